Source: an optimization exercise on an open RTL-to-GDS flow (aim: small area). Production flows keep margins and buffers that such runs may drop. RTL that was checked went through simulation tests only; none was proved equivalent to the original. Order is by start time. A run may have started before the one above it ended, and the first run may already hold edits. Not every run is shown, and edits may drop behaviour that the tests do not exercise. Only the layout flow was run in runs 4 to 10, 12, 13, 16, 21, 22, 26 to 29 and 32; the RTL was not checked for function there.

[design.v]
module cordic_iter_16bit(
    input clk,
    input rst_n,
    input mode,           
    input signed [15:0] rot_z,
    input [3:0] rot_num,
    input signed [15:0] xi,
    input signed [15:0] yi,
    input signed [15:0] zi,
    output reg signed [15:0] xo,
    output reg signed [15:0] yo,
    output reg signed [15:0] zo
);
wire signed [15:0] xs,ys;
assign xs = xi >>> rot_num;
assign ys = yi >>> rot_num;
always @ (posedge clk or negedge rst_n)
begin
    if(!rst_n)
    begin
        xo <= 16'b0;                         
        yo <= 16'b0;
        zo <= 16'b0;
    end
    else if(mode == 1'b0) begin
        if(zi >= 0)   begin       
            xo <= xi - ys;
            yo <= yi + xs;
            zo <= zi - rot_z;
        end
        else   begin                   
            xo <= xi + ys;
            yo <= yi - xs;
            zo <= zi + rot_z;
        end
    end
    else begin
        if(yi >= 0)   begin       
            xo <= xi + ys;
            yo <= yi - xs;
            zo <= zi + rot_z;
        end
        else   begin                   
            xo <= xi - ys;
            yo <= yi + xs;
            zo <= zi - rot_z;
        end
    end
end
endmodule  
module cordic_pipeline_top(
    input clk,
    input rst_n,
    input en,
    input mode,
    input [15:0] xi,
    input [15:0] yi,
    input [15:0] zi,
    output [15:0] xo,
    output [15:0] yo,
    output [15:0] zo,
    output valid
);
wire [15:0] x[15:0],y[15:0],z[15:0];
reg [15:0] valid_r;
assign x[0] = xi;
assign y[0] = yi;
assign z[0] = zi;
assign valid = valid_r[14];
always @(posedge clk or negedge rst_n) begin
    if(!rst_n)
        valid_r <= 16'b0;
    else
        valid_r <= {valid_r,en};
end
reg [14:0] mode_r;
always @(posedge clk or negedge rst_n) begin
    if(!rst_n)
        mode_r <= 15'b0;
    else
        mode_r <= {mode_r[13:0],mode};
end
cordic_iter_16bit cordic_rotator_16bit_00(
    .clk(clk),
    .rst_n(rst_n),
    .mode(mode),
    .rot_z(16'h3244),
    .rot_num(4'd0),
    .xi(x[0]),
    .yi(y[0]),
    .zi(z[0]),
    .xo(x[1]),
    .yo(y[1]),
    .zo(z[1])
);
cordic_iter_16bit cordic_rotator_16bit_01(
    .clk(clk),
    .rst_n(rst_n),
    .mode(mode_r[0]),
    .rot_z(16'h1DAC),
    .rot_num(4'd1),
    .xi(x[1]),
    .yi(y[1]),
    .zi(z[1]),
    .xo(x[2]),
    .yo(y[2]),
    .zo(z[2])
);
cordic_iter_16bit cordic_rotator_16bit_02(
    .clk(clk),
    .rst_n(rst_n),
    .mode(mode_r[1]),
    .rot_z(16'h0FAE),
    .rot_num(4'd2),
    .xi(x[2]),
    .yi(y[2]),
    .zi(z[2]),
    .xo(x[3]),
    .yo(y[3]),
    .zo(z[3])
);
cordic_iter_16bit cordic_rotator_16bit_03(
    .clk(clk),
    .rst_n(rst_n),
    .mode(mode_r[2]),
    .rot_z(16'h07F5),
    .rot_num(4'd3),
    .xi(x[3]),
    .yi(y[3]),
    .zi(z[3]),
    .xo(x[4]),
    .yo(y[4]),
    .zo(z[4])
);
cordic_iter_16bit cordic_rotator_16bit_04(
    .clk(clk),
    .rst_n(rst_n),
    .mode(mode_r[3]),
    .rot_z(16'h03FF),
    .rot_num(4'd4),
    .xi(x[4]),
    .yi(y[4]),
    .zi(z[4]),
    .xo(x[5]),
    .yo(y[5]),
    .zo(z[5])
);
cordic_iter_16bit cordic_rotator_16bit_05(
    .clk(clk),
    .rst_n(rst_n),
    .mode(mode_r[4]),
    .rot_z(16'h0200),
    .rot_num(4'd5),
    .xi(x[5]),
    .yi(y[5]),
    .zi(z[5]),
    .xo(x[6]),
    .yo(y[6]),
    .zo(z[6])
);
cordic_iter_16bit cordic_rotator_16bit_06(
    .clk(clk),
    .rst_n(rst_n),
    .mode(mode_r[5]),
    .rot_z(16'h0100),
    .rot_num(4'd6),
    .xi(x[6]),
    .yi(y[6]),
    .zi(z[6]),
    .xo(x[7]),
    .yo(y[7]),
    .zo(z[7])
);
cordic_iter_16bit cordic_rotator_16bit_07(
    .clk(clk),
    .rst_n(rst_n),
    .mode(mode_r[6]),
    .rot_z(16'h0080),
    .rot_num(4'd7),
    .xi(x[7]),
    .yi(y[7]),
    .zi(z[7]),
    .xo(x[8]),
    .yo(y[8]),
    .zo(z[8])
);
cordic_iter_16bit cordic_rotator_16bit_08(
    .clk(clk),
    .rst_n(rst_n),
    .mode(mode_r[7]),
    .rot_z(16'h0040),
    .rot_num(4'd8),
    .xi(x[8]),
    .yi(y[8]),
    .zi(z[8]),
    .xo(x[9]),
    .yo(y[9]),
    .zo(z[9])
);
cordic_iter_16bit cordic_rotator_16bit_09(
    .clk(clk),
    .rst_n(rst_n),
    .mode(mode_r[8]),
    .rot_z(16'h0020),
    .rot_num(4'd9),
    .xi(x[9]),
    .yi(y[9]),
    .zi(z[9]),
    .xo(x[10]),
    .yo(y[10]),
    .zo(z[10])
);
cordic_iter_16bit cordic_rotator_16bit_10(
    .clk(clk),
    .rst_n(rst_n),
    .mode(mode_r[9]),
    .rot_z(16'h0010),
    .rot_num(4'd10),
    .xi(x[10]),
    .yi(y[10]),
    .zi(z[10]),
    .xo(x[11]),
    .yo(y[11]),
    .zo(z[11])
);
cordic_iter_16bit cordic_rotator_16bit_11(
    .clk(clk),
    .rst_n(rst_n),
    .mode(mode_r[10]),
    .rot_z(16'h0008),
    .rot_num(4'd11),
    .xi(x[11]),
    .yi(y[11]),
    .zi(z[11]),
    .xo(x[12]),
    .yo(y[12]),
    .zo(z[12])
);
cordic_iter_16bit cordic_rotator_16bit_12(
    .clk(clk),
    .rst_n(rst_n),
    .mode(mode_r[11]),
    .rot_z(16'h0004),
    .rot_num(4'd12),
    .xi(x[12]),
    .yi(y[12]),
    .zi(z[12]),
    .xo(x[13]),
    .yo(y[13]),
    .zo(z[13])
);
cordic_iter_16bit cordic_rotator_16bit_13(
    .clk(clk),
    .rst_n(rst_n),
    .mode(mode_r[12]),
    .rot_z(16'h0002),
    .rot_num(4'd13),
    .xi(x[13]),
    .yi(y[13]),
    .zi(z[13]),
    .xo(x[14]),
    .yo(y[14]),
    .zo(z[14])
);
cordic_iter_16bit cordic_rotator_16bit_14(
    .clk(clk),
    .rst_n(rst_n),
    .mode(mode_r[13]),
    .rot_z(16'h0001),
    .rot_num(4'd14),
    .xi(x[14]),
    .yi(y[14]),
    .zi(z[14]),
    .xo(x[15]),
    .yo(y[15]),
    .zo(z[15])
);
assign xo = x[15];
assign yo = y[15];
assign zo = z[15];
endmodule  
[run.sh]
#!/bin/bash
# synth_recipe.tcl (not shown) runs the flow's synth.tcl, then flattens the netlist and writes it again
# the make line also repeats each setting of config.mk as NAME=value (left out here)
make -C /OpenROAD-flow-scripts/flow DESIGN_CONFIG=/design/flow/config.mk WORK_HOME=/design/flow/orfs CLKGATE_MAP_FILE= SYNTH_SCRIPT=/design/flow/synth_recipe.tcl finish
[config.mk]
export PLATFORM = sky130hd
export DESIGN_NAME = cordic_pipeline_top
export DESIGN_NICKNAME = cordic_pipeline_top
export VERILOG_FILES = /design/flow/design.v
export SDC_FILE = /design/flow/constraint.sdc
export NUM_CORES = 4
export LEC_CHECK = 0
export CAP_MARGIN = 20
export CORE_MARGIN = 2
export CORE_UTILIZATION = 40
export SLEW_MARGIN = 20
[constraint.sdc]
create_clock -name core_clock -period 8.0 [get_ports {clk}]
set_input_delay 1.6000 -clock core_clock [delete_from_list [all_inputs] [get_ports {clk}]]
set_output_delay 1.6000 -clock core_clock [all_outputs]
set_load 0.01 [all_outputs]
==> flow_metrics.env, run 1 <==
export IMPL_setup_violations=0
export IMPL_crit_chain="clkdlybuf4s50_1, inv_1, ha_1, nand2b_1, a221oi_1, nor3b_1, o21ai_1, o22ai_1, o41ai_1, a32oi_1, xnor2_1"
export IMPL_dp_cells=9343
export IMPL_area_delta_synth_final_pct=9.737
export IMPL_cts_resized=0
export IMPL_hp_start="cordic_rotator_16bit_04.zo[1]"
export IMPL_avgRoutedWirePerCell_um=17.20
export IMPL_synth_fp_nets=8431
export IMPL_die_w_um=404.5
export IMPL_clock_latency_ns=0.72
export IMPL_cts_buffers_inserted=93
export IMPL_slowest_stage="clkdlybuf4s50_1"
export IMPL_synthFlopType="dfrtp_1"
export IMPL_synth_seq_cells=748
export IMPL_fp_row_count=146
export IMPL_layout_nets=8401
export IMPL_grt_pass1_wl_um=270000
export IMPL_rr_worst_depth=10
export IMPL_grt_pass1_vias=51750
export IMPL_synth_avg_cell_area_um2=8.675
export IMPL_hold_viol=0
export IMPL_io_buffers=100
export IMPL_drt_pass1_iterations=8
export IMPL_worstReg2RegStart="cordic_rotator_16bit_13.xo[15]"
export IMPL_grt_overflow=0
export IMPL_gp_congestion=0.8940
export IMPL_cts_root_buffer="clkbuf_16"
export IMPL_crit_path_end_kind="register"
export IMPL_async_reset_ff_share_pct=100.0
export IMPL_cp_num_buf_inv=2
export IMPL_worst_clock_skew_ns=0.03878
export IMPL_slowest_delay_ns=0.65
export IMPL_ant_nets=0
export IMPL_initialDrtViolationCount=3552
export IMPL_drv_cap=0
export IMPL_cts_sinks=748
export IMPL_hold_depth=0
export IMPL_fmax_mhz=235.8
export IMPL_die_h_um=404.5
export IMPL_setup_tns_ns=0
export IMPL_track_usage_pct=19.73
export IMPL_initial_core_util_pct=40.37
export IMPL_yosysWarnings=2
export IMPL_antenna_found_initial=0
export IMPL_worst_r2r_setup_slack_ns=4.22
export IMPL_fillers=15430
export IMPL_min_period_ns=4.241
export IMPL_crit_type="in2reg"
export IMPL_drc=0
export IMPL_synthDistinctLibCells=94
export IMPL_cts_setup_buffers=0
export IMPL_clk_path_buf_depth=3
export IMPL_final_area_um2=70410
export IMPL_fin_cells=9513
export IMPL_postCtsHoldBufs=0
export IMPL_routed_via_density=5.540
export IMPL_n_antenna_cell=0
export IMPL_path_max_fanout=5
export IMPL_run_status="no timing/DRC/antenna violations"
export IMPL_post_dp_cell_area_um2=67200
export IMPL_grt_max_degree=148
export IMPL_period_share_pct=53.01
export IMPL_synth_cell_area_um2=64160
export IMPL_finalWirelength_um=163600
export IMPL_cts_tree="done"
export IMPL_rsz0062_at_grt="no"
export IMPL_drv_slew=0
export IMPL_fp_dieArea_um2=163600
export IMPL_core_area_um2=158900
export IMPL_relSlewSlack_pct=35.57
export IMPL_startpoint_type="input port"
export IMPL_htreeDepth=3
export IMPL_syn_inst=7396
export IMPL_tightest_slew_ns=0.9664
export IMPL_dp_final_hpwl_um=124400
export IMPL_vias=52700
export IMPL_r2r_end="cordic_rotator_16bit_14.yo[13]"
export IMPL_crit_family="compound AO/OA/AOI/OAI gates"
export IMPL_synth_edf_count=0
export IMPL_hold_end="cordic_rotator_16bit_05.zo[1]"
export IMPL_drive_gt1_share_pct=3.924
export IMPL_hold_class="reg2reg"
export IMPL_ios=101
export IMPL_synth_seq_area_share_pct=29.17
export IMPL_worstPathRequired_ns=8.57
export IMPL_cp_arrival_ns=4.82
export IMPL_clk_pin_slew_ns=0.06
cells in the mapped netlist, types with 78 or more instances:
| master | instances | area (µm²) |
|---|---|---|
| nand2_1 | 373 | 1400 |
| mux2i_1 | 90 | 900.9 |
| inv_1 | 698 | 2620 |
| nor3_1 | 220 | 1101 |
| nor2b_1 | 130 | 813.3 |
| a21o_1 | 125 | 938.4 |
| a211oi_1 | 83 | 623.1 |
| dfrtp_1 | 748 | 18720 |
| xnor2_1 | 422 | 3696 |
| clkbuf_1 | 200 | 750.7 |
| a31oi_1 | 99 | 619.3 |
| o21ai_0 | 520 | 2603 |
| xor2_1 | 168 | 1471 |
| ha_1 | 924 | 11560 |
| o21bai_1 | 78 | 585.6 |
| nor2_1 | 527 | 1978 |
| nand3_1 | 128 | 640.6 |
| o31ai_1 | 99 | 743.2 |
| a21oi_1 | 606 | 3033 |
| nand2b_1 | 107 | 669.4 |
| o21a_1 | 78 | 585.6 |
cells in the final DEF, fill, tap and decap left out, types with 83 or more instances in the layout:
cell,netlist,routed
a211oi_1,83,83
a21o_1,125,125
a21oi_1,606,599
a31oi_1,99,99
clkbuf_16,0,93
clkdlybuf4s50_1,0,99
dfrtp_1,748,748
ha_1,924,924
inv_1,698,698
mux2i_1,90,85
nand2_1,373,373
nand2b_1,107,107
nand3_1,128,128
nor2_1,527,527
nor2b_1,130,130
nor3_1,220,220
o21ai_0,520,517
o31ai_1,99,99
xnor2_1,422,422
xor2_1,168,168
layer usage:
layer	wire (µm)	track usage [%]	up-vias
li1	-	-	26120
met1	76260	26.86	25350
met2	77680	33.40	1031
met3	6335	2.274	207
met4	3347	4.550	0
met5	0	0	-
layout make-up:
| cell class | count | area, µm² | share of cell area (%) |
|---|---|---|---|
| Clock buffer | 124 | 2654 | 3.769 |
| Clock inverter | 46 | 556.8 | 0.7908 |
| Inverter | 700 | 2628 | 3.732 |
| Multi-Input combinational cell | 5690 | 41950 | 59.57 |
| Sequential cell | 748 | 18720 | 26.58 |
| Tap cell | 2072 | 2592 | 3.682 |
| Timing Repair Buffer | 133 | 1316 | 1.869 |
how the worst max path moves through the flow:
stage | startpoint | end | cells past startpoint
after floorplan | xi[1] | cordic_rotator_16bit_00.xo[15] | 10
after global placement | xi[1] | cordic_rotator_16bit_00.yo[15] | 11
after detailed placement | xi[1] | cordic_rotator_16bit_00.xo[15] | 11
after CTS | xi[1] | cordic_rotator_16bit_00.xo[15] | 11
after global routing | xi[1] | cordic_rotator_16bit_00.xo[15] | 11
final | xi[1] | cordic_rotator_16bit_00.xo[15] | 11
kinds of logic (layout without fill, tap and decap cells):
logic type	Yosys count	in the layout	share of synthesized area, %
and+or+nand+nor	1844	1844	14.19
adders and majority gates	983	983	19.86
DFF	748	748	29.17
buffers and inverters	958	1003	5.667
AOI/OAI and AO/OA	2174	2174	21.50
muxes	99	99	1.562
xor gates and xnor gates	590	590	8.054
metrics by stage:
step | setup WS, ns | hold slack [ns] | utilization (%)
final | 3.759 | 0.3400 | 44.30
after global routing | 3.692 | 0.3334 | 44.30
after CTS | 3.889 | 0.3347 | 44.30
after detailed placement | 3.114 | 0.3347 | 42.28
after global placement | 3.157 | 0.3346 | 42.28
after floorplan | 4.444 | 0.3312 | -
Power of run 1 is left out: the tool's default activity adds up to more than one toggle a clock period on the data nets, which glitch-free logic cannot reach.
==> run 2: changes to the inputs <==
==> design.v (replaced) <==
module rca16(
    input [15:0] a,
    input [15:0] b,
    input ci,
    output [15:0] s
);
wire [16:0] c;
assign c[0] = ci;
genvar k;
generate for (k = 0; k < 16; k = k + 1) begin : g
    assign s[k] = a[k] ^ b[k] ^ c[k];
    assign c[k+1] = (a[k] & b[k]) | (a[k] & c[k]) | (b[k] & c[k]);
end endgenerate
endmodule
module cordic_pipeline_top(
    input clk,
    input rst_n,
    input en,
    input mode,
    input [15:0] xi,
    input [15:0] yi,
    input [15:0] zi,
    output [15:0] xo,
    output [15:0] yo,
    output [15:0] zo,
    output valid
);
reg [6:0] valid_r;
always @(posedge clk or negedge rst_n)
    if (!rst_n) valid_r <= 7'b0;
    else valid_r <= {valid_r, en};
assign valid = valid_r[6];
wire [15:0] x0 = xi, y0 = yi, z0 = zi;
wire m0 = mode;
wire d0 = m0 ? y0[15] : ~z0[15];
wire [15:0] xs0 = x0;
wire [15:0] ys0 = y0;
wire [15:0] xn0 = d0 ? x0 - ys0 : x0 + ys0;
wire [15:0] yn0 = d0 ? y0 + xs0 : y0 - xs0;
wire [15:0] zn0 = d0 ? z0 - 16'h3244 : z0 + 16'h3244;
wire d1 = m0 ? yn0[15] : ~zn0[15];
wire [15:0] xs1 = {{1{xn0[15]}}, xn0[15:1]};
wire [15:0] ys1 = {{1{yn0[15]}}, yn0[15:1]};
wire [15:0] xn1 = d1 ? xn0 - ys1 : xn0 + ys1;
wire [15:0] yn1 = d1 ? yn0 + xs1 : yn0 - xs1;
wire [15:0] zn1 = d1 ? zn0 - 16'h1DAC : zn0 + 16'h1DAC;
reg [15:0] xr0, yr0, zr0;
reg mr0;
always @(posedge clk) begin
    xr0 <= xn1; yr0 <= yn1; zr0 <= zn1; mr0 <= m0;
end
wire d2 = mr0 ? yr0[15] : ~zr0[15];
wire [15:0] xs2 = {{2{xr0[15]}}, xr0[15:2]};
wire [15:0] ys2 = {{2{yr0[15]}}, yr0[15:2]};
wire [15:0] xn2 = d2 ? xr0 - ys2 : xr0 + ys2;
wire [15:0] yn2 = d2 ? yr0 + xs2 : yr0 - xs2;
wire [15:0] zn2 = d2 ? zr0 - 16'h0FAE : zr0 + 16'h0FAE;
wire d3 = mr0 ? yn2[15] : ~zn2[15];
wire [15:0] xs3 = {{3{xn2[15]}}, xn2[15:3]};
wire [15:0] ys3 = {{3{yn2[15]}}, yn2[15:3]};
wire [15:0] xn3 = d3 ? xn2 - ys3 : xn2 + ys3;
wire [15:0] yn3 = d3 ? yn2 + xs3 : yn2 - xs3;
wire [15:0] zn3 = d3 ? zn2 - 16'h07F5 : zn2 + 16'h07F5;
reg [15:0] xr1, yr1, zr1;
reg mr1;
always @(posedge clk) begin
    xr1 <= xn3; yr1 <= yn3; zr1 <= zn3; mr1 <= mr0;
end
wire d4 = mr1 ? yr1[15] : ~zr1[15];
wire [15:0] xs4 = {{4{xr1[15]}}, xr1[15:4]};
wire [15:0] ys4 = {{4{yr1[15]}}, yr1[15:4]};
wire [15:0] xn4 = d4 ? xr1 - ys4 : xr1 + ys4;
wire [15:0] yn4 = d4 ? yr1 + xs4 : yr1 - xs4;
wire [15:0] zn4 = d4 ? zr1 - 16'h03FF : zr1 + 16'h03FF;
wire d5 = mr1 ? yn4[15] : ~zn4[15];
wire [15:0] xs5 = {{5{xn4[15]}}, xn4[15:5]};
wire [15:0] ys5 = {{5{yn4[15]}}, yn4[15:5]};
wire [15:0] xn5 = d5 ? xn4 - ys5 : xn4 + ys5;
wire [15:0] yn5 = d5 ? yn4 + xs5 : yn4 - xs5;
wire [15:0] zn5 = d5 ? zn4 - 16'h0200 : zn4 + 16'h0200;
reg [15:0] xr2, yr2, zr2;
reg mr2;
always @(posedge clk) begin
    xr2 <= xn5; yr2 <= yn5; zr2 <= zn5; mr2 <= mr1;
end
wire d6 = mr2 ? yr2[15] : ~zr2[15];
wire [15:0] xs6 = {{6{xr2[15]}}, xr2[15:6]};
wire [15:0] ys6 = {{6{yr2[15]}}, yr2[15:6]};
wire [15:0] xn6 = d6 ? xr2 - ys6 : xr2 + ys6;
wire [15:0] yn6 = d6 ? yr2 + xs6 : yr2 - xs6;
wire [15:0] zn6 = d6 ? zr2 - 16'h0100 : zr2 + 16'h0100;
wire d7 = mr2 ? yn6[15] : ~zn6[15];
wire [15:0] xs7 = {{7{xn6[15]}}, xn6[15:7]};
wire [15:0] ys7 = {{7{yn6[15]}}, yn6[15:7]};
wire [15:0] xn7 = d7 ? xn6 - ys7 : xn6 + ys7;
wire [15:0] yn7 = d7 ? yn6 + xs7 : yn6 - xs7;
wire [15:0] zn7 = d7 ? zn6 - 16'h0080 : zn6 + 16'h0080;
reg [15:0] xr3, yr3, zr3;
reg mr3;
always @(posedge clk) begin
    xr3 <= xn7; yr3 <= yn7; zr3 <= zn7; mr3 <= mr2;
end
wire d8 = mr3 ? yr3[15] : ~zr3[15];
wire [15:0] xs8 = {{8{xr3[15]}}, xr3[15:8]};
wire [15:0] ys8 = {{8{yr3[15]}}, yr3[15:8]};
wire [15:0] xn8 = d8 ? xr3 - ys8 : xr3 + ys8;
wire [15:0] yn8 = d8 ? yr3 + xs8 : yr3 - xs8;
wire [15:0] zn8 = d8 ? zr3 - 16'h0040 : zr3 + 16'h0040;
wire d9 = mr3 ? yn8[15] : ~zn8[15];
wire [15:0] xs9 = {{9{xn8[15]}}, xn8[15:9]};
wire [15:0] ys9 = {{9{yn8[15]}}, yn8[15:9]};
wire [15:0] xn9 = d9 ? xn8 - ys9 : xn8 + ys9;
wire [15:0] yn9 = d9 ? yn8 + xs9 : yn8 - xs9;
wire [15:0] zn9 = d9 ? zn8 - 16'h0020 : zn8 + 16'h0020;
reg [15:0] xr4, yr4, zr4;
reg mr4;
always @(posedge clk) begin
    xr4 <= xn9; yr4 <= yn9; zr4 <= zn9; mr4 <= mr3;
end
wire d10 = mr4 ? yr4[15] : ~zr4[15];
wire [15:0] xs10 = {{10{xr4[15]}}, xr4[15:10]};
wire [15:0] ys10 = {{10{yr4[15]}}, yr4[15:10]};
wire [15:0] xn10 = d10 ? xr4 - ys10 : xr4 + ys10;
wire [15:0] yn10 = d10 ? yr4 + xs10 : yr4 - xs10;
wire [15:0] zn10 = d10 ? zr4 - 16'h0010 : zr4 + 16'h0010;
wire d11 = mr4 ? yn10[15] : ~zn10[15];
wire [15:0] xs11 = {{11{xn10[15]}}, xn10[15:11]};
wire [15:0] ys11 = {{11{yn10[15]}}, yn10[15:11]};
wire [15:0] xn11 = d11 ? xn10 - ys11 : xn10 + ys11;
wire [15:0] yn11 = d11 ? yn10 + xs11 : yn10 - xs11;
wire [15:0] zn11 = d11 ? zn10 - 16'h0008 : zn10 + 16'h0008;
reg [15:0] xr5, yr5, zr5;
reg mr5;
always @(posedge clk) begin
    xr5 <= xn11; yr5 <= yn11; zr5 <= zn11; mr5 <= mr4;
end
wire d12 = mr5 ? yr5[15] : ~zr5[15];
wire [15:0] xs12 = {{12{xr5[15]}}, xr5[15:12]};
wire [15:0] ys12 = {{12{yr5[15]}}, yr5[15:12]};
wire [15:0] xn12 = d12 ? xr5 - ys12 : xr5 + ys12;
wire [15:0] yn12 = d12 ? yr5 + xs12 : yr5 - xs12;
wire [15:0] zn12 = d12 ? zr5 - 16'h0004 : zr5 + 16'h0004;
wire d13 = mr5 ? yn12[15] : ~zn12[15];
wire [15:0] xs13 = {{13{xn12[15]}}, xn12[15:13]};
wire [15:0] ys13 = {{13{yn12[15]}}, yn12[15:13]};
wire [15:0] xn13 = d13 ? xn12 - ys13 : xn12 + ys13;
wire [15:0] yn13 = d13 ? yn12 + xs13 : yn12 - xs13;
wire [15:0] zn13 = d13 ? zn12 - 16'h0002 : zn12 + 16'h0002;
reg [15:0] xr6, yr6, zr6;
reg mr6;
always @(posedge clk) begin
    xr6 <= xn13; yr6 <= yn13; zr6 <= zn13; mr6 <= mr5;
end
wire d14 = mr6 ? yr6[15] : ~zr6[15];
wire [15:0] xs14 = {{14{xr6[15]}}, xr6[15:14]};
wire [15:0] ys14 = {{14{yr6[15]}}, yr6[15:14]};
wire [15:0] xn14 = d14 ? xr6 - ys14 : xr6 + ys14;
wire [15:0] yn14 = d14 ? yr6 + xs14 : yr6 - xs14;
wire [15:0] zn14 = d14 ? zr6 - 16'h0001 : zr6 + 16'h0001;
assign xo = xn14;
assign yo = yn14;
assign zo = zn14;
endmodule
==> run 2 against run 1 <==
  * Still clean
  * Global-route usage decreased by 0.98 points
  * Synthesized area decreased by 34%
  * Synthesized cell count decreased by 27%
  * Via count decreased by 30%
  * Fmax decreased by 41%
  * Critical path depth increased by 15
  * Die area decreased by 34%
  * Largest cell class unchanged
==> flow_metrics.env, run 2 <==
export IMPL_run_status="no timing/DRC/antenna violations"
export IMPL_cts_root_buffer="clkbuf_16"
export IMPL_clk_path_buf_depth=3
export IMPL_final_cell_mix="ha_1 (709), nor2_1 (523), xnor2_1 (477)"
export IMPL_die_h_um=329.4
export IMPL_path_max_fanout=16
export IMPL_synth_seq_cells=350
export IMPL_crit_path_end_kind="register"
export IMPL_antenna_found_initial=2
export IMPL_drv_cap=0
export IMPL_tightest_slew_ns=1.037
export IMPL_slowest_delay_ns=0.70
export IMPL_cts_buffers_inserted=44
export IMPL_period_share_pct=90.60
export IMPL_worst_clock_skew_ns=0.04579
export IMPL_yosysWarnings=1
export IMPL_drt_pass1_iterations=5
export IMPL_hold_viol=0
export IMPL_clock_latency_ns=0.63
export IMPL_io_buffers=100
export IMPL_syn_inst=5373
export IMPL_synthFlopType="dfxtp_1"
export IMPL_cts_tree="done"
export IMPL_synth_edf_count=0
export IMPL_cts_sinks=350
export IMPL_async_reset_ff_share_pct=2.000
export IMPL_setup_tns_ns=0
export IMPL_grt_max_degree=37
export IMPL_avgRoutedWirePerCell_um=14.91
export IMPL_ios=101
export IMPL_n_antenna_cell=0
export IMPL_fmax_mhz=138.0
export IMPL_vias=37000
export IMPL_synthDistinctLibCells=103
export IMPL_postCtsHoldBufs=0
export IMPL_grt_pass1_vias=35340
export IMPL_clk_pin_slew_ns=0.06
export IMPL_fp_dieArea_um2=108500
export IMPL_initial_core_util_pct=40.28
export IMPL_worstPathRequired_ns=8.50
export IMPL_synth_avg_cell_area_um2=7.880
export IMPL_dp_final_hpwl_um=85500
export IMPL_synth_cell_area_um2=42340
export IMPL_min_period_ns=7.248
export IMPL_area_sequential_um2=7042
export IMPL_multi_input_area_um2=33250
export IMPL_cp_common_cell="ha_1"
export IMPL_fillers=10610
export IMPL_relSlewSlack_pct=29.11
export IMPL_drc=0
export IMPL_synth_seq_area_share_pct=16.63
export IMPL_finalWirelength_um=102900
export IMPL_track_usage_pct=18.75
export IMPL_cp_arrival_ns=7.74
export IMPL_layout_nets=6281
export IMPL_drive_gt1_share_pct=3.612
export IMPL_slowest_stage="dfxtp_1"
export IMPL_final_area_um2=46540
export IMPL_synth_fp_nets=6179
export IMPL_initialDrtViolationCount=1879
export IMPL_grt_overflow=0
export IMPL_core_area_um2=105100
export IMPL_synth_most_common_cell="ha_1"
export IMPL_synth_area_leaders="ha_1 (21%), dfxtp_1 (16%), xnor2_1 (9.9%)"
export IMPL_die_w_um=329.4
export IMPL_routed_via_density=5.362
export IMPL_post_dp_cell_area_um2=44980
export IMPL_startpoint_type="register"
export IMPL_setup_violations=0
export IMPL_rsz0062_at_grt="no"
export IMPL_area_delta_synth_final_pct=9.905
export IMPL_hold_class="reg2reg"
export IMPL_synth_top_cells_by_count="ha_1 (709), nor2_1 (523), xnor2_1 (477)"
export IMPL_drv_slew=0
export IMPL_crit_type="reg2reg"
export IMPL_layout_commonest_cell="ha_1"
export IMPL_ant_nets=0
export IMPL_yosysTopAreaCellShare_pct=20.95
export IMPL_synth_top_area_cell="ha_1"
export IMPL_fp_row_count=119
export IMPL_gp_congestion=0.8699
export IMPL_grt_pass1_wl_um=170700
export IMPL_htreeDepth=2
==> run 2: cell types whose count changed in the layout (fill, tap and decap cells not counted), moves of 92 or more <==
| cell | delta |
|---|---|
| inv_1 | -248 |
| ha_1 | -215 |
| o21ai_0 | -196 |
| dfxtp_1 | +343 |
| dfrtp_1 | -741 |
| a21oi_1 | -222 |
| nor3_1 | -92 |
==> run 2: area by class of cell <==
class	instances	area share, %
repair buffers	129	2.619
flip-flops and latches	350	15.13
multi-input cells	4488	71.45
well taps	1391	3.740
inverters	462	3.726
clock buffers	61	2.675
clock inverters	19	0.6587
==> run 2: kinds of logic after synthesis <==
group | after synthesis | synth area share, %
buffers and inverters | 535 | 4.870
AND/OR/NAND/NOR | 1531 | 17.31
AO/OA/AOI/OAI | 1493 | 23.11
multiplexers | 41 | 1.028
XOR/XNOR | 669 | 13.98
flip-flops | 350 | 16.63
adder cells (fa/ha/maj) | 754 | 23.08
==> run 2: metal layers <==
layer	share of wire, %	wire length (µm)	up-vias	track usage, %
met4	2.3	2380	2	4.753
met1	47	47950	16980	23.95
met2	47	48810	577	33.36
met3	3.6	3740	126	2.162
li1	-	-	19320	-
met5	0.0097	10	-	0
==> run 2: path summary, 6_finish.rpt <==
| check | startpoint | end | slack (ns) | cells past startpoint |
|---|---|---|---|---|
| min in group asynchronous | rst_n | valid_r[1] | 1.24 | 1 |
| setup / recovery | mr3 | yr4[15] | 0.75 | 26 |
| setup reg to reg | mr3 | yr4[15] | 0.75 | 26 |
| hold reg to reg | zr2[4] | zr3[4] | 0.29 | 0 |
| max in group asynchronous | rst_n | valid_r[6] | 6.51 | 1 |
| hold / removal | zr2[4] | zr3[4] | 0.29 | 0 |
==> run 2: critical path: cells and delay by family (launching register included) <==
kind / cells / cell delay (ns)
and+or+nand+nor: 8 / 2.06
xor gates and xnor gates: 3 / 0.79
DFF: 1 / 0.70
AOI/OAI and AO/OA: 9 / 2.10
buffers and inverters: 2 / 0.40
adders and majority gates: 4 / 1.10
==> run 2: per-stage QoR <==
step | hold slack [ns] | utilization [%] | cells | setup WS, ns
2_1_floorplan | 0.3096 | - | 5373 | 0.9906
3_3_place_gp | 0.3106 | 42.79 | 6820 | 0.6074
3_5_place_dp | 0.3121 | 42.79 | 6820 | 0.5650
4_1_cts | 0.2851 | 44.27 | 6900 | 0.6145
5_1_grt | 0.3119 | 44.27 | 6900 | 0.07656
6_report | 0.2930 | 44.27 | 6900 | 0.7517
==> run 2: timing repair <==
| action | 4_1_cts | 5_1_grt |
|---|---|---|
| endpoints found under the setup margin | 0 | 2 |
| gates resized for setup | 0 | 1 |
| buffers inserted | 0 | 0 |
Power of run 2 is left out for the same reason.
==> run 3: changes to the inputs <==
==> design.v (replaced) <==
module add16_sk(
    input [15:0] a,
    input [15:0] b,
    input ci,
    output [15:0] s
);
wire [15:0] p = a ^ b;
wire [15:0] g = a & b;
wire G0_0 = g[0] | (p[0] & ci);
wire Gn1 = g[1] | (p[1] & G0_0);
wire Gn2 = g[3] | (p[3] & g[2]);
wire Pn2 = p[3] & p[2];
wire Gn3 = g[5] | (p[5] & g[4]);
wire Pn3 = p[5] & p[4];
wire Gn4 = g[7] | (p[7] & g[6]);
wire Pn4 = p[7] & p[6];
wire Gn5 = g[9] | (p[9] & g[8]);
wire Pn5 = p[9] & p[8];
wire Gn6 = g[11] | (p[11] & g[10]);
wire Pn6 = p[11] & p[10];
wire Gn7 = g[13] | (p[13] & g[12]);
wire Pn7 = p[13] & p[12];
wire Gn8 = g[15] | (p[15] & g[14]);
wire Pn8 = p[15] & p[14];
wire Gn9 = g[2] | (p[2] & Gn1);
wire Gn10 = Gn2 | (Pn2 & Gn1);
wire Gn11 = g[6] | (p[6] & Gn3);
wire Pn11 = p[6] & Pn3;
wire Gn12 = Gn4 | (Pn4 & Gn3);
wire Pn12 = Pn4 & Pn3;
wire Gn13 = g[10] | (p[10] & Gn5);
wire Pn13 = p[10] & Pn5;
wire Gn14 = Gn6 | (Pn6 & Gn5);
wire Pn14 = Pn6 & Pn5;
wire Gn15 = g[14] | (p[14] & Gn7);
wire Pn15 = p[14] & Pn7;
wire Gn16 = Gn8 | (Pn8 & Gn7);
wire Pn16 = Pn8 & Pn7;
wire Gn17 = g[4] | (p[4] & Gn10);
wire Gn18 = Gn3 | (Pn3 & Gn10);
wire Gn19 = Gn11 | (Pn11 & Gn10);
wire Gn20 = Gn12 | (Pn12 & Gn10);
wire Gn21 = g[12] | (p[12] & Gn14);
wire Pn21 = p[12] & Pn14;
wire Gn22 = Gn7 | (Pn7 & Gn14);
wire Pn22 = Pn7 & Pn14;
wire Gn23 = Gn15 | (Pn15 & Gn14);
wire Pn23 = Pn15 & Pn14;
wire Gn24 = Gn16 | (Pn16 & Gn14);
wire Pn24 = Pn16 & Pn14;
wire Gn25 = g[8] | (p[8] & Gn20);
wire Gn26 = Gn5 | (Pn5 & Gn20);
wire Gn27 = Gn13 | (Pn13 & Gn20);
wire Gn28 = Gn14 | (Pn14 & Gn20);
wire Gn29 = Gn21 | (Pn21 & Gn20);
wire Gn30 = Gn22 | (Pn22 & Gn20);
wire Gn31 = Gn23 | (Pn23 & Gn20);
wire Gn32 = Gn24 | (Pn24 & Gn20);
wire [15:0] c;
assign c[0] = ci;
assign c[1] = G0_0;
assign c[2] = Gn1;
assign c[3] = Gn9;
assign c[4] = Gn10;
assign c[5] = Gn17;
assign c[6] = Gn18;
assign c[7] = Gn19;
assign c[8] = Gn20;
assign c[9] = Gn25;
assign c[10] = Gn26;
assign c[11] = Gn27;
assign c[12] = Gn28;
assign c[13] = Gn29;
assign c[14] = Gn30;
assign c[15] = Gn31;
assign s = p ^ c;
endmodule
module cordic_pipeline_top(
    input clk,
    input rst_n,
    input en,
    input mode,
    input [15:0] xi,
    input [15:0] yi,
    input [15:0] zi,
    output [15:0] xo,
    output [15:0] yo,
    output [15:0] zo,
    output valid
);
reg [6:0] valid_r;
always @(posedge clk or negedge rst_n)
    if (!rst_n) valid_r <= 7'b0;
    else valid_r <= {valid_r[5:0], en};
assign valid = valid_r[6];
wire d0 = mode ? yi[15] : ~zi[15];
wire [15:0] x1, y1;
add16_sk ux0(.a(xi), .b(yi ^ {16{d0}}), .ci(d0), .s(x1));
add16_sk uy0(.a(yi), .b(xi ^ {16{~d0}}), .ci(~d0), .s(y1));
wire [15:0] z1;
add16_sk uz0(.a(zi), .b(16'h3244 ^ {16{d0}}), .ci(d0), .s(z1));
reg [15:0] xr0, yr0, zr0;
reg mr0;
always @(posedge clk) begin
    xr0 <= x1;
    yr0 <= y1;
    zr0 <= z1;
    mr0 <= mode;
end
wire d1 = mr0 ? yr0[15] : ~zr0[15];
wire [15:0] x2, y2;
add16_sk ux1(.a(xr0), .b({{1{yr0[15]}}, yr0[15:1]} ^ {16{d1}}), .ci(d1), .s(x2));
add16_sk uy1(.a(yr0), .b({{1{xr0[15]}}, xr0[15:1]} ^ {16{~d1}}), .ci(~d1), .s(y2));
wire [15:0] z2;
add16_sk uz1(.a(zr0), .b(16'h1DAC ^ {16{d1}}), .ci(d1), .s(z2));
wire d2 = mr0 ? y2[15] : ~z2[15];
wire [15:0] x3, y3;
add16_sk ux2(.a(x2), .b({{2{y2[15]}}, y2[15:2]} ^ {16{d2}}), .ci(d2), .s(x3));
add16_sk uy2(.a(y2), .b({{2{x2[15]}}, x2[15:2]} ^ {16{~d2}}), .ci(~d2), .s(y3));
wire [15:0] z3;
add16_sk uz2(.a(z2), .b(16'h0FAE ^ {16{d2}}), .ci(d2), .s(z3));
reg [15:0] xr1, yr1, zr1;
reg mr1;
always @(posedge clk) begin
    xr1 <= x3;
    yr1 <= y3;
    zr1 <= z3;
    mr1 <= mr0;
end
wire d3 = mr1 ? yr1[15] : ~zr1[15];
wire [15:0] x4, y4;
add16_sk ux3(.a(xr1), .b({{3{yr1[15]}}, yr1[15:3]} ^ {16{d3}}), .ci(d3), .s(x4));
add16_sk uy3(.a(yr1), .b({{3{xr1[15]}}, xr1[15:3]} ^ {16{~d3}}), .ci(~d3), .s(y4));
wire [15:0] z4;
add16_sk uz3(.a(zr1), .b(16'h07F5 ^ {16{d3}}), .ci(d3), .s(z4));
wire d4 = mr1 ? y4[15] : ~z4[15];
wire [15:0] x5, y5;
add16_sk ux4(.a(x4), .b({{4{y4[15]}}, y4[15:4]} ^ {16{d4}}), .ci(d4), .s(x5));
add16_sk uy4(.a(y4), .b({{4{x4[15]}}, x4[15:4]} ^ {16{~d4}}), .ci(~d4), .s(y5));
wire [15:0] z5;
add16_sk uz4(.a(z4), .b(16'h03FF ^ {16{d4}}), .ci(d4), .s(z5));
reg [15:0] xr2, yr2, zr2;
reg mr2;
always @(posedge clk) begin
    xr2 <= x5;
    yr2 <= y5;
    zr2 <= z5;
    mr2 <= mr1;
end
wire zin5 = (zr2[15:9] == {7{1'b0}}) | (zr2[15:9] == {7{1'b1}});   
wire d5 = mr2 ? yr2[15] : ~zr2[15];
wire [15:0] x6, y6;
add16_sk ux5(.a(xr2), .b({{5{yr2[15]}}, yr2[15:5]} ^ {16{d5}}), .ci(d5), .s(x6));
add16_sk uy5(.a(yr2), .b({{5{xr2[15]}}, xr2[15:5]} ^ {16{~d5}}), .ci(~d5), .s(y6));
wire d6 = mr2 ? y6[15] : (zin5 ? zr2[9] : ~zr2[15]);
wire [15:0] x7, y7;
add16_sk ux6(.a(x6), .b({{6{y6[15]}}, y6[15:6]} ^ {16{d6}}), .ci(d6), .s(x7));
add16_sk uy6(.a(y6), .b({{6{x6[15]}}, x6[15:6]} ^ {16{~d6}}), .ci(~d6), .s(y7));
wire [15:0] zk3 = 16'd768 - ({14'b0, {d5, d6}} << 9);
wire [15:0] zs3;
add16_sk uzs3(.a(zr2), .b(zk3), .ci(1'b0), .s(zs3));
reg [15:0] xr3, yr3, zr3;
reg mr3;
always @(posedge clk) begin
    xr3 <= x7;
    yr3 <= y7;
    zr3 <= zs3;
    mr3 <= mr2;
end
wire zin7 = (zr3[15:7] == {9{1'b0}}) | (zr3[15:7] == {9{1'b1}});   
wire d7 = mr3 ? yr3[15] : ~zr3[15];
wire [15:0] x8, y8;
add16_sk ux7(.a(xr3), .b({{7{yr3[15]}}, yr3[15:7]} ^ {16{d7}}), .ci(d7), .s(x8));
add16_sk uy7(.a(yr3), .b({{7{xr3[15]}}, xr3[15:7]} ^ {16{~d7}}), .ci(~d7), .s(y8));
wire d8 = mr3 ? y8[15] : (zin7 ? zr3[7] : ~zr3[15]);
wire [15:0] x9, y9;
add16_sk ux8(.a(x8), .b({{8{y8[15]}}, y8[15:8]} ^ {16{d8}}), .ci(d8), .s(x9));
add16_sk uy8(.a(y8), .b({{8{x8[15]}}, x8[15:8]} ^ {16{~d8}}), .ci(~d8), .s(y9));
wire [15:0] zk4 = 16'd192 - ({14'b0, {d7, d8}} << 7);
wire [15:0] zs4;
add16_sk uzs4(.a(zr3), .b(zk4), .ci(1'b0), .s(zs4));
reg [15:0] xr4, yr4, zr4;
reg mr4;
always @(posedge clk) begin
    xr4 <= x9;
    yr4 <= y9;
    zr4 <= zs4;
    mr4 <= mr3;
end
wire zin9 = (zr4[15:5] == {11{1'b0}}) | (zr4[15:5] == {11{1'b1}});   
wire d9 = mr4 ? yr4[15] : ~zr4[15];
wire [15:0] x10, y10;
add16_sk ux9(.a(xr4), .b({{9{yr4[15]}}, yr4[15:9]} ^ {16{d9}}), .ci(d9), .s(x10));
add16_sk uy9(.a(yr4), .b({{9{xr4[15]}}, xr4[15:9]} ^ {16{~d9}}), .ci(~d9), .s(y10));
wire d10 = mr4 ? y10[15] : (zin9 ? zr4[5] : ~zr4[15]);
wire [15:0] x11, y11;
add16_sk ux10(.a(x10), .b({{10{y10[15]}}, y10[15:10]} ^ {16{d10}}), .ci(d10), .s(x11));
add16_sk uy10(.a(y10), .b({{10{x10[15]}}, x10[15:10]} ^ {16{~d10}}), .ci(~d10), .s(y11));
wire [15:0] zk5 = 16'd48 - ({14'b0, {d9, d10}} << 5);
wire [15:0] zs5;
add16_sk uzs5(.a(zr4), .b(zk5), .ci(1'b0), .s(zs5));
reg [15:0] xr5, yr5, zr5;
reg mr5;
always @(posedge clk) begin
    xr5 <= x11;
    yr5 <= y11;
    zr5 <= zs5;
    mr5 <= mr4;
end
wire zin11 = (zr5[15:3] == {13{1'b0}}) | (zr5[15:3] == {13{1'b1}});   
wire d11 = mr5 ? yr5[15] : ~zr5[15];
wire [15:0] x12, y12;
add16_sk ux11(.a(xr5), .b({{11{yr5[15]}}, yr5[15:11]} ^ {16{d11}}), .ci(d11), .s(x12));
add16_sk uy11(.a(yr5), .b({{11{xr5[15]}}, xr5[15:11]} ^ {16{~d11}}), .ci(~d11), .s(y12));
wire d12 = mr5 ? y12[15] : (zin11 ? zr5[3] : ~zr5[15]);
wire [15:0] x13, y13;
add16_sk ux12(.a(x12), .b({{12{y12[15]}}, y12[15:12]} ^ {16{d12}}), .ci(d12), .s(x13));
add16_sk uy12(.a(y12), .b({{12{x12[15]}}, x12[15:12]} ^ {16{~d12}}), .ci(~d12), .s(y13));
wire [15:0] zk6 = 16'd12 - ({14'b0, {d11, d12}} << 3);
wire [15:0] zs6;
add16_sk uzs6(.a(zr5), .b(zk6), .ci(1'b0), .s(zs6));
reg [15:0] xr6, yr6, zr6;
reg mr6;
always @(posedge clk) begin
    xr6 <= x13;
    yr6 <= y13;
    zr6 <= zs6;
    mr6 <= mr5;
end
wire zin13 = (zr6[15:1] == {15{1'b0}}) | (zr6[15:1] == {15{1'b1}});   
wire d13 = mr6 ? yr6[15] : ~zr6[15];
wire [15:0] x14, y14;
add16_sk ux13(.a(xr6), .b({{13{yr6[15]}}, yr6[15:13]} ^ {16{d13}}), .ci(d13), .s(x14));
add16_sk uy13(.a(yr6), .b({{13{xr6[15]}}, xr6[15:13]} ^ {16{~d13}}), .ci(~d13), .s(y14));
wire d14 = mr6 ? y14[15] : (zin13 ? zr6[1] : ~zr6[15]);
wire [15:0] x15, y15;
add16_sk ux14(.a(x14), .b({{14{y14[15]}}, y14[15:14]} ^ {16{d14}}), .ci(d14), .s(x15));
add16_sk uy14(.a(y14), .b({{14{x14[15]}}, x14[15:14]} ^ {16{~d14}}), .ci(~d14), .s(y15));
wire [15:0] zk7 = 16'd3 - ({14'b0, {d13, d14}} << 1);
wire [15:0] zs7;
add16_sk uzs7(.a(zr6), .b(zk7), .ci(1'b0), .s(zs7));
assign xo = x15;
assign yo = y15;
assign zo = zs7;
endmodule
==> run 3 against run 2 <==
  * Still clean on timing, DRC and antenna
  * Routed wire length decreased by 38%
  * Synthesized area decreased by 27%
  * Final cell count decreased by 34%
  * Via count decreased by 38%
  * Global-route usage decreased by 2.6 points
  * Clock-buffer cell count decreased by 8
  * Synthesized cell count decreased by 37%
  * Setup slack got worse by 0.41 ns
  * Non-clock buffer count increased by 24
  * Largest cell class unchanged
==> flow_metrics.env, run 3 <==
export IMPL_run_status="no timing/DRC/antenna violations"
export IMPL_vias=22890
export IMPL_grt_overflow=0
export IMPL_drive_gt1_share_pct=6.086
export IMPL_fp_row_count=102
export IMPL_area_sequential_um2=7028
export IMPL_yosysWarnings=1
export IMPL_grt_max_degree=41
export IMPL_grt_pass1_wl_um=108000
export IMPL_die_h_um=282.4
export IMPL_track_usage_pct=16.17
export IMPL_clock_latency_ns=0.57
export IMPL_met1_usage_pct=19.64
export IMPL_tightest_slew_ns=1.089
export IMPL_drv_slew=0
export IMPL_cts_tree="done"
export IMPL_avgRoutedWirePerCell_um=13.91
export IMPL_period_share_pct=95.72
export IMPL_setup_tns_ns=0
export IMPL_synth_area_leaders="dfxtp_1 (22%), ha_1 (17%), xnor2_1 (14%)"
export IMPL_synth_avg_cell_area_um2=9.191
export IMPL_n_antenna_cell=0
export IMPL_htreeDepth=2
export IMPL_cts_root_buffer="clkbuf_16"
export IMPL_cp_arrival_ns=6.06
export IMPL_setup_violations=0
export IMPL_hold_class="reg2reg"
export IMPL_multi_input_area_um2=23160
export IMPL_synth_fp_nets=3967
export IMPL_globalRoute_busiestLayer="met2"
export IMPL_hold_viol=0
export IMPL_layout_commonest_cell="xnor2_1"
export IMPL_drc=0
export IMPL_crit_path_end_kind="primary output"
export IMPL_clk_pin_slew_ns=0.06
export IMPL_layout_nets=4080
export IMPL_synth_seq_area_share_pct=22.65
export IMPL_syn_inst=3373
export IMPL_grt_pass1_vias=22750
export IMPL_worstPathRequired_ns=6.40
export IMPL_gp_congestion=0.8547
export IMPL_core_area_um2=77080
export IMPL_worst_clock_skew_ns=0.01747
export IMPL_synth_seq_cells=349
export IMPL_min_period_ns=7.658
export IMPL_area_delta_synth_final_pct=12.90
export IMPL_routed_via_density=5.023
export IMPL_fillers=7528
export IMPL_final_cell_mix="xnor2_1 (484), ha_1 (426), dfxtp_1 (339)"
export IMPL_cts_buffers_inserted=43
export IMPL_die_w_um=282.4
export IMPL_synth_edf_count=0
export IMPL_fp_dieArea_um2=79740
export IMPL_drt_pass1_iterations=5
export IMPL_antenna_found_initial=0
export IMPL_io_buffers=100
export IMPL_dp_final_hpwl_um=52560
export IMPL_async_reset_ff_share_pct=2.006
export IMPL_cts_sinks=349
export IMPL_fmax_mhz=130.6
export IMPL_startpoint_type="register"
export IMPL_initial_core_util_pct=40.22
export IMPL_synthDistinctLibCells=102
export IMPL_crit_type="reg2out"
export IMPL_initialDrtViolationCount=679
export IMPL_ant_nets=0
export IMPL_synth_top_area_cell="dfxtp_1"
export IMPL_ios=101
export IMPL_clk_path_buf_depth=3
export IMPL_synth_cell_area_um2=31000
export IMPL_grtUsageMet2_pct=29.61
export IMPL_drv_cap=0
export IMPL_yosysTopAreaCellShare_pct=22.08
export IMPL_path_max_fanout=17
export IMPL_synth_most_common_cell="xnor2_1"
export IMPL_finalWirelength_um=63390
export IMPL_synthFlopType="dfxtp_1"
export IMPL_use_met3_pct=1.809
export IMPL_relSlewSlack_pct=26.48
export IMPL_synth_top_cells_by_count="xnor2_1 (485), ha_1 (426), dfxtp_1 (342)"
-- run 3: cell types whose count changed after synthesis, moves of 51 or more --
cell / change
inv_1: -289
fa_1: +71
nor2_1: -316
ha_1: -283
nand2_1: -233
a21boi_0: -52
nor2b_1: -66
a21oi_1: -186
o211ai_1: -51
o21ai_0: -199
-- run 3: worst max-delay path, stage by stage (launching register included) --
cell	delay, ns
dfxtp_4	0.37
nand2_1	0.11
o21ai_4	0.11
xnor2_1	0.14
buf_4	0.21
ha_1	0.26
or4_1	0.58
o21ai_4	0.18
o21ai_1	0.15
and2_2	0.25
xnor2_1	0.15
a21oi_2	0.16
mux2i_1	0.12
fa_2	0.45
o21a_1	0.24
o211ai_1	0.27
o2111ai_4	0.17
o41ai_2	0.24
nand2_1	0.16
a21oi_4	0.24
mux2i_1	0.24
xnor2_1	0.14
clkdlybuf4s50_1	0.55
-- run 3: path summary, 6_finish.rpt --
path	start	endpoint	slack, ns	cells past startpoint
max in group asynchronous	rst_n	valid_r[4]	6.47	1
worst min-delay path	zr2[3]	zr3[3]	0.32	0
worst max-delay path	yr6[15]	xo[15]	0.34	22
min in group asynchronous	rst_n	valid_r[6]	1.29	1
worst min register to register	zr2[3]	zr3[3]	0.32	0
worst max register to register	mr0	xr1[15]	0.69	31
-- run 3: stage by stage --
| stage | cell area, µm² | util (%) | hold WS (ns) | cells | worst slack, ns |
|---|---|---|---|---|---|
| 3_5_place_dp | 33330 | 43.24 | 0.3121 | 4473 | 0.2866 |
| 2_1_floorplan | 31000 | - | 0.3096 | 3373 | 0.1495 |
| 6_report | 35000 | 45.41 | 0.3209 | 4556 | 0.3421 |
| 4_1_cts | 34850 | 45.21 | 0.3222 | 4550 | 0.01271 |
| 3_3_place_gp | 33330 | 43.24 | 0.3108 | 4473 | 0.4452 |
| 5_1_grt | 35000 | 45.41 | 0.3212 | 4556 | -0.02173 |
-- run 3: layout make-up --
class,instances,area share (%)
multi-input combinational,2768,66.17
tap,1040,3.718
timing repair buffer,153,4.018
clock inverter,22,0.7864
inverter,171,1.848
sequential,349,20.08
clock buffer,53,3.385
-- run 3: routing by layer --
| layer | share of wire [%] | wire, µm | up-vias |
|---|---|---|---|
| li1 | - | - | 12080 |
| met2 | 49 | 31020 | 226 |
| met5 | 0 | 0 | - |
| met4 | 2.9 | 1844 | 0 |
| met1 | 46 | 28970 | 10490 |
| met3 | 2.5 | 1558 | 93 |
-- run 3: logic make-up (layout without fill, tap and decap cells) --
logic type,count (synthesis),count (layout),synth area share [%]
DFF,349,349,22.65
and+or+nand+nor,708,708,11.34
muxes,37,37,1.247
AOI/OAI and AO/OA,761,761,16.43
adders and majority gates,555,555,25.10
buffers and inverters,256,399,3.180
xor gates and xnor gates,707,707,20.05
-- run 3: timing repair --
item,CTS,global route
cloned,0,0
setup buffers,2,6
gates resized for setup,9,24
hold buffers,0,0
setup endpoints to repair,10,23
pin swaps,3,12
Power of run 3 is left out for the same reason.
==> run 4: changes to the inputs <==
--- a/design.v
+++ b/design.v
@@ -90,7 +90,7 @@
 );
-reg [6:0] valid_r;
+reg [5:0] valid_r;
 always @(posedge clk or negedge rst_n)
-    if (!rst_n) valid_r <= 7'b0;
-    else valid_r <= {valid_r[5:0], en};
-assign valid = valid_r[6];
+    if (!rst_n) valid_r <= 6'b0;
+    else valid_r <= {valid_r[4:0], en};
+assign valid = valid_r[5];
 wire d0 = mode ? yi[15] : ~zi[15];
@@ -158,3 +158,7 @@
 add16_sk uy6(.a(y6), .b({{6{x6[15]}}, x6[15:6]} ^ {16{~d6}}), .ci(~d6), .s(y7));
-wire [15:0] zk3 = 16'd768 - ({14'b0, {d5, d6}} << 9);
+wire d7 = mr2 ? y7[15] : (zin5 ? zr2[8] : ~zr2[15]);
+wire [15:0] x8, y8;
+add16_sk ux7(.a(x7), .b({{7{y7[15]}}, y7[15:7]} ^ {16{d7}}), .ci(d7), .s(x8));
+add16_sk uy7(.a(y7), .b({{7{x7[15]}}, x7[15:7]} ^ {16{~d7}}), .ci(~d7), .s(y8));
+wire [15:0] zk3 = 16'd896 - ({13'b0, {d5, d6, d7}} << 8);
 wire [15:0] zs3;
@@ -164,4 +168,4 @@
 always @(posedge clk) begin
-    xr3 <= x7;
-    yr3 <= y7;
+    xr3 <= x8;
+    yr3 <= y8;
     zr3 <= zs3;
@@ -169,12 +173,16 @@
 end
-wire zin7 = (zr3[15:7] == {9{1'b0}}) | (zr3[15:7] == {9{1'b1}});   
-wire d7 = mr3 ? yr3[15] : ~zr3[15];
-wire [15:0] x8, y8;
-add16_sk ux7(.a(xr3), .b({{7{yr3[15]}}, yr3[15:7]} ^ {16{d7}}), .ci(d7), .s(x8));
-add16_sk uy7(.a(yr3), .b({{7{xr3[15]}}, xr3[15:7]} ^ {16{~d7}}), .ci(~d7), .s(y8));
-wire d8 = mr3 ? y8[15] : (zin7 ? zr3[7] : ~zr3[15]);
+wire zin8 = (zr3[15:6] == {10{1'b0}}) | (zr3[15:6] == {10{1'b1}});   
+wire d8 = mr3 ? yr3[15] : ~zr3[15];
 wire [15:0] x9, y9;
-add16_sk ux8(.a(x8), .b({{8{y8[15]}}, y8[15:8]} ^ {16{d8}}), .ci(d8), .s(x9));
-add16_sk uy8(.a(y8), .b({{8{x8[15]}}, x8[15:8]} ^ {16{~d8}}), .ci(~d8), .s(y9));
-wire [15:0] zk4 = 16'd192 - ({14'b0, {d7, d8}} << 7);
+add16_sk ux8(.a(xr3), .b({{8{yr3[15]}}, yr3[15:8]} ^ {16{d8}}), .ci(d8), .s(x9));
+add16_sk uy8(.a(yr3), .b({{8{xr3[15]}}, xr3[15:8]} ^ {16{~d8}}), .ci(~d8), .s(y9));
+wire d9 = mr3 ? y9[15] : (zin8 ? zr3[6] : ~zr3[15]);
+wire [15:0] x10, y10;
+add16_sk ux9(.a(x9), .b({{9{y9[15]}}, y9[15:9]} ^ {16{d9}}), .ci(d9), .s(x10));
+add16_sk uy9(.a(y9), .b({{9{x9[15]}}, x9[15:9]} ^ {16{~d9}}), .ci(~d9), .s(y10));
+wire d10 = mr3 ? y10[15] : (zin8 ? zr3[5] : ~zr3[15]);
+wire [15:0] x11, y11;
+add16_sk ux10(.a(x10), .b({{10{y10[15]}}, y10[15:10]} ^ {16{d10}}), .ci(d10), .s(x11));
+add16_sk uy10(.a(y10), .b({{10{x10[15]}}, x10[15:10]} ^ {16{~d10}}), .ci(~d10), .s(y11));
+wire [15:0] zk4 = 16'd112 - ({13'b0, {d8, d9, d10}} << 5);
 wire [15:0] zs4;
@@ -184,4 +192,4 @@
 always @(posedge clk) begin
-    xr4 <= x9;
-    yr4 <= y9;
+    xr4 <= x11;
+    yr4 <= y11;
     zr4 <= zs4;
@@ -189,12 +197,16 @@
 end
-wire zin9 = (zr4[15:5] == {11{1'b0}}) | (zr4[15:5] == {11{1'b1}});   
-wire d9 = mr4 ? yr4[15] : ~zr4[15];
-wire [15:0] x10, y10;
-add16_sk ux9(.a(xr4), .b({{9{yr4[15]}}, yr4[15:9]} ^ {16{d9}}), .ci(d9), .s(x10));
-add16_sk uy9(.a(yr4), .b({{9{xr4[15]}}, xr4[15:9]} ^ {16{~d9}}), .ci(~d9), .s(y10));
-wire d10 = mr4 ? y10[15] : (zin9 ? zr4[5] : ~zr4[15]);
-wire [15:0] x11, y11;
-add16_sk ux10(.a(x10), .b({{10{y10[15]}}, y10[15:10]} ^ {16{d10}}), .ci(d10), .s(x11));
-add16_sk uy10(.a(y10), .b({{10{x10[15]}}, x10[15:10]} ^ {16{~d10}}), .ci(~d10), .s(y11));
-wire [15:0] zk5 = 16'd48 - ({14'b0, {d9, d10}} << 5);
+wire zin11 = (zr4[15:3] == {13{1'b0}}) | (zr4[15:3] == {13{1'b1}});   
+wire d11 = mr4 ? yr4[15] : ~zr4[15];
+wire [15:0] x12, y12;
+add16_sk ux11(.a(xr4), .b({{11{yr4[15]}}, yr4[15:11]} ^ {16{d11}}), .ci(d11), .s(x12));
+add16_sk uy11(.a(yr4), .b({{11{xr4[15]}}, xr4[15:11]} ^ {16{~d11}}), .ci(~d11), .s(y12));
+wire d12 = mr4 ? y12[15] : (zin11 ? zr4[3] : ~zr4[15]);
+wire [15:0] x13, y13;
+add16_sk ux12(.a(x12), .b({{12{y12[15]}}, y12[15:12]} ^ {16{d12}}), .ci(d12), .s(x13));
+add16_sk uy12(.a(y12), .b({{12{x12[15]}}, x12[15:12]} ^ {16{~d12}}), .ci(~d12), .s(y13));
+wire d13 = mr4 ? y13[15] : (zin11 ? zr4[2] : ~zr4[15]);
+wire [15:0] x14, y14;
+add16_sk ux13(.a(x13), .b({{13{y13[15]}}, y13[15:13]} ^ {16{d13}}), .ci(d13), .s(x14));
+add16_sk uy13(.a(y13), .b({{13{x13[15]}}, x13[15:13]} ^ {16{~d13}}), .ci(~d13), .s(y14));
+wire [15:0] zk5 = 16'd14 - ({13'b0, {d11, d12, d13}} << 2);
 wire [15:0] zs5;
@@ -204,4 +216,4 @@
 always @(posedge clk) begin
-    xr5 <= x11;
-    yr5 <= y11;
+    xr5 <= x14;
+    yr5 <= y14;
     zr5 <= zs5;
@@ -209,37 +221,13 @@
 end
-wire zin11 = (zr5[15:3] == {13{1'b0}}) | (zr5[15:3] == {13{1'b1}});   
-wire d11 = mr5 ? yr5[15] : ~zr5[15];
-wire [15:0] x12, y12;
-add16_sk ux11(.a(xr5), .b({{11{yr5[15]}}, yr5[15:11]} ^ {16{d11}}), .ci(d11), .s(x12));
-add16_sk uy11(.a(yr5), .b({{11{xr5[15]}}, xr5[15:11]} ^ {16{~d11}}), .ci(~d11), .s(y12));
-wire d12 = mr5 ? y12[15] : (zin11 ? zr5[3] : ~zr5[15]);
-wire [15:0] x13, y13;
-add16_sk ux12(.a(x12), .b({{12{y12[15]}}, y12[15:12]} ^ {16{d12}}), .ci(d12), .s(x13));
-add16_sk uy12(.a(y12), .b({{12{x12[15]}}, x12[15:12]} ^ {16{~d12}}), .ci(~d12), .s(y13));
-wire [15:0] zk6 = 16'd12 - ({14'b0, {d11, d12}} << 3);
+wire zin14 = (zr5[15:0] == {16{1'b0}}) | (zr5[15:0] == {16{1'b1}});   
+wire d14 = mr5 ? yr5[15] : ~zr5[15];
+wire [15:0] x15, y15;
+add16_sk ux14(.a(xr5), .b({{14{yr5[15]}}, yr5[15:14]} ^ {16{d14}}), .ci(d14), .s(x15));
+add16_sk uy14(.a(yr5), .b({{14{xr5[15]}}, xr5[15:14]} ^ {16{~d14}}), .ci(~d14), .s(y15));
+wire [15:0] zk6 = 16'd1 - ({15'b0, d14} << 1);
 wire [15:0] zs6;
 add16_sk uzs6(.a(zr5), .b(zk6), .ci(1'b0), .s(zs6));
-reg [15:0] xr6, yr6, zr6;
-reg mr6;
-always @(posedge clk) begin
-    xr6 <= x13;
-    yr6 <= y13;
-    zr6 <= zs6;
-    mr6 <= mr5;
-end
-wire zin13 = (zr6[15:1] == {15{1'b0}}) | (zr6[15:1] == {15{1'b1}});   
-wire d13 = mr6 ? yr6[15] : ~zr6[15];
-wire [15:0] x14, y14;
-add16_sk ux13(.a(xr6), .b({{13{yr6[15]}}, yr6[15:13]} ^ {16{d13}}), .ci(d13), .s(x14));
-add16_sk uy13(.a(yr6), .b({{13{xr6[15]}}, xr6[15:13]} ^ {16{~d13}}), .ci(~d13), .s(y14));
-wire d14 = mr6 ? y14[15] : (zin13 ? zr6[1] : ~zr6[15]);
-wire [15:0] x15, y15;
-add16_sk ux14(.a(x14), .b({{14{y14[15]}}, y14[15:14]} ^ {16{d14}}), .ci(d14), .s(x15));
-add16_sk uy14(.a(y14), .b({{14{x14[15]}}, x14[15:14]} ^ {16{~d14}}), .ci(~d14), .s(y15));
-wire [15:0] zk7 = 16'd3 - ({14'b0, {d13, d14}} << 1);
-wire [15:0] zs7;
-add16_sk uzs7(.a(zr6), .b(zk7), .ci(1'b0), .s(zs7));
 assign xo = x15;
 assign yo = y15;
-assign zo = zs7;
+assign zo = zs6;
 endmodule
--- a/config.mk
+++ b/config.mk
@@ -7,2 +7,3 @@
 export LEC_CHECK = 0
+export ABC_AREA = 1
 export CAP_MARGIN = 20
==> run 4 against run 3 <==
  * Still clean
  * Via count is 5.5% higher
  * Routed wire length is 4.2% higher
  * Clock skew up 0.012 ns
  * Critical path depth grew 26
  * Fmax rose by 6.3%
==> flow_metrics.env, run 4 <==
export IMPL_cp_arrival_ns=7.69
export IMPL_core_area_um2=76200
export IMPL_hold_viol=0
export IMPL_fp_dieArea_um2=79560
export IMPL_dpl_worst_slack_ns=0.4378
export IMPL_startpoint_type="register"
export IMPL_final_setup_worst_slack_ns=0.7939
export IMPL_synth_area_leaders="dfxtp_1 (19%), ha_1 (19%), xor2_1 (11%)"
export IMPL_cts_root_buffer="clkbuf_16"
export IMPL_period_share_pct=90.08
export IMPL_synth_cell_area_um2=30930
export IMPL_postCtsHoldBufs=0
export IMPL_clk_pin_slew_ns=0.06
export IMPL_run_status="no timing/DRC/antenna violations"
export IMPL_synth_avg_cell_area_um2=7.764
export IMPL_final_util_pct=45.51
export IMPL_dp_cells=5114
export IMPL_n_antenna_cell=0
export IMPL_die_h_um=282.1
export IMPL_async_reset_ff_share_pct=2.007
export IMPL_synth_edf_count=0
export IMPL_synth_top_area_cell="dfxtp_1"
export IMPL_initialDrtViolationCount=913
export IMPL_drt_pass1_iterations=5
export IMPL_setup_violations=0
export IMPL_htreeDepth=2
export IMPL_crit_type="reg2reg"
export IMPL_cts_buffers_inserted=38
export IMPL_dp_final_hpwl_um=56830
export IMPL_yosysWarnings=1
export IMPL_gp_congestion=0.8841
export IMPL_layout_nets=4769
export IMPL_ios=101
export IMPL_grt_pass1_vias=23480
export IMPL_grt_overflow=0
export IMPL_grt_pass1_wl_um=111000
export IMPL_synthDistinctLibCells=54
export IMPL_worst_clock_skew_ns=0.02973
export IMPL_relSlewSlack_pct=26.47
export IMPL_vias=24140
export IMPL_drv_cap=0
export IMPL_final_cell_mix="nand2_1 (765), inv_1 (672), ha_1 (459)"
export IMPL_fmax_mhz=138.8
export IMPL_antenna_found_initial=0
export IMPL_drc=0
export IMPL_tightest_slew_ns=1.091
export IMPL_avgRoutedWirePerCell_um=12.75
export IMPL_grt_max_degree=33
export IMPL_finalWirelength_um=66040
export IMPL_cts_setup_buffers=0
export IMPL_syn_inst=3983
export IMPL_slowest_delay_ns=0.46
export IMPL_initial_core_util_pct=40.58
export IMPL_fin_cells=5181
export IMPL_synth_fp_nets=4628
export IMPL_fp_row_count=101
export IMPL_drv_slew=0
export IMPL_area_delta_synth_final_pct=12.13
export IMPL_rsz0062_at_grt="no"
export IMPL_synth_top_cells_by_count="nand2_1 (766), inv_1 (673), ha_1 (459)"
export IMPL_cts_tree="done"
export IMPL_track_usage_pct=16.96
export IMPL_cts_resized=0
export IMPL_routed_via_density=4.659
export IMPL_cts_sinks=299
export IMPL_path_max_fanout=27
export IMPL_worstPathRequired_ns=8.48
export IMPL_yosysTopAreaCellShare_pct=18.97
export IMPL_drive_gt1_share_pct=5.228
export IMPL_cp_common_cell="nand2_1"
export IMPL_setup_tns_ns=0
export IMPL_synth_seq_cells=299
export IMPL_synthFlopType="dfxtp_1"
export IMPL_hold_class="reg2reg"
export IMPL_layout_commonest_cell="nand2_1"
export IMPL_min_period_ns=7.206
export IMPL_crit_path_end_kind="register"
export IMPL_synth_most_common_cell="nand2_1"
export IMPL_clk_path_buf_depth=3
export IMPL_synth_seq_area_share_pct=19.45
export IMPL_die_w_um=282.1
export IMPL_io_buffers=100
export IMPL_ant_nets=0
export IMPL_slowest_stage="fa_1"
export IMPL_clock_latency_ns=0.57
[run 4: cell types whose count changed after synthesis, sizes merged, moves of 88 or more]
cell   change
nand2    +685
xnor2    -272
xor2     +184
inv      +515
nor3      -88
nand3    +171
[run 4: per-layer routing]
layer | track usage [%] | up-vias | share of wire, %
met1 | 20.57 | 10850 | 45
li1 | - | 12940 | -
met2 | 31.19 | 260 | 49
met5 | 0 | - | 0
met3 | 1.999 | 93 | 2.7
met4 | 5.074 | 0 | 2.9
[run 4: final timing paths]
| path | startpoint | end | slack (ns) | depth (start not counted) |
|---|---|---|---|---|
| min reg2reg | zr2[6] | zr3[6] | 0.32 | 0 |
| max in group asynchronous | rst_n | valid_r[2] | 6.52 | 1 |
| min in group asynchronous | rst_n | valid_r[4] | 1.27 | 1 |
| max | yr2[15] | xr3[15] | 0.79 | 48 |
| max reg2reg | yr2[15] | xr3[15] | 0.79 | 48 |
| min | zr2[6] | zr3[6] | 0.32 | 0 |
[run 4: cell families (layout without fill, tap and decap cells)]
| group | count (synthesis) | after routing | share of synthesized area [%] |
|---|---|---|---|
| and+or+nand+nor | 1264 | 1264 | 17.55 |
| buffers and inverters | 715 | 883 | 8.840 |
| xor gates and xnor gates | 618 | 618 | 17.50 |
| adders and majority gates | 593 | 593 | 27.24 |
| AOI/OAI and AO/OA | 488 | 488 | 9.212 |
| DFF | 299 | 299 | 19.45 |
| muxes | 6 | 6 | 0.2023 |
[run 4: cell type report]
cell class,count,area [µm²]
inverters,688,2586
clock inverters,18,254.0
multi-input cells,2969,22230
flip-flops and latches,299,6017
well taps,1030,1289
clock buffers,49,1094
repair buffers,128,1211
fillers,7685,41530
[run 4: worst max-delay path: cells and delay by family, from the launching register on]
family / cells / cell delay [ns]
DFF: 1 / 0.39
adders and majority gates: 4 / 1.61
AOI/OAI and AO/OA: 9 / 1.34
and+or+nand+nor: 25 / 2.26
buffers and inverters: 6 / 0.66
xor gates and xnor gates: 4 / 0.87
[run 4: per-stage QoR]
step	hold WS [ns]	cell area, µm²
2_1_floorplan	0.3096	30930
3_5_place_dp	0.3128	33300
5_1_grt	0.3284	34680
6_report	0.3245	34680
4_1_cts	0.3258	34640
3_3_place_gp	0.3106	33300
Power of run 4 is left out for the same reason.
==> run 5: changes to the inputs <==
--- a/config.mk
+++ b/config.mk
@@ -11,2 +11,3 @@
 export CORE_UTILIZATION = 40
+export CTS_BUF_LIST = sky130_fd_sc_hd__clkbuf_2 sky130_fd_sc_hd__clkbuf_4
 export SLEW_MARGIN = 20
==> run 5 against run 4 <==
  * Global-route usage rose by 0.17 points
  * Setup slack improved by 0.011 ns
  * Worst hold slack got worse by 0.011 ns
  * Final cell count rose by 1.7%
  * First-iteration DRC count rose by 0.33%
  * Largest cell class unchanged
  * Core utilization fell by 0.39 points
  * Critical endpoint unchanged
  * Register-to-register slack barely moved
==> flow_metrics.env, run 5 <==
export IMPL_run_status="no timing/DRC/antenna violations"
export IMPL_synthAdderAreaFrac_pct=27.24
export IMPL_setup_tns_ns=0
export IMPL_post_dp_cell_area_um2=33300
export IMPL_relSlewSlack_pct=26.61
export IMPL_cts_tree="done"
export IMPL_syn_inst=3983
export IMPL_slowest_delay_ns=0.46
export IMPL_path_max_fanout=27
export IMPL_clock_latency_ns=0.85
export IMPL_synth_cell_area_um2=30930
export IMPL_htreeDepth=3
export IMPL_cts_sinks=299
export IMPL_postCtsHoldBufs=0
export IMPL_area_delta_synth_final_pct=11.16
export IMPL_synthDistinctLibCells=54
export IMPL_synth_top_family_by_area="adder cells"
export IMPL_synth_fp_nets=4628
export IMPL_synth_top_cells_by_count="nand2_1 (766), inv_1 (673), ha_1 (459)"
export IMPL_cp_common_cell="nand2_1"
export IMPL_synth_edf_count=0
export IMPL_die_w_um=282.1
export IMPL_core_area_um2=76200
export IMPL_drc=0
export IMPL_worstPathRequired_ns=8.71
export IMPL_finalWirelength_um=66420
export IMPL_drt_pass1_iterations=6
export IMPL_clk_path_buf_depth=3
export IMPL_async_reset_ff_share_pct=2.007
export IMPL_startpoint_type="register"
export IMPL_cts_root_buffer="clkbuf_4"
export IMPL_cp_num_buf_inv=6
export IMPL_dp_final_hpwl_um=56830
export IMPL_setup_violations=0
export IMPL_dp_cells=5114
export IMPL_vias=24430
export IMPL_layout_nets=4813
export IMPL_ant_nets=0
export IMPL_cp_arrival_ns=7.90
export IMPL_synth_most_common_cell="nand2_1"
export IMPL_drv_slew=0
export IMPL_fmax_mhz=139.0
export IMPL_gp_congestion=0.8841
export IMPL_rsz0062_at_grt="no"
export IMPL_period_share_pct=89.94
export IMPL_layout_commonest_cell="nand2_1"
export IMPL_ios=101
export IMPL_routed_via_density=4.634
export IMPL_synth_simple_area_share_pct=17.55
export IMPL_synthXorXnorAreaFrac_pct=17.50
export IMPL_hold_viol=0
export IMPL_crit_type="reg2reg"
export IMPL_hold_class="reg2reg"
export IMPL_fin_cells=5271
export IMPL_synth_avg_cell_area_um2=7.764
export IMPL_die_h_um=282.1
export IMPL_clk_pin_slew_ns=0.07
export IMPL_drv_cap=0
export IMPL_cts_buffers_inserted=82
export IMPL_initial_core_util_pct=40.58
export IMPL_yosysWarnings=1
export IMPL_grt_overflow=0
export IMPL_crit_family="simple AND/OR/NAND/NOR gates"
export IMPL_min_period_ns=7.196
export IMPL_grt_max_degree=33
export IMPL_fp_row_count=101
export IMPL_synth_compound_area_share_pct=9.212
export IMPL_final_cell_mix="nand2_1 (765), inv_1 (672), ha_1 (459)"
export IMPL_tightest_slew_ns=1.089
export IMPL_final_util_pct=45.11
export IMPL_final_area_um2=34380
export IMPL_synth_seq_cells=299
export IMPL_track_usage_pct=17.13
export IMPL_synthMuxAreaShare_pct=0.2023
export IMPL_fp_dieArea_um2=79560
export IMPL_yosysTopAreaCellShare_pct=18.97
export IMPL_initialDrtViolationCount=916
export IMPL_crit_path_end_kind="register"
export IMPL_drive_gt1_share_pct=6.659
export IMPL_synth_seq_area_share_pct=19.45
export IMPL_avgRoutedWirePerCell_um=12.60
export IMPL_io_buffers=100
export IMPL_synthFlopType="dfxtp_1"
export IMPL_grt_pass1_wl_um=111500
export IMPL_slowest_stage="fa_1"
export IMPL_synth_top_area_cell="dfxtp_1"
export IMPL_grt_pass1_vias=23870
export IMPL_synth_area_leaders="dfxtp_1 (19%), ha_1 (19%), xor2_1 (11%)"
export IMPL_worst_clock_skew_ns=0.08973
export IMPL_antenna_found_initial=2
[run 5: final timing paths]
check                             start          to  slack [ns]  cells past startpoint
worst max-delay path            yr2[15]     xr3[15]        0.80                     48
worst min-delay path             zr2[0]      zr3[0]        0.31                      0
worst max register to register  yr2[15]     xr3[15]        0.80                     48
worst min register to register   zr2[0]      zr3[0]        0.31                      0
max in group asynchronous         rst_n  valid_r[3]        6.78                      1
min in group asynchronous         rst_n  valid_r[0]        1.01                      1
[run 5: final cells by class]
| type | count | area (µm²) |
|---|---|---|
| multi-input combinational | 2969 | 22230 |
| tap | 1030 | 1289 |
| antenna | 6 | 15.01 |
| sequential | 299 | 6017 |
| fill | 7784 | 41830 |
| clock buffer | 109 | 818.3 |
| inverter | 688 | 2586 |
| timing repair buffer | 128 | 1211 |
| clock inverter | 42 | 215.2 |
[run 5: per-stage QoR]
stage / setup slack, ns / hold WS, ns
2_1_floorplan: 0.3787 / 0.3096
3_5_place_dp: 0.4378 / 0.3128
5_1_grt: 0.001911 / 0.3236
3_3_place_gp: 0.6060 / 0.3106
6_report: 0.8044 / 0.3130
4_1_cts: 0.4183 / 0.3148
[run 5: per-layer routing]
metal  global-route usage, %  vias up  wire length [µm]
li1                        -    13070                 -
met1                   20.48    10960             29840
met2                   31.09      282             32750
met3                   2.577      112              1866
met4                   5.851        0              1969
met5                       0        -                 0
[run 5: kinds of logic after synthesis]
logic type      after synthesis
fa+ha+maj                   593
compound gates              488
mux                           6
xor+xnor                    618
buf+inv                     715
simple gates               1264
flops                       299
[run 5: timing repair]
| action | 4_1_cts | 5_1_grt |
|---|---|---|
| endpoints found under the setup margin | 0 | 3 |
| buffers inserted | 0 | 0 |
| resized for setup | 0 | 9 |
[run 5: worst reg2reg max path, delay by kind of cell, from the launching register on]
family                   cells  cell delay, ns
XOR/XNOR                     4            0.87
AO/OA/AOI/OAI                9            1.33
AND/OR/NAND/NOR             25            2.27
adder cells (fa/ha/maj)      4            1.61
flip-flops                   1            0.39
buffers and inverters        6            0.67
Power of run 5 is left out for the same reason.
==> run 6: changes to the inputs <==
--- a/config.mk
+++ b/config.mk
@@ -11,3 +11,3 @@
 export CORE_UTILIZATION = 40
-export CTS_BUF_LIST = sky130_fd_sc_hd__clkbuf_2 sky130_fd_sc_hd__clkbuf_4
+export CTS_BUF_LIST = sky130_fd_sc_hd__clkbuf_4 sky130_fd_sc_hd__clkbuf_8
 export SLEW_MARGIN = 20
==> run 6 against run 5 <==
  * Global-route usage decreased by 0.15 points
  * Sequential cell count unchanged
  * Die area unchanged
  * Core utilization increased by 0.30 points
  * Fmax decreased by 0.17%
  * Synthesized area unchanged
  * Clock skew decreased by 0.042 ns
  * Clock-buffer cell count decreased by 32
  * Cell area increased by 0.67%
  * Setup slack got worse by 0.012 ns
  * Non-clock buffer count unchanged
==> flow_metrics.env, run 6 <==
export IMPL_synth_top_cells_by_count="nand2_1 (766), inv_1 (673), ha_1 (459)"
export IMPL_syn_inst=3983
export IMPL_ios=101
export IMPL_synth_edf_count=0
export IMPL_cts_root_buffer="clkbuf_8"
export IMPL_area_delta_synth_final_pct=11.91
export IMPL_avgRoutedWirePerCell_um=12.72
export IMPL_yosysTopAreaCellShare_pct=18.97
export IMPL_initial_core_util_pct=40.58
export IMPL_synth_avg_cell_area_um2=7.764
export IMPL_path_max_fanout=27
export IMPL_period_share_pct=90.09
export IMPL_drv_cap=0
export IMPL_die_w_um=282.1
export IMPL_synth_most_common_cell="nand2_1"
export IMPL_track_usage_pct=16.98
export IMPL_htreeDepth=2
export IMPL_dp_final_hpwl_um=56830
export IMPL_relSlewSlack_pct=26.81
export IMPL_synthDistinctLibCells=54
export IMPL_synth_top_area_cell="dfxtp_1"
export IMPL_antenna_found_initial=0
export IMPL_setup_violations=0
export IMPL_synth_seq_area_share_pct=19.45
export IMPL_routed_via_density=4.641
export IMPL_synth_area_leaders="dfxtp_1 (19%), ha_1 (19%), xor2_1 (11%)"
export IMPL_grt_max_degree=33
export IMPL_fp_dieArea_um2=79560
export IMPL_worst_clock_skew_ns=0.04769
export IMPL_n_antenna_cell=0
export IMPL_cp_arrival_ns=7.78
export IMPL_synth_fp_nets=4628
export IMPL_io_buffers=100
export IMPL_layout_commonest_cell="nand2_1"
export IMPL_drt_pass1_iterations=5
export IMPL_cp_common_cell="nand2_1"
export IMPL_hold_viol=0
export IMPL_clock_latency_ns=0.67
export IMPL_rsz0062_at_grt="no"
export IMPL_synth_cell_area_um2=30930
export IMPL_fp_row_count=101
export IMPL_cts_tree="done"
export IMPL_yosysWarnings=1
export IMPL_tightest_slew_ns=1.086
export IMPL_slowest_delay_ns=0.46
export IMPL_drc=0
export IMPL_grt_pass1_wl_um=110800
export IMPL_final_area_um2=34610
export IMPL_ant_nets=0
export IMPL_grt_overflow=0
export IMPL_die_h_um=282.1
export IMPL_run_status="no timing/DRC/antenna violations"
export IMPL_slowest_stage="fa_1"
export IMPL_crit_path_end_kind="register"
export IMPL_finalWirelength_um=66290
export IMPL_worstPathRequired_ns=8.57
export IMPL_drv_slew=0
export IMPL_post_dp_cell_area_um2=33300
export IMPL_gp_congestion=0.8841
export IMPL_worst_r2r_setup_slack_ns=0.79
export IMPL_final_cell_mix="nand2_1 (765), inv_1 (672), ha_1 (459)"
export IMPL_drive_gt1_share_pct=5.978
export IMPL_hold_class="reg2reg"
export IMPL_synthFlopType="dfxtp_1"
export IMPL_clk_pin_slew_ns=0.06
export IMPL_initialDrtViolationCount=905
export IMPL_layout_nets=4784
export IMPL_fmax_mhz=138.7
export IMPL_crit_type="reg2reg"
export IMPL_cts_buffers_inserted=53
export IMPL_cts_sinks=299
export IMPL_synth_seq_cells=299
export IMPL_setup_tns_ns=0
export IMPL_core_area_um2=76200
export IMPL_grt_pass1_vias=23510
export IMPL_async_reset_ff_share_pct=2.007
export IMPL_min_period_ns=7.208
export IMPL_startpoint_type="register"
export IMPL_vias=24190
export IMPL_clk_path_buf_depth=3
## run 6: cell counts after synthesis
No cell type changed its count.
## run 6: cell type report
class	instances	area (µm²)
clock buffer	77	1016
clock inverter	21	264.0
fill	7703	41590
inverter	688	2586
multi-input combinational	2969	22230
sequential	299	6017
tap	1030	1289
timing repair buffer	128	1211
## run 6: cells by family after synthesis
kind of cell | share of synthesized area (%)
simple gates | 17.55
buf+inv | 8.840
xor+xnor | 17.50
fa+ha+maj | 27.24
compound gates | 9.212
flops | 19.45
mux | 0.2023
## run 6: critical path: cells and delay by family, from the launching register on
| kind | cells | cell delay, ns |
|---|---|---|
| DFF | 1 | 0.39 |
| AOI/OAI and AO/OA | 9 | 1.34 |
| adders and majority gates | 4 | 1.61 |
| buffers and inverters | 6 | 0.67 |
| xor gates and xnor gates | 4 | 0.87 |
| and+or+nand+nor | 25 | 2.27 |
## run 6: metrics by stage
step | utilization [%] | hold slack [ns] | setup WS (ns) | cells
finish | 45.42 | 0.3248 | 0.7924 | 5212
global route | 45.42 | 0.3306 | 0.008813 | 5212
CTS | 45.37 | 0.3261 | 0.3989 | 5212
detailed placement | 43.69 | 0.3128 | 0.4378 | 5114
global placement | 43.69 | 0.3106 | 0.6060 | 5114
floorplan | - | 0.3096 | 0.3787 | 3983
## run 6: final timing paths
check                      depth (start not counted)  startpoint         end
max                                               48     yr2[15]     xr3[15]
min                                                0      zr2[1]      zr3[1]
max reg2reg                                       48     yr2[15]     xr3[15]
min reg2reg                                        0      zr2[1]      zr3[1]
max in group asynchronous                          1       rst_n  valid_r[2]
min in group asynchronous                          1       rst_n  valid_r[5]
## run 6: what timing repair did
item,4_1_cts,5_1_grt
hold buffers,0,0
endpoints found under the hold margin,0,0
setup endpoints to repair,0,3
setup buffers,0,0
gates resized for setup,0,9
## run 6: per-layer routing
metal	GRT usage [%]	share of wire, %
met4	5.551	3.0
met3	2.114	2.8
met5	0	0
met2	30.98	49
met1	20.54	45
Power of run 6 is left out for the same reason.
==> run 7: changes to the inputs <==
--- a/config.mk
+++ b/config.mk
@@ -11,3 +11,5 @@
 export CORE_UTILIZATION = 40
-export CTS_BUF_LIST = sky130_fd_sc_hd__clkbuf_4 sky130_fd_sc_hd__clkbuf_8
+export CTS_BUF_LIST = sky130_fd_sc_hd__clkbuf_8 sky130_fd_sc_hd__clkbuf_16
+export CTS_CLUSTER_DIAMETER = 100
+export CTS_CLUSTER_SIZE = 30
 export SLEW_MARGIN = 20
==> run 7 against run 6 <==
  * First-iteration DRC count fell by 2.3%
  * Still clean
  * Synthesized cell count did not move
  * Highest routed layer unchanged
  * Synthesized area did not move
  * Die area did not move
==> flow_metrics.env, run 7 <==
export IMPL_run_status="no timing/DRC/antenna violations"
export IMPL_synth_fp_nets=4628
export IMPL_crit_path_end_kind="register"
export IMPL_min_period_ns=7.217
export IMPL_setup_tns_ns=0
export IMPL_cts_root_buffer="clkbuf_16"
export IMPL_period_share_pct=90.21
export IMPL_synth_cell_area_um2=30930
export IMPL_cts_sinks=299
export IMPL_hold_class="reg2reg"
export IMPL_crit_type="reg2reg"
export IMPL_async_reset_ff_share_pct=2.007
export IMPL_dpl_worst_slack_ns=0.4378
export IMPL_cts_buffers_inserted=17
export IMPL_fp_row_count=101
export IMPL_core_area_um2=76200
export IMPL_synth_seq_cells=299
export IMPL_drc=0
export IMPL_synth_avg_cell_area_um2=7.764
export IMPL_cp_arrival_ns=7.70
export IMPL_hp_start="zr3[1]"
export IMPL_synth_area_leaders="dfxtp_1 (19%), ha_1 (19%), xor2_1 (11%)"
export IMPL_ant_nets=0
export IMPL_track_usage_pct=16.67
export IMPL_hold_viol=0
export IMPL_area_delta_synth_final_pct=9.855
export IMPL_grt_pass1_wl_um=109600
export IMPL_synth_most_common_cell="nand2_1"
export IMPL_startpoint_type="register"
export IMPL_finalWirelength_um=65490
export IMPL_initialDrtViolationCount=884
export IMPL_postCtsHoldBufs=0
export IMPL_drt_pass1_iterations=5
export IMPL_hold_end="zr4[1]"
export IMPL_drv_cap=0
export IMPL_synthDistinctLibCells=54
export IMPL_fin_cells=5144
export IMPL_path_max_fanout=14
export IMPL_drv_slew=0
export IMPL_worst_clock_skew_ns=0.04657
export IMPL_routed_via_density=4.663
export IMPL_fillers=7751
export IMPL_final_cell_mix="nand2_1 (763), inv_1 (672), ha_1 (459)"
export IMPL_die_h_um=282.1
export IMPL_cp_common_cell="nand2_1"
export IMPL_final_setup_worst_slack_ns=0.7832
export IMPL_multi_input_area_um2=22270
export IMPL_io_buffers=100
export IMPL_synth_seq_area_share_pct=19.45
export IMPL_synth_top_area_cell="dfxtp_1"
export IMPL_layout_nets=4750
export IMPL_tightest_slew_ns=1.103
export IMPL_fp_dieArea_um2=79560
export IMPL_hold_depth=0
export IMPL_gp_congestion=0.8841
export IMPL_worst_r2r_setup_slack_ns=0.78
export IMPL_grt_pass1_vias=23140
export IMPL_die_w_um=282.1
export IMPL_clk_path_buf_depth=3
export IMPL_globalRoute_busiestLayer="met2"
export IMPL_antenna_found_initial=0
export IMPL_met1_usage_pct=20.62
export IMPL_initial_core_util_pct=40.58
export IMPL_setup_violations=0
export IMPL_synthFlopType="dfxtp_1"
export IMPL_slowest_delay_ns=0.53
export IMPL_vias=23980
export IMPL_drive_gt1_share_pct=4.570
export IMPL_clk_pin_slew_ns=0.11
export IMPL_cts_tree="done"
export IMPL_syn_inst=3983
export IMPL_relSlewSlack_pct=25.70
export IMPL_grtUsageMet2_pct=30.96
export IMPL_use_met3_pct=1.412
export IMPL_slowest_stage="fa_1"
export IMPL_area_sequential_um2=6017
export IMPL_synth_top_cells_by_count="nand2_1 (766), inv_1 (673), ha_1 (459)"
export IMPL_worstPathRequired_ns=8.48
export IMPL_grt_overflow=0
export IMPL_worstReg2RegStart="mr2"
export IMPL_grt_max_degree=33
export IMPL_avgRoutedWirePerCell_um=12.73
export IMPL_r2r_end="xr3[15]"
export IMPL_htreeDepth=1
export IMPL_dp_final_hpwl_um=56830
export IMPL_layout_commonest_cell="nand2_1"
export IMPL_ios=101
export IMPL_synth_edf_count=0
export IMPL_fmax_mhz=138.6
export IMPL_clock_latency_ns=0.56
export IMPL_dp_cells=5114
export IMPL_rsz0062_at_grt="no"
export IMPL_yosysWarnings=1
export IMPL_n_antenna_cell=0
export IMPL_rr_worst_depth=47
export IMPL_yosysTopAreaCellShare_pct=18.97
-- run 7: cell counts after synthesis --
Identical to the previous run, type by type.
-- run 7: worst max-delay path by stage --
| stage | endpoint | depth (start not counted) | startpoint | slack, ns |
|---|---|---|---|---|
| floorplan | xr3[15] | 45 | mr2 | 0.38 |
| global placement | xr3[15] | 46 | mr2 | 0.61 |
| detailed placement | xr3[15] | 46 | mr2 | 0.44 |
| CTS | xr3[15] | 46 | mr2 | 0.37 |
| global route | xr3[15] | 51 | mr2 | 0.03 |
| finish | xr3[15] | 47 | mr2 | 0.78 |
-- run 7: what timing repair did --
item / CTS / global route
setup buffers: 0 / 1
resized for setup: 0 / 16
setup endpoints to repair: 0 / 6
-- run 7: stage by stage --
step / area, µm² / hold WS [ns] / utilization [%]
floorplan: 30930 / 0.3096 / -
global placement: 33300 / 0.3106 / 43.69
detailed placement: 33300 / 0.3128 / 43.69
CTS: 33890 / 0.3401 / 44.47
global route: 33970 / 0.3432 / 44.58
finish: 33970 / 0.3378 / 44.58
-- run 7: routing by layer --
metal | share of wire (%) | vias up
met5 | 0 | -
met4 | 2.7 | 0
li1 | - | 12870
met1 | 46 | 10800
met3 | 2.0 | 73
met2 | 50 | 246
-- run 7: cells by family (layout without fill, tap and decap cells) --
group,Yosys count,in the layout,synth area share (%)
flip-flops,299,299,19.45
AND/OR/NAND/NOR,1264,1265,17.55
buffers and inverters,715,845,8.840
adder cells (fa/ha/maj),593,593,27.24
multiplexers,6,6,0.2023
AO/OA/AOI/OAI,488,488,9.212
XOR/XNOR,618,618,17.50
-- run 7: worst max-delay path, delay by kind of cell, from the launching register on --
kind	cells	cell delay, ns
AND/OR/NAND/NOR	25	2.24
adder cells (fa/ha/maj)	4	1.87
AO/OA/AOI/OAI	9	1.35
buffers and inverters	6	0.70
XOR/XNOR	3	0.54
flip-flops	1	0.43
-- run 7: cell type report --
cell class	instances	share of cell area [%]
flip-flops and latches	299	17.71
clock inverters	10	0.4493
multi-input cells	2970	65.54
well taps	1030	3.793
clock buffers	18	1.293
inverters	688	7.623
repair buffers	129	3.587
Power of run 7 is left out for the same reason.
==> run 8: changes to the inputs <==
--- a/config.mk
+++ b/config.mk
@@ -10,3 +10,3 @@
 export CORE_MARGIN = 2
-export CORE_UTILIZATION = 40
+export CORE_UTILIZATION = 55
 export CTS_BUF_LIST = sky130_fd_sc_hd__clkbuf_8 sky130_fd_sc_hd__clkbuf_16
==> run 8 against run 7 <==
  * Sequential cell count unchanged
  * Clock skew about the same
  * Critical path depth up 1
==> flow_metrics.env, run 8 <==
export IMPL_final_cell_mix="nand2_1 (765), inv_1 (672), ha_1 (459)"
export IMPL_tightest_slew_ns=0.7581
export IMPL_grt_max_degree=33
export IMPL_ant_nets=0
export IMPL_fin_cells=4862
export IMPL_io_buffers=100
export IMPL_hold_end="zr3[2]"
export IMPL_async_reset_ff_share_pct=2.007
export IMPL_run_status="no timing/DRC/antenna violations"
export IMPL_htreeDepth=1
export IMPL_synth_seq_cells=299
export IMPL_drc=0
export IMPL_yosysWarnings=1
export IMPL_vias=23950
export IMPL_cp_common_cell="nand2_1"
export IMPL_synthFlopType="dfxtp_1"
export IMPL_finalWirelength_um=66250
export IMPL_grt_pass1_vias=22730
export IMPL_worst_r2r_setup_slack_ns=0.72
export IMPL_cts_tree="done"
export IMPL_synthDistinctLibCells=54
export IMPL_post_dp_cell_area_um2=32970
export IMPL_die_h_um=241.1
export IMPL_hold_depth=0
export IMPL_core_area_um2=55310
export IMPL_path_max_fanout=18
export IMPL_crit_path_end_kind="register"
export IMPL_rsz0062_at_grt="no"
export IMPL_drv_cap=0
export IMPL_avgRoutedWirePerCell_um=13.63
export IMPL_clock_latency_ns=0.56
export IMPL_initialDrtViolationCount=908
export IMPL_slowest_stage="fa_1"
export IMPL_clk_pin_slew_ns=0.11
export IMPL_crit_type="reg2reg"
export IMPL_synth_avg_cell_area_um2=7.764
export IMPL_synth_simple_area_share_pct=17.55
export IMPL_ios=101
export IMPL_fp_row_count=86
export IMPL_drt_pass1_iterations=5
export IMPL_grt_pass1_wl_um=110000
export IMPL_drv_slew=0
export IMPL_setup_tns_ns=0
export IMPL_r2r_end="xr3[15]"
export IMPL_hp_start="zr2[2]"
export IMPL_synth_top_area_cell="dfxtp_1"
export IMPL_worstPathRequired_ns=8.47
export IMPL_startpoint_type="register"
export IMPL_synth_edf_count=0
export IMPL_n_antenna_cell=0
export IMPL_grt_overflow=0
export IMPL_hold_class="reg2reg"
export IMPL_synth_compound_area_share_pct=9.212
export IMPL_die_w_um=241.1
export IMPL_hold_slack_ns=0.3354
export IMPL_initial_core_util_pct=55.92
export IMPL_area_delta_synth_final_pct=8.496
export IMPL_yosysTopAreaCellShare_pct=18.97
export IMPL_cp_num_buf_inv=6
export IMPL_rr_worst_depth=48
export IMPL_antenna_found_initial=0
export IMPL_postCtsHoldBufs=0
export IMPL_period_share_pct=91.02
export IMPL_dp_cells=4835
export IMPL_synth_top_cells_by_count="nand2_1 (766), inv_1 (673), ha_1 (459)"
export IMPL_synth_most_common_cell="nand2_1"
export IMPL_drive_gt1_share_pct=4.400
export IMPL_cts_setup_buffers=0
export IMPL_syn_inst=3983
export IMPL_routed_via_density=4.927
export IMPL_crit_family="simple AND/OR/NAND/NOR gates"
export IMPL_synth_fp_nets=4628
export IMPL_clk_path_buf_depth=3
export IMPL_synth_cell_area_um2=30930
export IMPL_cp_arrival_ns=7.75
export IMPL_cts_buffers_inserted=16
export IMPL_final_area_um2=33550
export IMPL_synthMuxAreaShare_pct=0.2023
export IMPL_worstReg2RegStart="mr2"
export IMPL_slowest_delay_ns=0.47
export IMPL_fmax_mhz=137.3
export IMPL_synth_seq_area_share_pct=19.45
export IMPL_cts_root_buffer="clkbuf_16"
export IMPL_worst_clock_skew_ns=0.04644
export IMPL_synthXorXnorAreaFrac_pct=17.50
export IMPL_relSlewSlack_pct=49.12
export IMPL_fp_dieArea_um2=58140
export IMPL_synth_top_family_by_area="adder cells"
export IMPL_min_period_ns=7.281
export IMPL_layout_commonest_cell="nand2_1"
export IMPL_cts_sinks=299
export IMPL_synth_area_leaders="dfxtp_1 (19%), ha_1 (19%), xor2_1 (11%)"
export IMPL_dp_final_hpwl_um=57440
export IMPL_layout_nets=4750
export IMPL_synthAdderAreaFrac_pct=27.24
export IMPL_hold_viol=0
export IMPL_gp_congestion=0.8864
export IMPL_track_usage_pct=23.33
export IMPL_setup_violations=0
-- run 8: worst max path at each step --
stage / start / end / slack, ns / cells past startpoint
global placement: mr2 / xr3[15] / 0.52 / 46
CTS: mr2 / xr3[15] / 0.27 / 46
detailed placement: mr2 / xr3[15] / 0.31 / 46
global route: mr2 / xr3[15] / 0.02 / 48
floorplan: mr2 / xr3[15] / 0.38 / 45
finish: mr2 / xr3[15] / 0.72 / 48
-- run 8: layout make-up --
| cell class | count | area (µm²) |
|---|---|---|
| repair buffers | 131 | 1237 |
| clock inverters | 8 | 97.59 |
| fillers | 5306 | 21750 |
| well taps | 748 | 935.9 |
| multi-input cells | 2969 | 22230 |
| flip-flops and latches | 299 | 6017 |
| inverters | 688 | 2586 |
| clock buffers | 19 | 452.9 |
-- run 8: cells by family after synthesis --
group | count (synthesis)
AOI/OAI and AO/OA | 488
xor gates and xnor gates | 618
DFF | 299
muxes | 6
and+or+nand+nor | 1264
adders and majority gates | 593
buffers and inverters | 715
-- run 8: timing repair --
| item | CTS | global route |
|---|---|---|
| endpoints found under the hold margin | 0 | 0 |
| setup endpoints to repair | 0 | 6 |
| gates resized for setup | 0 | 11 |
-- run 8: layer usage --
metal  track usage [%]  wire, µm  vias up
met5                 0         0        -
met4             4.733      1399        0
met3             2.116      1650       61
met2             42.56     32460      223
met1             29.91     30730    10790
li1                  -         -    12880
-- run 8: metrics by stage --
step / worst slack, ns / util [%]
2_1_floorplan: 0.3787 / -
3_5_place_dp: 0.3126 / 59.60
3_3_place_gp: 0.5196 / 59.60
6_report: 0.7186 / 60.67
4_1_cts: 0.2703 / 60.60
5_1_grt: 0.01670 / 60.67
-- run 8: worst register-to-register path, delay by kind of cell (launching register included) --
kind / cells / cell delay [ns]
simple gates: 25 / 2.23
fa+ha+maj: 4 / 1.61
compound gates: 10 / 1.59
buf+inv: 6 / 0.64
xor+xnor: 3 / 0.63
flops: 1 / 0.46
Power of run 8 is left out for the same reason.
==> run 9: changes to the inputs <==
==> flow/run.sh (new file) <==
#!/bin/bash
# The standard layout, except that the port buffers use the smallest buffer cell.
set -euo pipefail
export BUFFER_PORTS_ARGS="-buffer_cell sky130_fd_sc_hd__buf_1"
bash standard.sh > standard_flow.log 2>&1
==> standard.sh (new file) <==
#!/bin/bash
# synth_recipe.tcl (not shown) runs the flow's synth.tcl, then flattens the netlist and writes it again
# the make line also repeats each setting of config.mk as NAME=value (left out here)
make -C /OpenROAD-flow-scripts/flow DESIGN_CONFIG=/design/flow/config.mk WORK_HOME=/design/flow/orfs CLKGATE_MAP_FILE= SYNTH_SCRIPT=/design/flow/synth_recipe.tcl "${@:-finish}"
--- a/config.mk
+++ b/config.mk
@@ -10,3 +10,3 @@
 export CORE_MARGIN = 2
-export CORE_UTILIZATION = 55
+export CORE_UTILIZATION = 40
 export CTS_BUF_LIST = sky130_fd_sc_hd__clkbuf_8 sky130_fd_sc_hd__clkbuf_16
removed: run.sh
==> run 9 against run 8 <==
  * Cell area shrank 0.62%
  * Sequential share of layout area grew 0.11 points
  * Global-route usage shrank 6.7 points
  * Largest cell class unchanged
  * Critical endpoint unchanged
==> flow_metrics.env, run 9 <==
export IMPL_run_status="no timing/DRC/antenna violations"
export IMPL_synth_edf_count=0
export IMPL_critPathCapture="xr3[15]"
export IMPL_die_h_um=282.1
export IMPL_grt_overflow=0
export IMPL_syn_inst=3983
export IMPL_clock_latency_ns=0.54
export IMPL_async_reset_ff_share_pct=2.007
export IMPL_cts_tree="done"
export IMPL_setup_violations=0
export IMPL_fillers=7782
export IMPL_drive_gt1_share_pct=4.448
export IMPL_antenna_found_initial=0
export IMPL_synth_seq_area_share_pct=19.45
export IMPL_n_antenna_cell=0
export IMPL_final_util_pct=43.76
export IMPL_layout_nets=4749
export IMPL_setup_worst_path_start="mr2"
export IMPL_cts_sinks=299
export IMPL_relSlewSlack_pct=51.06
export IMPL_layout_commonest_cell="nand2_1"
export IMPL_grt_pass1_wl_um=110000
export IMPL_slowest_delay_ns=0.47
export IMPL_cts_buffers_inserted=17
export IMPL_dp_final_hpwl_um=56740
export IMPL_cp_common_cell="nand2_1"
export IMPL_tightest_slew_ns=0.7292
export IMPL_period_share_pct=92.72
export IMPL_yosysWarnings=1
export IMPL_cts_root_buffer="clkbuf_16"
export IMPL_crit_family="simple AND/OR/NAND/NOR gates"
export IMPL_track_usage_pct=16.63
export IMPL_synthFlopType="dfxtp_1"
export IMPL_htreeDepth=1
export IMPL_finalWirelength_um=64830
export IMPL_yosysTopAreaCellShare_pct=18.97
export IMPL_cts_setup_buffers=0
export IMPL_rr_worst_depth=42
export IMPL_slowest_stage="fa_1"
export IMPL_initialDrtViolationCount=767
export IMPL_worst_r2r_setup_slack_ns=0.58
export IMPL_ant_nets=0
export IMPL_synth_top_cells_by_count="nand2_1 (766), inv_1 (673), ha_1 (459)"
export IMPL_hold_class="reg2reg"
export IMPL_hold_slack_ns=0.3364
export IMPL_drv_slew=0
export IMPL_crit_type="reg2reg"
export IMPL_clk_path_buf_depth=3
export IMPL_synth_most_common_cell="nand2_1"
export IMPL_synth_avg_cell_area_um2=7.764
export IMPL_routed_via_density=4.624
export IMPL_worstPathRequired_ns=8.42
export IMPL_die_w_um=282.1
export IMPL_final_cell_mix="nand2_1 (764), inv_1 (672), ha_1 (459)"
export IMPL_synth_top_area_cell="dfxtp_1"
export IMPL_area_delta_synth_final_pct=7.821
export IMPL_avgRoutedWirePerCell_um=12.60
export IMPL_crit_cells=42
export IMPL_grt_pass1_vias=23560
export IMPL_cp_num_buf_inv=3
export IMPL_fp_row_count=101
export IMPL_synth_cell_area_um2=30930
export IMPL_startpoint_type="register"
export IMPL_crit_path_end_kind="register"
export IMPL_path_max_fanout=14
export IMPL_hold_viol=0
export IMPL_core_area_um2=76200
export IMPL_clk_pin_slew_ns=0.10
export IMPL_synth_seq_cells=299
export IMPL_cp_arrival_ns=7.84
export IMPL_gp_congestion=0.8660
export IMPL_ios=101
export IMPL_synth_fp_nets=4628
export IMPL_synthDistinctLibCells=54
export IMPL_drc=0
export IMPL_min_period_ns=7.417
export IMPL_setup_tns_ns=0
export IMPL_drv_cap=0
export IMPL_io_buffers=100
export IMPL_fp_dieArea_um2=79560
export IMPL_r2r_end="xr3[15]"
export IMPL_worstReg2RegStart="mr2"
export IMPL_worst_clock_skew_ns=0.02929
export IMPL_initial_core_util_pct=40.58
export IMPL_fmax_mhz=134.8
export IMPL_synth_area_leaders="dfxtp_1 (19%), ha_1 (19%), xor2_1 (11%)"
export IMPL_vias=23790
export IMPL_grt_max_degree=42
export IMPL_drt_pass1_iterations=5
-- run 9: cell counts after synthesis --
Identical to the previous run, type by type.
-- run 9: what timing repair did --
action	CTS	global route
setup endpoints to repair	0	17
hold buffers	0	0
gates resized for setup	0	12
-- run 9: area by class of cell --
| cell class | count | area (µm²) | area share [%] |
|---|---|---|---|
| repair buffers | 128 | 585.6 | 1.756 |
| clock buffers | 17 | 425.4 | 1.276 |
| flip-flops and latches | 299 | 6017 | 18.05 |
| inverters | 688 | 2590 | 7.767 |
| clock inverters | 12 | 188.9 | 0.5666 |
| multi-input cells | 2970 | 22250 | 66.72 |
| well taps | 1030 | 1289 | 3.865 |
-- run 9: worst min-delay path by stage --
stage	cells past startpoint	start	endpoint
after global placement	0	zr2[3]	zr3[3]
after CTS	0	zr3[0]	zr4[0]
after global routing	0	zr2[2]	zr3[2]
after floorplan	0	zr2[0]	zr3[0]
final	0	zr3[0]	zr4[0]
after detailed placement	0	zr2[3]	zr3[3]
-- run 9: cell families (layout without fill, tap and decap cells) --
group | count (synthesis) | after routing | share of synthesized area (%)
XOR/XNOR | 618 | 618 | 17.50
buffers and inverters | 715 | 845 | 8.840
multiplexers | 6 | 6 | 0.2023
AO/OA/AOI/OAI | 488 | 488 | 9.212
flip-flops | 299 | 299 | 19.45
AND/OR/NAND/NOR | 1264 | 1265 | 17.55
adder cells (fa/ha/maj) | 593 | 593 | 27.24
-- run 9: per-layer routing --
layer / GRT usage (%) / share of wire [%] / vias to the layer above
met2: 31.94 / 50 / 187
met4: 3.028 / 1.9 / 0
met1: 20.03 / 46 / 10670
li1: - / - / 12870
met3: 1.553 / 2.0 / 62
met5: 0 / 0 / -
-- run 9: through the flow --
stage	cells	cell area [µm²]	setup slack, ns
floorplan	3983	30930	0.3787
global placement	5114	32670	0.4616
detailed placement	5114	32670	0.3083
CTS	5143	33280	0.2930
global route	5144	33340	-0.003990
finish	5144	33340	0.5827
Power of run 9 is left out for the same reason.
==> run 10: changes to the inputs <==
==> design.v (replaced) <==
module add16_rca(
    input [15:0] a,
    input [15:0] b,
    input ci,
    output [15:0] s
);
wire [16:0] c;
assign c[0] = ci;
genvar k;
generate for (k = 0; k < 16; k = k + 1) begin : g
    assign s[k] = a[k] ^ b[k] ^ c[k];
    assign c[k+1] = (a[k] & b[k]) | (a[k] & c[k]) | (b[k] & c[k]);
end endgenerate
endmodule
module cordic_pipeline_top(
    input clk,
    input rst_n,
    input en,
    input mode,
    input [15:0] xi,
    input [15:0] yi,
    input [15:0] zi,
    output [15:0] xo,
    output [15:0] yo,
    output [15:0] zo,
    output valid
);
reg [4:0] valid_r;
always @(posedge clk or negedge rst_n)
    if (!rst_n) valid_r <= 5'b0;
    else valid_r <= {valid_r[3:0], en};
assign valid = valid_r[4];
wire d0 = mode ? yi[15] : ~zi[15];
wire [15:0] x1, y1;
add16_rca ux0(.a(xi), .b(yi ^ {16{d0}}), .ci(d0), .s(x1));
add16_rca uy0(.a(yi), .b(xi ^ {16{~d0}}), .ci(~d0), .s(y1));
wire [15:0] z1;
add16_rca uz0(.a(zi), .b(16'h3244 ^ {16{d0}}), .ci(d0), .s(z1));
wire d1 = mode ? y1[15] : ~z1[15];
wire [15:0] x2, y2;
add16_rca ux1(.a(x1), .b({{1{y1[15]}}, y1[15:1]} ^ {16{d1}}), .ci(d1), .s(x2));
add16_rca uy1(.a(y1), .b({{1{x1[15]}}, x1[15:1]} ^ {16{~d1}}), .ci(~d1), .s(y2));
wire [15:0] z2;
add16_rca uz1(.a(z1), .b(16'h1DAC ^ {16{d1}}), .ci(d1), .s(z2));
reg [15:0] xr0, yr0, zr0;
reg mr0;
always @(posedge clk) begin
    xr0 <= x2;
    yr0 <= y2;
    zr0 <= z2;
    mr0 <= mode;
end
wire d2 = mr0 ? yr0[15] : ~zr0[15];
wire [15:0] x3, y3;
add16_rca ux2(.a(xr0), .b({{2{yr0[15]}}, yr0[15:2]} ^ {16{d2}}), .ci(d2), .s(x3));
add16_rca uy2(.a(yr0), .b({{2{xr0[15]}}, xr0[15:2]} ^ {16{~d2}}), .ci(~d2), .s(y3));
wire [15:0] z3;
add16_rca uz2(.a(zr0), .b(16'h0FAE ^ {16{d2}}), .ci(d2), .s(z3));
wire d3 = mr0 ? y3[15] : ~z3[15];
wire [15:0] x4, y4;
add16_rca ux3(.a(x3), .b({{3{y3[15]}}, y3[15:3]} ^ {16{d3}}), .ci(d3), .s(x4));
add16_rca uy3(.a(y3), .b({{3{x3[15]}}, x3[15:3]} ^ {16{~d3}}), .ci(~d3), .s(y4));
wire [15:0] z4;
add16_rca uz3(.a(z3), .b(16'h07F5 ^ {16{d3}}), .ci(d3), .s(z4));
wire d4 = mr0 ? y4[15] : ~z4[15];
wire [15:0] x5, y5;
add16_rca ux4(.a(x4), .b({{4{y4[15]}}, y4[15:4]} ^ {16{d4}}), .ci(d4), .s(x5));
add16_rca uy4(.a(y4), .b({{4{x4[15]}}, x4[15:4]} ^ {16{~d4}}), .ci(~d4), .s(y5));
wire [15:0] z5;
add16_rca uz4(.a(z4), .b(16'h03FF ^ {16{d4}}), .ci(d4), .s(z5));
reg [15:0] xr1, yr1, zr1;
reg mr1;
always @(posedge clk) begin
    xr1 <= x5;
    yr1 <= y5;
    zr1 <= z5;
    mr1 <= mr0;
end
wire zin5 = (zr1[15:10] == {6{1'b0}}) | (zr1[15:10] == {6{1'b1}});   
wire d5 = mr1 ? yr1[15] : ~zr1[15];
wire [15:0] x6, y6;
add16_rca ux5(.a(xr1), .b({{5{yr1[15]}}, yr1[15:5]} ^ {16{d5}}), .ci(d5), .s(x6));
add16_rca uy5(.a(yr1), .b({{5{xr1[15]}}, xr1[15:5]} ^ {16{~d5}}), .ci(~d5), .s(y6));
wire d6 = mr1 ? y6[15] : (zin5 ? zr1[9] : ~zr1[15]);
wire [15:0] x7, y7;
add16_rca ux6(.a(x6), .b({{6{y6[15]}}, y6[15:6]} ^ {16{d6}}), .ci(d6), .s(x7));
add16_rca uy6(.a(y6), .b({{6{x6[15]}}, x6[15:6]} ^ {16{~d6}}), .ci(~d6), .s(y7));
wire d7 = mr1 ? y7[15] : (zin5 ? zr1[8] : ~zr1[15]);
wire [15:0] x8, y8;
add16_rca ux7(.a(x7), .b({{7{y7[15]}}, y7[15:7]} ^ {16{d7}}), .ci(d7), .s(x8));
add16_rca uy7(.a(y7), .b({{7{x7[15]}}, x7[15:7]} ^ {16{~d7}}), .ci(~d7), .s(y8));
wire [15:0] zk2 = 16'd896 - ({13'b0, {d5, d6, d7}} << 8);
wire [15:0] zs2;
add16_rca uzs2(.a(zr1), .b(zk2), .ci(1'b0), .s(zs2));
reg [15:0] xr2, yr2, zr2;
reg mr2;
always @(posedge clk) begin
    xr2 <= x8;
    yr2 <= y8;
    zr2 <= zs2;
    mr2 <= mr1;
end
wire zin8 = (zr2[15:7] == {9{1'b0}}) | (zr2[15:7] == {9{1'b1}});   
wire d8 = mr2 ? yr2[15] : ~zr2[15];
wire [15:0] x9, y9;
add16_rca ux8(.a(xr2), .b({{8{yr2[15]}}, yr2[15:8]} ^ {16{d8}}), .ci(d8), .s(x9));
add16_rca uy8(.a(yr2), .b({{8{xr2[15]}}, xr2[15:8]} ^ {16{~d8}}), .ci(~d8), .s(y9));
wire d9 = mr2 ? y9[15] : (zin8 ? zr2[6] : ~zr2[15]);
wire [15:0] x10, y10;
add16_rca ux9(.a(x9), .b({{9{y9[15]}}, y9[15:9]} ^ {16{d9}}), .ci(d9), .s(x10));
add16_rca uy9(.a(y9), .b({{9{x9[15]}}, x9[15:9]} ^ {16{~d9}}), .ci(~d9), .s(y10));
wire d10 = mr2 ? y10[15] : (zin8 ? zr2[5] : ~zr2[15]);
wire [15:0] x11, y11;
add16_rca ux10(.a(x10), .b({{10{y10[15]}}, y10[15:10]} ^ {16{d10}}), .ci(d10), .s(x11));
add16_rca uy10(.a(y10), .b({{10{x10[15]}}, x10[15:10]} ^ {16{~d10}}), .ci(~d10), .s(y11));
wire [15:0] zk3 = 16'd112 - ({13'b0, {d8, d9, d10}} << 5);
wire [15:0] zs3;
add16_rca uzs3(.a(zr2), .b(zk3), .ci(1'b0), .s(zs3));
reg [15:0] xr3, yr3, zr3;
reg mr3;
always @(posedge clk) begin
    xr3 <= x11;
    yr3 <= y11;
    zr3 <= zs3;
    mr3 <= mr2;
end
wire zin11 = (zr3[15:4] == {12{1'b0}}) | (zr3[15:4] == {12{1'b1}});   
wire d11 = mr3 ? yr3[15] : ~zr3[15];
wire [15:0] x12, y12;
add16_rca ux11(.a(xr3), .b({{11{yr3[15]}}, yr3[15:11]} ^ {16{d11}}), .ci(d11), .s(x12));
add16_rca uy11(.a(yr3), .b({{11{xr3[15]}}, xr3[15:11]} ^ {16{~d11}}), .ci(~d11), .s(y12));
wire d12 = mr3 ? y12[15] : (zin11 ? zr3[3] : ~zr3[15]);
wire [15:0] x13, y13;
add16_rca ux12(.a(x12), .b({{12{y12[15]}}, y12[15:12]} ^ {16{d12}}), .ci(d12), .s(x13));
add16_rca uy12(.a(y12), .b({{12{x12[15]}}, x12[15:12]} ^ {16{~d12}}), .ci(~d12), .s(y13));
wire d13 = mr3 ? y13[15] : (zin11 ? zr3[2] : ~zr3[15]);
wire [15:0] x14, y14;
add16_rca ux13(.a(x13), .b({{13{y13[15]}}, y13[15:13]} ^ {16{d13}}), .ci(d13), .s(x14));
add16_rca uy13(.a(y13), .b({{13{x13[15]}}, x13[15:13]} ^ {16{~d13}}), .ci(~d13), .s(y14));
wire [15:0] zk4 = 16'd14 - ({13'b0, {d11, d12, d13}} << 2);
wire [15:0] zs4;
add16_rca uzs4(.a(zr3), .b(zk4), .ci(1'b0), .s(zs4));
reg [15:0] xr4, yr4, zr4;
reg mr4;
always @(posedge clk) begin
    xr4 <= x14;
    yr4 <= y14;
    zr4 <= zs4;
    mr4 <= mr3;
end
wire zin14 = (zr4[15:1] == {15{1'b0}}) | (zr4[15:1] == {15{1'b1}});   
wire d14 = mr4 ? yr4[15] : ~zr4[15];
wire [15:0] x15, y15;
add16_rca ux14(.a(xr4), .b({{14{yr4[15]}}, yr4[15:14]} ^ {16{d14}}), .ci(d14), .s(x15));
add16_rca uy14(.a(yr4), .b({{14{xr4[15]}}, xr4[15:14]} ^ {16{~d14}}), .ci(~d14), .s(y15));
wire [15:0] zk5 = 16'd1 - ({15'b0, d14} << 1);
wire [15:0] zs5;
add16_rca uzs5(.a(zr4), .b(zk5), .ci(1'b0), .s(zs5));
assign xo = x15;
assign yo = y15;
assign zo = zs5;
endmodule
==> flow/run.sh (replaced) <==
#!/bin/bash
# The standard layout (standard.sh) with two changes:
#  - synthesis leaves the adders to ABC (no full/half adder cells extracted first);
#  - the port buffers use the smallest buffer cell.
set -euo pipefail
export ADDER_MAP_FILE=
export BUFFER_PORTS_ARGS="-buffer_cell sky130_fd_sc_hd__buf_1"
bash standard.sh > standard_flow.log 2>&1
--- a/config.mk
+++ b/config.mk
@@ -10,3 +10,3 @@
 export CORE_MARGIN = 2
-export CORE_UTILIZATION = 40
+export CORE_UTILIZATION = 55
 export CTS_BUF_LIST = sky130_fd_sc_hd__clkbuf_8 sky130_fd_sc_hd__clkbuf_16
==> run 10 against run 9 <==
  * Sequential cell count is 49 lower
  * Non-clock buffer count is 184 higher
  * Setup slack worse by 0.32 ns
  * Global-route usage is 6.2 points higher
  * Synthesized area is 10% lower
  * Synthesized cell count is 9.6% higher
  * First-iteration DRC count is 10% higher
  * Die area is 34% lower
  * Highest routed layer unchanged
==> flow_metrics.env, run 10 <==
export IMPL_yosysWarnings=1
export IMPL_synth_area_leaders="nand2_1 (23%), dfxtp_1 (18%), xor2_1 (14%)"
export IMPL_layout_commonest_cell="nand2_1"
export IMPL_worstPathRequired_ns=6.40
export IMPL_cts_sinks=250
export IMPL_slowest_delay_ns=0.38
export IMPL_initialDrtViolationCount=846
export IMPL_cts_root_buffer="clkbuf_16"
export IMPL_drt_pass1_iterations=7
export IMPL_clk_pin_slew_ns=0.11
export IMPL_multi_input_area_um2=21660
export IMPL_synth_simple_area_share_pct=44.70
export IMPL_crit_path_end_kind="primary output"
export IMPL_die_h_um=228.6
export IMPL_startpoint_type="register"
export IMPL_hold_end="zr2[5]"
export IMPL_synth_top_cells_by_count="nand2_1 (1712), xor2_1 (445), inv_1 (398)"
export IMPL_hold_class="reg2reg"
export IMPL_drv_slew=0
export IMPL_syn_inst=4365
export IMPL_synth_edf_count=0
export IMPL_rsz0062_at_grt="yes"
export IMPL_dp_cells=5190
export IMPL_synth_top_area_cell="nand2_1"
export IMPL_hold_viol=0
export IMPL_cts_tree="done"
export IMPL_routed_via_density=4.632
export IMPL_antenna_found_initial=0
export IMPL_dp_final_hpwl_um=51450
export IMPL_synth_most_common_cell="nand2_1"
export IMPL_period_share_pct=96.78
export IMPL_io_buffers=100
export IMPL_crit_chain="inv_1, nand2_1, nand2_2, inv_4, nor2_2, o21ai_1, maj3_2, maj3_2, maj3_2, maj3_2, maj3_2, maj3_2, maj3_1, maj3_2, maj3_2, maj3_2, maj3_1, maj3_1, maj3_1, xor2_2, buf_2"
export IMPL_hp_start="zr1[5]"
export IMPL_cp_common_cell="maj3_2"
export IMPL_worstReg2RegStart="mr2"
export IMPL_post_dp_cell_area_um2=29260
export IMPL_worst_r2r_setup_slack_ns=0.66
export IMPL_fmax_mhz=129.2
export IMPL_fp_row_count=82
export IMPL_final_area_um2=31720
export IMPL_fillers=4939
export IMPL_htreeDepth=1
export IMPL_synth_compound_area_share_pct=2.291
export IMPL_synthFlopType="dfxtp_1"
export IMPL_synthDistinctLibCells=52
export IMPL_setup_tns_ns=0
export IMPL_fp_dieArea_um2=52250
export IMPL_area_sequential_um2=5056
export IMPL_ios=101
export IMPL_area_delta_synth_final_pct=14.33
export IMPL_crit_type="reg2out"
export IMPL_gp_congestion=0.8543
export IMPL_hold_depth=0
export IMPL_die_w_um=228.6
export IMPL_clock_latency_ns=0.52
export IMPL_drc=0
export IMPL_grt_pass1_wl_um=100200
export IMPL_core_area_um2=49970
export IMPL_tightest_slew_ns=0.7753
export IMPL_synthMuxAreaShare_pct=0.07216
export IMPL_final_cell_mix="nand2_1 (1636), xor2_1 (427), inv_1 (396)"
export IMPL_grt_max_degree=32
export IMPL_cp_arrival_ns=6.14
export IMPL_initial_core_util_pct=55.52
export IMPL_setup_violations=0
export IMPL_relSlewSlack_pct=48.08
export IMPL_finalWirelength_um=62570
export IMPL_vias=24610
export IMPL_rr_worst_depth=84
export IMPL_synth_avg_cell_area_um2=6.355
export IMPL_synthAdderAreaFrac_pct=1.736
export IMPL_grt_pass1_vias=21920
export IMPL_r2r_end="xr3[15]"
export IMPL_drive_gt1_share_pct=25.33
export IMPL_async_reset_ff_share_pct=2.000
export IMPL_synth_seq_area_share_pct=18.13
export IMPL_run_status="no timing/DRC/antenna violations"
export IMPL_avgRoutedWirePerCell_um=11.77
export IMPL_slowest_stage="maj3_1"
export IMPL_synth_fp_nets=4417
export IMPL_worst_clock_skew_ns=0.02554
export IMPL_drv_cap=0
export IMPL_clk_path_buf_depth=3
export IMPL_n_antenna_cell=0
export IMPL_synth_seq_cells=250
export IMPL_min_period_ns=7.742
export IMPL_synthXorXnorAreaFrac_pct=25.32
export IMPL_grt_overflow=0
export IMPL_synth_cell_area_um2=27740
export IMPL_fin_cells=5314
export IMPL_track_usage_pct=22.80
export IMPL_layout_nets=4686
export IMPL_cts_buffers_inserted=14
export IMPL_yosysTopAreaCellShare_pct=23.16
export IMPL_ant_nets=0
export IMPL_hold_slack_ns=0.3367
export IMPL_synth_top_family_by_area="simple AND/OR/NAND/NOR gates"
export IMPL_path_max_fanout=5
-- run 10: cell types whose count changed after synthesis, sizes merged, moves of 54 or more --
cell	previous run	this run
a21o	59	5
a21oi	237	35
fa	134	0
ha	459	0
inv	685	408
nand2	806	2046
o21ai	106	46
or2	29	314
xnor2	213	355
-- run 10: logic make-up (layout without fill, tap and decap cells) --
kind of cell,after synthesis,after routing
compound gates,97,97
fa+ha+maj,47,47
flops,250,250
simple gates,2692,2699
mux,2,2
buf+inv,476,746
xor+xnor,801,801
-- run 10: what timing repair did --
| action | in CTS | in global routing |
|---|---|---|
| endpoints found under the hold margin | 0 | 0 |
| setup endpoints to repair | 6 | 88 |
| pin swaps | 0 | 84 |
| setup buffers | 0 | 92 |
| gates resized for setup | 31 | 283 |
| gates cloned | 0 | 8 |
| hold buffers | 0 | 0 |
-- run 10: worst max path at each step --
stage | start | to | slack (ns)
detailed placement | mode | yr0[15] | -0.26
floorplan | mode | yr0[15] | 0.03
CTS | yr4[15] | zo[15] | 0.04
finish | yr4[15] | zo[15] | 0.26
global placement | mode | yr0[15] | -0.17
global route | mode | yr0[15] | -0.09
-- run 10: metrics by stage --
stage,setup WS [ns],utilization (%)
finish,0.2579,63.48
detailed placement,-0.2634,58.56
global route,-0.09071,63.48
CTS,0.03913,59.62
floorplan,0.02921,-
global placement,-0.1716,58.56
-- run 10: metal layers --
layer	vias up	share of wire, %	routed length, µm	GRT usage (%)
met3	77	2.2	1350	1.859
met5	-	0	0	0
li1	13640	-	-	-
met4	0	2.1	1284	5.229
met1	10710	45	28050	27.57
met2	182	51	31890	43.38
-- run 10: critical path, delay by kind of cell, from the launching register on --
| family | cells | cell delay (ns) |
|---|---|---|
| XOR/XNOR | 1 | 0.19 |
| AND/OR/NAND/NOR | 3 | 0.26 |
| adder cells (fa/ha/maj) | 13 | 4.43 |
| buffers and inverters | 3 | 0.29 |
| AO/OA/AOI/OAI | 1 | 0.10 |
| flip-flops | 1 | 0.34 |
-- run 10: cell type report --
class | count | share of cell area (%)
multi-input combinational | 3646 | 68.30
sequential | 250 | 15.94
timing repair buffer | 312 | 6.655
inverter | 410 | 4.923
tap | 672 | 2.651
clock buffer | 15 | 1.183
clock inverter | 9 | 0.3471
Power of run 10 is left out for the same reason.
==> run 11: changes to the inputs <==
==> design.v (replaced) <==
module add16_rca(
    input [15:0] a,
    input [15:0] b,
    input ci,
    output [15:0] s
);
wire [16:0] c;
assign c[0] = ci;
genvar k;
generate for (k = 0; k < 16; k = k + 1) begin : g
    assign s[k] = a[k] ^ b[k] ^ c[k];
    assign c[k+1] = (a[k] & b[k]) | (a[k] & c[k]) | (b[k] & c[k]);
end endgenerate
endmodule
module cordic_pipeline_top(
    input clk,
    input rst_n,
    input en,
    input mode,
    input [15:0] xi,
    input [15:0] yi,
    input [15:0] zi,
    output [15:0] xo,
    output [15:0] yo,
    output [15:0] zo,
    output valid
);
reg [5:0] valid_r;
always @(posedge clk or negedge rst_n)
    if (!rst_n) valid_r <= 6'b0;
    else valid_r <= {valid_r[4:0], en};
assign valid = valid_r[5];
wire d0 = mode ? yi[15] : ~zi[15];
wire [15:0] x1, y1;
add16_rca ux0(.a(xi), .b(yi ^ {16{d0}}), .ci(d0), .s(x1));
add16_rca uy0(.a(yi), .b(xi ^ {16{~d0}}), .ci(~d0), .s(y1));
wire [15:0] z1;
add16_rca uz0(.a(zi), .b(16'h3244 ^ {16{d0}}), .ci(d0), .s(z1));
reg [15:0] xr0, yr0, zr0;
reg mr0;
always @(posedge clk) begin
    xr0 <= x1;
    yr0 <= y1;
    zr0 <= z1;
    mr0 <= mode;
end
wire d1 = mr0 ? yr0[15] : ~zr0[15];
wire [15:0] x2, y2;
add16_rca ux1(.a(xr0), .b({{1{yr0[15]}}, yr0[15:1]} ^ {16{d1}}), .ci(d1), .s(x2));
add16_rca uy1(.a(yr0), .b({{1{xr0[15]}}, xr0[15:1]} ^ {16{~d1}}), .ci(~d1), .s(y2));
wire [15:0] z2;
add16_rca uz1(.a(zr0), .b(16'h1DAC ^ {16{d1}}), .ci(d1), .s(z2));
wire d2 = mr0 ? y2[15] : ~z2[15];
wire [15:0] x3, y3;
add16_rca ux2(.a(x2), .b({{2{y2[15]}}, y2[15:2]} ^ {16{d2}}), .ci(d2), .s(x3));
add16_rca uy2(.a(y2), .b({{2{x2[15]}}, x2[15:2]} ^ {16{~d2}}), .ci(~d2), .s(y3));
wire [15:0] z3;
add16_rca uz2(.a(z2), .b(16'h0FAE ^ {16{d2}}), .ci(d2), .s(z3));
reg [15:0] xr1, yr1, zr1;
reg mr1;
always @(posedge clk) begin
    xr1 <= x3;
    yr1 <= y3;
    zr1 <= z3;
    mr1 <= mr0;
end
wire d3 = mr1 ? yr1[15] : ~zr1[15];
wire [15:0] x4, y4;
add16_rca ux3(.a(xr1), .b({{3{yr1[15]}}, yr1[15:3]} ^ {16{d3}}), .ci(d3), .s(x4));
add16_rca uy3(.a(yr1), .b({{3{xr1[15]}}, xr1[15:3]} ^ {16{~d3}}), .ci(~d3), .s(y4));
wire [15:0] z4;
add16_rca uz3(.a(zr1), .b(16'h07F5 ^ {16{d3}}), .ci(d3), .s(z4));
wire d4 = mr1 ? y4[15] : ~z4[15];
wire [15:0] x5, y5;
add16_rca ux4(.a(x4), .b({{4{y4[15]}}, y4[15:4]} ^ {16{d4}}), .ci(d4), .s(x5));
add16_rca uy4(.a(y4), .b({{4{x4[15]}}, x4[15:4]} ^ {16{~d4}}), .ci(~d4), .s(y5));
wire [15:0] z5;
add16_rca uz4(.a(z4), .b(16'h03FF ^ {16{d4}}), .ci(d4), .s(z5));
reg [15:0] xr2, yr2, zr2;
reg mr2;
always @(posedge clk) begin
    xr2 <= x5;
    yr2 <= y5;
    zr2 <= z5;
    mr2 <= mr1;
end
wire zin5 = (zr2[15:10] == {6{1'b0}}) | (zr2[15:10] == {6{1'b1}});   
wire d5 = mr2 ? yr2[15] : ~zr2[15];
wire [15:0] x6, y6;
add16_rca ux5(.a(xr2), .b({{5{yr2[15]}}, yr2[15:5]} ^ {16{d5}}), .ci(d5), .s(x6));
add16_rca uy5(.a(yr2), .b({{5{xr2[15]}}, xr2[15:5]} ^ {16{~d5}}), .ci(~d5), .s(y6));
wire d6 = mr2 ? y6[15] : (zin5 ? zr2[9] : ~zr2[15]);
wire [15:0] x7, y7;
add16_rca ux6(.a(x6), .b({{6{y6[15]}}, y6[15:6]} ^ {16{d6}}), .ci(d6), .s(x7));
add16_rca uy6(.a(y6), .b({{6{x6[15]}}, x6[15:6]} ^ {16{~d6}}), .ci(~d6), .s(y7));
wire d7 = mr2 ? y7[15] : (zin5 ? zr2[8] : ~zr2[15]);
wire [15:0] x8, y8;
add16_rca ux7(.a(x7), .b({{7{y7[15]}}, y7[15:7]} ^ {16{d7}}), .ci(d7), .s(x8));
add16_rca uy7(.a(y7), .b({{7{x7[15]}}, x7[15:7]} ^ {16{~d7}}), .ci(~d7), .s(y8));
wire [15:0] zk3 = 16'd896 - ({13'b0, {d5, d6, d7}} << 8);
wire [15:0] zs3;
add16_rca uzs3(.a(zr2), .b(zk3), .ci(1'b0), .s(zs3));
reg [15:0] xr3, yr3, zr3;
reg mr3;
always @(posedge clk) begin
    xr3 <= x8;
    yr3 <= y8;
    zr3 <= zs3;
    mr3 <= mr2;
end
wire zin8 = (zr3[15:7] == {9{1'b0}}) | (zr3[15:7] == {9{1'b1}});   
wire d8 = mr3 ? yr3[15] : ~zr3[15];
wire [15:0] x9, y9;
add16_rca ux8(.a(xr3), .b({{8{yr3[15]}}, yr3[15:8]} ^ {16{d8}}), .ci(d8), .s(x9));
add16_rca uy8(.a(yr3), .b({{8{xr3[15]}}, xr3[15:8]} ^ {16{~d8}}), .ci(~d8), .s(y9));
wire d9 = mr3 ? y9[15] : (zin8 ? zr3[6] : ~zr3[15]);
wire [15:0] x10, y10;
add16_rca ux9(.a(x9), .b({{9{y9[15]}}, y9[15:9]} ^ {16{d9}}), .ci(d9), .s(x10));
add16_rca uy9(.a(y9), .b({{9{x9[15]}}, x9[15:9]} ^ {16{~d9}}), .ci(~d9), .s(y10));
wire d10 = mr3 ? y10[15] : (zin8 ? zr3[5] : ~zr3[15]);
wire [15:0] x11, y11;
add16_rca ux10(.a(x10), .b({{10{y10[15]}}, y10[15:10]} ^ {16{d10}}), .ci(d10), .s(x11));
add16_rca uy10(.a(y10), .b({{10{x10[15]}}, x10[15:10]} ^ {16{~d10}}), .ci(~d10), .s(y11));
wire [15:0] zk4 = 16'd112 - ({13'b0, {d8, d9, d10}} << 5);
wire [15:0] zs4;
add16_rca uzs4(.a(zr3), .b(zk4), .ci(1'b0), .s(zs4));
reg [15:0] xr4, yr4, zr4;
reg mr4;
always @(posedge clk) begin
    xr4 <= x11;
    yr4 <= y11;
    zr4 <= zs4;
    mr4 <= mr3;
end
wire zin11 = (zr4[15:4] == {12{1'b0}}) | (zr4[15:4] == {12{1'b1}});   
wire d11 = mr4 ? yr4[15] : ~zr4[15];
wire [15:0] x12, y12;
add16_rca ux11(.a(xr4), .b({{11{yr4[15]}}, yr4[15:11]} ^ {16{d11}}), .ci(d11), .s(x12));
add16_rca uy11(.a(yr4), .b({{11{xr4[15]}}, xr4[15:11]} ^ {16{~d11}}), .ci(~d11), .s(y12));
wire d12 = mr4 ? y12[15] : (zin11 ? zr4[3] : ~zr4[15]);
wire [15:0] x13, y13;
add16_rca ux12(.a(x12), .b({{12{y12[15]}}, y12[15:12]} ^ {16{d12}}), .ci(d12), .s(x13));
add16_rca uy12(.a(y12), .b({{12{x12[15]}}, x12[15:12]} ^ {16{~d12}}), .ci(~d12), .s(y13));
wire d13 = mr4 ? y13[15] : (zin11 ? zr4[2] : ~zr4[15]);
wire [15:0] x14, y14;
add16_rca ux13(.a(x13), .b({{13{y13[15]}}, y13[15:13]} ^ {16{d13}}), .ci(d13), .s(x14));
add16_rca uy13(.a(y13), .b({{13{x13[15]}}, x13[15:13]} ^ {16{~d13}}), .ci(~d13), .s(y14));
wire [15:0] zk5 = 16'd14 - ({13'b0, {d11, d12, d13}} << 2);
wire [15:0] zs5;
add16_rca uzs5(.a(zr4), .b(zk5), .ci(1'b0), .s(zs5));
reg [15:0] xr5, yr5, zr5;
reg mr5;
always @(posedge clk) begin
    xr5 <= x14;
    yr5 <= y14;
    zr5 <= zs5;
    mr5 <= mr4;
end
wire zin14 = (zr5[15:1] == {15{1'b0}}) | (zr5[15:1] == {15{1'b1}});   
wire d14 = mr5 ? yr5[15] : ~zr5[15];
wire [15:0] x15, y15;
add16_rca ux14(.a(xr5), .b({{14{yr5[15]}}, yr5[15:14]} ^ {16{d14}}), .ci(d14), .s(x15));
add16_rca uy14(.a(yr5), .b({{14{xr5[15]}}, xr5[15:14]} ^ {16{~d14}}), .ci(~d14), .s(y15));
wire [15:0] zk6 = 16'd1 - ({15'b0, d14} << 1);
wire [15:0] zs6;
add16_rca uzs6(.a(zr5), .b(zk6), .ci(1'b0), .s(zs6));
assign xo = x15;
assign yo = y15;
assign zo = zs6;
endmodule
==> run 11 against run 10 <==
  * Core utilization shrank 4.0 points
  * Synthesized cell count shrank 1.4%
  * Global-route usage shrank 1.0 points
  * Critical path depth shrank 2
  * Still clean on timing, DRC and antenna
==> flow_metrics.env, run 11 <==
export IMPL_run_status="no timing/DRC/antenna violations"
export IMPL_synth_most_common_cell="nand2_1"
export IMPL_final_cell_mix="nand2_1 (1668), xor2_1 (483), inv_1 (356)"
export IMPL_yosysWarnings=1
export IMPL_fmax_mhz=130.0
export IMPL_synth_avg_cell_area_um2=6.556
export IMPL_dp_final_hpwl_um=50470
export IMPL_track_usage_pct=21.77
export IMPL_period_share_pct=96.15
export IMPL_final_setup_worst_slack_ns=0.3080
export IMPL_fp_dieArea_um2=53150
export IMPL_relSlewSlack_pct=50.34
export IMPL_initial_core_util_pct=55.35
export IMPL_gp_congestion=0.8686
export IMPL_drv_slew=0
export IMPL_multi_input_area_um2=20460
export IMPL_synthFlopType="dfxtp_1"
export IMPL_cts_tree="done"
export IMPL_routed_via_density=4.586
export IMPL_hold_class="reg2reg"
export IMPL_vias=23450
export IMPL_fillers=5134
export IMPL_yosysTopAreaCellShare_pct=22.24
export IMPL_layout_commonest_cell="nand2_1"
export IMPL_setup_violations=0
export IMPL_clock_latency_ns=0.56
export IMPL_synth_seq_cells=299
export IMPL_synth_edf_count=0
export IMPL_async_reset_ff_share_pct=2.007
export IMPL_fp_row_count=83
export IMPL_crit_family="adder cells"
export IMPL_layout_nets=4473
export IMPL_cp_arrival_ns=6.09
export IMPL_worst_clock_skew_ns=0.04189
export IMPL_slowest_stage="maj3_1"
export IMPL_postCtsHoldBufs=0
export IMPL_cp_num_buf_inv=2
export IMPL_clk_pin_slew_ns=0.11
export IMPL_drv_cap=0
export IMPL_ant_nets=0
export IMPL_initialDrtViolationCount=702
export IMPL_crit_cells=19
export IMPL_syn_inst=4305
export IMPL_rr_worst_depth=76
export IMPL_cts_buffers_inserted=19
export IMPL_dpl_worst_slack_ns=0.1646
export IMPL_startpoint_type="register"
export IMPL_die_w_um=230.5
export IMPL_drc=0
export IMPL_synth_cell_area_um2=28220
export IMPL_drive_gt1_share_pct=18.57
export IMPL_htreeDepth=1
export IMPL_grt_max_degree=41
export IMPL_slowest_delay_ns=0.38
export IMPL_clk_path_buf_depth=3
export IMPL_path_max_fanout=4
export IMPL_synth_seq_area_share_pct=21.31
export IMPL_grt_pass1_vias=20570
export IMPL_cts_sinks=299
export IMPL_drt_pass1_iterations=4
export IMPL_crit_chain="inv_1, or2_2, o21ai_2, o21ai_1, maj3_2, maj3_1, maj3_2, maj3_2, maj3_1, maj3_2, maj3_1, maj3_1, maj3_1, maj3_2, maj3_2, maj3_2, o21ai_2, xor2_1, buf_2"
export IMPL_core_area_um2=50990
export IMPL_crit_type="reg2out"
export IMPL_hold_depth=0
export IMPL_hold_viol=0
export IMPL_synth_top_cells_by_count="nand2_1 (1672), xor2_1 (484), inv_1 (359)"
export IMPL_tightest_slew_ns=0.7370
export IMPL_crit_path_end_kind="primary output"
export IMPL_cts_root_buffer="clkbuf_16"
export IMPL_synth_fp_nets=4357
export IMPL_io_buffers=100
export IMPL_antenna_found_initial=0
export IMPL_cp_common_cell="maj3_2"
export IMPL_die_h_um=230.5
export IMPL_n_antenna_cell=0
export IMPL_area_delta_synth_final_pct=7.368
export IMPL_avgRoutedWirePerCell_um=11.50
export IMPL_synth_area_leaders="nand2_1 (22%), dfxtp_1 (21%), xor2_1 (15%)"
export IMPL_min_period_ns=7.692
export IMPL_area_sequential_um2=6033
export IMPL_finalWirelength_um=58820
export IMPL_synth_top_area_cell="nand2_1"
export IMPL_synthDistinctLibCells=54
export IMPL_worstPathRequired_ns=6.40
export IMPL_ios=101
export IMPL_grt_pass1_wl_um=95450
export IMPL_grt_overflow=0
[run 11: cell types whose count changed after synthesis, sizes merged, moves of 3 or more]
cell / change
a21oi: +11
buf: -4
clkbuf: +5
dfxtp: +48
inv: -35
maj3: +3
nand2: -71
nand3: -45
nor2: -7
o21ai: +15
or2: +11
xnor2: -24
xor2: +42
[run 11: timing repair]
item / in CTS / in global routing
pin swaps: 2 / 9
setup buffers: 0 / 18
endpoints found under the setup margin: 3 / 44
gates resized for setup: 12 / 49
cloned: 0 / 1
endpoints found under the hold margin: 0 / 0
[run 11: path summary, 6_finish.rpt]
check | from | to | slack (ns)
worst max-delay path | yr5[14] | xo[15] | 0.31
worst min-delay path | zr2[3] | zr3[3] | 0.34
worst max register to register | mr2 | xr3[15] | 0.77
worst min register to register | zr2[3] | zr3[3] | 0.34
max in group asynchronous | rst_n | valid_r[2] | 6.88
min in group asynchronous | rst_n | valid_r[0] | 0.88
[run 11: cell families (layout without fill, tap and decap cells)]
logic type / after synthesis / count (layout) / synth area share, %
compound gates: 116 / 116 / 2.394
simple gates: 2578 / 2579 / 42.13
mux: 2 / 2 / 0.08422
flops: 299 / 299 / 21.31
buf+inv: 441 / 568 / 6.756
xor+xnor: 819 / 819 / 25.55
fa+ha+maj: 50 / 50 / 1.773
[run 11: area by class of cell]
cell class,instances,area share (%)
multi-input combinational,3566,67.51
sequential,299,19.91
inverter,374,4.715
tap,680,2.808
timing repair buffer,161,2.783
clock buffer,20,1.614
clock inverter,13,0.6606
[run 11: metal layers]
metal | vias to the layer above | GRT usage (%) | wire, µm
li1 | 13180 | - | -
met1 | 10080 | 26.33 | 26680
met2 | 133 | 41.78 | 29900
met3 | 54 | 1.853 | 1311
met4 | 0 | 4.113 | 925
met5 | - | 0 | 0
[run 11: per-stage QoR]
step,instances,setup TNS [ns],utilization [%],hold slack (ns),instance area (µm²)
after floorplan,4305,0,-,0.3096,28220
after global placement,5061,0,57.50,0.3098,29320
after detailed placement,5061,0,57.50,0.3128,29320
after CTS,5094,0,58.88,0.3374,30030
after global routing,5113,-0.005124,59.43,0.3446,30300
final,5113,0,59.43,0.3352,30300
Power of run 11 is left out for the same reason.
==> run 12: changes to the inputs <==
==> design.v (replaced) <==
module add16_rca(
    input [15:0] a,
    input [15:0] b,
    input ci,
    output [15:0] s
);
wire [16:0] c;
assign c[0] = ci;
genvar k;
generate for (k = 0; k < 16; k = k + 1) begin : g
    assign s[k] = a[k] ^ b[k] ^ c[k];
    assign c[k+1] = (a[k] & b[k]) | (a[k] & c[k]) | (b[k] & c[k]);
end endgenerate
endmodule
module cordic_pipeline_top(
    input clk,
    input rst_n,
    input en,
    input mode,
    input [15:0] xi,
    input [15:0] yi,
    input [15:0] zi,
    output [15:0] xo,
    output [15:0] yo,
    output [15:0] zo,
    output valid
);
reg [4:0] valid_r;
always @(posedge clk or negedge rst_n)
    if (!rst_n) valid_r <= 5'b0;
    else valid_r <= {valid_r[3:0], en};
assign valid = valid_r[4];
wire d0 = mode ? yi[15] : ~zi[15];
wire [15:0] x1, y1;
add16_rca ux0(.a(xi), .b(yi ^ {16{d0}}), .ci(d0), .s(x1));
add16_rca uy0(.a(yi), .b(xi ^ {16{~d0}}), .ci(~d0), .s(y1));
wire [15:0] z1;
add16_rca uz0(.a(zi), .b(16'h3244 ^ {16{d0}}), .ci(d0), .s(z1));
reg [15:0] xr0, yr0, zr0;
reg mr0;
always @(posedge clk) begin
    xr0 <= x1;
    yr0 <= y1;
    zr0 <= z1;
    mr0 <= mode;
end
wire d1 = mr0 ? yr0[15] : ~zr0[15];
wire [15:0] x2, y2;
add16_rca ux1(.a(xr0), .b({{1{yr0[15]}}, yr0[15:1]} ^ {16{d1}}), .ci(d1), .s(x2));
add16_rca uy1(.a(yr0), .b({{1{xr0[15]}}, xr0[15:1]} ^ {16{~d1}}), .ci(~d1), .s(y2));
wire [15:0] z2;
add16_rca uz1(.a(zr0), .b(16'h1DAC ^ {16{d1}}), .ci(d1), .s(z2));
wire d2 = mr0 ? y2[15] : ~z2[15];
wire [15:0] x3, y3;
add16_rca ux2(.a(x2), .b({{2{y2[15]}}, y2[15:2]} ^ {16{d2}}), .ci(d2), .s(x3));
add16_rca uy2(.a(y2), .b({{2{x2[15]}}, x2[15:2]} ^ {16{~d2}}), .ci(~d2), .s(y3));
wire [15:0] z3;
add16_rca uz2(.a(z2), .b(16'h0FAE ^ {16{d2}}), .ci(d2), .s(z3));
wire d3 = mr0 ? y3[15] : ~z3[15];
wire [15:0] x4, y4;
add16_rca ux3(.a(x3), .b({{3{y3[15]}}, y3[15:3]} ^ {16{d3}}), .ci(d3), .s(x4));
add16_rca uy3(.a(y3), .b({{3{x3[15]}}, x3[15:3]} ^ {16{~d3}}), .ci(~d3), .s(y4));
wire [15:0] z4;
add16_rca uz3(.a(z3), .b(16'h07F5 ^ {16{d3}}), .ci(d3), .s(z4));
reg [15:0] xr1, yr1, zr1;
reg mr1;
always @(posedge clk) begin
    xr1 <= x4;
    yr1 <= y4;
    zr1 <= z4;
    mr1 <= mr0;
end
wire d4 = mr1 ? yr1[15] : ~zr1[15];
wire [15:0] x5, y5;
add16_rca ux4(.a(xr1), .b({{4{yr1[15]}}, yr1[15:4]} ^ {16{d4}}), .ci(d4), .s(x5));
add16_rca uy4(.a(yr1), .b({{4{xr1[15]}}, xr1[15:4]} ^ {16{~d4}}), .ci(~d4), .s(y5));
wire [15:0] z5;
add16_rca uz4(.a(zr1), .b(16'h03FF ^ {16{d4}}), .ci(d4), .s(z5));
wire zin5 = (z5[15:10] == {6{1'b0}}) | (z5[15:10] == {6{1'b1}});   
wire d5 = mr1 ? y5[15] : ~z5[15];
wire [15:0] x6, y6;
add16_rca ux5(.a(x5), .b({{5{y5[15]}}, y5[15:5]} ^ {16{d5}}), .ci(d5), .s(x6));
add16_rca uy5(.a(y5), .b({{5{x5[15]}}, x5[15:5]} ^ {16{~d5}}), .ci(~d5), .s(y6));
wire d6 = mr1 ? y6[15] : (zin5 ? z5[9] : ~z5[15]);
wire [15:0] x7, y7;
add16_rca ux6(.a(x6), .b({{6{y6[15]}}, y6[15:6]} ^ {16{d6}}), .ci(d6), .s(x7));
add16_rca uy6(.a(y6), .b({{6{x6[15]}}, x6[15:6]} ^ {16{~d6}}), .ci(~d6), .s(y7));
wire [15:0] zk2 = 16'd768 - ({14'b0, {d5, d6}} << 9);
wire [15:0] zs2;
add16_rca uzs2(.a(z5), .b(zk2), .ci(1'b0), .s(zs2));
reg [15:0] xr2, yr2, zr2;
reg mr2;
always @(posedge clk) begin
    xr2 <= x7;
    yr2 <= y7;
    zr2 <= zs2;
    mr2 <= mr1;
end
wire zin7 = (zr2[15:8] == {8{1'b0}}) | (zr2[15:8] == {8{1'b1}});   
wire d7 = mr2 ? yr2[15] : ~zr2[15];
wire [15:0] x8, y8;
add16_rca ux7(.a(xr2), .b({{7{yr2[15]}}, yr2[15:7]} ^ {16{d7}}), .ci(d7), .s(x8));
add16_rca uy7(.a(yr2), .b({{7{xr2[15]}}, xr2[15:7]} ^ {16{~d7}}), .ci(~d7), .s(y8));
wire d8 = mr2 ? y8[15] : (zin7 ? zr2[7] : ~zr2[15]);
wire [15:0] x9, y9;
add16_rca ux8(.a(x8), .b({{8{y8[15]}}, y8[15:8]} ^ {16{d8}}), .ci(d8), .s(x9));
add16_rca uy8(.a(y8), .b({{8{x8[15]}}, x8[15:8]} ^ {16{~d8}}), .ci(~d8), .s(y9));
wire d9 = mr2 ? y9[15] : (zin7 ? zr2[6] : ~zr2[15]);
wire [15:0] x10, y10;
add16_rca ux9(.a(x9), .b({{9{y9[15]}}, y9[15:9]} ^ {16{d9}}), .ci(d9), .s(x10));
add16_rca uy9(.a(y9), .b({{9{x9[15]}}, x9[15:9]} ^ {16{~d9}}), .ci(~d9), .s(y10));
wire [15:0] zk3 = 16'd224 - ({13'b0, {d7, d8, d9}} << 6);
wire [15:0] zs3;
add16_rca uzs3(.a(zr2), .b(zk3), .ci(1'b0), .s(zs3));
reg [15:0] xr3, yr3, zr3;
reg mr3;
always @(posedge clk) begin
    xr3 <= x10;
    yr3 <= y10;
    zr3 <= zs3;
    mr3 <= mr2;
end
wire zin10 = (zr3[15:5] == {11{1'b0}}) | (zr3[15:5] == {11{1'b1}});   
wire d10 = mr3 ? yr3[15] : ~zr3[15];
wire [15:0] x11, y11;
add16_rca ux10(.a(xr3), .b({{10{yr3[15]}}, yr3[15:10]} ^ {16{d10}}), .ci(d10), .s(x11));
add16_rca uy10(.a(yr3), .b({{10{xr3[15]}}, xr3[15:10]} ^ {16{~d10}}), .ci(~d10), .s(y11));
wire d11 = mr3 ? y11[15] : (zin10 ? zr3[4] : ~zr3[15]);
wire [15:0] x12, y12;
add16_rca ux11(.a(x11), .b({{11{y11[15]}}, y11[15:11]} ^ {16{d11}}), .ci(d11), .s(x12));
add16_rca uy11(.a(y11), .b({{11{x11[15]}}, x11[15:11]} ^ {16{~d11}}), .ci(~d11), .s(y12));
wire d12 = mr3 ? y12[15] : (zin10 ? zr3[3] : ~zr3[15]);
wire [15:0] x13, y13;
add16_rca ux12(.a(x12), .b({{12{y12[15]}}, y12[15:12]} ^ {16{d12}}), .ci(d12), .s(x13));
add16_rca uy12(.a(y12), .b({{12{x12[15]}}, x12[15:12]} ^ {16{~d12}}), .ci(~d12), .s(y13));
wire [15:0] zk4 = 16'd28 - ({13'b0, {d10, d11, d12}} << 3);
wire [15:0] zs4;
add16_rca uzs4(.a(zr3), .b(zk4), .ci(1'b0), .s(zs4));
reg [15:0] xr4, yr4, zr4;
reg mr4;
always @(posedge clk) begin
    xr4 <= x13;
    yr4 <= y13;
    zr4 <= zs4;
    mr4 <= mr3;
end
wire zin13 = (zr4[15:2] == {14{1'b0}}) | (zr4[15:2] == {14{1'b1}});   
wire d13 = mr4 ? yr4[15] : ~zr4[15];
wire [15:0] x14, y14;
add16_rca ux13(.a(xr4), .b({{13{yr4[15]}}, yr4[15:13]} ^ {16{d13}}), .ci(d13), .s(x14));
add16_rca uy13(.a(yr4), .b({{13{xr4[15]}}, xr4[15:13]} ^ {16{~d13}}), .ci(~d13), .s(y14));
wire d14 = mr4 ? y14[15] : (zin13 ? zr4[1] : ~zr4[15]);
wire [15:0] x15, y15;
add16_rca ux14(.a(x14), .b({{14{y14[15]}}, y14[15:14]} ^ {16{d14}}), .ci(d14), .s(x15));
add16_rca uy14(.a(y14), .b({{14{x14[15]}}, x14[15:14]} ^ {16{~d14}}), .ci(~d14), .s(y15));
wire [15:0] zk5 = 16'd3 - ({14'b0, {d13, d14}} << 1);
wire [15:0] zs5;
add16_rca uzs5(.a(zr4), .b(zk5), .ci(1'b0), .s(zs5));
assign xo = x15;
assign yo = y15;
assign zo = zs5;
endmodule
==> run 12 against run 11 <==
  * Global-route usage is 1.2 points higher
  * Cell area increased by 3.9%
  * Critical endpoint is now yo[15]
  * Register-to-register slack got worse by 0.07 ns
  * Sequential cell count fell by 50
  * Synthesized cell count increased by 1.6%
  * Sequential share of layout area fell by 3.9 points
  * Clock-buffer cell count down 3
==> flow_metrics.env, run 12 <==
export IMPL_drv_cap=0
export IMPL_drc=0
export IMPL_dp_final_hpwl_um=51540
export IMPL_cp_common_cell="nand2_2"
export IMPL_startpoint_type="register"
export IMPL_clock_latency_ns=0.56
export IMPL_synth_fp_nets=4424
export IMPL_hold_viol=0
export IMPL_rr_worst_depth=78
export IMPL_cts_buffers_inserted=17
export IMPL_crit_type="reg2out"
export IMPL_synthDistinctLibCells=48
export IMPL_yosysWarnings=1
export IMPL_worst_clock_skew_ns=0.03876
export IMPL_period_share_pct=98.38
export IMPL_avgRoutedWirePerCell_um=11.83
export IMPL_cp_arrival_ns=6.27
export IMPL_grt_pass1_vias=22080
export IMPL_worstPathRequired_ns=6.40
export IMPL_grt_pass1_wl_um=100600
export IMPL_htreeDepth=1
export IMPL_clk_pin_slew_ns=0.10
export IMPL_async_reset_ff_share_pct=2.008
export IMPL_ant_nets=0
export IMPL_final_cell_mix="nand2_1 (1646), nand2_2 (452), xor2_1 (406)"
export IMPL_n_antenna_cell=0
export IMPL_synth_cell_area_um2=27720
export IMPL_cts_sinks=249
export IMPL_area_sequential_um2=5041
export IMPL_cp_num_buf_inv=4
export IMPL_cts_tree="done"
export IMPL_setup_violations=0
export IMPL_io_buffers=100
export IMPL_clk_path_buf_depth=3
export IMPL_fmax_mhz=127.1
export IMPL_syn_inst=4372
export IMPL_core_area_um2=49970
export IMPL_drv_slew=0
export IMPL_track_usage_pct=22.99
export IMPL_fillers=4923
export IMPL_hold_depth=0
export IMPL_finalWirelength_um=62700
export IMPL_grt_overflow=0
export IMPL_drt_pass1_iterations=5
export IMPL_layout_commonest_cell="nand2_1"
export IMPL_fp_row_count=82
export IMPL_rsz0062_at_grt="yes"
export IMPL_slowest_stage="dfxtp_2"
export IMPL_tightest_slew_ns=0.7840
export IMPL_min_period_ns=7.871
export IMPL_area_delta_synth_final_pct=13.56
export IMPL_gp_congestion=0.8860
export IMPL_synthFlopType="dfxtp_1"
export IMPL_synth_avg_cell_area_um2=6.340
export IMPL_synth_top_cells_by_count="nand2_1 (1735), xor2_1 (420), nand2_2 (383)"
export IMPL_synth_edf_count=0
export IMPL_run_status="no timing/DRC/antenna violations"
export IMPL_initial_core_util_pct=55.47
export IMPL_slowest_delay_ns=0.37
export IMPL_cts_root_buffer="clkbuf_16"
export IMPL_antenna_found_initial=0
export IMPL_die_h_um=228.5
export IMPL_hold_class="reg2reg"
export IMPL_initialDrtViolationCount=745
export IMPL_crit_cells=59
export IMPL_ios=101
export IMPL_grt_max_degree=41
export IMPL_relSlewSlack_pct=47.18
export IMPL_layout_nets=4668
export IMPL_synth_seq_cells=249
export IMPL_synth_top_area_cell="nand2_1"
export IMPL_crit_family="simple AND/OR/NAND/NOR gates"
export IMPL_die_w_um=228.5
export IMPL_synth_seq_area_share_pct=18.07
export IMPL_crit_path_end_kind="primary output"
export IMPL_routed_via_density=4.641
export IMPL_multi_input_area_um2=21700
export IMPL_synth_most_common_cell="nand2_1"
export IMPL_vias=24590
export IMPL_path_max_fanout=5
export IMPL_fp_dieArea_um2=52210
export IMPL_yosysTopAreaCellShare_pct=23.50
export IMPL_drive_gt1_share_pct=26.15
export IMPL_synth_area_leaders="nand2_1 (23%), dfxtp_1 (18%), xor2_1 (13%)"
export IMPL_final_util_pct=63.00
## run 12: final timing paths
| check | from | end | slack [ns] |
|---|---|---|---|
| min in group asynchronous | rst_n | valid_r[2] | 0.87 |
| hold / removal | zr2[2] | zr3[2] | 0.33 |
| max in group asynchronous | rst_n | valid_r[3] | 6.93 |
| hold reg to reg | zr2[2] | zr3[2] | 0.33 |
| setup / recovery | mr4 | yo[15] | 0.13 |
| setup reg to reg | zr2[15] | yr3[15] | 0.70 |
## run 12: per-stage QoR
| step | setup WS, ns | cells | instance area [µm²] | hold slack, ns | setup TNS, ns |
|---|---|---|---|---|---|
| final | 0.1294 | 5299 | 31480 | 0.3341 | 0 |
| after floorplan | 0.2730 | 4372 | 27720 | 0.3096 | 0 |
| after global routing | -0.3387 | 5299 | 31480 | 0.3390 | -1.876 |
| after global placement | 0.01749 | 5134 | 28850 | 0.3104 | 0 |
| after CTS | 0.008209 | 5194 | 29830 | 0.3370 | 0 |
| after detailed placement | -0.1593 | 5134 | 28850 | 0.3135 | -0.1626 |
## run 12: timing repair
item,4_1_cts,5_1_grt
setup buffers,29,99
pin swaps,33,109
hold buffers,0,0
endpoints found under the setup margin,16,77
cloned,1,6
resized for setup,57,211
## run 12: worst register-to-register path: cells and delay by family, from the launching register on
family                 cells  cell delay, ns
AND/OR/NAND/NOR           71            5.53
XOR/XNOR                   3            0.57
buffers and inverters      3            0.45
flip-flops                 1            0.40
AO/OA/AOI/OAI              1            0.24
## run 12: logic make-up (layout without fill, tap and decap cells)
logic type	after synthesis	after routing	synth area share, %
xor+xnor	776	776	24.66
buf+inv	425	676	6.703
simple gates	2796	2800	47.37
flops	249	249	18.07
compound gates	99	99	2.225
mux	2	2	0.07223
fa+ha+maj	25	25	0.9028
## run 12: metal layers
metal  track usage, %  vias up  share of wire, %
met5                0        -                 0
met4            5.699        0               2.3
met3            1.634       76               1.6
met2            43.36      169                50
met1            28.10    10700                46
li1                 -    13650                 -
## run 12: cell type report
cell class,instances,area share [%]
clock inverters,13,0.6042
well taps,672,2.671
inverters,364,4.428
flip-flops and latches,249,16.01
repair buffers,282,6.002
clock buffers,17,1.351
multi-input cells,3702,68.93
Power of run 12 is left out for the same reason.
==> run 13: changes to the inputs <==
--- a/config.mk
+++ b/config.mk
@@ -14,2 +14,3 @@
 export CTS_CLUSTER_SIZE = 30
+export GPL_TIMING_DRIVEN = 0
 export SLEW_MARGIN = 20
==> run 13 against run 12 <==
  * Cell area increased by 0.83%
  * Synthesized cell count unchanged
  * Critical path depth unchanged
  * Sequential share of layout area decreased by 0.15 points
  * Die area unchanged
  * Sequential cell count unchanged
  * Core utilization increased by 0.53 points
  * Highest routed layer unchanged
  * Clock-buffer cell count unchanged
  * Worst hold slack got worse by 0.013 ns
  * Largest cell class unchanged
  * Fmax increased by 0.19%
  * Non-clock buffer count increased by 8
  * Synthesized area unchanged
==> flow_metrics.env, run 13 <==
export IMPL_yosysTopAreaCellShare_pct=23.50
export IMPL_synth_most_common_cell="nand2_1"
export IMPL_initialDrtViolationCount=985
export IMPL_post_dp_cell_area_um2=28930
export IMPL_hold_class="reg2reg"
export IMPL_io_buffers=98
export IMPL_cts_buffers_inserted=16
export IMPL_rsz0062_at_grt="yes"
export IMPL_die_w_um=228.5
export IMPL_cp_arrival_ns=6.26
export IMPL_rr_worst_depth=80
export IMPL_route_met2_wl_um=30960
export IMPL_avgRoutedWirePerCell_um=11.95
export IMPL_ant_nets=0
export IMPL_startpoint_type="register"
export IMPL_die_h_um=228.5
export IMPL_synthDistinctLibCells=48
export IMPL_n_antenna_cell=0
export IMPL_synth_avg_cell_area_um2=6.340
export IMPL_r2r_end="yr2[13]"
export IMPL_final_area_um2=31740
export IMPL_hp_start="zr3[1]"
export IMPL_cp_common_cell="nand2_2"
export IMPL_antenna_found_initial=1
export IMPL_synthFlopType="dfxtp_1"
export IMPL_wl_met3_um=1279
export IMPL_drc=0
export IMPL_fillers=4895
export IMPL_synth_fp_nets=4424
export IMPL_worstReg2RegStart="mr1"
export IMPL_highest_layer="met4"
export IMPL_layout_nets=4672
export IMPL_min_period_ns=7.856
export IMPL_synth_top_area_cell="nand2_1"
export IMPL_tightest_slew_ns=0.8324
export IMPL_wl_met1_um=29640
export IMPL_cts_root_buffer="clkbuf_16"
export IMPL_fmax_mhz=127.3
export IMPL_cts_tree="done"
export IMPL_synth_seq_area_share_pct=18.07
export IMPL_drv_slew=0
export IMPL_synth_seq_cells=249
export IMPL_multi_input_area_um2=21820
export IMPL_critPathCapture="yo[15]"
export IMPL_htreeDepth=1
export IMPL_crit_path_end_kind="primary output"
export IMPL_crit_type="reg2out"
export IMPL_relSlewSlack_pct=44.13
export IMPL_area_sequential_um2=5036
export IMPL_ios=101
export IMPL_worstPathRequired_ns=6.40
export IMPL_finalWirelength_um=63370
export IMPL_fp_row_count=82
export IMPL_synth_area_leaders="nand2_1 (23%), dfxtp_1 (18%), xor2_1 (13%)"
export IMPL_period_share_pct=98.20
export IMPL_synth_edf_count=0
export IMPL_async_reset_ff_share_pct=2.008
export IMPL_grt_max_degree=31
export IMPL_core_area_um2=49970
export IMPL_gp_congestion=0.8615
export IMPL_drive_gt1_share_pct=26.63
export IMPL_area_delta_synth_final_pct=14.51
export IMPL_drt_pass1_iterations=5
export IMPL_dp_final_hpwl_um=52730
export IMPL_setup_worst_path_start="mr4"
export IMPL_drv_cap=0
export IMPL_synth_cell_area_um2=27720
export IMPL_worst_clock_skew_ns=0.02056
export IMPL_grt_pass1_wl_um=103600
export IMPL_track_usage_pct=23.85
export IMPL_vias=24730
export IMPL_fp_dieArea_um2=52210
export IMPL_setup_tns_ns=0
export IMPL_postCtsHoldBufs=0
export IMPL_clk_path_buf_depth=3
export IMPL_setup_violations=0
export IMPL_final_cell_mix="nand2_1 (1618), nand2_2 (476), xor2_1 (405)"
export IMPL_grt_overflow=0
export IMPL_clock_latency_ns=0.54
export IMPL_clk_pin_slew_ns=0.11
export IMPL_routed_via_density=4.664
export IMPL_path_max_fanout=5
export IMPL_hold_viol=0
export IMPL_syn_inst=4372
export IMPL_slowest_delay_ns=0.41
export IMPL_initial_core_util_pct=55.47
export IMPL_synth_top_cells_by_count="nand2_1 (1735), xor2_1 (420), nand2_2 (383)"
export IMPL_cts_sinks=249
export IMPL_yosysWarnings=1
export IMPL_layout_commonest_cell="nand2_1"
export IMPL_run_status="no timing/DRC/antenna violations"
export IMPL_grt_pass1_vias=22160
export IMPL_worst_r2r_setup_slack_ns=0.50
export IMPL_slowest_stage="dfxtp_4"
==> run 13: cell counts after synthesis <==
No cell type changed its count.
==> run 13: worst min-delay path by stage <==
stage / end / slack [ns] / cells past startpoint
after global placement: zr4[1] / 0.31 / 0
after global routing: zr4[1] / 0.33 / 0
after floorplan: zr3[0] / 0.31 / 0
after CTS: zr4[1] / 0.33 / 0
final: zr4[1] / 0.32 / 0
after detailed placement: zr3[1] / 0.31 / 0
==> run 13: per-layer routing <==
layer | vias up | global-route usage (%)
met5 | - | 0
met2 | 198 | 43.16
met3 | 74 | 1.934
met4 | 0 | 5.535
li1 | 13670 | -
met1 | 10790 | 30.63
==> run 13: worst max-delay path: cells and delay by family (launching register included) <==
kind                     cells  cell delay, ns
buffers and inverters        4            0.33
XOR/XNOR                     3            0.45
AND/OR/NAND/NOR             44            3.41
AO/OA/AOI/OAI                7            0.82
adder cells (fa/ha/maj)      1            0.32
flip-flops                   1            0.41
==> run 13: final cells by class <==
class | instances | share of cell area (%)
sequential | 249 | 15.87
tap | 672 | 2.649
timing repair buffer | 230 | 4.506
multi-input combinational | 3699 | 68.75
buffer | 60 | 1.738
clock buffer | 17 | 1.340
clock inverter | 11 | 0.7135
inverter | 364 | 4.435
==> run 13: through the flow <==
step,std cells,hold WS [ns],util (%),worst slack [ns]
floorplan,4372,0.3096,-,0.2730
global placement,5142,0.3099,57.89,-0.9952
detailed placement,5142,0.3121,57.89,-1.078
CTS,5203,0.3281,60.10,-0.02521
global route,5302,0.3339,63.52,-0.3376
finish,5302,0.3215,63.52,0.1443
==> run 13: logic make-up after synthesis <==
kind of cell / Yosys count / synth area share (%)
muxes: 2 / 0.07223
and+or+nand+nor: 2796 / 47.37
buffers and inverters: 425 / 6.703
AOI/OAI and AO/OA: 99 / 2.225
adders and majority gates: 25 / 0.9028
xor gates and xnor gates: 776 / 24.66
DFF: 249 / 18.07
==> run 13: repair_timing <==
action	CTS	global route
pin swaps	15	124
gates resized for setup	72	257
setup endpoints to repair	28	66
buffers inserted	33	100
cloned	0	2
Power of run 13 is left out for the same reason.
==> run 14: changes to the inputs <==
==> design.v: back to that of run 11 <==
==> run 14 against run 13 <==
  * Still clean on timing, DRC and antenna
  * Final cell count shrank 2.9%
  * Clock skew grew 0.0039 ns
  * Non-clock buffer count shrank 95
  * Synthesized area grew 1.8%
  * Fmax grew 1.6%
  * Core utilization shrank 3.3 points
  * Largest cell class unchanged
  * Highest routed layer unchanged
==> flow_metrics.env, run 14 <==
export IMPL_grt_max_degree=31
export IMPL_tightest_slew_ns=0.8135
export IMPL_grtUsageMet2_pct=41.97
export IMPL_drv_slew=0
export IMPL_min_period_ns=7.730
export IMPL_grt_pass1_wl_um=98120
export IMPL_hold_end="zr3[4]"
export IMPL_worstPathRequired_ns=6.40
export IMPL_die_h_um=230.5
export IMPL_met1_usage_pct=27.88
export IMPL_synth_seq_cells=299
export IMPL_setup_worst_path_start="yr5[15]"
export IMPL_worst_clock_skew_ns=0.02450
export IMPL_final_cell_mix="nand2_1 (1662), xor2_1 (477), inv_1 (356)"
export IMPL_io_buffers=98
export IMPL_cts_buffers_inserted=18
export IMPL_dp_final_hpwl_um=51650
export IMPL_globalRoute_busiestLayer="met2"
export IMPL_crit_path_end_kind="primary output"
export IMPL_synth_area_leaders="nand2_1 (22%), dfxtp_1 (21%), xor2_1 (15%)"
export IMPL_worst_r2r_setup_slack_ns=0.68
export IMPL_yosysWarnings=1
export IMPL_yosysTopAreaCellShare_pct=22.24
export IMPL_drt_pass1_iterations=5
export IMPL_cts_sinks=299
export IMPL_grt_pass1_vias=20980
export IMPL_period_share_pct=96.63
export IMPL_slowest_delay_ns=0.39
export IMPL_area_delta_synth_final_pct=8.715
export IMPL_synth_top_area_cell="nand2_1"
export IMPL_fp_dieArea_um2=53150
export IMPL_core_area_um2=50990
export IMPL_run_status="no timing/DRC/antenna violations"
export IMPL_fp_row_count=83
export IMPL_cts_root_buffer="clkbuf_16"
export IMPL_die_w_um=230.5
export IMPL_ant_nets=0
export IMPL_cp_arrival_ns=6.13
export IMPL_hold_slack_ns=0.3345
export IMPL_hold_viol=0
export IMPL_path_max_fanout=10
export IMPL_startpoint_type="register"
export IMPL_vias=23710
export IMPL_synthFlopType="dfxtp_1"
export IMPL_clk_path_buf_depth=3
export IMPL_antenna_found_initial=0
export IMPL_crit_family="adder cells"
export IMPL_use_met3_pct=1.890
export IMPL_clock_latency_ns=0.56
export IMPL_synth_cell_area_um2=28220
export IMPL_synth_avg_cell_area_um2=6.556
export IMPL_cp_num_buf_inv=3
export IMPL_layout_commonest_cell="nand2_1"
export IMPL_hold_class="reg2reg"
export IMPL_synth_fp_nets=4357
export IMPL_cts_tree="done"
export IMPL_synth_seq_area_share_pct=21.31
export IMPL_crit_chain="inv_1, nand2_1, nand2_4, inv_4, nor2_1, o21ai_1, maj3_1, maj3_1, maj3_1, maj3_1, maj3_1, maj3_1, maj3_2, a21oi_2, nand2_1, nand2_1, a21oi_1, maj3_1, maj3_1, maj3_1, xor2_2, clkbuf_2"
export IMPL_track_usage_pct=22.48
export IMPL_synth_top_cells_by_count="nand2_1 (1672), xor2_1 (484), inv_1 (359)"
export IMPL_layout_nets=4505
export IMPL_drv_cap=0
export IMPL_r2r_end="yr4[15]"
export IMPL_hp_start="zr2[4]"
export IMPL_clk_pin_slew_ns=0.10
export IMPL_htreeDepth=1
export IMPL_cp_common_cell="maj3_1"
export IMPL_slowest_stage="maj3_1"
export IMPL_finalWirelength_um=60150
export IMPL_rr_worst_depth=79
export IMPL_synth_edf_count=0
export IMPL_setup_violations=0
export IMPL_initialDrtViolationCount=817
export IMPL_avgRoutedWirePerCell_um=11.69
export IMPL_syn_inst=4305
export IMPL_routed_via_density=4.606
export IMPL_initial_core_util_pct=55.35
export IMPL_synth_most_common_cell="nand2_1"
export IMPL_fmax_mhz=129.4
export IMPL_synthDistinctLibCells=54
export IMPL_drive_gt1_share_pct=18.81
export IMPL_worstReg2RegStart="mr3"
export IMPL_relSlewSlack_pct=45.19
export IMPL_crit_type="reg2out"
export IMPL_ios=101
export IMPL_postCtsHoldBufs=0
export IMPL_async_reset_ff_share_pct=2.007
export IMPL_drc=0
export IMPL_grt_overflow=0
export IMPL_gp_congestion=0.8808
export IMPL_hold_depth=0
run 14: changes by cell type after synthesis, sizes merged, moves of 20 or more:
cell and change:
nand2 -165, xor2 +63, dfxtp +49, nand3 -32, maj3 +25, or2 -22, xnor2 -20
run 14: layout make-up:
cell class              instances  area (µm²)
fillers                      5005       20310
well taps                     680       850.8
repair buffers                128       608.1
clock inverters                13       216.5
multi-input cells            3565       20550
diodes                          1       2.502
plain buffers                  67       523.0
inverters                     374        1429
clock buffers                  19       475.5
flip-flops and latches        299        6030
run 14: kinds of logic (layout without fill, tap and decap cells):
family / count (synthesis) / count (layout) / share of synthesized area, %
buffers and inverters: 441 / 601 / 6.756
AO/OA/AOI/OAI: 116 / 116 / 2.394
AND/OR/NAND/NOR: 2578 / 2578 / 42.13
XOR/XNOR: 819 / 819 / 25.55
other: 0 / 1 / 0
multiplexers: 2 / 2 / 0.08422
flip-flops: 299 / 299 / 21.31
adder cells (fa/ha/maj): 50 / 50 / 1.773
run 14: metal layers:
metal  vias to the layer above  routed length, µm
li1                      13230                  -
met1                     10260              27980
met2                       153              29750
met3                        64               1092
met4                         0               1331
met5                         -                  0
run 14: stage by stage:
step	setup slack (ns)	setup TNS (ns)	instance area (µm²)	utilization, %	instances
after floorplan	0.3365	0	28220	-	4305
after global placement	-0.3508	-0.5480	29440	57.74	5083
after detailed placement	-0.3155	-0.5795	29440	57.74	5083
after CTS	0.004813	0	30200	59.23	5119
after global routing	-0.04866	-0.1224	30680	60.17	5145
final	0.2697	0	30680	60.18	5146
run 14: repair_timing:
item	4_1_cts	5_1_grt
endpoints found under the setup margin	4	48
setup buffers	4	26
resized for setup	21	71
pin swaps	3	10
run 14: worst max-delay path by stage:
stage               endpoint  slack, ns  depth (start not counted)
finish                zo[15]       0.27                         22
global route         yr2[15]      -0.05                         63
global placement     xr0[15]      -0.35                         19
CTS                  xr2[15]      0.005                         51
floorplan            xr0[15]       0.34                         18
detailed placement   xr0[15]      -0.32                         19
Power of run 14 is left out for the same reason.
==> run 15: changes to the inputs <==
--- a/config.mk
+++ b/config.mk
@@ -10,3 +10,3 @@
 export CORE_MARGIN = 2
-export CORE_UTILIZATION = 55
+export CORE_UTILIZATION = 45
 export CTS_BUF_LIST = sky130_fd_sc_hd__clkbuf_8 sky130_fd_sc_hd__clkbuf_16
@@ -14,3 +14,3 @@
 export CTS_CLUSTER_SIZE = 30
-export GPL_TIMING_DRIVEN = 0
+export PLACE_DENSITY = 0.7
 export SLEW_MARGIN = 20
==> run 15 against run 14 <==
  * Sequential share of layout area is 0.056 points higher
  * Routed wire length is 11% lower
  * Clock skew is 0.013 ns higher
  * Die area is 22% higher
  * Fmax is 0.43% higher
  * Critical endpoint unchanged
  * Synthesized cell count stayed put
  * Via count is 0.12% lower
  * Core utilization is 11 points lower
==> flow_metrics.env, run 15 <==
export IMPL_fp_row_count=91
export IMPL_track_usage_pct=16.76
export IMPL_synthDistinctLibCells=54
export IMPL_crit_type="reg2out"
export IMPL_dp_cells=5210
export IMPL_fp_dieArea_um2=64740
export IMPL_initial_core_util_pct=45.65
export IMPL_core_area_um2=61830
export IMPL_initialDrtViolationCount=795
export IMPL_cts_root_buffer="clkbuf_16"
export IMPL_worstPathRequired_ns=6.40
export IMPL_yosysTopAreaCellShare_pct=22.24
export IMPL_min_period_ns=7.698
export IMPL_crit_chain="nand2_1, nand2_1, inv_2, buf_6, nor2_1, o21ai_1, maj3_1, maj3_1, maj3_1, maj3_1, maj3_1, maj3_1, maj3_1, a21oi_2, nand2_1, nand2_1, a21oi_1, maj3_2, maj3_1, maj3_1, xor2_1, clkbuf_2"
export IMPL_synth_top_area_cell="nand2_1"
export IMPL_clk_path_buf_depth=3
export IMPL_worst_r2r_setup_slack_ns=0.69
export IMPL_die_h_um=254.4
export IMPL_drive_gt1_share_pct=19.04
export IMPL_hp_start="zr3[3]"
export IMPL_synth_area_leaders="nand2_1 (22%), dfxtp_1 (21%), xor2_1 (15%)"
export IMPL_relSlewSlack_pct=43.55
export IMPL_setup_violations=0
export IMPL_hold_end="zr4[3]"
export IMPL_tightest_slew_ns=0.8379
export IMPL_synth_seq_cells=299
export IMPL_cts_tree="done"
export IMPL_layout_commonest_cell="nand2_1"
export IMPL_drt_pass1_iterations=5
export IMPL_area_delta_synth_final_pct=8.542
export IMPL_period_share_pct=96.22
export IMPL_syn_inst=4305
export IMPL_grt_pass1_vias=21570
export IMPL_htreeDepth=1
export IMPL_drv_cap=0
export IMPL_drc=0
export IMPL_n_antenna_cell=0
export IMPL_hold_viol=0
export IMPL_gp_congestion=0.8761
export IMPL_slowest_delay_ns=0.40
export IMPL_slowest_stage="maj3_1"
export IMPL_vias=23680
export IMPL_ios=101
export IMPL_grt_max_degree=31
export IMPL_synth_edf_count=0
export IMPL_die_w_um=254.4
export IMPL_postCtsHoldBufs=0
export IMPL_layout_nets=4483
export IMPL_synthFlopType="dfxtp_1"
export IMPL_setup_tns_ns=0
export IMPL_async_reset_ff_share_pct=2.007
export IMPL_cp_arrival_ns=6.10
export IMPL_worstReg2RegStart="mr4"
export IMPL_synth_fp_nets=4357
export IMPL_grt_overflow=0
export IMPL_synth_avg_cell_area_um2=6.556
export IMPL_worst_clock_skew_ns=0.03753
export IMPL_rsz0062_at_grt="yes"
export IMPL_fmax_mhz=129.9
export IMPL_path_max_fanout=18
export IMPL_synth_top_cells_by_count="nand2_1 (1672), xor2_1 (484), inv_1 (359)"
export IMPL_final_setup_worst_slack_ns=0.3025
export IMPL_hold_depth=0
export IMPL_dpl_worst_slack_ns=0.1556
export IMPL_antenna_found_initial=0
export IMPL_clk_pin_slew_ns=0.09
export IMPL_clock_latency_ns=0.55
export IMPL_synth_seq_area_share_pct=21.31
export IMPL_final_cell_mix="nand2_1 (1660), xor2_1 (483), inv_1 (355)"
export IMPL_rr_worst_depth=80
export IMPL_r2r_end="yr5[15]"
export IMPL_avgRoutedWirePerCell_um=10.19
export IMPL_finalWirelength_um=53780
export IMPL_drv_slew=0
export IMPL_fin_cells=5276
export IMPL_crit_family="adder cells"
export IMPL_run_status="no timing/DRC/antenna violations"
export IMPL_cts_buffers_inserted=17
export IMPL_cp_num_buf_inv=3
export IMPL_routed_via_density=4.488
export IMPL_hold_slack_ns=0.3340
export IMPL_synth_most_common_cell="nand2_1"
export IMPL_hold_class="reg2reg"
export IMPL_crit_path_end_kind="primary output"
export IMPL_cp_common_cell="maj3_1"
export IMPL_grt_pass1_wl_um=91980
export IMPL_cts_sinks=299
export IMPL_ant_nets=0
export IMPL_io_buffers=100
export IMPL_startpoint_type="register"
export IMPL_yosysWarnings=1
export IMPL_dp_final_hpwl_um=45470
export IMPL_synth_cell_area_um2=28220
-- run 15: cell types whose count changed in the layout (fill, tap and decap cells not counted), sizes merged, moves of 2 or more --
cell and change:
buf +9, bufinv -2, clkbuf -35, clkinvlp +3
inv -3
-- run 15: repair_timing --
action | CTS | global route
buffers inserted | 0 | 36
gates cloned | 0 | 3
gates resized for setup | 9 | 85
pin swaps | 2 | 19
setup endpoints to repair | 2 | 54
-- run 15: worst max path at each step --
stage	start	endpoint	slack, ns	depth (start not counted)
after CTS	yr5[15]	xo[15]	0.008	22
after global placement	zi[15]	xr0[15]	0.20	19
final	zr5[15]	zo[15]	0.30	22
after floorplan	zi[15]	xr0[15]	0.34	18
after detailed placement	zi[15]	xr0[15]	0.16	19
after global routing	mr2	yr3[15]	-0.02	87
-- run 15: through the flow --
step / cell area (µm²) / util [%]
detailed placement: 29460 / 47.64
finish: 30640 / 49.55
global placement: 29460 / 47.64
floorplan: 28220 / -
CTS: 30040 / 48.59
global route: 30640 / 49.55
-- run 15: metal layers --
metal | track usage [%] | part of all wire, % | up-vias
met5 | 0 | 0 | -
met4 | 3.966 | 2.4 | 0
met3 | 1.572 | 2.1 | 62
met2 | 33.24 | 51 | 177
met1 | 18.99 | 45 | 10210
li1 | - | - | 13230
-- run 15: cell families (layout without fill, tap and decap cells) --
kind of cell / count (synthesis) / count (layout) / synth area share (%)
simple gates: 2578 / 2579 / 42.13
xor+xnor: 819 / 819 / 25.55
buf+inv: 441 / 573 / 6.756
flops: 299 / 299 / 21.31
compound gates: 116 / 117 / 2.394
fa+ha+maj: 50 / 50 / 1.773
mux: 2 / 2 / 0.08422
-- run 15: area by class of cell --
| cell class | instances | area, µm² |
|---|---|---|
| tap | 837 | 1047 |
| timing repair buffer | 171 | 973.4 |
| sequential | 299 | 6037 |
| clock inverter | 10 | 152.6 |
| fill | 6122 | 31190 |
| clock buffer | 17 | 425.4 |
| timing repair inverter | 1 | 5.005 |
| multi-input combinational | 3567 | 20560 |
| inverter | 374 | 1435 |
Power of run 15 is left out for the same reason.
==> run 16: changes to the inputs <==
==> design.v (replaced) <==
module add16_rca(
    input [15:0] a,
    input [15:0] b,
    input ci,
    output [15:0] s
);
wire [16:0] c;
assign c[0] = ci;
genvar k;
generate for (k = 0; k < 16; k = k + 1) begin : g
    assign s[k] = a[k] ^ b[k] ^ c[k];
    assign c[k+1] = (a[k] & b[k]) | (a[k] & c[k]) | (b[k] & c[k]);
end endgenerate
endmodule
module cordic_pipeline_top(
    input clk,
    input rst_n,
    input en,
    input mode,
    input [15:0] xi,
    input [15:0] yi,
    input [15:0] zi,
    output [15:0] xo,
    output [15:0] yo,
    output [15:0] zo,
    output valid
);
reg [4:0] valid_r;
always @(posedge clk or negedge rst_n)
    if (!rst_n) valid_r <= 5'b0;
    else valid_r <= {valid_r[3:0], en};
assign valid = valid_r[4];
wire d0 = mode ? yi[15] : ~zi[15];
wire [15:0] x1, y1;
add16_rca ux0(.a(xi), .b(yi ^ {16{d0}}), .ci(d0), .s(x1));
add16_rca uy0(.a(yi), .b(xi ^ {16{~d0}}), .ci(~d0), .s(y1));
wire [15:0] z1;
add16_rca uz0(.a(zi), .b(16'h3244 ^ {16{d0}}), .ci(d0), .s(z1));
reg [15:0] xr0, yr0, zr0;
reg mr0;
always @(posedge clk) begin
    xr0 <= x1;
    yr0 <= y1;
    zr0 <= z1;
    mr0 <= mode;
end
wire d1 = mr0 ? yr0[15] : ~zr0[15];
wire [15:0] x2, y2;
add16_rca ux1(.a(xr0), .b({{1{yr0[15]}}, yr0[15:1]} ^ {16{d1}}), .ci(d1), .s(x2));
add16_rca uy1(.a(yr0), .b({{1{xr0[15]}}, xr0[15:1]} ^ {16{~d1}}), .ci(~d1), .s(y2));
wire [15:0] z2;
add16_rca uz1(.a(zr0), .b(16'h1DAC ^ {16{d1}}), .ci(d1), .s(z2));
wire d2 = mr0 ? y2[15] : ~z2[15];
wire [15:0] x3, y3;
add16_rca ux2(.a(x2), .b({{2{y2[15]}}, y2[15:2]} ^ {16{d2}}), .ci(d2), .s(x3));
add16_rca uy2(.a(y2), .b({{2{x2[15]}}, x2[15:2]} ^ {16{~d2}}), .ci(~d2), .s(y3));
wire [15:0] z3;
add16_rca uz2(.a(z2), .b(16'h0FAE ^ {16{d2}}), .ci(d2), .s(z3));
wire d3 = mr0 ? y3[15] : ~z3[15];
wire [15:0] x4, y4;
add16_rca ux3(.a(x3), .b({{3{y3[15]}}, y3[15:3]} ^ {16{d3}}), .ci(d3), .s(x4));
add16_rca uy3(.a(y3), .b({{3{x3[15]}}, x3[15:3]} ^ {16{~d3}}), .ci(~d3), .s(y4));
wire [15:0] z4;
add16_rca uz3(.a(z3), .b(16'h07F5 ^ {16{d3}}), .ci(d3), .s(z4));
reg [15:0] xr1, yr1, zr1;
reg mr1;
always @(posedge clk) begin
    xr1 <= x4;
    yr1 <= y4;
    zr1 <= z4;
    mr1 <= mr0;
end
wire d4 = mr1 ? yr1[15] : ~zr1[15];
wire [15:0] x5, y5;
add16_rca ux4(.a(xr1), .b({{4{yr1[15]}}, yr1[15:4]} ^ {16{d4}}), .ci(d4), .s(x5));
add16_rca uy4(.a(yr1), .b({{4{xr1[15]}}, xr1[15:4]} ^ {16{~d4}}), .ci(~d4), .s(y5));
wire [15:0] z5;
add16_rca uz4(.a(zr1), .b(16'h03FF ^ {16{d4}}), .ci(d4), .s(z5));
wire zin5 = (z5[15:10] == {6{1'b0}}) | (z5[15:10] == {6{1'b1}});   
wire d5 = mr1 ? y5[15] : ~z5[15];
wire [15:0] x6, y6;
add16_rca ux5(.a(x5), .b({{5{y5[15]}}, y5[15:5]} ^ {16{d5}}), .ci(d5), .s(x6));
add16_rca uy5(.a(y5), .b({{5{x5[15]}}, x5[15:5]} ^ {16{~d5}}), .ci(~d5), .s(y6));
wire d6 = mr1 ? y6[15] : (zin5 ? z5[9] : ~z5[15]);
wire [15:0] x7, y7;
add16_rca ux6(.a(x6), .b({{6{y6[15]}}, y6[15:6]} ^ {16{d6}}), .ci(d6), .s(x7));
add16_rca uy6(.a(y6), .b({{6{x6[15]}}, x6[15:6]} ^ {16{~d6}}), .ci(~d6), .s(y7));
wire [15:0] zk2 = 16'd768 - ({14'b0, {d5, d6}} << 9);
wire [15:0] zs2;
add16_rca uzs2(.a(z5), .b(zk2), .ci(1'b0), .s(zs2));
reg [15:0] xr2, yr2, zr2;
reg mr2;
always @(posedge clk) begin
    xr2 <= x7;
    yr2 <= y7;
    zr2 <= zs2;
    mr2 <= mr1;
end
wire zin7 = (zr2[15:8] == {8{1'b0}}) | (zr2[15:8] == {8{1'b1}});   
wire d7 = mr2 ? yr2[15] : ~zr2[15];
wire [15:0] x8, y8;
add16_rca ux7(.a(xr2), .b({{7{yr2[15]}}, yr2[15:7]} ^ {16{d7}}), .ci(d7), .s(x8));
add16_rca uy7(.a(yr2), .b({{7{xr2[15]}}, xr2[15:7]} ^ {16{~d7}}), .ci(~d7), .s(y8));
wire d8 = mr2 ? y8[15] : (zin7 ? zr2[7] : ~zr2[15]);
wire [15:0] x9, y9;
add16_rca ux8(.a(x8), .b({{8{y8[15]}}, y8[15:8]} ^ {16{d8}}), .ci(d8), .s(x9));
add16_rca uy8(.a(y8), .b({{8{x8[15]}}, x8[15:8]} ^ {16{~d8}}), .ci(~d8), .s(y9));
wire d9 = mr2 ? y9[15] : (zin7 ? zr2[6] : ~zr2[15]);
wire [15:0] x10, y10;
add16_rca ux9(.a(x9), .b({{9{y9[15]}}, y9[15:9]} ^ {16{d9}}), .ci(d9), .s(x10));
add16_rca uy9(.a(y9), .b({{9{x9[15]}}, x9[15:9]} ^ {16{~d9}}), .ci(~d9), .s(y10));
wire [15:0] zk3 = 16'd224 - ({13'b0, {d7, d8, d9}} << 6);
wire [15:0] zs3;
add16_rca uzs3(.a(zr2), .b(zk3), .ci(1'b0), .s(zs3));
reg [15:0] xr3, yr3, zr3;
reg mr3;
always @(posedge clk) begin
    xr3 <= x10;
    yr3 <= y10;
    zr3 <= zs3;
    mr3 <= mr2;
end
wire zin10 = (zr3[15:5] == {11{1'b0}}) | (zr3[15:5] == {11{1'b1}});   
wire d10 = mr3 ? yr3[15] : ~zr3[15];
wire [15:0] x11, y11;
add16_rca ux10(.a(xr3), .b({{10{yr3[15]}}, yr3[15:10]} ^ {16{d10}}), .ci(d10), .s(x11));
add16_rca uy10(.a(yr3), .b({{10{xr3[15]}}, xr3[15:10]} ^ {16{~d10}}), .ci(~d10), .s(y11));
wire d11 = mr3 ? y11[15] : (zin10 ? zr3[4] : ~zr3[15]);
wire [15:0] x12, y12;
add16_rca ux11(.a(x11), .b({{11{y11[15]}}, y11[15:11]} ^ {16{d11}}), .ci(d11), .s(x12));
add16_rca uy11(.a(y11), .b({{11{x11[15]}}, x11[15:11]} ^ {16{~d11}}), .ci(~d11), .s(y12));
wire d12 = mr3 ? y12[15] : (zin10 ? zr3[3] : ~zr3[15]);
wire [15:0] x13, y13;
add16_rca ux12(.a(x12), .b({{12{y12[15]}}, y12[15:12]} ^ {16{d12}}), .ci(d12), .s(x13));
add16_rca uy12(.a(y12), .b({{12{x12[15]}}, x12[15:12]} ^ {16{~d12}}), .ci(~d12), .s(y13));
wire d13 = mr3 ? y13[15] : (zin10 ? zr3[2] : ~zr3[15]);
wire [15:0] x14, y14;
add16_rca ux13(.a(x13), .b({{13{y13[15]}}, y13[15:13]} ^ {16{d13}}), .ci(d13), .s(x14));
add16_rca uy13(.a(y13), .b({{13{x13[15]}}, x13[15:13]} ^ {16{~d13}}), .ci(~d13), .s(y14));
wire [15:0] zk4 = 16'd30 - ({12'b0, {d10, d11, d12, d13}} << 2);
wire [15:0] zs4;
add16_rca uzs4(.a(zr3), .b(zk4), .ci(1'b0), .s(zs4));
reg [15:0] xr4, yr4, zr4;
reg mr4;
always @(posedge clk) begin
    xr4 <= x14;
    yr4 <= y14;
    zr4 <= zs4;
    mr4 <= mr3;
end
wire zin14 = (zr4[15:1] == {15{1'b0}}) | (zr4[15:1] == {15{1'b1}});   
wire d14 = mr4 ? yr4[15] : ~zr4[15];
wire [15:0] x15, y15;
add16_rca ux14(.a(xr4), .b({{14{yr4[15]}}, yr4[15:14]} ^ {16{d14}}), .ci(d14), .s(x15));
add16_rca uy14(.a(yr4), .b({{14{xr4[15]}}, xr4[15:14]} ^ {16{~d14}}), .ci(~d14), .s(y15));
wire [15:0] zk5 = 16'd1 - ({15'b0, d14} << 1);
wire [15:0] zs5;
add16_rca uzs5(.a(zr4), .b(zk5), .ci(1'b0), .s(zs5));
assign xo = x15;
assign yo = y15;
assign zo = zs5;
endmodule
--- a/config.mk
+++ b/config.mk
@@ -10,3 +10,3 @@
 export CORE_MARGIN = 2
-export CORE_UTILIZATION = 45
+export CORE_UTILIZATION = 55
 export CTS_BUF_LIST = sky130_fd_sc_hd__clkbuf_8 sky130_fd_sc_hd__clkbuf_16
@@ -14,3 +14,2 @@
 export CTS_CLUSTER_SIZE = 30
-export PLACE_DENSITY = 0.7
 export SLEW_MARGIN = 20
==> run 16 against run 15 <==
  * Now fails the layout checks on negative setup slack
  * Clock-buffer cell count rose by 1
  * Non-clock buffer count up 949
  * Setup slack worse by 1.3 ns
  * First-iteration DRC count up 45%
  * Cell area up 23%
  * Worst hold slack improved by 0.0032 ns
  * Core utilization grew 30 points
  * Sequential cell count fell by 50
==> flow_metrics.env, run 16 <==
export IMPL_area_delta_synth_final_pct=42.70
export IMPL_grt_pass1_vias=25590
export IMPL_track_usage_pct=27.10
export IMPL_n_antenna_cell=0
export IMPL_synth_edf_count=0
export IMPL_postCtsHoldBufs=0
export IMPL_grt_max_degree=42
export IMPL_fmax_mhz=111.2
export IMPL_die_w_um=223.5
export IMPL_htreeDepth=1
export IMPL_initialDrtViolationCount=1155
export IMPL_synth_seq_area_share_pct=18.90
export IMPL_fp_dieArea_um2=49970
export IMPL_cp_common_cell="nand2_2"
export IMPL_relSlewSlack_pct=56.37
export IMPL_die_h_um=223.5
export IMPL_run_status="finished with violations"
export IMPL_ios=101
export IMPL_startpoint_type="register"
export IMPL_final_setup_worst_slack_ns=-0.9947
export IMPL_setup_violations=71
export IMPL_cp_arrival_ns=9.43
export IMPL_gp_congestion=0.8741
export IMPL_fp_row_count=80
export IMPL_hold_class="reg2reg"
export IMPL_hold_slack_ns=0.3372
export IMPL_layout_nets=5290
export IMPL_synth_seq_cells=249
export IMPL_grt_overflow=0
export IMPL_drv_cap=0
export IMPL_clock_latency_ns=0.55
export IMPL_routed_via_density=4.736
export IMPL_io_buffers=100
export IMPL_worst_clock_skew_ns=0.04102
export IMPL_synth_avg_cell_area_um2=6.369
export IMPL_grt_pass1_wl_um=113200
export IMPL_drc=0
export IMPL_drv_slew=0
export IMPL_synth_top_cells_by_count="nand2_1 (1714), xor2_1 (476), xnor2_1 (357)"
export IMPL_cts_buffers_inserted=17
export IMPL_avgRoutedWirePerCell_um=12.56
export IMPL_tightest_slew_ns=0.6499
export IMPL_dp_final_hpwl_um=52390
export IMPL_final_area_um2=37830
export IMPL_synth_cell_area_um2=26510
export IMPL_min_period_ns=8.995
export IMPL_core_area_um2=47650
export IMPL_worstPathRequired_ns=8.43
export IMPL_post_dp_cell_area_um2=32080
export IMPL_crit_type="reg2reg"
export IMPL_synth_top_area_cell="nand2_1"
export IMPL_hold_viol=0
export IMPL_synthDistinctLibCells=45
export IMPL_yosysWarnings=1
export IMPL_ant_nets=0
export IMPL_clk_path_buf_depth=3
export IMPL_finalWirelength_um=73660
export IMPL_crit_path_end_kind="register"
export IMPL_initial_core_util_pct=55.63
export IMPL_synth_fp_nets=4214
export IMPL_drt_pass1_iterations=5
export IMPL_so_faults="negative setup slack"
export IMPL_synthFlopType="dfxtp_1"
export IMPL_final_cell_mix="nand2_1 (1516), buf_4 (977), xor2_1 (449)"
export IMPL_path_max_fanout=5
export IMPL_async_reset_ff_share_pct=2.008
export IMPL_rsz0062_at_grt="yes"
export IMPL_clk_pin_slew_ns=0.10
export IMPL_syn_inst=4162
export IMPL_cts_root_buffer="clkbuf_16"
export IMPL_yosysTopAreaCellShare_pct=24.27
export IMPL_cts_tree="done"
export IMPL_drive_gt1_share_pct=38.89
export IMPL_slowest_stage="dfxtp_4"
export IMPL_antenna_found_initial=0
export IMPL_synth_area_leaders="nand2_1 (24%), dfxtp_1 (18%), xor2_1 (16%)"
export IMPL_cts_sinks=249
export IMPL_slowest_delay_ns=0.39
export IMPL_synth_most_common_cell="nand2_1"
export IMPL_period_share_pct=112.4
export IMPL_vias=27770
export IMPL_layout_commonest_cell="nand2_1"
-- run 16: cell count changes after synthesis, moves of 8 or more --
cell / delta
nand3_2: -15
o21ai_1: +16
or2_2: +25
inv_1: -28
o21ai_0: -9
nand2_1: +42
nand2_2: -107
xnor2_1: +27
dfxtp_1: -49
nor2_1: -11
xor2_1: -8
-- run 16: timing repair --
item                                    4_1_cts  5_1_grt
gates resized for setup                     140      370
endpoints found under the setup margin       61      137
pin swaps                                   109      238
hold endpoints to repair                      0        0
setup buffers                               332       99
gates cloned                                  0        0
-- run 16: cell families (layout without fill, tap and decap cells) --
logic type	Yosys count	after routing	share of synthesized area [%]
and+or+nand+nor	2487	2487	42.11
xor gates and xnor gates	836	836	27.71
buffers and inverters	409	1495	6.481
DFF	249	249	18.90
AOI/OAI and AO/OA	128	128	2.799
adders and majority gates	53	53	2.001
-- run 16: routing by layer --
layer,share of wire (%),track usage [%]
met2,52,52.64
met1,42,31.42
met5,0,0
met4,3.0,7.226
met3,2.8,2.584
-- run 16: cell type report --
cell class,instances,area [µm²]
multi-input combinational,3504,21790
tap,615,769.5
fill,3539,9819
timing repair buffer,1120,8252
clock inverter,11,210.2
sequential,249,5035
inverter,346,1326
clock buffer,18,439.2
-- run 16: worst paths after layout --
path / startpoint / endpoint / slack (ns) / depth (start not counted)
max in group asynchronous: rst_n / valid_r[2] / 6.93 / 1
max: mr3 / zr4[15] / -0.99 / 102
min in group asynchronous: rst_n / valid_r[0] / 0.87 / 1
max reg2reg: mr3 / zr4[15] / -0.99 / 102
min: zr2[3] / zr3[3] / 0.34 / 0
min reg2reg: zr2[3] / zr3[3] / 0.34 / 0
-- run 16: critical path, delay by kind of cell (launching register included) --
kind	cells	cell delay, ns
simple gates	78	5.55
flops	1	0.39
compound gates	5	0.64
buf+inv	18	2.10
xor+xnor	1	0.18
-- run 16: through the flow --
| stage | instances | setup slack (ns) | TNS (ns) | utilization, % |
|---|---|---|---|---|
| final | 5863 | -0.9947 | -32.10 | 79.39 |
| after global routing | 5863 | -1.723 | -101.47 | 79.39 |
| after CTS | 5780 | -0.5905 | -9.417 | 74.89 |
| after detailed placement | 5423 | -0.6931 | -13.70 | 67.33 |
| after global placement | 5423 | -0.4800 | -7.774 | 67.33 |
| after floorplan | 4162 | -0.1691 | -0.7323 | - |
Power of run 16 is left out for the same reason.
==> run 17: changes to the inputs <==
==> design.v: back to that of run 11 <==
==> flow/run.sh (replaced) <==
#!/bin/bash
# The standard layout (standard.sh), with these changes:
#  - synthesis leaves the adders to ABC (no full/half adder cells extracted first) and maps
#    with a delay-targeted area script (flow/abc_area_d.script, through flow/synth.tcl, which is
#    synth_recipe.tcl plus that one change);
#  - the port buffers use the smallest buffer cell.
set -euo pipefail
W=$PWD
export ADDER_MAP_FILE=
export BUFFER_PORTS_ARGS="-buffer_cell sky130_fd_sc_hd__buf_1"
export MY_ABC_SCRIPT="$W/flow/abc_area_d.script"
sed "s|SYNTH_SCRIPT=[^ ]*|SYNTH_SCRIPT=$W/flow/synth.tcl|" standard.sh > my_standard.sh
grep -q "SYNTH_SCRIPT=$W/flow/synth.tcl" my_standard.sh
bash my_standard.sh > standard_flow.log 2>&1
==> flow/abc_area_d.script (new file) <==
strash
dch
map -B 0.9 -D 7000
topo
stime -c
buffer -c
upsize -c -D 7000
dnsize -c -D 7000
==> flow/synth.tcl (new file) <==
proc synth {args} { yosys synth -nofsm -noshare {*}$args }
# ABC maps with the script in MY_ABC_SCRIPT instead of ORFS's area script.
proc abc {args} {
  set i [lsearch -exact $args -script]
  if { $i >= 0 && [info exists ::env(MY_ABC_SCRIPT)] } {
    set args [lreplace $args [expr {$i + 1}] [expr {$i + 1}] $::env(MY_ABC_SCRIPT)]
  }
  yosys abc {*}$args
}
source $::env(SCRIPTS_DIR)/synth.tcl
# left out here: clear keep_hierarchy, flatten, clean up, hide names made inside functions, write 1_2_yosys.v
==> run 17 against run 16 <==
  * Now clean on timing, DRC and antenna
  * Non-clock buffer count down 857
  * Synthesized area up 1.1%
  * Fmax up 16%
  * Setup slack better by 1.2 ns
  * Final cell count down 12%
  * Critical path type is now reg2out
  * Core utilization down 15 points
  * Routed wire length down 18%
  * Clock-buffer cell count up 1
  * Register-to-register slack better by 1.6 ns
==> flow_metrics.env, run 17 <==
export IMPL_routed_via_density=4.690
export IMPL_cts_buffers_inserted=18
export IMPL_final_cell_mix="nand2_1 (1810), xor2_1 (468), inv_1 (362)"
export IMPL_drt_pass1_iterations=6
export IMPL_synth_avg_cell_area_um2=6.227
export IMPL_drive_gt1_share_pct=17.91
export IMPL_synthXorXnorAreaFrac_pct=26.81
export IMPL_grt_pass1_vias=21200
export IMPL_n_antenna_cell=0
export IMPL_layout_nets=4575
export IMPL_drv_slew=0
export IMPL_crit_type="reg2out"
export IMPL_postCtsHoldBufs=0
export IMPL_ant_nets=0
export IMPL_cts_sinks=299
export IMPL_synth_most_common_cell="nand2_1"
export IMPL_initialDrtViolationCount=858
export IMPL_cp_arrival_ns=6.15
export IMPL_period_share_pct=96.85
export IMPL_grt_pass1_wl_um=97140
export IMPL_synthAdderAreaFrac_pct=1.867
export IMPL_syn_inst=4305
export IMPL_synth_simple_area_share_pct=40.18
export IMPL_yosysWarnings=1
export IMPL_synth_top_area_cell="nand2_1"
export IMPL_setup_violations=0
export IMPL_relSlewSlack_pct=50.21
export IMPL_startpoint_type="register"
export IMPL_path_max_fanout=4
export IMPL_run_status="no timing/DRC/antenna violations"
export IMPL_core_area_um2=47950
export IMPL_min_period_ns=7.748
export IMPL_hold_viol=0
export IMPL_synth_fp_nets=4357
export IMPL_worst_clock_skew_ns=0.02871
export IMPL_gp_congestion=0.9001
export IMPL_synth_top_family_by_area="simple AND/OR/NAND/NOR gates"
export IMPL_avgRoutedWirePerCell_um=11.69
export IMPL_hold_class="reg2reg"
export IMPL_slowest_stage="maj3_1"
export IMPL_finalWirelength_um=60200
export IMPL_track_usage_pct=23.33
export IMPL_fp_row_count=80
export IMPL_crit_path_end_kind="primary output"
export IMPL_slowest_delay_ns=0.38
export IMPL_crit_chain="inv_1, nand2_1, nand2_2, nand2_1, nand2_2, nor2_2, o21ai_2, maj3_2, maj3_2, maj3_1, maj3_1, maj3_2, maj3_2, maj3_1, maj3_1, maj3_2, maj3_2, maj3_1, maj3_1, o21ai_1, xor2_1, buf_2"
export IMPL_ios=101
export IMPL_fp_dieArea_um2=50520
export IMPL_synth_top_cells_by_count="nand2_1 (1964), xor2_1 (486), inv_1 (365)"
export IMPL_die_w_um=224.8
export IMPL_initial_core_util_pct=55.91
export IMPL_io_buffers=100
export IMPL_synth_compound_area_share_pct=2.273
export IMPL_grt_overflow=0
export IMPL_synth_area_leaders="nand2_1 (27%), dfxtp_1 (22%), xor2_1 (16%)"
export IMPL_fmax_mhz=129.1
export IMPL_async_reset_ff_share_pct=2.007
export IMPL_clk_pin_slew_ns=0.10
export IMPL_area_delta_synth_final_pct=14.77
export IMPL_synthDistinctLibCells=40
export IMPL_drc=0
export IMPL_synth_seq_area_share_pct=22.44
export IMPL_drv_cap=0
export IMPL_antenna_found_initial=0
export IMPL_die_h_um=224.8
export IMPL_tightest_slew_ns=0.7391
export IMPL_yosysTopAreaCellShare_pct=27.50
export IMPL_setup_tns_ns=0
export IMPL_htreeDepth=1
export IMPL_grt_max_degree=42
export IMPL_dp_final_hpwl_um=50050
export IMPL_cts_tree="done"
export IMPL_clk_path_buf_depth=3
export IMPL_synth_cell_area_um2=26810
export IMPL_synth_edf_count=0
export IMPL_synthMuxAreaShare_pct=0.07468
export IMPL_vias=24160
export IMPL_synth_seq_cells=299
export IMPL_layout_commonest_cell="nand2_1"
export IMPL_cts_root_buffer="clkbuf_16"
export IMPL_clock_latency_ns=0.55
export IMPL_worstPathRequired_ns=6.40
export IMPL_synthFlopType="dfxtp_1"
[run 17: changes by cell type after synthesis, sizes merged, moves of 10 or more]
cell	before	now
dfxtp	244	293
inv	345	373
nand2	1907	1975
nand3	121	142
nor2	105	118
o21ai	71	61
or2	337	325
xnor2	357	331
[run 17: what timing repair did]
action,4_1_cts,5_1_grt
setup buffers,0,43
gates cloned,0,2
pin swaps,2,55
gates resized for setup,15,324
endpoints found under the setup margin,5,80
[run 17: kinds of logic (layout without fill, tap and decap cells)]
logic type                 after synthesis  in the layout
adders and majority gates               50             50
DFF                                    299            299
xor gates and xnor gates               819            819
muxes                                    2              2
and+or+nand+nor                       2578           2580
AOI/OAI and AO/OA                      116            116
buffers and inverters                  441            669
[run 17: path summary, 6_finish.rpt]
| check | slack [ns] | endpoint | startpoint | cells after the start |
|---|---|---|---|---|
| hold / removal | 0.34 | zr3[5] | zr2[5] | 0 |
| max in group asynchronous | 6.85 | valid_r[5] | rst_n | 1 |
| hold reg to reg | 0.34 | zr3[5] | zr2[5] | 0 |
| min in group asynchronous | 0.90 | valid_r[0] | rst_n | 1 |
| setup / recovery | 0.25 | xo[15] | yr5[15] | 22 |
| setup reg to reg | 0.64 | yr5[15] | mr4 | 82 |
[run 17: layout make-up]
| class | instances | area, µm² |
|---|---|---|
| Multi-Input combinational cell | 3567 | 20210 |
| Fill cell | 4698 | 17180 |
| Sequential cell | 299 | 6041 |
| Timing Repair Buffer | 263 | 1674 |
| Inverter | 374 | 1415 |
| Tap cell | 615 | 769.5 |
| Clock buffer | 19 | 475.5 |
| Clock inverter | 13 | 186.4 |
[run 17: routing by layer]
metal	share of wire, %	global-route usage (%)	up-vias
met5	0	0	-
met4	1.6	3.674	0
met3	1.8	2.142	58
met2	51	45.01	167
met1	45	28.26	10560
li1	-	-	13370
[run 17: per-stage QoR]
stage          setup slack, ns  instances  hold slack [ns]  util [%]  instance area [µm²]
3_5_place_dp          -0.05670       5073           0.3121     59.66                28600
5_1_grt                -0.1750       5150           0.3466     64.17                30770
4_1_cts                0.02699       5105           0.3387     61.08                29290
6_report                0.2517       5150           0.3377     64.17                30770
2_1_floorplan           0.3365       4305           0.3096         -                26810
3_3_place_gp           0.08476       5073           0.3108     59.66                28600
[run 17: critical path, delay by kind of cell (launching register included)]
family,cells,cell delay (ns)
simple gates,5,0.44
compound gates,2,0.25
fa+ha+maj,12,4.19
xor+xnor,1,0.15
buf+inv,2,0.19
flops,1,0.35
Power of run 17 is left out for the same reason.
==> run 18: changes to the inputs <==
==> flow/run.sh (replaced) <==
#!/bin/bash
# The standard layout (standard.sh) with two changes:
#  - synthesis leaves the adders to ABC (no full/half adder cells extracted first);
#  - the port buffers use the smallest buffer cell.
set -euo pipefail
export ADDER_MAP_FILE=
export BUFFER_PORTS_ARGS="-buffer_cell sky130_fd_sc_hd__buf_1"
bash standard.sh > standard_flow.log 2>&1
--- a/config.mk
+++ b/config.mk
@@ -8,3 +8,3 @@
 export ABC_AREA = 1
-export CAP_MARGIN = 20
+export CAP_MARGIN = 5
 export CORE_MARGIN = 2
@@ -14,2 +14,2 @@
 export CTS_CLUSTER_SIZE = 30
-export SLEW_MARGIN = 20
+export SLEW_MARGIN = 5
removed: flow/abc_area_d.script
removed: flow/synth.tcl
==> run 18 against run 17 <==
  * Synthesized area rose by 5.3%
  * Routed wire length fell by 2.3%
  * Final cell count fell by 0.72%
  * Register-to-register slack improved by 0.13 ns
  * Critical path type unchanged
==> flow_metrics.env, run 18 <==
export IMPL_run_status="no timing/DRC/antenna violations"
export IMPL_die_w_um=230.5
export IMPL_grt_max_degree=41
export IMPL_grt_overflow=0
export IMPL_setup_violations=0
export IMPL_synth_area_leaders="nand2_1 (22%), dfxtp_1 (21%), xor2_1 (15%)"
export IMPL_synth_top_area_cell="nand2_1"
export IMPL_routed_via_density=4.586
export IMPL_synthFlopType="dfxtp_1"
export IMPL_crit_path_end_kind="primary output"
export IMPL_cts_root_buffer="clkbuf_16"
export IMPL_clock_latency_ns=0.56
export IMPL_crit_chain="inv_1, or2_2, o21ai_2, o21ai_1, maj3_2, maj3_1, maj3_2, maj3_2, maj3_1, maj3_2, maj3_1, maj3_1, maj3_1, maj3_2, maj3_2, maj3_2, o21ai_2, xor2_1, buf_2"
export IMPL_yosysWarnings=1
export IMPL_period_share_pct=96.15
export IMPL_grt_pass1_wl_um=95450
export IMPL_synthDistinctLibCells=54
export IMPL_finalWirelength_um=58820
export IMPL_drv_cap=0
export IMPL_async_reset_ff_share_pct=2.007
export IMPL_fp_row_count=83
export IMPL_core_area_um2=50990
export IMPL_cts_buffers_inserted=19
export IMPL_n_antenna_cell=0
export IMPL_cts_tree="done"
export IMPL_area_delta_synth_final_pct=7.368
export IMPL_clk_pin_slew_ns=0.11
export IMPL_hold_class="reg2reg"
export IMPL_io_buffers=100
export IMPL_dp_final_hpwl_um=50470
export IMPL_synth_cell_area_um2=28220
export IMPL_avgRoutedWirePerCell_um=11.50
export IMPL_cp_arrival_ns=6.09
export IMPL_drt_pass1_iterations=4
export IMPL_fmax_mhz=130.0
export IMPL_gp_congestion=0.8686
export IMPL_syn_inst=4305
export IMPL_vias=23450
export IMPL_fp_dieArea_um2=53150
export IMPL_relSlewSlack_pct=50.34
export IMPL_final_cell_mix="nand2_1 (1668), xor2_1 (483), inv_1 (356)"
export IMPL_track_usage_pct=21.77
export IMPL_synth_seq_cells=299
export IMPL_cts_sinks=299
export IMPL_layout_nets=4473
export IMPL_yosysTopAreaCellShare_pct=22.24
export IMPL_ant_nets=0
export IMPL_min_period_ns=7.692
export IMPL_synth_most_common_cell="nand2_1"
export IMPL_synth_edf_count=0
export IMPL_drv_slew=0
export IMPL_crit_type="reg2out"
export IMPL_tightest_slew_ns=0.7370
export IMPL_synth_avg_cell_area_um2=6.556
export IMPL_htreeDepth=1
export IMPL_clk_path_buf_depth=3
export IMPL_ios=101
export IMPL_drc=0
export IMPL_initialDrtViolationCount=702
export IMPL_grt_pass1_vias=20570
export IMPL_slowest_stage="maj3_1"
export IMPL_drive_gt1_share_pct=18.57
export IMPL_layout_commonest_cell="nand2_1"
export IMPL_die_h_um=230.5
export IMPL_worst_clock_skew_ns=0.04189
export IMPL_worstPathRequired_ns=6.40
export IMPL_startpoint_type="register"
export IMPL_slowest_delay_ns=0.38
export IMPL_synth_top_cells_by_count="nand2_1 (1672), xor2_1 (484), inv_1 (359)"
export IMPL_initial_core_util_pct=55.35
export IMPL_cp_common_cell="maj3_2"
export IMPL_path_max_fanout=4
export IMPL_synth_fp_nets=4357
export IMPL_hold_slack_ns=0.3352
export IMPL_antenna_found_initial=0
export IMPL_hold_viol=0
export IMPL_synth_seq_area_share_pct=21.31
run 18: area by class of cell:
type	count	area (µm²)
clock buffers	20	489.2
flip-flops and latches	299	6033
clock inverters	13	200.2
multi-input cells	3566	20460
fillers	5134	20690
well taps	680	850.8
repair buffers	161	843.3
inverters	374	1429
run 18: critical path, delay by kind of cell (launching register included):
kind	cells	cell delay, ns
AOI/OAI and AO/OA	3	0.36
xor gates and xnor gates	1	0.14
adders and majority gates	12	4.18
buffers and inverters	2	0.21
DFF	1	0.35
and+or+nand+nor	1	0.29
run 18: logic make-up (layout without fill, tap and decap cells):
family	count (synthesis)	count (layout)	synth area share (%)
buffers and inverters	441	568	6.756
flip-flops	299	299	21.31
XOR/XNOR	819	819	25.55
AO/OA/AOI/OAI	116	116	2.394
multiplexers	2	2	0.08422
adder cells (fa/ha/maj)	50	50	1.773
AND/OR/NAND/NOR	2578	2579	42.13
run 18: timing repair:
action / 4_1_cts / 5_1_grt
hold endpoints to repair: 0 / 0
gates resized for setup: 12 / 49
cloned: 0 / 1
hold buffers: 0 / 0
buffers inserted: 0 / 18
pin swaps: 2 / 9
endpoints found under the setup margin: 3 / 44
run 18: routing by layer:
metal | global-route usage [%] | vias to the layer above | routed length, µm
met2 | 41.78 | 133 | 29900
met1 | 26.33 | 10080 | 26680
met3 | 1.853 | 54 | 1311
li1 | - | 13180 | -
met5 | 0 | - | 0
met4 | 4.113 | 0 | 925
run 18: stage by stage:
stage	setup slack, ns	util [%]	TNS [ns]	std cells	cell area [µm²]
floorplan	0.3365	-	0	4305	28220
global placement	0.2023	57.50	0	5061	29320
detailed placement	0.1646	57.50	0	5061	29320
CTS	0.007510	58.88	0	5094	30030
global route	-0.005124	59.43	-0.005124	5113	30300
finish	0.3080	59.43	0	5113	30300
run 18: path summary, 6_finish.rpt:
| check | startpoint | end | slack (ns) | cells past startpoint |
|---|---|---|---|---|
| setup / recovery | yr5[14] | xo[15] | 0.31 | 19 |
| hold / removal | zr2[3] | zr3[3] | 0.34 | 0 |
| setup reg to reg | mr2 | xr3[15] | 0.77 | 76 |
| hold reg to reg | zr2[3] | zr3[3] | 0.34 | 0 |
| max in group asynchronous | rst_n | valid_r[2] | 6.88 | 1 |
| min in group asynchronous | rst_n | valid_r[0] | 0.88 | 1 |
Power of run 18 is left out for the same reason.
==> run 19: changes to the inputs <==
==> flow/run.sh (replaced) <==
#!/bin/bash
# The standard layout (standard.sh), with these changes:
#  - synthesis leaves the adders to ABC (no full/half adder cells extracted first) and maps
#    with a delay-targeted area script (flow/abc_area_d.script, through flow/synth.tcl, which is
#    synth_recipe.tcl plus that one change);
#  - the port buffers use the smallest buffer cell.
set -euo pipefail
W=$PWD
export ADDER_MAP_FILE=
export BUFFER_PORTS_ARGS="-buffer_cell sky130_fd_sc_hd__buf_1"
export MY_ABC_SCRIPT="$W/flow/abc_area_d.script"
sed "s|SYNTH_SCRIPT=[^ ]*|SYNTH_SCRIPT=$W/flow/synth.tcl|" standard.sh > my_standard.sh
grep -q "SYNTH_SCRIPT=$W/flow/synth.tcl" my_standard.sh
bash my_standard.sh > standard_flow.log 2>&1
==> flow/abc_area_d.script (new file) <==
strash
dch
map -B 0.9 -D 7000
topo
stime -c
buffer -c
upsize -c -D 7000
dnsize -c -D 7000
==> flow/synth.tcl (new file) <==
proc synth {args} { yosys synth -nofsm -noshare {*}$args }
# ABC maps with the script in MY_ABC_SCRIPT instead of ORFS's area script.
proc abc {args} {
  set i [lsearch -exact $args -script]
  if { $i >= 0 && [info exists ::env(MY_ABC_SCRIPT)] } {
    set args [lreplace $args [expr {$i + 1}] [expr {$i + 1}] $::env(MY_ABC_SCRIPT)]
  }
  yosys abc {*}$args
}
source $::env(SCRIPTS_DIR)/synth.tcl
# left out here: clear keep_hierarchy, flatten, clean up, hide names made inside functions, write 1_2_yosys.v
==> run 19 against run 18 <==
  * Critical path depth rose by 3
  * Die area shrank 4.9%
  * Worst hold slack better by 0.0025 ns
  * First-iteration DRC count grew 22%
  * Setup slack lost 0.056 ns
  * Synthesized area shrank 5.0%
  * Clock skew fell by 0.013 ns
  * Cell area rose by 1.5%
  * Core utilization is 4.7 points higher
  * Critical endpoint unchanged
  * Largest cell class unchanged
==> flow_metrics.env, run 19 <==
export IMPL_synth_most_common_cell="nand2_1"
export IMPL_drt_pass1_iterations=6
export IMPL_path_max_fanout=4
export IMPL_worstReg2RegStart="mr4"
export IMPL_setup_violations=0
export IMPL_grt_pass1_wl_um=97140
export IMPL_antenna_found_initial=0
export IMPL_fillers=4698
export IMPL_hold_end="zr3[5]"
export IMPL_synth_compound_area_share_pct=2.273
export IMPL_synth_seq_cells=299
export IMPL_synth_top_area_cell="nand2_1"
export IMPL_postCtsHoldBufs=0
export IMPL_synth_fp_nets=4357
export IMPL_period_share_pct=96.85
export IMPL_fmax_mhz=129.1
export IMPL_n_antenna_cell=0
export IMPL_die_h_um=224.8
export IMPL_final_cell_mix="nand2_1 (1810), xor2_1 (468), inv_1 (362)"
export IMPL_clk_path_buf_depth=3
export IMPL_crit_path_end_kind="primary output"
export IMPL_ant_nets=0
export IMPL_yosysTopAreaCellShare_pct=27.50
export IMPL_rr_worst_depth=82
export IMPL_io_buffers=100
export IMPL_ios=101
export IMPL_synth_top_family_by_area="simple AND/OR/NAND/NOR gates"
export IMPL_fp_dieArea_um2=50520
export IMPL_cts_root_buffer="clkbuf_16"
export IMPL_min_period_ns=7.748
export IMPL_hold_class="reg2reg"
export IMPL_track_usage_pct=23.33
export IMPL_worst_r2r_setup_slack_ns=0.64
export IMPL_yosysWarnings=1
export IMPL_layout_nets=4575
export IMPL_grt_overflow=0
export IMPL_area_delta_synth_final_pct=14.77
export IMPL_clock_latency_ns=0.55
export IMPL_fp_row_count=80
export IMPL_startpoint_type="register"
export IMPL_crit_type="reg2out"
export IMPL_worst_clock_skew_ns=0.02871
export IMPL_clk_pin_slew_ns=0.10
export IMPL_initial_core_util_pct=55.91
export IMPL_vias=24160
export IMPL_die_w_um=224.8
export IMPL_drv_cap=0
export IMPL_final_util_pct=64.17
export IMPL_synthDistinctLibCells=40
export IMPL_relSlewSlack_pct=50.21
export IMPL_drive_gt1_share_pct=17.91
export IMPL_area_sequential_um2=6041
export IMPL_run_status="no timing/DRC/antenna violations"
export IMPL_hold_depth=0
export IMPL_cts_tree="done"
export IMPL_finalWirelength_um=60200
export IMPL_worstPathRequired_ns=6.40
export IMPL_layout_commonest_cell="nand2_1"
export IMPL_synth_cell_area_um2=26810
export IMPL_hold_viol=0
export IMPL_synthMuxAreaShare_pct=0.07468
export IMPL_r2r_end="yr5[15]"
export IMPL_hp_start="zr2[5]"
export IMPL_synth_seq_area_share_pct=22.44
export IMPL_synth_avg_cell_area_um2=6.227
export IMPL_cts_sinks=299
export IMPL_synth_top_cells_by_count="nand2_1 (1964), xor2_1 (486), inv_1 (365)"
export IMPL_async_reset_ff_share_pct=2.007
export IMPL_drc=0
export IMPL_dp_final_hpwl_um=50050
export IMPL_multi_input_area_um2=20210
export IMPL_tightest_slew_ns=0.7391
export IMPL_synth_area_leaders="nand2_1 (27%), dfxtp_1 (22%), xor2_1 (16%)"
export IMPL_synth_simple_area_share_pct=40.18
export IMPL_htreeDepth=1
export IMPL_cts_buffers_inserted=18
export IMPL_syn_inst=4305
export IMPL_avgRoutedWirePerCell_um=11.69
export IMPL_cp_arrival_ns=6.15
export IMPL_synthXorXnorAreaFrac_pct=26.81
export IMPL_synthFlopType="dfxtp_1"
export IMPL_gp_congestion=0.9001
export IMPL_core_area_um2=47950
export IMPL_grt_max_degree=42
export IMPL_grt_pass1_vias=21200
export IMPL_synth_edf_count=0
export IMPL_initialDrtViolationCount=858
export IMPL_synthAdderAreaFrac_pct=1.867
export IMPL_routed_via_density=4.690
export IMPL_drv_slew=0
==> run 19: cells by family (layout without fill, tap and decap cells) <==
logic type	Yosys count	after routing
AND/OR/NAND/NOR	2578	2580
XOR/XNOR	819	819
buffers and inverters	441	669
flip-flops	299	299
AO/OA/AOI/OAI	116	116
adder cells (fa/ha/maj)	50	50
multiplexers	2	2
==> run 19: worst max-delay path by stage <==
stage,cells after the start,to,slack [ns],startpoint
floorplan,18,xr0[15],0.34,zi[15]
global placement,80,yr4[15],0.08,mr3
detailed placement,80,yr4[15],-0.06,mr3
CTS,87,xr4[15],0.03,mr3
global route,89,xr5[15],-0.18,mr4
finish,22,xo[15],0.25,yr5[15]
==> run 19: worst max-delay path, cell delays in order (launching register included) <==
cell	delay, ns
dfxtp_1	0.35
inv_1	0.05
nand2_1	0.07
nand2_2	0.09
nand2_1	0.08
nand2_2	0.08
nor2_2	0.12
o21ai_2	0.08
maj3_2	0.32
maj3_2	0.32
maj3_1	0.37
maj3_1	0.38
maj3_2	0.33
maj3_2	0.32
maj3_1	0.37
maj3_1	0.38
maj3_2	0.33
maj3_2	0.32
maj3_1	0.37
maj3_1	0.38
o21ai_1	0.17
xor2_1	0.15
buf_2	0.14
==> run 19: metal layers <==
| layer | part of all wire, % | up-vias | GRT usage (%) |
|---|---|---|---|
| met3 | 1.8 | 58 | 2.142 |
| met1 | 45 | 10560 | 28.26 |
| met4 | 1.6 | 0 | 3.674 |
| met2 | 51 | 167 | 45.01 |
| li1 | - | 13370 | - |
| met5 | 0 | - | 0 |
==> run 19: cell type report <==
type	instances	area share, %
clock buffers	19	1.545
clock inverters	13	0.6059
inverters	374	4.599
multi-input cells	3567	65.67
flip-flops and latches	299	19.63
well taps	615	2.501
repair buffers	263	5.441
==> run 19: stage by stage <==
| step | cells | hold slack, ns | cell area (µm²) | TNS (ns) | worst slack (ns) |
|---|---|---|---|---|---|
| finish | 5150 | 0.3377 | 30770 | 0 | 0.2517 |
| global route | 5150 | 0.3466 | 30770 | -0.9144 | -0.1750 |
| CTS | 5105 | 0.3387 | 29290 | 0 | 0.02699 |
| detailed placement | 5073 | 0.3121 | 28600 | -0.07492 | -0.05670 |
| global placement | 5073 | 0.3108 | 28600 | 0 | 0.08476 |
| floorplan | 4305 | 0.3096 | 26810 | 0 | 0.3365 |
==> run 19: timing repair <==
item | in CTS | in global routing
gates cloned | 0 | 2
setup endpoints to repair | 5 | 80
setup buffers | 0 | 43
gates resized for setup | 15 | 324
pin swaps | 2 | 55
hold endpoints to repair | 0 | 0
Power of run 19 is left out for the same reason.
==> run 20: changes to the inputs <==
--- a/flow/run.sh
+++ b/flow/run.sh
@@ -2,4 +2,5 @@
 # The standard layout (standard.sh), with these changes:
-#  - synthesis leaves the adders to ABC (no full/half adder cells extracted first) and maps
-#    with a delay-targeted area script (flow/abc_area_d.script, through flow/synth.tcl, which is
+#  - synthesis leaves the adders to ABC (no full/half adder cells extracted first) and maps in
+#    two passes with delay-targeted area scripts: the logic next to the ports with
+#    flow/abc_area_io.script, the rest with flow/abc_area_d.script (flow/synth.tcl is
 #    synth_recipe.tcl plus that one change);
@@ -11,2 +12,3 @@
 export MY_ABC_SCRIPT="$W/flow/abc_area_d.script"
+export MY_ABC_SCRIPT_IO="$W/flow/abc_area_io.script"
 sed "s|SYNTH_SCRIPT=[^ ]*|SYNTH_SCRIPT=$W/flow/synth.tcl|" standard.sh > my_standard.sh
==> flow/abc_area_io.script (new file) <==
strash
dch
map -B 0.9 -D 6000
topo
stime -c
buffer -c
upsize -c -D 6000
dnsize -c -D 6000
==> flow/synth.tcl (replaced) <==
proc synth {args} { yosys synth -nofsm -noshare {*}$args }
# ABC maps in two passes with delay-targeted area scripts: first the logic between the ports
# and the registers (whose paths also carry the input and output delays) with
# MY_ABC_SCRIPT_IO, then everything else with MY_ABC_SCRIPT.
proc abc {args} {
  set i [lsearch -exact $args -script]
  if { $i >= 0 && [info exists ::env(MY_ABC_SCRIPT)] } {
    set a_in [lreplace $args [expr {$i + 1}] [expr {$i + 1}] $::env(MY_ABC_SCRIPT_IO)]
    set a_rest [lreplace $args [expr {$i + 1}] [expr {$i + 1}] $::env(MY_ABC_SCRIPT)]
    set ff {sky130_fd_sc_hd__dfxtp_1 sky130_fd_sc_hd__dfrtp_1}
    yosys select -set ffs {*}[lmap c $ff {string cat t:$c}]
    yosys select -set iocone o:* %ci*:-sky130_fd_sc_hd__dfxtp_1\[Q\]:-sky130_fd_sc_hd__dfrtp_1\[Q\] i:* %co*:-sky130_fd_sc_hd__dfxtp_1\[D,CLK\]:-sky130_fd_sc_hd__dfrtp_1\[D,CLK,RESET_B\] %u @ffs %d
    yosys abc {*}$a_in @iocone
    yosys abc {*}$a_rest
  } else {
    yosys abc {*}$args
  }
}
source $::env(SCRIPTS_DIR)/synth.tcl
# left out here: clear keep_hierarchy, flatten, clean up, hide names made inside functions, write 1_2_yosys.v
--- a/config.mk
+++ b/config.mk
@@ -8,3 +8,3 @@
 export ABC_AREA = 1
-export CAP_MARGIN = 5
+export CAP_MARGIN = 20
 export CORE_MARGIN = 2
@@ -14,2 +14,2 @@
 export CTS_CLUSTER_SIZE = 30
-export SLEW_MARGIN = 5
+export SLEW_MARGIN = 20
==> run 20 against run 19 <==
  * Still clean on timing, DRC and antenna
  * Clock-buffer cell count shrank 4
  * Fmax grew 4.1%
  * Sequential cell count is the same
  * Critical path depth up 64
  * Routed wire length is 2.5% higher
  * Core utilization is 0.72 points higher
  * Synthesized cell count rose by 3.0%
==> flow_metrics.env, run 20 <==
export IMPL_startpoint_type="register"
export IMPL_period_share_pct=93.00
export IMPL_clock_latency_ns=0.54
export IMPL_grt_overflow=0
export IMPL_area_delta_synth_final_pct=16.77
export IMPL_synth_cell_area_um2=27090
export IMPL_die_w_um=225.9
export IMPL_dp_final_hpwl_um=50380
export IMPL_fin_cells=5381
export IMPL_crit_path_end_kind="register"
export IMPL_synth_fp_nets=4484
export IMPL_yosysWarnings=1
export IMPL_hold_end="zr3[0]"
export IMPL_avgRoutedWirePerCell_um=11.46
export IMPL_run_status="no timing/DRC/antenna violations"
export IMPL_hold_viol=0
export IMPL_layout_nets=4761
export IMPL_finalWirelength_um=61680
export IMPL_synth_top_area_cell="nand2_1"
export IMPL_hold_depth=0
export IMPL_postCtsHoldBufs=0
export IMPL_gp_congestion=0.8841
export IMPL_rsz0062_at_grt="yes"
export IMPL_grt_max_degree=47
export IMPL_setup_violations=0
export IMPL_synth_most_common_cell="nand2_1"
export IMPL_synth_seq_area_share_pct=22.21
export IMPL_drt_pass1_iterations=5
export IMPL_cp_arrival_ns=7.89
export IMPL_fmax_mhz=134.4
export IMPL_r2r_end="yr5[15]"
export IMPL_yosysTopAreaCellShare_pct=28.70
export IMPL_drv_cap=0
export IMPL_synth_avg_cell_area_um2=6.112
export IMPL_crit_family="simple AND/OR/NAND/NOR gates"
export IMPL_synth_area_leaders="nand2_1 (29%), dfxtp_1 (22%), xor2_1 (16%)"
export IMPL_cts_sinks=299
export IMPL_die_h_um=225.9
export IMPL_worst_r2r_setup_slack_ns=0.56
export IMPL_final_area_um2=31630
export IMPL_min_period_ns=7.440
export IMPL_initialDrtViolationCount=904
export IMPL_io_buffers=100
export IMPL_worstPathRequired_ns=8.45
export IMPL_initial_core_util_pct=55.57
export IMPL_final_util_pct=64.89
export IMPL_synthFlopType="dfxtp_1"
export IMPL_track_usage_pct=23.24
export IMPL_core_area_um2=48750
export IMPL_n_antenna_cell=0
export IMPL_htreeDepth=1
export IMPL_slowest_delay_ns=0.39
export IMPL_clk_path_buf_depth=3
export IMPL_fp_row_count=81
export IMPL_cp_common_cell="nand2_1"
export IMPL_worst_clock_skew_ns=0.02222
export IMPL_dp_cells=5255
export IMPL_hp_start="zr2[0]"
export IMPL_grt_pass1_wl_um=97790
export IMPL_layout_commonest_cell="nand2_1"
export IMPL_rr_worst_depth=86
export IMPL_cp_num_buf_inv=5
export IMPL_async_reset_ff_share_pct=2.007
export IMPL_syn_inst=4432
export IMPL_cts_tree="done"
export IMPL_antenna_found_initial=0
export IMPL_vias=24850
export IMPL_ios=101
export IMPL_synthDistinctLibCells=37
export IMPL_synth_top_cells_by_count="nand2_1 (2071), xor2_1 (484), inv_1 (371)"
export IMPL_drc=0
export IMPL_hold_class="reg2reg"
export IMPL_tightest_slew_ns=0.7059
export IMPL_grt_pass1_vias=21190
export IMPL_drive_gt1_share_pct=19.97
export IMPL_path_max_fanout=11
export IMPL_worstReg2RegStart="mr4"
export IMPL_clk_pin_slew_ns=0.11
export IMPL_post_dp_cell_area_um2=28990
export IMPL_slowest_stage="dfxtp_4"
export IMPL_cts_root_buffer="clkbuf_16"
export IMPL_fp_dieArea_um2=51040
export IMPL_routed_via_density=4.618
export IMPL_ant_nets=0
export IMPL_relSlewSlack_pct=52.78
export IMPL_crit_type="reg2reg"
export IMPL_synth_edf_count=0
export IMPL_cts_buffers_inserted=15
export IMPL_drv_slew=0
export IMPL_final_cell_mix="nand2_1 (1853), xor2_1 (464), inv_1 (362)"
export IMPL_synth_seq_cells=299
==> run 20: changes by cell type after synthesis, sizes merged, moves of 2 or more <==
cell and delta:
inv +5, or2 +13, xor2 -4, xnor2 -4, nor2 +6, o21ai +23, nand3 +11, clkbuf +5
clkinv +3, nand2 +114, a21oi -3, nand4 +2, maj3 -42, buf -3
==> run 20: worst max-delay path by stage <==
stage               from      end  slack (ns)  cells past startpoint
finish               mr4  yr5[15]        0.56                     86
global placement     mr3  yr4[15]        0.02                     76
global route         mr2  yr3[15]       -0.22                     86
detailed placement   mr3  yr4[15]       -0.08                     76
CTS                  mr3  yr4[15]       0.007                     77
floorplan            mr3  xr4[15]        0.95                     83
==> run 20: cell type report <==
cell class	instances	area, µm²
clock buffer	15	375.4
clock inverter	10	87.58
fill	4669	17120
inverter	382	1450
multi-input combinational	3684	20650
sequential	299	6035
tap	664	830.8
timing repair buffer	327	2207
==> run 20: worst register-to-register path: cells and delay by family (launching register included) <==
| family | cells | cell delay [ns] |
|---|---|---|
| buf+inv | 5 | 0.43 |
| flops | 1 | 0.39 |
| xor+xnor | 2 | 0.32 |
| simple gates | 79 | 6.24 |
==> run 20: per-layer routing <==
metal | up-vias | wire [µm] | track usage [%]
li1 | 13850 | - | -
met1 | 10780 | 28770 | 29.61
met4 | 0 | 1099 | 4.529
met5 | - | 0 | 0
met3 | 57 | 1001 | 1.717
met2 | 164 | 30810 | 42.86
==> run 20: through the flow <==
stage	hold WS [ns]	worst slack, ns	TNS, ns
after global routing	0.3387	-0.2246	-1.543
after CTS	0.3387	0.007208	0
after floorplan	0.3096	0.9506	0
after detailed placement	0.3121	-0.07957	-0.1296
final	0.3366	0.5598	0
after global placement	0.3113	0.01940	0
==> run 20: cells by family after synthesis <==
logic type | share of synthesized area (%)
compound gates | 2.610
flops | 22.21
fa+ha+maj | 0.2956
xor+xnor | 26.22
mux | 0.03695
simple gates | 42.16
buf+inv | 6.466
==> run 20: repair_timing <==
action                                  in CTS  in global routing
endpoints found under the setup margin       3                 78
gates resized for setup                      5                395
cloned                                       0                  2
pin swaps                                    0                126
buffers inserted                             0                 99
Power of run 20 is left out for the same reason.
==> run 21: changes to the inputs <==
==> design.v: back to that of run 12 <==
==> run 21 against run 20 <==
  * Still clean
  * Register-to-register slack got worse by 0.02 ns
  * Routed wire length increased by 3.0%
  * Worst hold slack improved by 0.0030 ns
  * Critical endpoint is now xr4[15]
==> flow_metrics.env, run 21 <==
export IMPL_dp_final_hpwl_um=50700
export IMPL_hp_start="zr2[2]"
export IMPL_n_antenna_cell=0
export IMPL_synth_avg_cell_area_um2=5.922
export IMPL_synthDistinctLibCells=42
export IMPL_grt_overflow=0
export IMPL_drv_cap=0
export IMPL_cts_sinks=249
export IMPL_slowest_stage="dfxtp_4"
export IMPL_yosysWarnings=1
export IMPL_synth_top_cells_by_count="nand2_1 (2198), xor2_1 (435), inv_1 (355)"
export IMPL_clk_path_buf_depth=3
export IMPL_gp_congestion=0.8665
export IMPL_htreeDepth=1
export IMPL_initialDrtViolationCount=908
export IMPL_avgRoutedWirePerCell_um=11.82
export IMPL_wl_met3_um=1093
export IMPL_hold_class="reg2reg"
export IMPL_relSlewSlack_pct=36.15
export IMPL_hold_viol=0
export IMPL_cp_common_cell="nand2_2"
export IMPL_worstReg2RegStart="mr3"
export IMPL_wl_met1_um=28850
export IMPL_track_usage_pct=23.85
export IMPL_synth_most_common_cell="nand2_1"
export IMPL_cp_arrival_ns=7.89
export IMPL_synth_fp_nets=4491
export IMPL_tightest_slew_ns=0.9477
export IMPL_synth_seq_cells=249
export IMPL_startpoint_type="register"
export IMPL_period_share_pct=93.27
export IMPL_io_buffers=100
export IMPL_yosysTopAreaCellShare_pct=31.39
export IMPL_slowest_delay_ns=0.42
export IMPL_crit_path_end_kind="register"
export IMPL_async_reset_ff_share_pct=2.008
export IMPL_fmax_mhz=134.0
export IMPL_crit_type="reg2reg"
export IMPL_antenna_found_initial=0
export IMPL_synth_cell_area_um2=26290
export IMPL_synth_seq_area_share_pct=19.06
export IMPL_worstPathRequired_ns=8.42
export IMPL_fp_dieArea_um2=49560
export IMPL_setup_tns_ns=0
export IMPL_post_dp_cell_area_um2=28190
export IMPL_setup_violations=0
export IMPL_drc=0
export IMPL_highest_layer="met4"
export IMPL_layout_commonest_cell="nand2_1"
export IMPL_path_max_fanout=7
export IMPL_rr_worst_depth=82
export IMPL_postCtsHoldBufs=0
export IMPL_initial_core_util_pct=55.40
export IMPL_synth_area_leaders="nand2_1 (31%), dfxtp_1 (19%), xor2_1 (14%)"
export IMPL_cts_buffers_inserted=15
export IMPL_clk_pin_slew_ns=0.11
export IMPL_cts_tree="done"
export IMPL_synthFlopType="dfxtp_1"
export IMPL_ant_nets=0
export IMPL_worst_clock_skew_ns=0.02822
export IMPL_routed_via_density=4.725
export IMPL_grt_pass1_vias=21990
export IMPL_fp_row_count=80
export IMPL_drv_slew=0
export IMPL_die_w_um=222.6
export IMPL_drive_gt1_share_pct=23.36
export IMPL_syn_inst=4439
export IMPL_drt_pass1_iterations=5
export IMPL_ios=101
export IMPL_core_area_um2=47450
export IMPL_final_area_um2=31600
export IMPL_worst_r2r_setup_slack_ns=0.54
export IMPL_grt_pass1_wl_um=99360
export IMPL_hold_end="zr3[2]"
export IMPL_route_met2_wl_um=32650
export IMPL_vias=25400
export IMPL_clock_latency_ns=0.54
export IMPL_min_period_ns=7.461
export IMPL_hold_depth=0
export IMPL_synth_edf_count=0
export IMPL_grt_max_degree=39
export IMPL_r2r_end="xr4[15]"
export IMPL_final_cell_mix="nand2_1 (1886), xor2_1 (421), inv_1 (346)"
export IMPL_die_h_um=222.6
export IMPL_finalWirelength_um=63540
export IMPL_rsz0062_at_grt="yes"
export IMPL_layout_nets=4804
export IMPL_cts_root_buffer="clkbuf_16"
export IMPL_run_status="no timing/DRC/antenna violations"
export IMPL_synth_top_area_cell="nand2_1"
export IMPL_area_delta_synth_final_pct=20.20
[run 21: cell types whose count changed after synthesis, moves of 14 or more]
cell / previous run / this run
nor2_1: 124 / 81
inv_1: 371 / 355
maj3_1: 8 / 23
xor2_1: 484 / 435
a21oi_1: 43 / 21
dfxtp_1: 293 / 244
nand3_1: 144 / 210
nand2_1: 2071 / 2198
o21ai_0: 76 / 31
clkbuf_1: 46 / 32
[run 21: final cells by class]
cell class                      instances  area [µm²]
Multi-Input combinational cell       3769       21350
Clock buffer                           15       375.4
Tap cell                              615       769.5
Fill cell                            4568       15850
Clock inverter                         10       146.4
Sequential cell                       249        5046
Inverter                              364        1418
Timing Repair Buffer                  353        2491
[run 21: worst max path at each step]
stage	start	to	slack (ns)	cells after the start
2_1_floorplan	mr3	yr4[15]	0.91	84
3_3_place_gp	zr3[15]	yr4[15]	-0.13	84
4_1_cts	mr4	yo[15]	0.01	63
6_report	mr3	xr4[15]	0.54	82
5_1_grt	mr1	xr2[15]	-0.16	89
3_5_place_dp	zr3[15]	yr4[15]	-0.25	86
[run 21: worst max-delay path, delay by kind of cell, from the launching register on]
kind	cells	cell delay [ns]
and+or+nand+nor	77	6.29
buffers and inverters	4	0.46
xor gates and xnor gates	1	0.14
DFF	1	0.42
[run 21: through the flow]
step | utilization [%] | cells | setup slack [ns] | hold slack [ns]
finish | 66.60 | 5375 | 0.5386 | 0.3396
global route | 66.60 | 5375 | -0.1552 | 0.3481
CTS | 60.66 | 5260 | 0.01287 | 0.3418
detailed placement | 59.43 | 5232 | -0.2473 | 0.3146
global placement | 59.43 | 5232 | -0.1318 | 0.3124
floorplan | - | 4439 | 0.9101 | 0.3096
[run 21: timing repair]
action | CTS | global route
setup endpoints to repair | 15 | 107
buffers inserted | 3 | 107
resized for setup | 14 | 558
gates cloned | 0 | 8
pin swaps | 1 | 154
[run 21: kinds of logic after synthesis]
kind of cell	share of synthesized area, %
adders and majority gates	0.8758
AOI/OAI and AO/OA	1.609
DFF	19.06
buffers and inverters	6.478
and+or+nand+nor	46.62
muxes	0.03808
xor gates and xnor gates	25.32
[run 21: metal layers]
| metal | track usage, % | vias to the layer above |
|---|---|---|
| met1 | 29.59 | 11160 |
| li1 | - | 14030 |
| met4 | 3.919 | 0 |
| met3 | 1.825 | 44 |
| met2 | 45.32 | 158 |
| met5 | 0 | - |
Power of run 21 is left out for the same reason.
==> run 22: changes to the inputs <==
==> flow/abc_area_d.script (replaced) <==
strash
dch
map -B 0.9
topo
stime -c
buffer -c
upsize -c
dnsize -c
==> run 22 against run 21 <==
  * Non-clock buffer count is 114 lower
  * Cell area is 1.2% lower
  * Via count is 1.8% lower
  * Fmax is 0.21% lower
  * Clock-buffer cell count is 2 higher
==> flow_metrics.env, run 22 <==
export IMPL_multi_input_area_um2=21750
export IMPL_initial_core_util_pct=55.95
export IMPL_io_buffers=100
export IMPL_dp_final_hpwl_um=51930
export IMPL_routed_via_density=4.691
export IMPL_ios=101
export IMPL_synthDistinctLibCells=47
export IMPL_cts_tree="done"
export IMPL_cts_buffers_inserted=17
export IMPL_synth_fp_nets=4491
export IMPL_run_status="no timing/DRC/antenna violations"
export IMPL_hold_class="reg2reg"
export IMPL_synth_cell_area_um2=27500
export IMPL_synth_top_area_cell="nand2_1"
export IMPL_synth_edf_count=0
export IMPL_cp_arrival_ns=5.88
export IMPL_final_cell_mix="nand2_1 (1767), nand2_2 (424), xor2_1 (418)"
export IMPL_synth_simple_area_share_pct=48.23
export IMPL_synthAdderAreaFrac_pct=0.8371
export IMPL_antenna_found_initial=0
export IMPL_layout_commonest_cell="nand2_1"
export IMPL_grt_pass1_wl_um=100600
export IMPL_crit_path_end_kind="primary output"
export IMPL_vias=24940
export IMPL_synth_top_cells_by_count="nand2_1 (1887), xor2_1 (434), inv_1 (348)"
export IMPL_startpoint_type="register"
export IMPL_synthMuxAreaShare_pct=0.08189
export IMPL_core_area_um2=49150
export IMPL_synth_top_family_by_area="simple AND/OR/NAND/NOR gates"
export IMPL_synthFlopType="dfxtp_1"
export IMPL_min_period_ns=7.477
export IMPL_synth_compound_area_share_pct=1.729
export IMPL_synth_seq_area_share_pct=18.22
export IMPL_slowest_delay_ns=0.41
export IMPL_async_reset_ff_share_pct=2.008
export IMPL_cp_common_cell="nand2_1"
export IMPL_fmax_mhz=133.7
export IMPL_period_share_pct=93.46
export IMPL_cts_sinks=249
export IMPL_area_delta_synth_final_pct=13.50
export IMPL_worstPathRequired_ns=6.40
export IMPL_grt_pass1_vias=22190
export IMPL_cts_root_buffer="clkbuf_16"
export IMPL_hold_viol=0
export IMPL_synth_most_common_cell="nand2_1"
export IMPL_synthXorXnorAreaFrac_pct=24.23
export IMPL_yosysWarnings=1
export IMPL_avgRoutedWirePerCell_um=12.00
export IMPL_n_antenna_cell=0
export IMPL_clk_path_buf_depth=3
export IMPL_initialDrtViolationCount=851
export IMPL_drc=0
export IMPL_die_w_um=227.6
export IMPL_setup_violations=0
export IMPL_finalWirelength_um=63790
export IMPL_gp_congestion=0.8535
export IMPL_grt_max_degree=50
export IMPL_hold_slack_ns=0.3358
export IMPL_drv_cap=0
export IMPL_clk_pin_slew_ns=0.09
export IMPL_syn_inst=4439
export IMPL_layout_nets=4695
export IMPL_synth_seq_cells=249
export IMPL_fp_row_count=81
export IMPL_drive_gt1_share_pct=24.05
export IMPL_path_max_fanout=21
export IMPL_slowest_stage="dfxtp_4"
export IMPL_area_sequential_um2=5054
export IMPL_synth_area_leaders="nand2_1 (26%), dfxtp_1 (18%), xor2_1 (14%)"
export IMPL_track_usage_pct=23.67
export IMPL_htreeDepth=1
export IMPL_yosysTopAreaCellShare_pct=25.75
export IMPL_ant_nets=0
export IMPL_drv_slew=0
export IMPL_tightest_slew_ns=0.7374
export IMPL_die_h_um=227.6
export IMPL_drt_pass1_iterations=5
export IMPL_worst_clock_skew_ns=0.02690
export IMPL_synth_avg_cell_area_um2=6.196
export IMPL_clock_latency_ns=0.54
export IMPL_grt_overflow=0
export IMPL_crit_type="reg2out"
export IMPL_fillers=4902
export IMPL_fp_dieArea_um2=51810
export IMPL_relSlewSlack_pct=50.51
==> run 22: cell count changes after synthesis, moves of 18 or more <==
cell	previous run	this run
nand3_1	210	173
or2_1	19	37
nand3_2	8	45
or2_2	330	310
nand2_2	19	323
nand2_1	2198	1887
==> run 22: kinds of logic after synthesis <==
kind of cell | after synthesis
buffers and inverters | 426
multiplexers | 1
XOR/XNOR | 760
adder cells (fa/ha/maj) | 23
AND/OR/NAND/NOR | 2904
AO/OA/AOI/OAI | 76
flip-flops | 249
==> run 22: cell type report <==
type                       count  area share [%]
inverter                     364           4.525
multi-input combinational   3772           69.69
clock inverter                12          0.6934
timing repair buffer         239           4.874
clock buffer                  17           1.363
sequential                   249           16.19
tap                          664           2.662
==> run 22: routing by layer <==
layer | GRT usage, % | vias up | wire length (µm)
met5 | 0 | - | 0
li1 | - | 13820 | -
met4 | 3.563 | 0 | 919
met2 | 44.85 | 134 | 31990
met1 | 29.61 | 10950 | 29830
met3 | 1.851 | 43 | 1054
==> run 22: path summary, 6_finish.rpt <==
kind	slack, ns	endpoint	start	depth (start not counted)
worst max register to register	0.68	xr1[14]	mr0	84
max in group asynchronous	6.92	valid_r[4]	rst_n	1
worst max-delay path	0.52	yo[14]	mr4	56
worst min register to register	0.34	zr3[4]	zr2[4]	0
worst min-delay path	0.34	zr3[4]	zr2[4]	0
min in group asynchronous	0.88	valid_r[0]	rst_n	1
==> run 22: stage by stage <==
step                      instances  utilization, %  worst slack, ns   TNS, ns  cell area, µm²
after CTS                      5207           59.41          0.02059         0           29200
after detailed placement       5178           58.08          -0.1193   -0.3279           28550
after global placement         5178           58.08         -0.02991  -0.03902           28550
after floorplan                4439               -            1.239         0           27500
final                          5317           63.51           0.5228         0           31210
after global routing           5317           63.51         -0.07517   -0.8849           31210
==> run 22: critical path: cells and delay by family, from the launching register on <==
| family | cells | cell delay [ns] |
|---|---|---|
| xor+xnor | 1 | 0.16 |
| simple gates | 50 | 4.00 |
| flops | 1 | 0.41 |
| buf+inv | 5 | 0.77 |
==> run 22: repair_timing <==
action / CTS / global route
endpoints found under the setup margin: 13 / 83
pin swaps: 0 / 83
buffers inserted: 0 / 102
hold buffers: 0 / 0
gates resized for setup: 7 / 308
cloned: 0 / 8
Power of run 22 is left out for the same reason.
==> run 23: changes to the inputs <==
==> design.v: back to that of run 11 <==
==> run 23 against run 22 <==
  * Sequential cell count is 50 higher
  * Non-clock buffer count is 72 lower
  * Global-route usage is 1.2 points lower
  * Setup slack better by 0.19 ns
  * Cell area is 2.8% lower
  * Critical path depth is 27 higher
  * Clock skew is 0.012 ns lower
  * Sequential share of layout area is 3.7 points higher
  * Synthesized cell count is 0.16% lower
  * Core utilization is 4.2 points lower
  * Synthesized area is 2.8% higher
  * Fmax is 2.6% higher
==> flow_metrics.env, run 23 <==
export IMPL_run_status="no timing/DRC/antenna violations"
export IMPL_hold_slack_ns=0.3379
export IMPL_synthXorXnorAreaFrac_pct=25.18
export IMPL_startpoint_type="register"
export IMPL_tightest_slew_ns=0.9331
export IMPL_synth_top_area_cell="nand2_1"
export IMPL_drc=0
export IMPL_path_max_fanout=7
export IMPL_setup_violations=0
export IMPL_antenna_found_initial=0
export IMPL_fp_row_count=83
export IMPL_routed_via_density=4.574
export IMPL_hold_viol=0
export IMPL_fillers=5199
export IMPL_clk_path_buf_depth=3
export IMPL_initial_core_util_pct=55.33
export IMPL_hp_start="zr2[1]"
export IMPL_dp_final_hpwl_um=51350
export IMPL_layout_commonest_cell="nand2_1"
export IMPL_use_met3_pct=1.705
export IMPL_synth_seq_area_share_pct=21.28
export IMPL_cts_buffers_inserted=15
export IMPL_synth_compound_area_share_pct=2.651
export IMPL_n_antenna_cell=0
export IMPL_globalRoute_busiestLayer="met2"
export IMPL_worstReg2RegStart="mr2"
export IMPL_synth_avg_cell_area_um2=6.378
export IMPL_async_reset_ff_share_pct=2.007
export IMPL_yosysTopAreaCellShare_pct=23.93
export IMPL_period_share_pct=91.09
export IMPL_worst_clock_skew_ns=0.01504
export IMPL_cts_root_buffer="clkbuf_16"
export IMPL_synth_fp_nets=4484
export IMPL_clock_latency_ns=0.53
export IMPL_fp_dieArea_um2=53230
export IMPL_vias=23950
export IMPL_core_area_um2=51090
export IMPL_cts_tree="done"
export IMPL_slowest_stage="dfxtp_4"
export IMPL_hold_class="reg2reg"
export IMPL_synth_simple_area_share_pct=43.78
export IMPL_layout_nets=4602
export IMPL_synth_edf_count=0
export IMPL_met1_usage_pct=28.21
export IMPL_setup_tns_ns=0
export IMPL_grt_overflow=0
export IMPL_postCtsHoldBufs=0
export IMPL_final_cell_mix="nand2_1 (1797), xor2_1 (477), inv_1 (366)"
export IMPL_cp_num_buf_inv=2
export IMPL_worst_r2r_setup_slack_ns=0.71
export IMPL_synthFlopType="dfxtp_1"
export IMPL_synthMuxAreaShare_pct=0.07967
export IMPL_gp_congestion=0.8509
export IMPL_rr_worst_depth=83
export IMPL_synth_top_cells_by_count="nand2_1 (1802), xor2_1 (482), inv_1 (367)"
export IMPL_initialDrtViolationCount=845
export IMPL_crit_type="reg2reg"
export IMPL_ant_nets=0
export IMPL_fmax_mhz=137.2
export IMPL_min_period_ns=7.288
export IMPL_slowest_delay_ns=0.39
export IMPL_synth_seq_cells=299
export IMPL_syn_inst=4432
export IMPL_yosysWarnings=1
export IMPL_synth_most_common_cell="nand2_1"
export IMPL_relSlewSlack_pct=37.14
export IMPL_grtUsageMet2_pct=42.34
export IMPL_crit_path_end_kind="register"
export IMPL_die_w_um=230.7
export IMPL_synthDistinctLibCells=45
export IMPL_avgRoutedWirePerCell_um=11.48
export IMPL_drive_gt1_share_pct=17.34
export IMPL_drt_pass1_iterations=5
export IMPL_grt_max_degree=36
export IMPL_hold_end="zr3[1]"
export IMPL_die_h_um=230.7
export IMPL_drv_cap=0
export IMPL_crit_family="simple AND/OR/NAND/NOR gates"
export IMPL_io_buffers=100
export IMPL_grt_pass1_wl_um=99340
export IMPL_worstPathRequired_ns=8.41
export IMPL_grt_pass1_vias=21410
export IMPL_synth_area_leaders="nand2_1 (24%), dfxtp_1 (21%), xor2_1 (15%)"
export IMPL_cts_sinks=299
export IMPL_htreeDepth=1
export IMPL_synth_top_family_by_area="simple AND/OR/NAND/NOR gates"
export IMPL_clk_pin_slew_ns=0.11
export IMPL_synthAdderAreaFrac_pct=0.2833
export IMPL_r2r_end="xr3[15]"
export IMPL_ios=101
export IMPL_area_delta_synth_final_pct=7.281
export IMPL_cp_arrival_ns=7.70
export IMPL_synth_cell_area_um2=28270
export IMPL_hold_depth=0
export IMPL_drv_slew=0
export IMPL_track_usage_pct=22.50
export IMPL_cp_common_cell="nand2_2"
export IMPL_finalWirelength_um=60140
-- run 23: changes by cell type in the layout (fill, tap and decap cells not counted), sizes merged, moves of 47 or more --
cell,before,now
xor2,435,484
buf,237,167
o21ai,37,84
nand3,218,153
nand2,2229,2092
dfxtp,244,293
-- run 23: layout make-up --
cell class / instances / area [µm²] / area share [%]
Clock buffer: 15 / 375.4 / 1.238
Timing Repair Buffer: 167 / 885.9 / 2.921
Multi-Input combinational cell: 3685 / 20570 / 67.82
Inverter: 382 / 1454 / 4.794
Tap cell: 680 / 850.8 / 2.806
Clock inverter: 9 / 157.7 / 0.5198
Sequential cell: 299 / 6036 / 19.90
-- run 23: what timing repair did --
item                       4_1_cts  5_1_grt
setup endpoints to repair        0       32
resized for setup                0       44
buffers inserted                 0       27
-- run 23: cells by family after synthesis --
| logic type | Yosys count |
|---|---|
| DFF | 299 |
| xor gates and xnor gates | 811 |
| adders and majority gates | 8 |
| AOI/OAI and AO/OA | 136 |
| and+or+nand+nor | 2726 |
| muxes | 1 |
| buffers and inverters | 451 |
-- run 23: stage by stage --
step,cell area (µm²),setup slack (ns),util [%],cells
final,30330,0.7125,59.35,5237
after global routing,30330,-0.02579,59.35,5237
after global placement,29380,0.3963,57.49,5183
after detailed placement,29380,0.2455,57.49,5183
after CTS,29910,0.2177,58.54,5207
after floorplan,28270,1.468,-,4432
-- run 23: how the worst max path moves through the flow --
stage                     start  endpoint  slack, ns  cells after the start
after floorplan             mr3   xr4[15]       1.47                     87
after detailed placement    mr3   xr4[15]       0.25                     92
after global routing        mr2   xr3[15]      -0.03                     77
final                       mr2   xr3[15]       0.71                     83
after global placement      mr3   xr4[15]       0.40                     92
after CTS                   mr3   xr4[15]       0.22                     92
-- run 23: per-layer routing --
| layer | part of all wire, % | wire, µm |
|---|---|---|
| met5 | 0 | 0 |
| met4 | 1.5 | 919 |
| met3 | 1.6 | 967 |
| met2 | 49 | 29730 |
| met1 | 47 | 28520 |
Power of run 23 is left out for the same reason.
==> run 24: changes to the inputs <==
==> flow/run.sh (replaced) <==
#!/bin/bash
# The standard layout (standard.sh) with two changes:
#  - synthesis leaves the adders to ABC (no full/half adder cells extracted first);
#  - the port buffers use the smallest buffer cell.
set -euo pipefail
export ADDER_MAP_FILE=
export BUFFER_PORTS_ARGS="-buffer_cell sky130_fd_sc_hd__buf_1"
bash standard.sh > standard_flow.log 2>&1
--- a/config.mk
+++ b/config.mk
@@ -14,2 +14,4 @@
 export CTS_CLUSTER_SIZE = 30
+export GPL_ROUTABILITY_DRIVEN = 0
+export PLACE_DENSITY = 0.7
 export SLEW_MARGIN = 20
removed: flow/abc_area_d.script
removed: flow/abc_area_io.script
removed: flow/synth.tcl
==> run 24 against run 23 <==
  * Largest cell class unchanged
  * Core utilization increased by 0.37 points
  * Sequential cell count unchanged
  * Synthesized cell count decreased by 2.9%
  * Clock skew increased by 0.0093 ns
  * Cell area increased by 0.43%
  * Still clean
  * Sequential share of layout area decreased by 0.076 points
==> flow_metrics.env, run 24 <==
export IMPL_run_status="no timing/DRC/antenna violations"
export IMPL_dp_final_hpwl_um=46770
export IMPL_worst_r2r_setup_slack_ns=0.74
export IMPL_startpoint_type="register"
export IMPL_drc=0
export IMPL_drive_gt1_share_pct=19.25
export IMPL_avgRoutedWirePerCell_um=10.75
export IMPL_synthFlopType="dfxtp_1"
export IMPL_cp_arrival_ns=6.16
export IMPL_htreeDepth=1
export IMPL_io_buffers=100
export IMPL_synth_edf_count=0
export IMPL_layout_nets=4490
export IMPL_track_usage_pct=20.86
export IMPL_min_period_ns=7.758
export IMPL_fp_row_count=83
export IMPL_hold_class="reg2reg"
export IMPL_crit_path_end_kind="primary output"
export IMPL_die_w_um=230.5
export IMPL_cts_tree="done"
export IMPL_final_cell_mix="nand2_1 (1656), xor2_1 (482), inv_1 (356)"
export IMPL_drv_slew=0
export IMPL_synth_most_common_cell="nand2_1"
export IMPL_synth_top_cells_by_count="nand2_1 (1672), xor2_1 (484), inv_1 (359)"
export IMPL_async_reset_ff_share_pct=2.007
export IMPL_rr_worst_depth=84
export IMPL_path_max_fanout=4
export IMPL_clk_pin_slew_ns=0.11
export IMPL_synth_seq_cells=299
export IMPL_synth_area_leaders="nand2_1 (22%), dfxtp_1 (21%), xor2_1 (15%)"
export IMPL_syn_inst=4305
export IMPL_worst_clock_skew_ns=0.02430
export IMPL_ant_nets=0
export IMPL_synthDistinctLibCells=54
export IMPL_clock_latency_ns=0.53
export IMPL_crit_type="reg2out"
export IMPL_setup_worst_path_start="yr5[14]"
export IMPL_cts_buffers_inserted=16
export IMPL_synth_fp_nets=4357
export IMPL_ios=101
export IMPL_synth_top_area_cell="nand2_1"
export IMPL_area_delta_synth_final_pct=7.904
export IMPL_fmax_mhz=128.9
export IMPL_n_antenna_cell=0
export IMPL_finalWirelength_um=55090
export IMPL_r2r_end="yr5[15]"
export IMPL_yosysWarnings=1
export IMPL_slowest_stage="maj3_1"
export IMPL_slowest_delay_ns=0.39
export IMPL_worstPathRequired_ns=6.40
export IMPL_cts_sinks=299
export IMPL_initialDrtViolationCount=716
export IMPL_synth_seq_area_share_pct=21.31
export IMPL_tightest_slew_ns=0.6217
export IMPL_initial_core_util_pct=55.35
export IMPL_cts_root_buffer="clkbuf_16"
export IMPL_relSlewSlack_pct=58.41
export IMPL_drv_cap=0
export IMPL_grt_pass1_vias=22020
export IMPL_layout_commonest_cell="nand2_1"
export IMPL_clk_path_buf_depth=3
export IMPL_grt_overflow=0
export IMPL_fp_dieArea_um2=53150
export IMPL_final_util_pct=59.73
export IMPL_yosysTopAreaCellShare_pct=22.24
export IMPL_worstReg2RegStart="mr4"
export IMPL_grt_max_degree=33
export IMPL_die_h_um=230.5
export IMPL_setup_violations=0
export IMPL_drt_pass1_iterations=5
export IMPL_crit_chain="inv_1, or2_2, o21ai_2, o21ai_1, maj3_2, maj3_1, maj3_1, maj3_2, maj3_2, maj3_1, maj3_2, maj3_1, maj3_1, maj3_1, maj3_2, maj3_2, o21ai_2, xor2_1, buf_2"
export IMPL_routed_via_density=4.640
export IMPL_hold_viol=0
export IMPL_critPathCapture="xo[15]"
export IMPL_core_area_um2=50990
export IMPL_period_share_pct=96.98
export IMPL_vias=23780
export IMPL_synth_cell_area_um2=28220
export IMPL_antenna_found_initial=0
export IMPL_grt_pass1_wl_um=94370
export IMPL_synth_avg_cell_area_um2=6.556
-- run 24: metal layers --
layer  part of all wire [%]  GRT usage (%)  routed length (µm)  vias to the layer above
li1                       -              -                   -                    13230
met3                    1.4          1.569                 784                       75
met2                     53          42.87               29130                      151
met4                    3.1          5.766                1709                        0
met5                      0              0                   0                        -
met1                     43          22.40               23470                    10330
-- run 24: kinds of logic after synthesis --
| group | count (synthesis) | synth area share, % |
|---|---|---|
| AOI/OAI and AO/OA | 116 | 2.394 |
| xor gates and xnor gates | 819 | 25.55 |
| adders and majority gates | 50 | 1.773 |
| buffers and inverters | 441 | 6.756 |
| DFF | 299 | 21.31 |
| muxes | 2 | 0.08422 |
| and+or+nand+nor | 2578 | 42.13 |
-- run 24: cell type report --
class | count | area (µm²)
clock inverters | 9 | 112.6
repair buffers | 179 | 998.5
multi-input cells | 3568 | 20600
flip-flops and latches | 299 | 6038
well taps | 680 | 850.8
inverters | 374 | 1431
clock buffers | 17 | 425.4
fillers | 4916 | 20530
-- run 24: timing repair --
item	in CTS	in global routing
buffers inserted	0	39
gates resized for setup	10	84
endpoints found under the setup margin	2	44
hold buffers	0	0
cloned	0	3
pin swaps	1	18
-- run 24: how the worst min path moves through the flow --
stage | depth (start not counted) | from | slack, ns | endpoint
2_1_floorplan | 0 | zr2[0] | 0.31 | zr3[0]
3_3_place_gp | 0 | zr2[0] | 0.31 | zr3[0]
3_5_place_dp | 0 | zr3[2] | 0.31 | zr4[2]
4_1_cts | 0 | zr3[2] | 0.34 | zr4[2]
5_1_grt | 0 | zr2[4] | 0.35 | zr3[4]
6_report | 0 | zr4[0] | 0.34 | zr5[0]
-- run 24: critical path, delay by kind of cell (launching register included) --
family / cells / cell delay, ns
compound gates: 3 / 0.35
xor+xnor: 1 / 0.15
fa+ha+maj: 12 / 4.27
buf+inv: 2 / 0.22
flops: 1 / 0.36
simple gates: 1 / 0.29
-- run 24: metrics by stage --
stage               cell area [µm²]  hold WS [ns]  cells  TNS, ns  setup slack [ns]
global placement              29300        0.3100   5058        0            0.2102
floorplan                     28220        0.3096   4305        0            0.3365
global route                  30460        0.3469   5126  -0.2041          -0.05001
finish                        30460        0.3375   5126        0            0.2416
detailed placement            29300        0.3121   5058        0            0.1371
CTS                           29850        0.3379   5084        0           0.04633
Power of run 24 is left out for the same reason.
==> run 25: changes to the inputs <==
--- a/config.mk
+++ b/config.mk
@@ -14,4 +14,3 @@
 export CTS_CLUSTER_SIZE = 30
-export GPL_ROUTABILITY_DRIVEN = 0
-export PLACE_DENSITY = 0.7
+export PLACE_DENSITY = 0.75
 export SLEW_MARGIN = 20
==> run 25 against run 24 <==
  * Still clean
  * Via count increased by 0.92%
  * Routed wire length about the same
  * Clock-buffer cell count unchanged
  * Sequential share of layout area shrank 0.11 points
  * Die area stayed put
  * Synthesized cell count unchanged
==> flow_metrics.env, run 25 <==
export IMPL_synth_top_area_cell="nand2_1"
export IMPL_hold_depth=0
export IMPL_grt_pass1_vias=21880
export IMPL_postCtsHoldBufs=0
export IMPL_die_h_um=230.5
export IMPL_finalWirelength_um=55080
export IMPL_ios=101
export IMPL_clock_latency_ns=0.54
export IMPL_clk_path_buf_depth=3
export IMPL_layout_commonest_cell="nand2_1"
export IMPL_grt_max_degree=32
export IMPL_layout_nets=4490
export IMPL_cts_buffers_inserted=16
export IMPL_htreeDepth=1
export IMPL_worstPathRequired_ns=6.40
export IMPL_fmax_mhz=129.5
export IMPL_antenna_found_initial=0
export IMPL_tightest_slew_ns=0.6358
export IMPL_synth_most_common_cell="nand2_1"
export IMPL_yosysWarnings=1
export IMPL_synth_seq_cells=299
export IMPL_synth_fp_nets=4357
export IMPL_area_delta_synth_final_pct=8.556
export IMPL_hold_end="zr4[3]"
export IMPL_crit_type="reg2out"
export IMPL_setup_worst_path_start="yr5[15]"
export IMPL_rsz0062_at_grt="yes"
export IMPL_period_share_pct=96.53
export IMPL_initial_core_util_pct=55.35
export IMPL_n_antenna_cell=0
export IMPL_async_reset_ff_share_pct=2.007
export IMPL_worst_clock_skew_ns=0.03240
export IMPL_routed_via_density=4.682
export IMPL_drive_gt1_share_pct=19.61
export IMPL_rr_worst_depth=80
export IMPL_fp_dieArea_um2=53150
export IMPL_setup_violations=0
export IMPL_min_period_ns=7.723
export IMPL_synthAdderAreaFrac_pct=1.773
export IMPL_gp_congestion=0.9084
export IMPL_synth_simple_area_share_pct=42.13
export IMPL_synth_area_leaders="nand2_1 (22%), dfxtp_1 (21%), xor2_1 (15%)"
export IMPL_relSlewSlack_pct=57.47
export IMPL_ant_nets=0
export IMPL_run_status="no timing/DRC/antenna violations"
export IMPL_synth_avg_cell_area_um2=6.556
export IMPL_cts_tree="done"
export IMPL_grt_overflow=0
export IMPL_grt_pass1_wl_um=92450
export IMPL_cts_sinks=299
export IMPL_startpoint_type="register"
export IMPL_clk_pin_slew_ns=0.11
export IMPL_synth_cell_area_um2=28220
export IMPL_io_buffers=100
export IMPL_drc=0
export IMPL_crit_path_end_kind="primary output"
export IMPL_dp_final_hpwl_um=45810
export IMPL_synthDistinctLibCells=54
export IMPL_synth_compound_area_share_pct=2.394
export IMPL_hp_start="zr3[3]"
export IMPL_hold_class="reg2reg"
export IMPL_worstReg2RegStart="mr2"
export IMPL_final_setup_worst_slack_ns=0.2773
export IMPL_drv_cap=0
export IMPL_synthFlopType="dfxtp_1"
export IMPL_die_w_um=230.5
export IMPL_synth_top_family_by_area="simple AND/OR/NAND/NOR gates"
export IMPL_synth_edf_count=0
export IMPL_cts_root_buffer="clkbuf_16"
export IMPL_synth_seq_area_share_pct=21.31
export IMPL_yosysTopAreaCellShare_pct=22.24
export IMPL_vias=24000
export IMPL_r2r_end="xr3[15]"
export IMPL_setup_tns_ns=0
export IMPL_hold_viol=0
export IMPL_path_max_fanout=4
export IMPL_drt_pass1_iterations=5
export IMPL_syn_inst=4305
export IMPL_fp_row_count=83
export IMPL_avgRoutedWirePerCell_um=10.74
export IMPL_synthMuxAreaShare_pct=0.08423
export IMPL_worst_r2r_setup_slack_ns=0.69
export IMPL_synthXorXnorAreaFrac_pct=25.55
export IMPL_final_cell_mix="nand2_1 (1660), xor2_1 (474), inv_1 (357)"
export IMPL_synth_top_cells_by_count="nand2_1 (1672), xor2_1 (484), inv_1 (359)"
export IMPL_core_area_um2=50990
export IMPL_drv_slew=0
export IMPL_initialDrtViolationCount=865
export IMPL_cp_arrival_ns=6.12
export IMPL_track_usage_pct=20.35
export IMPL_dpl_worst_slack_ns=0.08071
[run 25: cell counts after synthesis]
No cell type changed its count.
[run 25: how the worst max path moves through the flow]
stage               to  cells past startpoint
2_1_floorplan  xr0[15]                     18
3_3_place_gp   xr0[15]                     19
3_5_place_dp    xo[15]                     20
4_1_cts         xo[15]                     22
5_1_grt        yr5[15]                     85
6_report        xo[15]                     22
[run 25: stage by stage]
step                      std cells  hold WS (ns)  instance area, µm²  util [%]
after floorplan                4305        0.3096               28220         -
after global placement         5058        0.3102               29300     57.46
after detailed placement       5058        0.3132               29300     57.46
after CTS                      5089        0.3398               29920     58.67
after global routing           5127        0.3456               30640     60.09
final                          5127        0.3335               30640     60.09
[run 25: what timing repair did]
action                     4_1_cts  5_1_grt
setup endpoints to repair        3       46
resized for setup               14      111
buffers inserted                 4       35
pin swaps                        0       21
hold endpoints to repair         0        0
gates cloned                     0        3
[run 25: per-layer routing]
| metal | share of wire, % | vias to the layer above | global-route usage (%) |
|---|---|---|---|
| li1 | - | 13210 | - |
| met1 | 44 | 10500 | 22.55 |
| met2 | 51 | 221 | 40.67 |
| met3 | 2.0 | 74 | 1.816 |
| met4 | 3.0 | 0 | 5.766 |
| met5 | 0 | - | 0 |
[run 25: area by class of cell]
type	count	area, µm²
Multi-Input combinational cell	3568	20700
Clock buffer	17	425.4
Fill cell	4727	20350
Timing Repair Buffer	179	1050
Inverter	374	1434
Clock inverter	10	138.9
Tap cell	680	850.8
Sequential cell	299	6040
[run 25: kinds of logic after synthesis]
kind of cell,after synthesis
multiplexers,2
XOR/XNOR,819
flip-flops,299
buffers and inverters,441
AND/OR/NAND/NOR,2578
adder cells (fa/ha/maj),50
AO/OA/AOI/OAI,116
[run 25: critical path, stage by stage (launching register included)]
cell and delay (ns):
dfxtp_1 0.34, inv_1 0.05, nand2_1 0.05, nand2_1 0.10
nand2_1 0.08, nand2_1 0.11, nor2_2 0.16, o21ai_2 0.08
maj3_2 0.34, maj3_2 0.33, maj3_2 0.34, maj3_2 0.33
maj3_1 0.38, maj3_2 0.34, maj3_1 0.38, maj3_2 0.33
maj3_2 0.33, maj3_1 0.37, maj3_1 0.38, maj3_2 0.34
o21ai_2 0.13, xor2_1 0.14, buf_2 0.14
Power of run 25 is left out for the same reason.
==> run 26: changes to the inputs <==
--- a/design.v
+++ b/design.v
@@ -95,7 +95,3 @@
 add16_rca uy6(.a(y6), .b({{6{x6[15]}}, x6[15:6]} ^ {16{~d6}}), .ci(~d6), .s(y7));
-wire d7 = mr2 ? y7[15] : (zin5 ? zr2[8] : ~zr2[15]);
-wire [15:0] x8, y8;
-add16_rca ux7(.a(x7), .b({{7{y7[15]}}, y7[15:7]} ^ {16{d7}}), .ci(d7), .s(x8));
-add16_rca uy7(.a(y7), .b({{7{x7[15]}}, x7[15:7]} ^ {16{~d7}}), .ci(~d7), .s(y8));
-wire [15:0] zk3 = 16'd896 - ({13'b0, {d5, d6, d7}} << 8);
+wire [15:0] zk3 = 16'd768 - ({14'b0, {d5, d6}} << 9);
 wire [15:0] zs3;
@@ -105,4 +101,4 @@
 always @(posedge clk) begin
-    xr3 <= x8;
-    yr3 <= y8;
+    xr3 <= x7;
+    yr3 <= y7;
     zr3 <= zs3;
@@ -110,8 +106,12 @@
 end
-wire zin8 = (zr3[15:7] == {9{1'b0}}) | (zr3[15:7] == {9{1'b1}});   
-wire d8 = mr3 ? yr3[15] : ~zr3[15];
+wire zin7 = (zr3[15:8] == {8{1'b0}}) | (zr3[15:8] == {8{1'b1}});   
+wire d7 = mr3 ? yr3[15] : ~zr3[15];
+wire [15:0] x8, y8;
+add16_rca ux7(.a(xr3), .b({{7{yr3[15]}}, yr3[15:7]} ^ {16{d7}}), .ci(d7), .s(x8));
+add16_rca uy7(.a(yr3), .b({{7{xr3[15]}}, xr3[15:7]} ^ {16{~d7}}), .ci(~d7), .s(y8));
+wire d8 = mr3 ? y8[15] : (zin7 ? zr3[7] : ~zr3[15]);
 wire [15:0] x9, y9;
-add16_rca ux8(.a(xr3), .b({{8{yr3[15]}}, yr3[15:8]} ^ {16{d8}}), .ci(d8), .s(x9));
-add16_rca uy8(.a(yr3), .b({{8{xr3[15]}}, xr3[15:8]} ^ {16{~d8}}), .ci(~d8), .s(y9));
-wire d9 = mr3 ? y9[15] : (zin8 ? zr3[6] : ~zr3[15]);
+add16_rca ux8(.a(x8), .b({{8{y8[15]}}, y8[15:8]} ^ {16{d8}}), .ci(d8), .s(x9));
+add16_rca uy8(.a(y8), .b({{8{x8[15]}}, x8[15:8]} ^ {16{~d8}}), .ci(~d8), .s(y9));
+wire d9 = mr3 ? y9[15] : (zin7 ? zr3[6] : ~zr3[15]);
 wire [15:0] x10, y10;
@@ -119,7 +119,3 @@
 add16_rca uy9(.a(y9), .b({{9{x9[15]}}, x9[15:9]} ^ {16{~d9}}), .ci(~d9), .s(y10));
-wire d10 = mr3 ? y10[15] : (zin8 ? zr3[5] : ~zr3[15]);
-wire [15:0] x11, y11;
-add16_rca ux10(.a(x10), .b({{10{y10[15]}}, y10[15:10]} ^ {16{d10}}), .ci(d10), .s(x11));
-add16_rca uy10(.a(y10), .b({{10{x10[15]}}, x10[15:10]} ^ {16{~d10}}), .ci(~d10), .s(y11));
-wire [15:0] zk4 = 16'd112 - ({13'b0, {d8, d9, d10}} << 5);
+wire [15:0] zk4 = 16'd224 - ({13'b0, {d7, d8, d9}} << 6);
 wire [15:0] zs4;
@@ -129,4 +125,4 @@
 always @(posedge clk) begin
-    xr4 <= x11;
-    yr4 <= y11;
+    xr4 <= x10;
+    yr4 <= y10;
     zr4 <= zs4;
@@ -134,8 +130,12 @@
 end
-wire zin11 = (zr4[15:4] == {12{1'b0}}) | (zr4[15:4] == {12{1'b1}});   
-wire d11 = mr4 ? yr4[15] : ~zr4[15];
+wire zin10 = (zr4[15:5] == {11{1'b0}}) | (zr4[15:5] == {11{1'b1}});   
+wire d10 = mr4 ? yr4[15] : ~zr4[15];
+wire [15:0] x11, y11;
+add16_rca ux10(.a(xr4), .b({{10{yr4[15]}}, yr4[15:10]} ^ {16{d10}}), .ci(d10), .s(x11));
+add16_rca uy10(.a(yr4), .b({{10{xr4[15]}}, xr4[15:10]} ^ {16{~d10}}), .ci(~d10), .s(y11));
+wire d11 = mr4 ? y11[15] : (zin10 ? zr4[4] : ~zr4[15]);
 wire [15:0] x12, y12;
-add16_rca ux11(.a(xr4), .b({{11{yr4[15]}}, yr4[15:11]} ^ {16{d11}}), .ci(d11), .s(x12));
-add16_rca uy11(.a(yr4), .b({{11{xr4[15]}}, xr4[15:11]} ^ {16{~d11}}), .ci(~d11), .s(y12));
-wire d12 = mr4 ? y12[15] : (zin11 ? zr4[3] : ~zr4[15]);
+add16_rca ux11(.a(x11), .b({{11{y11[15]}}, y11[15:11]} ^ {16{d11}}), .ci(d11), .s(x12));
+add16_rca uy11(.a(y11), .b({{11{x11[15]}}, x11[15:11]} ^ {16{~d11}}), .ci(~d11), .s(y12));
+wire d12 = mr4 ? y12[15] : (zin10 ? zr4[3] : ~zr4[15]);
 wire [15:0] x13, y13;
@@ -143,7 +143,3 @@
 add16_rca uy12(.a(y12), .b({{12{x12[15]}}, x12[15:12]} ^ {16{~d12}}), .ci(~d12), .s(y13));
-wire d13 = mr4 ? y13[15] : (zin11 ? zr4[2] : ~zr4[15]);
-wire [15:0] x14, y14;
-add16_rca ux13(.a(x13), .b({{13{y13[15]}}, y13[15:13]} ^ {16{d13}}), .ci(d13), .s(x14));
-add16_rca uy13(.a(y13), .b({{13{x13[15]}}, x13[15:13]} ^ {16{~d13}}), .ci(~d13), .s(y14));
-wire [15:0] zk5 = 16'd14 - ({13'b0, {d11, d12, d13}} << 2);
+wire [15:0] zk5 = 16'd28 - ({13'b0, {d10, d11, d12}} << 3);
 wire [15:0] zs5;
@@ -153,4 +149,4 @@
 always @(posedge clk) begin
-    xr5 <= x14;
-    yr5 <= y14;
+    xr5 <= x13;
+    yr5 <= y13;
     zr5 <= zs5;
@@ -158,8 +154,12 @@
 end
-wire zin14 = (zr5[15:1] == {15{1'b0}}) | (zr5[15:1] == {15{1'b1}});   
-wire d14 = mr5 ? yr5[15] : ~zr5[15];
+wire zin13 = (zr5[15:2] == {14{1'b0}}) | (zr5[15:2] == {14{1'b1}});   
+wire d13 = mr5 ? yr5[15] : ~zr5[15];
+wire [15:0] x14, y14;
+add16_rca ux13(.a(xr5), .b({{13{yr5[15]}}, yr5[15:13]} ^ {16{d13}}), .ci(d13), .s(x14));
+add16_rca uy13(.a(yr5), .b({{13{xr5[15]}}, xr5[15:13]} ^ {16{~d13}}), .ci(~d13), .s(y14));
+wire d14 = mr5 ? y14[15] : (zin13 ? zr5[1] : ~zr5[15]);
 wire [15:0] x15, y15;
-add16_rca ux14(.a(xr5), .b({{14{yr5[15]}}, yr5[15:14]} ^ {16{d14}}), .ci(d14), .s(x15));
-add16_rca uy14(.a(yr5), .b({{14{xr5[15]}}, xr5[15:14]} ^ {16{~d14}}), .ci(~d14), .s(y15));
-wire [15:0] zk6 = 16'd1 - ({15'b0, d14} << 1);
+add16_rca ux14(.a(x14), .b({{14{y14[15]}}, y14[15:14]} ^ {16{d14}}), .ci(d14), .s(x15));
+add16_rca uy14(.a(y14), .b({{14{x14[15]}}, x14[15:14]} ^ {16{~d14}}), .ci(~d14), .s(y15));
+wire [15:0] zk6 = 16'd3 - ({14'b0, {d13, d14}} << 1);
 wire [15:0] zs6;
==> flow/run.sh (replaced) <==
#!/bin/bash
# The standard layout (standard.sh), with these changes:
#  - synthesis leaves the adders to ABC (no full/half adder cells extracted first) and maps in
#    two passes with delay-targeted area scripts: the logic next to the ports with
#    flow/abc_area_io.script, the rest with flow/abc_area_d.script (flow/synth.tcl is
#    synth_recipe.tcl plus that one change);
#  - the port buffers use the smallest buffer cell.
set -euo pipefail
W=$PWD
export ADDER_MAP_FILE=
export BUFFER_PORTS_ARGS="-buffer_cell sky130_fd_sc_hd__buf_1"
export MY_ABC_SCRIPT="$W/flow/abc_area_d.script"
export MY_ABC_SCRIPT_IO="$W/flow/abc_area_io.script"
sed "s|SYNTH_SCRIPT=[^ ]*|SYNTH_SCRIPT=$W/flow/synth.tcl|" standard.sh > my_standard.sh
grep -q "SYNTH_SCRIPT=$W/flow/synth.tcl" my_standard.sh
bash my_standard.sh > standard_flow.log 2>&1
==> flow/abc_area_d.script (new file) <==
strash
dch
map -B 0.9
topo
stime -c
buffer -c
upsize -c
dnsize -c
==> flow/abc_area_io.script (new file) <==
strash
dch
map -B 0.9 -D 6000
topo
stime -c
buffer -c
upsize -c -D 6000
dnsize -c -D 6000
==> flow/synth.tcl (new file) <==
proc synth {args} { yosys synth -nofsm -noshare {*}$args }
# ABC maps in two passes with delay-targeted area scripts: first the logic between the ports
# and the registers (whose paths also carry the input and output delays) with
# MY_ABC_SCRIPT_IO, then everything else with MY_ABC_SCRIPT.
proc abc {args} {
  set i [lsearch -exact $args -script]
  if { $i >= 0 && [info exists ::env(MY_ABC_SCRIPT)] } {
    set a_in [lreplace $args [expr {$i + 1}] [expr {$i + 1}] $::env(MY_ABC_SCRIPT_IO)]
    set a_rest [lreplace $args [expr {$i + 1}] [expr {$i + 1}] $::env(MY_ABC_SCRIPT)]
    set ff {sky130_fd_sc_hd__dfxtp_1 sky130_fd_sc_hd__dfrtp_1}
    yosys select -set ffs {*}[lmap c $ff {string cat t:$c}]
    yosys select -set iocone o:* %ci*:-sky130_fd_sc_hd__dfxtp_1\[Q\]:-sky130_fd_sc_hd__dfrtp_1\[Q\] i:* %co*:-sky130_fd_sc_hd__dfxtp_1\[D,CLK\]:-sky130_fd_sc_hd__dfrtp_1\[D,CLK,RESET_B\] %u @ffs %d
    yosys abc {*}$a_in @iocone
    yosys abc {*}$a_rest
  } else {
    yosys abc {*}$args
  }
}
source $::env(SCRIPTS_DIR)/synth.tcl
# left out here: clear keep_hierarchy, flatten, clean up, hide names made inside functions, write 1_2_yosys.v
--- a/config.mk
+++ b/config.mk
@@ -14,3 +14,2 @@
 export CTS_CLUSTER_SIZE = 30
-export PLACE_DENSITY = 0.75
 export SLEW_MARGIN = 20
==> run 26 against run 25 <==
  * Cell area down 0.98%
  * Critical path type unchanged
  * Clock skew fell by 0.0023 ns
  * Final cell count is 2.0% higher
  * Via count is 1.1% higher
  * Critical path depth rose by 42
  * Clock-buffer cell count is 1 higher
  * Routed wire length grew 10%
  * Worst hold slack gained 0.0027 ns
  * Non-clock buffer count is 1 higher
  * Die area is 2.3% lower
  * Highest routed layer unchanged
==> flow_metrics.env, run 26 <==
export IMPL_dp_cells=5150
export IMPL_hold_end="zr4[4]"
export IMPL_initialDrtViolationCount=942
export IMPL_ios=101
export IMPL_final_setup_worst_slack_ns=0.5620
export IMPL_grt_pass1_vias=21710
export IMPL_vias=24260
export IMPL_grt_overflow=0
export IMPL_relSlewSlack_pct=54.99
export IMPL_cts_tree="done"
export IMPL_n_antenna_cell=0
export IMPL_worst_clock_skew_ns=0.03008
export IMPL_dpl_worst_slack_ns=0.1030
export IMPL_cts_buffers_inserted=17
export IMPL_io_buffers=100
export IMPL_avgRoutedWirePerCell_um=11.63
export IMPL_crit_type="reg2out"
export IMPL_fin_cells=5231
export IMPL_async_reset_ff_share_pct=2.007
export IMPL_rsz0062_at_grt="yes"
export IMPL_routed_via_density=4.638
export IMPL_layout_commonest_cell="nand2_1"
export IMPL_track_usage_pct=23.08
export IMPL_finalWirelength_um=60840
export IMPL_syn_inst=4408
export IMPL_cp_common_cell="nand2_1"
export IMPL_clock_latency_ns=0.56
export IMPL_hold_viol=0
export IMPL_cts_sinks=299
export IMPL_synth_seq_cells=299
export IMPL_drc=0
export IMPL_worst_r2r_setup_slack_ns=0.69
export IMPL_cts_root_buffer="clkbuf_16"
export IMPL_clk_path_buf_depth=3
export IMPL_die_h_um=227.9
export IMPL_dp_final_hpwl_um=50940
export IMPL_crit_path_end_kind="primary output"
export IMPL_setup_violations=0
export IMPL_cp_arrival_ns=5.84
export IMPL_final_cell_mix="nand2_1 (1846), xor2_1 (464), inv_1 (380)"
export IMPL_synth_avg_cell_area_um2=6.255
export IMPL_initial_core_util_pct=55.30
export IMPL_synth_fp_nets=4460
export IMPL_drv_slew=0
export IMPL_die_w_um=227.9
export IMPL_yosysWarnings=1
export IMPL_synth_edf_count=0
export IMPL_grt_max_degree=31
export IMPL_final_area_um2=30340
export IMPL_yosysTopAreaCellShare_pct=25.91
export IMPL_gp_congestion=0.8500
export IMPL_post_dp_cell_area_um2=28740
export IMPL_fp_dieArea_um2=51940
export IMPL_drv_cap=0
export IMPL_synth_top_area_cell="nand2_1"
export IMPL_antenna_found_initial=0
export IMPL_period_share_pct=92.97
export IMPL_hp_start="zr3[4]"
export IMPL_layout_nets=4600
export IMPL_synth_area_leaders="nand2_1 (26%), dfxtp_1 (21%), xor2_1 (15%)"
export IMPL_synth_cell_area_um2=27570
export IMPL_slowest_delay_ns=0.42
export IMPL_fmax_mhz=134.4
export IMPL_synth_top_cells_by_count="nand2_1 (1903), xor2_1 (469), inv_1 (386)"
export IMPL_hold_depth=0
export IMPL_run_status="no timing/DRC/antenna violations"
export IMPL_grt_pass1_wl_um=100700
export IMPL_worstReg2RegStart="mr4"
export IMPL_min_period_ns=7.438
export IMPL_ant_nets=0
export IMPL_path_max_fanout=5
export IMPL_synth_most_common_cell="nand2_1"
export IMPL_r2r_end="zr5[15]"
export IMPL_worstPathRequired_ns=6.40
export IMPL_synth_seq_area_share_pct=21.82
export IMPL_hold_class="reg2reg"
export IMPL_drt_pass1_iterations=5
export IMPL_startpoint_type="register"
export IMPL_tightest_slew_ns=0.6707
export IMPL_core_area_um2=49860
export IMPL_synthDistinctLibCells=44
export IMPL_clk_pin_slew_ns=0.11
export IMPL_drive_gt1_share_pct=16.78
export IMPL_area_delta_synth_final_pct=10.02
export IMPL_rr_worst_depth=88
export IMPL_fp_row_count=82
export IMPL_synthFlopType="dfxtp_1"
export IMPL_setup_tns_ns=0
export IMPL_htreeDepth=1
export IMPL_slowest_stage="dfxtp_4"
## run 26: timing repair
action,in CTS,in global routing
setup endpoints to repair,3,58
gates cloned,0,3
buffers inserted,0,48
gates resized for setup,2,165
pin swaps,0,39
hold buffers,0,0
## run 26: layout make-up
cell class	instances	area (µm²)
clock buffer	18	439.2
clock inverter	12	214.0
fill	4978	19530
inverter	395	1511
multi-input combinational	3655	20260
sequential	299	6041
tap	672	840.8
timing repair buffer	180	1031
## run 26: routing by layer
metal	GRT usage, %	up-vias	share of wire, %
met5	0	-	0
met4	4.003	0	1.6
met3	1.762	56	1.5
met2	43.35	175	50
met1	29.00	10510	46
li1	-	13520	-
## run 26: critical path, delay by kind of cell, from the launching register on
kind / cells / cell delay, ns
buffers and inverters: 3 / 0.30
DFF: 1 / 0.42
and+or+nand+nor: 61 / 4.55
## run 26: how the worst max path moves through the flow
stage,startpoint,endpoint,depth (start not counted)
2_1_floorplan,mr5,xo[15],61
3_3_place_gp,zr4[15],zr5[15],82
3_5_place_dp,zr4[15],zr5[15],82
4_1_cts,mr5,zo[15],58
5_1_grt,mr5,xo[15],64
6_report,mr5,xo[15],64
## run 26: kinds of logic (layout without fill, tap and decap cells)
group / after synthesis / after routing / synth area share, %
adder cells (fa/ha/maj): 21 / 21 / 0.7623
flip-flops: 299 / 299 / 21.82
AND/OR/NAND/NOR: 2720 / 2723 / 43.27
buffers and inverters: 457 / 605 / 6.593
XOR/XNOR: 786 / 786 / 24.99
AO/OA/AOI/OAI: 125 / 125 / 2.564
## run 26: through the flow
step	util, %	hold slack (ns)
final	60.84	0.3362
after global routing	60.84	0.3424
after CTS	58.96	0.3368
after detailed placement	57.65	0.3121
after global placement	57.65	0.3103
after floorplan	-	0.3096
Power of run 26 is left out for the same reason.
==> run 27: changes to the inputs <==
==> flow/run.sh (replaced) <==
#!/bin/bash
# The standard layout (standard.sh) with two changes:
#  - synthesis leaves the adders to ABC (no full/half adder cells extracted first);
#  - the port buffers use the smallest buffer cell.
set -euo pipefail
export ADDER_MAP_FILE=
export BUFFER_PORTS_ARGS="-buffer_cell sky130_fd_sc_hd__buf_1"
bash standard.sh > standard_flow.log 2>&1
removed: flow/abc_area_d.script
removed: flow/abc_area_io.script
removed: flow/synth.tcl
==> run 27 against run 26 <==
  * Routed wire length fell by 7.5%
  * Register-to-register slack improved by 0.02 ns
  * Clock skew fell by 0.0069 ns
  * Sequential share of layout area fell by 0.32 points
  * Highest routed layer unchanged
  * Synthesized area barely moved
  * Global-route usage fell by 1.7 points
  * Clock-buffer cell count did not move
  * Cell area rose by 1.4%
  * Sequential cell count did not move
  * Setup slack got worse by 0.30 ns
  * First-iteration DRC count fell by 34%
  * Critical endpoint is now yo[15]
  * Die area barely moved
==> flow_metrics.env, run 27 <==
export IMPL_run_status="no timing/DRC/antenna violations"
export IMPL_cp_common_cell="nand2_2"
export IMPL_synth_area_leaders="nand2_1 (25%), dfxtp_1 (21%), xor2_1 (15%)"
export IMPL_clock_latency_ns=0.54
export IMPL_worst_clock_skew_ns=0.02315
export IMPL_fmax_mhz=129.3
export IMPL_yosysWarnings=1
export IMPL_clk_path_buf_depth=3
export IMPL_hold_class="reg2reg"
export IMPL_antenna_found_initial=0
export IMPL_cts_sinks=299
export IMPL_layout_commonest_cell="nand2_1"
export IMPL_clk_pin_slew_ns=0.11
export IMPL_drive_gt1_share_pct=19.01
export IMPL_cts_tree="done"
export IMPL_crit_type="reg2out"
export IMPL_slowest_stage="dfxtp_2"
export IMPL_synthFlopType="dfxtp_1"
export IMPL_io_buffers=100
export IMPL_worst_r2r_setup_slack_ns=0.71
export IMPL_ios=101
export IMPL_track_usage_pct=21.42
export IMPL_synth_cell_area_um2=27580
export IMPL_cts_root_buffer="clkbuf_16"
export IMPL_die_h_um=227.9
export IMPL_drt_pass1_iterations=4
export IMPL_relSlewSlack_pct=38.86
export IMPL_async_reset_ff_share_pct=2.007
export IMPL_postCtsHoldBufs=0
export IMPL_htreeDepth=1
export IMPL_grt_pass1_vias=21950
export IMPL_synth_top_cells_by_count="nand2_1 (1866), xor2_1 (457), inv_1 (400)"
export IMPL_grt_overflow=0
export IMPL_gp_congestion=0.8456
export IMPL_worstPathRequired_ns=6.40
export IMPL_synth_seq_cells=299
export IMPL_grt_pass1_wl_um=95470
export IMPL_hold_viol=0
export IMPL_grt_max_degree=32
export IMPL_drc=0
export IMPL_die_w_um=227.9
export IMPL_drv_cap=0
export IMPL_slowest_delay_ns=0.36
export IMPL_vias=24010
export IMPL_crit_path_end_kind="primary output"
export IMPL_min_period_ns=7.735
export IMPL_area_delta_synth_final_pct=11.56
export IMPL_syn_inst=4376
export IMPL_initial_core_util_pct=55.30
export IMPL_path_max_fanout=6
export IMPL_fp_row_count=82
export IMPL_initialDrtViolationCount=625
export IMPL_synth_edf_count=0
export IMPL_synthDistinctLibCells=47
export IMPL_routed_via_density=4.567
export IMPL_core_area_um2=49860
export IMPL_setup_violations=0
export IMPL_final_setup_worst_slack_ns=0.2653
export IMPL_final_util_pct=61.70
export IMPL_dpl_worst_slack_ns=-0.06299
export IMPL_finalWirelength_um=56300
export IMPL_tightest_slew_ns=0.9075
export IMPL_synth_seq_area_share_pct=21.82
export IMPL_synth_avg_cell_area_um2=6.301
export IMPL_yosysTopAreaCellShare_pct=25.40
export IMPL_synth_top_area_cell="nand2_1"
export IMPL_rsz0062_at_grt="yes"
export IMPL_final_cell_mix="nand2_1 (1760), xor2_1 (450), inv_1 (395)"
export IMPL_cts_buffers_inserted=16
export IMPL_cp_arrival_ns=6.13
export IMPL_ant_nets=0
export IMPL_n_antenna_cell=0
export IMPL_avgRoutedWirePerCell_um=10.71
export IMPL_dp_final_hpwl_um=47990
export IMPL_synth_most_common_cell="nand2_1"
export IMPL_layout_nets=4628
export IMPL_fp_dieArea_um2=51940
export IMPL_startpoint_type="register"
export IMPL_synth_fp_nets=4428
export IMPL_period_share_pct=96.68
export IMPL_setup_tns_ns=0
export IMPL_drv_slew=0
==> run 27: kinds of logic (layout without fill, tap and decap cells) <==
logic type | after synthesis | in the layout | share of synthesized area [%]
and+or+nand+nor | 2634 | 2634 | 41.81
xor gates and xnor gates | 802 | 802 | 25.58
buffers and inverters | 479 | 688 | 7.019
DFF | 299 | 299 | 21.82
AOI/OAI and AO/OA | 136 | 137 | 2.818
adders and majority gates | 25 | 25 | 0.9165
muxes | 1 | 1 | 0.03630
==> run 27: worst paths after layout <==
check	from	to	cells past startpoint
max	mr5	yo[15]	62
min	zr2[6]	zr3[6]	0
max reg2reg	mr4	zr5[15]	73
min reg2reg	zr2[6]	zr3[6]	0
max in group asynchronous	rst_n	valid_r[0]	1
min in group asynchronous	rst_n	valid_r[5]	1
==> run 27: per-stage QoR <==
stage	instance area (µm²)	instances	hold slack [ns]
2_1_floorplan	27580	4376	0.3096
3_3_place_gp	29130	5171	0.3107
3_5_place_dp	29130	5171	0.3121
4_1_cts	29900	5214	0.3415
5_1_grt	30760	5258	0.3500
6_report	30760	5258	0.3375
==> run 27: layout make-up <==
class / instances / area [µm²]
well taps: 672 / 840.8
clock inverters: 10 / 128.9
clock buffers: 18 / 439.2
flip-flops and latches: 299 / 6028
inverters: 415 / 1582
multi-input cells: 3599 / 20220
repair buffers: 245 / 1521
fillers: 5054 / 19100
==> run 27: critical path, delay by kind of cell, from the launching register on <==
| kind | cells | cell delay (ns) |
|---|---|---|
| AND/OR/NAND/NOR | 52 | 3.90 |
| XOR/XNOR | 3 | 0.45 |
| flip-flops | 1 | 0.36 |
| buffers and inverters | 4 | 0.36 |
| adder cells (fa/ha/maj) | 1 | 0.31 |
| AO/OA/AOI/OAI | 2 | 0.20 |
==> run 27: repair_timing <==
action                     in CTS  in global routing
setup endpoints to repair      11                 58
resized for setup              38                176
pin swaps                       6                 74
cloned                          0                  1
setup buffers                  15                 43
==> run 27: metal layers <==
layer / track usage (%) / vias to the layer above / wire [µm]
met5: 0 / - / 0
met4: 4.391 / 0 / 1035
met3: 1.525 / 50 / 796
met2: 43.61 / 119 / 29850
met1: 23.97 / 10330 / 24610
li1: - / 13510 / -
Power of run 27 is left out for the same reason.
==> run 28: changes to the inputs <==
==> design.v (replaced) <==
module add16_rca(
    input [15:0] a,
    input [15:0] b,
    input ci,
    output [15:0] s
);
wire [16:0] c;
assign c[0] = ci;
genvar k;
generate for (k = 0; k < 16; k = k + 1) begin : g
    assign s[k] = a[k] ^ b[k] ^ c[k];
    assign c[k+1] = (a[k] & b[k]) | (a[k] & c[k]) | (b[k] & c[k]);
end endgenerate
endmodule
module cordic_pipeline_top(
    input clk,
    input rst_n,
    input en,
    input mode,
    input [15:0] xi,
    input [15:0] yi,
    input [15:0] zi,
    output [15:0] xo,
    output [15:0] yo,
    output [15:0] zo,
    output valid
);
reg [3:0] valid_r;
always @(posedge clk or negedge rst_n)
    if (!rst_n) valid_r <= 4'b0;
    else valid_r <= {valid_r[2:0], en};
assign valid = valid_r[3];
wire d0 = mode ? yi[15] : ~zi[15];
wire [15:0] x1, y1;
add16_rca ux0(.a(xi), .b(yi ^ {16{d0}}), .ci(d0), .s(x1));
add16_rca uy0(.a(yi), .b(xi ^ {16{~d0}}), .ci(~d0), .s(y1));
wire [15:0] z1;
add16_rca uz0(.a(zi), .b(16'h3244 ^ {16{d0}}), .ci(d0), .s(z1));
reg [15:0] xr0, yr0, zr0;
reg mr0;
always @(posedge clk) begin
    xr0 <= x1;
    yr0 <= y1;
    zr0 <= z1;
    mr0 <= mode;
end
wire d1 = mr0 ? yr0[15] : ~zr0[15];
wire [15:0] x2, y2;
add16_rca ux1(.a(xr0), .b({{1{yr0[15]}}, yr0[15:1]} ^ {16{d1}}), .ci(d1), .s(x2));
add16_rca uy1(.a(yr0), .b({{1{xr0[15]}}, xr0[15:1]} ^ {16{~d1}}), .ci(~d1), .s(y2));
wire [15:0] z2;
add16_rca uz1(.a(zr0), .b(16'h1DAC ^ {16{d1}}), .ci(d1), .s(z2));
wire d2 = mr0 ? y2[15] : ~z2[15];
wire [15:0] x3, y3;
add16_rca ux2(.a(x2), .b({{2{y2[15]}}, y2[15:2]} ^ {16{d2}}), .ci(d2), .s(x3));
add16_rca uy2(.a(y2), .b({{2{x2[15]}}, x2[15:2]} ^ {16{~d2}}), .ci(~d2), .s(y3));
wire [15:0] z3;
add16_rca uz2(.a(z2), .b(16'h0FAE ^ {16{d2}}), .ci(d2), .s(z3));
wire d3 = mr0 ? y3[15] : ~z3[15];
wire [15:0] x4, y4;
add16_rca ux3(.a(x3), .b({{3{y3[15]}}, y3[15:3]} ^ {16{d3}}), .ci(d3), .s(x4));
add16_rca uy3(.a(y3), .b({{3{x3[15]}}, x3[15:3]} ^ {16{~d3}}), .ci(~d3), .s(y4));
wire [15:0] z4;
add16_rca uz3(.a(z3), .b(16'h07F5 ^ {16{d3}}), .ci(d3), .s(z4));
wire d4 = mr0 ? y4[15] : ~z4[15];
wire [15:0] x5, y5;
add16_rca ux4(.a(x4), .b({{4{y4[15]}}, y4[15:4]} ^ {16{d4}}), .ci(d4), .s(x5));
add16_rca uy4(.a(y4), .b({{4{x4[15]}}, x4[15:4]} ^ {16{~d4}}), .ci(~d4), .s(y5));
wire [15:0] z5;
add16_rca uz4(.a(z4), .b(16'h03FF ^ {16{d4}}), .ci(d4), .s(z5));
reg [15:0] xr1, yr1, zr1;
reg mr1;
always @(posedge clk) begin
    xr1 <= x5;
    yr1 <= y5;
    zr1 <= z5;
    mr1 <= mr0;
end
wire zin5 = (zr1[15:10] == {6{1'b0}}) | (zr1[15:10] == {6{1'b1}});   
wire d5 = mr1 ? yr1[15] : ~zr1[15];
wire [15:0] x6, y6;
add16_rca ux5(.a(xr1), .b({{5{yr1[15]}}, yr1[15:5]} ^ {16{d5}}), .ci(d5), .s(x6));
add16_rca uy5(.a(yr1), .b({{5{xr1[15]}}, xr1[15:5]} ^ {16{~d5}}), .ci(~d5), .s(y6));
wire d6 = mr1 ? y6[15] : (zin5 ? zr1[9] : ~zr1[15]);
wire [15:0] x7, y7;
add16_rca ux6(.a(x6), .b({{6{y6[15]}}, y6[15:6]} ^ {16{d6}}), .ci(d6), .s(x7));
add16_rca uy6(.a(y6), .b({{6{x6[15]}}, x6[15:6]} ^ {16{~d6}}), .ci(~d6), .s(y7));
wire d7 = mr1 ? y7[15] : (zin5 ? zr1[8] : ~zr1[15]);
wire [15:0] x8, y8;
add16_rca ux7(.a(x7), .b({{7{y7[15]}}, y7[15:7]} ^ {16{d7}}), .ci(d7), .s(x8));
add16_rca uy7(.a(y7), .b({{7{x7[15]}}, x7[15:7]} ^ {16{~d7}}), .ci(~d7), .s(y8));
wire d8 = mr1 ? y8[15] : (zin5 ? zr1[7] : ~zr1[15]);
wire [15:0] x9, y9;
add16_rca ux8(.a(x8), .b({{8{y8[15]}}, y8[15:8]} ^ {16{d8}}), .ci(d8), .s(x9));
add16_rca uy8(.a(y8), .b({{8{x8[15]}}, x8[15:8]} ^ {16{~d8}}), .ci(~d8), .s(y9));
wire [15:0] zk2 = 16'd960 - ({12'b0, {d5, d6, d7, d8}} << 7);
wire [15:0] zs2;
add16_rca uzs2(.a(zr1), .b(zk2), .ci(1'b0), .s(zs2));
reg [15:0] xr2, yr2, zr2;
reg mr2;
always @(posedge clk) begin
    xr2 <= x9;
    yr2 <= y9;
    zr2 <= zs2;
    mr2 <= mr1;
end
wire zin9 = (zr2[15:6] == {10{1'b0}}) | (zr2[15:6] == {10{1'b1}});   
wire d9 = mr2 ? yr2[15] : ~zr2[15];
wire [15:0] x10, y10;
add16_rca ux9(.a(xr2), .b({{9{yr2[15]}}, yr2[15:9]} ^ {16{d9}}), .ci(d9), .s(x10));
add16_rca uy9(.a(yr2), .b({{9{xr2[15]}}, xr2[15:9]} ^ {16{~d9}}), .ci(~d9), .s(y10));
wire d10 = mr2 ? y10[15] : (zin9 ? zr2[5] : ~zr2[15]);
wire [15:0] x11, y11;
add16_rca ux10(.a(x10), .b({{10{y10[15]}}, y10[15:10]} ^ {16{d10}}), .ci(d10), .s(x11));
add16_rca uy10(.a(y10), .b({{10{x10[15]}}, x10[15:10]} ^ {16{~d10}}), .ci(~d10), .s(y11));
wire d11 = mr2 ? y11[15] : (zin9 ? zr2[4] : ~zr2[15]);
wire [15:0] x12, y12;
add16_rca ux11(.a(x11), .b({{11{y11[15]}}, y11[15:11]} ^ {16{d11}}), .ci(d11), .s(x12));
add16_rca uy11(.a(y11), .b({{11{x11[15]}}, x11[15:11]} ^ {16{~d11}}), .ci(~d11), .s(y12));
wire d12 = mr2 ? y12[15] : (zin9 ? zr2[3] : ~zr2[15]);
wire [15:0] x13, y13;
add16_rca ux12(.a(x12), .b({{12{y12[15]}}, y12[15:12]} ^ {16{d12}}), .ci(d12), .s(x13));
add16_rca uy12(.a(y12), .b({{12{x12[15]}}, x12[15:12]} ^ {16{~d12}}), .ci(~d12), .s(y13));
wire [15:0] zk3 = 16'd60 - ({12'b0, {d9, d10, d11, d12}} << 3);
wire [15:0] zs3;
add16_rca uzs3(.a(zr2), .b(zk3), .ci(1'b0), .s(zs3));
reg [15:0] xr3, yr3, zr3;
reg mr3;
always @(posedge clk) begin
    xr3 <= x13;
    yr3 <= y13;
    zr3 <= zs3;
    mr3 <= mr2;
end
wire zin13 = (zr3[15:2] == {14{1'b0}}) | (zr3[15:2] == {14{1'b1}});   
wire d13 = mr3 ? yr3[15] : ~zr3[15];
wire [15:0] x14, y14;
add16_rca ux13(.a(xr3), .b({{13{yr3[15]}}, yr3[15:13]} ^ {16{d13}}), .ci(d13), .s(x14));
add16_rca uy13(.a(yr3), .b({{13{xr3[15]}}, xr3[15:13]} ^ {16{~d13}}), .ci(~d13), .s(y14));
wire d14 = mr3 ? y14[15] : (zin13 ? zr3[1] : ~zr3[15]);
wire [15:0] x15, y15;
add16_rca ux14(.a(x14), .b({{14{y14[15]}}, y14[15:14]} ^ {16{d14}}), .ci(d14), .s(x15));
add16_rca uy14(.a(y14), .b({{14{x14[15]}}, x14[15:14]} ^ {16{~d14}}), .ci(~d14), .s(y15));
wire [15:0] zk4 = 16'd3 - ({14'b0, {d13, d14}} << 1);
wire [15:0] zs4;
add16_rca uzs4(.a(zr3), .b(zk4), .ci(1'b0), .s(zs4));
assign xo = x15;
assign yo = y15;
assign zo = zs4;
endmodule
==> flow/run.sh (replaced) <==
#!/bin/bash
# The standard layout (standard.sh), with these changes:
#  - synthesis leaves the adders to ABC (no full/half adder cells extracted first) and maps in
#    two passes with delay-targeted area scripts: the logic next to the ports with
#    flow/abc_area_io.script, the rest with flow/abc_area_d.script (flow/synth.tcl is
#    synth_recipe.tcl plus that one change);
#  - the port buffers use the smallest buffer cell.
set -euo pipefail
W=$PWD
export ADDER_MAP_FILE=
export BUFFER_PORTS_ARGS="-buffer_cell sky130_fd_sc_hd__buf_1"
export MY_ABC_SCRIPT="$W/flow/abc_area_d.script"
export MY_ABC_SCRIPT_IO="$W/flow/abc_area_io.script"
sed "s|SYNTH_SCRIPT=[^ ]*|SYNTH_SCRIPT=$W/flow/synth.tcl|" standard.sh > my_standard.sh
grep -q "SYNTH_SCRIPT=$W/flow/synth.tcl" my_standard.sh
bash my_standard.sh > standard_flow.log 2>&1
==> flow/abc_area_d.script (new file) <==
strash
dc2
dch -f
map -B 0.9
topo
stime -c
buffer -c
upsize -c
dnsize -c
==> flow/abc_area_io.script (new file) <==
strash
dch
map -B 0.9 -D 6000
topo
stime -c
buffer -c
upsize -c -D 6000
dnsize -c -D 6000
==> flow/synth.tcl (new file) <==
proc synth {args} { yosys synth -nofsm -noshare {*}$args }
# ABC maps in two passes with delay-targeted area scripts: first the logic between the ports
# and the registers (whose paths also carry the input and output delays) with
# MY_ABC_SCRIPT_IO, then everything else with MY_ABC_SCRIPT.
proc abc {args} {
  set i [lsearch -exact $args -script]
  if { $i >= 0 && [info exists ::env(MY_ABC_SCRIPT)] } {
    set a_in [lreplace $args [expr {$i + 1}] [expr {$i + 1}] $::env(MY_ABC_SCRIPT_IO)]
    set a_rest [lreplace $args [expr {$i + 1}] [expr {$i + 1}] $::env(MY_ABC_SCRIPT)]
    set ff {sky130_fd_sc_hd__dfxtp_1 sky130_fd_sc_hd__dfrtp_1}
    yosys select -set ffs {*}[lmap c $ff {string cat t:$c}]
    yosys select -set iocone o:* %ci*:-sky130_fd_sc_hd__dfxtp_1\[Q\]:-sky130_fd_sc_hd__dfrtp_1\[Q\] i:* %co*:-sky130_fd_sc_hd__dfxtp_1\[D,CLK\]:-sky130_fd_sc_hd__dfrtp_1\[D,CLK,RESET_B\] %u @ffs %d
    yosys abc {*}$a_in @iocone
    yosys abc {*}$a_rest
  } else {
    yosys abc {*}$args
  }
}
source $::env(SCRIPTS_DIR)/synth.tcl
# left out here: clear keep_hierarchy, flatten, clean up, hide names made inside functions, write 1_2_yosys.v
==> run 28 against run 27 <==
  * The layout now fails its checks (negative setup slack)
  * Final cell count increased by 19%
  * Routed wire length is 51% higher
  * Global-route usage grew 7.7 points
  * Fmax decreased by 8.2%
  * Sequential share of layout area fell by 9.3 points
  * Critical path type is now reg2reg
==> flow_metrics.env, run 28 <==
export IMPL_n_antenna_cell=0
export IMPL_finalWirelength_um=84910
export IMPL_hold_depth=0
export IMPL_rsz0062_at_grt="yes"
export IMPL_run_status="finished with violations"
export IMPL_grt_pass1_wl_um=122800
export IMPL_core_area_um2=48950
export IMPL_hold_class="reg2reg"
export IMPL_initial_core_util_pct=55.71
export IMPL_synth_seq_cells=199
export IMPL_dp_final_hpwl_um=57380
export IMPL_ios=101
export IMPL_setup_violations=35
export IMPL_clock_latency_ns=0.52
export IMPL_final_area_um2=39190
export IMPL_hold_viol=0
export IMPL_post_dp_cell_area_um2=32000
export IMPL_fp_dieArea_um2=51380
export IMPL_track_usage_pct=29.11
export IMPL_fp_row_count=81
export IMPL_grtUsageMet2_pct=53.38
export IMPL_slowest_delay_ns=0.37
export IMPL_startpoint_type="register"
export IMPL_clk_path_buf_depth=2
export IMPL_ant_nets=0
export IMPL_cp_common_cell="nand2_2"
export IMPL_drv_slew=0
export IMPL_layout_nets=5633
export IMPL_period_share_pct=105.3
export IMPL_so_faults="negative setup slack"
export IMPL_gp_congestion=0.9158
export IMPL_slowest_stage="dfxtp_2"
export IMPL_final_util_pct=80.05
export IMPL_globalRoute_busiestLayer="met2"
export IMPL_io_buffers=100
export IMPL_fin_cells=6258
export IMPL_cts_buffers_inserted=17
export IMPL_cts_sinks=199
export IMPL_crit_path_end_kind="register"
export IMPL_synth_fp_nets=4719
export IMPL_min_period_ns=8.424
export IMPL_vias=31340
export IMPL_rr_worst_depth=89
export IMPL_synth_top_cells_by_count="nand2_1 (1808), inv_1 (545), nand3_1 (491)"
export IMPL_path_max_fanout=8
export IMPL_initialDrtViolationCount=1459
export IMPL_synth_area_leaders="nand2_1 (25%), dfxtp_1 (14%), xor2_1 (13%)"
export IMPL_area_delta_synth_final_pct=43.69
export IMPL_final_cell_mix="nand2_1 (1574), buf_4 (752), inv_1 (516)"
export IMPL_drive_gt1_share_pct=36.43
export IMPL_tightest_slew_ns=0.7788
export IMPL_layout_commonest_cell="nand2_1"
export IMPL_synth_most_common_cell="nand2_1"
export IMPL_relSlewSlack_pct=47.53
export IMPL_crit_type="reg2reg"
export IMPL_synth_cell_area_um2=27270
export IMPL_clk_pin_slew_ns=0.10
export IMPL_postCtsHoldBufs=0
export IMPL_synth_seq_area_share_pct=14.68
export IMPL_htreeDepth=4
export IMPL_yosysWarnings=1
export IMPL_met1_usage_pct=34.78
export IMPL_die_w_um=226.7
export IMPL_cts_root_buffer="clkbuf_16"
export IMPL_async_reset_ff_share_pct=2.010
export IMPL_synthFlopType="dfxtp_1"
export IMPL_synth_edf_count=0
export IMPL_grt_max_degree=48
export IMPL_avgRoutedWirePerCell_um=13.57
export IMPL_final_setup_worst_slack_ns=-0.4239
export IMPL_fmax_mhz=118.7
export IMPL_routed_via_density=5.008
export IMPL_synthDistinctLibCells=59
export IMPL_syn_inst=4667
export IMPL_yosysTopAreaCellShare_pct=24.89
export IMPL_grt_overflow=0
export IMPL_synth_avg_cell_area_um2=5.843
export IMPL_cp_arrival_ns=8.82
export IMPL_worst_clock_skew_ns=0.02996
export IMPL_use_met3_pct=4.056
export IMPL_setup_tns_ns=-6.340
export IMPL_drt_pass1_iterations=6
export IMPL_dp_cells=5905
export IMPL_worst_r2r_setup_slack_ns=-0.42
export IMPL_worstPathRequired_ns=8.40
export IMPL_die_h_um=226.7
export IMPL_drc=0
export IMPL_synth_top_area_cell="nand2_1"
export IMPL_cts_tree="done"
export IMPL_drv_cap=0
export IMPL_fillers=3663
export IMPL_grt_pass1_vias=27610
export IMPL_antenna_found_initial=1
[run 28: final cells by class]
class	count	area, µm²	share of cell area (%)
Sequential cell	199	4029	10.28
Clock inverter	14	153.9	0.3927
Inverter	561	2162	5.518
Clock buffer	18	439.2	1.121
Timing Repair Buffer	945	7257	18.52
Tap cell	664	830.8	2.120
Multi-Input combinational cell	3857	24310	62.05
[run 28: kinds of logic after synthesis]
| family | after synthesis | share of synthesized area, % |
|---|---|---|
| compound gates | 113 | 2.565 |
| xor+xnor | 711 | 22.97 |
| fa+ha+maj | 18 | 0.6607 |
| buf+inv | 621 | 9.594 |
| flops | 199 | 14.68 |
| mux | 1 | 0.04129 |
| simple gates | 3004 | 49.49 |
[run 28: path summary, 6_finish.rpt]
check,start,to
worst min register to register,zr1[3],zr2[3]
max in group asynchronous,rst_n,valid_r[2]
worst min-delay path,zr1[3],zr2[3]
min in group asynchronous,rst_n,valid_r[0]
worst max-delay path,mr1,yr2[15]
worst max register to register,mr1,yr2[15]
[run 28: stage by stage]
stage / hold slack (ns) / worst slack [ns]
after floorplan: 0.3096 / 0.4372
after CTS: 0.3286 / -0.02620
after global placement: 0.3103 / -0.4725
after detailed placement: 0.3121 / -0.5295
after global routing: 0.3414 / -0.9534
final: 0.3242 / -0.4239
[run 28: critical path: cells and delay by family, from the launching register on]
kind,cells,cell delay (ns)
compound gates,3,0.42
xor+xnor,4,0.81
simple gates,76,6.05
flops,1,0.37
buf+inv,6,0.61
[run 28: layer usage]
metal,share of wire [%],vias up,wire (µm)
li1,-,16120,-
met1,41,14320,34780
met2,52,680,43860
met3,4.1,219,3451
met4,3.3,2,2813
met5,0.014,-,12
[run 28: repair_timing]
action | 4_1_cts | 5_1_grt
resized for setup | 245 | 709
setup buffers | 189 | 130
pin swaps | 124 | 311
cloned | 11 | 4
setup endpoints to repair | 58 | 137
Power of run 28 is left out for the same reason.
==> run 29: changes to the inputs <==
==> design.v: back to that of run 12 <==
==> run 29 against run 28 <==
  * The run now finishes clean
  * First-iteration DRC count is 34% lower
  * Critical path type is now reg2out
  * Global-route usage is 5.1 points lower
  * Cell area is 21% lower
  * Clock skew is 0.0046 ns lower
  * Sequential share of layout area is 5.9 points higher
  * Worst hold slack worse by 0.0024 ns
==> flow_metrics.env, run 29 <==
export IMPL_drv_cap=0
export IMPL_hold_depth=0
export IMPL_drt_pass1_iterations=5
export IMPL_synthFlopType="dfxtp_1"
export IMPL_synthDistinctLibCells=61
export IMPL_grt_max_degree=32
export IMPL_clk_path_buf_depth=3
export IMPL_n_antenna_cell=0
export IMPL_run_status="no timing/DRC/antenna violations"
export IMPL_worst_r2r_setup_slack_ns=0.70
export IMPL_hold_end="zr3[3]"
export IMPL_hold_class="reg2reg"
export IMPL_setup_violations=0
export IMPL_cts_sinks=249
export IMPL_slowest_stage="dfxtp_4"
export IMPL_startpoint_type="register"
export IMPL_worstReg2RegStart="mr3"
export IMPL_drv_slew=0
export IMPL_fp_dieArea_um2=54450
export IMPL_avgRoutedWirePerCell_um=11.65
export IMPL_finalWirelength_um=65940
export IMPL_initial_core_util_pct=55.39
export IMPL_path_max_fanout=11
export IMPL_rsz0062_at_grt="yes"
export IMPL_synth_edf_count=0
export IMPL_synth_top_cells_by_count="nand2_1 (1832), inv_1 (622), nand3_1 (468)"
export IMPL_period_share_pct=93.20
export IMPL_die_w_um=233.4
export IMPL_cp_arrival_ns=5.86
export IMPL_relSlewSlack_pct=58.48
export IMPL_grt_pass1_vias=24230
export IMPL_worstPathRequired_ns=6.40
export IMPL_synth_fp_nets=4893
export IMPL_antenna_found_initial=1
export IMPL_slowest_delay_ns=0.41
export IMPL_yosysTopAreaCellShare_pct=23.77
export IMPL_dp_final_hpwl_um=56300
export IMPL_cts_root_buffer="clkbuf_16"
export IMPL_grt_pass1_wl_um=108900
export IMPL_ios=101
export IMPL_die_h_um=233.4
export IMPL_async_reset_ff_share_pct=2.008
export IMPL_drive_gt1_share_pct=12.93
export IMPL_final_setup_worst_slack_ns=0.5444
export IMPL_synth_seq_area_share_pct=17.32
export IMPL_cts_tree="done"
export IMPL_vias=26980
export IMPL_tightest_slew_ns=0.6162
export IMPL_clk_pin_slew_ns=0.11
export IMPL_crit_path_end_kind="primary output"
export IMPL_syn_inst=4841
export IMPL_synth_seq_cells=249
export IMPL_initialDrtViolationCount=966
export IMPL_ant_nets=0
export IMPL_hold_slack_ns=0.3217
export IMPL_synth_cell_area_um2=28930
export IMPL_synth_top_area_cell="nand2_1"
export IMPL_min_period_ns=7.456
export IMPL_layout_commonest_cell="nand2_1"
export IMPL_grt_overflow=0
export IMPL_cts_buffers_inserted=16
export IMPL_clock_latency_ns=0.53
export IMPL_rr_worst_depth=68
export IMPL_fmax_mhz=134.1
export IMPL_track_usage_pct=24.02
export IMPL_crit_type="reg2out"
export IMPL_htreeDepth=1
export IMPL_hp_start="zr2[3]"
export IMPL_fp_row_count=84
export IMPL_synth_area_leaders="nand2_1 (24%), dfxtp_1 (17%), xor2_1 (12%)"
export IMPL_yosysWarnings=1
export IMPL_synth_avg_cell_area_um2=5.976
export IMPL_core_area_um2=52240
export IMPL_drc=0
export IMPL_area_delta_synth_final_pct=7.434
export IMPL_hold_viol=0
export IMPL_r2r_end="yr4[15]"
export IMPL_dpl_worst_slack_ns=0.2362
export IMPL_final_cell_mix="nand2_1 (1777), inv_1 (620), nand3_1 (460)"
export IMPL_cp_common_cell="nand2_1"
export IMPL_synth_most_common_cell="nand2_1"
export IMPL_worst_clock_skew_ns=0.02537
export IMPL_io_buffers=100
export IMPL_gp_congestion=0.9100
export IMPL_routed_via_density=4.766
export IMPL_layout_nets=5015
==> run 29: cell types whose count changed after synthesis, moves of 20 or more <==
cell and change:
inv_1 +77, dfxtp_1 +49, nand2_1 +24, nand3_1 -23
nor2_1 +20, xor2_1 -20
==> run 29: worst max-delay path: cells and delay by family, from the launching register on <==
kind,cells,cell delay (ns)
flip-flops,1,0.41
buffers and inverters,5,0.50
AND/OR/NAND/NOR,57,4.40
==> run 29: cells by family (layout without fill, tap and decap cells) <==
kind of cell	count (synthesis)	in the layout	synth area share, %
AOI/OAI and AO/OA	121	121	2.725
xor gates and xnor gates	713	713	21.87
adders and majority gates	23	23	0.7957
buffers and inverters	704	835	10.15
DFF	249	249	17.32
muxes	1	1	0.04756
and+or+nand+nor	3030	3031	47.10
==> run 29: metal layers <==
| metal | share of wire (%) | wire [µm] | global-route usage (%) | up-vias |
|---|---|---|---|---|
| met5 | 0.020 | 13 | 0 | - |
| met4 | 2.0 | 1326 | 5.016 | 2 |
| met3 | 2.4 | 1597 | 2.197 | 72 |
| met2 | 48 | 31900 | 44.46 | 220 |
| met1 | 47 | 31100 | 30.00 | 11690 |
| li1 | - | - | - | 14990 |
==> run 29: final cells by class <==
class | count | area [µm²]
Multi-Input combinational cell | 3889 | 21300
Fill cell | 5430 | 21150
Sequential cell | 249 | 5022
Inverter | 646 | 2445
Timing Repair Buffer | 161 | 882.1
Tap cell | 688 | 860.8
Clock buffer | 18 | 439.2
Clock inverter | 10 | 130.1
==> run 29: metrics by stage <==
step	instances	util, %	setup TNS (ns)	area [µm²]
final	5661	59.50	0	31080
after global routing	5661	59.50	-0.1553	31080
after CTS	5636	58.50	0	30560
after detailed placement	5608	57.35	0	29960
after global placement	5608	57.35	0	29960
after floorplan	4841	-	0	28930
==> run 29: worst max-delay path by stage <==
| stage | start | to | cells after the start |
|---|---|---|---|
| 5_1_grt | mr4 | xo[15] | 62 |
| 6_report | mr4 | xo[15] | 62 |
| 2_1_floorplan | mr4 | xo[15] | 60 |
| 4_1_cts | mr4 | yo[15] | 63 |
| 3_5_place_dp | mr4 | yo[15] | 62 |
| 3_3_place_gp | mr4 | xo[15] | 62 |
==> run 29: what timing repair did <==
action / 4_1_cts / 5_1_grt
gates resized for setup: 10 / 103
hold buffers: 0 / 0
setup endpoints to repair: 10 / 57
gates cloned: 0 / 1
pin swaps: 0 / 22
setup buffers: 0 / 24
Power of run 29 is left out for the same reason.
==> run 30: changes to the inputs <==
==> design.v: back to that of run 11 <==
==> flow/run.sh (replaced) <==
#!/bin/bash
# The standard layout (standard.sh) with two changes:
#  - synthesis leaves the adders to ABC (no full/half adder cells extracted first);
#  - the port buffers use the smallest buffer cell.
set -euo pipefail
export ADDER_MAP_FILE=
export BUFFER_PORTS_ARGS="-buffer_cell sky130_fd_sc_hd__buf_1"
bash standard.sh > standard_flow.log 2>&1
--- a/config.mk
+++ b/config.mk
@@ -10,3 +10,3 @@
 export CORE_MARGIN = 2
-export CORE_UTILIZATION = 55
+export CORE_UTILIZATION = 65
 export CTS_BUF_LIST = sky130_fd_sc_hd__clkbuf_8 sky130_fd_sc_hd__clkbuf_16
removed: flow/abc_area_d.script
removed: flow/abc_area_io.script
removed: flow/synth.tcl
==> run 30 against run 29 <==
  * Clock skew is 0.0054 ns higher
  * Via count down 12%
  * First-iteration DRC count shrank 15%
  * Die area is 17% lower
  * Worst hold slack gained 0.017 ns
  * Critical path depth decreased by 40
  * Sequential cell count increased by 50
  * Cell area down 3.1%
==> flow_metrics.env, run 30 <==
export IMPL_hold_viol=0
export IMPL_post_dp_cell_area_um2=29170
export IMPL_ios=101
export IMPL_initialDrtViolationCount=825
export IMPL_dp_final_hpwl_um=48690
export IMPL_worst_r2r_setup_slack_ns=0.79
export IMPL_synth_most_common_cell="nand2_1"
export IMPL_worst_clock_skew_ns=0.03075
export IMPL_fin_cells=5007
export IMPL_globalRoute_busiestLayer="met2"
export IMPL_hold_depth=0
export IMPL_drc=0
export IMPL_io_buffers=100
export IMPL_rr_worst_depth=84
export IMPL_die_h_um=212.4
export IMPL_cts_buffers_inserted=16
export IMPL_hold_class="reg2reg"
export IMPL_final_util_pct=70.10
export IMPL_final_area_um2=30130
export IMPL_area_sequential_um2=6041
export IMPL_fp_dieArea_um2=45110
export IMPL_layout_nets=4466
export IMPL_clk_path_buf_depth=3
export IMPL_setup_worst_path_start="mr5"
export IMPL_area_delta_synth_final_pct=6.756
export IMPL_drv_slew=0
export IMPL_worstPathRequired_ns=6.40
export IMPL_routed_via_density=4.762
export IMPL_layout_commonest_cell="nand2_1"
export IMPL_grt_pass1_vias=21580
export IMPL_startpoint_type="register"
export IMPL_relSlewSlack_pct=49.40
export IMPL_crit_path_end_kind="primary output"
export IMPL_fp_row_count=76
export IMPL_cts_sinks=299
export IMPL_cts_tree="done"
export IMPL_ant_nets=0
export IMPL_crit_type="reg2out"
export IMPL_track_usage_pct=25.63
export IMPL_antenna_found_initial=0
export IMPL_path_max_fanout=5
export IMPL_setup_violations=0
export IMPL_period_share_pct=96.29
export IMPL_syn_inst=4305
export IMPL_cp_arrival_ns=6.10
export IMPL_rsz0062_at_grt="yes"
export IMPL_synth_edf_count=0
export IMPL_run_status="no timing/DRC/antenna violations"
export IMPL_multi_input_area_um2=20550
export IMPL_synth_area_leaders="nand2_1 (22%), dfxtp_1 (21%), xor2_1 (15%)"
export IMPL_yosysWarnings=1
export IMPL_tightest_slew_ns=0.7510
export IMPL_synth_top_cells_by_count="nand2_1 (1672), xor2_1 (484), inv_1 (359)"
export IMPL_drt_pass1_iterations=5
export IMPL_drv_cap=0
export IMPL_synth_seq_area_share_pct=21.31
export IMPL_postCtsHoldBufs=0
export IMPL_synth_top_area_cell="nand2_1"
export IMPL_hold_slack_ns=0.3384
export IMPL_drive_gt1_share_pct=18.59
export IMPL_synth_avg_cell_area_um2=6.556
export IMPL_finalWirelength_um=58040
export IMPL_dp_cells=4960
export IMPL_grt_max_degree=45
export IMPL_vias=23840
export IMPL_fillers=3976
export IMPL_worstReg2RegStart="zr4[15]"
export IMPL_yosysTopAreaCellShare_pct=22.24
export IMPL_avgRoutedWirePerCell_um=11.59
export IMPL_initial_core_util_pct=65.67
export IMPL_synthFlopType="dfxtp_1"
export IMPL_met1_usage_pct=29.38
export IMPL_fmax_mhz=129.8
export IMPL_synth_cell_area_um2=28220
export IMPL_hold_end="zr5[0]"
export IMPL_grt_overflow=0
export IMPL_core_area_um2=42980
export IMPL_synth_seq_cells=299
export IMPL_gp_congestion=0.8849
export IMPL_synthDistinctLibCells=54
export IMPL_clk_pin_slew_ns=0.10
export IMPL_die_w_um=212.4
export IMPL_final_cell_mix="nand2_1 (1660), xor2_1 (482), inv_1 (359)"
export IMPL_grt_pass1_wl_um=95390
export IMPL_use_met3_pct=2.024
export IMPL_synth_fp_nets=4357
export IMPL_async_reset_ff_share_pct=2.007
export IMPL_n_antenna_cell=0
export IMPL_clock_latency_ns=0.54
export IMPL_htreeDepth=1
export IMPL_r2r_end="xr5[15]"
export IMPL_hp_start="zr4[0]"
export IMPL_min_period_ns=7.703
export IMPL_cts_root_buffer="clkbuf_16"
export IMPL_grtUsageMet2_pct=51.32
[run 30: changes by cell type in the layout (fill, tap and decap cells not counted), moves of 39 or more]
| cell | change |
|---|---|
| nand2_2 | +123 |
| inv_1 | -261 |
| xor2_1 | +95 |
| dfxtp_1 | +45 |
| nand3_2 | -39 |
| nand3_1 | -369 |
| or2_2 | +103 |
| nor2_1 | -131 |
| nand2_1 | -117 |
[run 30: what timing repair did]
item,CTS,global route
setup buffers,3,16
gates resized for setup,13,73
setup endpoints to repair,4,46
pin swaps,3,12
cloned,0,2
[run 30: through the flow]
step                      TNS (ns)  setup WS [ns]
after global routing      -0.05624       -0.02797
after global placement           0         0.2436
final                            0         0.2967
after CTS                        0       0.007193
after detailed placement         0         0.1778
after floorplan                  0         0.3365
[run 30: layout make-up]
cell class | instances | area share [%]
Clock inverter | 9 | 0.3945
Tap cell | 585 | 2.429
Inverter | 374 | 4.730
Clock buffer | 17 | 1.412
Multi-Input combinational cell | 3567 | 68.19
Sequential cell | 299 | 20.05
Timing Repair Buffer | 156 | 2.799
[run 30: routing by layer]
metal	wire length, µm	vias up
met4	900	0
li1	-	13160
met2	30110	180
met5	0	-
met1	25730	10450
met3	1301	52
[run 30: kinds of logic after synthesis]
family	Yosys count	synth area share, %
buffers and inverters	441	6.756
AND/OR/NAND/NOR	2578	42.13
flip-flops	299	21.31
adder cells (fa/ha/maj)	50	1.773
AO/OA/AOI/OAI	116	2.394
multiplexers	2	0.08422
XOR/XNOR	819	25.55
[run 30: worst max path at each step]
stage / end / slack [ns] / cells past startpoint
after CTS: zo[15] / 0.007 / 23
final: xo[15] / 0.30 / 22
after detailed placement: xr0[15] / 0.18 / 19
after global placement: xr0[15] / 0.24 / 19
after global routing: yr4[15] / -0.03 / 80
after floorplan: xr0[15] / 0.34 / 18
[run 30: worst max-delay path, cell delays in order, from the launching register on]
cell,delay [ns]
dfxtp_2,0.36
inv_1,0.05
nand2_1,0.07
nand2_2,0.10
nand2_1,0.09
nand2_2,0.08
nor2_2,0.13
o21ai_1,0.11
maj3_2,0.34
maj3_1,0.37
maj3_1,0.38
maj3_2,0.33
maj3_1,0.38
maj3_2,0.34
maj3_2,0.32
maj3_1,0.37
maj3_2,0.34
maj3_2,0.32
maj3_2,0.32
maj3_2,0.33
o21ai_2,0.15
xor2_1,0.14
buf_2,0.14
Power of run 30 is left out for the same reason.
==> run 31: changes to the inputs <==
--- a/config.mk
+++ b/config.mk
@@ -10,3 +10,3 @@
 export CORE_MARGIN = 2
-export CORE_UTILIZATION = 65
+export CORE_UTILIZATION = 55
 export CTS_BUF_LIST = sky130_fd_sc_hd__clkbuf_8 sky130_fd_sc_hd__clkbuf_16
@@ -14,2 +14,3 @@
 export CTS_CLUSTER_SIZE = 30
+export MIN_ROUTING_LAYER = met2
 export SLEW_MARGIN = 20
==> run 31 against run 30 <==
  * Synthesized area unchanged
  * Final cell count up 2.4%
  * First-iteration DRC count rose to 4.5 times the previous value
  * Synthesized cell count unchanged
  * Fmax down 0.16%
  * Core utilization down 10 points
  * Sequential cell count unchanged
  * Non-clock buffer count up 19
  * Clock-buffer cell count up 2
  * Sequential share of layout area down 0.33 points
  * Critical path depth down 3
  * Routed wire length up 7.4%
  * Critical path type unchanged
==> flow_metrics.env, run 31 <==
export IMPL_period_share_pct=96.45
export IMPL_slowest_stage="maj3_1"
export IMPL_fp_row_count=83
export IMPL_die_w_um=230.5
export IMPL_grt_max_degree=40
export IMPL_synthFlopType="dfxtp_1"
export IMPL_final_setup_worst_slack_ns=0.2844
export IMPL_synth_fp_nets=4357
export IMPL_htreeDepth=1
export IMPL_area_delta_synth_final_pct=8.449
export IMPL_synth_top_cells_by_count="nand2_1 (1672), xor2_1 (484), inv_1 (359)"
export IMPL_crit_type="reg2out"
export IMPL_setup_violations=0
export IMPL_synth_seq_cells=299
export IMPL_cts_sinks=299
export IMPL_clk_pin_slew_ns=0.11
export IMPL_antenna_found_initial=0
export IMPL_synth_area_leaders="nand2_1 (22%), dfxtp_1 (21%), xor2_1 (15%)"
export IMPL_yosysTopAreaCellShare_pct=22.24
export IMPL_clock_latency_ns=0.57
export IMPL_path_max_fanout=4
export IMPL_relSlewSlack_pct=45.25
export IMPL_slowest_delay_ns=0.38
export IMPL_grt_pass1_vias=32080
export IMPL_io_buffers=100
export IMPL_cts_tree="done"
export IMPL_track_usage_pct=34.61
export IMPL_core_area_um2=50990
export IMPL_initial_core_util_pct=55.35
export IMPL_dp_final_hpwl_um=50840
export IMPL_synth_top_area_cell="nand2_1"
export IMPL_grt_pass1_wl_um=99660
export IMPL_crit_chain="inv_1, or2_2, o21ai_2, o21ai_2, maj3_2, maj3_1, maj3_1, maj3_2, maj3_1, maj3_1, maj3_1, maj3_2, maj3_2, maj3_2, maj3_1, maj3_2, o21ai_2, xor2_1, buf_2"
export IMPL_yosysWarnings=1
export IMPL_hold_slack_ns=0.3346
export IMPL_syn_inst=4305
export IMPL_async_reset_ff_share_pct=2.007
export IMPL_cts_root_buffer="clkbuf_16"
export IMPL_dp_cells=5062
export IMPL_synth_most_common_cell="nand2_1"
export IMPL_clk_path_buf_depth=3
export IMPL_fin_cells=5127
export IMPL_postCtsHoldBufs=0
export IMPL_cts_buffers_inserted=19
export IMPL_synth_edf_count=0
export IMPL_dpl_worst_slack_ns=0.09967
export IMPL_die_h_um=230.5
export IMPL_rr_worst_depth=81
export IMPL_final_cell_mix="nand2_1 (1656), xor2_1 (477), inv_1 (357)"
export IMPL_layout_commonest_cell="nand2_1"
export IMPL_fmax_mhz=129.6
export IMPL_drc=0
export IMPL_cp_arrival_ns=6.12
export IMPL_crit_path_end_kind="primary output"
export IMPL_ant_nets=0
export IMPL_layout_nets=4487
export IMPL_avgRoutedWirePerCell_um=12.16
export IMPL_synth_avg_cell_area_um2=6.556
export IMPL_drv_slew=0
export IMPL_startpoint_type="register"
export IMPL_synth_seq_area_share_pct=21.31
export IMPL_drive_gt1_share_pct=19.45
export IMPL_fp_dieArea_um2=53150
export IMPL_hold_viol=0
export IMPL_worst_r2r_setup_slack_ns=0.66
export IMPL_vias=33910
export IMPL_tightest_slew_ns=0.8127
export IMPL_initialDrtViolationCount=3726
export IMPL_n_antenna_cell=0
export IMPL_synthDistinctLibCells=54
export IMPL_worst_clock_skew_ns=0.02051
export IMPL_rsz0062_at_grt="yes"
export IMPL_routed_via_density=6.615
export IMPL_hold_depth=0
export IMPL_hold_class="reg2reg"
export IMPL_min_period_ns=7.716
export IMPL_gp_congestion=0.8884
export IMPL_worstPathRequired_ns=6.40
export IMPL_drt_pass1_iterations=6
export IMPL_run_status="no timing/DRC/antenna violations"
export IMPL_ios=101
export IMPL_finalWirelength_um=62340
export IMPL_drv_cap=0
export IMPL_synth_cell_area_um2=28220
export IMPL_grt_overflow=0
## run 31: cell count changes in the layout (fill, tap and decap cells not counted), moves of 4 or more
cell	before	now
a21oi_2	0	4
buf_4	52	68
buf_6	0	6
nand2_1	1660	1656
nand2_2	290	294
nand3_1	91	86
nand3_2	47	52
xor2_1	482	477
xor2_2	6	11
## run 31: stage by stage
stage	cell area (µm²)	setup TNS, ns	util (%)
2_1_floorplan	28220	0	-
3_3_place_gp	29340	0	57.54
3_5_place_dp	29340	0	57.54
4_1_cts	30030	-0.008110	58.89
5_1_grt	30610	-0.2199	60.03
6_report	30610	0	60.03
## run 31: critical path: cells and delay by family, from the launching register on
kind	cells	cell delay (ns)
compound gates	3	0.33
xor+xnor	1	0.14
fa+ha+maj	12	4.20
buf+inv	2	0.22
flops	1	0.36
simple gates	1	0.30
## run 31: timing repair
action	CTS	global route
endpoints found under the setup margin	3	54
gates cloned	0	1
setup buffers	0	31
gates resized for setup	8	94
pin swaps	1	19
## run 31: cells by family (layout without fill, tap and decap cells)
group           count (synthesis)  count (layout)  share of synthesized area (%)
simple gates                 2578            2579                          42.13
flops                         299             299                          21.31
xor+xnor                      819             819                          25.55
compound gates                116             116                          2.394
buf+inv                       441             582                          6.756
fa+ha+maj                      50              50                          1.773
mux                             2               2                        0.08422
## run 31: final cells by class
cell class                      count  area [µm²]
Multi-Input combinational cell   3566       20640
Fill cell                        5121       20380
Sequential cell                   299        6035
Inverter                          374        1428
Timing Repair Buffer              175       975.9
Tap cell                          680       850.8
Clock buffer                       19       475.5
Clock inverter                     14       202.7
## run 31: worst paths after layout
check                      startpoint         end
max in group asynchronous       rst_n  valid_r[5]
min in group asynchronous       rst_n  valid_r[1]
max                           yr5[14]      xo[15]
min reg2reg                    zr0[0]      zr1[0]
min                            zr0[0]      zr1[0]
max reg2reg                       mr4     yr5[15]
## run 31: per-layer routing
metal	GRT usage (%)	vias up	routed length [µm]
met5	4.412	-	252
met4	2.883	10	3975
met1	-	13150	0
li1	-	13130	-
met3	45.00	396	21970
met2	44.59	7235	36140
Power of run 31 is left out for the same reason.
==> run 32: changes to the inputs <==
==> design.v: back to that of run 26 <==
==> flow/run.sh (replaced) <==
#!/bin/bash
# The standard layout (standard.sh), with these changes:
#  - synthesis leaves the adders to ABC (no full/half adder cells extracted first) and maps in
#    two passes with delay-targeted area scripts: the logic next to the ports with
#    flow/abc_area_io.script, the rest with flow/abc_area_d.script (flow/synth.tcl is
#    synth_recipe.tcl plus that one change);
#  - the port buffers use the smallest buffer cell.
set -euo pipefail
W=$PWD
export ADDER_MAP_FILE=
export BUFFER_PORTS_ARGS="-buffer_cell sky130_fd_sc_hd__buf_1"
export MY_ABC_SCRIPT="$W/flow/abc_area_d.script"
export MY_ABC_SCRIPT_IO="$W/flow/abc_area_io.script"
sed "s|SYNTH_SCRIPT=[^ ]*|SYNTH_SCRIPT=$W/flow/synth.tcl|" standard.sh > my_standard.sh
grep -q "SYNTH_SCRIPT=$W/flow/synth.tcl" my_standard.sh
bash my_standard.sh > standard_flow.log 2>&1
==> flow/abc_area_d.script (new file) <==
strash
dch
map -B 0.9
topo
stime -c
buffer -c
upsize -c
dnsize -c
==> flow/abc_area_io.script (new file) <==
strash
dch
map -B 0.9 -D 6000
topo
stime -c
buffer -c
upsize -c -D 6000
dnsize -c -D 6000
==> flow/synth.tcl (new file) <==
proc synth {args} { yosys synth -nofsm -noshare {*}$args }
# ABC maps in two passes with delay-targeted area scripts: first the logic between the ports
# and the registers (whose paths also carry the input and output delays) with
# MY_ABC_SCRIPT_IO, then everything else with MY_ABC_SCRIPT.
proc abc {args} {
  set i [lsearch -exact $args -script]
  if { $i >= 0 && [info exists ::env(MY_ABC_SCRIPT)] } {
    set a_in [lreplace $args [expr {$i + 1}] [expr {$i + 1}] $::env(MY_ABC_SCRIPT_IO)]
    set a_rest [lreplace $args [expr {$i + 1}] [expr {$i + 1}] $::env(MY_ABC_SCRIPT)]
    set ff {sky130_fd_sc_hd__dfxtp_1 sky130_fd_sc_hd__dfrtp_1}
    yosys select -set ffs {*}[lmap c $ff {string cat t:$c}]
    yosys select -set iocone o:* %ci*:-sky130_fd_sc_hd__dfxtp_1\[Q\]:-sky130_fd_sc_hd__dfrtp_1\[Q\] i:* %co*:-sky130_fd_sc_hd__dfxtp_1\[D,CLK\]:-sky130_fd_sc_hd__dfrtp_1\[D,CLK,RESET_B\] %u @ffs %d
    yosys abc {*}$a_in @iocone
    yosys abc {*}$a_rest
  } else {
    yosys abc {*}$args
  }
}
source $::env(SCRIPTS_DIR)/synth.tcl
# left out here: clear keep_hierarchy, flatten, clean up, hide names made inside functions, write 1_2_yosys.v
--- a/config.mk
+++ b/config.mk
@@ -10,7 +10,6 @@
 export CORE_MARGIN = 2
-export CORE_UTILIZATION = 55
-export CTS_BUF_LIST = sky130_fd_sc_hd__clkbuf_8 sky130_fd_sc_hd__clkbuf_16
-export CTS_CLUSTER_DIAMETER = 100
-export CTS_CLUSTER_SIZE = 30
-export MIN_ROUTING_LAYER = met2
+export CORE_UTILIZATION = 65
+export CTS_BUF_LIST = sky130_fd_sc_hd__clkbuf_8
+export CTS_CLUSTER_DIAMETER = 80
+export CTS_CLUSTER_SIZE = 18
 export SLEW_MARGIN = 20
==> run 32 against run 31 <==
  * Sequential share of layout area increased by 0.40 points
  * Via count decreased by 27%
  * Synthesized cell count increased by 2.4%
  * Sequential cell count unchanged
  * Global-route usage decreased by 8.2 points
  * First-iteration DRC count decreased by 72%
  * Highest routed layer is now met4
==> flow_metrics.env, run 32 <==
export IMPL_yosysTopAreaCellShare_pct=25.91
export IMPL_synthDistinctLibCells=44
export IMPL_cts_sinks=299
export IMPL_htreeDepth=1
export IMPL_synth_area_leaders="nand2_1 (26%), dfxtp_1 (21%), xor2_1 (15%)"
export IMPL_async_reset_ff_share_pct=2.007
export IMPL_synth_edf_count=0
export IMPL_drc=0
export IMPL_initial_core_util_pct=65.74
export IMPL_cts_buffers_inserted=25
export IMPL_cp_arrival_ns=5.85
export IMPL_clock_latency_ns=0.62
export IMPL_die_w_um=210.0
export IMPL_yosysWarnings=1
export IMPL_io_buffers=100
export IMPL_run_status="no timing/DRC/antenna violations"
export IMPL_final_setup_worst_slack_ns=0.5516
export IMPL_clk_pin_slew_ns=0.10
export IMPL_hold_class="reg2reg"
export IMPL_crit_path_end_kind="primary output"
export IMPL_min_period_ns=7.448
export IMPL_dp_final_hpwl_um=49100
export IMPL_layout_commonest_cell="nand2_1"
export IMPL_synth_fp_nets=4460
export IMPL_grt_pass1_wl_um=97460
export IMPL_antenna_found_initial=0
export IMPL_synth_avg_cell_area_um2=6.255
export IMPL_routed_via_density=4.829
export IMPL_grt_max_degree=43
export IMPL_syn_inst=4408
export IMPL_setup_tns_ns=0
export IMPL_tightest_slew_ns=1.047
export IMPL_path_max_fanout=11
export IMPL_relSlewSlack_pct=29.49
export IMPL_synth_most_common_cell="nand2_1"
export IMPL_area_delta_synth_final_pct=9.044
export IMPL_ant_nets=0
export IMPL_synth_top_cells_by_count="nand2_1 (1903), xor2_1 (469), inv_1 (386)"
export IMPL_worst_clock_skew_ns=0.04085
export IMPL_hold_slack_ns=0.3313
export IMPL_post_dp_cell_area_um2=28550
export IMPL_synth_top_area_cell="nand2_1"
export IMPL_drive_gt1_share_pct=16.97
export IMPL_gp_congestion=0.8888
export IMPL_fp_dieArea_um2=44090
export IMPL_cp_common_cell="nand2_1"
export IMPL_layout_nets=4612
export IMPL_grt_pass1_vias=22010
export IMPL_final_area_um2=30070
export IMPL_synth_seq_cells=299
export IMPL_drt_pass1_iterations=7
export IMPL_ios=101
export IMPL_worstPathRequired_ns=6.40
export IMPL_final_cell_mix="nand2_1 (1848), xor2_1 (463), inv_1 (384)"
export IMPL_core_area_um2=41950
export IMPL_die_h_um=210.0
export IMPL_fillers=3797
export IMPL_synth_seq_area_share_pct=21.82
export IMPL_n_antenna_cell=0
export IMPL_track_usage_pct=26.42
export IMPL_fmax_mhz=134.3
export IMPL_fp_row_count=75
export IMPL_cp_num_buf_inv=3
export IMPL_period_share_pct=93.10
export IMPL_area_sequential_um2=6047
export IMPL_crit_family="simple AND/OR/NAND/NOR gates"
export IMPL_startpoint_type="register"
export IMPL_hold_viol=0
export IMPL_crit_type="reg2out"
export IMPL_cts_tree="done"
export IMPL_dpl_worst_slack_ns=0.2106
export IMPL_setup_violations=0
export IMPL_grt_overflow=0
export IMPL_avgRoutedWirePerCell_um=11.64
export IMPL_vias=24680
export IMPL_finalWirelength_um=59500
export IMPL_synthFlopType="dfxtp_1"
export IMPL_clk_path_buf_depth=3
export IMPL_multi_input_area_um2=20290
export IMPL_synth_cell_area_um2=27570
export IMPL_cts_root_buffer="clkbuf_8"
export IMPL_initialDrtViolationCount=1038
export IMPL_drv_cap=0
export IMPL_slowest_stage="dfxtp_4"
export IMPL_slowest_delay_ns=0.38
export IMPL_drv_slew=0
[run 32: cell types whose count changed in the layout (fill, tap and decap cells not counted), moves of 15 or more]
cell / before / now
inv_1: 357 / 384
nand2_2: 294 / 231
nand3_2: 52 / 31
nand3_1: 86 / 116
maj3_1: 41 / 21
or2_4: 17 / 2
clkbuf_16: 19 / 0
nand2_1: 1656 / 1848
clkbuf_8: 0 / 27
[run 32: layout make-up]
class                   instances  area share [%]
flip-flops and latches        299           20.11
repair buffers                185           3.462
clock inverters                12          0.4744
well taps                     539           2.243
inverters                     395           4.998
clock buffers                  27           1.236
multi-input cells            3654           67.48
[run 32: worst paths after layout]
kind,startpoint,slack [ns],endpoint,depth (start not counted)
setup / recovery,mr5,0.55,xo[15],62
hold / removal,zr2[3],0.33,zr3[3],0
setup reg to reg,yr3[15],0.69,yr4[15],85
hold reg to reg,zr2[3],0.33,zr3[3],0
max in group asynchronous,rst_n,6.89,valid_r[3],1
min in group asynchronous,rst_n,0.85,valid_r[2],1
[run 32: through the flow]
stage | utilization (%) | instances
CTS | 69.31 | 5053
floorplan | - | 4408
global route | 71.68 | 5111
detailed placement | 68.07 | 5014
finish | 71.68 | 5111
global placement | 68.07 | 5014
[run 32: what timing repair did]
item                                    CTS  global route
pin swaps                                 0            37
hold buffers                              0             0
cloned                                    0             2
resized for setup                         3           163
buffers inserted                          0            56
endpoints found under the setup margin    3            59
[run 32: metal layers]
layer,up-vias,wire [µm],track usage (%)
li1,13550,-,-
met1,10830,26840,31.67
met2,238,30070,50.98
met3,67,1538,2.533
met4,0,1060,5.234
met5,-,0,0
[run 32: logic make-up (layout without fill, tap and decap cells)]
| family | Yosys count | after routing | synth area share, % |
|---|---|---|---|
| AOI/OAI and AO/OA | 125 | 125 | 2.564 |
| xor gates and xnor gates | 786 | 786 | 24.99 |
| adders and majority gates | 21 | 21 | 0.7623 |
| buffers and inverters | 457 | 619 | 6.593 |
| DFF | 299 | 299 | 21.82 |
| and+or+nand+nor | 2720 | 2722 | 43.27 |
Power of run 32 is left out for the same reason.
==> run 33: changes to the inputs <==
==> design.v: back to that of run 11 <==
==> run 33 against run 32 <==
  * Routed wire length is 1.5% lower
  * Clock-buffer cell count is 4 lower
  * Sequential cell count stayed put
  * Synthesized cell count is 0.54% higher
  * Synthesized area is 2.5% higher
  * Fmax is 1.9% higher
  * Still clean
  * First-iteration DRC count is 15% lower
  * Critical endpoint is now xr5[15]
  * Final cell count is 1.1% higher
  * Non-clock buffer count is 4 lower
  * Die area is 2.5% higher
  * Via count is 0.45% lower
==> flow_metrics.env, run 33 <==
export IMPL_run_status="no timing/DRC/antenna violations"
export IMPL_antenna_found_initial=0
export IMPL_drv_slew=0
export IMPL_relSlewSlack_pct=38.20
export IMPL_drt_pass1_iterations=5
export IMPL_cts_buffers_inserted=23
export IMPL_layout_nets=4623
export IMPL_synth_avg_cell_area_um2=6.378
export IMPL_slowest_delay_ns=0.36
export IMPL_hold_class="reg2reg"
export IMPL_hold_depth=0
export IMPL_tightest_slew_ns=0.9173
export IMPL_yosysTopAreaCellShare_pct=23.93
export IMPL_area_delta_synth_final_pct=7.378
export IMPL_synth_seq_cells=299
export IMPL_syn_inst=4432
export IMPL_drv_cap=0
export IMPL_drc=0
export IMPL_worstReg2RegStart="mr4"
export IMPL_grt_max_degree=45
export IMPL_core_area_um2=42980
export IMPL_synth_cell_area_um2=28270
export IMPL_ios=101
export IMPL_synth_most_common_cell="nand2_1"
export IMPL_startpoint_type="register"
export IMPL_min_period_ns=7.311
export IMPL_grt_pass1_vias=21560
export IMPL_avgRoutedWirePerCell_um=11.34
export IMPL_fp_row_count=76
export IMPL_initial_core_util_pct=65.77
export IMPL_worst_clock_skew_ns=0.02621
export IMPL_setup_violations=0
export IMPL_hold_end="zr3[3]"
export IMPL_fp_dieArea_um2=45170
export IMPL_postCtsHoldBufs=0
export IMPL_dp_final_hpwl_um=48540
export IMPL_grt_pass1_wl_um=94520
export IMPL_period_share_pct=91.38
export IMPL_yosysWarnings=1
export IMPL_cts_tree="done"
export IMPL_synth_seq_area_share_pct=21.28
export IMPL_finalWirelength_um=58610
export IMPL_r2r_end="xr5[15]"
export IMPL_synth_area_leaders="nand2_1 (24%), dfxtp_1 (21%), xor2_1 (15%)"
export IMPL_clk_path_buf_depth=3
export IMPL_grt_overflow=0
export IMPL_routed_via_density=4.756
export IMPL_hp_start="zr2[3]"
export IMPL_synth_edf_count=0
export IMPL_die_h_um=212.5
export IMPL_synthDistinctLibCells=45
export IMPL_n_antenna_cell=0
export IMPL_clk_pin_slew_ns=0.11
export IMPL_layout_commonest_cell="nand2_1"
export IMPL_final_util_pct=70.62
export IMPL_clock_latency_ns=0.63
export IMPL_drive_gt1_share_pct=18.16
export IMPL_synth_fp_nets=4484
export IMPL_synth_top_cells_by_count="nand2_1 (1802), xor2_1 (482), inv_1 (367)"
export IMPL_htreeDepth=1
export IMPL_gp_congestion=0.8926
export IMPL_track_usage_pct=25.44
export IMPL_final_cell_mix="nand2_1 (1792), xor2_1 (474), inv_1 (368)"
export IMPL_die_w_um=212.5
export IMPL_path_max_fanout=15
export IMPL_vias=24570
export IMPL_cts_root_buffer="clkbuf_8"
export IMPL_worstPathRequired_ns=8.53
export IMPL_initialDrtViolationCount=882
export IMPL_worst_r2r_setup_slack_ns=0.69
export IMPL_slowest_stage="dfxtp_2"
export IMPL_crit_type="reg2reg"
export IMPL_synth_top_area_cell="nand2_1"
export IMPL_hold_slack_ns=0.3367
export IMPL_crit_path_end_kind="register"
export IMPL_cts_sinks=299
export IMPL_synthFlopType="dfxtp_1"
export IMPL_hold_viol=0
export IMPL_fmax_mhz=136.8
export IMPL_cp_arrival_ns=7.84
export IMPL_rr_worst_depth=88
export IMPL_cp_common_cell="nand2_2"
export IMPL_io_buffers=100
export IMPL_ant_nets=0
export IMPL_async_reset_ff_share_pct=2.007
-- run 33: cell types whose count changed after synthesis, sizes merged, moves of 4 or more --
| cell | change |
|---|---|
| a21oi | -6 |
| buf | +12 |
| clkbuf | -5 |
| clkinv | +4 |
| inv | -17 |
| maj3 | -13 |
| nand2 | -12 |
| nor2 | +5 |
| o21ai | +22 |
| or2 | +16 |
| xnor2 | +11 |
| xor2 | +14 |
-- run 33: critical path, delay by kind of cell (launching register included) --
kind                   cells  cell delay [ns]
XOR/XNOR                   2             0.32
buffers and inverters      4             0.46
AND/OR/NAND/NOR           82             6.05
flip-flops                 1             0.36
-- run 33: kinds of logic after synthesis --
family / Yosys count / share of synthesized area [%]
AO/OA/AOI/OAI: 136 / 2.651
XOR/XNOR: 811 / 25.18
adder cells (fa/ha/maj): 8 / 0.2833
buffers and inverters: 451 / 6.745
flip-flops: 299 / 21.28
multiplexers: 1 / 0.07967
AND/OR/NAND/NOR: 2726 / 43.78
-- run 33: stage by stage --
stage | setup TNS, ns | std cells | cell area [µm²] | setup WS [ns]
final | 0 | 5166 | 30350 | 0.6893
after global routing | -0.3258 | 5166 | 30350 | -0.1157
after CTS | 0 | 5112 | 29610 | 0.1850
after detailed placement | 0 | 5077 | 29170 | 0.2457
after global placement | 0 | 5077 | 29170 | 0.4385
after floorplan | 0 | 4432 | 28270 | 1.468
-- run 33: routing by layer --
metal | part of all wire [%] | vias to the layer above | track usage (%)
met5 | 0 | - | 0
met2 | 51 | 219 | 49.46
met3 | 2.3 | 86 | 2.186
li1 | - | 13590 | -
met4 | 2.8 | 0 | 6.294
met1 | 44 | 10680 | 29.71
-- run 33: what timing repair did --
action,4_1_cts,5_1_grt
resized for setup,0,81
setup buffers,0,52
setup endpoints to repair,0,48
-- run 33: worst max-delay path by stage --
| stage | slack, ns | cells after the start | to | start |
|---|---|---|---|---|
| final | 0.69 | 88 | xr5[15] | mr4 |
| after global routing | -0.12 | 93 | xr5[15] | mr4 |
| after CTS | 0.18 | 85 | yr4[15] | mr3 |
| after detailed placement | 0.25 | 92 | xr4[15] | mr3 |
| after global placement | 0.44 | 92 | xr4[15] | mr3 |
| after floorplan | 1.47 | 87 | xr4[15] | mr3 |
-- run 33: final cells by class --
class	instances	area (µm²)
tap	585	732.0
inverter	382	1453
fill	3932	12630
clock inverter	12	117.6
timing repair buffer	181	1031
sequential	299	6037
clock buffer	23	316.6
multi-input combinational	3684	20670
Power of run 33 is left out for the same reason.
==> run 34: changes to the inputs <==
==> flow/run.sh (replaced) <==
#!/bin/bash
# The standard layout (standard.sh) with two changes:
#  - synthesis leaves the adders to ABC (no full/half adder cells extracted first);
#  - the port buffers use the smallest buffer cell.
set -euo pipefail
export ADDER_MAP_FILE=
export BUFFER_PORTS_ARGS="-buffer_cell sky130_fd_sc_hd__buf_1"
bash standard.sh > standard_flow.log 2>&1
removed: flow/abc_area_d.script
removed: flow/abc_area_io.script
removed: flow/synth.tcl
==> run 34 against run 33 <==
  * Worst hold slack worse by 0.014 ns
  * Die area fell by 0.15%
  * Clock-buffer cell count unchanged
  * Global-route usage about the same
  * Non-clock buffer count down 14
  * Register-to-register slack gained 0.10 ns
  * Sequential cell count unchanged
  * Fmax is 5.0% lower
  * Critical endpoint is now yo[15]
  * Largest cell class unchanged
  * Highest routed layer unchanged
==> flow_metrics.env, run 34 <==
export IMPL_startpoint_type="register"
export IMPL_final_area_um2=30100
export IMPL_setup_tns_ns=0
export IMPL_slowest_stage="maj3_1"
export IMPL_layout_commonest_cell="nand2_1"
export IMPL_relSlewSlack_pct=44.95
export IMPL_avgRoutedWirePerCell_um=11.48
export IMPL_fin_cells=5026
export IMPL_drt_pass1_iterations=5
export IMPL_core_area_um2=42980
export IMPL_synth_fp_nets=4357
export IMPL_cp_arrival_ns=6.10
export IMPL_multi_input_area_um2=20560
export IMPL_synth_top_cells_by_count="nand2_1 (1672), xor2_1 (484), inv_1 (359)"
export IMPL_finalWirelength_um=57680
export IMPL_area_sequential_um2=6041
export IMPL_tightest_slew_ns=0.8171
export IMPL_synth_seq_cells=299
export IMPL_grt_pass1_vias=21470
export IMPL_final_cell_mix="nand2_1 (1662), xor2_1 (481), inv_1 (359)"
export IMPL_crit_type="reg2out"
export IMPL_synth_compound_area_share_pct=2.394
export IMPL_drc=0
export IMPL_run_status="no timing/DRC/antenna violations"
export IMPL_fp_dieArea_um2=45110
export IMPL_vias=23860
export IMPL_layout_nets=4484
export IMPL_synth_simple_area_share_pct=42.13
export IMPL_gp_congestion=0.8849
export IMPL_synth_top_area_cell="nand2_1"
export IMPL_cts_sinks=299
export IMPL_setup_violations=0
export IMPL_cts_buffers_inserted=23
export IMPL_drv_cap=0
export IMPL_clk_pin_slew_ns=0.11
export IMPL_synthFlopType="dfxtp_1"
export IMPL_drive_gt1_share_pct=19.05
export IMPL_min_period_ns=7.695
export IMPL_cts_tree="done"
export IMPL_grt_max_degree=45
export IMPL_yosysWarnings=1
export IMPL_htreeDepth=1
export IMPL_area_delta_synth_final_pct=6.645
export IMPL_period_share_pct=96.19
export IMPL_die_w_um=212.4
export IMPL_track_usage_pct=25.45
export IMPL_synthMuxAreaShare_pct=0.08423
export IMPL_synthXorXnorAreaFrac_pct=25.55
export IMPL_ios=101
export IMPL_routed_via_density=4.747
export IMPL_initialDrtViolationCount=779
export IMPL_synth_most_common_cell="nand2_1"
export IMPL_synth_area_leaders="nand2_1 (22%), dfxtp_1 (21%), xor2_1 (15%)"
export IMPL_fp_row_count=76
export IMPL_async_reset_ff_share_pct=2.007
export IMPL_yosysTopAreaCellShare_pct=22.24
export IMPL_crit_path_end_kind="primary output"
export IMPL_hold_class="reg2reg"
export IMPL_antenna_found_initial=0
export IMPL_worstPathRequired_ns=6.40
export IMPL_grt_overflow=0
export IMPL_dp_cells=4960
export IMPL_n_antenna_cell=0
export IMPL_postCtsHoldBufs=0
export IMPL_grt_pass1_wl_um=94790
export IMPL_clk_path_buf_depth=3
export IMPL_synthAdderAreaFrac_pct=1.773
export IMPL_synth_edf_count=0
export IMPL_slowest_delay_ns=0.40
export IMPL_synth_seq_area_share_pct=21.31
export IMPL_path_max_fanout=18
export IMPL_synth_top_family_by_area="simple AND/OR/NAND/NOR gates"
export IMPL_synthDistinctLibCells=54
export IMPL_ant_nets=0
export IMPL_fmax_mhz=129.9
export IMPL_hold_viol=0
export IMPL_synth_cell_area_um2=28220
export IMPL_worst_clock_skew_ns=0.04508
export IMPL_syn_inst=4305
export IMPL_fillers=4003
export IMPL_synth_avg_cell_area_um2=6.556
export IMPL_final_util_pct=70.03
export IMPL_cp_common_cell="maj3_1"
export IMPL_io_buffers=100
export IMPL_drv_slew=0
export IMPL_die_h_um=212.4
export IMPL_clock_latency_ns=0.63
export IMPL_cts_root_buffer="clkbuf_8"
export IMPL_post_dp_cell_area_um2=29170
export IMPL_initial_core_util_pct=65.67
export IMPL_dp_final_hpwl_um=48690
run 34: cell count changes after synthesis, moves of 8 or more:
cell and change:
nand3_1 -14, inv_1 -8, maj3_1 +42, or2_1 -8, o21ai_0 -21, nand2_2 +12
nor2_1 -8, nand2_1 -130, or2_2 -13, or2_4 +8
run 34: final cells by class:
cell class | count | share of cell area, %
tap | 585 | 2.432
timing repair buffer | 167 | 3.093
clock buffer | 23 | 1.052
clock inverter | 11 | 0.3201
multi-input combinational | 3567 | 68.31
sequential | 299 | 20.07
inverter | 374 | 4.726
run 34: metrics by stage:
step | setup WS (ns) | hold slack, ns
floorplan | 0.3365 | 0.3096
global placement | 0.2436 | 0.3115
detailed placement | 0.1778 | 0.3121
CTS | 0.04083 | 0.3274
global route | -0.01482 | 0.3388
finish | 0.3047 | 0.3223
run 34: cells by family (layout without fill, tap and decap cells):
logic type                 after synthesis  in the layout
buffers and inverters                  441            575
adders and majority gates               50             50
and+or+nand+nor                       2578           2579
AOI/OAI and AO/OA                      116            117
xor gates and xnor gates               819            819
DFF                                    299            299
muxes                                    2              2
run 34: what timing repair did:
| item | CTS | global route |
|---|---|---|
| gates cloned | 0 | 2 |
| endpoints found under the setup margin | 4 | 46 |
| resized for setup | 20 | 72 |
| hold endpoints to repair | 0 | 0 |
| setup buffers | 5 | 25 |
| pin swaps | 3 | 11 |
run 34: final timing paths:
path,endpoint,cells after the start,startpoint,slack (ns)
max in group asynchronous,valid_r[5],1,rst_n,6.95
setup / recovery,yo[15],25,yr5[15],0.30
min in group asynchronous,valid_r[1],1,rst_n,0.82
hold reg to reg,zr4[1],0,zr3[1],0.32
setup reg to reg,xr5[15],82,mr4,0.79
hold / removal,zr4[1],0,zr3[1],0.32
run 34: routing by layer:
metal	up-vias	track usage, %	wire, µm	part of all wire, %
met4	0	4.992	990	1.7
met5	-	0	0	0
met2	153	50.55	29770	52
met3	62	2.112	1294	2.2
li1	13190	-	-	-
met1	10460	29.40	25630	44
run 34: worst max-delay path, delay by kind of cell (launching register included):
family | cells | cell delay, ns
AOI/OAI and AO/OA | 5 | 0.70
xor gates and xnor gates | 1 | 0.13
adders and majority gates | 8 | 3.08
buffers and inverters | 4 | 0.47
DFF | 1 | 0.34
and+or+nand+nor | 7 | 0.73
Power of run 34 is left out for the same reason.
==> run 35: changes to the inputs <==
==> flow/run.sh (replaced) <==
#!/bin/bash
# The standard layout (standard.sh), with these changes:
#  - synthesis leaves the adders to ABC (no full/half adder cells extracted first) and maps in
#    two passes with delay-targeted area scripts: the logic next to the ports with
#    flow/abc_area_io.script, the rest with flow/abc_area_d.script (flow/synth.tcl is
#    synth_recipe.tcl plus that one change);
#  - the port buffers use the smallest buffer cell.
set -euo pipefail
W=$PWD
export ADDER_MAP_FILE=
export BUFFER_PORTS_ARGS="-buffer_cell sky130_fd_sc_hd__buf_1"
export MY_ABC_SCRIPT="$W/flow/abc_area_d.script"
export MY_ABC_SCRIPT_IO="$W/flow/abc_area_io.script"
sed "s|SYNTH_SCRIPT=[^ ]*|SYNTH_SCRIPT=$W/flow/synth.tcl|" standard.sh > my_standard.sh
grep -q "SYNTH_SCRIPT=$W/flow/synth.tcl" my_standard.sh
bash my_standard.sh > standard_flow.log 2>&1
==> flow/abc_area_d.script (new file) <==
strash
dch
map -B 0.9
topo
stime -c
dnsize -c
==> flow/abc_area_io.script (new file) <==
strash
dch
map -B 0.9 -D 6000
topo
stime -c
buffer -c
upsize -c -D 6000
dnsize -c -D 6000
==> flow/synth.tcl (new file) <==
proc synth {args} { yosys synth -nofsm -noshare {*}$args }
# ABC maps in two passes with delay-targeted area scripts: first the logic between the ports
# and the registers (whose paths also carry the input and output delays) with
# MY_ABC_SCRIPT_IO, then everything else with MY_ABC_SCRIPT.
proc abc {args} {
  set i [lsearch -exact $args -script]
  if { $i >= 0 && [info exists ::env(MY_ABC_SCRIPT)] } {
    set a_in [lreplace $args [expr {$i + 1}] [expr {$i + 1}] $::env(MY_ABC_SCRIPT_IO)]
    set a_rest [lreplace $args [expr {$i + 1}] [expr {$i + 1}] $::env(MY_ABC_SCRIPT)]
    set ff {sky130_fd_sc_hd__dfxtp_1 sky130_fd_sc_hd__dfrtp_1}
    yosys select -set ffs {*}[lmap c $ff {string cat t:$c}]
    yosys select -set iocone o:* %ci*:-sky130_fd_sc_hd__dfxtp_1\[Q\]:-sky130_fd_sc_hd__dfrtp_1\[Q\] i:* %co*:-sky130_fd_sc_hd__dfxtp_1\[D,CLK\]:-sky130_fd_sc_hd__dfrtp_1\[D,CLK,RESET_B\] %u @ffs %d
    yosys abc {*}$a_in @iocone
    yosys abc {*}$a_rest
  } else {
    yosys abc {*}$args
  }
}
source $::env(SCRIPTS_DIR)/synth.tcl
# left out here: clear keep_hierarchy, flatten, clean up, hide names made inside functions, write 1_2_yosys.v
==> run 35 against run 34 <==
  * Still clean on timing, DRC and antenna
  * Cell area increased by 2.8%
  * Highest routed layer unchanged
  * Fmax is 2.8% higher
  * Synthesized cell count grew 1.8%
  * Critical path depth is 57 higher
  * Routed wire length up 1.6%
  * Sequential share of layout area down 0.55 points
==> flow_metrics.env, run 35 <==
export IMPL_run_status="no timing/DRC/antenna violations"
export IMPL_drt_pass1_iterations=5
export IMPL_min_period_ns=7.487
export IMPL_yosysTopAreaCellShare_pct=29.32
export IMPL_drv_slew=0
export IMPL_syn_inst=4381
export IMPL_grt_max_degree=45
export IMPL_synth_seq_cells=299
export IMPL_initialDrtViolationCount=929
export IMPL_cts_buffers_inserted=23
export IMPL_cts_tree="done"
export IMPL_final_util_pct=75.97
export IMPL_path_max_fanout=5
export IMPL_slowest_delay_ns=0.41
export IMPL_clk_path_buf_depth=3
export IMPL_clock_latency_ns=0.61
export IMPL_final_area_um2=30950
export IMPL_htreeDepth=1
export IMPL_synth_fp_nets=4433
export IMPL_ios=101
export IMPL_cp_num_buf_inv=5
export IMPL_fp_dieArea_um2=42780
export IMPL_hold_class="reg2reg"
export IMPL_io_buffers=100
export IMPL_clk_pin_slew_ns=0.11
export IMPL_yosysWarnings=1
export IMPL_synth_edf_count=0
export IMPL_async_reset_ff_share_pct=2.007
export IMPL_period_share_pct=93.59
export IMPL_grt_pass1_vias=21210
export IMPL_hold_viol=0
export IMPL_grt_pass1_wl_um=91730
export IMPL_cp_arrival_ns=8.00
export IMPL_fillers=3511
export IMPL_area_sequential_um2=6040
export IMPL_post_dp_cell_area_um2=28540
export IMPL_synth_avg_cell_area_um2=6.104
export IMPL_synthFlopType="dfxtp_1"
export IMPL_drc=0
export IMPL_fmax_mhz=133.6
export IMPL_track_usage_pct=25.92
export IMPL_die_w_um=206.8
export IMPL_cp_common_cell="nand2_1"
export IMPL_n_antenna_cell=0
export IMPL_layout_nets=4709
export IMPL_crit_path_end_kind="register"
export IMPL_synth_most_common_cell="nand2_1"
export IMPL_crit_type="reg2reg"
export IMPL_drive_gt1_share_pct=19.62
export IMPL_slowest_stage="dfxtp_4"
export IMPL_cts_root_buffer="clkbuf_8"
export IMPL_synth_top_cells_by_count="nand2_1 (2089), xor2_1 (484), or2_2 (338)"
export IMPL_fp_row_count=74
export IMPL_synth_cell_area_um2=26740
export IMPL_synth_area_leaders="nand2_1 (29%), dfxtp_1 (22%), xor2_1 (16%)"
export IMPL_die_h_um=206.8
export IMPL_relSlewSlack_pct=50.78
export IMPL_synth_seq_area_share_pct=22.50
export IMPL_worstPathRequired_ns=8.52
export IMPL_postCtsHoldBufs=0
export IMPL_tightest_slew_ns=0.7306
export IMPL_grt_overflow=0
export IMPL_setup_violations=0
export IMPL_routed_via_density=4.815
export IMPL_vias=25020
export IMPL_area_delta_synth_final_pct=15.74
export IMPL_worst_clock_skew_ns=0.02472
export IMPL_avgRoutedWirePerCell_um=11.28
export IMPL_dp_cells=5092
export IMPL_ant_nets=0
export IMPL_multi_input_area_um2=20640
export IMPL_cts_sinks=299
export IMPL_dp_final_hpwl_um=46820
export IMPL_final_cell_mix="nand2_1 (1857), xor2_1 (465), xnor2_1 (326)"
export IMPL_crit_family="simple AND/OR/NAND/NOR gates"
export IMPL_antenna_found_initial=0
export IMPL_finalWirelength_um=58600
export IMPL_fin_cells=5196
export IMPL_gp_congestion=0.8873
export IMPL_setup_tns_ns=0
export IMPL_synthDistinctLibCells=27
export IMPL_startpoint_type="register"
export IMPL_initial_core_util_pct=65.64
export IMPL_drv_cap=0
export IMPL_synth_top_area_cell="nand2_1"
export IMPL_layout_commonest_cell="nand2_1"
export IMPL_core_area_um2=40740
## run 35: path summary, 6_finish.rpt
kind	start	end	slack (ns)	cells past startpoint
worst max-delay path	mr3	yr4[15]	0.51	82
worst min-delay path	zr2[0]	zr3[0]	0.33	0
worst max register to register	mr3	yr4[15]	0.51	82
worst min register to register	zr2[0]	zr3[0]	0.33	0
max in group asynchronous	rst_n	valid_r[1]	6.92	1
min in group asynchronous	rst_n	valid_r[0]	0.85	1
## run 35: what timing repair did
| item | CTS | global route |
|---|---|---|
| pin swaps | 3 | 114 |
| setup buffers | 4 | 66 |
| resized for setup | 21 | 432 |
| gates cloned | 0 | 2 |
| setup endpoints to repair | 15 | 90 |
## run 35: logic make-up after synthesis
group	after synthesis	share of synthesized area, %
buf+inv	400	5.615
xor+xnor	811	26.56
compound gates	136	2.630
fa+ha+maj	8	0.2995
simple gates	2726	42.36
mux	1	0.03743
flops	299	22.50
## run 35: routing by layer
metal / GRT usage, % / routed length (µm) / vias up
met5: 0 / 0 / -
met4: 7.573 / 1629 / 0
met3: 2.088 / 1681 / 92
met2: 50.27 / 30070 / 322
met1: 30.08 / 25220 / 10820
li1: - / - / 13790
## run 35: final cells by class
class	instances	area share (%)
repair buffers	267	5.619
clock buffers	24	1.067
flip-flops and latches	299	19.51
inverters	382	4.706
clock inverters	8	0.2587
multi-input cells	3684	66.68
well taps	532	2.151
## run 35: stage by stage
stage | setup WS [ns] | hold WS (ns)
4_1_cts | 0.001663 | 0.3331
3_3_place_gp | -0.05578 | 0.3100
5_1_grt | -0.2564 | 0.3434
3_5_place_dp | -0.2794 | 0.3121
6_report | 0.5131 | 0.3294
2_1_floorplan | 0.01090 | 0.3096
Power of run 35 is left out for the same reason.
==> run 36: changes to the inputs <==
==> flow/run.sh (replaced) <==
#!/bin/bash
# The standard layout (standard.sh), with these changes:
#  - synthesis leaves the adders to ABC (no full/half adder cells extracted first) and maps
#    with a delay-targeted area script (flow/abc_area_d.script, through flow/synth.tcl, which is
#    synth_recipe.tcl plus that one change);
#  - the port buffers use the smallest buffer cell.
set -euo pipefail
W=$PWD
export ADDER_MAP_FILE=
export BUFFER_PORTS_ARGS="-buffer_cell sky130_fd_sc_hd__buf_1"
export MY_ABC_SCRIPT="$W/flow/abc_area_d.script"
sed "s|SYNTH_SCRIPT=[^ ]*|SYNTH_SCRIPT=$W/flow/synth.tcl|" standard.sh > my_standard.sh
grep -q "SYNTH_SCRIPT=$W/flow/synth.tcl" my_standard.sh
bash my_standard.sh > standard_flow.log 2>&1
==> flow/synth.tcl (replaced) <==
proc synth {args} { yosys synth -nofsm -noshare {*}$args }
# ABC maps with the script in MY_ABC_SCRIPT instead of ORFS's area script.
proc abc {args} {
  set i [lsearch -exact $args -script]
  if { $i >= 0 && [info exists ::env(MY_ABC_SCRIPT)] } {
    set args [lreplace $args [expr {$i + 1}] [expr {$i + 1}] $::env(MY_ABC_SCRIPT)]
  }
  yosys abc {*}$args
}
source $::env(SCRIPTS_DIR)/synth.tcl
# left out here: clear keep_hierarchy, flatten, clean up, hide names made inside functions, write 1_2_yosys.v
removed: flow/abc_area_io.script
==> run 36 against run 35 <==
  * Highest routed layer unchanged
  * Fmax shrank 2.9%
  * Clock skew grew 0.037 ns
  * Setup slack lost 0.22 ns
==> flow_metrics.env, run 36 <==
export IMPL_crit_path_end_kind="primary output"
export IMPL_synthMuxAreaShare_pct=0.07570
export IMPL_ant_nets=0
export IMPL_io_buffers=100
export IMPL_area_delta_synth_final_pct=16.61
export IMPL_grt_pass1_wl_um=92870
export IMPL_startpoint_type="register"
export IMPL_hold_viol=0
export IMPL_synth_most_common_cell="nand2_1"
export IMPL_die_w_um=205.7
export IMPL_synthXorXnorAreaFrac_pct=27.13
export IMPL_synth_avg_cell_area_um2=6.234
export IMPL_cts_buffers_inserted=23
export IMPL_vias=24610
export IMPL_cts_sinks=299
export IMPL_clock_latency_ns=0.65
export IMPL_initialDrtViolationCount=958
export IMPL_drive_gt1_share_pct=20.18
export IMPL_synth_top_family_by_area="simple AND/OR/NAND/NOR gates"
export IMPL_cp_arrival_ns=6.11
export IMPL_area_sequential_um2=6047
export IMPL_layout_commonest_cell="nand2_1"
export IMPL_antenna_found_initial=0
export IMPL_grt_pass1_vias=21560
export IMPL_setup_tns_ns=0
export IMPL_crit_type="reg2out"
export IMPL_tightest_slew_ns=0.5750
export IMPL_clk_path_buf_depth=3
export IMPL_fmax_mhz=129.7
export IMPL_yosysTopAreaCellShare_pct=28.03
export IMPL_finalWirelength_um=58490
export IMPL_core_area_um2=39910
export IMPL_grt_overflow=0
export IMPL_min_period_ns=7.710
export IMPL_synth_area_leaders="nand2_1 (28%), dfxtp_1 (22%), xor2_1 (16%)"
export IMPL_avgRoutedWirePerCell_um=11.52
export IMPL_fp_dieArea_um2=42310
export IMPL_track_usage_pct=26.37
export IMPL_synth_seq_area_share_pct=22.75
export IMPL_dp_final_hpwl_um=46960
export IMPL_period_share_pct=96.38
export IMPL_ios=101
export IMPL_synthAdderAreaFrac_pct=1.893
export IMPL_synthFlopType="dfxtp_1"
export IMPL_die_h_um=205.7
export IMPL_fillers=3273
export IMPL_synth_top_area_cell="nand2_1"
export IMPL_postCtsHoldBufs=0
export IMPL_async_reset_ff_share_pct=2.007
export IMPL_drt_pass1_iterations=6
export IMPL_htreeDepth=1
export IMPL_cts_root_buffer="clkbuf_8"
export IMPL_run_status="no timing/DRC/antenna violations"
export IMPL_cts_tree="done"
export IMPL_slowest_stage="dfxtp_2"
export IMPL_drc=0
export IMPL_slowest_delay_ns=0.39
export IMPL_fp_row_count=73
export IMPL_synth_top_cells_by_count="nand2_1 (1975), xor2_1 (488), clkinv_1 (374)"
export IMPL_routed_via_density=4.846
export IMPL_synth_seq_cells=299
export IMPL_synth_cell_area_um2=26440
export IMPL_grt_max_degree=28
export IMPL_synth_compound_area_share_pct=2.276
export IMPL_syn_inst=4242
export IMPL_setup_violations=0
export IMPL_synth_fp_nets=4294
export IMPL_synthDistinctLibCells=26
export IMPL_worst_clock_skew_ns=0.06154
export IMPL_drv_slew=0
export IMPL_layout_nets=4593
export IMPL_gp_congestion=0.9000
export IMPL_yosysWarnings=1
export IMPL_synth_simple_area_share_pct=40.52
export IMPL_multi_input_area_um2=20460
export IMPL_clk_pin_slew_ns=0.12
export IMPL_final_cell_mix="nand2_1 (1773), xor2_1 (465), clkinv_1 (351)"
export IMPL_path_max_fanout=4
export IMPL_cp_common_cell="maj3_2"
export IMPL_synth_edf_count=0
export IMPL_initial_core_util_pct=66.25
export IMPL_hold_class="reg2reg"
export IMPL_worstPathRequired_ns=6.40
export IMPL_crit_chain="clkinv_1, nand2_1, nand2_2, nand2_1, nand2_2, nor2_2, o21ai_2, maj3_2, maj3_1, maj3_2, maj3_2, maj3_2, maj3_1, maj3_2, maj3_2, maj3_2, maj3_2, maj3_2, maj3_2, o21ai_2, xor2_1, buf_2"
export IMPL_relSlewSlack_pct=61.26
export IMPL_rsz0062_at_grt="yes"
export IMPL_drv_cap=0
[run 36: cell types whose count changed in the layout (fill, tap and decap cells not counted), moves of 6 or more]
cell	change
or2_2	-8
inv_1	-54
clkinv_1	+56
nand2_1	-84
maj3_2	+15
inv_2	-8
maj3_1	+27
o21ai_0	-33
o21ai_1	+7
nand2_2	-25
nor2_1	-6
nand3_2	+11
buf_4	+11
nand3_1	-20
[run 36: final cells by class]
cell class,instances,area share [%]
well taps,525,2.130
diodes,1,0.008115
clock inverters,14,0.4017
clock buffers,23,1.027
multi-input cells,3566,66.35
repair buffers,277,5.875
inverters,374,4.601
flip-flops and latches,299,19.61
[run 36: worst max-delay path, delay by kind of cell, from the launching register on]
| kind | cells | cell delay (ns) |
|---|---|---|
| AO/OA/AOI/OAI | 2 | 0.22 |
| XOR/XNOR | 1 | 0.14 |
| buffers and inverters | 2 | 0.21 |
| flip-flops | 1 | 0.39 |
| adder cells (fa/ha/maj) | 12 | 4.04 |
| AND/OR/NAND/NOR | 5 | 0.44 |
[run 36: timing repair]
action,CTS,global route
buffers inserted,1,39
endpoints found under the setup margin,17,95
resized for setup,35,420
cloned,0,2
pin swaps,1,81
[run 36: worst paths after layout]
path                         start          to  slack, ns  depth (start not counted)
max                            mr5      xo[15]       0.29                         22
min reg2reg                 zr3[2]      zr4[2]       0.34                          0
max in group asynchronous    rst_n  valid_r[3]       6.93                          1
min in group asynchronous    rst_n  valid_r[0]       0.84                          1
max reg2reg                zr4[15]     xr5[15]       0.39                         88
min                         zr3[2]      zr4[2]       0.34                          0
[run 36: per-layer routing]
layer,routed length (µm),track usage (%),vias to the layer above
met5,0,0,-
met4,1440,6.655,0
met3,1555,1.901,96
met2,30870,52.62,312
met1,24620,29.82,10720
li1,-,-,13490
[run 36: kinds of logic (layout without fill, tap and decap cells)]
family | count (synthesis) | in the layout
AOI/OAI and AO/OA | 116 | 116
xor gates and xnor gates | 819 | 819
adders and majority gates | 50 | 50
buffers and inverters | 378 | 688
DFF | 299 | 299
muxes | 2 | 2
other | 0 | 1
and+or+nand+nor | 2578 | 2579
[run 36: stage by stage]
| step | setup WS, ns | util (%) | area, µm² | hold WS (ns) | std cells |
|---|---|---|---|---|---|
| 2_1_floorplan | 0.0006812 | - | 26540 | 0.3096 | 4242 |
| 3_3_place_gp | -0.09477 | 71.59 | 28570 | 0.3101 | 4999 |
| 3_5_place_dp | -0.2451 | 71.59 | 28570 | 0.3136 | 4999 |
| 4_1_cts | 0.004102 | 72.91 | 29100 | 0.3411 | 5037 |
| 5_1_grt | -0.3831 | 77.25 | 30830 | 0.3459 | 5078 |
| 6_report | 0.2895 | 77.26 | 30840 | 0.3369 | 5079 |
Power of run 36 is left out for the same reason.

## afterwards: timing with drivers on the ports
No port has a modelled driver above. Below, the same layouts with a new extraction and two added sets of constraints.
Step 1 sets driving cells, clkbuf_16 on the clock port and buf_2 on the other inputs (assumed; they add their load-dependent delay and slew).
Step 2 moves the port delays by t, midway between the first and last clock arrival at a register: inputs arrive t later, outputs are due t later. That takes back most of the time a late clock gives input paths.
Three values: no drivers, after step 1, after step 2; two values: the first two.
| run | t (ns) | setup WS [ns] | worst setup path at the end |
|---|---|---|---|
| run 1 | 0.778 | 3.759 / 3.805 / 3.027 | input to register |
| run 2 | 0.672 | 0.752 / 0.752 / 0.387 | input to register |
| run 3 | 0.620 | 0.342 / 0.281 / 0.687 | register to register |
| run 4 | 0.615 | 0.794 / 0.794 / 0.794 | register to register |
| run 5 | 0.863 | 0.804 / 0.804 / 0.804 | register to register |
| run 6 | 0.704 | 0.792 / 0.792 / 0.792 | register to register |
| run 7 | 0.600 | 0.783 / 0.783 / 0.783 | register to register |
| run 8 | 0.601 | 0.719 / 0.719 / 0.719 | register to register |
| run 9 | 0.593 | 0.583 / 0.583 / 0.583 | register to register |
| run 10 | 0.570 | 0.258 / 0.199 / -0.264 | input to register |
| run 11 | 0.603 | 0.308 / 0.250 / 0.160 | input to register |
| run 12 | 0.601 | 0.129 / 0.070 / 0.670 | register to output |
| run 13 | 0.583 | 0.144 / 0.088 / 0.501 | register to register |
| run 14 | 0.603 | 0.270 / 0.212 / -0.140 | input to register |
| run 15 | 0.589 | 0.302 / 0.244 / 0.134 | input to register |
| run 16 | 0.587 | -0.995 / -0.995 / -0.995 | register to register |
| run 17 | 0.597 | 0.252 / 0.195 / 0.158 | input to register |
| run 18 | 0.603 | 0.308 / 0.250 / 0.160 | input to register |
| run 19 | 0.597 | 0.252 / 0.195 / 0.158 | input to register |
| run 20 | 0.586 | 0.560 / 0.560 / 0.560 | register to register |
| run 21 | 0.581 | 0.539 / 0.539 / 0.539 | register to register |
| run 22 | 0.588 | 0.523 / 0.460 / 0.684 | register to register |
| run 23 | 0.581 | 0.712 / 0.712 / 0.712 | register to register |
| run 24 | 0.582 | 0.242 / 0.180 / 0.182 | input to register |
| run 25 | 0.587 | 0.277 / 0.216 / 0.130 | input to register |
| run 26 | 0.599 | 0.562 / 0.504 / 0.695 | register to register |
| run 27 | 0.589 | 0.265 / 0.204 / 0.608 | input to register |
| run 28 | 0.566 | -0.424 / -0.424 / -0.424 | register to register |
| run 29 | 0.579 | 0.544 / 0.487 / 0.700 | register to register |
| run 30 | 0.589 | 0.297 / 0.238 / 0.133 | input to register |
| run 31 | 0.611 | 0.284 / 0.229 / 0.042 | input to register |
| run 32 | 0.657 | 0.552 / 0.499 / 0.694 | register to register |
| run 33 | 0.667 | 0.689 / 0.689 / 0.689 | register to register |
| run 34 | 0.662 | 0.305 / 0.252 / 0.157 | input to register |
| run 35 | 0.649 | 0.513 / 0.513 / 0.513 | register to register |
| run 36 | 0.667 | 0.290 / 0.236 / 0.150 | input to register |
Met with ideal ports but missed after step 2: setup timing in run 10 and run 14. For run 1, which loses most, drivers alone change the setup slack by +0.046 ns; drivers and shift together by -0.732 ns.
